What follows belongs to an exercise in optimizing a design on an open flow for small area, a short achievable clock period and few clock cycles; a production flow would make more cautious choices.
Where RTL was checked, it was by simulation tests only, not by an equivalence proof against the original.
The runs stand in the order in which they began. Some may have run side by side, so a run need not build on the results above it, and the first need not be the original design.
The series may have gaps, and a smaller design here may also do less where the tests do not look.
The RTL of runs 1 to 7, 15, 20, 22 to 26 and 30 was laid out without a check of its function.
The clock port is modelled as an ideal driver, which makes a skipped or thinned clock tree look cheaper than it is; a real chip needs a root buffer or a tree.

==> design.v <==
`timescale 1ns/100ps
`default_nettype none
module Multiplier (
	input logic signed [31:0] Mult_op_1, 
	input logic signed [31:0] Mult_op_2,
	output logic signed [31:0] Mult_result,
	output logic signed[63:0] Mult_result_long
);
assign Mult_result_long = Mult_op_1 * Mult_op_2;
assign Mult_result = Mult_result_long[31:0];
endmodule
`timescale 1ns/100ps
`default_nettype none
module Interpolation (
	input  logic            Clock,
	input  logic            Rst_n,
   input  logic            Resetn,
	input  logic I_en,
	input logic   [7:0]   inputdata,
	input logic   [7:0]   inputdata_wire,
	output wire   [31:0]   MACdata,
	output logic   [7:0]   bottomData,
	output logic      outputready,
	input logic [3:0] sync_state,
	input logic force_state
);
enum logic [1:0] {
	Idle,
	initLoad,
	Process
} top_state_type;
logic [5:0][7:0] old_values;
logic [2:0] load_counter;
logic [2:0] async_stage_counter;
logic [7:0] op1;
logic [31:0] acc_mult_result;
logic [31:0] mult_result;
logic [31:0] sum;
assign bottomData = old_values[3];
assign load_counter = force_state ? sync_state : async_stage_counter;
Multiplier mult_unit_I (
.Mult_op_1({24'd0,op1}),
.Mult_op_2({24'd0,old_values[0]}),
.Mult_result(mult_result)
);
assign MACdata = {{8{sum[31]}}, sum[31:8]};
always_comb begin
		sum = 32'd0;
		outputready = 1'd0;
	if(load_counter == 3'd5)begin
		sum = acc_mult_result + mult_result + 8'd128;
		outputready =  1'd1;
	end
end
always_ff @(posedge Clock or negedge Rst_n) begin
	if(!Rst_n)begin
		old_values <= {8'd0,8'd0,8'd0,8'd0,8'd0,8'd0};
		async_stage_counter <= 3'd0;
		top_state_type <=Idle;
		acc_mult_result <= 32'd0;
		op1 <= 8'd0;
	end else if(!Resetn)begin
		old_values <= {8'd0,8'd0,8'd0,8'd0,8'd0,8'd0};
		async_stage_counter <= 3'd0;
		top_state_type <=Idle;
		acc_mult_result <= 32'd0;
		op1 <= 8'd0;
	end else begin
		case(top_state_type)
			Idle:begin
				async_stage_counter <= 3'd0;
				if(I_en == 1'd1)begin
					top_state_type <= initLoad;							
				end
			end
			initLoad: begin
			if(load_counter == 3'd0)begin
				old_values <= {inputdata, inputdata,inputdata,old_values[5],old_values[4],old_values[3]}; 									 
				async_stage_counter <= async_stage_counter + 3'd3;
			end else begin
				old_values <= {inputdata, old_values[5],old_values[4],old_values[3],old_values[2],old_values[1]};
				async_stage_counter <= async_stage_counter + 3'd1;
					if(load_counter == 3'd5)begin
						top_state_type <= Process;
						op1 <= 8'd21;
						async_stage_counter <= 3'd0;
					end
				end
			end
			Process: begin
				case(load_counter)
					3'd0:begin
						op1 <= 8'd52;
						if(!force_state)
							async_stage_counter <= async_stage_counter +3'd1;
						acc_mult_result <= acc_mult_result + mult_result; 
						old_values <= {old_values[0], old_values[5],old_values[4],old_values[3],old_values[2],old_values[1]};				 
					end
					3'd1:begin
						op1 <= 8'd159;
						if(!force_state)
							async_stage_counter <= async_stage_counter +3'd1;
						acc_mult_result <= acc_mult_result - mult_result;
						old_values <= {old_values[0], old_values[5],old_values[4],old_values[3],old_values[2],old_values[1]};				 
					end
					3'd2:begin
						op1 <= 8'd159;
						if(!force_state)
							async_stage_counter <= async_stage_counter +3'd1;
						acc_mult_result <= acc_mult_result + mult_result; 
						old_values <= {old_values[0], old_values[5],old_values[4],old_values[3],old_values[2],old_values[1]};				 
					end
					3'd3:begin
						op1 <= 8'd52;
						if(!force_state)
							async_stage_counter <= async_stage_counter +3'd1;
						acc_mult_result <= acc_mult_result + mult_result; 
						old_values <= {old_values[0], old_values[5],old_values[4],old_values[3],old_values[2],old_values[1]};				 
					end
					3'd4:begin
						op1 <= 8'd21;
						if(!force_state)
							async_stage_counter <= async_stage_counter +3'd1;
						acc_mult_result <= acc_mult_result - mult_result;	
						old_values <= {old_values[0], old_values[5],old_values[4],old_values[3],old_values[2],old_values[1]};				 
					end
					3'd5:begin
						acc_mult_result <= 32'd0;
						if(!force_state) begin
							async_stage_counter <= 3'd0;
							old_values <= {inputdata, old_values[0], old_values[5],old_values[4],old_values[3],old_values[2]};  				 
						end else begin
							old_values <= {inputdata_wire, old_values[0], old_values[5],old_values[4],old_values[3],old_values[2]};  
						end
						op1 <= 8'd21;
						if(!I_en)
							top_state_type <=Idle;
					end
					default:begin
						op1 <= 8'd0;
						async_stage_counter <= 3'd0;	
					end
				endcase
			end
		endcase
	end
end
endmodule
`timescale 1ns/100ps
`default_nettype none
module CSConversion (
	input  logic            Clock,
	input  logic            Rst_n,
   input  logic            Resetn,
	input  logic CS_en,
	input wire [31:0] Yi,
	input logic [31:0] Ui,
	input logic [31:0] Vi,
	output logic R_flag,
	output logic  G_flag,
	output logic  B_flag,
	output logic [7:0] Ro,
	output logic [7:0] Go,
	output logic [7:0] Bo,
	output logic [7:0] Ro_reg,
	output logic [7:0] Go_reg,
	output logic [7:0] Bo_reg,
	input logic [3:0] sync_state,
	input logic force_state
);
enum logic [1:0] {
	Idle,
	Process
} top_state_type;
reg [31:0] Y_result; 
reg [31:0] U_intermediary;
logic [2:0] async_stage_counter;
logic [2:0] stage_counter;
logic [31:0] op1;
logic [31:0] op2;
reg [31:0] mult_result;
logic [31:0] sum;
assign stage_counter = force_state ? sync_state : async_stage_counter;
Multiplier mult_unit_C (
.Mult_op_1(op1),
.Mult_op_2(op2),
.Mult_result(mult_result)
);
always_comb begin
	op1 = 0;
	op2 = 0;
	Ro = 0;
	Go = 0;
	Bo = 0;
	R_flag = 0;
	G_flag = 0;
	B_flag = 0;
	sum = 0;
	case(stage_counter)
		3'd0:begin
			op1 = (Yi-32'd16);												
			op2 = 32'd76284;
		end
		3'd1:begin
			op1 = (Vi-32'd128);
			op2 = 32'd104595;
			sum = Y_result + mult_result;
			if(sum[31])
				Ro = 8'd0;
			else if(|sum[30:24] )
				Ro = 8'd255;
			else 
				Ro = sum[23:16];
			R_flag = 1;
		end
		3'd2:begin
			op1 = (Ui-32'd128);
			op2 = 32'd25624;
		end
		3'd3:begin
			op1 = (Vi-32'd128);
			op2 = 32'd53281;
			sum = Y_result - U_intermediary - mult_result;
			if(sum[31])
				Go = 8'd0;
			else if(|sum[30:24] )
				Go = 8'd255;
			else 
				Go = sum[23:16];
			G_flag = 1;
		end
		3'd4:begin
			op1 = (Ui-32'd128);
			op2 = 32'd132251;
			sum = Y_result + mult_result;
			if(sum[31])
				Bo = 8'd0;
			else if(|sum[30:24] )
				Bo = 8'd255;
			else 
				Bo = sum[23:16];
			B_flag = 1;
		end
		default:begin
			Ro = 0;
			Go = 0;
			Bo = 0;
			R_flag = 0;
			G_flag = 0;
			B_flag = 0;
			sum = 0;
		end
	endcase
end
always_ff @(posedge Clock or negedge Rst_n) begin
	if(!Rst_n)begin
		top_state_type <=Idle;
		Y_result <= 32'd0;
		U_intermediary <= 32'd0;
		async_stage_counter <= 3'd0;
	end else if(!Resetn)begin
		top_state_type <=Idle;
		Y_result <= 32'd0;
		U_intermediary <= 32'd0;
		async_stage_counter <= 3'd0;
	end else begin
		case(top_state_type)
			Idle:begin
			async_stage_counter <= 3'd0;
				if(CS_en)begin
					top_state_type <= Process;
					Y_result <= mult_result;
				end
			end
			Process:begin
				case(stage_counter)
					3'd0:begin
						Y_result <= mult_result;
						if(!force_state)
							async_stage_counter <= async_stage_counter +3'd1;
					end
					3'd1:begin
						if(!force_state)
							async_stage_counter <= async_stage_counter +3'd1;
					end
					3'd2:begin
						U_intermediary <= mult_result;
						if(!force_state)
							async_stage_counter <= async_stage_counter +3'd1;
					end
					3'd3:begin
						if(!force_state)
							async_stage_counter <= async_stage_counter +3'd1;
					end
					3'd4:begin
						if(!force_state)
							async_stage_counter <= async_stage_counter +3'd1;
						if(!CS_en)
							top_state_type <= Idle;
					end
					3'd5:begin
						if(!force_state)
							async_stage_counter <= 3'd0;
					end
				endcase
			end
		endcase
	end
end
always_ff @(posedge Clock) begin
	if(Resetn && top_state_type == Process)begin
		case(stage_counter)
			3'd1: Ro_reg <= Ro;
			3'd3: Go_reg <= Go;
			3'd4: Bo_reg <= Bo;
			default: ;
		endcase
	end
end
endmodule
`timescale 1ns/100ps
`default_nettype none
module ColorspaceConversion_Interpolation (
	input  logic            Clock,
   input  logic            Resetn,
	input  logic 				CSI_en,
   output wire   [17:0]   SRAM_address_o,
	output  wire   [15:0]   SRAM_write_data_o,
   input  wire   [15:0]   SRAM_read_data,
	output wire SRAM_we_n_o,
	output logic [0:2] errorCode,
	output logic   done,
	output logic [8:0] CSC_x,
	output logic [7:0] CSC_y
);
localparam logic [0:2] Normal = 3'd0;
localparam logic [0:2] InitInterpolFail = 3'd1;
logic flip_flop;
logic force_state;
logic reset_CS_e;
logic enable_CS_e;
wire [31:0] Y_e;
wire [31:0] U_e;
reg [7:0] U_e_r;
wire [31:0] V_e;
reg [7:0] V_e_r;
logic R_flag_e;
logic G_flag_e;
logic B_flag_e;
logic [7:0] Ro_e;
logic [7:0] Go_e;
logic [7:0] Bo_e;
wire [7:0] nexteven_U;
logic reset_CS_o;
logic enable_CS_o;
wire [31:0] Y_o;
logic [31:0] U_o;
logic [31:0] V_o;
logic R_flag_o;
logic G_flag_o;
logic B_flag_o;
logic [7:0] Ro_o;
logic [7:0] Go_o;
logic [7:0] Bo_o;
wire [7:0] nexteven_V;
assign U_e = {24'd0, U_e_r};
assign V_e = {24'd0, V_e_r};
logic [8:0] x_counter;
logic [7:0] y_counter;
assign CSC_x = x_counter;
assign CSC_y = y_counter;
enum logic [1:0] {
	Init,
	Load_I_unit,
	GenerateUV1,
	process
} state;
logic [15:0] Y;
logic [15:0] U;
logic [15:0] U_buffer;
logic [15:0] V;
logic [31:0] U_odd;
logic [31:0] V_odd;
logic [3:0] load_counter;
logic [17:0] Y_address;
logic [17:0] U_address;
logic [17:0] V_address;
logic [17:0] write_address;
logic [17:0]   SRAM_address;
logic 	SRAM_we_n;
logic [15:0]   SRAM_write_data;
assign SRAM_address_o = SRAM_address;
assign SRAM_we_n_o = SRAM_we_n;
assign SRAM_write_data_o = SRAM_write_data;
logic enable_I_U;
logic reset_I_U;
reg [7:0] load_I_U;
wire [7:0] load_I_U_wire;
wire [31:0] Uprime;
logic outputready_U;
logic enable_I_V;
logic reset_I_V;
reg [7:0] load_I_V;
wire [7:0] load_I_V_wire;
wire [31:0] Vprime;
logic outputready_V;
Interpolation I_unit_U(
.Clock (Clock),
.Rst_n(Resetn),
.Resetn(reset_I_U),
.I_en(enable_I_U),
.MACdata(Uprime),
.inputdata(load_I_U),
.inputdata_wire(load_I_U_wire),
.outputready(outputready_U),
.bottomData(nexteven_U),
.force_state(force_state),
.sync_state(load_counter)
);
Interpolation I_unit_V(
.Clock (Clock),
.Rst_n(Resetn),
.Resetn(reset_I_V),
.I_en(enable_I_V),
.MACdata(Vprime),
.inputdata(load_I_V),
.inputdata_wire(load_I_V_wire),
.outputready(outputready_V),
.bottomData(nexteven_V),
.force_state(force_state),
.sync_state(load_counter)
);
CSConversion CS_unit_e(
.Clock (Clock),
.Rst_n(Resetn),
.Resetn(reset_CS_e),
.CS_en(enable_CS_e),
.Yi(Y_e),
.Ui(U_e),
.Vi(V_e),
.R_flag(R_flag_e),
.G_flag(G_flag_e),
.B_flag(B_flag_e),
.Ro_reg(Ro_e),
.Go_reg(Go_e),
.Bo_reg(Bo_e),
.force_state(force_state),
.sync_state(load_counter)
);
CSConversion CS_unit_o(
.Clock (Clock),
.Rst_n(Resetn),
.Resetn(reset_CS_o),
.CS_en(enable_CS_o),
.Yi(Y_o),
.Ui(U_o),
.Vi(V_o),
.R_flag(R_flag_o),
.G_flag(G_flag_o),
.B_flag(B_flag_o),
.Ro_reg(Ro_o),
.Go_reg(Go_o),
.Bo_reg(Bo_o),
.force_state(force_state),
.sync_state(load_counter)
);
assign Y_e = Y[7:0];
assign Y_o = Y[15:8];
assign load_I_V_wire = !flip_flop ? V[15:8] : (x_counter < (9'd160-9'd6) ? SRAM_read_data[15:8] : V[7:0] );  
assign load_I_U_wire = !flip_flop ? U[15:8] : U[7:0];
always_comb begin
	U_o = 32'd0;
	V_o = 32'd0;
	SRAM_write_data = 16'd0;
		case(state)
			GenerateUV1:begin
				if(outputready_V && outputready_U)begin		
					U_o = Uprime;							
					V_o = Vprime;
				end
			end
			process:begin
				case(load_counter)
				4'd0:begin
					U_o = U_odd;							
					V_o = V_odd;
					SRAM_write_data = {Go_o,Bo_o};
				end
				4'd1:begin
					U_o = U_odd;							
					V_o = V_odd;
				end
				4'd2:begin
					U_o = U_odd;							
					V_o = V_odd;
				end
				4'd3:begin
					U_o = U_odd;							
					V_o = V_odd;
				end
				4'd4:begin
					U_o = U_odd;							
					V_o = V_odd;
					SRAM_write_data = {Ro_e,Go_e};
				end
				4'd5:begin
					U_o = U_odd;							
					V_o = V_odd;
					SRAM_write_data = {Bo_e,Ro_o};
				end
			endcase
		end
	endcase
end
always_ff @(posedge Clock or negedge Resetn) begin
	if(!Resetn)begin
		SRAM_address <= 18'd0;
		Y_address <= 18'd0;
		U_address <= 18'd38400;
		V_address <= 18'd57600;
		write_address <= 18'd146944;
		reset_I_U <= 1'd1;
		reset_I_V <= 1'd1;
		reset_CS_e <= 1'd1;
		reset_CS_o <= 1'd1;
		enable_I_U <= 1'd0;
		enable_I_V <= 1'd0;
		enable_CS_e <= 1'd0;
		enable_CS_o <= 1'd0;
		U_odd <= 32'd0;
		V_odd <= 32'd0;
		U_buffer <= 16'd0;
		Y <= 16'd0;
		U <= 16'd0;
		V <= 16'd0;
		load_I_U <= 8'd0;
		load_I_V <= 8'd0;
		load_counter <= 4'd0;
		SRAM_we_n <= 1'd1;
		errorCode <= Normal;
		flip_flop <= 0;
		x_counter <= 8'd0;
		y_counter <= 9'd0;
		done <= 0;
		state <= Init;
		U_e_r <= 8'd0;
		V_e_r <= 8'd0;
		force_state<=0;
	end else begin
		case(state)
			Init:begin
			Y_address <= 18'd0;
			U_address <= 18'd38400;
			V_address <= 18'd57600;
			enable_I_U <= 1'd0;
			enable_I_V <= 1'd0;
			enable_CS_e <= 1'd0;
			enable_CS_o <= 1'd0;
			x_counter <= 9'd0;
			y_counter <= 8'd0;
			write_address <= 18'd146944;
			reset_I_U <= 1'd0;
			reset_I_V <= 1'd0;
			load_I_U <= 8'd0;
			load_I_V <= 8'd0;
			load_counter <= 4'd0;
			reset_CS_e <= 1'd0;
			reset_CS_o <= 1'd0;
				if(CSI_en)begin
					done <= 0;
					state <= Load_I_unit;				
					SRAM_address <= 18'd0;													 
					Y_address <= 18'd1;
					reset_I_U <= 1'd0;
					reset_I_V <= 1'd0;
					reset_CS_e <= 1'd0;
					reset_CS_o <= 1'd0;
				end
			end
			Load_I_unit:begin
				case(load_counter)
					4'd0:begin
						done <= 0;
						reset_I_U <= 1'd1;
						reset_I_V <= 1'd1;
						reset_CS_e <= 1'd1;
						reset_CS_o <= 1'd1;
					if(0)
						flip_flop <= 0;
						load_counter <= load_counter + 4'd1;								 
						SRAM_address <= U_address;
						U_address <= U_address + 18'd1;
					end
					4'd1:begin
						load_counter <= load_counter + 4'd1;								 
						SRAM_address <= V_address;
						V_address <= V_address + 18'd1;
					end
					4'd2:begin
						load_counter <= load_counter + 4'd1;								 
						SRAM_address <= U_address;
						U_address <= U_address + 18'd1;										 
						Y[15:8] <= SRAM_read_data[7:0];
						Y[7:0] <= SRAM_read_data[15:8];
					end
					4'd3:begin
						load_counter <= load_counter + 4'd1;								 
						SRAM_address <= V_address;
						V_address <= V_address + 18'd1;										 
						U[15:8] <= SRAM_read_data[7:0];
						U[7:0] <= SRAM_read_data[15:8];
						enable_I_U <= 1'd1;														 
						enable_I_V <= 1'd1;													    
					end
					4'd4:begin
						load_counter <= load_counter + 4'd1;								 
						SRAM_address <= U_address;
						U_address <= U_address + 18'd1;										 
						V[15:8] <= SRAM_read_data[7:0];
						V[7:0] <= SRAM_read_data[15:8];										 
						load_I_V <= SRAM_read_data[15:8];									 
						load_I_U <= U[7:0];
					end
					4'd5:begin
						load_counter <= load_counter + 4'd1;								 
						SRAM_address <= V_address;
						V_address <= V_address + 18'd1;										 
						load_I_V <=V[15:8];														 
						load_I_U <=U[15:8];														 
						U[15:8] <= SRAM_read_data[7:0];
						U[7:0] <= SRAM_read_data[15:8];
					end
					4'd6:begin
						load_counter <= load_counter + 4'd1;
						load_I_V <= SRAM_read_data[15:8];									 
						load_I_U <= U[7:0];														 
						V[15:8] <= SRAM_read_data[7:0];										 
						V[7:0] <= SRAM_read_data[15:8];												
					end
					4'd7:begin
						load_counter <= load_counter + 4'd1;
						U[15:8] <= SRAM_read_data[7:0];
						U[7:0] <= SRAM_read_data[15:8];					
						load_I_V <=V[15:8];														 
						load_I_U <=U[15:8];														 
					end
					4'd8:begin											
						V[15:8] <= SRAM_read_data[7:0];										 
						V[7:0] <= SRAM_read_data[15:8];
						state <= GenerateUV1;													 
						load_counter <= 4'd0;
					end
				endcase
			end
			GenerateUV1:begin
			case(load_counter)
					4'd0:begin
						load_counter <= load_counter + 4'd1;
					end
					4'd1:begin
						load_counter <= load_counter + 4'd1;
					end
					4'd2:begin
						load_counter <= load_counter + 4'd1;
						load_I_U<= U[7:0];
						load_I_V<= V[7:0];
					end
					4'd3:begin
						load_counter <= load_counter + 4'd1;
					end
					4'd4:begin
						load_counter <= load_counter + 4'd1;
					end
					4'd5:begin
						load_counter <= load_counter + 4'd1;
						enable_CS_e <= 1'd1;														 
						enable_CS_o <= 1'd1;
					end
					4'd6:begin
						errorCode <= InitInterpolFail;
						state <= Init;
					end
				endcase
				if(outputready_V && outputready_U)begin									 
					load_counter <= 4'd0;														 
					state <= process;
					U_odd <= Uprime;
					V_odd <= Vprime;
					U_buffer <= U;					
					U_e_r <= nexteven_U;
					V_e_r <= nexteven_V;
					force_state<=1;																 
				end
			end
			process:begin
				if(y_counter < 9'd240)begin
					if(x_counter < 9'd160)begin
						case(load_counter)
							4'd0:begin
								if(x_counter < (9'd160-9'd1))begin
									SRAM_address <= Y_address;
									Y_address <= Y_address + 18'd1;
								end
								SRAM_we_n <= 1'd1;
							end
							4'd1:begin
								if(flip_flop && x_counter < (9'd160-9'd6))begin
									SRAM_address <= U_address;
									U_address <= U_address + 18'd1;
								end
								SRAM_we_n <= 1'd1;
							end
							4'd2:begin
								if(flip_flop && x_counter < (9'd160-9'd6))begin
									SRAM_address <= V_address;
									V_address <= V_address + 18'd1;
								end
								SRAM_we_n <= 1'd1;
							end
							4'd3:begin
								if(x_counter < (9'd160-9'd1))									 
									Y[15:8] <= SRAM_read_data[7:0];
								Y[7:0] <= SRAM_read_data[15:8];
								SRAM_address <= write_address;
								write_address <= write_address + 18'd1;
								SRAM_we_n <= 1'd0;
							end
							4'd4:begin
								if(flip_flop && x_counter < (9'd160-9'd6))begin
									U[15:8] <= SRAM_read_data[7:0];
									U[7:0] <= SRAM_read_data[15:8];
								end
								SRAM_address <= write_address;
								write_address <= write_address + 18'd1;
								SRAM_we_n <= 1'd0;
							end
							4'd5:begin
								if(flip_flop && x_counter < (9'd160-9'd6))begin
									V[15:8] <= SRAM_read_data[7:0];
									V[7:0] <= SRAM_read_data[15:8];
								end
								SRAM_address <= write_address;
								write_address <= write_address + 18'd1;
								SRAM_we_n <= 1'd0;
							end
						endcase
						case(load_counter)
							4'd0:begin
								load_counter <= load_counter + 4'd1;
							end
							4'd1:begin
								load_counter <= load_counter + 4'd1;
							end
							4'd2:begin
								load_counter <= load_counter + 4'd1;
							end
							4'd3:begin
								load_counter <= load_counter + 4'd1;
								if(!flip_flop)										
									load_I_U <= U[15:8];
								else
									load_I_U <= U[7:0];
								end
							4'd4:begin
								load_counter <= load_counter + 4'd1;
							end
							4'd5:begin
								load_counter <= 4'd0;
								x_counter <= x_counter + 9'd1;
								if(x_counter < (9'd160-9'd6))
									flip_flop <= ~flip_flop;									 
								U_odd <= Uprime;
								U_buffer <= U;
							end
						endcase
						case(load_counter)
							4'd3:begin
								if(!flip_flop)
								load_I_V <= V[15:8];
								else
								load_I_V <= V[7:0];
							end
							4'd5:begin
								V_odd <= Vprime;
							end
						endcase
						case(load_counter)
							4'd5:begin
								U_e_r <= nexteven_U;
								V_e_r <= nexteven_V;
							end
						endcase
					end else begin		 
						y_counter <= y_counter+8'd1;
						x_counter <= 9'd0;
						state <= Load_I_unit;
						SRAM_address <= Y_address;
						Y_address <= Y_address + 18'd1;
						reset_I_U <= 1'd0;
						reset_I_V <= 1'd0;
						load_counter <= 4'd0;
						force_state<=0;
						reset_CS_e <= 1'd0;
						reset_CS_o <= 1'd0;
						SRAM_we_n <= 1'd1;
						enable_CS_e <= 1'd0;
						enable_CS_o <= 1'd0;
						enable_I_U <= 1'd0;														 
						enable_I_V <= 1'd0;														 
					end 
				end else begin		 
					done <=1;
					state <= Init;
					reset_I_U <= 1'd0;
					reset_I_V <= 1'd0;
					load_counter <= 4'd0;
					force_state<=0;
					SRAM_we_n <= 1'd1;
					reset_CS_e <= 1'd0;
					reset_CS_o <= 1'd0;
				end 
			end																						 
		endcase
	end
end
endmodule
`timescale 1ns/100ps
module csi_top (
	input  logic        clk,
	input  logic        rst_n,
	input  logic        start,
	output logic [17:0] sram_addr,
	output logic [15:0] sram_wdata,
	output logic        sram_we_n,
	input  logic [15:0] sram_rdata,
	output logic        done
);
logic [0:2] error_code;
logic [8:0] csc_x;
logic [7:0] csc_y;
ColorspaceConversion_Interpolation CSI_unit (
	.Clock(clk),
	.Resetn(rst_n),
	.CSI_en(start),
	.SRAM_address_o(sram_addr),
	.SRAM_write_data_o(sram_wdata),
	.SRAM_read_data(sram_rdata),
	.SRAM_we_n_o(sram_we_n),
	.errorCode(error_code),
	.done(done),
	.CSC_x(csc_x),
	.CSC_y(csc_y)
);
endmodule
==> run.sh <==
#!/bin/bash
# synth_recipe.tcl (not shown) runs the flow's synth.tcl, then flattens the netlist and writes it again
# the make line also repeats each setting of config.mk as NAME=value (left out here)
make -C /OpenROAD-flow-scripts/flow DESIGN_CONFIG=/design/flow/config.mk WORK_HOME=/design/flow/orfs CLKGATE_MAP_FILE= SYNTH_SCRIPT=/design/flow/synth_recipe.tcl finish
==> config.mk <==
export PLATFORM = sky130hd
export DESIGN_NAME = csi_top
export DESIGN_NICKNAME = csi_top
export VERILOG_FILES = /design/flow/design.v
export SDC_FILE = /design/flow/constraint.sdc
export NUM_CORES = 4
export LEC_CHECK = 0
export CAP_MARGIN = 20
export CORE_MARGIN = 2
export CORE_UTILIZATION = 40
export PLACE_DENSITY = 0.6
export SLEW_MARGIN = 20
==> constraint.sdc <==
create_clock -name core_clock -period 17.0 [get_ports {clk}]
set_input_delay 3.4000 -clock core_clock [delete_from_list [all_inputs] [get_ports {clk}]]
set_output_delay 3.4000 -clock core_clock [all_outputs]
set_load 0.01 [all_outputs]
==> flow_metrics.env, run 1 <==
export IMPL_status="no timing/DRC/antenna violations"
export IMPL_finish_net_count=8898
export IMPL_cp_required_ns=17.40
export IMPL_worstHoldPathType="flip-flop to flip-flop"
export IMPL_numCtsBuffers=76
export IMPL_drv_slew=0
export IMPL_dr_pass1_iters=9
export IMPL_first_global_vias=54469
export IMPL_die_w_um=409
export IMPL_tightest_slew_ns=1.17
export IMPL_yosys_cell_count_top_type="inv_1"
export IMPL_reg2regPathDepth=67
export IMPL_io_buffers=54
export IMPL_start_util_pct=40.3
export IMPL_synthArstFlopShare_pct=92.1
export IMPL_min_period_ns=16.31
export IMPL_hold_buffers=0
export IMPL_post_drt_wl_per_cell_um=19.5
export IMPL_holdWs_ns=0.477
export IMPL_cts_root_buf="clkbuf_16"
export IMPL_synth_avg_cell_area_um2=8.50
export IMPL_ys_flop_type="dfrtp_1"
export IMPL_synth_seq_cells=610
export IMPL_track_usage_pct=22.8
export IMPL_ys_types=102
export IMPL_crit_type="flip-flop to flip-flop"
export IMPL_hpwl_um=147000
export IMPL_hold_viol=0
export IMPL_fin_crit_sh_pct=96.0
export IMPL_crit_path_start_kind="flip-flop"
export IMPL_clock_sinks=610
export IMPL_antenna_found_initial=3
export IMPL_worst_slack_ns=0.686
export IMPL_finClkSkew_ns=0.0667
export IMPL_ys_warn_count=3
export IMPL_relSlewSlack_pct=22.3
export IMPL_slowest_delay_ns=0.56
export IMPL_drc_errors=0
export IMPL_endpoint_kind="flip-flop"
export IMPL_htreeDepth=3
export IMPL_dp_slack_ns=-0.137
export IMPL_drt_wl_total_um=195000
export IMPL_num_vias=54948
export IMPL_setup_violations_final=0
export IMPL_fmax_mhz=61.3
export IMPL_rows=148
export IMPL_grt_pass1_wl_um=308000
export IMPL_globalplace_congestion=0.927
export IMPL_hold_depth=2
export IMPL_core_um2=163000
export IMPL_overflow=0
export IMPL_maxCapViolations=0
export IMPL_ys_top_cells_by_count="inv_1, nand2_1, nor2_1"
export IMPL_drt_vias_per_instance=5.50
export IMPL_crit_path_top_delay_cell="fa_1"
export IMPL_yosysTopAreaCellShare_pct=20.8
export IMPL_cts_tree="built"
export IMPL_synthesis_instances=7730
export IMPL_syn_to_final_growth_pct=11.3
export IMPL_crit_arrival_ns=16.72
export IMPL_drive_above_1_share_pct=8.77
export IMPL_grt_start_max_net_pins=176
export IMPL_synth_top_area_cell="dfrtp_1"
export IMPL_ios=55
export IMPL_cp_common_cell="fa_1"
export IMPL_cts_buffer_depth=3
export IMPL_clock_latency_ns=0.72
export IMPL_synth_edf_count=48
export IMPL_drt_antenna_violating_nets=0
export IMPL_yosysSeqAreaShare_pct=23.6
export IMPL_synth_area_leaders="dfrtp_1, fa_1, ha_1, inv_1, nand2_1"
export IMPL_reg_top3="CSI_unit.I_unit_U.old_values (48), CSI_unit.I_unit_V.old_values (48)"
export IMPL_die_area_um2=167000
export IMPL_path_max_fanout=8
export IMPL_clk_pin_slew_ns=0.06
export IMPL_first_iter_violations=4669
export IMPL_synth_area_um2=65700
export IMPL_die_h_um=409
## final cells by class
| class | instances | area (um^2) |
|---|---|---|
| fillers | 15894 | 89800 |
| multi-input cells | 5600 | 45500 |
| flip-flops and latches | 610 | 15500 |
| well taps | 2175 | 2720 |
| clock inverters | 33 | 563 |
| diodes | 2 | 5.00 |
| repair buffers | 281 | 2300 |
| inverters | 1185 | 4450 |
| clock buffers | 106 | 2110 |
## kinds of logic (layout without fill, tap and decap cells)
| group | after synthesis | in the layout | synth area share (%) |
|---|---|---|---|
| AND/OR/NAND/NOR | 2444 | 2444 | 16.7 |
| buffers and inverters | 1521 | 1605 | 8.73 |
| other | 0 | 2 | 0 |
| flip-flops | 610 | 610 | 23.6 |
| XOR/XNOR | 282 | 282 | 3.87 |
| multiplexers | 128 | 128 | 2.13 |
| AO/OA/AOI/OAI | 1620 | 1621 | 16.4 |
| adder cells (fa/ha/maj) | 1125 | 1125 | 28.5 |
## layout by cell type, fill, tap and decap left out, drive strengths merged, types with 115 or more instances in the layout
cell	count
nor3	127
nand2	1056
o21ai	362
buf	226
inv	1188
fa	619
xnor2	170
ha	506
nand3	115
and2	115
a21oi	421
dfrtp	546
nor2	627
## per-layer routing
layer / track usage, % / part of all wire [%]
met1: 32.9 / 46
met2: 36.0 / 45
met3: 2.63 / 5.6
met4: 6.26 / 2.7
met5: 0 / 0.0036
## worst max-delay path, delay by kind of cell (launching register included)
| kind | cells | cell delay, ns |
|---|---|---|
| xor+xnor | 3 | 0.49 |
| fa+ha+maj | 15 | 6.45 |
| compound gates | 22 | 4.57 |
| mux | 1 | 0.38 |
| buf+inv | 10 | 0.70 |
| flops | 1 | 0.39 |
| simple gates | 16 | 3.02 |
## per-stage QoR
stage | instances | instance area, um^2 | utilization, % | TNS, ns
detailed placement | 9800 | 69200 | 42.5 | -1.05
global route | 9991 | 73100 | 44.9 | -0.563
finish | 9992 | 73100 | 44.9 | 0
CTS | 9939 | 71900 | 44.1 | 0
global placement | 9800 | 69200 | 42.5 | -0.549
floorplan | 7730 | 65700 | - | 0
## timing repair
action,in CTS,in global routing
buffers inserted,0,47
gates resized for setup,13,173
pin swaps,0,63
gates cloned,0,1
endpoints found under the setup margin,8,24
## path summary, 6_finish.rpt
kind	end	slack, ns	from
min	CSI_unit.V_odd[4]$_DFFE_PN0P_	0.48	CSI_unit.V_odd[4]$_DFFE_PN0P_
min in group asynchronous	CSI_unit.I_unit_U.acc_mult_result[15]$_DFFE_PN0P_	2.64	rst_n
max reg2reg	CSI_unit.CS_unit_o.Go_reg[7]$_SDFFCE_PP0P_	0.69	CSI_unit.I_unit_V.op1[4]$_DFFE_PN0P_
min reg2reg	CSI_unit.V_odd[4]$_DFFE_PN0P_	0.48	CSI_unit.V_odd[4]$_DFFE_PN0P_
max in group asynchronous	CSI_unit.CS_unit_o.Y_result[13]$_DFFE_PN0P_	11.50	rst_n
max	CSI_unit.CS_unit_o.Go_reg[7]$_SDFFCE_PP0P_	0.69	CSI_unit.I_unit_V.op1[4]$_DFFE_PN0P_
Power of run 1 is left out: the tool's default activity adds up to more than one toggle a clock period on the data nets, which glitch-free logic cannot reach.
==> run 2: changes to the inputs <==
==> design.v (replaced) <==
`timescale 1ns/100ps
module csi_rb_tree (
  input wire [7:0] y,
  input wire [8:0] x,
  input wire selb,
  output wire [26:0] s,
  output wire [26:0] c
);
  wire n1 = ~y[6] ^ x[1];
  wire n2 = ~y[6] & x[1];
  wire n3 = y[0] ^ ~y[7];
  wire n4 = y[0] & ~y[7];
  wire n5 = y[0] ^ y[2] ^ x[4];
  wire n6 = (y[0] & y[2]) | (y[0] & x[4]) | (y[2] & x[4]);
  wire n7 = y[1] ^ y[3] ^ x[5];
  wire n8 = (y[1] & y[3]) | (y[1] & x[5]) | (y[3] & x[5]);
  wire n9 = y[0] ^ y[2] ^ y[4];
  wire n10 = (y[0] & y[2]) | (y[0] & y[4]) | (y[2] & y[4]);
  wire n11 = y[1] ^ y[3] ^ y[5];
  wire n12 = (y[1] & y[3]) | (y[1] & y[5]) | (y[3] & y[5]);
  wire n13 = x[7] ^ (selb & x[4]);
  wire n14 = x[7] & (selb & x[4]);
  wire n15 = y[2] ^ y[4] ^ y[6];
  wire n16 = (y[2] & y[4]) | (y[2] & y[6]) | (y[4] & y[6]);
  wire n17 = x[8] ^ (selb ? x[5] : x[0]) ^ (~selb & x[3]);
  wire n18 = (x[8] & (selb ? x[5] : x[0])) | (x[8] & (~selb & x[3])) | ((selb ? x[5] : x[0]) & (~selb & x[3]));
  wire n19 = y[0] ^ y[3] ^ y[5];
  wire n20 = (y[0] & y[3]) | (y[0] & y[5]) | (y[3] & y[5]);
  wire n21 = y[7] ^ (~selb & x[0]) ^ (selb ? x[6] : x[1]);
  wire n22 = (y[7] & (~selb & x[0])) | (y[7] & (selb ? x[6] : x[1])) | ((~selb & x[0]) & (selb ? x[6] : x[1]));
  wire n23 = y[1] ^ y[4] ^ y[6];
  wire n24 = (y[1] & y[4]) | (y[1] & y[6]) | (y[4] & y[6]);
  wire n25 = (selb ? x[0] : x[1]) ^ (selb ? x[7] : x[2]);
  wire n26 = (selb ? x[0] : x[1]) & (selb ? x[7] : x[2]);
  wire n27 = y[2] ^ y[5] ^ y[7];
  wire n28 = (y[2] & y[5]) | (y[2] & y[7]) | (y[5] & y[7]);
  wire n29 = (selb ? x[1] : x[2]) ^ (selb ? x[8] : x[3]) ^ (~selb & x[6]);
  wire n30 = ((selb ? x[1] : x[2]) & (selb ? x[8] : x[3])) | ((selb ? x[1] : x[2]) & (~selb & x[6])) | ((selb ? x[8] : x[3]) & (~selb & x[6]));
  wire n31 = y[3] ^ y[6] ^ (selb ? x[2] : x[3]);
  wire n32 = (y[3] & y[6]) | (y[3] & (selb ? x[2] : x[3])) | (y[6] & (selb ? x[2] : x[3]));
  wire n33 = (~selb & x[4]) ^ (~selb & x[7]);
  wire n34 = (~selb & x[4]) & (~selb & x[7]);
  wire n35 = y[4] ^ y[7] ^ (selb ? x[3] : x[4]);
  wire n36 = (y[4] & y[7]) | (y[4] & (selb ? x[3] : x[4])) | (y[7] & (selb ? x[3] : x[4]));
  wire n37 = ~y[2] ^ x[0];
  wire n38 = ~y[2] & x[0];
  wire n39 = ~y[3] ^ x[1] ^ x[4];
  wire n40 = (~y[3] & x[1]) | (~y[3] & x[4]) | (x[1] & x[4]);
  wire n41 = ~y[4] ^ x[2] ^ x[5];
  wire n42 = (~y[4] & x[2]) | (~y[4] & x[5]) | (x[2] & x[5]);
  wire n43 = x[6] ^ (selb & x[3]);
  wire n44 = x[6] & (selb & x[3]);
  wire n45 = ~y[5] ^ x[0] ^ x[3];
  wire n46 = (~y[5] & x[0]) | (~y[5] & x[3]) | (x[0] & x[3]);
  wire n47 = x[6] ^ x[7] ^ (selb & x[4]);
  wire n48 = (x[6] & x[7]) | (x[6] & (selb & x[4])) | (x[7] & (selb & x[4]));
  wire n49 = x[4] ^ x[7] ^ x[8];
  wire n50 = (x[4] & x[7]) | (x[4] & x[8]) | (x[7] & x[8]);
  wire n51 = (selb & x[5]) ^ 1'b1 ^ n1;
  wire n52 = ((selb & x[5]) & 1'b1) | ((selb & x[5]) & n1) | (1'b1 & n1);
  wire n53 = x[2] ^ x[5] ^ x[8];
  wire n54 = (x[2] & x[5]) | (x[2] & x[8]) | (x[5] & x[8]);
  wire n55 = (selb & x[6]) ^ n3 ^ n2;
  wire n56 = ((selb & x[6]) & n3) | ((selb & x[6]) & n2) | (n3 & n2);
  wire n57 = y[1] ^ x[3] ^ x[6];
  wire n58 = (y[1] & x[3]) | (y[1] & x[6]) | (x[3] & x[6]);
  wire n59 = (selb & x[0]) ^ (selb & x[7]) ^ n4;
  wire n60 = ((selb & x[0]) & (selb & x[7])) | ((selb & x[0]) & n4) | ((selb & x[7]) & n4);
  wire n61 = x[7] ^ (selb & x[1]) ^ (selb & x[8]);
  wire n62 = (x[7] & (selb & x[1])) | (x[7] & (selb & x[8])) | ((selb & x[1]) & (selb & x[8]));
  wire n63 = (~selb & x[0]) ^ ~selb ^ n5;
  wire n64 = ((~selb & x[0]) & ~selb) | ((~selb & x[0]) & n5) | (~selb & n5);
  wire n65 = x[8] ^ (selb & x[2]) ^ (~selb & x[0]);
  wire n66 = (x[8] & (selb & x[2])) | (x[8] & (~selb & x[0])) | ((selb & x[2]) & (~selb & x[0]));
  wire n67 = (~selb & x[1]) ^ n7 ^ n6;
  wire n68 = ((~selb & x[1]) & n7) | ((~selb & x[1]) & n6) | (n7 & n6);
  wire n69 = x[6] ^ (selb & x[3]) ^ (~selb & x[1]);
  wire n70 = (x[6] & (selb & x[3])) | (x[6] & (~selb & x[1])) | ((selb & x[3]) & (~selb & x[1]));
  wire n71 = (~selb & x[2]) ^ n9 ^ n8;
  wire n72 = ((~selb & x[2]) & n9) | ((~selb & x[2]) & n8) | (n9 & n8);
  wire n73 = (~selb & x[2]) ^ (~selb & x[3]) ^ 1'b1;
  wire n74 = ((~selb & x[2]) & (~selb & x[3])) | ((~selb & x[2]) & 1'b1) | ((~selb & x[3]) & 1'b1);
  wire n75 = n11 ^ n13 ^ n10;
  wire n76 = (n11 & n13) | (n11 & n10) | (n13 & n10);
  wire n77 = (~selb & x[4]) ^ 1'b1 ^ n15;
  wire n78 = ((~selb & x[4]) & 1'b1) | ((~selb & x[4]) & n15) | (1'b1 & n15);
  wire n79 = n17 ^ n12 ^ n14;
  wire n80 = (n17 & n12) | (n17 & n14) | (n12 & n14);
  wire n81 = (~selb & x[4]) ^ (~selb & x[5]) ^ n19;
  wire n82 = ((~selb & x[4]) & (~selb & x[5])) | ((~selb & x[4]) & n19) | ((~selb & x[5]) & n19);
  wire n83 = n21 ^ n16 ^ n18;
  wire n84 = (n21 & n16) | (n21 & n18) | (n16 & n18);
  wire n85 = (~selb & x[5]) ^ (~selb & x[6]) ^ n23;
  wire n86 = ((~selb & x[5]) & (~selb & x[6])) | ((~selb & x[5]) & n23) | ((~selb & x[6]) & n23);
  wire n87 = n25 ^ n20 ^ n22;
  wire n88 = (n25 & n20) | (n25 & n22) | (n20 & n22);
  wire n89 = (~selb & x[7]) ^ ~selb ^ n27;
  wire n90 = ((~selb & x[7]) & ~selb) | ((~selb & x[7]) & n27) | (~selb & n27);
  wire n91 = n29 ^ n24 ^ n26;
  wire n92 = (n29 & n24) | (n29 & n26) | (n24 & n26);
  wire n93 = (~selb & x[8]) ^ selb ^ n31;
  wire n94 = ((~selb & x[8]) & selb) | ((~selb & x[8]) & n31) | (selb & n31);
  wire n95 = n33 ^ n28 ^ n30;
  wire n96 = (n33 & n28) | (n33 & n30) | (n28 & n30);
  wire n97 = (~selb & x[5]) ^ (~selb & x[8]) ^ ~selb;
  wire n98 = ((~selb & x[5]) & (~selb & x[8])) | ((~selb & x[5]) & ~selb) | ((~selb & x[8]) & ~selb);
  wire n99 = n35 ^ n32 ^ n34;
  wire n100 = (n35 & n32) | (n35 & n34) | (n32 & n34);
  wire n101 = y[5] ^ (selb ? x[4] : x[5]) ^ (~selb & x[6]);
  wire n102 = (y[5] & (selb ? x[4] : x[5])) | (y[5] & (~selb & x[6])) | ((selb ? x[4] : x[5]) & (~selb & x[6]));
  wire n103 = selb ^ n36;
  wire n104 = selb & n36;
  wire n105 = y[6] ^ (selb ? x[5] : x[6]) ^ (~selb & x[7]);
  wire n106 = (y[6] & (selb ? x[5] : x[6])) | (y[6] & (~selb & x[7])) | ((selb ? x[5] : x[6]) & (~selb & x[7]));
  wire n107 = y[7] ^ (selb ? x[6] : x[7]);
  wire n108 = y[7] & (selb ? x[6] : x[7]);
  wire n109 = ~y[0] ^ x[1];
  wire n110 = ~y[0] & x[1];
  wire n111 = ~y[1] ^ x[2] ^ x[3];
  wire n112 = (~y[1] & x[2]) | (~y[1] & x[3]) | (x[2] & x[3]);
  wire n113 = x[3] ^ x[4] ^ (selb & x[1]);
  wire n114 = (x[3] & x[4]) | (x[3] & (selb & x[1])) | (x[4] & (selb & x[1]));
  wire n115 = x[5] ^ (selb & x[2]) ^ n39;
  wire n116 = (x[5] & (selb & x[2])) | (x[5] & n39) | ((selb & x[2]) & n39);
  wire n117 = 1'b1 ^ n41 ^ n43;
  wire n118 = (1'b1 & n41) | (1'b1 & n43) | (n41 & n43);
  wire n119 = n45 ^ n47 ^ n42;
  wire n120 = (n45 & n47) | (n45 & n42) | (n47 & n42);
  wire n121 = n49 ^ n51 ^ n46;
  wire n122 = (n49 & n51) | (n49 & n46) | (n51 & n46);
  wire n123 = n53 ^ n55 ^ n50;
  wire n124 = (n53 & n55) | (n53 & n50) | (n55 & n50);
  wire n125 = n57 ^ n59 ^ n54;
  wire n126 = (n57 & n59) | (n57 & n54) | (n59 & n54);
  wire n127 = n61 ^ n63 ^ n58;
  wire n128 = (n61 & n63) | (n61 & n58) | (n63 & n58);
  wire n129 = n65 ^ n67 ^ n62;
  wire n130 = (n65 & n67) | (n65 & n62) | (n67 & n62);
  wire n131 = n69 ^ n71 ^ n66;
  wire n132 = (n69 & n71) | (n69 & n66) | (n71 & n66);
  wire n133 = n73 ^ n75 ^ n70;
  wire n134 = (n73 & n75) | (n73 & n70) | (n75 & n70);
  wire n135 = n77 ^ n79 ^ n74;
  wire n136 = (n77 & n79) | (n77 & n74) | (n79 & n74);
  wire n137 = n81 ^ n83 ^ n78;
  wire n138 = (n81 & n83) | (n81 & n78) | (n83 & n78);
  wire n139 = n85 ^ n87 ^ n82;
  wire n140 = (n85 & n87) | (n85 & n82) | (n87 & n82);
  wire n141 = n89 ^ n91 ^ n86;
  wire n142 = (n89 & n91) | (n89 & n86) | (n91 & n86);
  wire n143 = n93 ^ n95 ^ n90;
  wire n144 = (n93 & n95) | (n93 & n90) | (n95 & n90);
  wire n145 = n97 ^ n99 ^ n94;
  wire n146 = (n97 & n99) | (n97 & n94) | (n99 & n94);
  wire n147 = n101 ^ n103 ^ n98;
  wire n148 = (n101 & n103) | (n101 & n98) | (n103 & n98);
  wire n149 = 1'b1 ^ n105 ^ n102;
  wire n150 = (1'b1 & n105) | (1'b1 & n102) | (n105 & n102);
  wire n151 = (~selb & x[8]) ^ selb ^ n107;
  wire n152 = ((~selb & x[8]) & selb) | ((~selb & x[8]) & n107) | (selb & n107);
  wire n153 = (selb ? x[7] : x[8]) ^ selb;
  wire n154 = (selb ? x[7] : x[8]) & selb;
  wire n155 = x[2] ^ 1'b1;
  wire n156 = x[2] & 1'b1;
  wire n157 = (selb & x[0]) ^ n111 ^ n110;
  wire n158 = ((selb & x[0]) & n111) | ((selb & x[0]) & n110) | (n111 & n110);
  wire n159 = n37 ^ n113 ^ n112;
  wire n160 = (n37 & n113) | (n37 & n112) | (n113 & n112);
  wire n161 = n38 ^ n115 ^ n114;
  wire n162 = (n38 & n115) | (n38 & n114) | (n115 & n114);
  wire n163 = n40 ^ n117 ^ n116;
  wire n164 = (n40 & n117) | (n40 & n116) | (n117 & n116);
  wire n165 = n44 ^ n119 ^ n118;
  wire n166 = (n44 & n119) | (n44 & n118) | (n119 & n118);
  wire n167 = n48 ^ n121 ^ n120;
  wire n168 = (n48 & n121) | (n48 & n120) | (n121 & n120);
  wire n169 = n52 ^ n123 ^ n122;
  wire n170 = (n52 & n123) | (n52 & n122) | (n123 & n122);
  wire n171 = n56 ^ n125 ^ n124;
  wire n172 = (n56 & n125) | (n56 & n124) | (n125 & n124);
  wire n173 = n60 ^ n127 ^ n126;
  wire n174 = (n60 & n127) | (n60 & n126) | (n127 & n126);
  wire n175 = n64 ^ n129 ^ n128;
  wire n176 = (n64 & n129) | (n64 & n128) | (n129 & n128);
  wire n177 = n68 ^ n131 ^ n130;
  wire n178 = (n68 & n131) | (n68 & n130) | (n131 & n130);
  wire n179 = n72 ^ n133 ^ n132;
  wire n180 = (n72 & n133) | (n72 & n132) | (n133 & n132);
  wire n181 = n76 ^ n135 ^ n134;
  wire n182 = (n76 & n135) | (n76 & n134) | (n135 & n134);
  wire n183 = n80 ^ n137 ^ n136;
  wire n184 = (n80 & n137) | (n80 & n136) | (n137 & n136);
  wire n185 = n84 ^ n139 ^ n138;
  wire n186 = (n84 & n139) | (n84 & n138) | (n139 & n138);
  wire n187 = n88 ^ n141 ^ n140;
  wire n188 = (n88 & n141) | (n88 & n140) | (n141 & n140);
  wire n189 = n92 ^ n143 ^ n142;
  wire n190 = (n92 & n143) | (n92 & n142) | (n143 & n142);
  wire n191 = n96 ^ n145 ^ n144;
  wire n192 = (n96 & n145) | (n96 & n144) | (n145 & n144);
  wire n193 = n100 ^ n147 ^ n146;
  wire n194 = (n100 & n147) | (n100 & n146) | (n147 & n146);
  wire n195 = n104 ^ n149 ^ n148;
  wire n196 = (n104 & n149) | (n104 & n148) | (n149 & n148);
  wire n197 = n106 ^ n151 ^ n150;
  wire n198 = (n106 & n151) | (n106 & n150) | (n151 & n150);
  wire n199 = n108 ^ n153 ^ n152;
  wire n200 = (n108 & n153) | (n108 & n152) | (n153 & n152);
  wire n201 = (selb & x[8]) ^ ~selb ^ n154;
  wire n202 = ((selb & x[8]) & ~selb) | ((selb & x[8]) & n154) | (~selb & n154);
  assign s = {1'b1, n201, n199, n197, n195, n193, n191, n189, n187, n185, n183, n181, n179, n177, n175, n173, n171, n169, n167, n165, n163, n161, n159, n157, n109, x[0], x[0]};
  assign c = {n202, n200, n198, n196, n194, n192, n190, n188, n186, n184, n182, n180, n178, n176, n174, n172, n170, n168, n166, n164, n162, n160, n158, n156, n155, x[1], 1'b0};
endmodule
module csi_g_tree (
  input wire [7:0] y,
  input wire [8:0] u,
  input wire [8:0] v,
  output wire [26:0] s,
  output wire [26:0] c
);
  wire n1 = y[0] ^ y[3];
  wire n2 = y[0] & y[3];
  wire n3 = y[1] ^ y[4] ^ y[6];
  wire n4 = (y[1] & y[4]) | (y[1] & y[6]) | (y[4] & y[6]);
  wire n5 = y[2] ^ y[5];
  wire n6 = y[2] & y[5];
  wire n7 = y[0] ^ y[2] ^ y[4];
  wire n8 = (y[0] & y[2]) | (y[0] & y[4]) | (y[2] & y[4]);
  wire n9 = u[0] ^ ~u[3];
  wire n10 = u[0] & ~u[3];
  wire n11 = y[1] ^ y[3] ^ y[5];
  wire n12 = (y[1] & y[3]) | (y[1] & y[5]) | (y[3] & y[5]);
  wire n13 = u[1] ^ ~u[4];
  wire n14 = u[1] & ~u[4];
  wire n15 = y[2] ^ y[4] ^ y[6];
  wire n16 = (y[2] & y[4]) | (y[2] & y[6]) | (y[4] & y[6]);
  wire n17 = ~u[0] ^ u[2] ^ ~u[5];
  wire n18 = (~u[0] & u[2]) | (~u[0] & ~u[5]) | (u[2] & ~u[5]);
  wire n19 = v[1] ^ ~v[3];
  wire n20 = v[1] & ~v[3];
  wire n21 = y[5] ^ y[7] ^ ~u[1];
  wire n22 = (y[5] & y[7]) | (y[5] & ~u[1]) | (y[7] & ~u[1]);
  wire n23 = u[3] ^ ~u[6] ^ ~v[0];
  wire n24 = (u[3] & ~u[6]) | (u[3] & ~v[0]) | (~u[6] & ~v[0]);
  wire n25 = v[2] ^ ~v[4] ^ n1;
  wire n26 = (v[2] & ~v[4]) | (v[2] & n1) | (~v[4] & n1);
  wire n27 = ~u[2] ^ u[4] ^ ~u[7];
  wire n28 = (~u[2] & u[4]) | (~u[2] & ~u[7]) | (u[4] & ~u[7]);
  wire n29 = ~v[1] ^ v[3] ^ ~v[5];
  wire n30 = (~v[1] & v[3]) | (~v[1] & ~v[5]) | (v[3] & ~v[5]);
  wire n31 = 1'b1 ^ n3 ^ n2;
  wire n32 = (1'b1 & n3) | (1'b1 & n2) | (n3 & n2);
  wire n33 = y[7] ^ ~u[3] ^ u[5];
  wire n34 = (y[7] & ~u[3]) | (y[7] & u[5]) | (~u[3] & u[5]);
  wire n35 = ~u[8] ^ ~v[2] ^ v[4];
  wire n36 = (~u[8] & ~v[2]) | (~u[8] & v[4]) | (~v[2] & v[4]);
  wire n37 = ~v[6] ^ n5 ^ n4;
  wire n38 = (~v[6] & n5) | (~v[6] & n4) | (n5 & n4);
  wire n39 = y[3] ^ y[6] ^ ~u[4];
  wire n40 = (y[3] & y[6]) | (y[3] & ~u[4]) | (y[6] & ~u[4]);
  wire n41 = u[6] ^ ~v[3] ^ v[5];
  wire n42 = (u[6] & ~v[3]) | (u[6] & v[5]) | (~v[3] & v[5]);
  wire n43 = ~v[7] ^ 1'b1 ^ n6;
  wire n44 = (~v[7] & 1'b1) | (~v[7] & n6) | (1'b1 & n6);
  wire n45 = y[4] ^ y[7] ^ ~u[5];
  wire n46 = (y[4] & y[7]) | (y[4] & ~u[5]) | (y[7] & ~u[5]);
  wire n47 = u[7] ^ ~v[4] ^ v[6];
  wire n48 = (u[7] & ~v[4]) | (u[7] & v[6]) | (~v[4] & v[6]);
  wire n49 = ~v[8] ^ 1'b1;
  wire n50 = ~v[8] & 1'b1;
  wire n51 = y[5] ^ ~u[6] ^ u[8];
  wire n52 = (y[5] & ~u[6]) | (y[5] & u[8]) | (~u[6] & u[8]);
  wire n53 = ~v[5] ^ v[7];
  wire n54 = ~v[5] & v[7];
  wire n55 = y[6] ^ ~u[7];
  wire n56 = y[6] & ~u[7];
  wire n57 = ~y[3] ^ ~u[0];
  wire n58 = ~y[3] & ~u[0];
  wire n59 = ~y[4] ^ ~u[1] ^ u[3];
  wire n60 = (~y[4] & ~u[1]) | (~y[4] & u[3]) | (~u[1] & u[3]);
  wire n61 = ~y[5] ^ ~u[2] ^ u[4];
  wire n62 = (~y[5] & ~u[2]) | (~y[5] & u[4]) | (~u[2] & u[4]);
  wire n63 = ~v[2] ^ ~v[7];
  wire n64 = ~v[2] & ~v[7];
  wire n65 = ~y[6] ^ ~u[3] ^ u[5];
  wire n66 = (~y[6] & ~u[3]) | (~y[6] & u[5]) | (~u[3] & u[5]);
  wire n67 = ~v[3] ^ ~v[8] ^ 1'b1;
  wire n68 = (~v[3] & ~v[8]) | (~v[3] & 1'b1) | (~v[8] & 1'b1);
  wire n69 = y[0] ^ ~y[7] ^ ~u[4];
  wire n70 = (y[0] & ~y[7]) | (y[0] & ~u[4]) | (~y[7] & ~u[4]);
  wire n71 = u[6] ^ ~v[4] ^ 1'b1;
  wire n72 = (u[6] & ~v[4]) | (u[6] & 1'b1) | (~v[4] & 1'b1);
  wire n73 = y[1] ^ ~u[0] ^ ~u[5];
  wire n74 = (y[1] & ~u[0]) | (y[1] & ~u[5]) | (~u[0] & ~u[5]);
  wire n75 = u[7] ^ ~v[5] ^ 1'b1;
  wire n76 = (u[7] & ~v[5]) | (u[7] & 1'b1) | (~v[5] & 1'b1);
  wire n77 = y[0] ^ y[2] ^ ~u[1];
  wire n78 = (y[0] & y[2]) | (y[0] & ~u[1]) | (y[2] & ~u[1]);
  wire n79 = ~u[6] ^ u[8] ^ ~v[6];
  wire n80 = (~u[6] & u[8]) | (~u[6] & ~v[6]) | (u[8] & ~v[6]);
  wire n81 = y[1] ^ y[3] ^ ~u[2];
  wire n82 = (y[1] & y[3]) | (y[1] & ~u[2]) | (y[3] & ~u[2]);
  wire n83 = ~u[7] ^ ~v[0] ^ ~v[7];
  wire n84 = (~u[7] & ~v[0]) | (~u[7] & ~v[7]) | (~v[0] & ~v[7]);
  wire n85 = ~u[8] ^ ~v[1] ^ ~v[8];
  wire n86 = (~u[8] & ~v[1]) | (~u[8] & ~v[8]) | (~v[1] & ~v[8]);
  wire n87 = 1'b1 ^ n7 ^ n9;
  wire n88 = (1'b1 & n7) | (1'b1 & n9) | (n7 & n9);
  wire n89 = v[0] ^ ~v[2] ^ n11;
  wire n90 = (v[0] & ~v[2]) | (v[0] & n11) | (~v[2] & n11);
  wire n91 = n13 ^ n8 ^ n10;
  wire n92 = (n13 & n8) | (n13 & n10) | (n8 & n10);
  wire n93 = 1'b1 ^ n15 ^ n17;
  wire n94 = (1'b1 & n15) | (1'b1 & n17) | (n15 & n17);
  wire n95 = n19 ^ n12 ^ n14;
  wire n96 = (n19 & n12) | (n19 & n14) | (n12 & n14);
  wire n97 = n21 ^ n23 ^ n25;
  wire n98 = (n21 & n23) | (n21 & n25) | (n23 & n25);
  wire n99 = n16 ^ n18 ^ n20;
  wire n100 = (n16 & n18) | (n16 & n20) | (n18 & n20);
  wire n101 = n27 ^ n29 ^ n31;
  wire n102 = (n27 & n29) | (n27 & n31) | (n29 & n31);
  wire n103 = n22 ^ n24 ^ n26;
  wire n104 = (n22 & n24) | (n22 & n26) | (n24 & n26);
  wire n105 = n33 ^ n35 ^ n37;
  wire n106 = (n33 & n35) | (n33 & n37) | (n35 & n37);
  wire n107 = n28 ^ n30 ^ n32;
  wire n108 = (n28 & n30) | (n28 & n32) | (n30 & n32);
  wire n109 = n39 ^ n41 ^ n43;
  wire n110 = (n39 & n41) | (n39 & n43) | (n41 & n43);
  wire n111 = n34 ^ n36 ^ n38;
  wire n112 = (n34 & n36) | (n34 & n38) | (n36 & n38);
  wire n113 = n45 ^ n47 ^ n49;
  wire n114 = (n45 & n47) | (n45 & n49) | (n47 & n49);
  wire n115 = n40 ^ n42 ^ n44;
  wire n116 = (n40 & n42) | (n40 & n44) | (n42 & n44);
  wire n117 = 1'b1 ^ n51 ^ n53;
  wire n118 = (1'b1 & n51) | (1'b1 & n53) | (n51 & n53);
  wire n119 = n46 ^ n48 ^ n50;
  wire n120 = (n46 & n48) | (n46 & n50) | (n48 & n50);
  wire n121 = ~v[6] ^ v[8] ^ 1'b1;
  wire n122 = (~v[6] & v[8]) | (~v[6] & 1'b1) | (v[8] & 1'b1);
  wire n123 = n55 ^ n52 ^ n54;
  wire n124 = (n55 & n52) | (n55 & n54) | (n52 & n54);
  wire n125 = y[7] ^ ~u[8] ^ ~v[7];
  wire n126 = (y[7] & ~u[8]) | (y[7] & ~v[7]) | (~u[8] & ~v[7]);
  wire n127 = 1'b1 ^ n56;
  wire n128 = 1'b1 & n56;
  wire n129 = u[2] ^ ~v[0];
  wire n130 = u[2] & ~v[0];
  wire n131 = ~v[1] ^ ~v[6] ^ n59;
  wire n132 = (~v[1] & ~v[6]) | (~v[1] & n59) | (~v[6] & n59);
  wire n133 = 1'b1 ^ n61 ^ n63;
  wire n134 = (1'b1 & n61) | (1'b1 & n63) | (n61 & n63);
  wire n135 = n65 ^ n67 ^ n62;
  wire n136 = (n65 & n67) | (n65 & n62) | (n67 & n62);
  wire n137 = n69 ^ n71 ^ n66;
  wire n138 = (n69 & n71) | (n69 & n66) | (n71 & n66);
  wire n139 = n73 ^ n75 ^ n70;
  wire n140 = (n73 & n75) | (n73 & n70) | (n75 & n70);
  wire n141 = n77 ^ n79 ^ n74;
  wire n142 = (n77 & n79) | (n77 & n74) | (n79 & n74);
  wire n143 = n81 ^ n83 ^ n78;
  wire n144 = (n81 & n83) | (n81 & n78) | (n83 & n78);
  wire n145 = n85 ^ n87 ^ n82;
  wire n146 = (n85 & n87) | (n85 & n82) | (n87 & n82);
  wire n147 = n89 ^ n91 ^ n86;
  wire n148 = (n89 & n91) | (n89 & n86) | (n91 & n86);
  wire n149 = n93 ^ n95 ^ n90;
  wire n150 = (n93 & n95) | (n93 & n90) | (n95 & n90);
  wire n151 = n97 ^ n99 ^ n94;
  wire n152 = (n97 & n99) | (n97 & n94) | (n99 & n94);
  wire n153 = n101 ^ n103 ^ n98;
  wire n154 = (n101 & n103) | (n101 & n98) | (n103 & n98);
  wire n155 = n105 ^ n107 ^ n102;
  wire n156 = (n105 & n107) | (n105 & n102) | (n107 & n102);
  wire n157 = n109 ^ n111 ^ n106;
  wire n158 = (n109 & n111) | (n109 & n106) | (n111 & n106);
  wire n159 = n113 ^ n115 ^ n110;
  wire n160 = (n113 & n115) | (n113 & n110) | (n115 & n110);
  wire n161 = n117 ^ n119 ^ n114;
  wire n162 = (n117 & n119) | (n117 & n114) | (n119 & n114);
  wire n163 = n121 ^ n123 ^ n118;
  wire n164 = (n121 & n123) | (n121 & n118) | (n123 & n118);
  wire n165 = n125 ^ n127 ^ n122;
  wire n166 = (n125 & n127) | (n125 & n122) | (n127 & n122);
  wire n167 = ~v[8] ^ 1'b1 ^ n126;
  wire n168 = (~v[8] & 1'b1) | (~v[8] & n126) | (1'b1 & n126);
  wire n169 = ~y[0] ^ ~v[2];
  wire n170 = ~y[0] & ~v[2];
  wire n171 = ~y[1] ^ u[0] ^ ~v[3];
  wire n172 = (~y[1] & u[0]) | (~y[1] & ~v[3]) | (u[0] & ~v[3]);
  wire n173 = ~y[2] ^ u[1] ^ ~v[4];
  wire n174 = (~y[2] & u[1]) | (~y[2] & ~v[4]) | (u[1] & ~v[4]);
  wire n175 = ~v[5] ^ n57 ^ n129;
  wire n176 = (~v[5] & n57) | (~v[5] & n129) | (n57 & n129);
  wire n177 = n58 ^ n131 ^ n130;
  wire n178 = (n58 & n131) | (n58 & n130) | (n131 & n130);
  wire n179 = n60 ^ n133 ^ n132;
  wire n180 = (n60 & n133) | (n60 & n132) | (n133 & n132);
  wire n181 = n64 ^ n135 ^ n134;
  wire n182 = (n64 & n135) | (n64 & n134) | (n135 & n134);
  wire n183 = n68 ^ n137 ^ n136;
  wire n184 = (n68 & n137) | (n68 & n136) | (n137 & n136);
  wire n185 = n72 ^ n139 ^ n138;
  wire n186 = (n72 & n139) | (n72 & n138) | (n139 & n138);
  wire n187 = n76 ^ n141 ^ n140;
  wire n188 = (n76 & n141) | (n76 & n140) | (n141 & n140);
  wire n189 = n80 ^ n143 ^ n142;
  wire n190 = (n80 & n143) | (n80 & n142) | (n143 & n142);
  wire n191 = n84 ^ n145 ^ n144;
  wire n192 = (n84 & n145) | (n84 & n144) | (n145 & n144);
  wire n193 = n88 ^ n147 ^ n146;
  wire n194 = (n88 & n147) | (n88 & n146) | (n147 & n146);
  wire n195 = n92 ^ n149 ^ n148;
  wire n196 = (n92 & n149) | (n92 & n148) | (n149 & n148);
  wire n197 = n96 ^ n151 ^ n150;
  wire n198 = (n96 & n151) | (n96 & n150) | (n151 & n150);
  wire n199 = n100 ^ n153 ^ n152;
  wire n200 = (n100 & n153) | (n100 & n152) | (n153 & n152);
  wire n201 = n104 ^ n155 ^ n154;
  wire n202 = (n104 & n155) | (n104 & n154) | (n155 & n154);
  wire n203 = n108 ^ n157 ^ n156;
  wire n204 = (n108 & n157) | (n108 & n156) | (n157 & n156);
  wire n205 = n112 ^ n159 ^ n158;
  wire n206 = (n112 & n159) | (n112 & n158) | (n159 & n158);
  wire n207 = n116 ^ n161 ^ n160;
  wire n208 = (n116 & n161) | (n116 & n160) | (n161 & n160);
  wire n209 = n120 ^ n163 ^ n162;
  wire n210 = (n120 & n163) | (n120 & n162) | (n163 & n162);
  wire n211 = n124 ^ n165 ^ n164;
  wire n212 = (n124 & n165) | (n124 & n164) | (n165 & n164);
  wire n213 = n128 ^ n167 ^ n166;
  wire n214 = (n128 & n167) | (n128 & n166) | (n167 & n166);
  assign s = {1'b1, n168, n213, n211, n209, n207, n205, n203, n201, n199, n197, n195, n193, n191, n189, n187, n185, n183, n181, n179, n177, n175, n173, n171, 1'b1, ~v[1], ~v[0]};
  assign c = {1'b0, n214, n212, n210, n208, n206, n204, n202, n200, n198, n196, n194, n192, n190, n188, n186, n184, n182, n180, n178, n176, n174, n172, n170, n169, 1'b0, 1'b1};
endmodule
module csi_i_tree (
  input wire [8:0] a,
  input wire [8:0] b,
  input wire [8:0] c_in,
  output wire [16:0] s,
  output wire [16:0] c
);
  wire n1 = a[0] ^ a[2];
  wire n2 = a[0] & a[2];
  wire n3 = a[1] ^ a[3];
  wire n4 = a[1] & a[3];
  wire n5 = a[0] ^ ~a[5];
  wire n6 = a[0] & ~a[5];
  wire n7 = a[1] ^ ~a[6] ^ ~b[0];
  wire n8 = (a[1] & ~a[6]) | (a[1] & ~b[0]) | (~a[6] & ~b[0]);
  wire n9 = b[3] ^ b[4] ^ c_in[2];
  wire n10 = (b[3] & b[4]) | (b[3] & c_in[2]) | (b[4] & c_in[2]);
  wire n11 = ~a[7] ^ ~b[1] ^ b[4];
  wire n12 = (~a[7] & ~b[1]) | (~a[7] & b[4]) | (~b[1] & b[4]);
  wire n13 = b[5] ^ c_in[3] ^ c_in[5];
  wire n14 = (b[5] & c_in[3]) | (b[5] & c_in[5]) | (c_in[3] & c_in[5]);
  wire n15 = c_in[7] ^ 1'b1;
  wire n16 = c_in[7] & 1'b1;
  wire n17 = ~a[8] ^ ~b[2] ^ b[5];
  wire n18 = (~a[8] & ~b[2]) | (~a[8] & b[5]) | (~b[2] & b[5]);
  wire n19 = b[6] ^ c_in[4] ^ c_in[6];
  wire n20 = (b[6] & c_in[4]) | (b[6] & c_in[6]) | (c_in[4] & c_in[6]);
  wire n21 = c_in[8] ^ n3 ^ n2;
  wire n22 = (c_in[8] & n3) | (c_in[8] & n2) | (n3 & n2);
  wire n23 = a[2] ^ a[4] ^ ~b[3];
  wire n24 = (a[2] & a[4]) | (a[2] & ~b[3]) | (a[4] & ~b[3]);
  wire n25 = b[6] ^ b[7] ^ c_in[5];
  wire n26 = (b[6] & b[7]) | (b[6] & c_in[5]) | (b[7] & c_in[5]);
  wire n27 = c_in[7] ^ 1'b1 ^ n4;
  wire n28 = (c_in[7] & 1'b1) | (c_in[7] & n4) | (1'b1 & n4);
  wire n29 = a[3] ^ a[5] ^ ~b[4];
  wire n30 = (a[3] & a[5]) | (a[3] & ~b[4]) | (a[5] & ~b[4]);
  wire n31 = b[7] ^ b[8] ^ c_in[6];
  wire n32 = (b[7] & b[8]) | (b[7] & c_in[6]) | (b[8] & c_in[6]);
  wire n33 = c_in[8] ^ 1'b1;
  wire n34 = c_in[8] & 1'b1;
  wire n35 = a[4] ^ a[6] ^ ~b[5];
  wire n36 = (a[4] & a[6]) | (a[4] & ~b[5]) | (a[6] & ~b[5]);
  wire n37 = b[8] ^ c_in[7];
  wire n38 = b[8] & c_in[7];
  wire n39 = a[5] ^ a[7];
  wire n40 = a[5] & a[7];
  wire n41 = ~a[3] ^ b[0];
  wire n42 = ~a[3] & b[0];
  wire n43 = ~a[4] ^ b[1] ^ b[2];
  wire n44 = (~a[4] & b[1]) | (~a[4] & b[2]) | (b[1] & b[2]);
  wire n45 = c_in[0] ^ c_in[2];
  wire n46 = c_in[0] & c_in[2];
  wire n47 = b[2] ^ b[3] ^ c_in[1];
  wire n48 = (b[2] & b[3]) | (b[2] & c_in[1]) | (b[3] & c_in[1]);
  wire n49 = c_in[3] ^ c_in[5] ^ n5;
  wire n50 = (c_in[3] & c_in[5]) | (c_in[3] & n5) | (c_in[5] & n5);
  wire n51 = c_in[4] ^ c_in[6] ^ 1'b1;
  wire n52 = (c_in[4] & c_in[6]) | (c_in[4] & 1'b1) | (c_in[6] & 1'b1);
  wire n53 = n7 ^ n9 ^ n6;
  wire n54 = (n7 & n9) | (n7 & n6) | (n9 & n6);
  wire n55 = n1 ^ n11 ^ n13;
  wire n56 = (n1 & n11) | (n1 & n13) | (n11 & n13);
  wire n57 = n15 ^ n8 ^ n10;
  wire n58 = (n15 & n8) | (n15 & n10) | (n8 & n10);
  wire n59 = n17 ^ n19 ^ n21;
  wire n60 = (n17 & n19) | (n17 & n21) | (n19 & n21);
  wire n61 = n12 ^ n14 ^ n16;
  wire n62 = (n12 & n14) | (n12 & n16) | (n14 & n16);
  wire n63 = n23 ^ n25 ^ n27;
  wire n64 = (n23 & n25) | (n23 & n27) | (n25 & n27);
  wire n65 = n18 ^ n20 ^ n22;
  wire n66 = (n18 & n20) | (n18 & n22) | (n20 & n22);
  wire n67 = n29 ^ n31 ^ n33;
  wire n68 = (n29 & n31) | (n29 & n33) | (n31 & n33);
  wire n69 = n24 ^ n26 ^ n28;
  wire n70 = (n24 & n26) | (n24 & n28) | (n26 & n28);
  wire n71 = 1'b1 ^ n35 ^ n37;
  wire n72 = (1'b1 & n35) | (1'b1 & n37) | (n35 & n37);
  wire n73 = n30 ^ n32 ^ n34;
  wire n74 = (n30 & n32) | (n30 & n34) | (n32 & n34);
  wire n75 = ~b[6] ^ c_in[8] ^ 1'b1;
  wire n76 = (~b[6] & c_in[8]) | (~b[6] & 1'b1) | (c_in[8] & 1'b1);
  wire n77 = n39 ^ n36 ^ n38;
  wire n78 = (n39 & n36) | (n39 & n38) | (n36 & n38);
  wire n79 = a[6] ^ a[8] ^ ~b[7];
  wire n80 = (a[6] & a[8]) | (a[6] & ~b[7]) | (a[8] & ~b[7]);
  wire n81 = 1'b1 ^ n40;
  wire n82 = 1'b1 & n40;
  wire n83 = a[7] ^ ~b[8];
  wire n84 = a[7] & ~b[8];
  wire n85 = ~a[2] ^ b[0];
  wire n86 = ~a[2] & b[0];
  wire n87 = b[1] ^ c_in[1] ^ c_in[3];
  wire n88 = (b[1] & c_in[1]) | (b[1] & c_in[3]) | (c_in[1] & c_in[3]);
  wire n89 = c_in[4] ^ n43 ^ n45;
  wire n90 = (c_in[4] & n43) | (c_in[4] & n45) | (n43 & n45);
  wire n91 = n47 ^ n49 ^ n44;
  wire n92 = (n47 & n49) | (n47 & n44) | (n49 & n44);
  wire n93 = n51 ^ n53 ^ n48;
  wire n94 = (n51 & n53) | (n51 & n48) | (n53 & n48);
  wire n95 = n55 ^ n57 ^ n52;
  wire n96 = (n55 & n57) | (n55 & n52) | (n57 & n52);
  wire n97 = n59 ^ n61 ^ n56;
  wire n98 = (n59 & n61) | (n59 & n56) | (n61 & n56);
  wire n99 = n63 ^ n65 ^ n60;
  wire n100 = (n63 & n65) | (n63 & n60) | (n65 & n60);
  wire n101 = n67 ^ n69 ^ n64;
  wire n102 = (n67 & n69) | (n67 & n64) | (n69 & n64);
  wire n103 = n71 ^ n73 ^ n68;
  wire n104 = (n71 & n73) | (n71 & n68) | (n73 & n68);
  wire n105 = n75 ^ n77 ^ n72;
  wire n106 = (n75 & n77) | (n75 & n72) | (n77 & n72);
  wire n107 = n79 ^ n81 ^ n76;
  wire n108 = (n79 & n81) | (n79 & n76) | (n81 & n76);
  wire n109 = 1'b1 ^ n83 ^ n80;
  wire n110 = (1'b1 & n83) | (1'b1 & n80) | (n83 & n80);
  wire n111 = a[8] ^ 1'b1;
  wire n112 = a[8] & 1'b1;
  wire n113 = ~a[0] ^ c_in[0];
  wire n114 = ~a[0] & c_in[0];
  wire n115 = ~a[1] ^ c_in[1];
  wire n116 = ~a[1] & c_in[1];
  wire n117 = c_in[0] ^ c_in[2] ^ n85;
  wire n118 = (c_in[0] & c_in[2]) | (c_in[0] & n85) | (c_in[2] & n85);
  wire n119 = n41 ^ n87 ^ n86;
  wire n120 = (n41 & n87) | (n41 & n86) | (n87 & n86);
  wire n121 = n42 ^ n89 ^ n88;
  wire n122 = (n42 & n89) | (n42 & n88) | (n89 & n88);
  wire n123 = n46 ^ n91 ^ n90;
  wire n124 = (n46 & n91) | (n46 & n90) | (n91 & n90);
  wire n125 = n50 ^ n93 ^ n92;
  wire n126 = (n50 & n93) | (n50 & n92) | (n93 & n92);
  wire n127 = n54 ^ n95 ^ n94;
  wire n128 = (n54 & n95) | (n54 & n94) | (n95 & n94);
  wire n129 = n58 ^ n97 ^ n96;
  wire n130 = (n58 & n97) | (n58 & n96) | (n97 & n96);
  wire n131 = n62 ^ n99 ^ n98;
  wire n132 = (n62 & n99) | (n62 & n98) | (n99 & n98);
  wire n133 = n66 ^ n101 ^ n100;
  wire n134 = (n66 & n101) | (n66 & n100) | (n101 & n100);
  wire n135 = n70 ^ n103 ^ n102;
  wire n136 = (n70 & n103) | (n70 & n102) | (n103 & n102);
  wire n137 = n74 ^ n105 ^ n104;
  wire n138 = (n74 & n105) | (n74 & n104) | (n105 & n104);
  wire n139 = n78 ^ n107 ^ n106;
  wire n140 = (n78 & n107) | (n78 & n106) | (n107 & n106);
  wire n141 = n82 ^ n109 ^ n108;
  wire n142 = (n82 & n109) | (n82 & n108) | (n109 & n108);
  wire n143 = n84 ^ n111 ^ n110;
  wire n144 = (n84 & n111) | (n84 & n110) | (n111 & n110);
  wire n145 = 1'b1 ^ n112;
  wire n146 = 1'b1 & n112;
  assign s = {n145, n143, n141, n139, n137, n135, n133, n131, n129, n127, n125, n123, n121, n119, n117, n115, 1'b1};
  assign c = {n144, n142, n140, n138, n136, n134, n132, n130, n128, n126, n124, n122, n120, n118, n116, n114, n113};
endmodule
`timescale 1ns/100ps
module csi_top (
	input  logic        clk,
	input  logic        rst_n,
	input  logic        start,
	output logic [17:0] sram_addr,
	output logic [15:0] sram_wdata,
	output logic        sram_we_n,
	input  logic [15:0] sram_rdata,
	output logic        done
);
localparam logic [17:0] U_BASE   = 18'd38400;
localparam logic [17:0] V_BASE   = 18'd57600;
localparam logic [17:0] RGB_BASE = 18'd146944;
localparam logic [15:0] C_END    = 16'd38406;
logic        run;
logic [2:0]  ph;
logic [15:0] c;         
logic [7:0]  col;       
logic [17:0] wc;        
wire p0 = (ph == 3'd0);
wire p1 = (ph == 3'd1);
wire p2 = (ph == 3'd2);
wire p3 = (ph == 3'd3);
wire p4 = (ph == 3'd4);
wire wact = (|c[15:3]) | (c[2] & c[1]);    
logic [15:0] yw;
logic [7:0]  uh, ul, vh, vl;
logic [7:0]  L [0:10];
wire [7:0] ins = p0 ? (c[0] ? vl : vh) : (c[0] ? ul : uh);
wire head = (col == 8'd0);
wire t157 = (col == 8'd157);
wire t158 = (col == 8'd158);
wire t159 = (col == 8'd159);
wire [7:0] tp1 = t159 ? L[6] : L[4];
wire [7:0] tp2 = t159 ? L[6] : (t158 ? L[4] : L[2]);
wire [7:0] tp3 = t159 ? L[6] : (t158 ? L[4] : (t157 ? L[2] : L[0]));
logic [8:0] ia, ib, ic;
logic [8:0] uo, vo;
wire [16:0] is_, ic_;
csi_i_tree itree (.a(ia), .b(ib), .c_in(ic), .s(is_), .c(ic_));
wire [16:0] isum = is_ + ic_;
wire [8:0]  ires = isum[16:8];
function automatic logic [8:0] ex(input logic [7:0] s);    
	ex = {s[7], ~s[7], s[6:0]};
endfunction
wire [7:0] y   = (p0 | p1) ? yw[15:8] : yw[7:0];
wire [8:0] rbx = (p0 | p1) ? ex(L[7]) : (p2 ? vo : uo);
wire       selb = p1 | p3;
wire [8:0] gu  = p0 ? ex(L[6]) : uo;
wire [8:0] gv  = p0 ? ex(L[7]) : vo;
wire [26:0] rb_s, rb_c, g_s, g_c;
csi_rb_tree rbtree (.y(y), .x(rbx), .selb(selb), .s(rb_s), .c(rb_c));
csi_g_tree  gtree  (.y(y), .u(gu), .v(gv), .s(g_s), .c(g_c));
wire [16:0] rb_lo = {1'b0, rb_s[15:0]} + {1'b0, rb_c[15:0]};
wire [16:0] g_lo  = {1'b0, g_s[15:0]} + {1'b0, g_c[15:0]};
logic [10:0] rb_hs, rb_hc, g_hs, g_hc;
logic        rb_cy, g_cy;
function automatic logic [7:0] clip(input logic [10:0] h);   
	if (h[10])
		clip = 8'd0;
	else if (h[9] | h[8])
		clip = 8'd255;
	else
		clip = h[7:0];
endfunction
wire [10:0] rb_h = rb_hs + rb_hc + {10'd0, rb_cy};
wire [10:0] g_h  = g_hs + g_hc + {10'd0, g_cy};
wire [7:0]  rb   = clip(rb_h);
wire [7:0]  gg   = clip(g_h);
logic [7:0] bbuf;
always_ff @(posedge clk or negedge rst_n) begin
	if (!rst_n) begin
		run       <= 1'b0;
		done      <= 1'b0;
		sram_we_n <= 1'b1;
	end else begin
		sram_we_n <= ~(run & wact & (p1 | p3 | p4));
		if (!run) begin
			if (start) begin
				run  <= 1'b1;
				done <= 1'b0;
			end
		end else if (p0 && c == C_END) begin
			run  <= 1'b0;
			done <= 1'b1;
		end
	end
end
always_ff @(posedge clk) begin
	if (!run) begin
		ph  <= 3'd0;
		c   <= 16'd0;
		col <= 8'd155;
		wc  <= RGB_BASE;
	end else begin
		ph <= p4 ? 3'd0 : ph + 3'd1;
		if (p4) begin
			c   <= c + 16'd1;
			col <= (col == 8'd159) ? 8'd0 : col + 8'd1;
		end
		if (wact & (p1 | p3 | p4))
			wc <= wc + 18'd1;
	end
end
always_ff @(posedge clk) begin
	case (ph)
		3'd0:    sram_addr <= {2'b00, c - 16'd5};
		3'd2:    sram_addr <= (c[0] ? U_BASE : V_BASE) + {3'b000, c[15:1]};
		default: sram_addr <= wc;
	endcase
	sram_wdata[15:8] <= p1 ? rb : (p3 ? bbuf : gg);
	sram_wdata[7:0]  <= p1 ? gg : rb;
	if (p2)
		bbuf <= rb;
end
always_ff @(posedge clk) begin
	if (p3)
		yw <= sram_rdata;
	if (p0 & c[0])
		{vh, vl} <= sram_rdata;
	if (p0 & ~c[0])
		{uh, ul} <= sram_rdata;
	if (run & (p0 | p2)) begin
		L[0] <= ins;
		for (int i = 1; i <= 10; i++)
			L[i] <= L[i-1];
		if (head) begin
			L[8]  <= L[5];
			L[10] <= L[5];
		end
	end
end
always_ff @(posedge clk) begin
	ia <= {1'b0, L[6]} + {1'b0, tp1};
	ib <= {1'b0, L[8]} + {1'b0, tp2};
	ic <= {1'b0, L[10]} + {1'b0, tp3};
	if (p3)
		vo <= ires;
	if (p4)
		uo <= ires;
	rb_hs <= rb_s[26:16];
	rb_hc <= rb_c[26:16];
	rb_cy <= rb_lo[16];
	g_hs  <= g_s[26:16];
	g_hc  <= g_c[26:16];
	g_cy  <= g_lo[16];
end
endmodule
==> flow_metrics.env, run 2 <==
export IMPL_overflow=0
export IMPL_synthAdderAreaFrac_pct=28.3
export IMPL_postCtsSetupRepairBufs=0
export IMPL_tightest_slew_ns=0.960
export IMPL_met3_usage_pct=2.82
export IMPL_synth_compound_area_share_pct=8.58
export IMPL_finClkSkew_ns=0.0343
export IMPL_cts_buffer_depth=3
export IMPL_ys_top_cells_by_count="inv_1, fa_1, ha_1"
export IMPL_synth_area_leaders="edfxtp_1, fa_1, dfxtp_1, ha_1, inv_1"
export IMPL_synth_area_mux_share_pct=3.19
export IMPL_core_um2=51500
export IMPL_hold_viol=0
export IMPL_worstHoldPathType="flip-flop to flip-flop"
export IMPL_grt_start_max_net_pins=89
export IMPL_busiest_layer="met2"
export IMPL_layout_commonest_cell="inv_1"
export IMPL_finish_net_count=2386
export IMPL_yosysSeqAreaShare_pct=37.8
export IMPL_clock_sinks=314
export IMPL_synthSimpleGateAreaFrac_pct=9.51
export IMPL_r2r_end="rb_cy$_DFF_P_"
export IMPL_synth_edf_count=162
export IMPL_path_max_fanout=21
export IMPL_syn_to_final_growth_pct=12.4
export IMPL_track_usage_pct=19.0
export IMPL_fin_util_pct=45.7
export IMPL_rsz0062_at_grt="false"
export IMPL_yosys_cell_count_top_type="inv_1"
export IMPL_fillers=4844
export IMPL_placed_cells=2652
export IMPL_htreeDepth=2
export IMPL_hold_buffers=0
export IMPL_cp_required_ns=17.44
export IMPL_status="no timing/DRC/antenna violations"
export IMPL_io_buffers=54
export IMPL_setup_tns_final_ns=0
export IMPL_largest_register_ffs=88
export IMPL_synthesis_instances=1948
export IMPL_grt_pass1_wl_um=79500
export IMPL_crit_path_start_kind="flip-flop"
export IMPL_insertedDiodeCount=0
export IMPL_drt_antenna_violating_nets=0
export IMPL_drt_wl_total_um=49600
export IMPL_ys_warn_count=2
export IMPL_final_cells=2718
export IMPL_ios=55
export IMPL_drv_slew=0
export IMPL_rows=83
export IMPL_synthArstFlopShare_pct=0.955
export IMPL_die_area_um2=54200
export IMPL_ys_types=75
export IMPL_crit_start="ph[0]$_SDFF_PP0_"
export IMPL_numCtsBuffers=36
export IMPL_worstHoldEndpoint="L[2][1]$_DFFE_PP_"
export IMPL_synth_area_um2=21000
export IMPL_synth_seq_cells=314
export IMPL_grt_use_met1_pct=25.4
export IMPL_cts_tree="built"
export IMPL_cts_root_buf="clkbuf_16"
export IMPL_final_cell_mix="inv_1, fa_1, ha_1"
export IMPL_setup_violations_final=0
export IMPL_ys_flop_type="edfxtp_1"
export IMPL_hold_depth=0
export IMPL_drt_vias_per_instance=5.05
export IMPL_start_util_pct=40.7
export IMPL_yosysTopAreaCellShare_pct=23.2
export IMPL_hpwl_um=38800
export IMPL_synth_top_family_by_area="adder cells"
export IMPL_die_h_um=233
export IMPL_globalplace_congestion=0.899
export IMPL_clk_pin_slew_ns=0.06
export IMPL_drc_errors=0
export IMPL_drive_above_1_share_pct=6.43
export IMPL_relSlewSlack_pct=34.1
export IMPL_dr_pass1_iters=5
export IMPL_rr_startpoint="ph[0]$_SDFF_PP0_"
export IMPL_cts_resized=0
export IMPL_fin_crit_sh_pct=35.2
export IMPL_synth_top_area_cell="edfxtp_1"
export IMPL_dp_slack_ns=11.08
export IMPL_clock_latency_ns=0.57
export IMPL_die_w_um=233
export IMPL_num_vias=13726
export IMPL_antenna_found_initial=0
export IMPL_reg2regPathDepth=20
export IMPL_min_period_ns=5.98
export IMPL_rrSetupSlack_ns=11.02
export IMPL_post_drt_wl_per_cell_um=18.2
export IMPL_reg_top3="L (88), sram_addr (18), wc (18)"
export IMPL_worst_slack_ns=11.02
export IMPL_met2_usage_pct=31.6
export IMPL_first_iter_violations=789
export IMPL_hp_start="L[1][1]$_DFFE_PP_"
export IMPL_top_register="L"
export IMPL_first_global_vias=14471
export IMPL_maxCapViolations=0
export IMPL_crit_type="flip-flop to flip-flop"
export IMPL_endpoint_kind="flip-flop"
export IMPL_synth_avg_cell_area_um2=10.8
export IMPL_synth_xor_area_share_pct=5.48
export IMPL_crit_arrival_ns=6.42
export IMPL_fmax_mhz=167
## run 2: cell types whose count changed in the layout (fill, tap and decap cells not counted), sizes merged, moves of 89 or more
cell | before | now
dfxtp | 0 | 149
buf | 226 | 20
a21oi | 421 | 92
nor2 | 627 | 95
inv | 1188 | 330
nand2 | 1056 | 165
o21ai | 362 | 75
edfxtp | 48 | 162
a22o | 109 | 1
and3 | 101 | 12
dfrtp | 546 | 2
nor3 | 127 | 14
fa | 619 | 188
ha | 506 | 169
## run 2: layout make-up
cell class / instances / area [um^2] / share of cell area, %
multi-input cells: 1256 / 11600 / 49.1
flip-flops and latches: 314 / 7920 / 33.6
repair buffers: 74 / 694 / 2.95
well taps: 680 / 851 / 3.61
inverters: 328 / 1230 / 5.23
clock buffers: 50 / 1020 / 4.34
clock inverters: 16 / 277 / 1.17
## run 2: kinds of logic (layout without fill, tap and decap cells)
logic type,after synthesis,in the layout
flip-flops,314,314
AND/OR/NAND/NOR,420,420
XOR/XNOR,131,131
AO/OA/AOI/OAI,288,288
buffers and inverters,378,468
multiplexers,54,54
adder cells (fa/ha/maj),363,363
## run 2: per-layer routing
| layer | share of wire, % | vias up |
|---|---|---|
| met1 | 46 | 6780 |
| met3 | 4.2 | 82 |
| met5 | 0 | - |
| met4 | 2.8 | 0 |
| li1 | - | 6565 |
| met2 | 47 | 299 |
## run 2: worst max-delay path: stages, from the launching register on
cell and delay [ns]:
dfxtp_1 0.49, inv_1 0.11, ha_1 0.33, nand2b_1 0.43, inv_2 0.37, nand2_1 0.16, a21oi_1 0.07, a21oi_1 0.64
inv_1 0.23, ha_1 0.25, inv_1 0.07, fa_1 0.43, fa_1 0.52, inv_1 0.07, fa_1 0.48, ha_1 0.31
a21o_1 0.18, a21o_1 0.18, a21oi_1 0.21, o2111ai_1 0.14, and3_1 0.18
## run 2: worst max-delay path by stage
stage,end
2_1_floorplan,rb_cy$_DFF_P_
3_3_place_gp,rb_cy$_DFF_P_
3_5_place_dp,rb_cy$_DFF_P_
4_1_cts,rb_cy$_DFF_P_
5_1_grt,rb_cy$_DFF_P_
6_report,rb_cy$_DFF_P_
## run 2: stage by stage
stage / area, um^2 / hold WS [ns]
after global routing: 23600 / 0.424
after floorplan: 21000 / 0.400
after CTS: 23600 / 0.413
after detailed placement: 22300 / 0.405
final: 23600 / 0.412
after global placement: 22300 / 0.401
Power of run 2 is left out for the same reason.
## Run 3: large edit since run 2, in outline
design.v: 742 -> 728 lines; modules unchanged: 0
  csi_fa: new, 7 lines
  csi_ha: new, 7 lines
  csi_top: edited, 148 -> 712 lines, shown in part
  removed: csi_rb_tree, csi_g_tree, csi_i_tree
==> module csi_fa as of run 3 <==
module csi_fa (
	input  wire a, b, c,
	output wire s, co
);
assign s  = a ^ b ^ c;
assign co = (a & b) | (a & c) | (b & c);
endmodule
==> module csi_ha as of run 3 <==
module csi_ha (
	input  wire a, b,
	output wire s, co
);
assign s  = a ^ b;
assign co = a & b;
endmodule
==> module csi_top, changes in run 3, first 50 of 720 lines <==
@@ -14,19 +14,13 @@
 localparam logic [15:0] C_END    = 16'd38406;
 logic        run;
-logic [2:0]  ph;
+logic [4:0]  ph;        
 logic [15:0] c;         
 logic [7:0]  col;       
 logic [17:0] wc;        
-wire p0 = (ph == 3'd0);
-wire p1 = (ph == 3'd1);
-wire p2 = (ph == 3'd2);
-wire p3 = (ph == 3'd3);
-wire p4 = (ph == 3'd4);
 wire wact = (|c[15:3]) | (c[2] & c[1]);    
-logic [15:0] yw;
 logic [7:0]  uh, ul, vh, vl;
 logic [7:0]  L [0:10];
-wire [7:0] ins = p0 ? (c[0] ? vl : vh) : (c[0] ? ul : uh);
-wire head = (col == 8'd0);
+wire [7:0] ins  = ph[0] ? (c[0] ? vl : vh) : (c[0] ? ul : uh);
+wire       head = (col == 8'd0);
 wire t157 = (col == 8'd157);
 wire t158 = (col == 8'd158);
@@ -37,21 +31,582 @@
 logic [8:0] ia, ib, ic;
 logic [8:0] uo, vo;
-wire [16:0] is_, ic_;
-csi_i_tree itree (.a(ia), .b(ib), .c_in(ic), .s(is_), .c(ic_));
-wire [16:0] isum = is_ + ic_;
+wire  [16:0] it_s, it_c;
+wire it_n1 = ~ia[0];
+wire it_n2, it_n3;
+csi_ha u_it_n2 (.a(ia[1]), .b(ia[3]), .s(it_n2), .co(it_n3));
+wire it_n4, it_n5;
+csi_ha u_it_n4 (.a(ia[0]), .b(~ia[5]), .s(it_n4), .co(it_n5));
+wire it_n6 = ~(ia[1] ^ ~ia[6]);
+wire it_n7 = ia[1] | ~ia[6];
+wire it_n8, it_n9;
+csi_fa u_it_n8 (.a(~ib[0]), .b(ib[3]), .c(ib[4]), .s(it_n8), .co(it_n9));
+wire it_n10, it_n11;
+csi_fa u_it_n10 (.a(ia[2]), .b(~ia[7]), .c(~ib[1]), .s(it_n10), .co(it_n11));
+wire it_n12, it_n13;
+csi_fa u_it_n12 (.a(ib[4]), .b(ib[5]), .c(ic[3]), .s(it_n12), .co(it_n13));
+wire it_n14, it_n15;
+csi_ha u_it_n14 (.a(ic[5]), .b(ic[7]), .s(it_n14), .co(it_n15));
+wire it_n16, it_n17;
+csi_fa u_it_n16 (.a(~ia[8]), .b(~ib[2]), .c(ib[5]), .s(it_n16), .co(it_n17));
+wire it_n18, it_n19;
+csi_fa u_it_n18 (.a(ib[6]), .b(ic[4]), .c(ic[6]), .s(it_n18), .co(it_n19));
+wire it_n20, it_n21;
--- a/config.mk
+++ b/config.mk
@@ -11,2 +11,4 @@
 export PLACE_DENSITY = 0.6
 export SLEW_MARGIN = 20
+export SYNTH_HIERARCHICAL = 1
+export SYNTH_MINIMUM_KEEP_SIZE = 0
==> flow_metrics.env, run 3 <==
export IMPL_synth_avg_cell_area_um2=12.5
export IMPL_hold_buffers=0
export IMPL_relSlewSlack_pct=36.9
export IMPL_clk_pin_slew_ns=0.06
export IMPL_overflow=0
export IMPL_finish_net_count=2113
export IMPL_post_drt_wl_per_cell_um=18.9
export IMPL_num_vias=12500
export IMPL_hpwl_um=34800
export IMPL_crit_start="sram_we_n$_DFF_PN1_"
export IMPL_globalplace_congestion=0.881
export IMPL_synthesis_instances=1667
export IMPL_rows=83
export IMPL_crit_path_top_delay_cell="clkdlybuf4s50_1"
export IMPL_maxCapViolations=0
export IMPL_syn_to_final_growth_pct=12.0
export IMPL_die_h_um=232
export IMPL_path_depth=1
export IMPL_path_cells="clkdlybuf4s50_1"
export IMPL_status="no timing/DRC/antenna violations"
export IMPL_top_register="L"
export IMPL_layout_commonest_cell="fa_1"
export IMPL_drt_vias_per_instance=5.15
export IMPL_drc_errors=0
export IMPL_cts_tree="built"
export IMPL_htreeDepth=2
export IMPL_rrSetupSlack_ns=12.44
export IMPL_finClkSkew_ns=0.0264
export IMPL_yosys_cell_count_top_type="fa_1"
export IMPL_synth_area_um2=20800
export IMPL_clock_sinks=343
export IMPL_io_buffers=54
export IMPL_clock_latency_ns=0.57
export IMPL_synthArstFlopShare_pct=0.875
export IMPL_yosysSeqAreaShare_pct=40.8
export IMPL_crit_arrival_ns=1.60
export IMPL_synth_top_area_cell="edfxtp_1"
export IMPL_hp_start="L[3][5]$_DFFE_PP_"
export IMPL_setup_violations_final=0
export IMPL_hold_viol=0
export IMPL_ys_top_cells_by_count="fa_1, dfxtp_1, edfxtp_1"
export IMPL_ys_warn_count=8
export IMPL_fmax_mhz=200
export IMPL_first_global_vias=13147
export IMPL_start_util_pct=40.5
export IMPL_cts_buffer_depth=3
export IMPL_endpoint_kind="primary output"
export IMPL_largest_register_ffs=88
export IMPL_track_usage_pct=17.6
export IMPL_core_um2=51400
export IMPL_rsz0062_at_grt="false"
export IMPL_cts_resized=0
export IMPL_yosysTopAreaCellShare_pct=23.3
export IMPL_min_period_ns=5.00
export IMPL_fin_crit_sh_pct=29.4
export IMPL_path_max_fanout=1
export IMPL_tightest_slew_ns=0.943
export IMPL_die_area_um2=53900
export IMPL_drive_above_1_share_pct=8.35
export IMPL_cp_endpoint="sram_we_n"
export IMPL_synth_area_leaders="edfxtp_1, fa_1, dfxtp_1, ha_1, xnor2_1"
export IMPL_synth_edf_count=162
export IMPL_cts_root_buf="clkbuf_16"
export IMPL_worstHoldPathType="flip-flop to flip-flop"
export IMPL_ys_flop_type="dfxtp_1"
export IMPL_dr_pass1_iters=4
export IMPL_drv_slew=0
export IMPL_crit_buf_inv=1
export IMPL_setup_tns_final_ns=0
export IMPL_reg2regPathDepth=12
export IMPL_die_w_um=232
export IMPL_r2r_end="uo[8]$_DFFE_PP_"
export IMPL_first_iter_violations=774
export IMPL_crit_path_start_kind="flip-flop"
export IMPL_rr_startpoint="ia[1]$_DFF_P_"
export IMPL_ios=55
export IMPL_drt_antenna_violating_nets=0
export IMPL_reg_top3="L (88), sram_addr (18), wc (18)"
export IMPL_postCtsSetupRepairBufs=0
export IMPL_cp_top_family="buffers and inverters"
export IMPL_crit_type="flip-flop to primary output"
export IMPL_final_cell_mix="fa_1, dfxtp_1, edfxtp_1"
export IMPL_antenna_found_initial=0
export IMPL_insertedDiodeCount=0
export IMPL_grt_start_max_net_pins=89
export IMPL_slowest_delay_ns=0.53
export IMPL_cp_required_ns=13.60
export IMPL_ys_types=71
export IMPL_numCtsBuffers=38
export IMPL_synth_seq_cells=343
export IMPL_drt_wl_total_um=45900
export IMPL_grt_pass1_wl_um=73400
==> run 3: kinds of logic after synthesis <==
group	share of synthesized area, %
buf+inv	3.45
simple gates	8.85
compound gates	7.93
flops	40.8
xor+xnor	3.69
fa+ha+maj	30.8
mux	4.43
==> run 3: stage by stage <==
stage / hold WS (ns) / instance area (um^2) / instances / worst slack (ns) / util [%]
floorplan: 0.400 / 20800 / 1667 / 12.71 / -
global placement: 0.400 / 22100 / 2359 / 12.52 / 42.9
detailed placement: 0.405 / 22100 / 2359 / 12.46 / 42.9
CTS: 0.407 / 23300 / 2429 / 11.96 / 45.4
global route: 0.407 / 23300 / 2429 / 11.96 / 45.4
finish: 0.407 / 23300 / 2429 / 12.00 / 45.4
==> run 3: per-module statistics from Yosys, one instance, submodules excluded <==
module / cells inside / copies in the design
csi_top: 1416 / 1
csi_ha: 1 / 28
csi_fa: 1 / 223
==> run 3: how the worst min path moves through the flow <==
stage / to / slack [ns] / depth (start not counted)
6_report: L[4][5]$_DFFE_PP_ / 0.41 / 0
5_1_grt: L[4][5]$_DFFE_PP_ / 0.41 / 0
3_5_place_dp: L[2][0]$_DFFE_PP_ / 0.40 / 0
2_1_floorplan: L[2][0]$_DFFE_PP_ / 0.40 / 0
3_3_place_gp: L[4][0]$_DFFE_PP_ / 0.40 / 0
4_1_cts: L[4][5]$_DFFE_PP_ / 0.41 / 0
==> run 3: layout make-up <==
| class | count | area [um^2] |
|---|---|---|
| Clock buffer | 46 | 1000 |
| Multi-Input combinational cell | 1148 | 11600 |
| Timing Repair Buffer | 66 | 634 |
| Sequential cell | 343 | 8510 |
| Clock inverter | 24 | 259 |
| Inverter | 122 | 458 |
| Tap cell | 680 | 851 |
| Fill cell | 4666 | 28100 |
==> run 3: metal layers <==
metal / GRT usage (%) / share of wire [%] / up-vias
li1: - / - / 5908
met1: 24.7 / 47 / 6291
met2: 28.1 / 47 / 241
met3: 2.59 / 4.1 / 60
met4: 5.49 / 2.2 / 0
met5: 0 / 0 / -
Power of run 3 is left out for the same reason.
==> run 4: changes to the inputs <==
--- a/design.v
+++ b/design.v
@@ -68,5 +68,5 @@
 csi_fa u_it_n18 (.a(ib[6]), .b(ic[4]), .c(ic[6]), .s(it_n18), .co(it_n19));
 wire it_n20, it_n21;
-csi_fa u_it_n20 (.a(ic[8]), .b(it_n2), .c(ia[0]), .s(it_n20), .co(it_n21));
+csi_fa u_it_n20 (.a(ic[8]), .b(ia[0]), .c(it_n2), .s(it_n20), .co(it_n21));
 wire it_n22 = ~(ia[2] ^ ia[4]);
 wire it_n23 = ia[2] | ia[4];
@@ -99,13 +99,13 @@
 csi_fa u_it_n49 (.a(ic[2]), .b(ic[4]), .c(ic[6]), .s(it_n49), .co(it_n50));
 wire it_n51, it_n52;
-csi_fa u_it_n51 (.a(it_n6), .b(it_n8), .c(it_n5), .s(it_n51), .co(it_n52));
+csi_fa u_it_n51 (.a(it_n6), .b(it_n5), .c(it_n8), .s(it_n51), .co(it_n52));
 wire it_n53, it_n54;
 csi_fa u_it_n53 (.a(it_n1), .b(it_n10), .c(it_n12), .s(it_n53), .co(it_n54));
 wire it_n55, it_n56;
-csi_fa u_it_n55 (.a(it_n14), .b(it_n7), .c(it_n9), .s(it_n55), .co(it_n56));
+csi_fa u_it_n55 (.a(it_n7), .b(it_n14), .c(it_n9), .s(it_n55), .co(it_n56));
 wire it_n57, it_n58;
 csi_fa u_it_n57 (.a(it_n16), .b(it_n18), .c(it_n20), .s(it_n57), .co(it_n58));
 wire it_n59, it_n60;
-csi_fa u_it_n59 (.a(it_n11), .b(it_n13), .c(it_n15), .s(it_n59), .co(it_n60));
+csi_fa u_it_n59 (.a(it_n15), .b(it_n11), .c(it_n13), .s(it_n59), .co(it_n60));
 wire it_n61, it_n62;
 csi_fa u_it_n61 (.a(it_n22), .b(it_n24), .c(it_n26), .s(it_n61), .co(it_n62));
@@ -113,5 +113,5 @@
 csi_fa u_it_n63 (.a(it_n17), .b(it_n19), .c(it_n21), .s(it_n63), .co(it_n64));
 wire it_n65, it_n66;
-csi_fa u_it_n65 (.a(it_n28), .b(it_n30), .c(it_n32), .s(it_n65), .co(it_n66));
+csi_fa u_it_n65 (.a(it_n28), .b(it_n32), .c(it_n30), .s(it_n65), .co(it_n66));
 wire it_n67, it_n68;
 csi_fa u_it_n67 (.a(it_n23), .b(it_n25), .c(it_n27), .s(it_n67), .co(it_n68));
@@ -119,5 +119,5 @@
 csi_fa u_it_n69 (.a(ic[7]), .b(it_n34), .c(it_n36), .s(it_n69), .co(it_n70));
 wire it_n71, it_n72;
-csi_fa u_it_n71 (.a(it_n29), .b(it_n31), .c(it_n33), .s(it_n71), .co(it_n72));
+csi_fa u_it_n71 (.a(it_n29), .b(it_n33), .c(it_n31), .s(it_n71), .co(it_n72));
 wire it_n73, it_n74;
 csi_fa u_it_n73 (.a(ia[7]), .b(~ib[6]), .c(ic[8]), .s(it_n73), .co(it_n74));
@@ -134,21 +134,21 @@
 csi_fa u_it_n84 (.a(ib[1]), .b(ic[1]), .c(ic[3]), .s(it_n84), .co(it_n85));
 wire it_n86, it_n87;
-csi_fa u_it_n86 (.a(ic[4]), .b(it_n41), .c(it_n43), .s(it_n86), .co(it_n87));
+csi_fa u_it_n86 (.a(ic[4]), .b(it_n43), .c(it_n41), .s(it_n86), .co(it_n87));
 wire it_n88, it_n89;
-csi_fa u_it_n88 (.a(it_n45), .b(it_n47), .c(it_n42), .s(it_n88), .co(it_n89));
+csi_fa u_it_n88 (.a(it_n42), .b(it_n45), .c(it_n47), .s(it_n88), .co(it_n89));
 wire it_n90, it_n91;
-csi_fa u_it_n90 (.a(it_n49), .b(it_n51), .c(it_n46), .s(it_n90), .co(it_n91));
+csi_fa u_it_n90 (.a(it_n46), .b(it_n49), .c(it_n51), .s(it_n90), .co(it_n91));
 wire it_n92, it_n93;
-csi_fa u_it_n92 (.a(it_n53), .b(it_n55), .c(it_n50), .s(it_n92), .co(it_n93));
+csi_fa u_it_n92 (.a(it_n50), .b(it_n55), .c(it_n53), .s(it_n92), .co(it_n93));
 wire it_n94, it_n95;
-csi_fa u_it_n94 (.a(it_n57), .b(it_n59), .c(it_n54), .s(it_n94), .co(it_n95));
+csi_fa u_it_n94 (.a(it_n59), .b(it_n54), .c(it_n57), .s(it_n94), .co(it_n95));
 wire it_n96, it_n97;
 csi_fa u_it_n96 (.a(it_n61), .b(it_n63), .c(it_n58), .s(it_n96), .co(it_n97));
 wire it_n98, it_n99;
-csi_fa u_it_n98 (.a(it_n65), .b(it_n67), .c(it_n62), .s(it_n98), .co(it_n99));
+csi_fa u_it_n98 (.a(it_n65), .b(it_n62), .c(it_n67), .s(it_n98), .co(it_n99));
 wire it_n100, it_n101;
 csi_fa u_it_n100 (.a(it_n69), .b(it_n71), .c(it_n66), .s(it_n100), .co(it_n101));
 wire it_n102, it_n103;
-csi_fa u_it_n102 (.a(it_n73), .b(it_n75), .c(it_n70), .s(it_n102), .co(it_n103));
+csi_fa u_it_n102 (.a(it_n73), .b(it_n70), .c(it_n75), .s(it_n102), .co(it_n103));
 wire it_n104, it_n105;
 csi_fa u_it_n104 (.a(it_n77), .b(it_n79), .c(it_n74), .s(it_n104), .co(it_n105));
@@ -162,17 +162,17 @@
 csi_fa u_it_n112 (.a(ic[0]), .b(ic[2]), .c(it_n82), .s(it_n112), .co(it_n113));
 wire it_n114, it_n115;
-csi_fa u_it_n114 (.a(it_n39), .b(it_n84), .c(it_n83), .s(it_n114), .co(it_n115));
+csi_fa u_it_n114 (.a(it_n83), .b(it_n39), .c(it_n84), .s(it_n114), .co(it_n115));
 wire it_n116, it_n117;
-csi_fa u_it_n116 (.a(it_n40), .b(it_n86), .c(it_n85), .s(it_n116), .co(it_n117));
+csi_fa u_it_n116 (.a(it_n40), .b(it_n85), .c(it_n86), .s(it_n116), .co(it_n117));
 wire it_n118, it_n119;
-csi_fa u_it_n118 (.a(it_n44), .b(it_n88), .c(it_n87), .s(it_n118), .co(it_n119));
+csi_fa u_it_n118 (.a(it_n44), .b(it_n87), .c(it_n88), .s(it_n118), .co(it_n119));
 wire it_n120, it_n121;
-csi_fa u_it_n120 (.a(it_n48), .b(it_n90), .c(it_n89), .s(it_n120), .co(it_n121));
+csi_fa u_it_n120 (.a(it_n48), .b(it_n89), .c(it_n90), .s(it_n120), .co(it_n121));
 wire it_n122, it_n123;
-csi_fa u_it_n122 (.a(it_n52), .b(it_n92), .c(it_n91), .s(it_n122), .co(it_n123));
+csi_fa u_it_n122 (.a(it_n52), .b(it_n91), .c(it_n92), .s(it_n122), .co(it_n123));
 wire it_n124, it_n125;
-csi_fa u_it_n124 (.a(it_n56), .b(it_n94), .c(it_n93), .s(it_n124), .co(it_n125));
+csi_fa u_it_n124 (.a(it_n56), .b(it_n93), .c(it_n94), .s(it_n124), .co(it_n125));
 wire it_n126, it_n127;
-csi_fa u_it_n126 (.a(it_n60), .b(it_n96), .c(it_n95), .s(it_n126), .co(it_n127));
+csi_fa u_it_n126 (.a(it_n60), .b(it_n95), .c(it_n96), .s(it_n126), .co(it_n127));
 wire it_n128, it_n129;
 csi_fa u_it_n128 (.a(it_n64), .b(it_n98), .c(it_n97), .s(it_n128), .co(it_n129));
@@ -260,5 +260,5 @@
 csi_fa u_rbt_n52 (.a(rb_x[2]), .b(rb_x[5]), .c(rb_x[8]), .s(rbt_n52), .co(rbt_n53));
 wire rbt_n54, rbt_n55;
-csi_fa u_rbt_n54 (.a((rb_selb & rb_x[6])), .b(rbt_n2), .c(~rb_y[6]), .s(rbt_n54), .co(rbt_n55));
+csi_fa u_rbt_n54 (.a((rb_selb & rb_x[6])), .b(~rb_y[6]), .c(rbt_n2), .s(rbt_n54), .co(rbt_n55));
 wire rbt_n56, rbt_n57;
 csi_fa u_rbt_n56 (.a(rb_y[1]), .b(rb_x[3]), .c(rb_x[6]), .s(rbt_n56), .co(rbt_n57));
@@ -272,9 +272,9 @@
 csi_fa u_rbt_n64 (.a(rb_x[8]), .b((rb_selb & rb_x[2])), .c((~rb_selb & rb_x[0])), .s(rbt_n64), .co(rbt_n65));
 wire rbt_n66, rbt_n67;
-csi_fa u_rbt_n66 (.a((~rb_selb & rb_x[1])), .b(rbt_n6), .c(rbt_n5), .s(rbt_n66), .co(rbt_n67));
+csi_fa u_rbt_n66 (.a((~rb_selb & rb_x[1])), .b(rbt_n5), .c(rbt_n6), .s(rbt_n66), .co(rbt_n67));
 wire rbt_n68, rbt_n69;
 csi_fa u_rbt_n68 (.a(rb_x[6]), .b((rb_selb & rb_x[3])), .c((~rb_selb & rb_x[1])), .s(rbt_n68), .co(rbt_n69));
 wire rbt_n70, rbt_n71;
-csi_fa u_rbt_n70 (.a((~rb_selb & rb_x[2])), .b(rbt_n8), .c(rbt_n7), .s(rbt_n70), .co(rbt_n71));
+csi_fa u_rbt_n70 (.a((~rb_selb & rb_x[2])), .b(rbt_n7), .c(rbt_n8), .s(rbt_n70), .co(rbt_n71));
 wire rbt_n72, rbt_n73;
 csi_fa u_rbt_n72 (.a((rb_selb & rb_x[4])), .b((~rb_selb & rb_x[2])), .c((~rb_selb & rb_x[3])), .s(rbt_n72), .co(rbt_n73));
@@ -284,9 +284,9 @@
 csi_fa u_rbt_n76 (.a((~rb_selb & rb_x[3])), .b((~rb_selb & rb_x[4])), .c(rbt_n14), .s(rbt_n76), .co(rbt_n77));
 wire rbt_n78, rbt_n79;
-csi_fa u_rbt_n78 (.a(rbt_n16), .b(rbt_n11), .c(rbt_n13), .s(rbt_n78), .co(rbt_n79));
+csi_fa u_rbt_n78 (.a(rbt_n11), .b(rbt_n13), .c(rbt_n16), .s(rbt_n78), .co(rbt_n79));
 wire rbt_n80, rbt_n81;
 csi_fa u_rbt_n80 (.a((~rb_selb & rb_x[4])), .b((~rb_selb & rb_x[5])), .c(rbt_n18), .s(rbt_n80), .co(rbt_n81));
 wire rbt_n82, rbt_n83;
-csi_fa u_rbt_n82 (.a(rbt_n20), .b(rbt_n15), .c(rbt_n17), .s(rbt_n82), .co(rbt_n83));
+csi_fa u_rbt_n82 (.a(rbt_n15), .b(rbt_n17), .c(rbt_n20), .s(rbt_n82), .co(rbt_n83));
 wire rbt_n84, rbt_n85;
 csi_fa u_rbt_n84 (.a((~rb_selb & rb_x[5])), .b((~rb_selb & rb_x[6])), .c(rbt_n22), .s(rbt_n84), .co(rbt_n85));
@@ -296,5 +296,5 @@
 csi_fa u_rbt_n88 (.a((~rb_selb & rb_x[7])), .b(~rb_selb), .c(rbt_n26), .s(rbt_n88), .co(rbt_n89));
 wire rbt_n90, rbt_n91;
-csi_fa u_rbt_n90 (.a(rbt_n28), .b(rbt_n23), .c(rbt_n25), .s(rbt_n90), .co(rbt_n91));
+csi_fa u_rbt_n90 (.a(rbt_n25), .b(rbt_n23), .c(rbt_n28), .s(rbt_n90), .co(rbt_n91));
 wire rbt_n92, rbt_n93;
 csi_fa u_rbt_n92 (.a((~rb_selb & rb_x[8])), .b(rb_selb), .c(rbt_n30), .s(rbt_n92), .co(rbt_n93));
@@ -304,5 +304,5 @@
 csi_fa u_rbt_n96 (.a((~rb_selb & rb_x[5])), .b((~rb_selb & rb_x[8])), .c(~rb_selb), .s(rbt_n96), .co(rbt_n97));
 wire rbt_n98, rbt_n99;
-csi_fa u_rbt_n98 (.a(rbt_n34), .b(rbt_n31), .c(rbt_n33), .s(rbt_n98), .co(rbt_n99));
+csi_fa u_rbt_n98 (.a(rbt_n33), .b(rbt_n31), .c(rbt_n34), .s(rbt_n98), .co(rbt_n99));
 wire rbt_n100, rbt_n101;
 csi_fa u_rbt_n100 (.a(rb_y[5]), .b((rb_selb ? rb_x[4] : rb_x[5])), .c((~rb_selb & rb_x[6])), .s(rbt_n100), .co(rbt_n101));
@@ -323,33 +323,33 @@
 csi_fa u_rbt_n115 (.a((rb_selb & rb_x[3])), .b(rbt_n40), .c(rbt_n42), .s(rbt_n115), .co(rbt_n116));
 wire rbt_n117, rbt_n118;
-csi_fa u_rbt_n117 (.a(rbt_n44), .b(rbt_n46), .c(rbt_n41), .s(rbt_n117), .co(rbt_n118));
+csi_fa u_rbt_n117 (.a(rbt_n41), .b(rbt_n44), .c(rbt_n46), .s(rbt_n117), .co(rbt_n118));
 wire rbt_n119, rbt_n120;
-csi_fa u_rbt_n119 (.a(rbt_n48), .b(rbt_n50), .c(rbt_n45), .s(rbt_n119), .co(rbt_n120));
+csi_fa u_rbt_n119 (.a(rbt_n45), .b(rbt_n48), .c(rbt_n50), .s(rbt_n119), .co(rbt_n120));
 wire rbt_n121, rbt_n122;
-csi_fa u_rbt_n121 (.a(rbt_n52), .b(rbt_n54), .c(rbt_n49), .s(rbt_n121), .co(rbt_n122));
+csi_fa u_rbt_n121 (.a(rbt_n49), .b(rbt_n52), .c(rbt_n54), .s(rbt_n121), .co(rbt_n122));
 wire rbt_n123, rbt_n124;
-csi_fa u_rbt_n123 (.a(rbt_n56), .b(rbt_n58), .c(rbt_n53), .s(rbt_n123), .co(rbt_n124));
+csi_fa u_rbt_n123 (.a(rbt_n53), .b(rbt_n56), .c(rbt_n58), .s(rbt_n123), .co(rbt_n124));
 wire rbt_n125, rbt_n126;
-csi_fa u_rbt_n125 (.a(rbt_n60), .b(rbt_n62), .c(rbt_n57), .s(rbt_n125), .co(rbt_n126));
+csi_fa u_rbt_n125 (.a(rbt_n57), .b(rbt_n60), .c(rbt_n62), .s(rbt_n125), .co(rbt_n126));
 wire rbt_n127, rbt_n128;
-csi_fa u_rbt_n127 (.a(rbt_n64), .b(rbt_n66), .c(rbt_n61), .s(rbt_n127), .co(rbt_n128));
+csi_fa u_rbt_n127 (.a(rbt_n61), .b(rbt_n64), .c(rbt_n66), .s(rbt_n127), .co(rbt_n128));
 wire rbt_n129, rbt_n130;
-csi_fa u_rbt_n129 (.a(rbt_n68), .b(rbt_n70), .c(rbt_n65), .s(rbt_n129), .co(rbt_n130));
+csi_fa u_rbt_n129 (.a(rbt_n65), .b(rbt_n68), .c(rbt_n70), .s(rbt_n129), .co(rbt_n130));
 wire rbt_n131, rbt_n132;
-csi_fa u_rbt_n131 (.a(rbt_n72), .b(rbt_n74), .c(rbt_n69), .s(rbt_n131), .co(rbt_n132));
+csi_fa u_rbt_n131 (.a(rbt_n69), .b(rbt_n72), .c(rbt_n74), .s(rbt_n131), .co(rbt_n132));
 wire rbt_n133, rbt_n134;
-csi_fa u_rbt_n133 (.a(rbt_n76), .b(rbt_n78), .c(rbt_n73), .s(rbt_n133), .co(rbt_n134));
+csi_fa u_rbt_n133 (.a(rbt_n73), .b(rbt_n76), .c(rbt_n78), .s(rbt_n133), .co(rbt_n134));
 wire rbt_n135, rbt_n136;
-csi_fa u_rbt_n135 (.a(rbt_n80), .b(rbt_n82), .c(rbt_n77), .s(rbt_n135), .co(rbt_n136));
+csi_fa u_rbt_n135 (.a(rbt_n77), .b(rbt_n80), .c(rbt_n82), .s(rbt_n135), .co(rbt_n136));
 wire rbt_n137, rbt_n138;
-csi_fa u_rbt_n137 (.a(rbt_n84), .b(rbt_n86), .c(rbt_n81), .s(rbt_n137), .co(rbt_n138));
+csi_fa u_rbt_n137 (.a(rbt_n81), .b(rbt_n84), .c(rbt_n86), .s(rbt_n137), .co(rbt_n138));
 wire rbt_n139, rbt_n140;
-csi_fa u_rbt_n139 (.a(rbt_n88), .b(rbt_n90), .c(rbt_n85), .s(rbt_n139), .co(rbt_n140));
+csi_fa u_rbt_n139 (.a(rbt_n85), .b(rbt_n88), .c(rbt_n90), .s(rbt_n139), .co(rbt_n140));
 wire rbt_n141, rbt_n142;
-csi_fa u_rbt_n141 (.a(rbt_n92), .b(rbt_n94), .c(rbt_n89), .s(rbt_n141), .co(rbt_n142));
+csi_fa u_rbt_n141 (.a(rbt_n89), .b(rbt_n92), .c(rbt_n94), .s(rbt_n141), .co(rbt_n142));
 wire rbt_n143, rbt_n144;
-csi_fa u_rbt_n143 (.a(rbt_n96), .b(rbt_n98), .c(rbt_n93), .s(rbt_n143), .co(rbt_n144));
+csi_fa u_rbt_n143 (.a(rbt_n96), .b(rbt_n93), .c(rbt_n98), .s(rbt_n143), .co(rbt_n144));
 wire rbt_n145, rbt_n146;
-csi_fa u_rbt_n145 (.a(rbt_n100), .b(rbt_n102), .c(rbt_n97), .s(rbt_n145), .co(rbt_n146));
+csi_fa u_rbt_n145 (.a(rbt_n97), .b(rbt_n100), .c(rbt_n102), .s(rbt_n145), .co(rbt_n146));
 wire rbt_n147, rbt_n148;
 csi_fa u_rbt_n147 (.a((~rb_selb & rb_x[7])), .b(rbt_n104), .c(rbt_n101), .s(rbt_n147), .co(rbt_n148));
@@ -361,37 +361,37 @@
 csi_ha u_rbt_n153 (.a(rb_x[1]), .b(rb_x[2]), .s(rbt_n153), .co(rbt_n154));
 wire rbt_n155, rbt_n156;
-csi_fa u_rbt_n155 (.a((rb_selb & rb_x[0])), .b(rbt_n109), .c(~rb_y[0]), .s(rbt_n155), .co(rbt_n156));
+csi_fa u_rbt_n155 (.a((rb_selb & rb_x[0])), .b(~rb_y[0]), .c(rbt_n109), .s(rbt_n155), .co(rbt_n156));
 wire rbt_n157, rbt_n158;
-csi_fa u_rbt_n157 (.a(rbt_n36), .b(rbt_n111), .c(rbt_n110), .s(rbt_n157), .co(rbt_n158));
+csi_fa u_rbt_n157 (.a(rbt_n36), .b(rbt_n110), .c(rbt_n111), .s(rbt_n157), .co(rbt_n158));
 wire rbt_n159, rbt_n160;
-csi_fa u_rbt_n159 (.a(rbt_n37), .b(rbt_n113), .c(rbt_n112), .s(rbt_n159), .co(rbt_n160));
+csi_fa u_rbt_n159 (.a(rbt_n37), .b(rbt_n112), .c(rbt_n113), .s(rbt_n159), .co(rbt_n160));
 wire rbt_n161, rbt_n162;
 csi_fa u_rbt_n161 (.a(rbt_n39), .b(rbt_n115), .c(rbt_n114), .s(rbt_n161), .co(rbt_n162));
 wire rbt_n163, rbt_n164;
-csi_fa u_rbt_n163 (.a(rbt_n43), .b(rbt_n117), .c(rbt_n116), .s(rbt_n163), .co(rbt_n164));
+csi_fa u_rbt_n163 (.a(rbt_n43), .b(rbt_n116), .c(rbt_n117), .s(rbt_n163), .co(rbt_n164));
 wire rbt_n165, rbt_n166;
-csi_fa u_rbt_n165 (.a(rbt_n47), .b(rbt_n119), .c(rbt_n118), .s(rbt_n165), .co(rbt_n166));
+csi_fa u_rbt_n165 (.a(rbt_n47), .b(rbt_n118), .c(rbt_n119), .s(rbt_n165), .co(rbt_n166));
 wire rbt_n167, rbt_n168;
-csi_fa u_rbt_n167 (.a(rbt_n51), .b(rbt_n121), .c(rbt_n120), .s(rbt_n167), .co(rbt_n168));
+csi_fa u_rbt_n167 (.a(rbt_n51), .b(rbt_n120), .c(rbt_n121), .s(rbt_n167), .co(rbt_n168));
 wire rbt_n169, rbt_n170;
 csi_fa u_rbt_n169 (.a(rbt_n55), .b(rbt_n123), .c(rbt_n122), .s(rbt_n169), .co(rbt_n170));
 wire rbt_n171, rbt_n172;
-csi_fa u_rbt_n171 (.a(rbt_n59), .b(rbt_n125), .c(rbt_n124), .s(rbt_n171), .co(rbt_n172));
+csi_fa u_rbt_n171 (.a(rbt_n59), .b(rbt_n124), .c(rbt_n125), .s(rbt_n171), .co(rbt_n172));
 wire rbt_n173, rbt_n174;
-csi_fa u_rbt_n173 (.a(rbt_n63), .b(rbt_n127), .c(rbt_n126), .s(rbt_n173), .co(rbt_n174));
+csi_fa u_rbt_n173 (.a(rbt_n63), .b(rbt_n126), .c(rbt_n127), .s(rbt_n173), .co(rbt_n174));
 wire rbt_n175, rbt_n176;
-csi_fa u_rbt_n175 (.a(rbt_n67), .b(rbt_n129), .c(rbt_n128), .s(rbt_n175), .co(rbt_n176));
+csi_fa u_rbt_n175 (.a(rbt_n67), .b(rbt_n128), .c(rbt_n129), .s(rbt_n175), .co(rbt_n176));
 wire rbt_n177, rbt_n178;
 csi_fa u_rbt_n177 (.a(rbt_n71), .b(rbt_n131), .c(rbt_n130), .s(rbt_n177), .co(rbt_n178));
 wire rbt_n179, rbt_n180;
-csi_fa u_rbt_n179 (.a(rbt_n75), .b(rbt_n133), .c(rbt_n132), .s(rbt_n179), .co(rbt_n180));
+csi_fa u_rbt_n179 (.a(rbt_n75), .b(rbt_n132), .c(rbt_n133), .s(rbt_n179), .co(rbt_n180));
 wire rbt_n181, rbt_n182;
-csi_fa u_rbt_n181 (.a(rbt_n79), .b(rbt_n135), .c(rbt_n134), .s(rbt_n181), .co(rbt_n182));
+csi_fa u_rbt_n181 (.a(rbt_n79), .b(rbt_n134), .c(rbt_n135), .s(rbt_n181), .co(rbt_n182));
 wire rbt_n183, rbt_n184;
-csi_fa u_rbt_n183 (.a(rbt_n83), .b(rbt_n137), .c(rbt_n136), .s(rbt_n183), .co(rbt_n184));
+csi_fa u_rbt_n183 (.a(rbt_n83), .b(rbt_n136), .c(rbt_n137), .s(rbt_n183), .co(rbt_n184));
 wire rbt_n185, rbt_n186;
-csi_fa u_rbt_n185 (.a(rbt_n87), .b(rbt_n139), .c(rbt_n138), .s(rbt_n185), .co(rbt_n186));
+csi_fa u_rbt_n185 (.a(rbt_n87), .b(rbt_n138), .c(rbt_n139), .s(rbt_n185), .co(rbt_n186));
 wire rbt_n187, rbt_n188;
-csi_fa u_rbt_n187 (.a(rbt_n91), .b(rbt_n141), .c(rbt_n140), .s(rbt_n187), .co(rbt_n188));
+csi_fa u_rbt_n187 (.a(rbt_n91), .b(rbt_n140), .c(rbt_n141), .s(rbt_n187), .co(rbt_n188));
 wire rbt_n189, rbt_n190;
 csi_fa u_rbt_n189 (.a(rbt_n95), .b(rbt_n143), .c(rbt_n142), .s(rbt_n189), .co(rbt_n190));
@@ -444,5 +444,5 @@
 csi_fa u_gt_n34 (.a(g_nu[8]), .b(g_nv[3]), .c(g_nv[4]), .s(gt_n34), .co(gt_n35));
 wire gt_n36, gt_n37;
-csi_fa u_gt_n36 (.a(g_nv[6]), .b(gt_n5), .c(gt_n4), .s(gt_n36), .co(gt_n37));
+csi_fa u_gt_n36 (.a(g_nv[6]), .b(gt_n4), .c(gt_n5), .s(gt_n36), .co(gt_n37));
 wire gt_n38 = ~(g_y[3] ^ g_y[6]);
 wire gt_n39 = g_y[3] | g_y[6];
@@ -497,17 +497,17 @@
 csi_fa u_gt_n87 (.a(g_nu[0]), .b(g_nu[3]), .c(g_nv[1]), .s(gt_n87), .co(gt_n88));
 wire gt_n89, gt_n90;
-csi_fa u_gt_n89 (.a(g_nv[8]), .b(gt_n8), .c(g_y[1]), .s(gt_n89), .co(gt_n90));
+csi_fa u_gt_n89 (.a(g_nv[8]), .b(g_y[1]), .c(gt_n8), .s(gt_n89), .co(gt_n90));
 wire gt_n91, gt_n92;
 csi_fa u_gt_n91 (.a(g_nu[4]), .b(g_nv[0]), .c(g_nv[2]), .s(gt_n91), .co(gt_n92));
 wire gt_n93, gt_n94;
-csi_fa u_gt_n93 (.a(gt_n10), .b(gt_n12), .c(gt_n9), .s(gt_n93), .co(gt_n94));
+csi_fa u_gt_n93 (.a(gt_n10), .b(gt_n9), .c(gt_n12), .s(gt_n93), .co(gt_n94));
 wire gt_n95, gt_n96;
 csi_fa u_gt_n95 (.a(g_nv[3]), .b(gt_n14), .c(gt_n16), .s(gt_n95), .co(gt_n96));
 wire gt_n97, gt_n98;
-csi_fa u_gt_n97 (.a(gt_n18), .b(gt_n11), .c(gt_n13), .s(gt_n97), .co(gt_n98));
+csi_fa u_gt_n97 (.a(gt_n11), .b(gt_n18), .c(gt_n13), .s(gt_n97), .co(gt_n98));
 wire gt_n99, gt_n100;
 csi_fa u_gt_n99 (.a(gt_n20), .b(gt_n22), .c(gt_n24), .s(gt_n99), .co(gt_n100));
 wire gt_n101, gt_n102;
-csi_fa u_gt_n101 (.a(gt_n15), .b(gt_n17), .c(gt_n19), .s(gt_n101), .co(gt_n102));
+csi_fa u_gt_n101 (.a(gt_n19), .b(gt_n15), .c(gt_n17), .s(gt_n101), .co(gt_n102));
 wire gt_n103, gt_n104;
 csi_fa u_gt_n103 (.a(gt_n26), .b(gt_n28), .c(gt_n30), .s(gt_n103), .co(gt_n104));
@@ -523,5 +523,5 @@
 csi_fa u_gt_n113 (.a(gt_n33), .b(gt_n35), .c(gt_n37), .s(gt_n113), .co(gt_n114));
 wire gt_n115, gt_n116;
-csi_fa u_gt_n115 (.a(gt_n44), .b(gt_n46), .c(gt_n48), .s(gt_n115), .co(gt_n116));
+csi_fa u_gt_n115 (.a(gt_n44), .b(gt_n48), .c(gt_n46), .s(gt_n115), .co(gt_n116));
 wire gt_n117, gt_n118;
 csi_fa u_gt_n117 (.a(gt_n39), .b(gt_n41), .c(gt_n43), .s(gt_n117), .co(gt_n118));
@@ -529,5 +529,5 @@
 csi_fa u_gt_n119 (.a(g_nv[7]), .b(gt_n50), .c(gt_n52), .s(gt_n119), .co(gt_n120));
 wire gt_n121, gt_n122;
-csi_fa u_gt_n121 (.a(gt_n45), .b(gt_n47), .c(gt_n49), .s(gt_n121), .co(gt_n122));
+csi_fa u_gt_n121 (.a(gt_n45), .b(gt_n49), .c(gt_n47), .s(gt_n121), .co(gt_n122));
 wire gt_n123, gt_n124;
 csi_fa u_gt_n123 (.a(g_y[6]), .b(g_nu[8]), .c(g_nv[7]), .s(gt_n123), .co(gt_n124));
@@ -541,37 +541,37 @@
 csi_fa u_gt_n131 (.a(g_nv[5]), .b(gt_n55), .c(gt_n57), .s(gt_n131), .co(gt_n132));
 wire gt_n133, gt_n134;
-csi_fa u_gt_n133 (.a(gt_n59), .b(gt_n61), .c(gt_n56), .s(gt_n133), .co(gt_n134));
+csi_fa u_gt_n133 (.a(gt_n59), .b(gt_n56), .c(gt_n61), .s(gt_n133), .co(gt_n134));
 wire gt_n135, gt_n136;
-csi_fa u_gt_n135 (.a(gt_n63), .b(gt_n65), .c(gt_n60), .s(gt_n135), .co(gt_n136));
+csi_fa u_gt_n135 (.a(gt_n60), .b(gt_n65), .c(gt_n63), .s(gt_n135), .co(gt_n136));
 wire gt_n137, gt_n138;
-csi_fa u_gt_n137 (.a(gt_n67), .b(gt_n69), .c(gt_n64), .s(gt_n137), .co(gt_n138));
+csi_fa u_gt_n137 (.a(gt_n67), .b(gt_n64), .c(gt_n69), .s(gt_n137), .co(gt_n138));
 wire gt_n139, gt_n140;
-csi_fa u_gt_n139 (.a(gt_n71), .b(gt_n73), .c(gt_n68), .s(gt_n139), .co(gt_n140));
+csi_fa u_gt_n139 (.a(gt_n71), .b(gt_n68), .c(gt_n73), .s(gt_n139), .co(gt_n140));
 wire gt_n141, gt_n142;
-csi_fa u_gt_n141 (.a(gt_n75), .b(gt_n77), .c(gt_n72), .s(gt_n141), .co(gt_n142));
+csi_fa u_gt_n141 (.a(gt_n75), .b(gt_n72), .c(gt_n77), .s(gt_n141), .co(gt_n142));
 wire gt_n143, gt_n144;
-csi_fa u_gt_n143 (.a(gt_n79), .b(gt_n81), .c(gt_n76), .s(gt_n143), .co(gt_n144));
+csi_fa u_gt_n143 (.a(gt_n76), .b(gt_n79), .c(gt_n81), .s(gt_n143), .co(gt_n144));
 wire gt_n145, gt_n146;
-csi_fa u_gt_n145 (.a(gt_n83), .b(gt_n85), .c(gt_n80), .s(gt_n145), .co(gt_n146));
+csi_fa u_gt_n145 (.a(gt_n80), .b(gt_n83), .c(gt_n85), .s(gt_n145), .co(gt_n146));
 wire gt_n147, gt_n148;
-csi_fa u_gt_n147 (.a(gt_n87), .b(gt_n89), .c(gt_n84), .s(gt_n147), .co(gt_n148));
+csi_fa u_gt_n147 (.a(gt_n84), .b(gt_n87), .c(gt_n89), .s(gt_n147), .co(gt_n148));
 wire gt_n149, gt_n150;
-csi_fa u_gt_n149 (.a(gt_n91), .b(gt_n93), .c(gt_n88), .s(gt_n149), .co(gt_n150));
+csi_fa u_gt_n149 (.a(gt_n88), .b(gt_n91), .c(gt_n93), .s(gt_n149), .co(gt_n150));
 wire gt_n151, gt_n152;
-csi_fa u_gt_n151 (.a(gt_n95), .b(gt_n97), .c(gt_n92), .s(gt_n151), .co(gt_n152));
+csi_fa u_gt_n151 (.a(gt_n92), .b(gt_n97), .c(gt_n95), .s(gt_n151), .co(gt_n152));
 wire gt_n153, gt_n154;
-csi_fa u_gt_n153 (.a(gt_n99), .b(gt_n101), .c(gt_n96), .s(gt_n153), .co(gt_n154));
+csi_fa u_gt_n153 (.a(gt_n101), .b(gt_n96), .c(gt_n99), .s(gt_n153), .co(gt_n154));
 wire gt_n155, gt_n156;
-csi_fa u_gt_n155 (.a(gt_n103), .b(gt_n105), .c(gt_n100), .s(gt_n155), .co(gt_n156));
+csi_fa u_gt_n155 (.a(gt_n105), .b(gt_n100), .c(gt_n103), .s(gt_n155), .co(gt_n156));
 wire gt_n157, gt_n158;
-csi_fa u_gt_n157 (.a(gt_n107), .b(gt_n109), .c(gt_n104), .s(gt_n157), .co(gt_n158));
+csi_fa u_gt_n157 (.a(gt_n109), .b(gt_n104), .c(gt_n107), .s(gt_n157), .co(gt_n158));
 wire gt_n159, gt_n160;
 csi_fa u_gt_n159 (.a(gt_n111), .b(gt_n113), .c(gt_n108), .s(gt_n159), .co(gt_n160));
 wire gt_n161, gt_n162;
-csi_fa u_gt_n161 (.a(gt_n115), .b(gt_n117), .c(gt_n112), .s(gt_n161), .co(gt_n162));
+csi_fa u_gt_n161 (.a(gt_n115), .b(gt_n112), .c(gt_n117), .s(gt_n161), .co(gt_n162));
 wire gt_n163, gt_n164;
 csi_fa u_gt_n163 (.a(gt_n119), .b(gt_n121), .c(gt_n116), .s(gt_n163), .co(gt_n164));
 wire gt_n165, gt_n166;
-csi_fa u_gt_n165 (.a(gt_n123), .b(gt_n125), .c(gt_n120), .s(gt_n165), .co(gt_n166));
+csi_fa u_gt_n165 (.a(gt_n123), .b(gt_n120), .c(gt_n125), .s(gt_n165), .co(gt_n166));
 wire gt_n167, gt_n168;
 csi_fa u_gt_n167 (.a(g_nv[8]), .b(gt_n127), .c(gt_n124), .s(gt_n167), .co(gt_n168));
@@ -580,35 +580,35 @@
 csi_fa u_gt_n170 (.a(g_nu[0]), .b(g_nv[3]), .c(gt_n128), .s(gt_n170), .co(gt_n171));
 wire gt_n172, gt_n173;
-csi_fa u_gt_n172 (.a(gt_n54), .b(gt_n129), .c(~g_y[1]), .s(gt_n172), .co(gt_n173));
+csi_fa u_gt_n172 (.a(~g_y[1]), .b(gt_n54), .c(gt_n129), .s(gt_n172), .co(gt_n173));
 wire gt_n174, gt_n175;
-csi_fa u_gt_n174 (.a(~g_y[2]), .b(gt_n131), .c(gt_n130), .s(gt_n174), .co(gt_n175));
+csi_fa u_gt_n174 (.a(~g_y[2]), .b(gt_n130), .c(gt_n131), .s(gt_n174), .co(gt_n175));
 wire gt_n176, gt_n177;
-csi_fa u_gt_n176 (.a(gt_n58), .b(gt_n133), .c(gt_n132), .s(gt_n176), .co(gt_n177));
+csi_fa u_gt_n176 (.a(gt_n58), .b(gt_n132), .c(gt_n133), .s(gt_n176), .co(gt_n177));
 wire gt_n178, gt_n179;
-csi_fa u_gt_n178 (.a(gt_n62), .b(gt_n135), .c(gt_n134), .s(gt_n178), .co(gt_n179));
+csi_fa u_gt_n178 (.a(gt_n62), .b(gt_n134), .c(gt_n135), .s(gt_n178), .co(gt_n179));
 wire gt_n180, gt_n181;
-csi_fa u_gt_n180 (.a(gt_n66), .b(gt_n137), .c(gt_n136), .s(gt_n180), .co(gt_n181));
+csi_fa u_gt_n180 (.a(gt_n66), .b(gt_n136), .c(gt_n137), .s(gt_n180), .co(gt_n181));
 wire gt_n182, gt_n183;
 csi_fa u_gt_n182 (.a(gt_n70), .b(gt_n139), .c(gt_n138), .s(gt_n182), .co(gt_n183));
 wire gt_n184, gt_n185;
-csi_fa u_gt_n184 (.a(gt_n74), .b(gt_n141), .c(gt_n140), .s(gt_n184), .co(gt_n185));
+csi_fa u_gt_n184 (.a(gt_n74), .b(gt_n140), .c(gt_n141), .s(gt_n184), .co(gt_n185));
 wire gt_n186, gt_n187;
-csi_fa u_gt_n186 (.a(gt_n78), .b(gt_n143), .c(gt_n142), .s(gt_n186), .co(gt_n187));
+csi_fa u_gt_n186 (.a(gt_n78), .b(gt_n142), .c(gt_n143), .s(gt_n186), .co(gt_n187));
 wire gt_n188, gt_n189;
-csi_fa u_gt_n188 (.a(gt_n82), .b(gt_n145), .c(gt_n144), .s(gt_n188), .co(gt_n189));
+csi_fa u_gt_n188 (.a(gt_n82), .b(gt_n144), .c(gt_n145), .s(gt_n188), .co(gt_n189));
 wire gt_n190, gt_n191;
-csi_fa u_gt_n190 (.a(gt_n86), .b(gt_n147), .c(gt_n146), .s(gt_n190), .co(gt_n191));
+csi_fa u_gt_n190 (.a(gt_n86), .b(gt_n146), .c(gt_n147), .s(gt_n190), .co(gt_n191));
 wire gt_n192, gt_n193;
-csi_fa u_gt_n192 (.a(gt_n90), .b(gt_n149), .c(gt_n148), .s(gt_n192), .co(gt_n193));
+csi_fa u_gt_n192 (.a(gt_n90), .b(gt_n148), .c(gt_n149), .s(gt_n192), .co(gt_n193));
 wire gt_n194, gt_n195;
-csi_fa u_gt_n194 (.a(gt_n94), .b(gt_n151), .c(gt_n150), .s(gt_n194), .co(gt_n195));
+csi_fa u_gt_n194 (.a(gt_n94), .b(gt_n150), .c(gt_n151), .s(gt_n194), .co(gt_n195));
 wire gt_n196, gt_n197;
-csi_fa u_gt_n196 (.a(gt_n98), .b(gt_n153), .c(gt_n152), .s(gt_n196), .co(gt_n197));
+csi_fa u_gt_n196 (.a(gt_n98), .b(gt_n152), .c(gt_n153), .s(gt_n196), .co(gt_n197));
 wire gt_n198, gt_n199;
-csi_fa u_gt_n198 (.a(gt_n102), .b(gt_n155), .c(gt_n154), .s(gt_n198), .co(gt_n199));
+csi_fa u_gt_n198 (.a(gt_n102), .b(gt_n154), .c(gt_n155), .s(gt_n198), .co(gt_n199));
 wire gt_n200, gt_n201;
-csi_fa u_gt_n200 (.a(gt_n106), .b(gt_n157), .c(gt_n156), .s(gt_n200), .co(gt_n201));
+csi_fa u_gt_n200 (.a(gt_n106), .b(gt_n156), .c(gt_n157), .s(gt_n200), .co(gt_n201));
 wire gt_n202, gt_n203;
-csi_fa u_gt_n202 (.a(gt_n110), .b(gt_n159), .c(gt_n158), .s(gt_n202), .co(gt_n203));
+csi_fa u_gt_n202 (.a(gt_n110), .b(gt_n158), .c(gt_n159), .s(gt_n202), .co(gt_n203));
 wire gt_n204, gt_n205;
 csi_fa u_gt_n204 (.a(gt_n114), .b(gt_n161), .c(gt_n160), .s(gt_n204), .co(gt_n205));
--- a/config.mk
+++ b/config.mk
@@ -9,4 +9,5 @@
 export CORE_MARGIN = 2
 export CORE_UTILIZATION = 40
+export CTS_BUF_LIST = sky130_fd_sc_hd__clkbuf_4
 export PLACE_DENSITY = 0.6
 export SLEW_MARGIN = 20
==> flow_metrics.env, run 4 <==
export IMPL_die_w_um=232
export IMPL_crit_path_top_delay_cell="clkdlybuf4s50_1"
export IMPL_drc_errors=0
export IMPL_drt_antenna_violating_nets=0
export IMPL_setup_tns_final_ns=0
export IMPL_synthArstFlopShare_pct=0.875
export IMPL_cp_top_family="buffers and inverters"
export IMPL_drt_wl_total_um=46300
export IMPL_setup_violations_final=0
export IMPL_yosysTopAreaCellShare_pct=23.3
export IMPL_path_depth=1
export IMPL_rr_startpoint="ib[3]$_DFF_P_"
export IMPL_rsz0062_at_grt="false"
export IMPL_synth_area_um2=20800
export IMPL_antenna_found_initial=2
export IMPL_maxCapViolations=0
export IMPL_cp_required_ns=13.60
export IMPL_yosysSeqAreaShare_pct=40.8
export IMPL_worstHoldPathType="flip-flop to flip-flop"
export IMPL_path_max_fanout=1
export IMPL_reg2regPathDepth=12
export IMPL_cp_endpoint="sram_we_n"
export IMPL_synth_seq_cells=343
export IMPL_holdWs_ns=0.385
export IMPL_postCtsSetupRepairBufs=0
export IMPL_endpoint_kind="primary output"
export IMPL_top_register="L"
export IMPL_slowest_delay_ns=0.53
export IMPL_crit_arrival_ns=1.88
export IMPL_overflow=0
export IMPL_ys_top_cells_by_count="fa_1, dfxtp_1, edfxtp_1"
export IMPL_track_usage_pct=17.8
export IMPL_start_util_pct=40.5
export IMPL_clock_sinks=343
export IMPL_first_iter_violations=801
export IMPL_finClkSkew_ns=0.0742
export IMPL_cts_buffer_depth=3
export IMPL_ys_types=71
export IMPL_layout_commonest_cell="fa_1"
export IMPL_synth_top_area_cell="edfxtp_1"
export IMPL_core_um2=51400
export IMPL_relSlewSlack_pct=36.9
export IMPL_io_buffers=54
export IMPL_rows=83
export IMPL_numCtsBuffers=89
export IMPL_synth_avg_cell_area_um2=12.5
export IMPL_post_drt_wl_per_cell_um=18.3
export IMPL_status="no timing/DRC/antenna violations"
export IMPL_clock_latency_ns=0.84
export IMPL_reg_top3="L (88), sram_addr (18), wc (18)"
export IMPL_finish_net_count=2166
export IMPL_dr_pass1_iters=5
export IMPL_ys_warn_count=8
export IMPL_grt_start_max_net_pins=65
export IMPL_cts_resized=0
export IMPL_hold_viol=0
export IMPL_r2r_end="vo[8]$_DFFE_PP_"
export IMPL_cts_root_buf="clkbuf_4"
export IMPL_rrSetupSlack_ns=12.55
export IMPL_yosys_cell_count_top_type="fa_1"
export IMPL_crit_path_start_kind="flip-flop"
export IMPL_crit_start="sram_we_n$_DFF_PN1_"
export IMPL_cts_tree="built"
export IMPL_crit_type="flip-flop to primary output"
export IMPL_final_cell_mix="fa_1, dfxtp_1, edfxtp_1"
export IMPL_clk_pin_slew_ns=0.07
export IMPL_hold_depth=0
export IMPL_htreeDepth=3
export IMPL_globalplace_congestion=0.862
export IMPL_crit_buf_inv=1
export IMPL_drv_slew=0
export IMPL_die_h_um=232
export IMPL_path_cells="clkdlybuf4s50_1"
export IMPL_grt_pass1_wl_um=74500
export IMPL_fin_crit_sh_pct=31.1
export IMPL_hpwl_um=35000
export IMPL_ys_flop_type="dfxtp_1"
export IMPL_hold_buffers=0
export IMPL_fillers=4728
export IMPL_min_period_ns=5.28
export IMPL_num_vias=12922
export IMPL_synth_area_leaders="edfxtp_1, fa_1, dfxtp_1, ha_1, xnor2_1"
export IMPL_first_global_vias=13969
export IMPL_synthesis_instances=1667
export IMPL_syn_to_final_growth_pct=11.5
export IMPL_ios=55
export IMPL_fmax_mhz=189
export IMPL_drt_vias_per_instance=5.11
export IMPL_synth_edf_count=162
export IMPL_largest_register_ffs=88
export IMPL_die_area_um2=53900
export IMPL_tightest_slew_ns=0.946
export IMPL_drive_above_1_share_pct=12.5
## run 4: kinds of logic (layout without fill, tap and decap cells)
group / count (synthesis) / in the layout / share of synthesized area [%]
xor+xnor: 87 / 87 / 3.69
mux: 79 / 79 / 4.43
other cells: 0 / 1 / 0
flops: 343 / 343 / 40.8
fa+ha+maj: 375 / 375 / 30.8
compound gates: 247 / 247 / 7.93
buf+inv: 176 / 355 / 3.45
simple gates: 360 / 360 / 8.85
## run 4: cell type report
class	instances	area (um^2)	share of cell area, %
diodes	1	2.50	0.0108
inverters	122	458	1.97
well taps	680	851	3.66
repair buffers	68	646	2.78
clock buffers	130	976	4.20
multi-input cells	1148	11600	50.0
flip-flops and latches	343	8510	36.6
clock inverters	35	175	0.754
## run 4: worst min path at each step
stage	from	end
final	L[3][5]$_DFFE_PP_	L[4][5]$_DFFE_PP_
after global routing	L[3][5]$_DFFE_PP_	L[4][5]$_DFFE_PP_
after CTS	L[3][5]$_DFFE_PP_	L[4][5]$_DFFE_PP_
after detailed placement	L[1][0]$_DFFE_PP_	L[2][0]$_DFFE_PP_
after global placement	L[3][1]$_DFFE_PP_	L[4][1]$_DFFE_PP_
after floorplan	L[1][0]$_DFFE_PP_	L[2][0]$_DFFE_PP_
## run 4: modules after synthesis, one instance, submodules excluded
| module | times used | cell area (um^2) | flops+latches |
|---|---|---|---|
| csi_top | 1 | 16000 | 343 |
| csi_ha | 28 | 12.5 | 0 |
| csi_fa | 223 | 20.0 | 0 |
## run 4: metrics by stage
stage               worst slack (ns)  util [%]  area (um^2)  instances
finish                         11.72      45.2        23200       2527
global route                   11.61      45.2        23200       2527
CTS                            11.61      45.2        23200       2526
detailed placement             12.55      43.0        22100       2361
global placement               12.58      43.0        22100       2361
floorplan                      12.77         -        20800       1667
## run 4: per-layer routing
layer | track usage [%] | vias up | routed length [um]
li1 | - | 6078 | -
met1 | 23.8 | 6479 | 21000
met2 | 28.5 | 298 | 21900
met3 | 3.50 | 67 | 2130
met4 | 7.21 | 0 | 1200
met5 | 0 | - | 0
Power of run 4 is left out for the same reason.
==> run 5: changes to the inputs <==
--- a/config.mk
+++ b/config.mk
@@ -9,5 +9,6 @@
 export CORE_MARGIN = 2
 export CORE_UTILIZATION = 40
-export CTS_BUF_LIST = sky130_fd_sc_hd__clkbuf_4
+export CTS_BUF_LIST = sky130_fd_sc_hd__clkbuf_8
+export CTS_CLUSTER_SIZE = 50
 export PLACE_DENSITY = 0.6
 export SLEW_MARGIN = 20
==> flow_metrics.env, run 5 <==
export IMPL_cts_tree="built"
export IMPL_cp_required_ns=13.60
export IMPL_crit_path_start_kind="flip-flop"
export IMPL_start_util_pct=40.5
export IMPL_yosysTopAreaCellShare_pct=23.3
export IMPL_drt_vias_per_instance=5.15
export IMPL_postCtsSetupRepairBufs=0
export IMPL_cts_buffer_depth=3
export IMPL_crit_buf_inv=1
export IMPL_maxCapViolations=0
export IMPL_fin_crit_sh_pct=30.1
export IMPL_rsz0062_at_grt="false"
export IMPL_cts_resized=0
export IMPL_ys_top_cells_by_count="fa_1, dfxtp_1, edfxtp_1"
export IMPL_synth_seq_cells=343
export IMPL_insertedDiodeCount=0
export IMPL_status="no timing/DRC/antenna violations"
export IMPL_clock_latency_ns=0.68
export IMPL_htreeDepth=2
export IMPL_crit_arrival_ns=1.71
export IMPL_core_um2=51400
export IMPL_io_buffers=54
export IMPL_synth_area_leaders="edfxtp_1, fa_1, dfxtp_1, ha_1, xnor2_1"
export IMPL_first_iter_violations=893
export IMPL_yosysSeqAreaShare_pct=40.8
export IMPL_ys_warn_count=8
export IMPL_ios=55
export IMPL_ys_flop_type="dfxtp_1"
export IMPL_layout_commonest_cell="fa_1"
export IMPL_track_usage_pct=17.7
export IMPL_relSlewSlack_pct=36.8
export IMPL_dr_pass1_iters=5
export IMPL_setup_tns_final_ns=0
export IMPL_synth_avg_cell_area_um2=12.5
export IMPL_num_vias=12709
export IMPL_slowest_delay_ns=0.53
export IMPL_worstHoldPathType="flip-flop to flip-flop"
export IMPL_finish_net_count=2135
export IMPL_path_cells="clkdlybuf4s50_1"
export IMPL_globalplace_congestion=0.862
export IMPL_synthArstFlopShare_pct=0.875
export IMPL_cp_top_family="buffers and inverters"
export IMPL_grt_pass1_wl_um=74600
export IMPL_reg_top3="L (88), sram_addr (18), wc (18)"
export IMPL_path_max_fanout=1
export IMPL_rows=83
export IMPL_clock_sinks=343
export IMPL_overflow=0
export IMPL_clk_pin_slew_ns=0.06
export IMPL_fillers=4692
export IMPL_drv_slew=0
export IMPL_endpoint_kind="primary output"
export IMPL_tightest_slew_ns=0.946
export IMPL_synth_edf_count=162
export IMPL_antenna_found_initial=1
export IMPL_hpwl_um=35000
export IMPL_synth_area_um2=20800
export IMPL_synthesis_instances=1667
export IMPL_finClkSkew_ns=0.0381
export IMPL_drive_above_1_share_pct=9.83
export IMPL_crit_type="flip-flop to primary output"
export IMPL_top_register="L"
export IMPL_largest_register_ffs=88
export IMPL_min_period_ns=5.11
export IMPL_first_global_vias=13767
export IMPL_ys_types=71
export IMPL_syn_to_final_growth_pct=11.9
export IMPL_yosys_cell_count_top_type="fa_1"
export IMPL_die_area_um2=53900
export IMPL_crit_path_top_delay_cell="clkdlybuf4s50_1"
export IMPL_hold_buffers=0
export IMPL_numCtsBuffers=58
export IMPL_drt_antenna_violating_nets=0
export IMPL_fmax_mhz=196
export IMPL_setup_violations_final=0
export IMPL_drt_wl_total_um=46100
export IMPL_die_h_um=232
export IMPL_post_drt_wl_per_cell_um=18.7
export IMPL_die_w_um=232
export IMPL_hold_viol=0
export IMPL_synth_top_area_cell="edfxtp_1"
export IMPL_drc_errors=0
export IMPL_final_cell_mix="fa_1, dfxtp_1, edfxtp_1"
export IMPL_cts_root_buf="clkbuf_8"
export IMPL_grt_start_max_net_pins=65
-- run 5: cell counts after synthesis --
Identical to the previous run, type by type.
-- run 5: layer usage --
layer / routed length (um) / track usage (%)
met5: 0 / 0
met4: 1110 / 5.43
met3: 2330 / 3.40
met2: 21900 / 28.6
met1: 20700 / 24.2
-- run 5: per-module statistics from Yosys (local to each module, per instance) --
module,flops+latches,copies in the design
csi_fa,0,223
csi_ha,0,28
csi_top,343,1
-- run 5: cell families (layout without fill, tap and decap cells) --
| logic type | after synthesis | in the layout | synth area share (%) |
|---|---|---|---|
| adders and majority gates | 375 | 375 | 30.8 |
| buffers and inverters | 176 | 299 | 3.45 |
| muxes | 79 | 79 | 4.43 |
| DFF | 343 | 343 | 40.8 |
| and+or+nand+nor | 360 | 360 | 8.85 |
| AOI/OAI and AO/OA | 247 | 247 | 7.93 |
| xor gates and xnor gates | 87 | 87 | 3.69 |
-- run 5: area by class of cell --
class / count / area [um^2] / area share, %
Clock buffer: 71 / 977 / 4.19
Multi-Input combinational cell: 1148 / 11600 / 49.8
Clock inverter: 38 / 262 / 1.12
Sequential cell: 343 / 8510 / 36.5
Tap cell: 680 / 851 / 3.65
Timing Repair Buffer: 68 / 646 / 2.77
Inverter: 122 / 458 / 1.96
-- run 5: through the flow --
stage	cell area, um^2	hold WS [ns]	util (%)	worst slack, ns	cells
final	23300	0.415	45.4	11.89	2470
after floorplan	20800	0.400	-	12.77	1667
after CTS	23300	0.418	45.4	11.83	2470
after global placement	22100	0.401	43.0	12.58	2361
after global routing	23300	0.422	45.4	11.81	2470
after detailed placement	22100	0.405	43.0	12.55	2361
-- run 5: path summary, 6_finish.rpt --
path	from	depth (start not counted)	slack, ns	end
min reg2reg	L[1][6]$_DFFE_PP_	0	0.41	L[2][6]$_DFFE_PP_
min in group asynchronous	rst_n	1	2.91	done$_DFFE_PN0P_
max in group asynchronous	rst_n	1	13.85	sram_we_n$_DFF_PN1_
min	L[1][6]$_DFFE_PP_	0	0.41	L[2][6]$_DFFE_PP_
max	sram_we_n$_DFF_PN1_	1	11.89	sram_we_n
max reg2reg	ib[3]$_DFF_P_	12	12.56	uo[8]$_DFFE_PP_
Power of run 5 is left out for the same reason.
==> run 6: changes to the inputs <==
==> flow/run.sh (new file) <==
#!/bin/bash
# Standard ORFS layout; the I/O ports get a buf_2 as their port buffer.
set -euo pipefail
bash standard.sh "BUFFER_PORTS_ARGS=-buffer_cell sky130_fd_sc_hd__buf_2" finish > flow.log 2>&1
==> standard.sh (new file) <==
#!/bin/bash
# synth_recipe.tcl (not shown) runs the flow's synth.tcl, then flattens the netlist and writes it again
# the make line also repeats each setting of config.mk as NAME=value (left out here)
make -C /OpenROAD-flow-scripts/flow DESIGN_CONFIG=/design/flow/config.mk WORK_HOME=/design/flow/orfs CLKGATE_MAP_FILE= SYNTH_SCRIPT=/design/flow/synth_recipe.tcl "${@:-finish}"
--- a/config.mk
+++ b/config.mk
@@ -9,6 +9,4 @@
 export CORE_MARGIN = 2
 export CORE_UTILIZATION = 40
-export CTS_BUF_LIST = sky130_fd_sc_hd__clkbuf_8
-export CTS_CLUSTER_SIZE = 50
 export PLACE_DENSITY = 0.6
 export SLEW_MARGIN = 20
removed: run.sh
==> flow_metrics.env, run 6 <==
export IMPL_yosysTopAreaCellShare_pct=23.3
export IMPL_endpoint_kind="primary output"
export IMPL_drc_errors=0
export IMPL_top_register="L"
export IMPL_drt_antenna_violating_nets=0
export IMPL_fin_crit_sh_pct=27.1
export IMPL_ios=55
export IMPL_multiInputGateArea_um2=11600
export IMPL_synth_area_leaders="edfxtp_1, fa_1, dfxtp_1, ha_1, xnor2_1"
export IMPL_die_w_um=232
export IMPL_syn_to_final_growth_pct=10.4
export IMPL_numCtsBuffers=37
export IMPL_fmax_mhz=217
export IMPL_start_util_pct=40.5
export IMPL_ys_flop_type="dfxtp_1"
export IMPL_layout_commonest_cell="fa_1"
export IMPL_htreeDepth=2
export IMPL_synth_top_area_cell="edfxtp_1"
export IMPL_path_max_fanout=1
export IMPL_crit_path_top_delay_cell="dfstp_2"
export IMPL_cts_root_buf="clkbuf_16"
export IMPL_crit_type="flip-flop to primary output"
export IMPL_ys_warn_count=8
export IMPL_dr_pass1_iters=5
export IMPL_place_area_um2=21800
export IMPL_setup_violations_final=0
export IMPL_crit_arrival_ns=1.21
export IMPL_core_um2=51400
export IMPL_cp_required_ns=13.60
export IMPL_relSlewSlack_pct=33.0
export IMPL_slowest_delay_ns=0.52
export IMPL_antenna_found_initial=2
export IMPL_die_h_um=232
export IMPL_hold_viol=0
export IMPL_overflow=0
export IMPL_drt_wl_total_um=46000
export IMPL_crit_path_start_kind="flip-flop"
export IMPL_synth_area_um2=20800
export IMPL_final_cell_mix="fa_1, dfxtp_1, edfxtp_1"
export IMPL_fillers=4692
export IMPL_tightest_slew_ns=1.00
export IMPL_post_drt_wl_per_cell_um=19.0
export IMPL_min_period_ns=4.61
export IMPL_clk_pin_slew_ns=0.06
export IMPL_first_global_vias=13435
export IMPL_cts_buffer_depth=3
export IMPL_synthArstFlopShare_pct=0.875
export IMPL_worstHoldPathType="flip-flop to flip-flop"
export IMPL_rows=83
export IMPL_yosysSeqAreaShare_pct=40.8
export IMPL_placed_cells=2358
export IMPL_num_vias=12521
export IMPL_drive_above_1_share_pct=11.3
export IMPL_grt_pass1_wl_um=74000
export IMPL_cts_tree="built"
export IMPL_largest_register_ffs=88
export IMPL_io_buffers=54
export IMPL_regArea_um2=8510
export IMPL_finClkSkew_ns=0.0303
export IMPL_grt_start_max_net_pins=89
export IMPL_synth_edf_count=162
export IMPL_reg_top3="L (88), sram_addr (18), wc (18)"
export IMPL_clock_sinks=343
export IMPL_insertedDiodeCount=0
export IMPL_final_cells=2426
export IMPL_holdWs_ns=0.416
export IMPL_fin_area_um2=23000
export IMPL_drt_vias_per_instance=5.16
export IMPL_clock_latency_ns=0.57
export IMPL_synth_seq_cells=343
export IMPL_synth_avg_cell_area_um2=12.5
export IMPL_first_iter_violations=705
export IMPL_path_cells="buf_2"
export IMPL_yosys_cell_count_top_type="fa_1"
export IMPL_finish_net_count=2111
export IMPL_postCtsSetupRepairBufs=0
export IMPL_synthesis_instances=1667
export IMPL_status="no timing/DRC/antenna violations"
export IMPL_ys_top_cells_by_count="fa_1, dfxtp_1, edfxtp_1"
export IMPL_cp_top_family="flip-flops"
export IMPL_globalplace_congestion=0.880
export IMPL_track_usage_pct=17.6
export IMPL_maxCapViolations=0
export IMPL_rsz0062_at_grt="false"
export IMPL_crit_buf_inv=1
export IMPL_drv_slew=0
export IMPL_ys_types=71
export IMPL_setup_tns_final_ns=0
export IMPL_hpwl_um=35400
export IMPL_die_area_um2=53900
export IMPL_cts_resized=0
export IMPL_hold_buffers=0
run 6: cell counts after synthesis:
No cell type changed its count.
run 6: per-module statistics from Yosys (local to each module, per instance):
module,cell area (um^2),cells,copies in the design
csi_ha,12.5,1,28
csi_fa,20.0,1,223
csi_top,16000,1416,1
run 6: metrics by stage:
stage	util [%]	setup WS, ns
5_1_grt	44.7	12.31
2_1_floorplan	-	12.77
6_report	44.7	12.39
3_3_place_gp	42.4	12.58
3_5_place_dp	42.4	12.53
4_1_cts	44.7	12.35
run 6: layout make-up:
class,count,share of cell area [%]
Timing Repair Buffer,65,1.55
Clock inverter,20,0.892
Clock buffer,48,4.38
Multi-Input combinational cell,1148,50.5
Tap cell,680,3.70
Sequential cell,343,37.0
Inverter,122,1.99
run 6: path summary, 6_finish.rpt:
| check | startpoint | to | slack [ns] | cells past startpoint |
|---|---|---|---|---|
| worst max-delay path | sram_we_n$_DFF_PN1_ | sram_we_n | 12.39 | 1 |
| worst min-delay path | L[3][6]$_DFFE_PP_ | L[4][6]$_DFFE_PP_ | 0.42 | 0 |
| worst max register to register | ib[3]$_DFF_P_ | uo[8]$_DFFE_PP_ | 12.57 | 12 |
| worst min register to register | L[3][6]$_DFFE_PP_ | L[4][6]$_DFFE_PP_ | 0.42 | 0 |
| max in group asynchronous | rst_n | sram_we_n$_DFF_PN1_ | 14.20 | 1 |
| min in group asynchronous | rst_n | run$_DFF_PN0_ | 2.60 | 1 |
run 6: cells by family (layout without fill, tap and decap cells):
family	count (synthesis)	count (layout)	synth area share, %
AO/OA/AOI/OAI	247	247	7.93
XOR/XNOR	87	87	3.69
adder cells (fa/ha/maj)	375	375	30.8
buffers and inverters	176	255	3.45
flip-flops	343	343	40.8
multiplexers	79	79	4.43
AND/OR/NAND/NOR	360	360	8.85
run 6: layer usage:
metal,track usage [%],up-vias,share of wire [%]
met5,0,-,0
met4,5.39,0,2.7
met3,3.07,67,4.1
met2,29.1,244,48
met1,23.7,6316,45
li1,-,5894,-
Power of run 6 is left out for the same reason.
==> run 7: changes to the inputs <==
--- a/design.v
+++ b/design.v
@@ -30,4 +30,5 @@
 localparam logic [15:0] C_END    = 16'd38406;
 logic        run;
+logic        we;        
 logic [4:0]  ph;        
 logic [15:0] c;         
@@ -38,12 +39,12 @@
 logic [7:0]  L [0:10];
 wire [7:0] ins  = ph[0] ? (c[0] ? vl : vh) : (c[0] ? ul : uh);
-wire       head = (col == 8'd0);
-wire t157 = (col == 8'd157);
-wire t158 = (col == 8'd158);
-wire t159 = (col == 8'd159);
+logic      head, t157, t158, t159;    
 wire [7:0] tp1 = t159 ? L[6] : L[4];
 wire [7:0] tp2 = t159 ? L[6] : (t158 ? L[4] : L[2]);
 wire [7:0] tp3 = t159 ? L[6] : (t158 ? L[4] : (t157 ? L[2] : L[0]));
 logic [8:0] ia, ib, ic;
+wire [7:0] tm1 = L[8];
+wire [7:0] tm2 = L[10];
+wire [7:0] tp0 = L[6];
 logic [8:0] uo, vo;
 wire  [16:0] it_s, it_c;
@@ -190,6 +191,8 @@
 assign it_s = {it_n140, it_n138, it_n136, it_n134, it_n132, it_n130, it_n128, it_n126, it_n124, it_n122, it_n120, it_n118, it_n116, it_n114, it_n112, it_n110, ic[0]};
 assign it_c = {it_n139, it_n137, it_n135, it_n133, it_n131, it_n129, it_n127, it_n125, it_n123, it_n121, it_n119, it_n117, it_n115, it_n113, it_n111, ~ia[0], it_n109};
-wire [16:0] isum = it_s + it_c;
-wire [8:0]  ires = isum[16:8];
+wire [8:0]  it_lo = {1'b0, it_s[7:0]} + {1'b0, it_c[7:0]};
+logic [8:0] i_hs, i_hc;
+logic       i_cy;
+wire [8:0]  ires = i_hs + i_hc + {8'd0, i_cy};
 function automatic logic [8:0] ex(input logic [7:0] s);    
 	ex = {s[7], ~s[7], s[6:0]};
@@ -644,7 +647,7 @@
 		run       <= 1'b0;
 		done      <= 1'b0;
-		sram_we_n <= 1'b1;
+		we   <= 1'b0;
 	end else begin
-		sram_we_n <= ~(run & wact & (ph[1] | ph[3] | ph[4]));
+		we   <= run & wact & (ph[1] | ph[3] | ph[4]);
 		if (!run) begin
 			if (start) begin
@@ -662,11 +665,19 @@
 		ph  <= 5'b00001;
 		c   <= 16'd0;
-		col <= 8'd155;
+		col  <= 8'd155;
+		head <= 1'b0;
+		t157 <= 1'b0;
+		t158 <= 1'b0;
+		t159 <= 1'b0;
 		wc  <= RGB_BASE;
 	end else begin
 		ph <= {ph[3:0], ph[4]};
 		if (ph[4]) begin
-			c   <= c + 16'd1;
-			col <= (col == 8'd159) ? 8'd0 : col + 8'd1;
+			c    <= c + 16'd1;
+			col  <= t159 ? 8'd0 : col + 8'd1;
+			head <= t159;
+			t157 <= (col == 8'd156);
+			t158 <= t157;
+			t159 <= t158;
 		end
 		if (wact & (ph[1] | ph[3] | ph[4]))
@@ -674,4 +685,5 @@
 	end
 end
+assign sram_we_n = ~we;
 always_ff @(posedge clk) begin
 	if (ph[0])
@@ -712,10 +724,13 @@
 	gnu  <= ~(ph[4] ? ex(L[6]) : uo);
 	gnv  <= ~(ph[4] ? ex(L[7]) : vo);
-	ia <= {1'b0, L[6]} + {1'b0, tp1};
-	ib <= {1'b0, L[8]} + {1'b0, tp2};
-	ic <= {1'b0, L[10]} + {1'b0, tp3};
-	if (ph[3])
-		vo <= ires;
+	ia <= {1'b0, tp0} + {1'b0, tp1};
+	ib <= {1'b0, tm1} + {1'b0, tp2};
+	ic <= {1'b0, tm2} + {1'b0, tp3};
+	i_hs <= it_s[16:8];
+	i_hc <= it_c[16:8];
+	i_cy <= it_lo[8];
 	if (ph[4])
+		vo <= ires;
+	if (ph[0])
 		uo <= ires;
 	rb_hs <= rbt_s[26:16];
==> flow/run.sh (replaced) <==
#!/bin/bash
# Standard ORFS layout with buf_2 port buffers and timing repair aimed at a
# 4.3 ns path delay (the constraints stay the design's: 17 ns clock).
set -euo pipefail
bash standard.sh "BUFFER_PORTS_ARGS=-buffer_cell sky130_fd_sc_hd__buf_2" SETUP_SLACK_MARGIN=12.7 finish > flow.log 2>&1
==> flow_metrics.env, run 7 <==
export IMPL_tightest_slew_ns=0.997
export IMPL_yosysTopAreaCellShare_pct=23.1
export IMPL_cp_top_family="flip-flops"
export IMPL_htreeDepth=2
export IMPL_endpoint_kind="primary output"
export IMPL_reg2regPathDepth=11
export IMPL_post_drt_wl_per_cell_um=18.1
export IMPL_setup_violations_final=0
export IMPL_rows=84
export IMPL_fillers=4774
export IMPL_ys_warn_count=8
export IMPL_hold_viol=0
export IMPL_cts_root_buf="clkbuf_16"
export IMPL_synthArstFlopShare_pct=0.820
export IMPL_hpwl_um=34700
export IMPL_ys_types=58
export IMPL_dr_pass1_iters=6
export IMPL_crit_path_top_delay_cell="dfrtp_1"
export IMPL_yosysSeqAreaShare_pct=42.5
export IMPL_holdWs_ns=0.419
export IMPL_synthesis_instances=1719
export IMPL_num_vias=12564
export IMPL_synth_top_area_cell="edfxtp_1"
export IMPL_hold_depth=0
export IMPL_finish_net_count=2168
export IMPL_io_buffers=54
export IMPL_final_cells=2492
export IMPL_fin_crit_sh_pct=26.2
export IMPL_cts_tree="built"
export IMPL_reg_top3="L (88), sram_addr (18), wc (18)"
export IMPL_crit_type="flip-flop to primary output"
export IMPL_clk_pin_slew_ns=0.06
export IMPL_synth_area_um2=21100
export IMPL_clock_sinks=366
export IMPL_hp_start="L[1][7]$_DFFE_PP_"
export IMPL_ys_flop_type="dfxtp_1"
export IMPL_worstHoldEndpoint="L[2][7]$_DFFE_PP_"
export IMPL_crit_path_start_kind="flip-flop"
export IMPL_antenna_found_initial=1
export IMPL_die_w_um=234
export IMPL_globalplace_congestion=0.873
export IMPL_first_iter_violations=721
export IMPL_status="no timing/DRC/antenna violations"
export IMPL_min_period_ns=4.45
export IMPL_rr_startpoint="ycur[7]$_DFFE_PP_"
export IMPL_setup_tns_final_ns=0
export IMPL_drv_slew=0
export IMPL_slowest_delay_ns=0.38
export IMPL_layout_commonest_cell="fa_1"
export IMPL_synth_seq_cells=366
export IMPL_cts_resized=13
export IMPL_worstHoldPathType="flip-flop to flip-flop"
export IMPL_fmax_mhz=225
export IMPL_postCtsSetupRepairBufs=0
export IMPL_relSlewSlack_pct=33.4
export IMPL_drt_antenna_violating_nets=0
export IMPL_synth_avg_cell_area_um2=12.3
export IMPL_grt_pass1_wl_um=73500
export IMPL_track_usage_pct=17.3
export IMPL_die_area_um2=54600
export IMPL_path_cells="buf_2"
export IMPL_yosys_cell_count_top_type="fa_1"
export IMPL_drc_errors=0
export IMPL_largest_register_ffs=88
export IMPL_crit_buf_inv=1
export IMPL_r2r_end="rb_cy$_DFF_P_"
export IMPL_synth_edf_count=162
export IMPL_finClkSkew_ns=0.0100
export IMPL_numCtsBuffers=39
export IMPL_drt_wl_total_um=45100
export IMPL_rrSetupSlack_ns=12.90
export IMPL_first_global_vias=13450
export IMPL_start_util_pct=40.3
export IMPL_crit_start="done$_DFFE_PN0P_"
export IMPL_clock_latency_ns=0.54
export IMPL_cts_buffer_depth=3
export IMPL_top_register="L"
export IMPL_ios=55
export IMPL_cp_required_ns=13.60
export IMPL_synth_area_leaders="edfxtp_1, fa_1, dfxtp_1, ha_1, inv_1"
export IMPL_rsz0062_at_grt="true"
export IMPL_drive_above_1_share_pct=10.5
export IMPL_overflow=0
export IMPL_crit_arrival_ns=1.05
export IMPL_syn_to_final_growth_pct=11.7
export IMPL_path_max_fanout=2
export IMPL_insertedDiodeCount=0
export IMPL_maxCapViolations=0
export IMPL_final_cell_mix="fa_1, dfxtp_1, edfxtp_1"
export IMPL_hold_buffers=0
export IMPL_ys_top_cells_by_count="fa_1, dfxtp_1, edfxtp_1"
export IMPL_grt_start_max_net_pins=80
export IMPL_die_h_um=234
export IMPL_drt_vias_per_instance=5.04
export IMPL_placed_cells=2422
export IMPL_core_um2=52300
[run 7: stage by stage]
step,setup slack [ns],util [%],instance area [um^2]
global placement,12.86,42.3,22100
finish,12.55,45.0,23600
detailed placement,12.71,42.3,22100
global route,12.50,45.0,23600
floorplan,13.10,-,21100
CTS,12.52,44.8,23500
[run 7: cells by family after synthesis]
family,synth area share (%)
xor+xnor,3.53
fa+ha+maj,30.5
mux,3.38
buf+inv,3.68
simple gates,8.63
flops,42.5
compound gates,7.80
[run 7: cell type report]
type / instances / area, um^2 / share of cell area [%]
well taps: 688 / 861 / 3.66
inverters: 153 / 574 / 2.44
flip-flops and latches: 366 / 8990 / 38.2
repair buffers: 67 / 474 / 2.01
clock inverters: 13 / 133 / 0.563
clock buffers: 57 / 1170 / 4.96
multi-input cells: 1148 / 11400 / 48.2
[run 7: worst max path at each step]
stage / cells after the start / slack (ns) / endpoint
floorplan: 1 / 13.10 / ycur[0]$_DFFE_PP_
global placement: 11 / 12.86 / rb_cy$_DFF_P_
detailed placement: 11 / 12.71 / rb_cy$_DFF_P_
CTS: 1 / 12.52 / done
global route: 2 / 12.50 / sram_we_n
finish: 1 / 12.55 / done
[run 7: Yosys stat by module, one instance, submodules excluded]
module   cells inside  area [um^2]  times used
csi_ha              1         12.5          28
csi_fa              1         20.0         223
csi_top          1468        16300           1
[run 7: worst register-to-register path: cells and delay by family, from the launching register on]
family                     cells  cell delay, ns
and+or+nand+nor                1            0.27
buffers and inverters          1            0.25
adders and majority gates      5            2.00
AOI/OAI and AO/OA              4            0.69
DFF                            1            0.79
[run 7: routing by layer]
metal / share of wire [%] / GRT usage [%] / vias up
li1: - / - / 5972
met1: 47 / 24.7 / 6260
met2: 46 / 27.2 / 265
met3: 4.7 / 2.89 / 65
met4: 2.1 / 4.71 / 2
met5: 0.033 / 0 / -
Power of run 7 is left out for the same reason.
==> run 8: changes to the inputs <==
--- a/design.v
+++ b/design.v
@@ -191,8 +191,6 @@
 assign it_s = {it_n140, it_n138, it_n136, it_n134, it_n132, it_n130, it_n128, it_n126, it_n124, it_n122, it_n120, it_n118, it_n116, it_n114, it_n112, it_n110, ic[0]};
 assign it_c = {it_n139, it_n137, it_n135, it_n133, it_n131, it_n129, it_n127, it_n125, it_n123, it_n121, it_n119, it_n117, it_n115, it_n113, it_n111, ~ia[0], it_n109};
-wire [8:0]  it_lo = {1'b0, it_s[7:0]} + {1'b0, it_c[7:0]};
-logic [8:0] i_hs, i_hc;
-logic       i_cy;
-wire [8:0]  ires = i_hs + i_hc + {8'd0, i_cy};
+wire [16:0] isum = it_s + it_c;
+wire [8:0]  ires = isum[16:8];
 function automatic logic [8:0] ex(input logic [7:0] s);    
 	ex = {s[7], ~s[7], s[6:0]};
@@ -727,10 +725,7 @@
 	ib <= {1'b0, tm1} + {1'b0, tp2};
 	ic <= {1'b0, tm2} + {1'b0, tp3};
-	i_hs <= it_s[16:8];
-	i_hc <= it_c[16:8];
-	i_cy <= it_lo[8];
-	if (ph[4])
+	if (ph[3])
 		vo <= ires;
-	if (ph[0])
+	if (ph[4])
 		uo <= ires;
 	rb_hs <= rbt_s[26:16];
==> flow_metrics.env, run 8 <==
export IMPL_rows=83
export IMPL_hp_start="L[3][0]$_DFFE_PP_"
export IMPL_cts_root_buf="clkbuf_16"
export IMPL_relSlewSlack_pct=27.8
export IMPL_min_period_ns=4.47
export IMPL_drc_errors=0
export IMPL_ys_types=67
export IMPL_rsz0062_at_grt="true"
export IMPL_cp_required_ns=13.60
export IMPL_crit_arrival_ns=1.07
export IMPL_overflow=0
export IMPL_hpwl_um=33900
export IMPL_yosysSeqAreaShare_pct=41.6
export IMPL_die_w_um=231
export IMPL_fmax_mhz=224
export IMPL_hold_viol=0
export IMPL_ys_warn_count=8
export IMPL_track_usage_pct=17.4
export IMPL_die_area_um2=53400
export IMPL_synthArstFlopShare_pct=0.865
export IMPL_reg_top3="L (88), sram_addr (18), wc (18)"
export IMPL_reg2regPathDepth=12
export IMPL_drt_antenna_violating_nets=0
export IMPL_yosys_cell_count_top_type="fa_1"
export IMPL_regArea_um2=8610
export IMPL_first_iter_violations=777
export IMPL_start_util_pct=40.3
export IMPL_globalplace_congestion=0.856
export IMPL_ios=55
export IMPL_clock_sinks=347
export IMPL_crit_buf_inv=1
export IMPL_tightest_slew_ns=1.08
export IMPL_post_drt_wl_per_cell_um=18.0
export IMPL_yosysTopAreaCellShare_pct=23.6
export IMPL_hold_depth=0
export IMPL_synth_avg_cell_area_um2=12.3
export IMPL_cp_top_family="flip-flops"
export IMPL_grt_pass1_wl_um=72700
export IMPL_drt_vias_per_instance=5.06
export IMPL_setup_tns_final_ns=0
export IMPL_synth_area_um2=20600
export IMPL_crit_type="flip-flop to primary output"
export IMPL_htreeDepth=2
export IMPL_synth_seq_cells=347
export IMPL_synth_top_area_cell="edfxtp_1"
export IMPL_syn_to_final_growth_pct=12.2
export IMPL_drt_wl_total_um=44200
export IMPL_numCtsBuffers=40
export IMPL_largest_register_ffs=88
export IMPL_rr_startpoint="ia[1]$_DFF_P_"
export IMPL_fillers=4627
export IMPL_core_um2=51100
export IMPL_final_cell_mix="fa_1, edfxtp_1, dfxtp_1"
export IMPL_finClkSkew_ns=0.0323
export IMPL_grt_start_max_net_pins=69
export IMPL_cts_buffer_depth=3
export IMPL_cts_tree="built"
export IMPL_worstHoldEndpoint="L[4][0]$_DFFE_PP_"
export IMPL_drv_slew=0
export IMPL_rrSetupSlack_ns=12.78
export IMPL_top_register="L"
export IMPL_crit_path_start_kind="flip-flop"
export IMPL_layout_commonest_cell="fa_1"
export IMPL_status="no timing/DRC/antenna violations"
export IMPL_drive_above_1_share_pct=11.6
export IMPL_synth_edf_count=162
export IMPL_clock_latency_ns=0.56
export IMPL_first_global_vias=13238
export IMPL_num_vias=12411
export IMPL_maxCapViolations=0
export IMPL_path_cells="buf_2"
export IMPL_die_h_um=231
export IMPL_dr_pass1_iters=5
export IMPL_path_max_fanout=2
export IMPL_multiInputGateArea_um2=11400
export IMPL_antenna_found_initial=0
export IMPL_io_buffers=54
export IMPL_finish_net_count=2133
export IMPL_insertedDiodeCount=0
export IMPL_setup_violations_final=0
export IMPL_clk_pin_slew_ns=0.06
export IMPL_ys_top_cells_by_count="fa_1, dfxtp_1, edfxtp_1"
export IMPL_slowest_delay_ns=0.38
export IMPL_r2r_end="uo[8]$_DFFE_PP_"
export IMPL_endpoint_kind="primary output"
export IMPL_synthesis_instances=1679
export IMPL_crit_path_top_delay_cell="dfrtp_1"
export IMPL_worstHoldPathType="flip-flop to flip-flop"
export IMPL_ys_flop_type="dfxtp_1"
export IMPL_synth_area_leaders="edfxtp_1, fa_1, dfxtp_1, ha_1, inv_1"
export IMPL_fin_crit_sh_pct=26.3
-- run 8: cell types whose count changed after synthesis, sizes merged, moves of 7 or more --
cell    previous run  this run
inv              153       143
and2              49        41
a21oi             70        58
nor2b             39        29
dfxtp            201       182
o22ai             11        18
nor3              21        30
clkbuf            46        39
-- run 8: what timing repair did --
| action | 4_1_cts | 5_1_grt |
|---|---|---|
| resized for setup | 9 | 36 |
| gates cloned | 0 | 0 |
| setup endpoints to repair | 46 | 45 |
| setup buffers | 1 | 3 |
| pin swaps | 1 | 2 |
| hold buffers | 0 | 0 |
-- run 8: worst max path at each step --
stage	from	slack, ns	to	cells past startpoint
after global routing	we$_DFF_PN0_	12.48	sram_we_n	2
after detailed placement	ia[7]$_DFF_P_	12.44	vo[8]$_DFFE_PP_	13
final	done$_DFFE_PN0P_	12.53	done	1
after CTS	we$_DFF_PN0_	12.48	sram_we_n	2
after floorplan	ia[7]$_DFF_P_	12.88	uo[7]$_DFFE_PP_	13
after global placement	ia[7]$_DFF_P_	12.49	uo[8]$_DFFE_PP_	13
-- run 8: Yosys stat by module (local to each module, per instance) --
module   area [um^2]  cells inside  copies in the design
csi_top        15800          1428                     1
csi_fa          20.0             1                   223
csi_ha          12.5             1                    28
-- run 8: metal layers --
layer	GRT usage, %	vias up	part of all wire [%]
li1	-	5897	-
met1	24.1	6234	46
met2	28.1	227	48
met3	3.27	53	4.6
met4	4.62	0	2.0
met5	0	-	0
-- run 8: stage by stage --
stage,cells,util [%],cell area (um^2),setup WS [ns],hold WS [ns]
floorplan,1679,-,20600,12.88,0.400
global placement,2375,42.3,21600,12.49,0.402
detailed placement,2375,42.3,21600,12.44,0.405
CTS,2449,45.0,23000,12.48,0.418
global route,2452,45.3,23100,12.48,0.426
finish,2452,45.3,23100,12.53,0.414
-- run 8: kinds of logic (layout without fill, tap and decap cells) --
family | count (synthesis) | count (layout) | synth area share [%]
adder cells (fa/ha/maj) | 373 | 373 | 31.0
AND/OR/NAND/NOR | 359 | 359 | 8.78
flip-flops | 347 | 347 | 41.6
AO/OA/AOI/OAI | 263 | 263 | 7.96
buffers and inverters | 194 | 287 | 3.59
XOR/XNOR | 83 | 83 | 3.53
multiplexers | 60 | 60 | 3.46
-- run 8: layout make-up --
cell class	instances	share of cell area, %
well taps	680	3.68
inverters	144	2.34
multi-input cells	1138	49.1
clock inverters	18	0.692
flip-flops and latches	347	37.2
repair buffers	70	2.09
clock buffers	55	4.90
Testbench counts for the RTL of run 8, summed over its fixed seeds: cycles 2,304,384.
Power of run 8 is left out for the same reason.
==> run 9: changes to the inputs <==
--- a/config.mk
+++ b/config.mk
@@ -8,6 +8,6 @@
 export CAP_MARGIN = 20
 export CORE_MARGIN = 2
-export CORE_UTILIZATION = 40
-export PLACE_DENSITY = 0.6
+export CORE_UTILIZATION = 65
+export PLACE_DENSITY = 0.75
 export SLEW_MARGIN = 20
 export SYNTH_HIERARCHICAL = 1
==> flow_metrics.env, run 9 <==
export IMPL_fin_util_pct=72.1
export IMPL_crit_path_start_kind="flip-flop"
export IMPL_syn_to_final_growth_pct=9.86
export IMPL_hp_start="L[3][5]$_DFFE_PP_"
export IMPL_min_period_ns=4.44
export IMPL_drc_errors=0
export IMPL_die_w_um=182
export IMPL_cp_top_family="flip-flops"
export IMPL_synthesis_instances=1679
export IMPL_die_area_um2=33200
export IMPL_reg_top3="L (88), sram_addr (18), wc (18)"
export IMPL_rrSetupSlack_ns=12.72
export IMPL_synth_seq_cells=347
export IMPL_yosys_cell_count_top_type="fa_1"
export IMPL_multiInputGateArea_um2=11400
export IMPL_final_cell_mix="fa_1, edfxtp_1, dfxtp_1"
export IMPL_rows=65
export IMPL_ys_warn_count=8
export IMPL_ys_types=67
export IMPL_synth_edf_count=162
export IMPL_rr_startpoint="ia[1]$_DFF_P_"
export IMPL_setup_tns_final_ns=0
export IMPL_dr_pass1_iters=5
export IMPL_relSlewSlack_pct=30.3
export IMPL_drt_antenna_violating_nets=0
export IMPL_yosysSeqAreaShare_pct=41.6
export IMPL_yosysTopAreaCellShare_pct=23.6
export IMPL_hold_buffers=0
export IMPL_start_util_pct=65.7
export IMPL_grt_start_max_net_pins=89
export IMPL_maxCapViolations=0
export IMPL_worstHoldEndpoint="L[4][5]$_DFFE_PP_"
export IMPL_regArea_um2=8620
export IMPL_insertedDiodeCount=0
export IMPL_ys_top_cells_by_count="fa_1, dfxtp_1, edfxtp_1"
export IMPL_cts_tree="built"
export IMPL_antenna_found_initial=0
export IMPL_grt_pass1_wl_um=70200
export IMPL_die_h_um=182
export IMPL_globalplace_congestion=0.880
export IMPL_drv_slew=0
export IMPL_fmax_mhz=225
export IMPL_finClkSkew_ns=0.0220
export IMPL_fin_crit_sh_pct=26.1
export IMPL_top_register="L"
export IMPL_track_usage_pct=27.3
export IMPL_numCtsBuffers=36
export IMPL_rsz0062_at_grt="true"
export IMPL_synth_top_area_cell="edfxtp_1"
export IMPL_post_drt_wl_per_cell_um=19.8
export IMPL_overflow=0
export IMPL_status="no timing/DRC/antenna violations"
export IMPL_cp_required_ns=13.60
export IMPL_ios=55
export IMPL_setup_violations_final=0
export IMPL_drive_above_1_share_pct=12.2
export IMPL_synth_avg_cell_area_um2=12.3
export IMPL_drt_wl_total_um=43100
export IMPL_core_um2=31400
export IMPL_num_vias=12664
export IMPL_first_iter_violations=954
export IMPL_hold_depth=0
export IMPL_hpwl_um=32400
export IMPL_holdWs_ns=0.415
export IMPL_path_max_fanout=2
export IMPL_synth_area_um2=20600
export IMPL_ys_flop_type="dfxtp_1"
export IMPL_path_cells="buf_2"
export IMPL_tightest_slew_ns=1.04
export IMPL_layout_commonest_cell="fa_1"
export IMPL_worstHoldPathType="flip-flop to flip-flop"
export IMPL_finish_net_count=2133
export IMPL_clk_pin_slew_ns=0.06
export IMPL_synth_area_leaders="edfxtp_1, fa_1, dfxtp_1, ha_1, inv_1"
export IMPL_htreeDepth=2
export IMPL_r2r_end="uo[8]$_DFFE_PP_"
export IMPL_clock_sinks=347
export IMPL_reg2regPathDepth=12
export IMPL_crit_arrival_ns=1.04
export IMPL_cts_buffer_depth=3
export IMPL_clock_latency_ns=0.53
export IMPL_cts_root_buf="clkbuf_16"
export IMPL_slowest_delay_ns=0.37
export IMPL_crit_buf_inv=1
export IMPL_fillers=2141
export IMPL_io_buffers=54
export IMPL_drt_vias_per_instance=5.83
export IMPL_synthArstFlopShare_pct=0.865
export IMPL_endpoint_kind="primary output"
export IMPL_first_global_vias=13134
export IMPL_largest_register_ffs=88
export IMPL_crit_type="flip-flop to primary output"
export IMPL_crit_path_top_delay_cell="dfrtp_1"
export IMPL_hold_viol=0
==> run 9: cell families (layout without fill, tap and decap cells) <==
| logic type | count (synthesis) | count (layout) | synth area share (%) |
|---|---|---|---|
| muxes | 60 | 60 | 3.46 |
| buffers and inverters | 194 | 284 | 3.59 |
| AOI/OAI and AO/OA | 263 | 263 | 7.96 |
| and+or+nand+nor | 359 | 359 | 8.78 |
| xor gates and xnor gates | 83 | 83 | 3.53 |
| adders and majority gates | 373 | 373 | 31.0 |
| DFF | 347 | 347 | 41.6 |
==> run 9: worst max-delay path by stage <==
stage	start	end	slack, ns	cells after the start
after detailed placement	ia[7]$_DFF_P_	uo[8]$_DFFE_PP_	12.45	13
after global placement	ia[7]$_DFF_P_	uo[7]$_DFFE_PP_	12.53	13
after CTS	done$_DFFE_PN0P_	done	12.53	1
after global routing	we$_DFF_PN0_	sram_we_n	12.53	2
final	done$_DFFE_PN0P_	done	12.56	1
after floorplan	ia[7]$_DFF_P_	uo[7]$_DFFE_PP_	12.88	13
==> run 9: worst register-to-register path: stages, from the launching register on <==
cell	delay, ns
dfxtp_2	0.34
ha_4	0.23
fa_1	0.46
fa_2	0.55
fa_2	0.44
fa_1	0.43
ha_4	0.28
a21o_1	0.16
a21oi_2	0.22
o32ai_4	0.15
o41a_1	0.44
mux2i_1	0.18
nand4_1	0.13
==> run 9: repair_timing <==
item,in CTS,in global routing
pin swaps,1,13
endpoints found under the setup margin,46,45
resized for setup,8,41
buffers inserted,1,9
==> run 9: Yosys stat by module, one instance, submodules excluded <==
module,copies in the design,area (um^2),cells
csi_fa,223,20.0,1
csi_top,1,15800,1428
csi_ha,28,12.5,1
==> run 9: area by class of cell <==
cell class / instances / share of cell area, %
clock inverter: 20 / 0.608
timing repair buffer: 74 / 2.09
multi-input combinational: 1138 / 50.3
clock buffer: 46 / 4.37
inverter: 144 / 2.39
tap: 402 / 2.22
sequential: 347 / 38.1
==> run 9: routing by layer <==
metal,GRT usage [%],vias to the layer above,wire [um]
li1,-,5888,-
met1,39.9,6348,19600
met2,43.6,371,20200
met3,4.59,57,2550
met4,6.13,0,772
met5,0,-,0
==> run 9: per-stage QoR <==
step | setup WS [ns] | cells | area, um^2
6_report | 12.56 | 2171 | 22600
5_1_grt | 12.53 | 2171 | 22600
4_1_cts | 12.53 | 2162 | 22400
3_5_place_dp | 12.45 | 2095 | 21300
3_3_place_gp | 12.53 | 2095 | 21300
2_1_floorplan | 12.88 | 1679 | 20600
Power of run 9 is left out for the same reason.
==> run 10: changes to the inputs <==
--- a/config.mk
+++ b/config.mk
@@ -9,4 +9,6 @@
 export CORE_MARGIN = 2
 export CORE_UTILIZATION = 65
+export CTS_CLUSTER_DIAMETER = 70
+export CTS_CLUSTER_SIZE = 36
 export PLACE_DENSITY = 0.75
 export SLEW_MARGIN = 20
==> flow_metrics.env, run 10 <==
export IMPL_ys_flop_type="dfxtp_1"
export IMPL_hold_buffers=0
export IMPL_slowest_delay_ns=0.39
export IMPL_synth_area_um2=20600
export IMPL_relSlewSlack_pct=29.8
export IMPL_reg_top3="L (88), sram_addr (18), wc (18)"
export IMPL_numCtsBuffers=22
export IMPL_crit_arrival_ns=1.10
export IMPL_r2r_end="uo[8]$_DFFE_PP_"
export IMPL_grt_pass1_wl_um=70000
export IMPL_io_buffers=54
export IMPL_synth_top_area_cell="edfxtp_1"
export IMPL_num_vias=12523
export IMPL_setup_violations_final=0
export IMPL_endpoint_kind="primary output"
export IMPL_yosysSeqAreaShare_pct=41.6
export IMPL_rows=65
export IMPL_die_h_um=182
export IMPL_overflow=0
export IMPL_post_drt_wl_per_cell_um=20.0
export IMPL_crit_type="flip-flop to primary output"
export IMPL_first_iter_violations=832
export IMPL_ys_types=67
export IMPL_min_period_ns=4.50
export IMPL_first_global_vias=13016
export IMPL_fin_crit_sh_pct=26.5
export IMPL_cts_tree="built"
export IMPL_drv_slew=0
export IMPL_cp_required_ns=13.60
export IMPL_rrSetupSlack_ns=12.74
export IMPL_drive_above_1_share_pct=11.1
export IMPL_cp_top_family="flip-flops"
export IMPL_core_um2=31400
export IMPL_regArea_um2=8620
export IMPL_rr_startpoint="ia[3]$_DFF_P_"
export IMPL_ios=55
export IMPL_yosys_cell_count_top_type="fa_1"
export IMPL_drt_antenna_violating_nets=0
export IMPL_die_w_um=182
export IMPL_start_util_pct=65.7
export IMPL_fmax_mhz=222
export IMPL_crit_path_top_delay_cell="dfrtp_1"
export IMPL_dr_pass1_iters=5
export IMPL_fillers=2165
export IMPL_met2_usage_pct=44.0
export IMPL_drt_vias_per_instance=5.85
export IMPL_clock_sinks=347
export IMPL_path_max_fanout=2
export IMPL_maxCapViolations=0
export IMPL_synth_seq_cells=347
export IMPL_layout_commonest_cell="fa_1"
export IMPL_die_area_um2=33200
export IMPL_worstHoldEndpoint="L[4][7]$_DFFE_PP_"
export IMPL_insertedDiodeCount=0
export IMPL_finClkSkew_ns=0.0457
export IMPL_placed_cells=2095
export IMPL_hold_viol=0
export IMPL_worstHoldPathType="flip-flop to flip-flop"
export IMPL_syn_to_final_growth_pct=8.77
export IMPL_globalplace_congestion=0.880
export IMPL_synth_area_leaders="edfxtp_1, fa_1, dfxtp_1, ha_1, inv_1"
export IMPL_finish_net_count=2116
export IMPL_synthArstFlopShare_pct=0.865
export IMPL_hpwl_um=32400
export IMPL_ys_warn_count=8
export IMPL_hold_depth=0
export IMPL_top_register="L"
export IMPL_multiInputGateArea_um2=11400
export IMPL_grt_use_met1_pct=39.9
export IMPL_hp_start="L[3][7]$_DFFE_PP_"
export IMPL_drt_wl_total_um=42900
export IMPL_htreeDepth=1
export IMPL_track_usage_pct=27.2
export IMPL_status="no timing/DRC/antenna violations"
export IMPL_final_cells=2142
export IMPL_antenna_found_initial=0
export IMPL_final_cell_mix="fa_1, edfxtp_1, dfxtp_1"
export IMPL_reg2regPathDepth=12
export IMPL_busiest_layer="met2"
export IMPL_drc_errors=0
export IMPL_synth_avg_cell_area_um2=12.3
export IMPL_ys_top_cells_by_count="fa_1, dfxtp_1, edfxtp_1"
export IMPL_tightest_slew_ns=1.05
export IMPL_crit_buf_inv=1
export IMPL_grt_start_max_net_pins=89
export IMPL_yosysTopAreaCellShare_pct=23.6
export IMPL_synth_edf_count=162
export IMPL_met3_usage_pct=4.35
export IMPL_cts_root_buf="clkbuf_16"
export IMPL_cts_buffer_depth=3
export IMPL_path_cells="buf_2"
export IMPL_rsz0062_at_grt="true"
export IMPL_clk_pin_slew_ns=0.11
export IMPL_synthesis_instances=1679
export IMPL_crit_path_start_kind="flip-flop"
export IMPL_setup_tns_final_ns=0
export IMPL_largest_register_ffs=88
export IMPL_clock_latency_ns=0.57
export IMPL_fin_util_pct=71.4
==> run 10: changes by cell type in the layout (fill, tap and decap cells not counted), moves of 4 or more <==
cell	before	now
clkinv_16	1	7
clkbuf_16	37	22
clkinv_2	10	0
inv_12	0	4
clkbuf_1	6	0
==> run 10: timing repair <==
item                       CTS  global route
pin swaps                    2            10
resized for setup           18            31
setup endpoints to repair   46            43
hold endpoints to repair     0             0
buffers inserted             2             5
==> run 10: kinds of logic (layout without fill, tap and decap cells) <==
family	after synthesis	count (layout)	synth area share [%]
compound gates	263	263	7.96
xor+xnor	83	83	3.53
fa+ha+maj	373	373	31.0
buf+inv	194	255	3.59
flops	347	347	41.6
mux	60	60	3.46
simple gates	359	359	8.78
==> run 10: per-layer routing <==
| layer | routed length, um | up-vias |
|---|---|---|
| met5 | 0 | - |
| met4 | 656 | 0 |
| met3 | 2620 | 49 |
| met2 | 20300 | 343 |
| met1 | 19400 | 6301 |
| li1 | - | 5830 |
==> run 10: modules after synthesis (local to each module, per instance) <==
module	cell area (um^2)	cells inside	times used
csi_ha	12.5	1	28
csi_fa	20.0	1	223
csi_top	15800	1428	1
==> run 10: cell type report <==
cell class                 count  area share (%)
timing repair buffer          71            2.07
clock inverter                17            1.56
clock buffer                  23            2.52
sequential                   347            38.4
multi-input combinational   1138            50.8
tap                          402            2.24
inverter                     144            2.41
==> run 10: per-stage QoR <==
stage | cell area, um^2 | setup WS [ns] | hold slack, ns
2_1_floorplan | 20600 | 12.88 | 0.400
3_3_place_gp | 21300 | 12.53 | 0.400
3_5_place_dp | 21300 | 12.45 | 0.405
4_1_cts | 22300 | 12.48 | 0.432
5_1_grt | 22400 | 12.47 | 0.438
6_report | 22400 | 12.50 | 0.431
==> run 10: worst max-delay path by stage <==
stage | start | to | slack, ns | depth (start not counted)
detailed placement | ia[7]$_DFF_P_ | uo[8]$_DFFE_PP_ | 12.45 | 13
CTS | done$_DFFE_PN0P_ | done | 12.48 | 1
finish | done$_DFFE_PN0P_ | done | 12.50 | 1
global route | done$_DFFE_PN0P_ | done | 12.47 | 1
global placement | ia[7]$_DFF_P_ | uo[7]$_DFFE_PP_ | 12.53 | 13
floorplan | ia[7]$_DFF_P_ | uo[7]$_DFFE_PP_ | 12.88 | 13
Power of run 10 is left out for the same reason.
==> run 11: changes to the inputs <==
--- a/config.mk
+++ b/config.mk
@@ -9,6 +9,6 @@
 export CORE_MARGIN = 2
 export CORE_UTILIZATION = 65
-export CTS_CLUSTER_DIAMETER = 70
-export CTS_CLUSTER_SIZE = 36
+export CTS_CLUSTER_DIAMETER = 100
+export CTS_CLUSTER_SIZE = 30
 export PLACE_DENSITY = 0.75
 export SLEW_MARGIN = 20
==> flow_metrics.env, run 11 <==
export IMPL_status="no timing/DRC/antenna violations"
export IMPL_finClkSkew_ns=0.0375
export IMPL_drt_antenna_violating_nets=0
export IMPL_numCtsBuffers=16
export IMPL_crit_type="flip-flop to primary output"
export IMPL_io_buffers=54
export IMPL_synth_seq_cells=347
export IMPL_drc_errors=0
export IMPL_cts_root_buf="clkbuf_16"
export IMPL_num_vias=12466
export IMPL_synthesis_instances=1679
export IMPL_core_um2=31400
export IMPL_drive_above_1_share_pct=9.72
export IMPL_synth_edf_count=162
export IMPL_drt_wl_total_um=42500
export IMPL_setup_violations_final=0
export IMPL_insertedDiodeCount=0
export IMPL_post_drt_wl_per_cell_um=20.0
export IMPL_endpoint_kind="primary output"
export IMPL_synthArstFlopShare_pct=0.865
export IMPL_holdWs_ns=0.417
export IMPL_final_cell_mix="fa_1, dfxtp_1, edfxtp_1"
export IMPL_grt_start_max_net_pins=89
export IMPL_hold_buffers=0
export IMPL_ys_warn_count=8
export IMPL_start_util_pct=65.7
export IMPL_rsz0062_at_grt="true"
export IMPL_fin_crit_sh_pct=26.3
export IMPL_drt_vias_per_instance=5.85
export IMPL_yosysSeqAreaShare_pct=41.6
export IMPL_tightest_slew_ns=1.04
export IMPL_grt_pass1_wl_um=69100
export IMPL_rr_startpoint="ib[3]$_DFF_P_"
export IMPL_rrSetupSlack_ns=12.72
export IMPL_setup_tns_final_ns=0
export IMPL_track_usage_pct=26.8
export IMPL_maxCapViolations=0
export IMPL_fmax_mhz=224
export IMPL_fillers=2228
export IMPL_cp_required_ns=13.60
export IMPL_htreeDepth=1
export IMPL_ios=55
export IMPL_relSlewSlack_pct=30.4
export IMPL_clock_sinks=347
export IMPL_largest_register_ffs=88
export IMPL_crit_path_start_kind="flip-flop"
export IMPL_cp_endpoint="sram_we_n"
export IMPL_ys_types=67
export IMPL_dr_pass1_iters=5
export IMPL_layout_commonest_cell="fa_1"
export IMPL_cts_tree="built"
export IMPL_min_period_ns=4.47
export IMPL_synth_area_um2=20600
export IMPL_synth_top_area_cell="edfxtp_1"
export IMPL_die_h_um=182
export IMPL_crit_start="we$_DFF_PN0_"
export IMPL_antenna_found_initial=0
export IMPL_crit_arrival_ns=1.07
export IMPL_synth_avg_cell_area_um2=12.3
export IMPL_worstHoldPathType="flip-flop to flip-flop"
export IMPL_globalplace_congestion=0.880
export IMPL_die_w_um=182
export IMPL_reg2regPathDepth=12
export IMPL_r2r_end="vo[8]$_DFFE_PP_"
export IMPL_yosys_cell_count_top_type="fa_1"
export IMPL_final_cells=2130
export IMPL_rows=65
export IMPL_top_register="L"
export IMPL_ys_top_cells_by_count="fa_1, dfxtp_1, edfxtp_1"
export IMPL_cts_buffer_depth=3
export IMPL_overflow=0
export IMPL_ys_flop_type="dfxtp_1"
export IMPL_syn_to_final_growth_pct=6.79
export IMPL_path_max_fanout=1
export IMPL_first_iter_violations=936
export IMPL_hold_viol=0
export IMPL_die_area_um2=33200
export IMPL_placed_cells=2095
export IMPL_synth_area_leaders="edfxtp_1, fa_1, dfxtp_1, ha_1, inv_1"
export IMPL_clk_pin_slew_ns=0.11
export IMPL_first_global_vias=12846
export IMPL_finish_net_count=2110
export IMPL_yosysTopAreaCellShare_pct=23.6
export IMPL_hpwl_um=32400
export IMPL_reg_top3="L (88), sram_addr (18), wc (18)"
export IMPL_clock_latency_ns=0.54
export IMPL_drv_slew=0
## run 11: cell counts after synthesis
Identical to the previous run, type by type.
## run 11: through the flow
| step | setup WS (ns) | area (um^2) | utilization, % |
|---|---|---|---|
| 2_1_floorplan | 12.88 | 20600 | - |
| 3_3_place_gp | 12.53 | 21300 | 67.8 |
| 3_5_place_dp | 12.45 | 21300 | 67.8 |
| 4_1_cts | 12.50 | 21800 | 69.6 |
| 5_1_grt | 12.48 | 22000 | 70.1 |
| 6_report | 12.53 | 22000 | 70.1 |
## run 11: how the worst min path moves through the flow
stage	slack, ns	cells past startpoint	start	end
finish	0.42	0	L[3][5]$_DFFE_PP_	L[4][5]$_DFFE_PP_
global route	0.43	0	L[3][5]$_DFFE_PP_	L[4][5]$_DFFE_PP_
CTS	0.42	0	L[3][5]$_DFFE_PP_	L[4][5]$_DFFE_PP_
floorplan	0.40	0	L[1][0]$_DFFE_PP_	L[2][0]$_DFFE_PP_
detailed placement	0.40	0	L[1][5]$_DFFE_PP_	L[2][5]$_DFFE_PP_
global placement	0.40	0	L[3][1]$_DFFE_PP_	L[4][1]$_DFFE_PP_
## run 11: timing repair
item	4_1_cts	5_1_grt
resized for setup	7	32
setup endpoints to repair	46	45
endpoints found under the hold margin	0	0
pin swaps	1	5
gates cloned	0	0
setup buffers	1	6
## run 11: worst max-delay path, cell delays in order, from the launching register on
cell and delay, ns:
dfrtp_1 0.37, inv_1 0.04, buf_2 0.12
## run 11: logic make-up (layout without fill, tap and decap cells)
logic type | Yosys count | count (layout) | share of synthesized area (%)
compound gates | 263 | 263 | 7.96
xor+xnor | 83 | 83 | 3.53
fa+ha+maj | 373 | 373 | 31.0
buf+inv | 194 | 243 | 3.59
flops | 347 | 347 | 41.6
mux | 60 | 60 | 3.46
simple gates | 359 | 359 | 8.78
## run 11: modules after synthesis (local to each module, per instance)
module | cells | copies in the design
csi_fa | 1 | 223
csi_ha | 1 | 28
csi_top | 1428 | 1
## run 11: final cells by class
class | count | area [um^2] | share of cell area [%]
multi-input combinational | 1138 | 11400 | 51.6
sequential | 347 | 8610 | 39.1
inverter | 144 | 541 | 2.46
tap | 402 | 503 | 2.28
clock buffer | 25 | 490 | 2.23
timing repair buffer | 71 | 458 | 2.08
clock inverter | 3 | 52.6 | 0.239
## run 11: routing by layer
| metal | global-route usage (%) | vias to the layer above | routed length (um) |
|---|---|---|---|
| li1 | - | 5819 | - |
| met1 | 39.4 | 6241 | 19100 |
| met2 | 43.8 | 366 | 20100 |
| met3 | 3.85 | 40 | 2600 |
| met4 | 4.45 | 0 | 711 |
| met5 | 0 | - | 0 |
Power of run 11 is left out for the same reason.
==> run 12: changes to the inputs <==
==> flow/run.sh (replaced) <==
#!/bin/bash
# Standard ORFS layout with buf_2 port buffers and timing repair aimed at a
# 4.3 ns path delay (the constraints stay the design's: 17 ns clock).
set -euo pipefail
bash standard.sh "BUFFER_PORTS_ARGS=-buffer_cell sky130_fd_sc_hd__buf_2" SETUP_SLACK_MARGIN=12.8 MATCH_CELL_FOOTPRINT=0 finish > flow.log 2>&1
==> flow_metrics.env, run 12 <==
export IMPL_crit_path_start_kind="flip-flop"
export IMPL_insertedDiodeCount=0
export IMPL_largest_register_ffs=88
export IMPL_final_cell_mix="fa_1, edfxtp_1, dfxtp_1"
export IMPL_synth_top_area_cell="edfxtp_1"
export IMPL_grt_start_max_net_pins=89
export IMPL_ios=55
export IMPL_fmax_mhz=224
export IMPL_yosys_cell_count_top_type="fa_1"
export IMPL_drc_errors=0
export IMPL_clock_latency_ns=0.53
export IMPL_worstHoldEndpoint="L[4][5]$_DFFE_PP_"
export IMPL_rows=65
export IMPL_clock_sinks=347
export IMPL_first_iter_violations=988
export IMPL_num_vias=12490
export IMPL_finish_net_count=2118
export IMPL_fin_crit_sh_pct=26.3
export IMPL_relSlewSlack_pct=29.9
export IMPL_maxCapViolations=0
export IMPL_finClkSkew_ns=0.0368
export IMPL_layout_commonest_cell="fa_1"
export IMPL_endpoint_kind="primary output"
export IMPL_rr_startpoint="ia[3]$_DFF_P_"
export IMPL_track_usage_pct=26.9
export IMPL_cp_required_ns=13.60
export IMPL_synthAdderAreaFrac_pct=31.0
export IMPL_overflow=0
export IMPL_synth_area_mux_share_pct=3.46
export IMPL_clk_pin_slew_ns=0.11
export IMPL_synthesis_instances=1679
export IMPL_rrSetupSlack_ns=12.81
export IMPL_tightest_slew_ns=1.05
export IMPL_multiInputGateArea_um2=11400
export IMPL_die_w_um=182
export IMPL_cts_root_buf="clkbuf_16"
export IMPL_die_area_um2=33200
export IMPL_drt_wl_total_um=42600
export IMPL_synth_edf_count=162
export IMPL_path_max_fanout=1
export IMPL_io_buffers=54
export IMPL_synth_avg_cell_area_um2=12.3
export IMPL_numCtsBuffers=16
export IMPL_grt_pass1_wl_um=69300
export IMPL_synthSimpleGateAreaFrac_pct=8.78
export IMPL_worstHoldPathType="flip-flop to flip-flop"
export IMPL_synth_compound_area_share_pct=7.96
export IMPL_hold_buffers=0
export IMPL_reg2regPathDepth=12
export IMPL_synth_top_family_by_area="adder cells"
export IMPL_hp_start="L[3][5]$_DFFE_PP_"
export IMPL_ys_types=67
export IMPL_setup_tns_final_ns=0
export IMPL_htreeDepth=1
export IMPL_crit_buf_inv=2
export IMPL_rsz0062_at_grt="true"
export IMPL_synth_area_leaders="edfxtp_1, fa_1, dfxtp_1, ha_1, inv_1"
export IMPL_ys_warn_count=8
export IMPL_first_global_vias=12883
export IMPL_status="no timing/DRC/antenna violations"
export IMPL_globalplace_congestion=0.880
export IMPL_fillers=2210
export IMPL_syn_to_final_growth_pct=7.35
export IMPL_drv_slew=0
export IMPL_drive_above_1_share_pct=10.5
export IMPL_die_h_um=182
export IMPL_crit_type="flip-flop to primary output"
export IMPL_reg_top3="L (88), sram_addr (18), wc (18)"
export IMPL_synth_xor_area_share_pct=3.53
export IMPL_min_period_ns=4.47
export IMPL_dr_pass1_iters=5
export IMPL_regArea_um2=8610
export IMPL_cts_tree="built"
export IMPL_synth_seq_cells=347
export IMPL_core_um2=31400
export IMPL_place_area_um2=21300
export IMPL_start_util_pct=65.7
export IMPL_post_drt_wl_per_cell_um=19.9
export IMPL_setup_violations_final=0
export IMPL_drt_antenna_violating_nets=0
export IMPL_hold_depth=0
export IMPL_ys_flop_type="dfxtp_1"
export IMPL_yosysTopAreaCellShare_pct=23.6
export IMPL_fin_util_pct=70.5
export IMPL_ys_top_cells_by_count="fa_1, dfxtp_1, edfxtp_1"
export IMPL_slowest_delay_ns=0.37
export IMPL_crit_arrival_ns=1.07
export IMPL_yosysSeqAreaShare_pct=41.6
export IMPL_holdWs_ns=0.417
export IMPL_crit_path_top_delay_cell="dfrtp_1"
export IMPL_synthArstFlopShare_pct=0.865
export IMPL_path_cells="inv_1 -> buf_2"
export IMPL_cp_top_family="flip-flops"
export IMPL_r2r_end="vo[8]$_DFFE_PP_"
export IMPL_synth_area_um2=20600
export IMPL_hold_viol=0
export IMPL_fin_area_um2=22100
export IMPL_top_register="L"
export IMPL_cts_buffer_depth=3
export IMPL_drt_vias_per_instance=5.84
export IMPL_antenna_found_initial=0
export IMPL_hpwl_um=32400
-- run 12: cell type report --
class / count / share of cell area [%]
clock inverters: 3 / 0.237
well taps: 402 / 2.27
inverters: 144 / 2.44
flip-flops and latches: 347 / 38.9
multi-input cells: 1138 / 51.5
repair buffers: 79 / 2.45
clock buffers: 25 / 2.22
-- run 12: per-stage QoR --
step / setup WS [ns] / cells
global route: 12.48 / 2138
CTS: 12.50 / 2126
floorplan: 12.88 / 1679
global placement: 12.53 / 2095
detailed placement: 12.45 / 2095
finish: 12.53 / 2138
-- run 12: metal layers --
layer | vias to the layer above | share of wire, % | track usage [%]
met1 | 6267 | 45 | 39.5
li1 | 5839 | - | -
met4 | 0 | 1.7 | 4.45
met3 | 38 | 5.9 | 3.85
met2 | 346 | 47 | 44.0
met5 | - | 0 | 0
-- run 12: modules after synthesis, one instance, submodules excluded --
module | cells | times used | flip-flops and latches | cell area, um^2
csi_top | 1428 | 1 | 347 | 15800
csi_fa | 1 | 223 | 0 | 20.0
csi_ha | 1 | 28 | 0 | 12.5
-- run 12: worst max-delay path by stage --
stage             startpoint         endpoint  slack (ns)  cells past startpoint
2_1_floorplan  ia[7]$_DFF_P_  uo[7]$_DFFE_PP_       12.88                     13
3_3_place_gp   ia[7]$_DFF_P_  uo[7]$_DFFE_PP_       12.53                     13
3_5_place_dp   ia[7]$_DFF_P_  uo[8]$_DFFE_PP_       12.45                     13
4_1_cts         we$_DFF_PN0_        sram_we_n       12.50                      2
5_1_grt         we$_DFF_PN0_        sram_we_n       12.48                      2
6_report        we$_DFF_PN0_        sram_we_n       12.53                      2
-- run 12: what timing repair did --
item / in CTS / in global routing
hold endpoints to repair: 0 / 0
setup buffers: 3 / 12
pin swaps: 4 / 10
endpoints found under the setup margin: 47 / 43
cloned: 0 / 0
gates resized for setup: 18 / 29
-- run 12: worst reg2reg max path, cell delays in order (launching register included) --
cell,delay (ns)
dfxtp_2,0.35
ha_4,0.24
fa_2,0.53
fa_2,0.44
fa_1,0.54
fa_2,0.46
ha_4,0.18
a21o_1,0.18
a21oi_2,0.21
o32ai_4,0.13
o41a_1,0.38
mux2i_1,0.18
nand4_1,0.13
-- run 12: logic make-up after synthesis --
group	Yosys count
adder cells (fa/ha/maj)	373
AO/OA/AOI/OAI	263
buffers and inverters	194
flip-flops	347
AND/OR/NAND/NOR	359
XOR/XNOR	83
multiplexers	60
Power of run 12 is left out for the same reason.
==> run 13: changes to the inputs <==
--- a/design.v
+++ b/design.v
@@ -28,5 +28,5 @@
 localparam logic [17:0] V_BASE   = 18'd57600;
 localparam logic [17:0] RGB_BASE = 18'd146944;
-localparam logic [15:0] C_END    = 16'd38406;
+localparam logic [15:0] C_END    = 16'd38405;
 logic        run;
 logic        we;        
@@ -35,9 +35,10 @@
 logic [7:0]  col;       
 logic [17:0] wc;        
-wire wact = (|c[15:3]) | (c[2] & c[1]);    
-logic [7:0]  uh, ul, vh, vl;
+wire wact = (|c[15:3]) | (c[2] & (c[1] | c[0]));    
+logic [7:0]  ul, vh, vl;
 logic [7:0]  L [0:10];
-wire [7:0] ins  = ph[0] ? (c[0] ? vl : vh) : (c[0] ? ul : uh);
+wire [7:0] ins  = ph[0] ? (c[0] ? ul : sram_rdata[15:8]) : (c[0] ? vh : vl);
 logic      head, t157, t158, t159;    
+wire       hmod = (ph[0] & head) | (ph[4] & t159);    
 wire [7:0] tp1 = t159 ? L[6] : L[4];
 wire [7:0] tp2 = t159 ? L[6] : (t158 ? L[4] : L[2]);
@@ -47,5 +48,4 @@
 wire [7:0] tm2 = L[10];
 wire [7:0] tp0 = L[6];
-logic [8:0] uo, vo;
 wire  [16:0] it_s, it_c;
 wire it_n1 = ~ia[0];
@@ -686,5 +686,5 @@
 always_ff @(posedge clk) begin
 	if (ph[0])
-		sram_addr <= {2'b00, c - 16'd5};
+		sram_addr <= {2'b00, c - 16'd4};
 	else if (ph[2])
 		sram_addr <= (c[0] ? U_BASE : V_BASE) + {3'b000, c[15:1]};
@@ -706,10 +706,10 @@
 		{vh, vl} <= sram_rdata;
 	if (ph[0] & ~c[0])
-		{uh, ul} <= sram_rdata;
-	if (run & (ph[0] | ph[2])) begin
+		ul <= sram_rdata[7:0];
+	if (run & (ph[0] | ph[4])) begin
 		L[0] <= ins;
 		for (int i = 1; i <= 10; i++)
 			L[i] <= L[i-1];
-		if (head) begin
+		if (hmod) begin
 			L[8]  <= L[5];
 			L[10] <= L[5];
@@ -718,15 +718,12 @@
 end
 always_ff @(posedge clk) begin
-	xcur <= ph[4] ? ex(L[7]) : (ph[0] ? ex(L[6]) : (ph[1] ? vo : uo));
+	xcur <= (ph[4] | ph[0]) ? ex(L[5]) : ires;
 	selb <= ph[0] | ph[2];
-	gnu  <= ~(ph[4] ? ex(L[6]) : uo);
-	gnv  <= ~(ph[4] ? ex(L[7]) : vo);
+	gnu  <= ~(ph[4] ? ex(L[4]) : ires);
+	if (ph[4] | ph[1])
+		gnv <= ~(ph[4] ? ex(L[5]) : ires);
 	ia <= {1'b0, tp0} + {1'b0, tp1};
 	ib <= {1'b0, tm1} + {1'b0, tp2};
 	ic <= {1'b0, tm2} + {1'b0, tp3};
-	if (ph[3])
-		vo <= ires;
-	if (ph[4])
-		uo <= ires;
 	rb_hs <= rbt_s[26:16];
 	rb_hc <= rbt_c[26:16];
==> flow/run.sh (replaced) <==
#!/bin/bash
# Standard ORFS layout with buf_2 port buffers, a shallower clock tree (no
# intermediate buffers between the root and the sink-cluster buffers) and timing
# repair aimed at a 4.3 ns path delay. The constraints stay the design's.
set -euo pipefail
bash standard.sh "BUFFER_PORTS_ARGS=-buffer_cell sky130_fd_sc_hd__buf_2" SETUP_SLACK_MARGIN=12.7 \
  "CTS_ARGS=-sink_clustering_enable -repair_clock_nets -sink_clustering_size 30 -sink_clustering_max_diameter 100 -distance_between_buffers 400 -branching_point_buffers_distance 400" \
  finish > flow.log 2>&1
==> flow_metrics.env, run 13 <==
export IMPL_drc_errors=0
export IMPL_ios=55
export IMPL_die_area_um2=32200
export IMPL_finish_net_count=2084
export IMPL_layout_commonest_cell="fa_1"
export IMPL_top_register="L"
export IMPL_dr_pass1_iters=5
export IMPL_clock_sinks=321
export IMPL_synthArstFlopShare_pct=0.935
export IMPL_worstHoldPathType="flip-flop to flip-flop"
export IMPL_tightest_slew_ns=1.10
export IMPL_numCtsBuffers=15
export IMPL_hold_viol=0
export IMPL_cp_required_ns=13.60
export IMPL_crit_arrival_ns=1.05
export IMPL_fillers=2170
export IMPL_synth_area_leaders="fa_1, edfxtp_1, dfxtp_1, ha_1, inv_1"
export IMPL_rows=64
export IMPL_crit_buf_inv=1
export IMPL_num_vias=12453
export IMPL_yosys_cell_count_top_type="fa_1"
export IMPL_setup_tns_final_ns=0
export IMPL_largest_register_ffs=88
export IMPL_antenna_found_initial=0
export IMPL_ys_warn_count=8
export IMPL_clk_pin_slew_ns=0.11
export IMPL_syn_to_final_growth_pct=6.98
export IMPL_finClkSkew_ns=0.0214
export IMPL_crit_path_top_delay_cell="dfrtp_1"
export IMPL_insertedDiodeCount=0
export IMPL_path_cells="buf_2"
export IMPL_crit_path_start_kind="flip-flop"
export IMPL_synth_seq_cells=321
export IMPL_ys_flop_type="dfxtp_1"
export IMPL_placed_cells=2063
export IMPL_io_buffers=54
export IMPL_drive_above_1_share_pct=10.4
export IMPL_crit_type="flip-flop to primary output"
export IMPL_fmax_mhz=225
export IMPL_htreeDepth=1
export IMPL_synth_top_area_cell="fa_1"
export IMPL_cts_tree="built"
export IMPL_die_h_um=180
export IMPL_grt_start_max_net_pins=85
export IMPL_synthesis_instances=1649
export IMPL_cts_buffer_depth=3
export IMPL_drt_vias_per_instance=5.95
export IMPL_overflow=0
export IMPL_grt_pass1_wl_um=69800
export IMPL_globalplace_congestion=0.873
export IMPL_core_um2=30500
export IMPL_first_global_vias=13026
export IMPL_setup_violations_final=0
export IMPL_drt_antenna_violating_nets=0
export IMPL_ys_top_cells_by_count="fa_1, dfxtp_1, edfxtp_1, ha_1, inv_1"
export IMPL_fin_crit_sh_pct=26.1
export IMPL_ys_types=68
export IMPL_clock_latency_ns=0.52
export IMPL_start_util_pct=65.7
export IMPL_synth_edf_count=145
export IMPL_drv_slew=0
export IMPL_maxCapViolations=0
export IMPL_hold_buffers=0
export IMPL_track_usage_pct=27.4
export IMPL_endpoint_kind="primary output"
export IMPL_synth_area_um2=20000
export IMPL_relSlewSlack_pct=25.9
export IMPL_die_w_um=180
export IMPL_first_iter_violations=972
export IMPL_hpwl_um=33200
export IMPL_status="no timing/DRC/antenna violations"
export IMPL_post_drt_wl_per_cell_um=20.6
export IMPL_yosysTopAreaCellShare_pct=23.1
export IMPL_final_cell_mix="fa_1, dfxtp_1, edfxtp_1"
export IMPL_path_max_fanout=2
export IMPL_cts_root_buf="clkbuf_16"
export IMPL_min_period_ns=4.45
export IMPL_drt_wl_total_um=43100
export IMPL_yosysSeqAreaShare_pct=39.4
export IMPL_synth_avg_cell_area_um2=12.1
export IMPL_rsz0062_at_grt="true"
export IMPL_slowest_delay_ns=0.40
export IMPL_final_cells=2094
export IMPL_cp_top_family="flip-flops"
export IMPL_reg_top3="L (88), sram_addr (18), wc (18)"
-- run 13: cell count changes in the layout (fill, tap and decap cells not counted), sizes merged, moves of 9 or more --
cell and delta:
dfxtp -9, o22ai -18, a211oi +11, nand2 +25, nor3 -12, and2 +9, xnor2 -11, buf -9
nor2 -23, edfxtp -17
-- run 13: worst register-to-register path: stages, from the launching register on --
cell and delay (ns):
dfxtp_2 0.36, ha_4 0.24, fa_1 0.45, fa_1 0.53
fa_1 0.45, fa_1 0.56, ha_4 0.22, a211oi_2 0.24
o21ai_2 0.12, o2111ai_4 0.26, a21oi_4 0.12, buf_4 0.17
o2111ai_1 0.20, o31ai_1 0.13, nor3_1 0.21
-- run 13: final cells by class --
type,count,area [um^2],share of cell area [%]
Clock buffer,20,415,1.94
Tap cell,396,495,2.31
Clock inverter,6,65.1,0.304
Sequential cell,321,7910,36.9
Timing Repair Buffer,70,453,2.11
Multi-Input combinational cell,1147,11600,54.1
Inverter,134,503,2.35
-- run 13: repair_timing --
action | 4_1_cts | 5_1_grt
endpoints found under the setup margin | 53 | 54
resized for setup | 19 | 36
setup buffers | 2 | 3
pin swaps | 4 | 7
hold endpoints to repair | 0 | 0
-- run 13: routing by layer --
metal	wire, um	vias up	GRT usage [%]
li1	-	5725	-
met1	19100	6219	40.2
met2	19800	438	43.0
met3	3030	71	4.56
met4	1090	0	6.73
met5	0	-	0
-- run 13: worst paths after layout --
| path | from | to | slack [ns] | cells after the start |
|---|---|---|---|---|
| min in group asynchronous | rst_n | done$_DFFE_PN0P_ | 2.66 | 1 |
| max | done$_DFFE_PN0P_ | done | 12.55 | 1 |
| max reg2reg | ia[1]$_DFF_P_ | gnv[7]$_DFFE_PP_ | 12.58 | 14 |
| max in group asynchronous | rst_n | we$_DFF_PN0_ | 14.23 | 1 |
| min reg2reg | L[3][0]$_DFFE_PP_ | L[4][0]$_DFFE_PP_ | 0.42 | 0 |
| min | L[3][0]$_DFFE_PP_ | L[4][0]$_DFFE_PP_ | 0.42 | 0 |
-- run 13: modules after synthesis (local to each module, per instance) --
module	flops+latches	times used	cells	cell area [um^2]
csi_top	321	1	1398	15200
csi_fa	0	223	1	20.0
csi_ha	0	28	1	12.5
-- run 13: through the flow --
stage / util, % / cell area (um^2) / hold slack (ns) / setup slack [ns]
2_1_floorplan: - / 20000 / 0.400 / 12.73
3_3_place_gp: 67.8 / 20700 / 0.401 / 12.40
3_5_place_dp: 67.8 / 20700 / 0.405 / 12.33
4_1_cts: 69.7 / 21300 / 0.423 / 12.53
5_1_grt: 70.2 / 21400 / 0.419 / 12.43
6_report: 70.2 / 21400 / 0.418 / 12.55
-- run 13: logic make-up after synthesis --
kind of cell,synth area share [%]
buffers and inverters,3.48
XOR/XNOR,3.50
AO/OA/AOI/OAI,8.33
flip-flops,39.4
multiplexers,3.49
AND/OR/NAND/NOR,9.67
adder cells (fa/ha/maj),32.1
Testbench counts for the RTL of run 13, summed over its fixed seeds: cycles 2,304,324.
Power of run 13 is left out for the same reason.
==> run 14: changes to the inputs <==
==> flow/run.sh (replaced) <==
#!/bin/bash
# Standard ORFS layout with buf_2 port buffers and timing repair aimed at a
# 4.3 ns path delay (the constraints stay the design's: 17 ns clock).
set -euo pipefail
bash standard.sh "BUFFER_PORTS_ARGS=-buffer_cell sky130_fd_sc_hd__buf_2" SETUP_SLACK_MARGIN=12.7 finish > flow.log 2>&1
==> flow_metrics.env, run 14 <==
export IMPL_final_cell_mix="fa_1, dfxtp_1, edfxtp_1"
export IMPL_ys_top_cells_by_count="fa_1, dfxtp_1, edfxtp_1, ha_1, inv_1"
export IMPL_relSlewSlack_pct=25.9
export IMPL_finish_net_count=2084
export IMPL_htreeDepth=1
export IMPL_numCtsBuffers=15
export IMPL_synth_seq_cells=321
export IMPL_clock_latency_ns=0.52
export IMPL_crit_arrival_ns=1.05
export IMPL_fin_crit_sh_pct=26.1
export IMPL_ys_flop_type="dfxtp_1"
export IMPL_crit_type="flip-flop to primary output"
export IMPL_path_cells="buf_2"
export IMPL_finClkSkew_ns=0.0214
export IMPL_slowest_delay_ns=0.40
export IMPL_synth_area_leaders="fa_1, edfxtp_1, dfxtp_1, ha_1, inv_1"
export IMPL_reg2regPathDepth=14
export IMPL_yosys_cell_count_top_type="fa_1"
export IMPL_hpwl_um=33200
export IMPL_cp_top_family="flip-flops"
export IMPL_globalplace_congestion=0.873
export IMPL_synthArstFlopShare_pct=0.935
export IMPL_cts_buffer_depth=3
export IMPL_die_w_um=180
export IMPL_drt_antenna_violating_nets=0
export IMPL_crit_path_top_delay_cell="dfrtp_1"
export IMPL_crit_path_start_kind="flip-flop"
export IMPL_ys_warn_count=8
export IMPL_largest_register_ffs=88
export IMPL_drt_vias_per_instance=5.95
export IMPL_yosysSeqAreaShare_pct=39.4
export IMPL_clock_sinks=321
export IMPL_overflow=0
export IMPL_antenna_found_initial=0
export IMPL_cts_root_buf="clkbuf_16"
export IMPL_layout_commonest_cell="fa_1"
export IMPL_tightest_slew_ns=1.10
export IMPL_maxCapViolations=0
export IMPL_ios=55
export IMPL_rsz0062_at_grt="true"
export IMPL_status="no timing/DRC/antenna violations"
export IMPL_drc_errors=0
export IMPL_post_drt_wl_per_cell_um=20.6
export IMPL_path_max_fanout=2
export IMPL_hold_depth=0
export IMPL_num_vias=12453
export IMPL_clk_pin_slew_ns=0.11
export IMPL_hold_viol=0
export IMPL_dr_pass1_iters=5
export IMPL_top_register="L"
export IMPL_synth_avg_cell_area_um2=12.1
export IMPL_reg_top3="L (88), sram_addr (18), wc (18)"
export IMPL_synth_top_area_cell="fa_1"
export IMPL_die_area_um2=32200
export IMPL_fmax_mhz=225
export IMPL_drive_above_1_share_pct=10.4
export IMPL_worstHoldPathType="flip-flop to flip-flop"
export IMPL_yosysTopAreaCellShare_pct=23.1
export IMPL_crit_buf_inv=1
export IMPL_ys_types=68
export IMPL_min_period_ns=4.45
export IMPL_endpoint_kind="primary output"
export IMPL_core_um2=30500
export IMPL_syn_to_final_growth_pct=6.98
export IMPL_start_util_pct=65.7
export IMPL_setup_violations_final=0
export IMPL_grt_start_max_net_pins=85
export IMPL_grt_pass1_wl_um=69800
export IMPL_synth_area_um2=20000
export IMPL_first_global_vias=13026
export IMPL_first_iter_violations=972
export IMPL_insertedDiodeCount=0
export IMPL_setup_tns_final_ns=0
export IMPL_die_h_um=180
export IMPL_io_buffers=54
export IMPL_synth_edf_count=145
export IMPL_cp_required_ns=13.60
export IMPL_drt_wl_total_um=43100
export IMPL_cts_tree="built"
export IMPL_drv_slew=0
export IMPL_rows=64
export IMPL_path_depth=1
export IMPL_synthesis_instances=1649
export IMPL_track_usage_pct=27.4
==> run 14: cell counts in the layout (fill, tap and decap cells not counted) <==
No cell type changed its count.
==> run 14: final cells by class <==
type                       instances  area [um^2]
sequential                       321         7910
tap                              396          495
clock inverter                     6         65.1
clock buffer                      20          415
multi-input combinational       1147        11600
timing repair buffer              70          453
fill                            2170         9080
inverter                         134          503
==> run 14: metal layers <==
metal | share of wire, % | vias to the layer above | wire length (um) | GRT usage (%)
met1 | 44 | 6219 | 19100 | 40.2
met4 | 2.5 | 0 | 1090 | 6.73
li1 | - | 5725 | - | -
met5 | 0 | - | 0 | 0
met3 | 7.0 | 71 | 3030 | 4.56
met2 | 46 | 438 | 19800 | 43.0
==> run 14: path summary, 6_finish.rpt <==
kind	from	endpoint	slack, ns
worst max-delay path	done$_DFFE_PN0P_	done	12.55
worst min-delay path	L[3][0]$_DFFE_PP_	L[4][0]$_DFFE_PP_	0.42
worst max register to register	ia[1]$_DFF_P_	gnv[7]$_DFFE_PP_	12.58
worst min register to register	L[3][0]$_DFFE_PP_	L[4][0]$_DFFE_PP_	0.42
max in group asynchronous	rst_n	we$_DFF_PN0_	14.23
min in group asynchronous	rst_n	done$_DFFE_PN0P_	2.66
==> run 14: stage by stage <==
stage	utilization, %	instance area, um^2	std cells	setup slack [ns]	hold WS (ns)
detailed placement	67.8	20700	2063	12.33	0.405
finish	70.2	21400	2094	12.55	0.418
floorplan	-	20000	1649	12.73	0.400
global placement	67.8	20700	2063	12.40	0.401
global route	70.2	21400	2094	12.43	0.419
CTS	69.7	21300	2091	12.53	0.423
==> run 14: what timing repair did <==
item / 4_1_cts / 5_1_grt
setup endpoints to repair: 53 / 54
setup buffers: 2 / 3
gates resized for setup: 19 / 36
hold buffers: 0 / 0
pin swaps: 4 / 7
==> run 14: per-module statistics from Yosys (local to each module, per instance) <==
module,flip-flops and latches,area (um^2),cells inside,copies in the design
csi_top,321,15200,1398,1
csi_fa,0,20.0,1,223
csi_ha,0,12.5,1,28
==> run 14: kinds of logic after synthesis <==
group	after synthesis	synth area share, %
DFF	321	39.4
xor gates and xnor gates	80	3.50
and+or+nand+nor	377	9.67
adders and majority gates	376	32.1
buffers and inverters	181	3.48
AOI/OAI and AO/OA	256	8.33
muxes	58	3.49
Power of run 14 is left out for the same reason.
==> run 15: changes to the inputs <==
--- a/design.v
+++ b/design.v
@@ -35,4 +35,127 @@
 logic [7:0]  col;       
 logic [17:0] wc;        
+wire [15:0] c_inc;
+assign c_inc[0] = ~c[0];
+wire c_inc_s1, c_inc_c1;
+csi_ha u_c_inc_1 (.a(c[1]), .b(c[0]), .s(c_inc_s1), .co(c_inc_c1));
+assign c_inc[1] = c_inc_s1;
+wire c_inc_s2, c_inc_c2;
+csi_ha u_c_inc_2 (.a(c[2]), .b(c_inc_c1), .s(c_inc_s2), .co(c_inc_c2));
+assign c_inc[2] = c_inc_s2;
+wire c_inc_s3, c_inc_c3;
+csi_ha u_c_inc_3 (.a(c[3]), .b(c_inc_c2), .s(c_inc_s3), .co(c_inc_c3));
+assign c_inc[3] = c_inc_s3;
+wire c_inc_s4, c_inc_c4;
+csi_ha u_c_inc_4 (.a(c[4]), .b(c_inc_c3), .s(c_inc_s4), .co(c_inc_c4));
+assign c_inc[4] = c_inc_s4;
+wire c_inc_s5, c_inc_c5;
+csi_ha u_c_inc_5 (.a(c[5]), .b(c_inc_c4), .s(c_inc_s5), .co(c_inc_c5));
+assign c_inc[5] = c_inc_s5;
+wire c_inc_s6, c_inc_c6;
+csi_ha u_c_inc_6 (.a(c[6]), .b(c_inc_c5), .s(c_inc_s6), .co(c_inc_c6));
+assign c_inc[6] = c_inc_s6;
+wire c_inc_s7, c_inc_c7;
+csi_ha u_c_inc_7 (.a(c[7]), .b(c_inc_c6), .s(c_inc_s7), .co(c_inc_c7));
+assign c_inc[7] = c_inc_s7;
+wire c_inc_s8, c_inc_c8;
+csi_ha u_c_inc_8 (.a(c[8]), .b(c_inc_c7), .s(c_inc_s8), .co(c_inc_c8));
+assign c_inc[8] = c_inc_s8;
+wire c_inc_s9, c_inc_c9;
+csi_ha u_c_inc_9 (.a(c[9]), .b(c_inc_c8), .s(c_inc_s9), .co(c_inc_c9));
+assign c_inc[9] = c_inc_s9;
+wire c_inc_s10, c_inc_c10;
+csi_ha u_c_inc_10 (.a(c[10]), .b(c_inc_c9), .s(c_inc_s10), .co(c_inc_c10));
+assign c_inc[10] = c_inc_s10;
+wire c_inc_s11, c_inc_c11;
+csi_ha u_c_inc_11 (.a(c[11]), .b(c_inc_c10), .s(c_inc_s11), .co(c_inc_c11));
+assign c_inc[11] = c_inc_s11;
+wire c_inc_s12, c_inc_c12;
+csi_ha u_c_inc_12 (.a(c[12]), .b(c_inc_c11), .s(c_inc_s12), .co(c_inc_c12));
+assign c_inc[12] = c_inc_s12;
+wire c_inc_s13, c_inc_c13;
+csi_ha u_c_inc_13 (.a(c[13]), .b(c_inc_c12), .s(c_inc_s13), .co(c_inc_c13));
+assign c_inc[13] = c_inc_s13;
+wire c_inc_s14, c_inc_c14;
+csi_ha u_c_inc_14 (.a(c[14]), .b(c_inc_c13), .s(c_inc_s14), .co(c_inc_c14));
+assign c_inc[14] = c_inc_s14;
+wire c_inc_s15, c_inc_c15;
+csi_ha u_c_inc_15 (.a(c[15]), .b(c_inc_c14), .s(c_inc_s15), .co(c_inc_c15));
+assign c_inc[15] = c_inc_s15;
+wire [17:0] wc_inc;
+assign wc_inc[0] = ~wc[0];
+wire wc_inc_s1, wc_inc_c1;
+csi_ha u_wc_inc_1 (.a(wc[1]), .b(wc[0]), .s(wc_inc_s1), .co(wc_inc_c1));
+assign wc_inc[1] = wc_inc_s1;
+wire wc_inc_s2, wc_inc_c2;
+csi_ha u_wc_inc_2 (.a(wc[2]), .b(wc_inc_c1), .s(wc_inc_s2), .co(wc_inc_c2));
+assign wc_inc[2] = wc_inc_s2;
+wire wc_inc_s3, wc_inc_c3;
+csi_ha u_wc_inc_3 (.a(wc[3]), .b(wc_inc_c2), .s(wc_inc_s3), .co(wc_inc_c3));
+assign wc_inc[3] = wc_inc_s3;
+wire wc_inc_s4, wc_inc_c4;
+csi_ha u_wc_inc_4 (.a(wc[4]), .b(wc_inc_c3), .s(wc_inc_s4), .co(wc_inc_c4));
+assign wc_inc[4] = wc_inc_s4;
+wire wc_inc_s5, wc_inc_c5;
+csi_ha u_wc_inc_5 (.a(wc[5]), .b(wc_inc_c4), .s(wc_inc_s5), .co(wc_inc_c5));
+assign wc_inc[5] = wc_inc_s5;
+wire wc_inc_s6, wc_inc_c6;
+csi_ha u_wc_inc_6 (.a(wc[6]), .b(wc_inc_c5), .s(wc_inc_s6), .co(wc_inc_c6));
+assign wc_inc[6] = wc_inc_s6;
+wire wc_inc_s7, wc_inc_c7;
+csi_ha u_wc_inc_7 (.a(wc[7]), .b(wc_inc_c6), .s(wc_inc_s7), .co(wc_inc_c7));
+assign wc_inc[7] = wc_inc_s7;
+wire wc_inc_s8, wc_inc_c8;
+csi_ha u_wc_inc_8 (.a(wc[8]), .b(wc_inc_c7), .s(wc_inc_s8), .co(wc_inc_c8));
+assign wc_inc[8] = wc_inc_s8;
+wire wc_inc_s9, wc_inc_c9;
+csi_ha u_wc_inc_9 (.a(wc[9]), .b(wc_inc_c8), .s(wc_inc_s9), .co(wc_inc_c9));
+assign wc_inc[9] = wc_inc_s9;
+wire wc_inc_s10, wc_inc_c10;
+csi_ha u_wc_inc_10 (.a(wc[10]), .b(wc_inc_c9), .s(wc_inc_s10), .co(wc_inc_c10));
+assign wc_inc[10] = wc_inc_s10;
+wire wc_inc_s11, wc_inc_c11;
+csi_ha u_wc_inc_11 (.a(wc[11]), .b(wc_inc_c10), .s(wc_inc_s11), .co(wc_inc_c11));
+assign wc_inc[11] = wc_inc_s11;
+wire wc_inc_s12, wc_inc_c12;
+csi_ha u_wc_inc_12 (.a(wc[12]), .b(wc_inc_c11), .s(wc_inc_s12), .co(wc_inc_c12));
+assign wc_inc[12] = wc_inc_s12;
+wire wc_inc_s13, wc_inc_c13;
+csi_ha u_wc_inc_13 (.a(wc[13]), .b(wc_inc_c12), .s(wc_inc_s13), .co(wc_inc_c13));
+assign wc_inc[13] = wc_inc_s13;
+wire wc_inc_s14, wc_inc_c14;
+csi_ha u_wc_inc_14 (.a(wc[14]), .b(wc_inc_c13), .s(wc_inc_s14), .co(wc_inc_c14));
+assign wc_inc[14] = wc_inc_s14;
+wire wc_inc_s15, wc_inc_c15;
+csi_ha u_wc_inc_15 (.a(wc[15]), .b(wc_inc_c14), .s(wc_inc_s15), .co(wc_inc_c15));
+assign wc_inc[15] = wc_inc_s15;
+wire wc_inc_s16, wc_inc_c16;
+csi_ha u_wc_inc_16 (.a(wc[16]), .b(wc_inc_c15), .s(wc_inc_s16), .co(wc_inc_c16));
+assign wc_inc[16] = wc_inc_s16;
+wire wc_inc_s17, wc_inc_c17;
+csi_ha u_wc_inc_17 (.a(wc[17]), .b(wc_inc_c16), .s(wc_inc_s17), .co(wc_inc_c17));
+assign wc_inc[17] = wc_inc_s17;
+wire [7:0] col_inc;
+assign col_inc[0] = ~col[0];
+wire col_inc_s1, col_inc_c1;
+csi_ha u_col_inc_1 (.a(col[1]), .b(col[0]), .s(col_inc_s1), .co(col_inc_c1));
+assign col_inc[1] = col_inc_s1;
+wire col_inc_s2, col_inc_c2;
+csi_ha u_col_inc_2 (.a(col[2]), .b(col_inc_c1), .s(col_inc_s2), .co(col_inc_c2));
+assign col_inc[2] = col_inc_s2;
+wire col_inc_s3, col_inc_c3;
+csi_ha u_col_inc_3 (.a(col[3]), .b(col_inc_c2), .s(col_inc_s3), .co(col_inc_c3));
+assign col_inc[3] = col_inc_s3;
+wire col_inc_s4, col_inc_c4;
+csi_ha u_col_inc_4 (.a(col[4]), .b(col_inc_c3), .s(col_inc_s4), .co(col_inc_c4));
+assign col_inc[4] = col_inc_s4;
+wire col_inc_s5, col_inc_c5;
+csi_ha u_col_inc_5 (.a(col[5]), .b(col_inc_c4), .s(col_inc_s5), .co(col_inc_c5));
+assign col_inc[5] = col_inc_s5;
+wire col_inc_s6, col_inc_c6;
+csi_ha u_col_inc_6 (.a(col[6]), .b(col_inc_c5), .s(col_inc_s6), .co(col_inc_c6));
+assign col_inc[6] = col_inc_s6;
+wire col_inc_s7, col_inc_c7;
+csi_ha u_col_inc_7 (.a(col[7]), .b(col_inc_c6), .s(col_inc_s7), .co(col_inc_c7));
+assign col_inc[7] = col_inc_s7;
 wire wact = (|c[15:3]) | (c[2] & (c[1] | c[0]));    
 logic [7:0]  ul, vh, vl;
@@ -49,146 +172,141 @@
 wire [7:0] tp0 = L[6];
 wire  [16:0] it_s, it_c;
-wire it_n1 = ~ia[0];
-wire it_n2, it_n3;
-csi_ha u_it_n2 (.a(ia[1]), .b(ia[3]), .s(it_n2), .co(it_n3));
-wire it_n4, it_n5;
-csi_ha u_it_n4 (.a(ia[0]), .b(~ia[5]), .s(it_n4), .co(it_n5));
-wire it_n6 = ~(ia[1] ^ ~ia[6]);
-wire it_n7 = ia[1] | ~ia[6];
-wire it_n8, it_n9;
-csi_fa u_it_n8 (.a(~ib[0]), .b(ib[3]), .c(ib[4]), .s(it_n8), .co(it_n9));
-wire it_n10, it_n11;
-csi_fa u_it_n10 (.a(ia[2]), .b(~ia[7]), .c(~ib[1]), .s(it_n10), .co(it_n11));
-wire it_n12, it_n13;
-csi_fa u_it_n12 (.a(ib[4]), .b(ib[5]), .c(ic[3]), .s(it_n12), .co(it_n13));
-wire it_n14, it_n15;
-csi_ha u_it_n14 (.a(ic[5]), .b(ic[7]), .s(it_n14), .co(it_n15));
-wire it_n16, it_n17;
-csi_fa u_it_n16 (.a(~ia[8]), .b(~ib[2]), .c(ib[5]), .s(it_n16), .co(it_n17));
-wire it_n18, it_n19;
-csi_fa u_it_n18 (.a(ib[6]), .b(ic[4]), .c(ic[6]), .s(it_n18), .co(it_n19));
-wire it_n20, it_n21;
-csi_fa u_it_n20 (.a(ic[8]), .b(ia[0]), .c(it_n2), .s(it_n20), .co(it_n21));
-wire it_n22 = ~(ia[2] ^ ia[4]);
-wire it_n23 = ia[2] | ia[4];
-wire it_n24, it_n25;
-csi_fa u_it_n24 (.a(~ib[3]), .b(ib[6]), .c(ib[7]), .s(it_n24), .co(it_n25));
-wire it_n26, it_n27;
-csi_fa u_it_n26 (.a(ic[5]), .b(ic[7]), .c(it_n3), .s(it_n26), .co(it_n27));
-wire it_n28 = ~(ia[3] ^ ia[5]);
-wire it_n29 = ia[3] | ia[5];
-wire it_n30, it_n31;
-csi_fa u_it_n30 (.a(~ib[4]), .b(ib[7]), .c(ib[8]), .s(it_n30), .co(it_n31));
-wire it_n32, it_n33;
-csi_ha u_it_n32 (.a(ic[6]), .b(ic[8]), .s(it_n32), .co(it_n33));
-wire it_n34 = ~(ia[4] ^ ia[6]);
-wire it_n35 = ia[4] | ia[6];
+wire it_n1 = ~(ia[0] ^ ~ia[5]);
+wire it_n2 = ia[0] | ~ia[5];
+wire it_n3, it_n4;
+csi_fa u_it_n3 (.a(ia[1]), .b(~ia[6]), .c(~ib[0]), .s(it_n3), .co(it_n4));
+wire it_n5, it_n6;
+csi_ha u_it_n5 (.a(ib[3]), .b(ib[4]), .s(it_n5), .co(it_n6));
+wire it_n7, it_n8;
+csi_fa u_it_n7 (.a(ia[0]), .b(ia[2]), .c(~ia[7]), .s(it_n7), .co(it_n8));
+wire it_n9, it_n10;
+csi_fa u_it_n9 (.a(~ib[1]), .b(ib[4]), .c(ib[5]), .s(it_n9), .co(it_n10));
+wire it_n11, it_n12;
+csi_ha u_it_n11 (.a(ic[3]), .b(ic[5]), .s(it_n11), .co(it_n12));
+wire it_n13, it_n14;
+csi_fa u_it_n13 (.a(ia[1]), .b(ia[3]), .c(~ia[8]), .s(it_n13), .co(it_n14));
+wire it_n15, it_n16;
+csi_fa u_it_n15 (.a(~ib[2]), .b(ib[5]), .c(ib[6]), .s(it_n15), .co(it_n16));
+wire it_n17, it_n18;
+csi_fa u_it_n17 (.a(ic[4]), .b(ic[6]), .c(ic[8]), .s(it_n17), .co(it_n18));
+wire it_n19 = ~(ia[2] ^ ia[4]);
+wire it_n20 = ia[2] | ia[4];
+wire it_n21, it_n22;
+csi_fa u_it_n21 (.a(~ib[3]), .b(ib[6]), .c(ib[7]), .s(it_n21), .co(it_n22));
+wire it_n23, it_n24;
+csi_ha u_it_n23 (.a(ic[5]), .b(ic[7]), .s(it_n23), .co(it_n24));
+wire it_n25 = ~(ia[3] ^ ia[5]);
+wire it_n26 = ia[3] | ia[5];
+wire it_n27, it_n28;
+csi_fa u_it_n27 (.a(~ib[4]), .b(ib[7]), .c(ib[8]), .s(it_n27), .co(it_n28));
+wire it_n29, it_n30;
+csi_ha u_it_n29 (.a(ic[6]), .b(ic[8]), .s(it_n29), .co(it_n30));
+wire it_n31 = ~(ia[4] ^ ia[6]);
+wire it_n32 = ia[4] | ia[6];
+wire it_n33, it_n34;
+csi_ha u_it_n33 (.a(~ib[5]), .b(ib[8]), .s(it_n33), .co(it_n34));
+wire it_n35 = ~ia[5];
 wire it_n36, it_n37;
-csi_ha u_it_n36 (.a(~ib[5]), .b(ib[8]), .s(it_n36), .co(it_n37));
-wire it_n38 = ~ia[5];
-wire it_n39, it_n40;
-csi_ha u_it_n39 (.a(~ia[3]), .b(ib[0]), .s(it_n39), .co(it_n40));
-wire it_n41, it_n42;
-csi_fa u_it_n41 (.a(~ia[4]), .b(ib[1]), .c(ib[2]), .s(it_n41), .co(it_n42));
-wire it_n43, it_n44;
-csi_ha u_it_n43 (.a(ic[0]), .b(ic[2]), .s(it_n43), .co(it_n44));
-wire it_n45, it_n46;
-csi_fa u_it_n45 (.a(ib[2]), .b(ib[3]), .c(ic[1]), .s(it_n45), .co(it_n46));
-wire it_n47, it_n48;
-csi_fa u_it_n47 (.a(ic[3]), .b(ic[5]), .c(it_n4), .s(it_n47), .co(it_n48));
-wire it_n49, it_n50;
-csi_fa u_it_n49 (.a(ic[2]), .b(ic[4]), .c(ic[6]), .s(it_n49), .co(it_n50));
-wire it_n51, it_n52;
-csi_fa u_it_n51 (.a(it_n6), .b(it_n5), .c(it_n8), .s(it_n51), .co(it_n52));
-wire it_n53, it_n54;
-csi_fa u_it_n53 (.a(it_n1), .b(it_n10), .c(it_n12), .s(it_n53), .co(it_n54));
-wire it_n55, it_n56;
-csi_fa u_it_n55 (.a(it_n7), .b(it_n14), .c(it_n9), .s(it_n55), .co(it_n56));
-wire it_n57, it_n58;
-csi_fa u_it_n57 (.a(it_n16), .b(it_n18), .c(it_n20), .s(it_n57), .co(it_n58));
-wire it_n59, it_n60;
-csi_fa u_it_n59 (.a(it_n15), .b(it_n11), .c(it_n13), .s(it_n59), .co(it_n60));
-wire it_n61, it_n62;
-csi_fa u_it_n61 (.a(it_n22), .b(it_n24), .c(it_n26), .s(it_n61), .co(it_n62));
-wire it_n63, it_n64;
-csi_fa u_it_n63 (.a(it_n17), .b(it_n19), .c(it_n21), .s(it_n63), .co(it_n64));
-wire it_n65, it_n66;
-csi_fa u_it_n65 (.a(it_n28), .b(it_n32), .c(it_n30), .s(it_n65), .co(it_n66));
-wire it_n67, it_n68;
-csi_fa u_it_n67 (.a(it_n23), .b(it_n25), .c(it_n27), .s(it_n67), .co(it_n68));
-wire it_n69, it_n70;
-csi_fa u_it_n69 (.a(ic[7]), .b(it_n34), .c(it_n36), .s(it_n69), .co(it_n70));
-wire it_n71, it_n72;
-csi_fa u_it_n71 (.a(it_n29), .b(it_n33), .c(it_n31), .s(it_n71), .co(it_n72));
-wire it_n73, it_n74;
-csi_fa u_it_n73 (.a(ia[7]), .b(~ib[6]), .c(ic[8]), .s(it_n73), .co(it_n74));
-wire it_n75, it_n76;
-csi_fa u_it_n75 (.a(it_n38), .b(it_n35), .c(it_n37), .s(it_n75), .co(it_n76));
-wire it_n77 = ~(ia[6] ^ ia[8]);
-wire it_n78 = ia[6] | ia[8];
+csi_ha u_it_n36 (.a(~ia[3]), .b(ib[0]), .s(it_n36), .co(it_n37));
+wire it_n38, it_n39;
+csi_fa u_it_n38 (.a(~ia[4]), .b(ib[1]), .c(ib[2]), .s(it_n38), .co(it_n39));
+wire it_n40, it_n41;
+csi_ha u_it_n40 (.a(ic[0]), .b(ic[2]), .s(it_n40), .co(it_n41));
+wire it_n42, it_n43;
+csi_fa u_it_n42 (.a(ib[2]), .b(ib[3]), .c(ic[1]), .s(it_n42), .co(it_n43));
+wire it_n44, it_n45;
+csi_fa u_it_n44 (.a(ic[3]), .b(ic[5]), .c(it_n1), .s(it_n44), .co(it_n45));
+wire it_n46, it_n47;
+csi_fa u_it_n46 (.a(ic[2]), .b(ic[4]), .c(ic[6]), .s(it_n46), .co(it_n47));
+wire it_n48, it_n49;
+csi_fa u_it_n48 (.a(it_n2), .b(it_n5), .c(it_n3), .s(it_n48), .co(it_n49));
+wire it_n50, it_n51;
+csi_fa u_it_n50 (.a(ic[7]), .b(it_n7), .c(it_n9), .s(it_n50), .co(it_n51));
+wire it_n52, it_n53;
+csi_fa u_it_n52 (.a(it_n6), .b(it_n11), .c(it_n4), .s(it_n52), .co(it_n53));
+wire it_n54, it_n55;
+csi_fa u_it_n54 (.a(it_n13), .b(it_n15), .c(it_n17), .s(it_n54), .co(it_n55));
+wire it_n56, it_n57;
+csi_fa u_it_n56 (.a(it_n12), .b(it_n8), .c(it_n10), .s(it_n56), .co(it_n57));
+wire it_n58, it_n59;
+csi_fa u_it_n58 (.a(it_n19), .b(it_n23), .c(it_n21), .s(it_n58), .co(it_n59));
+wire it_n60, it_n61;
+csi_fa u_it_n60 (.a(it_n14), .b(it_n16), .c(it_n18), .s(it_n60), .co(it_n61));
+wire it_n62, it_n63;
+csi_fa u_it_n62 (.a(it_n25), .b(it_n29), .c(it_n27), .s(it_n62), .co(it_n63));
+wire it_n64, it_n65;
+csi_fa u_it_n64 (.a(it_n20), .b(it_n24), .c(it_n22), .s(it_n64), .co(it_n65));
+wire it_n66, it_n67;
+csi_fa u_it_n66 (.a(ic[7]), .b(it_n31), .c(it_n33), .s(it_n66), .co(it_n67));
+wire it_n68, it_n69;
+csi_fa u_it_n68 (.a(it_n26), .b(it_n30), .c(it_n28), .s(it_n68), .co(it_n69));
+wire it_n70, it_n71;
+csi_fa u_it_n70 (.a(ia[7]), .b(~ib[6]), .c(ic[8]), .s(it_n70), .co(it_n71));
+wire it_n72, it_n73;
+csi_fa u_it_n72 (.a(it_n35), .b(it_n32), .c(it_n34), .s(it_n72), .co(it_n73));
+wire it_n74 = ~(ia[6] ^ ia[8]);
+wire it_n75 = ia[6] | ia[8];
+wire it_n76, it_n77;
+csi_ha u_it_n76 (.a(~ib[7]), .b(ia[5]), .s(it_n76), .co(it_n77));
+wire it_n78 = ~ia[7];
 wire it_n79, it_n80;
-csi_ha u_it_n79 (.a(~ib[7]), .b(ia[5]), .s(it_n79), .co(it_n80));
-wire it_n81 = ~ia[7];
-wire it_n82, it_n83;
-csi_ha u_it_n82 (.a(~ia[2]), .b(ib[0]), .s(it_n82), .co(it_n83));
-wire it_n84, it_n85;
-csi_fa u_it_n84 (.a(ib[1]), .b(ic[1]), .c(ic[3]), .s(it_n84), .co(it_n85));
-wire it_n86, it_n87;
-csi_fa u_it_n86 (.a(ic[4]), .b(it_n43), .c(it_n41), .s(it_n86), .co(it_n87));
-wire it_n88, it_n89;
-csi_fa u_it_n88 (.a(it_n42), .b(it_n45), .c(it_n47), .s(it_n88), .co(it_n89));
-wire it_n90, it_n91;
-csi_fa u_it_n90 (.a(it_n46), .b(it_n49), .c(it_n51), .s(it_n90), .co(it_n91));
-wire it_n92, it_n93;
-csi_fa u_it_n92 (.a(it_n50), .b(it_n55), .c(it_n53), .s(it_n92), .co(it_n93));
-wire it_n94, it_n95;
-csi_fa u_it_n94 (.a(it_n59), .b(it_n54), .c(it_n57), .s(it_n94), .co(it_n95));
-wire it_n96, it_n97;
-csi_fa u_it_n96 (.a(it_n61), .b(it_n63), .c(it_n58), .s(it_n96), .co(it_n97));
-wire it_n98, it_n99;
-csi_fa u_it_n98 (.a(it_n65), .b(it_n62), .c(it_n67), .s(it_n98), .co(it_n99));
-wire it_n100, it_n101;
-csi_fa u_it_n100 (.a(it_n69), .b(it_n71), .c(it_n66), .s(it_n100), .co(it_n101));
-wire it_n102, it_n103;
-csi_fa u_it_n102 (.a(it_n73), .b(it_n70), .c(it_n75), .s(it_n102), .co(it_n103));
-wire it_n104, it_n105;
-csi_fa u_it_n104 (.a(it_n77), .b(it_n79), .c(it_n74), .s(it_n104), .co(it_n105));
-wire it_n106, it_n107;
-csi_fa u_it_n106 (.a(~ib[8]), .b(it_n81), .c(it_n78), .s(it_n106), .co(it_n107));
-wire it_n108 = ~ia[8];
-wire it_n109 = ~~ia[0];
-wire it_n110, it_n111;
-csi_ha u_it_n110 (.a(~ia[1]), .b(ic[1]), .s(it_n110), .co(it_n111));
-wire it_n112, it_n113;
-csi_fa u_it_n112 (.a(ic[0]), .b(ic[2]), .c(it_n82), .s(it_n112), .co(it_n113));
-wire it_n114, it_n115;
-csi_fa u_it_n114 (.a(it_n83), .b(it_n39), .c(it_n84), .s(it_n114), .co(it_n115));
-wire it_n116, it_n117;
-csi_fa u_it_n116 (.a(it_n40), .b(it_n85), .c(it_n86), .s(it_n116), .co(it_n117));
-wire it_n118, it_n119;
-csi_fa u_it_n118 (.a(it_n44), .b(it_n87), .c(it_n88), .s(it_n118), .co(it_n119));
-wire it_n120, it_n121;
-csi_fa u_it_n120 (.a(it_n48), .b(it_n89), .c(it_n90), .s(it_n120), .co(it_n121));
-wire it_n122, it_n123;
-csi_fa u_it_n122 (.a(it_n52), .b(it_n91), .c(it_n92), .s(it_n122), .co(it_n123));
-wire it_n124, it_n125;
-csi_fa u_it_n124 (.a(it_n56), .b(it_n93), .c(it_n94), .s(it_n124), .co(it_n125));
-wire it_n126, it_n127;
-csi_fa u_it_n126 (.a(it_n60), .b(it_n95), .c(it_n96), .s(it_n126), .co(it_n127));
-wire it_n128, it_n129;
-csi_fa u_it_n128 (.a(it_n64), .b(it_n98), .c(it_n97), .s(it_n128), .co(it_n129));
-wire it_n130, it_n131;
-csi_fa u_it_n130 (.a(it_n68), .b(it_n100), .c(it_n99), .s(it_n130), .co(it_n131));
-wire it_n132, it_n133;
-csi_fa u_it_n132 (.a(it_n72), .b(it_n102), .c(it_n101), .s(it_n132), .co(it_n133));
-wire it_n134, it_n135;
-csi_fa u_it_n134 (.a(it_n76), .b(it_n104), .c(it_n103), .s(it_n134), .co(it_n135));
-wire it_n136, it_n137;
-csi_fa u_it_n136 (.a(it_n80), .b(it_n106), .c(it_n105), .s(it_n136), .co(it_n137));
-wire it_n138, it_n139;
-csi_fa u_it_n138 (.a(ia[7]), .b(it_n108), .c(it_n107), .s(it_n138), .co(it_n139));
-wire it_n140 = ~ia[8];
-assign it_s = {it_n140, it_n138, it_n136, it_n134, it_n132, it_n130, it_n128, it_n126, it_n124, it_n122, it_n120, it_n118, it_n116, it_n114, it_n112, it_n110, ic[0]};
-assign it_c = {it_n139, it_n137, it_n135, it_n133, it_n131, it_n129, it_n127, it_n125, it_n123, it_n121, it_n119, it_n117, it_n115, it_n113, it_n111, ~ia[0], it_n109};
+csi_ha u_it_n79 (.a(~ia[2]), .b(ib[0]), .s(it_n79), .co(it_n80));
+wire it_n81, it_n82;
+csi_fa u_it_n81 (.a(ib[1]), .b(ic[1]), .c(ic[3]), .s(it_n81), .co(it_n82));
+wire it_n83, it_n84;
+csi_fa u_it_n83 (.a(ic[4]), .b(it_n40), .c(it_n38), .s(it_n83), .co(it_n84));
+wire it_n85, it_n86;
+csi_fa u_it_n85 (.a(it_n39), .b(it_n42), .c(it_n44), .s(it_n85), .co(it_n86));
+wire it_n87, it_n88;
+csi_fa u_it_n87 (.a(it_n43), .b(it_n46), .c(it_n48), .s(it_n87), .co(it_n88));
+wire it_n89, it_n90;
+csi_fa u_it_n89 (.a(it_n47), .b(it_n52), .c(it_n50), .s(it_n89), .co(it_n90));
+wire it_n91, it_n92;
+csi_fa u_it_n91 (.a(it_n56), .b(it_n51), .c(it_n54), .s(it_n91), .co(it_n92));
+wire it_n93, it_n94;
+csi_fa u_it_n93 (.a(it_n58), .b(it_n60), .c(it_n55), .s(it_n93), .co(it_n94));
+wire it_n95, it_n96;
+csi_fa u_it_n95 (.a(it_n64), .b(it_n59), .c(it_n62), .s(it_n95), .co(it_n96));
+wire it_n97, it_n98;
+csi_fa u_it_n97 (.a(it_n66), .b(it_n68), .c(it_n63), .s(it_n97), .co(it_n98));
+wire it_n99, it_n100;
+csi_fa u_it_n99 (.a(it_n70), .b(it_n67), .c(it_n72), .s(it_n99), .co(it_n100));
+wire it_n101, it_n102;
+csi_fa u_it_n101 (.a(it_n74), .b(it_n76), .c(it_n71), .s(it_n101), .co(it_n102));
+wire it_n103, it_n104;
+csi_fa u_it_n103 (.a(~ib[8]), .b(it_n78), .c(it_n75), .s(it_n103), .co(it_n104));
+wire it_n105 = ~ia[8];
+wire it_n106 = ~~ia[1];
+wire it_n107, it_n108;
+csi_fa u_it_n107 (.a(ic[0]), .b(ic[2]), .c(it_n79), .s(it_n107), .co(it_n108));
+wire it_n109, it_n110;
+csi_fa u_it_n109 (.a(it_n80), .b(it_n36), .c(it_n81), .s(it_n109), .co(it_n110));
+wire it_n111, it_n112;
+csi_fa u_it_n111 (.a(it_n37), .b(it_n82), .c(it_n83), .s(it_n111), .co(it_n112));
+wire it_n113, it_n114;
+csi_fa u_it_n113 (.a(it_n41), .b(it_n84), .c(it_n85), .s(it_n113), .co(it_n114));
+wire it_n115, it_n116;
+csi_fa u_it_n115 (.a(it_n45), .b(it_n86), .c(it_n87), .s(it_n115), .co(it_n116));
+wire it_n117, it_n118;
+csi_fa u_it_n117 (.a(it_n49), .b(it_n88), .c(it_n89), .s(it_n117), .co(it_n118));
+wire it_n119, it_n120;
+csi_fa u_it_n119 (.a(it_n53), .b(it_n90), .c(it_n91), .s(it_n119), .co(it_n120));
+wire it_n121, it_n122;
+csi_fa u_it_n121 (.a(it_n57), .b(it_n92), .c(it_n93), .s(it_n121), .co(it_n122));
+wire it_n123, it_n124;
+csi_fa u_it_n123 (.a(it_n61), .b(it_n95), .c(it_n94), .s(it_n123), .co(it_n124));
+wire it_n125, it_n126;
+csi_fa u_it_n125 (.a(it_n65), .b(it_n96), .c(it_n97), .s(it_n125), .co(it_n126));
+wire it_n127, it_n128;
+csi_fa u_it_n127 (.a(it_n69), .b(it_n99), .c(it_n98), .s(it_n127), .co(it_n128));
+wire it_n129, it_n130;
+csi_fa u_it_n129 (.a(it_n73), .b(it_n101), .c(it_n100), .s(it_n129), .co(it_n130));
+wire it_n131, it_n132;
+csi_fa u_it_n131 (.a(it_n77), .b(it_n103), .c(it_n102), .s(it_n131), .co(it_n132));
+wire it_n133, it_n134;
+csi_fa u_it_n133 (.a(ia[7]), .b(it_n105), .c(it_n104), .s(it_n133), .co(it_n134));
+wire it_n135 = ~ia[8];
+assign it_s = {it_n135, it_n133, it_n131, it_n129, it_n127, it_n125, it_n123, it_n121, it_n119, it_n117, it_n115, it_n113, it_n111, it_n109, it_n107, ic[1], ~ia[0]};
+assign it_c = {it_n134, it_n132, it_n130, it_n128, it_n126, it_n124, it_n122, it_n120, it_n118, it_n116, it_n114, it_n112, it_n110, it_n108, ~ia[1], it_n106, ic[0]};
 wire [16:0] isum = it_s + it_c;
 wire [8:0]  ires = isum[16:8];
@@ -672,6 +790,6 @@
 		ph <= {ph[3:0], ph[4]};
 		if (ph[4]) begin
-			c    <= c + 16'd1;
-			col  <= t159 ? 8'd0 : col + 8'd1;
+			c    <= c_inc;
+			col  <= t159 ? 8'd0 : col_inc;
 			head <= t159;
 			t157 <= (col == 8'd156);
@@ -680,5 +798,5 @@
 		end
 		if (wact & (ph[1] | ph[3] | ph[4]))
-			wc <= wc + 18'd1;
+			wc <= wc_inc;
 	end
 end
@@ -723,5 +841,5 @@
 	if (ph[4] | ph[1])
 		gnv <= ~(ph[4] ? ex(L[5]) : ires);
-	ia <= {1'b0, tp0} + {1'b0, tp1};
+	ia <= {1'b0, tp0} + {1'b0, tp1} + 9'd1;    
 	ib <= {1'b0, tm1} + {1'b0, tp2};
 	ic <= {1'b0, tm2} + {1'b0, tp3};
==> flow_metrics.env, run 15 <==
export IMPL_io_buffers=54
export IMPL_cp_common_cell="fa_1"
export IMPL_htreeDepth=1
export IMPL_globalplace_congestion=0.902
export IMPL_clock_sinks=321
export IMPL_yosys_cell_count_top_type="fa_1"
export IMPL_synth_edf_count=145
export IMPL_finish_net_count=2053
export IMPL_drt_vias_per_instance=5.90
export IMPL_synthArstFlopShare_pct=0.935
export IMPL_crit_path_top_delay_cell="fa_1"
export IMPL_synth_area_leaders="fa_1, edfxtp_1, dfxtp_1, ha_1, mux2i_1"
export IMPL_core_um2=29800
export IMPL_cts_root_buf="clkbuf_16"
export IMPL_clock_latency_ns=0.52
export IMPL_cp_required_ns=17.27
export IMPL_synthesis_instances=1568
export IMPL_path_max_fanout=3
export IMPL_num_vias=11955
export IMPL_crit_path_start_kind="flip-flop"
export IMPL_hpwl_um=32600
export IMPL_crit_arrival_ns=4.83
export IMPL_fmax_mhz=219
export IMPL_fin_crit_sh_pct=26.8
export IMPL_antenna_found_initial=0
export IMPL_endpoint_kind="flip-flop"
export IMPL_rsz0062_at_grt="true"
export IMPL_grt_pass1_wl_um=68700
export IMPL_synth_seq_cells=321
export IMPL_ys_top_cells_by_count="fa_1, ha_1, dfxtp_1"
export IMPL_setup_violations_final=0
export IMPL_min_period_ns=4.56
export IMPL_overflow=0
export IMPL_holdWs_ns=0.421
export IMPL_path_cells="inv_2 -> fa_1 -> fa_1 -> fa_1 -> fa_1 -> ha_4 -> and3_4 -> a221o_1 -> o2111a_2 -> o2111ai_4 -> nand3b_1 -> a21oi_2 -> xor2_1 -> mux2_2"
export IMPL_synth_avg_cell_area_um2=12.6
export IMPL_drt_antenna_violating_nets=0
export IMPL_first_global_vias=12763
export IMPL_post_drt_wl_per_cell_um=20.8
export IMPL_slowest_delay_ns=0.54
export IMPL_start_util_pct=66.3
export IMPL_ios=55
export IMPL_setup_tns_final_ns=0
export IMPL_synth_top_area_cell="fa_1"
export IMPL_cts_buffer_depth=3
export IMPL_hold_viol=0
export IMPL_yosysTopAreaCellShare_pct=23.3
export IMPL_synth_area_um2=19700
export IMPL_crit_type="flip-flop to flip-flop"
export IMPL_die_area_um2=31800
export IMPL_layout_commonest_cell="fa_1"
export IMPL_ys_warn_count=8
export IMPL_die_w_um=178
export IMPL_track_usage_pct=28.3
export IMPL_syn_to_final_growth_pct=7.92
export IMPL_final_cell_mix="fa_1, ha_1, dfxtp_1"
export IMPL_drv_slew=0
export IMPL_maxCapViolations=0
export IMPL_ys_types=66
export IMPL_grt_start_max_net_pins=83
export IMPL_tightest_slew_ns=1.02
export IMPL_yosysSeqAreaShare_pct=40.0
export IMPL_ys_flop_type="dfxtp_1"
export IMPL_relSlewSlack_pct=32.1
export IMPL_status="no timing/DRC/antenna violations"
export IMPL_clk_pin_slew_ns=0.12
export IMPL_top_register="L"
export IMPL_first_iter_violations=916
export IMPL_numCtsBuffers=15
export IMPL_drc_errors=0
export IMPL_drt_wl_total_um=42000
export IMPL_dr_pass1_iters=5
export IMPL_insertedDiodeCount=0
export IMPL_cts_tree="built"
export IMPL_die_h_um=178
export IMPL_finClkSkew_ns=0.0308
export IMPL_reg_top3="L (88), sram_addr (18), wc (18)"
export IMPL_rows=63
export IMPL_worstHoldPathType="flip-flop to flip-flop"
export IMPL_largest_register_ffs=88
export IMPL_drive_above_1_share_pct=11.6
## run 15: cell types whose count changed in the layout (fill, tap and decap cells not counted), moves of 13 or more
cell | previous run | this run
inv_1 | 133 | 120
xnor2_1 | 46 | 27
nor2_1 | 57 | 92
nand3_1 | 21 | 8
mux2i_1 | 35 | 67
o21ai_0 | 79 | 62
nand2_1 | 110 | 92
and2_1 | 49 | 12
ha_1 | 143 | 174
## run 15: cell type report
cell class	instances	area, um^2
flip-flops and latches	321	7920
well taps	390	488
repair buffers	85	591
inverters	125	472
clock inverters	4	71.3
multi-input cells	1080	11400
clock buffers	21	398
fillers	2110	8480
## run 15: what timing repair did
item / CTS / global route
setup buffers: 10 / 7
setup endpoints to repair: 52 / 61
gates resized for setup: 18 / 31
endpoints found under the hold margin: 0 / 0
pin swaps: 10 / 7
hold buffers: 0 / 0
## run 15: kinds of logic after synthesis
group,after synthesis,synth area share [%]
compound gates,228,7.62
xor+xnor,53,2.35
fa+ha+maj,406,34.5
buf+inv,167,3.22
flops,321,40.0
mux,93,5.33
simple gates,300,7.04
## run 15: metrics by stage
stage / setup slack, ns / cell area, um^2 / util, % / std cells
after detailed placement: 12.37 / 20500 / 68.7 / 1983
after floorplan: 12.64 / 19800 / - / 1568
final: 12.44 / 21300 / 71.5 / 2026
after global routing: 12.29 / 21300 / 71.5 / 2026
after global placement: 12.43 / 20500 / 68.7 / 1983
after CTS: 12.40 / 21100 / 70.8 / 2018
## run 15: critical path: cells and delay by family, from the launching register on
kind                       cells  cell delay (ns)
adders and majority gates      5             2.18
AOI/OAI and AO/OA              4             1.01
DFF                            1             0.38
and+or+nand+nor                2             0.32
muxes                          1             0.28
xor gates and xnor gates       1             0.11
buffers and inverters          1             0.04
## run 15: routing by layer
layer	GRT usage [%]	up-vias	part of all wire, %
met5	0	-	0
met2	44.9	347	46
met1	41.1	6058	45
met4	5.18	0	1.7
li1	-	5506	-
met3	6.03	44	7.1
## run 15: final timing paths
check / start / endpoint / depth (start not counted) / slack (ns)
max: ib[1]$_DFF_P_ / gnv[7]$_DFFE_PP_ / 14 / 12.44
min: L[3][6]$_DFFE_PP_ / L[4][6]$_DFFE_PP_ / 0 / 0.42
max reg2reg: ib[1]$_DFF_P_ / gnv[7]$_DFFE_PP_ / 14 / 12.44
min reg2reg: L[3][6]$_DFFE_PP_ / L[4][6]$_DFFE_PP_ / 0 / 0.42
max in group asynchronous: rst_n / we$_DFF_PN0_ / 1 / 14.21
min in group asynchronous: rst_n / run$_DFF_PN0_ / 1 / 2.68
## run 15: modules after synthesis, one instance, submodules excluded
module   times used  area, um^2  flops+latches  cells inside
csi_top           1       14500            321          1280
csi_fa          222        20.0              0             1
csi_ha           66        12.5              0             1
Power of run 15 is left out for the same reason.
==> run 16: changes to the inputs <==
--- a/design.v
+++ b/design.v
@@ -172,141 +172,146 @@
 wire [7:0] tp0 = L[6];
 wire  [16:0] it_s, it_c;
-wire it_n1 = ~(ia[0] ^ ~ia[5]);
-wire it_n2 = ia[0] | ~ia[5];
-wire it_n3, it_n4;
-csi_fa u_it_n3 (.a(ia[1]), .b(~ia[6]), .c(~ib[0]), .s(it_n3), .co(it_n4));
-wire it_n5, it_n6;
-csi_ha u_it_n5 (.a(ib[3]), .b(ib[4]), .s(it_n5), .co(it_n6));
-wire it_n7, it_n8;
-csi_fa u_it_n7 (.a(ia[0]), .b(ia[2]), .c(~ia[7]), .s(it_n7), .co(it_n8));
-wire it_n9, it_n10;
-csi_fa u_it_n9 (.a(~ib[1]), .b(ib[4]), .c(ib[5]), .s(it_n9), .co(it_n10));
-wire it_n11, it_n12;
-csi_ha u_it_n11 (.a(ic[3]), .b(ic[5]), .s(it_n11), .co(it_n12));
-wire it_n13, it_n14;
-csi_fa u_it_n13 (.a(ia[1]), .b(ia[3]), .c(~ia[8]), .s(it_n13), .co(it_n14));
-wire it_n15, it_n16;
-csi_fa u_it_n15 (.a(~ib[2]), .b(ib[5]), .c(ib[6]), .s(it_n15), .co(it_n16));
-wire it_n17, it_n18;
-csi_fa u_it_n17 (.a(ic[4]), .b(ic[6]), .c(ic[8]), .s(it_n17), .co(it_n18));
-wire it_n19 = ~(ia[2] ^ ia[4]);
-wire it_n20 = ia[2] | ia[4];
-wire it_n21, it_n22;
-csi_fa u_it_n21 (.a(~ib[3]), .b(ib[6]), .c(ib[7]), .s(it_n21), .co(it_n22));
-wire it_n23, it_n24;
-csi_ha u_it_n23 (.a(ic[5]), .b(ic[7]), .s(it_n23), .co(it_n24));
-wire it_n25 = ~(ia[3] ^ ia[5]);
-wire it_n26 = ia[3] | ia[5];
-wire it_n27, it_n28;
-csi_fa u_it_n27 (.a(~ib[4]), .b(ib[7]), .c(ib[8]), .s(it_n27), .co(it_n28));
-wire it_n29, it_n30;
-csi_ha u_it_n29 (.a(ic[6]), .b(ic[8]), .s(it_n29), .co(it_n30));
-wire it_n31 = ~(ia[4] ^ ia[6]);
-wire it_n32 = ia[4] | ia[6];
-wire it_n33, it_n34;
-csi_ha u_it_n33 (.a(~ib[5]), .b(ib[8]), .s(it_n33), .co(it_n34));
-wire it_n35 = ~ia[5];
+wire it_n1 = ~ia[0];
+wire it_n2, it_n3;
+csi_ha u_it_n2 (.a(ia[1]), .b(ia[3]), .s(it_n2), .co(it_n3));
+wire it_n4, it_n5;
+csi_ha u_it_n4 (.a(ia[0]), .b(~ia[5]), .s(it_n4), .co(it_n5));
+wire it_n6 = ~(ia[1] ^ ~ia[6]);
+wire it_n7 = ia[1] | ~ia[6];
+wire it_n8, it_n9;
+csi_fa u_it_n8 (.a(~ib[0]), .b(ib[3]), .c(ib[4]), .s(it_n8), .co(it_n9));
+wire it_n10, it_n11;
+csi_fa u_it_n10 (.a(ia[2]), .b(~ia[7]), .c(~ib[1]), .s(it_n10), .co(it_n11));
+wire it_n12, it_n13;
+csi_fa u_it_n12 (.a(ib[4]), .b(ib[5]), .c(ic[3]), .s(it_n12), .co(it_n13));
+wire it_n14, it_n15;
+csi_ha u_it_n14 (.a(ic[5]), .b(ic[7]), .s(it_n14), .co(it_n15));
+wire it_n16, it_n17;
+csi_fa u_it_n16 (.a(~ia[8]), .b(~ib[2]), .c(ib[5]), .s(it_n16), .co(it_n17));
+wire it_n18, it_n19;
+csi_fa u_it_n18 (.a(ib[6]), .b(ic[4]), .c(ic[6]), .s(it_n18), .co(it_n19));
+wire it_n20, it_n21;
+csi_fa u_it_n20 (.a(ic[8]), .b(ia[0]), .c(it_n2), .s(it_n20), .co(it_n21));
+wire it_n22 = ~(ia[2] ^ ia[4]);
+wire it_n23 = ia[2] | ia[4];
+wire it_n24, it_n25;
+csi_fa u_it_n24 (.a(~ib[3]), .b(ib[6]), .c(ib[7]), .s(it_n24), .co(it_n25));
+wire it_n26, it_n27;
+csi_fa u_it_n26 (.a(ic[5]), .b(ic[7]), .c(it_n3), .s(it_n26), .co(it_n27));
+wire it_n28 = ~(ia[3] ^ ia[5]);
+wire it_n29 = ia[3] | ia[5];
+wire it_n30, it_n31;
+csi_fa u_it_n30 (.a(~ib[4]), .b(ib[7]), .c(ib[8]), .s(it_n30), .co(it_n31));
+wire it_n32, it_n33;
+csi_ha u_it_n32 (.a(ic[6]), .b(ic[8]), .s(it_n32), .co(it_n33));
+wire it_n34 = ~(ia[4] ^ ia[6]);
+wire it_n35 = ia[4] | ia[6];
 wire it_n36, it_n37;
-csi_ha u_it_n36 (.a(~ia[3]), .b(ib[0]), .s(it_n36), .co(it_n37));
-wire it_n38, it_n39;
-csi_fa u_it_n38 (.a(~ia[4]), .b(ib[1]), .c(ib[2]), .s(it_n38), .co(it_n39));
-wire it_n40, it_n41;
-csi_ha u_it_n40 (.a(ic[0]), .b(ic[2]), .s(it_n40), .co(it_n41));
-wire it_n42, it_n43;
-csi_fa u_it_n42 (.a(ib[2]), .b(ib[3]), .c(ic[1]), .s(it_n42), .co(it_n43));
-wire it_n44, it_n45;
-csi_fa u_it_n44 (.a(ic[3]), .b(ic[5]), .c(it_n1), .s(it_n44), .co(it_n45));
-wire it_n46, it_n47;
-csi_fa u_it_n46 (.a(ic[2]), .b(ic[4]), .c(ic[6]), .s(it_n46), .co(it_n47));
-wire it_n48, it_n49;
-csi_fa u_it_n48 (.a(it_n2), .b(it_n5), .c(it_n3), .s(it_n48), .co(it_n49));
-wire it_n50, it_n51;
-csi_fa u_it_n50 (.a(ic[7]), .b(it_n7), .c(it_n9), .s(it_n50), .co(it_n51));
-wire it_n52, it_n53;
-csi_fa u_it_n52 (.a(it_n6), .b(it_n11), .c(it_n4), .s(it_n52), .co(it_n53));
-wire it_n54, it_n55;
-csi_fa u_it_n54 (.a(it_n13), .b(it_n15), .c(it_n17), .s(it_n54), .co(it_n55));
-wire it_n56, it_n57;
-csi_fa u_it_n56 (.a(it_n12), .b(it_n8), .c(it_n10), .s(it_n56), .co(it_n57));
-wire it_n58, it_n59;
-csi_fa u_it_n58 (.a(it_n19), .b(it_n23), .c(it_n21), .s(it_n58), .co(it_n59));
-wire it_n60, it_n61;
-csi_fa u_it_n60 (.a(it_n14), .b(it_n16), .c(it_n18), .s(it_n60), .co(it_n61));
-wire it_n62, it_n63;
-csi_fa u_it_n62 (.a(it_n25), .b(it_n29), .c(it_n27), .s(it_n62), .co(it_n63));
-wire it_n64, it_n65;
-csi_fa u_it_n64 (.a(it_n20), .b(it_n24), .c(it_n22), .s(it_n64), .co(it_n65));
-wire it_n66, it_n67;
-csi_fa u_it_n66 (.a(ic[7]), .b(it_n31), .c(it_n33), .s(it_n66), .co(it_n67));
-wire it_n68, it_n69;
-csi_fa u_it_n68 (.a(it_n26), .b(it_n30), .c(it_n28), .s(it_n68), .co(it_n69));
-wire it_n70, it_n71;
-csi_fa u_it_n70 (.a(ia[7]), .b(~ib[6]), .c(ic[8]), .s(it_n70), .co(it_n71));
-wire it_n72, it_n73;
-csi_fa u_it_n72 (.a(it_n35), .b(it_n32), .c(it_n34), .s(it_n72), .co(it_n73));
-wire it_n74 = ~(ia[6] ^ ia[8]);
-wire it_n75 = ia[6] | ia[8];
-wire it_n76, it_n77;
-csi_ha u_it_n76 (.a(~ib[7]), .b(ia[5]), .s(it_n76), .co(it_n77));
-wire it_n78 = ~ia[7];
+csi_ha u_it_n36 (.a(~ib[5]), .b(ib[8]), .s(it_n36), .co(it_n37));
+wire it_n38 = ~ia[5];
+wire it_n39, it_n40;
+csi_ha u_it_n39 (.a(~ia[3]), .b(ib[0]), .s(it_n39), .co(it_n40));
+wire it_n41, it_n42;
+csi_fa u_it_n41 (.a(~ia[4]), .b(ib[1]), .c(ib[2]), .s(it_n41), .co(it_n42));
+wire it_n43, it_n44;
+csi_ha u_it_n43 (.a(ic[0]), .b(ic[2]), .s(it_n43), .co(it_n44));
+wire it_n45, it_n46;
+csi_fa u_it_n45 (.a(ib[2]), .b(ib[3]), .c(ic[1]), .s(it_n45), .co(it_n46));
+wire it_n47, it_n48;
+csi_fa u_it_n47 (.a(ic[3]), .b(ic[5]), .c(it_n4), .s(it_n47), .co(it_n48));
+wire it_n49, it_n50;
+csi_fa u_it_n49 (.a(ic[2]), .b(ic[4]), .c(ic[6]), .s(it_n49), .co(it_n50));
+wire it_n51, it_n52;
+csi_fa u_it_n51 (.a(it_n6), .b(it_n5), .c(it_n8), .s(it_n51), .co(it_n52));
+wire it_n53, it_n54;
+csi_fa u_it_n53 (.a(it_n1), .b(it_n10), .c(it_n12), .s(it_n53), .co(it_n54));
+wire it_n55, it_n56;
+csi_fa u_it_n55 (.a(it_n7), .b(it_n14), .c(it_n9), .s(it_n55), .co(it_n56));
+wire it_n57, it_n58;
+csi_fa u_it_n57 (.a(it_n16), .b(it_n18), .c(it_n20), .s(it_n57), .co(it_n58));
+wire it_n59, it_n60;
+csi_fa u_it_n59 (.a(it_n15), .b(it_n11), .c(it_n13), .s(it_n59), .co(it_n60));
+wire it_n61, it_n62;
+csi_fa u_it_n61 (.a(it_n22), .b(it_n24), .c(it_n26), .s(it_n61), .co(it_n62));
+wire it_n63, it_n64;
+csi_fa u_it_n63 (.a(it_n17), .b(it_n19), .c(it_n21), .s(it_n63), .co(it_n64));
+wire it_n65, it_n66;
+csi_fa u_it_n65 (.a(it_n28), .b(it_n32), .c(it_n30), .s(it_n65), .co(it_n66));
+wire it_n67, it_n68;
+csi_fa u_it_n67 (.a(it_n23), .b(it_n25), .c(it_n27), .s(it_n67), .co(it_n68));
+wire it_n69, it_n70;
+csi_fa u_it_n69 (.a(ic[7]), .b(it_n34), .c(it_n36), .s(it_n69), .co(it_n70));
+wire it_n71, it_n72;
+csi_fa u_it_n71 (.a(it_n29), .b(it_n33), .c(it_n31), .s(it_n71), .co(it_n72));
+wire it_n73, it_n74;
+csi_fa u_it_n73 (.a(ia[7]), .b(~ib[6]), .c(ic[8]), .s(it_n73), .co(it_n74));
+wire it_n75, it_n76;
+csi_fa u_it_n75 (.a(it_n38), .b(it_n35), .c(it_n37), .s(it_n75), .co(it_n76));
+wire it_n77 = ~(ia[6] ^ ia[8]);
+wire it_n78 = ia[6] | ia[8];
 wire it_n79, it_n80;
-csi_ha u_it_n79 (.a(~ia[2]), .b(ib[0]), .s(it_n79), .co(it_n80));
-wire it_n81, it_n82;
-csi_fa u_it_n81 (.a(ib[1]), .b(ic[1]), .c(ic[3]), .s(it_n81), .co(it_n82));
-wire it_n83, it_n84;
-csi_fa u_it_n83 (.a(ic[4]), .b(it_n40), .c(it_n38), .s(it_n83), .co(it_n84));
-wire it_n85, it_n86;
-csi_fa u_it_n85 (.a(it_n39), .b(it_n42), .c(it_n44), .s(it_n85), .co(it_n86));
-wire it_n87, it_n88;
-csi_fa u_it_n87 (.a(it_n43), .b(it_n46), .c(it_n48), .s(it_n87), .co(it_n88));
-wire it_n89, it_n90;
-csi_fa u_it_n89 (.a(it_n47), .b(it_n52), .c(it_n50), .s(it_n89), .co(it_n90));
-wire it_n91, it_n92;
-csi_fa u_it_n91 (.a(it_n56), .b(it_n51), .c(it_n54), .s(it_n91), .co(it_n92));
-wire it_n93, it_n94;
-csi_fa u_it_n93 (.a(it_n58), .b(it_n60), .c(it_n55), .s(it_n93), .co(it_n94));
-wire it_n95, it_n96;
-csi_fa u_it_n95 (.a(it_n64), .b(it_n59), .c(it_n62), .s(it_n95), .co(it_n96));
-wire it_n97, it_n98;
-csi_fa u_it_n97 (.a(it_n66), .b(it_n68), .c(it_n63), .s(it_n97), .co(it_n98));
-wire it_n99, it_n100;
-csi_fa u_it_n99 (.a(it_n70), .b(it_n67), .c(it_n72), .s(it_n99), .co(it_n100));
-wire it_n101, it_n102;
-csi_fa u_it_n101 (.a(it_n74), .b(it_n76), .c(it_n71), .s(it_n101), .co(it_n102));
-wire it_n103, it_n104;
-csi_fa u_it_n103 (.a(~ib[8]), .b(it_n78), .c(it_n75), .s(it_n103), .co(it_n104));
-wire it_n105 = ~ia[8];
-wire it_n106 = ~~ia[1];
-wire it_n107, it_n108;
-csi_fa u_it_n107 (.a(ic[0]), .b(ic[2]), .c(it_n79), .s(it_n107), .co(it_n108));
-wire it_n109, it_n110;
-csi_fa u_it_n109 (.a(it_n80), .b(it_n36), .c(it_n81), .s(it_n109), .co(it_n110));
-wire it_n111, it_n112;
-csi_fa u_it_n111 (.a(it_n37), .b(it_n82), .c(it_n83), .s(it_n111), .co(it_n112));
-wire it_n113, it_n114;
-csi_fa u_it_n113 (.a(it_n41), .b(it_n84), .c(it_n85), .s(it_n113), .co(it_n114));
-wire it_n115, it_n116;
-csi_fa u_it_n115 (.a(it_n45), .b(it_n86), .c(it_n87), .s(it_n115), .co(it_n116));
-wire it_n117, it_n118;
-csi_fa u_it_n117 (.a(it_n49), .b(it_n88), .c(it_n89), .s(it_n117), .co(it_n118));
-wire it_n119, it_n120;
-csi_fa u_it_n119 (.a(it_n53), .b(it_n90), .c(it_n91), .s(it_n119), .co(it_n120));
-wire it_n121, it_n122;
-csi_fa u_it_n121 (.a(it_n57), .b(it_n92), .c(it_n93), .s(it_n121), .co(it_n122));
-wire it_n123, it_n124;
-csi_fa u_it_n123 (.a(it_n61), .b(it_n95), .c(it_n94), .s(it_n123), .co(it_n124));
-wire it_n125, it_n126;
-csi_fa u_it_n125 (.a(it_n65), .b(it_n96), .c(it_n97), .s(it_n125), .co(it_n126));
-wire it_n127, it_n128;
-csi_fa u_it_n127 (.a(it_n69), .b(it_n99), .c(it_n98), .s(it_n127), .co(it_n128));
-wire it_n129, it_n130;
-csi_fa u_it_n129 (.a(it_n73), .b(it_n101), .c(it_n100), .s(it_n129), .co(it_n130));
-wire it_n131, it_n132;
-csi_fa u_it_n131 (.a(it_n77), .b(it_n103), .c(it_n102), .s(it_n131), .co(it_n132));
-wire it_n133, it_n134;
-csi_fa u_it_n133 (.a(ia[7]), .b(it_n105), .c(it_n104), .s(it_n133), .co(it_n134));
-wire it_n135 = ~ia[8];
-assign it_s = {it_n135, it_n133, it_n131, it_n129, it_n127, it_n125, it_n123, it_n121, it_n119, it_n117, it_n115, it_n113, it_n111, it_n109, it_n107, ic[1], ~ia[0]};
-assign it_c = {it_n134, it_n132, it_n130, it_n128, it_n126, it_n124, it_n122, it_n120, it_n118, it_n116, it_n114, it_n112, it_n110, it_n108, ~ia[1], it_n106, ic[0]};
+csi_ha u_it_n79 (.a(~ib[7]), .b(ia[5]), .s(it_n79), .co(it_n80));
+wire it_n81 = ~ia[7];
+wire it_n82, it_n83;
+csi_ha u_it_n82 (.a(~ia[2]), .b(ib[0]), .s(it_n82), .co(it_n83));
+wire it_n84, it_n85;
+csi_fa u_it_n84 (.a(ib[1]), .b(ic[1]), .c(ic[3]), .s(it_n84), .co(it_n85));
+wire it_n86, it_n87;
+csi_fa u_it_n86 (.a(ic[4]), .b(it_n43), .c(it_n41), .s(it_n86), .co(it_n87));
+wire it_n88, it_n89;
+csi_fa u_it_n88 (.a(it_n42), .b(it_n45), .c(it_n47), .s(it_n88), .co(it_n89));
+wire it_n90, it_n91;
+csi_fa u_it_n90 (.a(it_n46), .b(it_n49), .c(it_n51), .s(it_n90), .co(it_n91));
+wire it_n92, it_n93;
+csi_fa u_it_n92 (.a(it_n50), .b(it_n55), .c(it_n53), .s(it_n92), .co(it_n93));
+wire it_n94, it_n95;
+csi_fa u_it_n94 (.a(it_n59), .b(it_n54), .c(it_n57), .s(it_n94), .co(it_n95));
+wire it_n96, it_n97;
+csi_fa u_it_n96 (.a(it_n61), .b(it_n63), .c(it_n58), .s(it_n96), .co(it_n97));
+wire it_n98, it_n99;
+csi_fa u_it_n98 (.a(it_n65), .b(it_n62), .c(it_n67), .s(it_n98), .co(it_n99));
+wire it_n100, it_n101;
+csi_fa u_it_n100 (.a(it_n69), .b(it_n71), .c(it_n66), .s(it_n100), .co(it_n101));
+wire it_n102, it_n103;
+csi_fa u_it_n102 (.a(it_n73), .b(it_n70), .c(it_n75), .s(it_n102), .co(it_n103));
+wire it_n104, it_n105;
+csi_fa u_it_n104 (.a(it_n77), .b(it_n79), .c(it_n74), .s(it_n104), .co(it_n105));
+wire it_n106, it_n107;
+csi_fa u_it_n106 (.a(~ib[8]), .b(it_n81), .c(it_n78), .s(it_n106), .co(it_n107));
+wire it_n108 = ~ia[8];
+wire it_n109 = ~~ia[0];
+wire it_n110, it_n111;
+csi_ha u_it_n110 (.a(~ia[1]), .b(ic[1]), .s(it_n110), .co(it_n111));
+wire it_n112, it_n113;
+csi_fa u_it_n112 (.a(ic[0]), .b(ic[2]), .c(it_n82), .s(it_n112), .co(it_n113));
+wire it_n114, it_n115;
+csi_fa u_it_n114 (.a(it_n83), .b(it_n39), .c(it_n84), .s(it_n114), .co(it_n115));
+wire it_n116, it_n117;
+csi_fa u_it_n116 (.a(it_n40), .b(it_n85), .c(it_n86), .s(it_n116), .co(it_n117));
+wire it_n118, it_n119;
+csi_fa u_it_n118 (.a(it_n44), .b(it_n87), .c(it_n88), .s(it_n118), .co(it_n119));
+wire it_n120, it_n121;
+csi_fa u_it_n120 (.a(it_n48), .b(it_n89), .c(it_n90), .s(it_n120), .co(it_n121));
+wire it_n122, it_n123;
+csi_fa u_it_n122 (.a(it_n52), .b(it_n91), .c(it_n92), .s(it_n122), .co(it_n123));
+wire it_n124, it_n125;
+csi_fa u_it_n124 (.a(it_n56), .b(it_n93), .c(it_n94), .s(it_n124), .co(it_n125));
+wire it_n126, it_n127;
+csi_fa u_it_n126 (.a(it_n60), .b(it_n95), .c(it_n96), .s(it_n126), .co(it_n127));
+wire it_n128, it_n129;
+csi_fa u_it_n128 (.a(it_n64), .b(it_n98), .c(it_n97), .s(it_n128), .co(it_n129));
+wire it_n130, it_n131;
+csi_fa u_it_n130 (.a(it_n68), .b(it_n100), .c(it_n99), .s(it_n130), .co(it_n131));
+wire it_n132, it_n133;
+csi_fa u_it_n132 (.a(it_n72), .b(it_n102), .c(it_n101), .s(it_n132), .co(it_n133));
+wire it_n134, it_n135;
+csi_fa u_it_n134 (.a(it_n76), .b(it_n104), .c(it_n103), .s(it_n134), .co(it_n135));
+wire it_n136, it_n137;
+csi_fa u_it_n136 (.a(it_n80), .b(it_n106), .c(it_n105), .s(it_n136), .co(it_n137));
+wire it_n138, it_n139;
+csi_fa u_it_n138 (.a(ia[7]), .b(it_n108), .c(it_n107), .s(it_n138), .co(it_n139));
+wire it_n140 = ~ia[8];
+assign it_s = {it_n140, it_n138, it_n136, it_n134, it_n132, it_n130, it_n128, it_n126, it_n124, it_n122, it_n120, it_n118, it_n116, it_n114, it_n112, it_n110, ic[0]};
+assign it_c = {it_n139, it_n137, it_n135, it_n133, it_n131, it_n129, it_n127, it_n125, it_n123, it_n121, it_n119, it_n117, it_n115, it_n113, it_n111, ~ia[0], it_n109};
 wire [16:0] isum = it_s + it_c;
 wire [8:0]  ires = isum[16:8];
@@ -841,5 +846,5 @@
 	if (ph[4] | ph[1])
 		gnv <= ~(ph[4] ? ex(L[5]) : ires);
-	ia <= {1'b0, tp0} + {1'b0, tp1} + 9'd1;    
+	ia <= {1'b0, tp0} + {1'b0, tp1};
 	ib <= {1'b0, tm1} + {1'b0, tp2};
 	ic <= {1'b0, tm2} + {1'b0, tp3};
==> flow_metrics.env, run 16 <==
export IMPL_status="no timing/DRC/antenna violations"
export IMPL_synth_area_um2=19900
export IMPL_finClkSkew_ns=0.0343
export IMPL_path_cells="inv_1 -> buf_2"
export IMPL_syn_to_final_growth_pct=8.23
export IMPL_ys_types=66
export IMPL_crit_path_top_delay_cell="dfrtp_1"
export IMPL_drt_antenna_violating_nets=0
export IMPL_synthesis_instances=1587
export IMPL_core_um2=30300
export IMPL_hpwl_um=31600
export IMPL_start_util_pct=65.6
export IMPL_synth_compound_area_share_pct=8.15
export IMPL_fin_util_pct=71.0
export IMPL_synthSimpleGateAreaFrac_pct=7.35
export IMPL_crit_arrival_ns=1.07
export IMPL_finish_net_count=2069
export IMPL_fin_crit_sh_pct=26.3
export IMPL_synth_xor_area_share_pct=2.07
export IMPL_post_drt_wl_per_cell_um=20.1
export IMPL_synthAdderAreaFrac_pct=34.4
export IMPL_hold_viol=0
export IMPL_synth_top_area_cell="fa_1"
export IMPL_drc_errors=0
export IMPL_cts_buffer_depth=3
export IMPL_drive_above_1_share_pct=12.8
export IMPL_synth_top_family_by_area="adder cells"
export IMPL_r2r_end="xcur[8]$_DFF_P_"
export IMPL_layout_commonest_cell="fa_1"
export IMPL_drt_wl_total_um=41100
export IMPL_crit_path_start_kind="flip-flop"
export IMPL_die_area_um2=32000
export IMPL_synthArstFlopShare_pct=0.935
export IMPL_reg2regPathDepth=14
export IMPL_synth_area_mux_share_pct=5.19
export IMPL_rsz0062_at_grt="true"
export IMPL_regArea_um2=7930
export IMPL_ys_warn_count=8
export IMPL_cp_endpoint="sram_we_n"
export IMPL_yosys_cell_count_top_type="fa_1"
export IMPL_multiInputGateArea_um2=11600
export IMPL_rr_startpoint="ia[7]$_DFF_P_"
export IMPL_rows=64
export IMPL_top_register="L"
export IMPL_die_w_um=179
export IMPL_final_cell_mix="fa_1, ha_1, edfxtp_1, dfxtp_1, inv_1"
export IMPL_die_h_um=179
export IMPL_largest_register_ffs=88
export IMPL_grt_start_max_net_pins=89
export IMPL_ios=55
export IMPL_setup_tns_final_ns=0
export IMPL_cts_root_buf="clkbuf_16"
export IMPL_crit_start="we$_DFF_PN0_"
export IMPL_crit_type="flip-flop to primary output"
export IMPL_cp_required_ns=13.60
export IMPL_yosysSeqAreaShare_pct=39.7
export IMPL_insertedDiodeCount=0
export IMPL_relSlewSlack_pct=20.7
export IMPL_yosysTopAreaCellShare_pct=23.2
export IMPL_htreeDepth=1
export IMPL_first_global_vias=12557
export IMPL_ys_top_cells_by_count="fa_1, ha_1, dfxtp_1"
export IMPL_rrSetupSlack_ns=12.66
export IMPL_globalplace_congestion=0.879
export IMPL_setup_violations_final=0
export IMPL_clk_pin_slew_ns=0.11
export IMPL_maxCapViolations=0
export IMPL_synth_seq_cells=321
export IMPL_clock_sinks=321
export IMPL_ys_flop_type="dfxtp_1"
export IMPL_overflow=0
export IMPL_synth_area_leaders="fa_1, edfxtp_1, dfxtp_1, ha_1, mux2i_1"
export IMPL_endpoint_kind="primary output"
export IMPL_cts_tree="built"
export IMPL_synth_avg_cell_area_um2=12.5
export IMPL_synth_edf_count=145
export IMPL_reg_top3="L (88), sram_addr (18), wc (18)"
export IMPL_drt_vias_per_instance=5.82
export IMPL_slowest_delay_ns=0.38
export IMPL_drv_slew=0
export IMPL_dr_pass1_iters=5
export IMPL_num_vias=11911
export IMPL_fillers=2098
export IMPL_numCtsBuffers=15
export IMPL_path_max_fanout=1
export IMPL_min_period_ns=4.47
export IMPL_clock_latency_ns=0.54
export IMPL_worstHoldPathType="flip-flop to flip-flop"
export IMPL_fmax_mhz=224
export IMPL_antenna_found_initial=0
export IMPL_io_buffers=54
export IMPL_grt_pass1_wl_um=65800
export IMPL_tightest_slew_ns=1.19
export IMPL_track_usage_pct=27.0
export IMPL_first_iter_violations=850
## run 16: changes by cell type after synthesis, sizes merged, moves of 5 or more
cell     change
nor2b       +11
a21boi       +5
inv          +7
a2111oi      +8
xor2         -8
## run 16: through the flow
stage / cell area (um^2) / instances / worst slack (ns) / hold slack, ns
after floorplan: 19900 / 1587 / 12.82 / 0.400
after global placement: 20600 / 2007 / 12.56 / 0.401
after detailed placement: 20600 / 2007 / 12.47 / 0.406
after CTS: 21200 / 2032 / 12.52 / 0.421
after global routing: 21500 / 2046 / 12.50 / 0.420
final: 21500 / 2046 / 12.53 / 0.418
## run 16: logic make-up (layout without fill, tap and decap cells)
kind of cell,after synthesis,after routing
fa+ha+maj,408,408
flops,321,321
simple gates,311,311
compound gates,239,239
buf+inv,171,234
mux,90,90
xor+xnor,47,47
## run 16: modules after synthesis (local to each module, per instance)
module / flip-flops and latches / copies in the design / cell area (um^2)
csi_top: 321 / 1 / 14600
csi_fa: 0 / 223 / 20.0
csi_ha: 0 / 67 / 12.5
## run 16: worst max-delay path, delay by kind of cell, from the launching register on
| kind | cells | cell delay (ns) |
|---|---|---|
| buffers and inverters | 2 | 0.17 |
| flip-flops | 1 | 0.38 |
## run 16: per-layer routing
metal | vias up | wire length, um | global-route usage (%)
met5 | - | 0 | 0
li1 | 5574 | - | -
met1 | 5976 | 17900 | 38.1
met3 | 50 | 2750 | 4.58
met2 | 311 | 19800 | 44.6
met4 | 0 | 690 | 5.45
## run 16: final cells by class
cell class	instances	area share, %
multi-input cells	1095	53.8
flip-flops and latches	321	36.8
repair buffers	78	2.63
well taps	396	2.30
inverters	131	2.29
clock buffers	21	1.85
clock inverters	4	0.348
## run 16: worst min path at each step
stage / startpoint / end / cells past startpoint
global route: L[1][2]$_DFFE_PP_ / L[2][2]$_DFFE_PP_ / 0
CTS: L[1][2]$_DFFE_PP_ / L[2][2]$_DFFE_PP_ / 0
finish: L[1][2]$_DFFE_PP_ / L[2][2]$_DFFE_PP_ / 0
global placement: L[1][6]$_DFFE_PP_ / L[2][6]$_DFFE_PP_ / 0
detailed placement: L[3][6]$_DFFE_PP_ / L[4][6]$_DFFE_PP_ / 0
floorplan: L[1][0]$_DFFE_PP_ / L[2][0]$_DFFE_PP_ / 0
## run 16: repair_timing
item / 4_1_cts / 5_1_grt
pin swaps: 2 / 22
resized for setup: 21 / 62
hold buffers: 0 / 0
setup endpoints to repair: 48 / 53
buffers inserted: 0 / 14
Testbench counts for the RTL of run 16, summed over its fixed seeds: cycles 2,304,324.
Power of run 16 is left out for the same reason.
==> run 17: changes to the inputs <==
==> flow/run.sh (replaced) <==
#!/bin/bash
# Standard ORFS layout with buf_2 port buffers, clock tree options below, and
# timing repair aimed at a 4.3 ns path delay. The constraints stay the design's.
set -euo pipefail
bash standard.sh "BUFFER_PORTS_ARGS=-buffer_cell sky130_fd_sc_hd__buf_2" SETUP_SLACK_MARGIN=12.7 \
  "CTS_ARGS=-sink_clustering_enable -repair_clock_nets -sink_clustering_size 40 -sink_clustering_max_diameter 70 -dont_use_dummy_load" \
  finish > flow.log 2>&1
==> flow_metrics.env, run 17 <==
export IMPL_syn_to_final_growth_pct=8.67
export IMPL_ys_top_cells_by_count="fa_1, ha_1, dfxtp_1"
export IMPL_yosysSeqAreaShare_pct=39.7
export IMPL_finClkSkew_ns=0.0814
export IMPL_layout_commonest_cell="fa_1"
export IMPL_synth_xor_area_share_pct=2.07
export IMPL_path_cells="inv_1 -> buf_2"
export IMPL_core_um2=30300
export IMPL_crit_arrival_ns=1.04
export IMPL_fin_crit_sh_pct=26.1
export IMPL_overflow=0
export IMPL_synth_area_leaders="fa_1, edfxtp_1, dfxtp_1, ha_1, mux2i_1"
export IMPL_die_area_um2=32000
export IMPL_drive_above_1_share_pct=13.1
export IMPL_crit_type="flip-flop to primary output"
export IMPL_drv_slew=0
export IMPL_hold_buffers=0
export IMPL_synth_compound_area_share_pct=8.15
export IMPL_clock_sinks=321
export IMPL_status="no timing/DRC/antenna violations"
export IMPL_crit_path_start_kind="flip-flop"
export IMPL_die_h_um=179
export IMPL_first_iter_violations=794
export IMPL_cts_buffer_depth=3
export IMPL_synthArstFlopShare_pct=0.935
export IMPL_die_w_um=179
export IMPL_synthAdderAreaFrac_pct=34.4
export IMPL_synthesis_instances=1587
export IMPL_synth_area_mux_share_pct=5.19
export IMPL_path_max_fanout=1
export IMPL_numCtsBuffers=23
export IMPL_crit_path_top_delay_cell="dfrtp_1"
export IMPL_clk_pin_slew_ns=0.12
export IMPL_ys_flop_type="dfxtp_1"
export IMPL_worstHoldPathType="flip-flop to flip-flop"
export IMPL_post_drt_wl_per_cell_um=20.1
export IMPL_ys_types=66
export IMPL_drc_errors=0
export IMPL_rows=64
export IMPL_hold_viol=0
export IMPL_min_period_ns=4.44
export IMPL_slowest_delay_ns=0.37
export IMPL_grt_pass1_wl_um=66200
export IMPL_clock_latency_ns=0.56
export IMPL_finish_net_count=2076
export IMPL_tightest_slew_ns=1.21
export IMPL_drt_vias_per_instance=5.84
export IMPL_synth_top_area_cell="fa_1"
export IMPL_cts_tree="built"
export IMPL_final_cell_mix="fa_1, ha_1, dfxtp_1"
export IMPL_hpwl_um=31600
export IMPL_reg_top3="L (88), sram_addr (18), wc (18)"
export IMPL_io_buffers=54
export IMPL_ios=55
export IMPL_fmax_mhz=225
export IMPL_track_usage_pct=27.0
export IMPL_largest_register_ffs=88
export IMPL_setup_violations_final=0
export IMPL_synth_seq_cells=321
export IMPL_maxCapViolations=0
export IMPL_synth_area_um2=19900
export IMPL_yosys_cell_count_top_type="fa_1"
export IMPL_synth_avg_cell_area_um2=12.5
export IMPL_start_util_pct=65.6
export IMPL_yosysTopAreaCellShare_pct=23.2
export IMPL_dr_pass1_iters=5
export IMPL_synthSimpleGateAreaFrac_pct=7.35
export IMPL_insertedDiodeCount=0
export IMPL_relSlewSlack_pct=19.3
export IMPL_htreeDepth=1
export IMPL_crit_buf_inv=2
export IMPL_cp_top_family="flip-flops"
export IMPL_setup_tns_final_ns=0
export IMPL_synth_edf_count=145
export IMPL_synth_top_family_by_area="adder cells"
export IMPL_fin_area_um2=21600
export IMPL_num_vias=11922
export IMPL_globalplace_congestion=0.879
export IMPL_first_global_vias=12655
export IMPL_cp_required_ns=13.60
export IMPL_drt_antenna_violating_nets=0
export IMPL_endpoint_kind="primary output"
export IMPL_cts_root_buf="clkbuf_16"
export IMPL_drt_wl_total_um=41100
export IMPL_fillers=2100
export IMPL_place_area_um2=20600
export IMPL_ys_warn_count=8
export IMPL_rsz0062_at_grt="true"
export IMPL_grt_start_max_net_pins=89
export IMPL_top_register="L"
export IMPL_antenna_found_initial=0
-- run 17: cell counts after synthesis --
No cell type changed its count.
-- run 17: modules after synthesis, one instance, submodules excluded --
module   area, um^2  flip-flops and latches
csi_ha         12.5                       0
csi_top       14600                     321
csi_fa         20.0                       0
-- run 17: kinds of logic (layout without fill, tap and decap cells) --
group | Yosys count | count (layout)
AOI/OAI and AO/OA | 239 | 239
buffers and inverters | 171 | 231
and+or+nand+nor | 311 | 311
muxes | 90 | 90
adders and majority gates | 408 | 408
xor gates and xnor gates | 47 | 47
DFF | 321 | 321
-- run 17: area by class of cell --
class	count	area, um^2	area share [%]
Clock buffer	23	576	2.66
Tap cell	396	495	2.29
Timing Repair Buffer	77	558	2.58
Inverter	131	492	2.27
Multi-Input combinational cell	1095	11600	53.5
Sequential cell	321	7930	36.7
-- run 17: path summary, 6_finish.rpt --
kind,startpoint,end,slack [ns],cells past startpoint
max reg2reg,ib[0]$_DFF_P_,gnv[6]$_DFFE_PP_,12.73,14
min,L[1][2]$_DFFE_PP_,L[2][2]$_DFFE_PP_,0.33,0
max,we$_DFF_PN0_,sram_we_n,12.56,2
max in group asynchronous,rst_n,we$_DFF_PN0_,14.22,1
min reg2reg,L[1][2]$_DFFE_PP_,L[2][2]$_DFFE_PP_,0.33,0
min in group asynchronous,rst_n,run$_DFF_PN0_,2.67,1
-- run 17: layer usage --
metal,global-route usage [%],routed length [um]
met1,38.3,18100
met2,44.5,19500
met3,4.62,2710
met4,5.39,729
met5,0,0
-- run 17: timing repair --
| action | in CTS | in global routing |
|---|---|---|
| gates resized for setup | 22 | 62 |
| setup buffers | 0 | 13 |
| pin swaps | 1 | 23 |
| setup endpoints to repair | 46 | 57 |
-- run 17: stage by stage --
step | hold WS (ns) | setup WS [ns] | utilization [%] | cells
2_1_floorplan | 0.400 | 12.82 | - | 1587
3_3_place_gp | 0.401 | 12.56 | 68.0 | 2007
3_5_place_dp | 0.406 | 12.47 | 68.0 | 2007
4_1_cts | 0.330 | 12.54 | 70.2 | 2030
5_1_grt | 0.322 | 12.52 | 71.3 | 2043
6_report | 0.330 | 12.56 | 71.3 | 2043
Power of run 17 is left out for the same reason.
==> run 18: changes to the inputs <==
==> flow/run.sh (replaced) <==
#!/bin/bash
# Standard ORFS layout with buf_2 port buffers, clock tree options below, and
# timing repair aimed at a 4.3 ns path delay. The constraints stay the design's.
set -euo pipefail
bash standard.sh "BUFFER_PORTS_ARGS=-buffer_cell sky130_fd_sc_hd__buf_2" SETUP_SLACK_MARGIN=12.7 \
  "CTS_ARGS=-sink_clustering_enable -repair_clock_nets -sink_clustering_size 30 -sink_clustering_max_diameter 100 -dont_use_dummy_load -sink_clustering_levels 1" \
  finish > flow.log 2>&1
--- a/config.mk
+++ b/config.mk
@@ -8,8 +8,8 @@
 export CAP_MARGIN = 20
 export CORE_MARGIN = 2
-export CORE_UTILIZATION = 65
+export CORE_UTILIZATION = 75
 export CTS_CLUSTER_DIAMETER = 100
 export CTS_CLUSTER_SIZE = 30
-export PLACE_DENSITY = 0.75
+export PLACE_DENSITY = 0.85
 export SLEW_MARGIN = 20
 export SYNTH_HIERARCHICAL = 1
==> flow_metrics.env, run 18 <==
export IMPL_track_usage_pct=31.3
export IMPL_ys_top_cells_by_count="fa_1, ha_1, dfxtp_1"
export IMPL_first_iter_violations=1003
export IMPL_rr_startpoint="ia[1]$_DFF_P_"
export IMPL_fmax_mhz=224
export IMPL_hold_viol=0
export IMPL_fin_crit_sh_pct=26.3
export IMPL_path_max_fanout=1
export IMPL_holdWs_ns=0.430
export IMPL_drt_vias_per_instance=6.27
export IMPL_insertedDiodeCount=0
export IMPL_layout_commonest_cell="fa_1"
export IMPL_worst_slack_ns=12.54
export IMPL_globalplace_congestion=0.915
export IMPL_drc_errors=0
export IMPL_setup_violations_final=0
export IMPL_cts_buffer_depth=3
export IMPL_die_w_um=167
export IMPL_cp_required_ns=13.60
export IMPL_dr_pass1_iters=7
export IMPL_clk_pin_slew_ns=0.11
export IMPL_rsz0062_at_grt="true"
export IMPL_crit_arrival_ns=1.06
export IMPL_tightest_slew_ns=0.963
export IMPL_clock_sinks=321
export IMPL_grt_pass1_wl_um=67900
export IMPL_synthesis_instances=1587
export IMPL_yosys_cell_count_top_type="fa_1"
export IMPL_drv_slew=0
export IMPL_post_drt_wl_per_cell_um=21.7
export IMPL_multiInputGateArea_um2=11600
export IMPL_overflow=0
export IMPL_drt_antenna_violating_nets=0
export IMPL_top_register="L"
export IMPL_syn_to_final_growth_pct=6.74
export IMPL_first_global_vias=13194
export IMPL_reg_top3="L (88), sram_addr (18), wc (18)"
export IMPL_synth_area_um2=19900
export IMPL_synth_top_area_cell="fa_1"
export IMPL_htreeDepth=1
export IMPL_fillers=1465
export IMPL_synth_avg_cell_area_um2=12.5
export IMPL_clock_latency_ns=0.52
export IMPL_die_area_um2=27900
export IMPL_numCtsBuffers=15
export IMPL_finish_net_count=2060
export IMPL_synth_area_leaders="fa_1, edfxtp_1, dfxtp_1, ha_1, mux2i_1"
export IMPL_maxCapViolations=0
export IMPL_min_period_ns=4.46
export IMPL_hp_start="L[3][2]$_DFFE_PP_"
export IMPL_rows=59
export IMPL_regArea_um2=7930
export IMPL_core_um2=26100
export IMPL_yosysTopAreaCellShare_pct=23.2
export IMPL_relSlewSlack_pct=35.3
export IMPL_ys_warn_count=8
export IMPL_ys_types=66
export IMPL_synth_seq_cells=321
export IMPL_final_cell_mix="fa_1, ha_1, dfxtp_1"
export IMPL_io_buffers=54
export IMPL_start_util_pct=76.4
export IMPL_die_h_um=167
export IMPL_largest_register_ffs=88
export IMPL_drt_wl_total_um=42600
export IMPL_crit_type="flip-flop to primary output"
export IMPL_crit_start="we$_DFF_PN0_"
export IMPL_ys_flop_type="dfxtp_1"
export IMPL_yosysSeqAreaShare_pct=39.7
export IMPL_endpoint_kind="primary output"
export IMPL_dp_slack_ns=12.45
export IMPL_worstHoldPathType="flip-flop to flip-flop"
export IMPL_grt_start_max_net_pins=89
export IMPL_drive_above_1_share_pct=11.7
export IMPL_finClkSkew_ns=0.0523
export IMPL_setup_tns_final_ns=0
export IMPL_cts_tree="built"
export IMPL_cts_root_buf="clkbuf_16"
export IMPL_synth_edf_count=145
export IMPL_crit_path_start_kind="flip-flop"
export IMPL_antenna_found_initial=0
export IMPL_status="no timing/DRC/antenna violations"
export IMPL_ios=55
export IMPL_synthArstFlopShare_pct=0.935
export IMPL_num_vias=12332
export IMPL_hpwl_um=32400
==> run 18: logic make-up (layout without fill, tap and decap cells) <==
| logic type | Yosys count | after routing | share of synthesized area (%) |
|---|---|---|---|
| DFF | 321 | 321 | 39.7 |
| adders and majority gates | 408 | 408 | 34.4 |
| muxes | 90 | 90 | 5.19 |
| and+or+nand+nor | 311 | 311 | 7.35 |
| buffers and inverters | 171 | 215 | 3.24 |
| AOI/OAI and AO/OA | 239 | 239 | 8.15 |
| xor gates and xnor gates | 47 | 47 | 2.07 |
==> run 18: worst paths after layout <==
kind                                endpoint  slack, ns  cells past startpoint
max                                sram_we_n      12.54                      2
min in group asynchronous       we$_DFF_PN0_       2.65                      1
min                        L[4][2]$_DFFE_PP_       0.43                      0
min reg2reg                L[4][2]$_DFFE_PP_       0.43                      0
max reg2reg                 gnv[7]$_DFFE_PP_      12.71                     13
max in group asynchronous   done$_DFFE_PN0P_      14.24                      1
==> run 18: repair_timing <==
item                                    in CTS  in global routing
gates resized for setup                     10                 56
hold endpoints to repair                     0                  0
hold buffers                                 0                  0
setup buffers                                1                  3
pin swaps                                    1                 20
endpoints found under the setup margin      48                 53
==> run 18: worst max-delay path, cell delays in order, from the launching register on <==
cell     delay [ns]
dfrtp_1        0.38
inv_1          0.05
buf_2          0.12
==> run 18: area by class of cell <==
type | count | area share (%)
timing repair buffer | 69 | 2.15
tap | 335 | 1.97
inverter | 131 | 2.31
sequential | 321 | 37.3
clock buffer | 15 | 1.77
multi-input combinational | 1095 | 54.5
==> run 18: per-module statistics from Yosys, one instance, submodules excluded <==
| module | cells | times used | flip-flops and latches |
|---|---|---|---|
| csi_fa | 1 | 223 | 0 |
| csi_top | 1297 | 1 | 321 |
| csi_ha | 1 | 67 | 0 |
==> run 18: metal layers <==
layer  track usage [%]  part of all wire (%)  vias to the layer above
li1                  -                     -                     5549
met1              42.5                    41                     6240
met2              53.0                    50                      452
met3              5.49                   7.1                       91
met4              8.43                   2.7                        0
met5                 0                     0                        -
==> run 18: stage by stage <==
step | area, um^2 | util (%) | cells
floorplan | 19900 | - | 1587
global route | 21200 | 81.5 | 1966
finish | 21200 | 81.5 | 1966
global placement | 20500 | 78.8 | 1946
detailed placement | 20600 | 78.9 | 1947
CTS | 21000 | 80.5 | 1963
Power of run 18 is left out for the same reason.
==> run 19: changes to the inputs <==
--- a/config.mk
+++ b/config.mk
@@ -6,11 +6,11 @@
 export NUM_CORES = 4
 export LEC_CHECK = 0
-export CAP_MARGIN = 20
+export CAP_MARGIN = 0
 export CORE_MARGIN = 2
-export CORE_UTILIZATION = 75
+export CORE_UTILIZATION = 65
 export CTS_CLUSTER_DIAMETER = 100
 export CTS_CLUSTER_SIZE = 30
-export PLACE_DENSITY = 0.85
-export SLEW_MARGIN = 20
+export PLACE_DENSITY = 0.75
+export SLEW_MARGIN = 0
 export SYNTH_HIERARCHICAL = 1
 export SYNTH_MINIMUM_KEEP_SIZE = 0
==> flow_metrics.env, run 19 <==
export IMPL_status="no timing/DRC/antenna violations"
export IMPL_yosysSeqAreaShare_pct=39.7
export IMPL_ys_top_cells_by_count="fa_1, ha_1, dfxtp_1"
export IMPL_die_area_um2=32000
export IMPL_crit_buf_inv=2
export IMPL_cts_tree="built"
export IMPL_top_register="L"
export IMPL_place_area_um2=20600
export IMPL_fmax_mhz=225
export IMPL_first_global_vias=12578
export IMPL_rsz0062_at_grt="true"
export IMPL_clk_pin_slew_ns=0.10
export IMPL_fin_crit_sh_pct=26.1
export IMPL_largest_register_ffs=88
export IMPL_drv_slew=0
export IMPL_yosysTopAreaCellShare_pct=23.2
export IMPL_ys_types=66
export IMPL_dr_pass1_iters=5
export IMPL_synth_top_area_cell="fa_1"
export IMPL_ys_warn_count=8
export IMPL_maxCapViolations=0
export IMPL_synth_edf_count=145
export IMPL_path_max_fanout=1
export IMPL_setup_tns_final_ns=0
export IMPL_overflow=0
export IMPL_insertedDiodeCount=0
export IMPL_cts_buffer_depth=3
export IMPL_endpoint_kind="primary output"
export IMPL_relSlewSlack_pct=14.1
export IMPL_htreeDepth=1
export IMPL_die_h_um=179
export IMPL_hold_depth=0
export IMPL_min_period_ns=4.44
export IMPL_holdWs_ns=0.382
export IMPL_placed_cells=2007
export IMPL_hpwl_um=31600
export IMPL_antenna_found_initial=1
export IMPL_crit_arrival_ns=1.04
export IMPL_clock_sinks=321
export IMPL_final_cells=2030
export IMPL_grt_start_max_net_pins=89
export IMPL_drt_vias_per_instance=5.87
export IMPL_cts_root_buf="clkbuf_16"
export IMPL_drt_antenna_violating_nets=0
export IMPL_core_um2=30300
export IMPL_reg2regPathDepth=13
export IMPL_drt_wl_total_um=40900
export IMPL_setup_violations_final=0
export IMPL_path_depth=2
export IMPL_synth_seq_cells=321
export IMPL_clock_latency_ns=0.53
export IMPL_ys_flop_type="dfxtp_1"
export IMPL_first_iter_violations=832
export IMPL_rows=64
export IMPL_slowest_delay_ns=0.39
export IMPL_synth_area_leaders="fa_1, edfxtp_1, dfxtp_1, ha_1, mux2i_1"
export IMPL_post_drt_wl_per_cell_um=20.1
export IMPL_final_cell_mix="fa_1, ha_1, dfxtp_1"
export IMPL_numCtsBuffers=15
export IMPL_rr_startpoint="ia[3]$_DFF_P_"
export IMPL_num_vias=11923
export IMPL_fillers=2123
export IMPL_crit_path_top_delay_cell="dfrtp_1"
export IMPL_synthArstFlopShare_pct=0.935
export IMPL_hp_start="L[1][2]$_DFFE_PP_"
export IMPL_finClkSkew_ns=0.0750
export IMPL_worstHoldPathType="flip-flop to flip-flop"
export IMPL_yosys_cell_count_top_type="fa_1"
export IMPL_synthesis_instances=1587
export IMPL_globalplace_congestion=0.879
export IMPL_cp_required_ns=13.60
export IMPL_layout_commonest_cell="fa_1"
export IMPL_crit_path_start_kind="flip-flop"
export IMPL_crit_start="we$_DFF_PN0_"
export IMPL_drive_above_1_share_pct=12.1
export IMPL_fin_area_um2=21400
export IMPL_io_buffers=54
export IMPL_reg_top3="L (88), sram_addr (18), wc (18)"
export IMPL_path_cells="inv_1 -> buf_2"
export IMPL_tightest_slew_ns=1.28
export IMPL_cp_top_family="flip-flops"
export IMPL_track_usage_pct=27.0
export IMPL_crit_type="flip-flop to primary output"
export IMPL_ios=55
export IMPL_finish_net_count=2063
export IMPL_hold_viol=0
export IMPL_die_w_um=179
export IMPL_grt_pass1_wl_um=65900
export IMPL_drc_errors=0
export IMPL_syn_to_final_growth_pct=7.46
export IMPL_synth_area_um2=19900
export IMPL_synth_avg_cell_area_um2=12.5
export IMPL_start_util_pct=65.6
## run 19: cell counts after synthesis
Identical to the previous run, type by type.
## run 19: timing repair
action	4_1_cts	5_1_grt
endpoints found under the setup margin	48	53
buffers inserted	0	8
hold buffers	0	0
gates resized for setup	15	67
pin swaps	2	29
cloned	0	0
## run 19: path summary, 6_finish.rpt
path / slack (ns) / to
max in group asynchronous: 14.22 / run$_DFF_PN0_
hold / removal: 0.38 / L[2][2]$_DFFE_PP_
setup reg to reg: 12.69 / gnv[7]$_DFFE_PP_
min in group asynchronous: 2.68 / done$_DFFE_PN0P_
hold reg to reg: 0.38 / L[2][2]$_DFFE_PP_
setup / recovery: 12.56 / sram_we_n
## run 19: cells by family (layout without fill, tap and decap cells)
group	Yosys count	in the layout	share of synthesized area (%)
adder cells (fa/ha/maj)	408	408	34.4
flip-flops	321	321	39.7
AND/OR/NAND/NOR	311	311	7.35
AO/OA/AOI/OAI	239	239	8.15
buffers and inverters	171	218	3.24
multiplexers	90	90	5.19
XOR/XNOR	47	47	2.07
## run 19: worst reg2reg max path, cell delays in order (launching register included)
cell	delay [ns]
dfxtp_2	0.36
ha_4	0.24
fa_1	0.56
fa_1	0.45
fa_2	0.56
fa_2	0.46
ha_4	0.19
a21o_1	0.16
a21oi_2	0.14
inv_2	0.07
o2111ai_4	0.30
a21boi_2	0.11
o21ai_1	0.31
a31oi_2	0.13
## run 19: modules after synthesis (local to each module, per instance)
module	flops+latches	cells inside	area (um^2)	copies in the design
csi_top	321	1297	14600	1
csi_fa	0	1	20.0	223
csi_ha	0	1	12.5	67
## run 19: stage by stage
stage | setup slack (ns) | utilization, %
floorplan | 12.82 | -
global placement | 12.56 | 68.0
detailed placement | 12.48 | 68.0
CTS | 12.54 | 69.4
global route | 12.52 | 70.5
finish | 12.56 | 70.5
## run 19: area by class of cell
class / instances / area [um^2] / share of cell area [%]
sequential: 321 / 7930 / 37.1
clock buffer: 15 / 375 / 1.75
inverter: 131 / 492 / 2.30
tap: 396 / 495 / 2.32
timing repair buffer: 72 / 500 / 2.34
multi-input combinational: 1095 / 11600 / 54.2
## run 19: layer usage
metal	part of all wire, %	vias up	track usage, %
met4	1.4	0	4.64
met5	0	-	0
li1	-	5556	-
met2	48	298	44.9
met3	5.9	42	4.52
met1	45	6027	38.4
Power of run 19 is left out for the same reason.
==> run 20: changes to the inputs <==
--- a/design.v
+++ b/design.v
@@ -34,5 +34,5 @@
 logic [15:0] c;         
 logic [7:0]  col;       
-logic [17:0] wc;        
+logic [16:0] wc;        
 wire [15:0] c_inc;
 assign c_inc[0] = ~c[0];
@@ -82,5 +82,5 @@
 csi_ha u_c_inc_15 (.a(c[15]), .b(c_inc_c14), .s(c_inc_s15), .co(c_inc_c15));
 assign c_inc[15] = c_inc_s15;
-wire [17:0] wc_inc;
+wire [16:0] wc_inc;
 assign wc_inc[0] = ~wc[0];
 wire wc_inc_s1, wc_inc_c1;
@@ -132,7 +132,4 @@
 csi_ha u_wc_inc_16 (.a(wc[16]), .b(wc_inc_c15), .s(wc_inc_s16), .co(wc_inc_c16));
 assign wc_inc[16] = wc_inc_s16;
-wire wc_inc_s17, wc_inc_c17;
-csi_ha u_wc_inc_17 (.a(wc[17]), .b(wc_inc_c16), .s(wc_inc_s17), .co(wc_inc_c17));
-assign wc_inc[17] = wc_inc_s17;
 wire [7:0] col_inc;
 assign col_inc[0] = ~col[0];
@@ -791,5 +788,5 @@
 		t158 <= 1'b0;
 		t159 <= 1'b0;
-		wc  <= RGB_BASE;
+		wc  <= RGB_BASE[16:0];
 	end else begin
 		ph <= {ph[3:0], ph[4]};
@@ -813,5 +810,5 @@
 		sram_addr <= (c[0] ? U_BASE : V_BASE) + {3'b000, c[15:1]};
 	else
-		sram_addr <= wc;
+		sram_addr <= {1'b1, wc};
 	sram_wdata[15:8] <= ph[1] ? rb : (ph[3] ? bbuf : gg);
 	sram_wdata[7:0]  <= ph[1] ? gg : rb;
@@ -844,6 +841,5 @@
 	selb <= ph[0] | ph[2];
 	gnu  <= ~(ph[4] ? ex(L[4]) : ires);
-	if (ph[4] | ph[1])
-		gnv <= ~(ph[4] ? ex(L[5]) : ires);
+	gnv  <= ~(ph[4] ? ex(L[5]) : xcur);    
 	ia <= {1'b0, tp0} + {1'b0, tp1};
 	ib <= {1'b0, tm1} + {1'b0, tp2};
--- a/config.mk
+++ b/config.mk
@@ -6,5 +6,5 @@
 export NUM_CORES = 4
 export LEC_CHECK = 0
-export CAP_MARGIN = 0
+export CAP_MARGIN = 20
 export CORE_MARGIN = 2
 export CORE_UTILIZATION = 65
@@ -12,5 +12,5 @@
 export CTS_CLUSTER_SIZE = 30
 export PLACE_DENSITY = 0.75
-export SLEW_MARGIN = 0
+export SLEW_MARGIN = 20
 export SYNTH_HIERARCHICAL = 1
 export SYNTH_MINIMUM_KEEP_SIZE = 0
==> flow_metrics.env, run 20 <==
export IMPL_status="no timing/DRC/antenna violations"
export IMPL_worstHoldPathType="flip-flop to flip-flop"
export IMPL_crit_path_start_kind="flip-flop"
export IMPL_grt_start_max_net_pins=67
export IMPL_endpoint_kind="primary output"
export IMPL_setup_tns_final_ns=0
export IMPL_hold_viol=0
export IMPL_synth_area_leaders="fa_1, edfxtp_1, dfxtp_1, ha_1, mux2i_1"
export IMPL_hold_buffers=0
export IMPL_drt_antenna_violating_nets=0
export IMPL_synth_avg_cell_area_um2=12.3
export IMPL_globalplace_congestion=0.920
export IMPL_placed_cells=2040
export IMPL_largest_register_ffs=88
export IMPL_die_area_um2=32200
export IMPL_dp_slack_ns=12.62
export IMPL_fillers=2192
export IMPL_first_iter_violations=853
export IMPL_syn_to_final_growth_pct=7.01
export IMPL_layout_commonest_cell="fa_1"
export IMPL_yosys_cell_count_top_type="fa_1"
export IMPL_rsz0062_at_grt="true"
export IMPL_finish_net_count=2093
export IMPL_dr_pass1_iters=7
export IMPL_drt_vias_per_instance=5.97
export IMPL_first_global_vias=12739
export IMPL_antenna_found_initial=0
export IMPL_synth_edf_count=136
export IMPL_drive_above_1_share_pct=11.2
export IMPL_synth_seq_cells=320
export IMPL_synthesis_instances=1625
export IMPL_clock_sinks=320
export IMPL_tightest_slew_ns=1.06
export IMPL_yosysTopAreaCellShare_pct=23.1
export IMPL_slowest_delay_ns=0.38
export IMPL_cts_buffer_depth=3
export IMPL_io_buffers=54
export IMPL_drc_errors=0
export IMPL_min_period_ns=4.46
export IMPL_path_max_fanout=1
export IMPL_insertedDiodeCount=0
export IMPL_crit_path_top_delay_cell="dfrtp_1"
export IMPL_clk_pin_slew_ns=0.11
export IMPL_synth_area_um2=20000
export IMPL_synthArstFlopShare_pct=0.938
export IMPL_clock_latency_ns=0.52
export IMPL_crit_type="flip-flop to primary output"
export IMPL_reg_top3="L (88), sram_addr (18), wc (17)"
export IMPL_hpwl_um=32400
export IMPL_maxCapViolations=0
export IMPL_ys_flop_type="dfxtp_1"
export IMPL_die_h_um=180
export IMPL_rows=64
export IMPL_fin_crit_sh_pct=26.2
export IMPL_path_cells="inv_1 -> buf_2"
export IMPL_overflow=0
export IMPL_ys_warn_count=8
export IMPL_fmax_mhz=224
export IMPL_final_cells=2061
export IMPL_finClkSkew_ns=0.0484
export IMPL_post_drt_wl_per_cell_um=20.3
export IMPL_regArea_um2=7820
export IMPL_start_util_pct=65.7
export IMPL_numCtsBuffers=15
export IMPL_track_usage_pct=26.8
export IMPL_drt_wl_total_um=41800
export IMPL_drv_slew=0
export IMPL_multiInputGateArea_um2=11800
export IMPL_crit_arrival_ns=1.06
export IMPL_die_w_um=180
export IMPL_top_register="L"
export IMPL_ys_types=71
export IMPL_num_vias=12307
export IMPL_relSlewSlack_pct=28.8
export IMPL_cp_required_ns=13.60
export IMPL_ios=55
export IMPL_setup_violations_final=0
export IMPL_ys_top_cells_by_count="fa_1, dfxtp_1, ha_1"
export IMPL_htreeDepth=1
export IMPL_cts_tree="built"
export IMPL_final_cell_mix="fa_1, ha_1, dfxtp_1"
export IMPL_grt_pass1_wl_um=68200
export IMPL_yosysSeqAreaShare_pct=38.8
export IMPL_synth_top_area_cell="fa_1"
export IMPL_worst_slack_ns=12.54
export IMPL_core_um2=30500
export IMPL_cts_root_buf="clkbuf_16"
==> run 20: final cells by class <==
type                       instances  share of cell area (%)
clock buffer                      15                    1.75
multi-input combinational       1129                    54.9
sequential                       320                    36.4
inverter                         132                    2.31
tap                              396                    2.31
timing repair buffer              69                    2.32
==> run 20: cells by family (layout without fill, tap and decap cells) <==
kind of cell | count (synthesis) | count (layout) | share of synthesized area [%]
adder cells (fa/ha/maj) | 407 | 407 | 34.1
AND/OR/NAND/NOR | 328 | 328 | 7.83
flip-flops | 320 | 320 | 38.8
AO/OA/AOI/OAI | 251 | 251 | 8.41
buffers and inverters | 176 | 216 | 3.37
multiplexers | 95 | 95 | 5.38
XOR/XNOR | 48 | 48 | 2.10
==> run 20: path summary, 6_finish.rpt <==
check | from | end | slack (ns) | cells past startpoint
hold reg to reg | L[1][3]$_DFFE_PP_ | L[2][3]$_DFFE_PP_ | 0.43 | 0
setup / recovery | we$_DFF_PN0_ | sram_we_n | 12.54 | 2
setup reg to reg | ia[1]$_DFF_P_ | xcur[3]$_DFF_P_ | 12.75 | 14
hold / removal | L[1][3]$_DFFE_PP_ | L[2][3]$_DFFE_PP_ | 0.43 | 0
max in group asynchronous | rst_n | we$_DFF_PN0_ | 14.24 | 1
min in group asynchronous | rst_n | run$_DFF_PN0_ | 2.65 | 1
==> run 20: worst max-delay path, delay by kind of cell, from the launching register on <==
kind	cells	cell delay [ns]
flip-flops	1	0.38
buffers and inverters	2	0.16
==> run 20: stage by stage <==
stage          utilization [%]  area (um^2)  hold WS, ns
3_5_place_dp              67.9        20700        0.405
2_1_floorplan                -        20000        0.400
6_report                  70.3        21400        0.430
4_1_cts                   69.4        21200        0.429
3_3_place_gp              67.9        20700        0.401
5_1_grt                   70.3        21400        0.438
==> run 20: what timing repair did <==
| action | 4_1_cts | 5_1_grt |
|---|---|---|
| setup endpoints to repair | 40 | 46 |
| buffers inserted | 1 | 4 |
| resized for setup | 19 | 51 |
| pin swaps | 1 | 8 |
==> run 20: metal layers <==
| layer | vias up | GRT usage, % | share of wire, % |
|---|---|---|---|
| met4 | 0 | 6.15 | 2.1 |
| met5 | - | 0 | 0 |
| met3 | 58 | 3.75 | 6.1 |
| li1 | 5684 | - | - |
| met1 | 6224 | 40.3 | 46 |
| met2 | 341 | 41.9 | 46 |
==> run 20: per-module statistics from Yosys, one instance, submodules excluded <==
module   copies in the design  flip-flops and latches  cells inside
csi_fa                    223                       0             1
csi_top                     1                     320          1336
csi_ha                     66                       0             1
Power of run 20 is left out for the same reason.
==> run 21: changes to the inputs <==
--- a/design.v
+++ b/design.v
@@ -34,5 +34,5 @@
 logic [15:0] c;         
 logic [7:0]  col;       
-logic [16:0] wc;        
+logic [17:0] wc;        
 wire [15:0] c_inc;
 assign c_inc[0] = ~c[0];
@@ -82,5 +82,5 @@
 csi_ha u_c_inc_15 (.a(c[15]), .b(c_inc_c14), .s(c_inc_s15), .co(c_inc_c15));
 assign c_inc[15] = c_inc_s15;
-wire [16:0] wc_inc;
+wire [17:0] wc_inc;
 assign wc_inc[0] = ~wc[0];
 wire wc_inc_s1, wc_inc_c1;
@@ -132,4 +132,7 @@
 csi_ha u_wc_inc_16 (.a(wc[16]), .b(wc_inc_c15), .s(wc_inc_s16), .co(wc_inc_c16));
 assign wc_inc[16] = wc_inc_s16;
+wire wc_inc_s17, wc_inc_c17;
+csi_ha u_wc_inc_17 (.a(wc[17]), .b(wc_inc_c16), .s(wc_inc_s17), .co(wc_inc_c17));
+assign wc_inc[17] = wc_inc_s17;
 wire [7:0] col_inc;
 assign col_inc[0] = ~col[0];
@@ -788,5 +791,5 @@
 		t158 <= 1'b0;
 		t159 <= 1'b0;
-		wc  <= RGB_BASE[16:0];
+		wc  <= RGB_BASE;
 	end else begin
 		ph <= {ph[3:0], ph[4]};
@@ -810,5 +813,5 @@
 		sram_addr <= (c[0] ? U_BASE : V_BASE) + {3'b000, c[15:1]};
 	else
-		sram_addr <= {1'b1, wc};
+		sram_addr <= wc;
 	sram_wdata[15:8] <= ph[1] ? rb : (ph[3] ? bbuf : gg);
 	sram_wdata[7:0]  <= ph[1] ? gg : rb;
@@ -841,5 +844,6 @@
 	selb <= ph[0] | ph[2];
 	gnu  <= ~(ph[4] ? ex(L[4]) : ires);
-	gnv  <= ~(ph[4] ? ex(L[5]) : xcur);    
+	if (ph[4] | ph[1])
+		gnv <= ~(ph[4] ? ex(L[5]) : ires);
 	ia <= {1'b0, tp0} + {1'b0, tp1};
 	ib <= {1'b0, tm1} + {1'b0, tp2};
==> flow_metrics.env, run 21 <==
export IMPL_status="no timing/DRC/antenna violations"
export IMPL_rows=64
export IMPL_yosysSeqAreaShare_pct=39.7
export IMPL_fmax_mhz=225
export IMPL_yosys_cell_count_top_type="fa_1"
export IMPL_tightest_slew_ns=1.15
export IMPL_yosysTopAreaCellShare_pct=23.2
export IMPL_num_vias=11861
export IMPL_final_cells=2030
export IMPL_cp_required_ns=13.60
export IMPL_path_max_fanout=1
export IMPL_hpwl_um=31600
export IMPL_worstHoldPathType="flip-flop to flip-flop"
export IMPL_synthesis_instances=1587
export IMPL_synth_area_um2=19900
export IMPL_grt_start_max_net_pins=89
export IMPL_synthArstFlopShare_pct=0.935
export IMPL_syn_to_final_growth_pct=7.27
export IMPL_cts_tree="built"
export IMPL_globalplace_congestion=0.879
export IMPL_placed_cells=2007
export IMPL_drt_wl_total_um=40700
export IMPL_reg_top3="L (88), sram_addr (18), wc (18)"
export IMPL_first_iter_violations=878
export IMPL_track_usage_pct=26.9
export IMPL_min_period_ns=4.44
export IMPL_die_h_um=179
export IMPL_die_area_um2=32000
export IMPL_cts_root_buf="clkbuf_16"
export IMPL_crit_path_start_kind="flip-flop"
export IMPL_ios=55
export IMPL_layout_commonest_cell="fa_1"
export IMPL_rsz0062_at_grt="true"
export IMPL_finClkSkew_ns=0.0754
export IMPL_fin_crit_sh_pct=26.1
export IMPL_top_register="L"
export IMPL_numCtsBuffers=15
export IMPL_grt_pass1_wl_um=65600
export IMPL_setup_tns_final_ns=0
export IMPL_maxCapViolations=0
export IMPL_post_drt_wl_per_cell_um=20.1
export IMPL_hold_buffers=0
export IMPL_synth_avg_cell_area_um2=12.5
export IMPL_ys_types=66
export IMPL_drive_above_1_share_pct=11.8
export IMPL_setup_violations_final=0
export IMPL_crit_arrival_ns=1.04
export IMPL_multiInputGateArea_um2=11500
export IMPL_crit_path_top_delay_cell="dfrtp_1"
export IMPL_clock_latency_ns=0.53
export IMPL_hold_viol=0
export IMPL_drt_antenna_violating_nets=0
export IMPL_drt_vias_per_instance=5.84
export IMPL_clock_sinks=321
export IMPL_cts_buffer_depth=3
export IMPL_crit_type="flip-flop to primary output"
export IMPL_first_global_vias=12542
export IMPL_synth_top_area_cell="fa_1"
export IMPL_slowest_delay_ns=0.38
export IMPL_relSlewSlack_pct=22.9
export IMPL_clk_pin_slew_ns=0.11
export IMPL_htreeDepth=1
export IMPL_regArea_um2=7930
export IMPL_synth_edf_count=145
export IMPL_synth_seq_cells=321
export IMPL_drv_slew=0
export IMPL_overflow=0
export IMPL_endpoint_kind="primary output"
export IMPL_start_util_pct=65.6
export IMPL_final_cell_mix="fa_1, ha_1, dfxtp_1"
export IMPL_fillers=2124
export IMPL_dr_pass1_iters=5
export IMPL_ys_warn_count=8
export IMPL_finish_net_count=2063
export IMPL_ys_top_cells_by_count="fa_1, ha_1, dfxtp_1"
export IMPL_die_w_um=179
export IMPL_largest_register_ffs=88
export IMPL_synth_area_leaders="fa_1, edfxtp_1, dfxtp_1, ha_1, mux2i_1"
export IMPL_ys_flop_type="dfxtp_1"
export IMPL_drc_errors=0
export IMPL_io_buffers=54
export IMPL_core_um2=30300
export IMPL_antenna_found_initial=0
export IMPL_path_cells="inv_1 -> buf_2"
export IMPL_insertedDiodeCount=0
-- run 21: changes by cell type after synthesis, moves of 5 or more --
cell / before / now
nor2b_1: 31 / 37
o22ai_1: 2 / 8
a21o_1: 22 / 27
edfxtp_1: 136 / 145
o221ai_1: 5 / 0
a31o_2: 0 / 5
nor2_1: 105 / 98
dfxtp_1: 181 / 173
a2111oi_2: 3 / 8
nand3b_1: 5 / 0
-- run 21: layout make-up --
class                           count  area share (%)
Tap cell                          396            2.32
Inverter                          131            2.31
Multi-Input combinational cell   1095            54.1
Timing Repair Buffer               72            2.40
Sequential cell                   321            37.1
Clock buffer                       15            1.76
-- run 21: critical path: cells and delay by family, from the launching register on --
family,cells,cell delay [ns]
buf+inv,2,0.17
flops,1,0.38
-- run 21: per-layer routing --
layer	GRT usage [%]	vias up	share of wire (%)
met3	4.54	56	6.3
li1	-	5550	-
met5	0	-	0
met1	38.1	5954	44
met2	44.5	301	48
met4	5.49	0	1.9
-- run 21: cells by family (layout without fill, tap and decap cells) --
group / count (synthesis) / count (layout) / synth area share [%]
AOI/OAI and AO/OA: 239 / 239 / 8.15
adders and majority gates: 408 / 408 / 34.4
muxes: 90 / 90 / 5.19
buffers and inverters: 171 / 218 / 3.24
and+or+nand+nor: 311 / 311 / 7.35
DFF: 321 / 321 / 39.7
xor gates and xnor gates: 47 / 47 / 2.07
-- run 21: per-module statistics from Yosys (local to each module, per instance) --
module	flops+latches	area (um^2)
csi_top	321	14600
csi_fa	0	20.0
csi_ha	0	12.5
-- run 21: timing repair --
item / in CTS / in global routing
resized for setup: 21 / 51
pin swaps: 2 / 12
endpoints found under the setup margin: 48 / 53
setup buffers: 0 / 8
-- run 21: path summary, 6_finish.rpt --
kind | from | to | slack (ns) | cells past startpoint
max | we$_DFF_PN0_ | sram_we_n | 12.56 | 2
min | L[1][2]$_DFFE_PP_ | L[2][2]$_DFFE_PP_ | 0.38 | 0
max reg2reg | ia[3]$_DFF_P_ | xcur[7]$_DFF_P_ | 12.75 | 13
min reg2reg | L[1][2]$_DFFE_PP_ | L[2][2]$_DFFE_PP_ | 0.38 | 0
max in group asynchronous | rst_n | we$_DFF_PN0_ | 14.21 | 1
min in group asynchronous | rst_n | run$_DFF_PN0_ | 2.68 | 1
-- run 21: per-stage QoR --
step | setup WS (ns) | utilization (%) | instance area, um^2 | hold slack, ns
floorplan | 12.82 | - | 19900 | 0.400
global placement | 12.56 | 68.0 | 20600 | 0.401
detailed placement | 12.47 | 68.0 | 20600 | 0.406
CTS | 12.54 | 69.5 | 21100 | 0.386
global route | 12.53 | 70.4 | 21400 | 0.384
finish | 12.56 | 70.4 | 21400 | 0.381
Testbench counts for the RTL of run 21, summed over its fixed seeds: cycles 2,304,324.
Power of run 21 is left out for the same reason.
==> run 22: changes to the inputs <==
--- a/design.v
+++ b/design.v
@@ -34,5 +34,5 @@
 logic [15:0] c;         
 logic [7:0]  col;       
-logic [17:0] wc;        
+logic [16:0] wc;        
 wire [15:0] c_inc;
 assign c_inc[0] = ~c[0];
@@ -82,5 +82,5 @@
 csi_ha u_c_inc_15 (.a(c[15]), .b(c_inc_c14), .s(c_inc_s15), .co(c_inc_c15));
 assign c_inc[15] = c_inc_s15;
-wire [17:0] wc_inc;
+wire [16:0] wc_inc;
 assign wc_inc[0] = ~wc[0];
 wire wc_inc_s1, wc_inc_c1;
@@ -132,7 +132,4 @@
 csi_ha u_wc_inc_16 (.a(wc[16]), .b(wc_inc_c15), .s(wc_inc_s16), .co(wc_inc_c16));
 assign wc_inc[16] = wc_inc_s16;
-wire wc_inc_s17, wc_inc_c17;
-csi_ha u_wc_inc_17 (.a(wc[17]), .b(wc_inc_c16), .s(wc_inc_s17), .co(wc_inc_c17));
-assign wc_inc[17] = wc_inc_s17;
 wire [7:0] col_inc;
 assign col_inc[0] = ~col[0];
@@ -171,4 +168,22 @@
 wire [7:0] tm2 = L[10];
 wire [7:0] tp0 = L[6];
+wire [8:0] sa;
+wire sa_s0, sa_c0;
+csi_ha u_sa_0 (.a(tp0[0]), .b(tp1[0]), .s(sa_s0), .co(sa_c0));
+wire sa_s1, sa_c1;
+csi_fa u_sa_1 (.a(tp0[1]), .b(tp1[1]), .c(sa_c0), .s(sa_s1), .co(sa_c1));
+wire sa_s2, sa_c2;
+csi_fa u_sa_2 (.a(tp0[2]), .b(tp1[2]), .c(sa_c1), .s(sa_s2), .co(sa_c2));
+wire sa_s3, sa_c3;
+csi_fa u_sa_3 (.a(tp0[3]), .b(tp1[3]), .c(sa_c2), .s(sa_s3), .co(sa_c3));
+wire sa_s4, sa_c4;
+csi_fa u_sa_4 (.a(tp0[4]), .b(tp1[4]), .c(sa_c3), .s(sa_s4), .co(sa_c4));
+wire sa_s5, sa_c5;
+csi_fa u_sa_5 (.a(tp0[5]), .b(tp1[5]), .c(sa_c4), .s(sa_s5), .co(sa_c5));
+wire sa_s6, sa_c6;
+csi_fa u_sa_6 (.a(tp0[6]), .b(tp1[6]), .c(sa_c5), .s(sa_s6), .co(sa_c6));
+wire sa_s7, sa_c7;
+csi_fa u_sa_7 (.a(tp0[7]), .b(tp1[7]), .c(sa_c6), .s(sa_s7), .co(sa_c7));
+assign sa = {sa_c7, sa_s7, sa_s6, sa_s5, sa_s4, sa_s3, sa_s2, sa_s1, sa_s0};
 wire  [16:0] it_s, it_c;
 wire it_n1 = ~ia[0];
@@ -791,5 +806,5 @@
 		t158 <= 1'b0;
 		t159 <= 1'b0;
-		wc  <= RGB_BASE;
+		wc  <= RGB_BASE[16:0];
 	end else begin
 		ph <= {ph[3:0], ph[4]};
@@ -813,9 +828,8 @@
 		sram_addr <= (c[0] ? U_BASE : V_BASE) + {3'b000, c[15:1]};
 	else
-		sram_addr <= wc;
+		sram_addr <= {1'b1, wc};
 	sram_wdata[15:8] <= ph[1] ? rb : (ph[3] ? bbuf : gg);
 	sram_wdata[7:0]  <= ph[1] ? gg : rb;
-	if (ph[2])
-		bbuf <= rb;
+	bbuf <= rb;    
 end
 always_ff @(posedge clk) begin
@@ -844,7 +858,6 @@
 	selb <= ph[0] | ph[2];
 	gnu  <= ~(ph[4] ? ex(L[4]) : ires);
-	if (ph[4] | ph[1])
-		gnv <= ~(ph[4] ? ex(L[5]) : ires);
-	ia <= {1'b0, tp0} + {1'b0, tp1};
+	gnv  <= ~(ph[4] ? ex(L[5]) : xcur);    
+	ia <= sa;
 	ib <= {1'b0, tm1} + {1'b0, tp2};
 	ic <= {1'b0, tm2} + {1'b0, tp3};
==> flow_metrics.env, run 22 <==
export IMPL_finish_net_count=2024
export IMPL_first_global_vias=12079
export IMPL_rsz0062_at_grt="true"
export IMPL_crit_arrival_ns=1.05
export IMPL_maxCapViolations=0
export IMPL_yosysSeqAreaShare_pct=39.0
export IMPL_ys_top_cells_by_count="fa_1, dfxtp_1, ha_1"
export IMPL_rrSetupSlack_ns=12.80
export IMPL_drv_slew=0
export IMPL_worstHoldPathType="flip-flop to flip-flop"
export IMPL_tightest_slew_ns=1.02
export IMPL_start_util_pct=66.3
export IMPL_grt_use_met1_pct=39.5
export IMPL_final_cell_mix="fa_1, dfxtp_1, ha_1"
export IMPL_dp_slack_ns=12.37
export IMPL_rr_startpoint="ia[1]$_DFF_P_"
export IMPL_path_cells="inv_1 -> buf_2"
export IMPL_min_period_ns=4.45
export IMPL_relSlewSlack_pct=32.0
export IMPL_status="no timing/DRC/antenna violations"
export IMPL_crit_path_start_kind="flip-flop"
export IMPL_layout_commonest_cell="fa_1"
export IMPL_path_max_fanout=1
export IMPL_grt_pass1_wl_um=64300
export IMPL_synth_area_leaders="fa_1, edfxtp_1, dfxtp_1, ha_1, mux2i_1"
export IMPL_finClkSkew_ns=0.0608
export IMPL_synthesis_instances=1549
export IMPL_cts_tree="built"
export IMPL_drc_errors=0
export IMPL_fin_crit_sh_pct=26.2
export IMPL_track_usage_pct=26.3
export IMPL_cts_root_buf="clkbuf_16"
export IMPL_met2_usage_pct=41.7
export IMPL_synth_area_mux_share_pct=5.48
export IMPL_busiest_layer="met2"
export IMPL_reg2regPathDepth=16
export IMPL_post_drt_wl_per_cell_um=20.0
export IMPL_synth_top_area_cell="fa_1"
export IMPL_top_register="L"
export IMPL_synthAdderAreaFrac_pct=34.8
export IMPL_drive_above_1_share_pct=11.4
export IMPL_cp_required_ns=13.60
export IMPL_setup_violations_final=0
export IMPL_io_buffers=54
export IMPL_syn_to_final_growth_pct=6.57
export IMPL_ys_flop_type="dfxtp_1"
export IMPL_numCtsBuffers=15
export IMPL_ys_types=84
export IMPL_path_depth=2
export IMPL_grt_start_max_net_pins=58
export IMPL_slowest_delay_ns=0.38
export IMPL_synth_compound_area_share_pct=8.02
export IMPL_endpoint_kind="primary output"
export IMPL_die_w_um=178
export IMPL_synthSimpleGateAreaFrac_pct=7.29
export IMPL_clock_sinks=320
export IMPL_crit_buf_inv=2
export IMPL_num_vias=11645
export IMPL_hpwl_um=31100
export IMPL_drt_antenna_violating_nets=0
export IMPL_yosysTopAreaCellShare_pct=24.0
export IMPL_crit_start="we$_DFF_PN0_"
export IMPL_core_um2=29800
export IMPL_synth_xor_area_share_pct=2.13
export IMPL_r2r_end="xcur[2]$_DFF_P_"
export IMPL_cp_endpoint="sram_we_n"
export IMPL_largest_register_ffs=88
export IMPL_crit_type="flip-flop to primary output"
export IMPL_final_cells=1987
export IMPL_synth_top_family_by_area="adder cells"
export IMPL_worst_slack_ns=12.55
export IMPL_crit_path_top_delay_cell="dfrtp_1"
export IMPL_clk_pin_slew_ns=0.11
export IMPL_synthArstFlopShare_pct=0.938
export IMPL_drt_wl_total_um=39700
export IMPL_synth_seq_cells=320
export IMPL_cp_top_family="flip-flops"
export IMPL_synth_avg_cell_area_um2=12.7
export IMPL_antenna_found_initial=0
export IMPL_met3_usage_pct=4.05
export IMPL_placed_cells=1965
export IMPL_synth_edf_count=128
export IMPL_setup_tns_final_ns=0
export IMPL_die_area_um2=31800
export IMPL_overflow=0
export IMPL_first_iter_violations=999
export IMPL_htreeDepth=1
export IMPL_ys_warn_count=8
export IMPL_drt_vias_per_instance=5.86
export IMPL_fin_util_pct=70.6
export IMPL_hold_buffers=0
export IMPL_ios=55
export IMPL_dr_pass1_iters=5
export IMPL_reg_top3="L (88), sram_addr (18), wc (17)"
export IMPL_clock_latency_ns=0.52
export IMPL_yosys_cell_count_top_type="fa_1"
export IMPL_insertedDiodeCount=0
export IMPL_synth_area_um2=19700
export IMPL_cts_buffer_depth=3
export IMPL_hold_viol=0
export IMPL_globalplace_congestion=0.930
export IMPL_fmax_mhz=225
export IMPL_rows=63
export IMPL_die_h_um=178
==> run 22: timing repair <==
| item | 4_1_cts | 5_1_grt |
|---|---|---|
| endpoints found under the setup margin | 41 | 51 |
| endpoints found under the hold margin | 0 | 0 |
| setup buffers | 2 | 5 |
| pin swaps | 3 | 8 |
| gates cloned | 0 | 0 |
| gates resized for setup | 15 | 35 |
==> run 22: cell type report <==
type,count,area [um^2]
fill,2080,8760
multi-input combinational,1067,11500
tap,390,488
timing repair buffer,72,494
inverter,123,462
sequential,320,7730
clock buffer,15,375
==> run 22: worst register-to-register path, cell delays in order (launching register included) <==
cell	delay, ns
dfxtp_2	0.35
ha_4	0.24
fa_1	0.45
fa_1	0.51
fa_1	0.43
fa_1	0.54
ha_4	0.22
a211oi_2	0.17
o21ai_1	0.11
o21ai_2	0.14
buf_6	0.14
buf_6	0.09
buf_4	0.10
nor2_2	0.04
nor2_1	0.15
xnor2_1	0.13
mux2_4	0.27
==> run 22: cells by family after synthesis <==
kind of cell             count (synthesis)
flip-flops                             320
multiplexers                            96
adder cells (fa/ha/maj)                407
AO/OA/AOI/OAI                          230
XOR/XNOR                                48
buffers and inverters                  162
AND/OR/NAND/NOR                        286
==> run 22: stage by stage <==
step,instance area (um^2),hold slack [ns]
5_1_grt,21000,0.438
4_1_cts,20900,0.429
6_report,21000,0.426
3_5_place_dp,20400,0.405
2_1_floorplan,19700,0.400
3_3_place_gp,20400,0.401
==> run 22: metal layers <==
metal | up-vias | share of wire (%) | wire length, um
li1 | 5423 | - | -
met1 | 5864 | 46 | 18300
met2 | 320 | 46 | 18200
met3 | 38 | 6.5 | 2590
met4 | 0 | 1.5 | 615
met5 | - | 0 | 0
==> run 22: how the worst min path moves through the flow <==
stage	cells past startpoint	start	to	slack (ns)
after floorplan	0	L[1][0]$_DFFE_PP_	L[2][0]$_DFFE_PP_	0.40
after global placement	0	L[3][3]$_DFFE_PP_	L[4][3]$_DFFE_PP_	0.40
after detailed placement	0	L[3][2]$_DFFE_PP_	L[4][2]$_DFFE_PP_	0.41
after CTS	0	L[3][2]$_DFFE_PP_	L[4][2]$_DFFE_PP_	0.43
after global routing	0	L[1][5]$_DFFE_PP_	L[2][5]$_DFFE_PP_	0.44
final	0	L[3][2]$_DFFE_PP_	L[4][2]$_DFFE_PP_	0.43
==> run 22: Yosys stat by module, one instance, submodules excluded <==
module	area (um^2)	times used
csi_ha	12.5	67
csi_top	14300	1
csi_fa	20.0	230
Power of run 22 is left out for the same reason.
==> run 23: changes to the inputs <==
--- a/design.v
+++ b/design.v
@@ -161,7 +161,8 @@
 logic      head, t157, t158, t159;    
 wire       hmod = (ph[0] & head) | (ph[4] & t159);    
-wire [7:0] tp1 = t159 ? L[6] : L[4];
-wire [7:0] tp2 = t159 ? L[6] : (t158 ? L[4] : L[2]);
-wire [7:0] tp3 = t159 ? L[6] : (t158 ? L[4] : (t157 ? L[2] : L[0]));
+logic tn2, tn3;
+wire [7:0] tp1 = ({8{~t159}} & L[4]) | ({8{t159}} & L[6]);
+wire [7:0] tp2 = ({8{tn2}} & L[2]) | ({8{t158}} & L[4]) | ({8{t159}} & L[6]);
+wire [7:0] tp3 = ({8{tn3}} & L[0]) | ({8{t157}} & L[2]) | ({8{t158}} & L[4]) | ({8{t159}} & L[6]);
 logic [8:0] ia, ib, ic;
 wire [7:0] tm1 = L[8];
@@ -186,4 +187,40 @@
 csi_fa u_sa_7 (.a(tp0[7]), .b(tp1[7]), .c(sa_c6), .s(sa_s7), .co(sa_c7));
 assign sa = {sa_c7, sa_s7, sa_s6, sa_s5, sa_s4, sa_s3, sa_s2, sa_s1, sa_s0};
+wire [8:0] sb;
+wire sb_s0, sb_c0;
+csi_ha u_sb_0 (.a(tm1[0]), .b(tp2[0]), .s(sb_s0), .co(sb_c0));
+wire sb_s1, sb_c1;
+csi_fa u_sb_1 (.a(tm1[1]), .b(tp2[1]), .c(sb_c0), .s(sb_s1), .co(sb_c1));
+wire sb_s2, sb_c2;
+csi_fa u_sb_2 (.a(tm1[2]), .b(tp2[2]), .c(sb_c1), .s(sb_s2), .co(sb_c2));
+wire sb_s3, sb_c3;
+csi_fa u_sb_3 (.a(tm1[3]), .b(tp2[3]), .c(sb_c2), .s(sb_s3), .co(sb_c3));
+wire sb_s4, sb_c4;
+csi_fa u_sb_4 (.a(tm1[4]), .b(tp2[4]), .c(sb_c3), .s(sb_s4), .co(sb_c4));
+wire sb_s5, sb_c5;
+csi_fa u_sb_5 (.a(tm1[5]), .b(tp2[5]), .c(sb_c4), .s(sb_s5), .co(sb_c5));
+wire sb_s6, sb_c6;
+csi_fa u_sb_6 (.a(tm1[6]), .b(tp2[6]), .c(sb_c5), .s(sb_s6), .co(sb_c6));
+wire sb_s7, sb_c7;
+csi_fa u_sb_7 (.a(tm1[7]), .b(tp2[7]), .c(sb_c6), .s(sb_s7), .co(sb_c7));
+assign sb = {sb_c7, sb_s7, sb_s6, sb_s5, sb_s4, sb_s3, sb_s2, sb_s1, sb_s0};
+wire [8:0] sc;
+wire sc_s0, sc_c0;
+csi_ha u_sc_0 (.a(tm2[0]), .b(tp3[0]), .s(sc_s0), .co(sc_c0));
+wire sc_s1, sc_c1;
+csi_fa u_sc_1 (.a(tm2[1]), .b(tp3[1]), .c(sc_c0), .s(sc_s1), .co(sc_c1));
+wire sc_s2, sc_c2;
+csi_fa u_sc_2 (.a(tm2[2]), .b(tp3[2]), .c(sc_c1), .s(sc_s2), .co(sc_c2));
+wire sc_s3, sc_c3;
+csi_fa u_sc_3 (.a(tm2[3]), .b(tp3[3]), .c(sc_c2), .s(sc_s3), .co(sc_c3));
+wire sc_s4, sc_c4;
+csi_fa u_sc_4 (.a(tm2[4]), .b(tp3[4]), .c(sc_c3), .s(sc_s4), .co(sc_c4));
+wire sc_s5, sc_c5;
+csi_fa u_sc_5 (.a(tm2[5]), .b(tp3[5]), .c(sc_c4), .s(sc_s5), .co(sc_c5));
+wire sc_s6, sc_c6;
+csi_fa u_sc_6 (.a(tm2[6]), .b(tp3[6]), .c(sc_c5), .s(sc_s6), .co(sc_c6));
+wire sc_s7, sc_c7;
+csi_fa u_sc_7 (.a(tm2[7]), .b(tp3[7]), .c(sc_c6), .s(sc_s7), .co(sc_c7));
+assign sc = {sc_c7, sc_s7, sc_s6, sc_s5, sc_s4, sc_s3, sc_s2, sc_s1, sc_s0};
 wire  [16:0] it_s, it_c;
 wire it_n1 = ~ia[0];
@@ -806,4 +843,6 @@
 		t158 <= 1'b0;
 		t159 <= 1'b0;
+		tn2  <= 1'b1;
+		tn3  <= 1'b1;
 		wc  <= RGB_BASE[16:0];
 	end else begin
@@ -816,4 +855,6 @@
 			t158 <= t157;
 			t159 <= t158;
+			tn2  <= ~(t157 | t158) | t159;
+			tn3  <= ~((col == 8'd156) | t157 | t158) | t159;
 		end
 		if (wact & (ph[1] | ph[3] | ph[4]))
@@ -860,6 +901,6 @@
 	gnv  <= ~(ph[4] ? ex(L[5]) : xcur);    
 	ia <= sa;
-	ib <= {1'b0, tm1} + {1'b0, tp2};
-	ic <= {1'b0, tm2} + {1'b0, tp3};
+	ib <= sb;
+	ic <= sc;
 	rb_hs <= rbt_s[26:16];
 	rb_hc <= rbt_c[26:16];
==> flow_metrics.env, run 23 <==
export IMPL_status="no timing/DRC/antenna violations"
export IMPL_core_um2=29700
export IMPL_yosysSeqAreaShare_pct=39.4
export IMPL_drt_vias_per_instance=6.06
export IMPL_crit_type="flip-flop to primary output"
export IMPL_first_global_vias=12539
export IMPL_rrSetupSlack_ns=12.76
export IMPL_synth_seq_cells=322
export IMPL_htreeDepth=1
export IMPL_cp_top_family="flip-flops"
export IMPL_regArea_um2=7760
export IMPL_synth_xor_area_share_pct=1.66
export IMPL_io_buffers=54
export IMPL_globalplace_congestion=0.950
export IMPL_multiInputGateArea_um2=11400
export IMPL_crit_path_start_kind="flip-flop"
export IMPL_crit_buf_inv=2
export IMPL_min_period_ns=4.46
export IMPL_clk_pin_slew_ns=0.11
export IMPL_maxCapViolations=0
export IMPL_drt_wl_total_um=40900
export IMPL_path_depth=2
export IMPL_synthArstFlopShare_pct=0.932
export IMPL_crit_start="we$_DFF_PN0_"
export IMPL_cts_root_buf="clkbuf_16"
export IMPL_clock_latency_ns=0.53
export IMPL_endpoint_kind="primary output"
export IMPL_final_cell_mix="fa_1, dfxtp_1, ha_1"
export IMPL_clock_sinks=322
export IMPL_cp_endpoint="sram_we_n"
export IMPL_ys_warn_count=8
export IMPL_rr_startpoint="ia[1]$_DFF_P_"
export IMPL_die_h_um=178
export IMPL_rows=63
export IMPL_ys_flop_type="dfxtp_1"
export IMPL_layout_commonest_cell="fa_1"
export IMPL_synth_avg_cell_area_um2=12.9
export IMPL_synth_edf_count=128
export IMPL_tightest_slew_ns=0.923
export IMPL_setup_violations_final=0
export IMPL_crit_path_top_delay_cell="dfrtp_1"
export IMPL_first_iter_violations=1031
export IMPL_synthAdderAreaFrac_pct=35.3
export IMPL_path_max_fanout=1
export IMPL_overflow=0
export IMPL_antenna_found_initial=0
export IMPL_synth_top_family_by_area="adder cells"
export IMPL_finClkSkew_ns=0.0554
export IMPL_fillers=2103
export IMPL_cts_buffer_depth=3
export IMPL_grt_start_max_net_pins=75
export IMPL_path_cells="inv_1 -> buf_2"
export IMPL_synth_area_um2=19600
export IMPL_synthesis_instances=1520
export IMPL_die_w_um=178
export IMPL_synth_area_mux_share_pct=4.84
export IMPL_worstHoldPathType="flip-flop to flip-flop"
export IMPL_synth_top_area_cell="fa_1"
export IMPL_setup_tns_final_ns=0
export IMPL_relSlewSlack_pct=38.3
export IMPL_rsz0062_at_grt="true"
export IMPL_die_area_um2=31600
export IMPL_fin_crit_sh_pct=26.3
export IMPL_drc_errors=0
export IMPL_hpwl_um=32100
export IMPL_crit_arrival_ns=1.06
export IMPL_drive_above_1_share_pct=10.6
export IMPL_start_util_pct=66.1
export IMPL_syn_to_final_growth_pct=6.52
export IMPL_cp_required_ns=13.60
export IMPL_finish_net_count=1990
export IMPL_post_drt_wl_per_cell_um=20.9
export IMPL_drv_slew=0
export IMPL_hold_buffers=0
export IMPL_r2r_end="xcur[5]$_DFF_P_"
export IMPL_top_register="L"
export IMPL_reg2regPathDepth=12
export IMPL_ys_top_cells_by_count="fa_1, dfxtp_1, ha_1"
export IMPL_yosys_cell_count_top_type="fa_1"
export IMPL_numCtsBuffers=15
export IMPL_worst_slack_ns=12.54
export IMPL_num_vias=11855
export IMPL_fmax_mhz=224
export IMPL_cts_tree="built"
export IMPL_ios=55
export IMPL_synth_area_leaders="fa_1, edfxtp_1, dfxtp_1, ha_1, mux2i_1"
export IMPL_ys_types=69
export IMPL_grt_pass1_wl_um=66400
export IMPL_yosysTopAreaCellShare_pct=25.4
export IMPL_synth_compound_area_share_pct=8.91
export IMPL_largest_register_ffs=88
export IMPL_dr_pass1_iters=5
export IMPL_drt_antenna_violating_nets=0
export IMPL_track_usage_pct=27.4
export IMPL_dp_slack_ns=12.72
export IMPL_hold_viol=0
export IMPL_slowest_delay_ns=0.38
export IMPL_synthSimpleGateAreaFrac_pct=6.95
export IMPL_reg_top3="L (88), sram_addr (18), wc (17)"
export IMPL_insertedDiodeCount=0
run 23: area by class of cell:
type	count	share of cell area [%]
Clock buffer	15	1.79
Sequential cell	322	37.1
Inverter	109	1.96
Tap cell	390	2.33
Timing Repair Buffer	71	2.42
Multi-Input combinational cell	1048	54.4
run 23: timing repair:
action,CTS,global route
hold endpoints to repair,0,0
pin swaps,0,3
setup buffers,0,8
gates resized for setup,13,20
setup endpoints to repair,40,50
run 23: cell families after synthesis:
logic type	after synthesis
DFF	322
buffers and inverters	150
muxes	82
and+or+nand+nor	285
adders and majority gates	404
xor gates and xnor gates	35
AOI/OAI and AO/OA	242
run 23: routing by layer:
| layer | part of all wire (%) | global-route usage, % | vias to the layer above |
|---|---|---|---|
| met5 | 0 | 0 | - |
| met4 | 2.2 | 6.11 | 0 |
| met3 | 6.1 | 4.76 | 60 |
| met2 | 47 | 44.1 | 377 |
| met1 | 45 | 39.3 | 6002 |
| li1 | - | - | 5416 |
run 23: Yosys stat by module, one instance, submodules excluded:
module | times used | area [um^2]
csi_ha | 69 | 12.5
csi_top | 1 | 13900
csi_fa | 244 | 20.0
run 23: stage by stage:
step           instance area, um^2  util, %  cells  hold slack [ns]
2_1_floorplan                19600        -   1520            0.400
3_5_place_dp                 20300     68.4   1931            0.405
3_3_place_gp                 20300     68.4   1931            0.401
6_report                     20900     70.4   1955            0.393
4_1_cts                      20700     69.8   1946            0.392
5_1_grt                      20900     70.4   1955            0.410
run 23: worst register-to-register path: cells and delay by family, from the launching register on:
| family | cells | cell delay [ns] |
|---|---|---|
| simple gates | 1 | 0.13 |
| compound gates | 5 | 1.22 |
| fa+ha+maj | 6 | 2.47 |
| flops | 1 | 0.32 |
run 23: worst min path at each step:
| stage | slack (ns) | end | from | depth (start not counted) |
|---|---|---|---|---|
| 2_1_floorplan | 0.40 | L[2][0]$_DFFE_PP_ | L[1][0]$_DFFE_PP_ | 0 |
| 3_3_place_gp | 0.40 | L[2][0]$_DFFE_PP_ | L[1][0]$_DFFE_PP_ | 0 |
| 3_5_place_dp | 0.40 | L[2][1]$_DFFE_PP_ | L[1][1]$_DFFE_PP_ | 0 |
| 4_1_cts | 0.39 | L[4][0]$_DFFE_PP_ | L[3][0]$_DFFE_PP_ | 0 |
| 5_1_grt | 0.41 | L[4][0]$_DFFE_PP_ | L[3][0]$_DFFE_PP_ | 0 |
| 6_report | 0.39 | L[4][0]$_DFFE_PP_ | L[3][0]$_DFFE_PP_ | 0 |
Power of run 23 is left out for the same reason.
==> run 24: changes to the inputs <==
--- a/design.v
+++ b/design.v
@@ -156,7 +156,7 @@
 assign col_inc[7] = col_inc_s7;
 wire wact = (|c[15:3]) | (c[2] & (c[1] | c[0]));    
-logic [7:0]  ul, vh, vl;
+logic [7:0]  q0, q1;      
 logic [7:0]  L [0:10];
-wire [7:0] ins  = ph[0] ? (c[0] ? ul : sram_rdata[15:8]) : (c[0] ? vh : vl);
+wire [7:0] ins  = (ph[0] & ~c[0]) ? sram_rdata[15:8] : q0;
 logic      head, t157, t158, t159;    
 wire       hmod = (ph[0] & head) | (ph[4] & t159);    
@@ -171,5 +171,6 @@
 wire [8:0] sa;
 wire sa_s0, sa_c0;
-csi_ha u_sa_0 (.a(tp0[0]), .b(tp1[0]), .s(sa_s0), .co(sa_c0));
+assign sa_s0 = ~(tp0[0] ^ tp1[0]);
+assign sa_c0 = tp0[0] | tp1[0];
 wire sa_s1, sa_c1;
 csi_fa u_sa_1 (.a(tp0[1]), .b(tp1[1]), .c(sa_c0), .s(sa_s1), .co(sa_c1));
@@ -224,146 +225,141 @@
 assign sc = {sc_c7, sc_s7, sc_s6, sc_s5, sc_s4, sc_s3, sc_s2, sc_s1, sc_s0};
 wire  [16:0] it_s, it_c;
-wire it_n1 = ~ia[0];
-wire it_n2, it_n3;
-csi_ha u_it_n2 (.a(ia[1]), .b(ia[3]), .s(it_n2), .co(it_n3));
-wire it_n4, it_n5;
-csi_ha u_it_n4 (.a(ia[0]), .b(~ia[5]), .s(it_n4), .co(it_n5));
-wire it_n6 = ~(ia[1] ^ ~ia[6]);
-wire it_n7 = ia[1] | ~ia[6];
-wire it_n8, it_n9;
-csi_fa u_it_n8 (.a(~ib[0]), .b(ib[3]), .c(ib[4]), .s(it_n8), .co(it_n9));
-wire it_n10, it_n11;
-csi_fa u_it_n10 (.a(ia[2]), .b(~ia[7]), .c(~ib[1]), .s(it_n10), .co(it_n11));
-wire it_n12, it_n13;
-csi_fa u_it_n12 (.a(ib[4]), .b(ib[5]), .c(ic[3]), .s(it_n12), .co(it_n13));
-wire it_n14, it_n15;
-csi_ha u_it_n14 (.a(ic[5]), .b(ic[7]), .s(it_n14), .co(it_n15));
-wire it_n16, it_n17;
-csi_fa u_it_n16 (.a(~ia[8]), .b(~ib[2]), .c(ib[5]), .s(it_n16), .co(it_n17));
-wire it_n18, it_n19;
-csi_fa u_it_n18 (.a(ib[6]), .b(ic[4]), .c(ic[6]), .s(it_n18), .co(it_n19));
-wire it_n20, it_n21;
-csi_fa u_it_n20 (.a(ic[8]), .b(ia[0]), .c(it_n2), .s(it_n20), .co(it_n21));
-wire it_n22 = ~(ia[2] ^ ia[4]);
-wire it_n23 = ia[2] | ia[4];
-wire it_n24, it_n25;
-csi_fa u_it_n24 (.a(~ib[3]), .b(ib[6]), .c(ib[7]), .s(it_n24), .co(it_n25));
-wire it_n26, it_n27;
-csi_fa u_it_n26 (.a(ic[5]), .b(ic[7]), .c(it_n3), .s(it_n26), .co(it_n27));
-wire it_n28 = ~(ia[3] ^ ia[5]);
-wire it_n29 = ia[3] | ia[5];
-wire it_n30, it_n31;
-csi_fa u_it_n30 (.a(~ib[4]), .b(ib[7]), .c(ib[8]), .s(it_n30), .co(it_n31));
-wire it_n32, it_n33;
-csi_ha u_it_n32 (.a(ic[6]), .b(ic[8]), .s(it_n32), .co(it_n33));
-wire it_n34 = ~(ia[4] ^ ia[6]);
-wire it_n35 = ia[4] | ia[6];
+wire it_n1 = ~(ia[0] ^ ~ia[5]);
+wire it_n2 = ia[0] | ~ia[5];
+wire it_n3, it_n4;
+csi_fa u_it_n3 (.a(ia[1]), .b(~ia[6]), .c(~ib[0]), .s(it_n3), .co(it_n4));
+wire it_n5, it_n6;
+csi_ha u_it_n5 (.a(ib[3]), .b(ib[4]), .s(it_n5), .co(it_n6));
+wire it_n7, it_n8;
+csi_fa u_it_n7 (.a(ia[0]), .b(ia[2]), .c(~ia[7]), .s(it_n7), .co(it_n8));
+wire it_n9, it_n10;
+csi_fa u_it_n9 (.a(~ib[1]), .b(ib[4]), .c(ib[5]), .s(it_n9), .co(it_n10));
+wire it_n11, it_n12;
+csi_ha u_it_n11 (.a(ic[3]), .b(ic[5]), .s(it_n11), .co(it_n12));
+wire it_n13, it_n14;
+csi_fa u_it_n13 (.a(ia[1]), .b(ia[3]), .c(~ia[8]), .s(it_n13), .co(it_n14));
+wire it_n15, it_n16;
+csi_fa u_it_n15 (.a(~ib[2]), .b(ib[5]), .c(ib[6]), .s(it_n15), .co(it_n16));
+wire it_n17, it_n18;
+csi_fa u_it_n17 (.a(ic[4]), .b(ic[6]), .c(ic[8]), .s(it_n17), .co(it_n18));
+wire it_n19 = ~(ia[2] ^ ia[4]);
+wire it_n20 = ia[2] | ia[4];
+wire it_n21, it_n22;
+csi_fa u_it_n21 (.a(~ib[3]), .b(ib[6]), .c(ib[7]), .s(it_n21), .co(it_n22));
+wire it_n23, it_n24;
+csi_ha u_it_n23 (.a(ic[5]), .b(ic[7]), .s(it_n23), .co(it_n24));
+wire it_n25 = ~(ia[3] ^ ia[5]);
+wire it_n26 = ia[3] | ia[5];
+wire it_n27, it_n28;
+csi_fa u_it_n27 (.a(~ib[4]), .b(ib[7]), .c(ib[8]), .s(it_n27), .co(it_n28));
+wire it_n29, it_n30;
+csi_ha u_it_n29 (.a(ic[6]), .b(ic[8]), .s(it_n29), .co(it_n30));
+wire it_n31 = ~(ia[4] ^ ia[6]);
+wire it_n32 = ia[4] | ia[6];
+wire it_n33, it_n34;
+csi_ha u_it_n33 (.a(~ib[5]), .b(ib[8]), .s(it_n33), .co(it_n34));
+wire it_n35 = ~ia[5];
 wire it_n36, it_n37;
-csi_ha u_it_n36 (.a(~ib[5]), .b(ib[8]), .s(it_n36), .co(it_n37));
-wire it_n38 = ~ia[5];
-wire it_n39, it_n40;
-csi_ha u_it_n39 (.a(~ia[3]), .b(ib[0]), .s(it_n39), .co(it_n40));
-wire it_n41, it_n42;
-csi_fa u_it_n41 (.a(~ia[4]), .b(ib[1]), .c(ib[2]), .s(it_n41), .co(it_n42));
-wire it_n43, it_n44;
-csi_ha u_it_n43 (.a(ic[0]), .b(ic[2]), .s(it_n43), .co(it_n44));
-wire it_n45, it_n46;
-csi_fa u_it_n45 (.a(ib[2]), .b(ib[3]), .c(ic[1]), .s(it_n45), .co(it_n46));
-wire it_n47, it_n48;
-csi_fa u_it_n47 (.a(ic[3]), .b(ic[5]), .c(it_n4), .s(it_n47), .co(it_n48));
-wire it_n49, it_n50;
-csi_fa u_it_n49 (.a(ic[2]), .b(ic[4]), .c(ic[6]), .s(it_n49), .co(it_n50));
-wire it_n51, it_n52;
-csi_fa u_it_n51 (.a(it_n6), .b(it_n5), .c(it_n8), .s(it_n51), .co(it_n52));
-wire it_n53, it_n54;
-csi_fa u_it_n53 (.a(it_n1), .b(it_n10), .c(it_n12), .s(it_n53), .co(it_n54));
-wire it_n55, it_n56;
-csi_fa u_it_n55 (.a(it_n7), .b(it_n14), .c(it_n9), .s(it_n55), .co(it_n56));
-wire it_n57, it_n58;
-csi_fa u_it_n57 (.a(it_n16), .b(it_n18), .c(it_n20), .s(it_n57), .co(it_n58));
-wire it_n59, it_n60;
-csi_fa u_it_n59 (.a(it_n15), .b(it_n11), .c(it_n13), .s(it_n59), .co(it_n60));
-wire it_n61, it_n62;
-csi_fa u_it_n61 (.a(it_n22), .b(it_n24), .c(it_n26), .s(it_n61), .co(it_n62));
-wire it_n63, it_n64;
-csi_fa u_it_n63 (.a(it_n17), .b(it_n19), .c(it_n21), .s(it_n63), .co(it_n64));
-wire it_n65, it_n66;
-csi_fa u_it_n65 (.a(it_n28), .b(it_n32), .c(it_n30), .s(it_n65), .co(it_n66));
-wire it_n67, it_n68;
-csi_fa u_it_n67 (.a(it_n23), .b(it_n25), .c(it_n27), .s(it_n67), .co(it_n68));
-wire it_n69, it_n70;
-csi_fa u_it_n69 (.a(ic[7]), .b(it_n34), .c(it_n36), .s(it_n69), .co(it_n70));
-wire it_n71, it_n72;
-csi_fa u_it_n71 (.a(it_n29), .b(it_n33), .c(it_n31), .s(it_n71), .co(it_n72));
-wire it_n73, it_n74;
-csi_fa u_it_n73 (.a(ia[7]), .b(~ib[6]), .c(ic[8]), .s(it_n73), .co(it_n74));
-wire it_n75, it_n76;
-csi_fa u_it_n75 (.a(it_n38), .b(it_n35), .c(it_n37), .s(it_n75), .co(it_n76));
-wire it_n77 = ~(ia[6] ^ ia[8]);
-wire it_n78 = ia[6] | ia[8];
+csi_ha u_it_n36 (.a(~ia[3]), .b(ib[0]), .s(it_n36), .co(it_n37));
+wire it_n38, it_n39;
+csi_fa u_it_n38 (.a(~ia[4]), .b(ib[1]), .c(ib[2]), .s(it_n38), .co(it_n39));
+wire it_n40, it_n41;
+csi_ha u_it_n40 (.a(ic[0]), .b(ic[2]), .s(it_n40), .co(it_n41));
+wire it_n42, it_n43;
+csi_fa u_it_n42 (.a(ib[2]), .b(ib[3]), .c(ic[1]), .s(it_n42), .co(it_n43));
+wire it_n44, it_n45;
+csi_fa u_it_n44 (.a(ic[3]), .b(ic[5]), .c(it_n1), .s(it_n44), .co(it_n45));
+wire it_n46, it_n47;
+csi_fa u_it_n46 (.a(ic[2]), .b(ic[4]), .c(ic[6]), .s(it_n46), .co(it_n47));
+wire it_n48, it_n49;
+csi_fa u_it_n48 (.a(it_n2), .b(it_n5), .c(it_n3), .s(it_n48), .co(it_n49));
+wire it_n50, it_n51;
+csi_fa u_it_n50 (.a(ic[7]), .b(it_n7), .c(it_n9), .s(it_n50), .co(it_n51));
+wire it_n52, it_n53;
+csi_fa u_it_n52 (.a(it_n6), .b(it_n11), .c(it_n4), .s(it_n52), .co(it_n53));
+wire it_n54, it_n55;
+csi_fa u_it_n54 (.a(it_n13), .b(it_n15), .c(it_n17), .s(it_n54), .co(it_n55));
+wire it_n56, it_n57;
+csi_fa u_it_n56 (.a(it_n12), .b(it_n8), .c(it_n10), .s(it_n56), .co(it_n57));
+wire it_n58, it_n59;
+csi_fa u_it_n58 (.a(it_n19), .b(it_n23), .c(it_n21), .s(it_n58), .co(it_n59));
+wire it_n60, it_n61;
+csi_fa u_it_n60 (.a(it_n14), .b(it_n16), .c(it_n18), .s(it_n60), .co(it_n61));
+wire it_n62, it_n63;
+csi_fa u_it_n62 (.a(it_n25), .b(it_n29), .c(it_n27), .s(it_n62), .co(it_n63));
+wire it_n64, it_n65;
+csi_fa u_it_n64 (.a(it_n20), .b(it_n24), .c(it_n22), .s(it_n64), .co(it_n65));
+wire it_n66, it_n67;
+csi_fa u_it_n66 (.a(ic[7]), .b(it_n31), .c(it_n33), .s(it_n66), .co(it_n67));
+wire it_n68, it_n69;
+csi_fa u_it_n68 (.a(it_n26), .b(it_n30), .c(it_n28), .s(it_n68), .co(it_n69));
+wire it_n70, it_n71;
+csi_fa u_it_n70 (.a(ia[7]), .b(~ib[6]), .c(ic[8]), .s(it_n70), .co(it_n71));
+wire it_n72, it_n73;
+csi_fa u_it_n72 (.a(it_n35), .b(it_n32), .c(it_n34), .s(it_n72), .co(it_n73));
+wire it_n74 = ~(ia[6] ^ ia[8]);
+wire it_n75 = ia[6] | ia[8];
+wire it_n76, it_n77;
+csi_ha u_it_n76 (.a(~ib[7]), .b(ia[5]), .s(it_n76), .co(it_n77));
+wire it_n78 = ~ia[7];
 wire it_n79, it_n80;
-csi_ha u_it_n79 (.a(~ib[7]), .b(ia[5]), .s(it_n79), .co(it_n80));
-wire it_n81 = ~ia[7];
-wire it_n82, it_n83;
-csi_ha u_it_n82 (.a(~ia[2]), .b(ib[0]), .s(it_n82), .co(it_n83));
-wire it_n84, it_n85;
-csi_fa u_it_n84 (.a(ib[1]), .b(ic[1]), .c(ic[3]), .s(it_n84), .co(it_n85));
-wire it_n86, it_n87;
-csi_fa u_it_n86 (.a(ic[4]), .b(it_n43), .c(it_n41), .s(it_n86), .co(it_n87));
-wire it_n88, it_n89;
-csi_fa u_it_n88 (.a(it_n42), .b(it_n45), .c(it_n47), .s(it_n88), .co(it_n89));
-wire it_n90, it_n91;
-csi_fa u_it_n90 (.a(it_n46), .b(it_n49), .c(it_n51), .s(it_n90), .co(it_n91));
-wire it_n92, it_n93;
-csi_fa u_it_n92 (.a(it_n50), .b(it_n55), .c(it_n53), .s(it_n92), .co(it_n93));
-wire it_n94, it_n95;
-csi_fa u_it_n94 (.a(it_n59), .b(it_n54), .c(it_n57), .s(it_n94), .co(it_n95));
-wire it_n96, it_n97;
-csi_fa u_it_n96 (.a(it_n61), .b(it_n63), .c(it_n58), .s(it_n96), .co(it_n97));
-wire it_n98, it_n99;
-csi_fa u_it_n98 (.a(it_n65), .b(it_n62), .c(it_n67), .s(it_n98), .co(it_n99));
-wire it_n100, it_n101;
-csi_fa u_it_n100 (.a(it_n69), .b(it_n71), .c(it_n66), .s(it_n100), .co(it_n101));
-wire it_n102, it_n103;
-csi_fa u_it_n102 (.a(it_n73), .b(it_n70), .c(it_n75), .s(it_n102), .co(it_n103));
-wire it_n104, it_n105;
-csi_fa u_it_n104 (.a(it_n77), .b(it_n79), .c(it_n74), .s(it_n104), .co(it_n105));
-wire it_n106, it_n107;
-csi_fa u_it_n106 (.a(~ib[8]), .b(it_n81), .c(it_n78), .s(it_n106), .co(it_n107));
-wire it_n108 = ~ia[8];
-wire it_n109 = ~~ia[0];
-wire it_n110, it_n111;
-csi_ha u_it_n110 (.a(~ia[1]), .b(ic[1]), .s(it_n110), .co(it_n111));
-wire it_n112, it_n113;
-csi_fa u_it_n112 (.a(ic[0]), .b(ic[2]), .c(it_n82), .s(it_n112), .co(it_n113));
-wire it_n114, it_n115;
-csi_fa u_it_n114 (.a(it_n83), .b(it_n39), .c(it_n84), .s(it_n114), .co(it_n115));
-wire it_n116, it_n117;
-csi_fa u_it_n116 (.a(it_n40), .b(it_n85), .c(it_n86), .s(it_n116), .co(it_n117));
-wire it_n118, it_n119;
-csi_fa u_it_n118 (.a(it_n44), .b(it_n87), .c(it_n88), .s(it_n118), .co(it_n119));
-wire it_n120, it_n121;
-csi_fa u_it_n120 (.a(it_n48), .b(it_n89), .c(it_n90), .s(it_n120), .co(it_n121));
-wire it_n122, it_n123;
-csi_fa u_it_n122 (.a(it_n52), .b(it_n91), .c(it_n92), .s(it_n122), .co(it_n123));
-wire it_n124, it_n125;
-csi_fa u_it_n124 (.a(it_n56), .b(it_n93), .c(it_n94), .s(it_n124), .co(it_n125));
-wire it_n126, it_n127;
-csi_fa u_it_n126 (.a(it_n60), .b(it_n95), .c(it_n96), .s(it_n126), .co(it_n127));
-wire it_n128, it_n129;
-csi_fa u_it_n128 (.a(it_n64), .b(it_n98), .c(it_n97), .s(it_n128), .co(it_n129));
-wire it_n130, it_n131;
-csi_fa u_it_n130 (.a(it_n68), .b(it_n100), .c(it_n99), .s(it_n130), .co(it_n131));
-wire it_n132, it_n133;
-csi_fa u_it_n132 (.a(it_n72), .b(it_n102), .c(it_n101), .s(it_n132), .co(it_n133));
-wire it_n134, it_n135;
-csi_fa u_it_n134 (.a(it_n76), .b(it_n104), .c(it_n103), .s(it_n134), .co(it_n135));
-wire it_n136, it_n137;
-csi_fa u_it_n136 (.a(it_n80), .b(it_n106), .c(it_n105), .s(it_n136), .co(it_n137));
-wire it_n138, it_n139;
-csi_fa u_it_n138 (.a(ia[7]), .b(it_n108), .c(it_n107), .s(it_n138), .co(it_n139));
-wire it_n140 = ~ia[8];
-assign it_s = {it_n140, it_n138, it_n136, it_n134, it_n132, it_n130, it_n128, it_n126, it_n124, it_n122, it_n120, it_n118, it_n116, it_n114, it_n112, it_n110, ic[0]};
-assign it_c = {it_n139, it_n137, it_n135, it_n133, it_n131, it_n129, it_n127, it_n125, it_n123, it_n121, it_n119, it_n117, it_n115, it_n113, it_n111, ~ia[0], it_n109};
+csi_ha u_it_n79 (.a(~ia[2]), .b(ib[0]), .s(it_n79), .co(it_n80));
+wire it_n81, it_n82;
+csi_fa u_it_n81 (.a(ib[1]), .b(ic[1]), .c(ic[3]), .s(it_n81), .co(it_n82));
+wire it_n83, it_n84;
+csi_fa u_it_n83 (.a(ic[4]), .b(it_n40), .c(it_n38), .s(it_n83), .co(it_n84));
+wire it_n85, it_n86;
+csi_fa u_it_n85 (.a(it_n39), .b(it_n42), .c(it_n44), .s(it_n85), .co(it_n86));
+wire it_n87, it_n88;
+csi_fa u_it_n87 (.a(it_n43), .b(it_n46), .c(it_n48), .s(it_n87), .co(it_n88));
+wire it_n89, it_n90;
+csi_fa u_it_n89 (.a(it_n47), .b(it_n52), .c(it_n50), .s(it_n89), .co(it_n90));
+wire it_n91, it_n92;
+csi_fa u_it_n91 (.a(it_n56), .b(it_n51), .c(it_n54), .s(it_n91), .co(it_n92));
+wire it_n93, it_n94;
+csi_fa u_it_n93 (.a(it_n58), .b(it_n60), .c(it_n55), .s(it_n93), .co(it_n94));
+wire it_n95, it_n96;
+csi_fa u_it_n95 (.a(it_n64), .b(it_n59), .c(it_n62), .s(it_n95), .co(it_n96));
+wire it_n97, it_n98;
+csi_fa u_it_n97 (.a(it_n66), .b(it_n68), .c(it_n63), .s(it_n97), .co(it_n98));
+wire it_n99, it_n100;
+csi_fa u_it_n99 (.a(it_n70), .b(it_n67), .c(it_n72), .s(it_n99), .co(it_n100));
+wire it_n101, it_n102;
+csi_fa u_it_n101 (.a(it_n74), .b(it_n76), .c(it_n71), .s(it_n101), .co(it_n102));
+wire it_n103, it_n104;
+csi_fa u_it_n103 (.a(~ib[8]), .b(it_n78), .c(it_n75), .s(it_n103), .co(it_n104));
+wire it_n105 = ~ia[8];
+wire it_n106 = ~~ia[1];
+wire it_n107, it_n108;
+csi_fa u_it_n107 (.a(ic[0]), .b(ic[2]), .c(it_n79), .s(it_n107), .co(it_n108));
+wire it_n109, it_n110;
+csi_fa u_it_n109 (.a(it_n80), .b(it_n36), .c(it_n81), .s(it_n109), .co(it_n110));
+wire it_n111, it_n112;
+csi_fa u_it_n111 (.a(it_n37), .b(it_n82), .c(it_n83), .s(it_n111), .co(it_n112));
+wire it_n113, it_n114;
+csi_fa u_it_n113 (.a(it_n41), .b(it_n84), .c(it_n85), .s(it_n113), .co(it_n114));
+wire it_n115, it_n116;
+csi_fa u_it_n115 (.a(it_n45), .b(it_n86), .c(it_n87), .s(it_n115), .co(it_n116));
+wire it_n117, it_n118;
+csi_fa u_it_n117 (.a(it_n49), .b(it_n88), .c(it_n89), .s(it_n117), .co(it_n118));
+wire it_n119, it_n120;
+csi_fa u_it_n119 (.a(it_n53), .b(it_n90), .c(it_n91), .s(it_n119), .co(it_n120));
+wire it_n121, it_n122;
+csi_fa u_it_n121 (.a(it_n57), .b(it_n92), .c(it_n93), .s(it_n121), .co(it_n122));
+wire it_n123, it_n124;
+csi_fa u_it_n123 (.a(it_n61), .b(it_n95), .c(it_n94), .s(it_n123), .co(it_n124));
+wire it_n125, it_n126;
+csi_fa u_it_n125 (.a(it_n65), .b(it_n96), .c(it_n97), .s(it_n125), .co(it_n126));
+wire it_n127, it_n128;
+csi_fa u_it_n127 (.a(it_n69), .b(it_n99), .c(it_n98), .s(it_n127), .co(it_n128));
+wire it_n129, it_n130;
+csi_fa u_it_n129 (.a(it_n73), .b(it_n101), .c(it_n100), .s(it_n129), .co(it_n130));
+wire it_n131, it_n132;
+csi_fa u_it_n131 (.a(it_n77), .b(it_n103), .c(it_n102), .s(it_n131), .co(it_n132));
+wire it_n133, it_n134;
+csi_fa u_it_n133 (.a(ia[7]), .b(it_n105), .c(it_n104), .s(it_n133), .co(it_n134));
+wire it_n135 = ~ia[8];
+assign it_s = {it_n135, it_n133, it_n131, it_n129, it_n127, it_n125, it_n123, it_n121, it_n119, it_n117, it_n115, it_n113, it_n111, it_n109, it_n107, ic[1], ~ia[0]};
+assign it_c = {it_n134, it_n132, it_n130, it_n128, it_n126, it_n124, it_n122, it_n120, it_n118, it_n116, it_n114, it_n112, it_n110, it_n108, ~ia[1], it_n106, ic[0]};
 wire [16:0] isum = it_s + it_c;
 wire [8:0]  ires = isum[16:8];
@@ -881,8 +877,8 @@
 		ycur <= ylo;
 	end
-	if (ph[0] & c[0])
-		{vh, vl} <= sram_rdata;
-	if (ph[0] & ~c[0])
-		ul <= sram_rdata[7:0];
+	if ((ph[0] & c[0]) | ph[4])
+		q0 <= ph[0] ? sram_rdata[15:8] : q1;
+	if (ph[0])
+		q1 <= sram_rdata[7:0];
 	if (run & (ph[0] | ph[4])) begin
 		L[0] <= ins;
@@ -900,5 +896,5 @@
 	gnu  <= ~(ph[4] ? ex(L[4]) : ires);
 	gnv  <= ~(ph[4] ? ex(L[5]) : xcur);    
-	ia <= sa;
+	ia <= sa;    
 	ib <= sb;
 	ic <= sc;
==> flow_metrics.env, run 24 <==
export IMPL_globalplace_congestion=0.934
export IMPL_hp_start="L[3][5]$_DFFE_PP_"
export IMPL_ys_warn_count=8
export IMPL_numCtsBuffers=15
export IMPL_crit_type="flip-flop to primary output"
export IMPL_drc_errors=0
export IMPL_tightest_slew_ns=1.01
export IMPL_ys_types=70
export IMPL_worst_slack_ns=12.55
export IMPL_min_period_ns=4.45
export IMPL_setup_tns_final_ns=0
export IMPL_synth_seq_cells=314
export IMPL_first_iter_violations=1061
export IMPL_clk_pin_slew_ns=0.11
export IMPL_endpoint_kind="primary output"
export IMPL_synthesis_instances=1506
export IMPL_dr_pass1_iters=5
export IMPL_finClkSkew_ns=0.0728
export IMPL_start_util_pct=66.3
export IMPL_rsz0062_at_grt="true"
export IMPL_drt_vias_per_instance=5.95
export IMPL_hpwl_um=31100
export IMPL_drt_antenna_violating_nets=0
export IMPL_ios=55
export IMPL_cp_required_ns=13.60
export IMPL_synth_edf_count=120
export IMPL_status="no timing/DRC/antenna violations"
export IMPL_yosysSeqAreaShare_pct=39.2
export IMPL_largest_register_ffs=88
export IMPL_num_vias=11512
export IMPL_relSlewSlack_pct=32.1
export IMPL_antenna_found_initial=2
export IMPL_yosys_cell_count_top_type="fa_1"
export IMPL_ys_flop_type="dfxtp_1"
export IMPL_syn_to_final_growth_pct=6.40
export IMPL_synth_area_leaders="fa_1, dfxtp_1, edfxtp_1, ha_1, mux2i_1"
export IMPL_die_area_um2=30800
export IMPL_fillers=2107
export IMPL_synth_avg_cell_area_um2=12.7
export IMPL_top_register="L"
export IMPL_overflow=0
export IMPL_path_max_fanout=1
export IMPL_maxCapViolations=0
export IMPL_grt_pass1_wl_um=64500
export IMPL_placed_cells=1918
export IMPL_ys_top_cells_by_count="fa_1, dfxtp_1, ha_1"
export IMPL_grt_start_max_net_pins=89
export IMPL_cts_buffer_depth=3
export IMPL_core_um2=28900
export IMPL_rr_startpoint="t159$_SDFFE_PN0P_"
export IMPL_first_global_vias=12065
export IMPL_layout_commonest_cell="fa_1"
export IMPL_fin_crit_sh_pct=26.2
export IMPL_worstHoldPathType="flip-flop to flip-flop"
export IMPL_post_drt_wl_per_cell_um=20.5
export IMPL_crit_path_start_kind="flip-flop"
export IMPL_hold_depth=0
export IMPL_io_buffers=54
export IMPL_finish_net_count=1972
export IMPL_reg2regPathDepth=11
export IMPL_r2r_end="ic[7]$_DFF_P_"
export IMPL_final_cell_mix="fa_1, dfxtp_1, ha_1"
export IMPL_yosysTopAreaCellShare_pct=26.0
export IMPL_drv_slew=0
export IMPL_track_usage_pct=27.0
export IMPL_synthArstFlopShare_pct=0.955
export IMPL_fmax_mhz=225
export IMPL_crit_arrival_ns=1.05
export IMPL_rows=62
export IMPL_hold_viol=0
export IMPL_cts_root_buf="clkbuf_16"
export IMPL_die_w_um=176
export IMPL_rrSetupSlack_ns=12.79
export IMPL_reg_top3="L (88), sram_addr (18), wc (17)"
export IMPL_clock_sinks=314
export IMPL_htreeDepth=1
export IMPL_dp_slack_ns=12.70
export IMPL_clock_latency_ns=0.53
export IMPL_cts_tree="built"
export IMPL_drt_wl_total_um=39700
export IMPL_synth_area_um2=19100
export IMPL_drive_above_1_share_pct=11.0
export IMPL_final_cells=1934
export IMPL_synth_top_area_cell="fa_1"
export IMPL_die_h_um=176
export IMPL_setup_violations_final=0
export IMPL_worstHoldEndpoint="L[4][5]$_DFFE_PP_"
export IMPL_hold_buffers=0
[run 24: layout make-up]
cell class,instances,area [um^2],area share [%]
Clock buffer,15,375,1.85
Timing Repair Buffer,66,440,2.17
Sequential cell,314,7530,37.0
Multi-Input combinational cell,1043,11100,54.6
Tap cell,384,480,2.36
Inverter,111,417,2.05
Antenna cell,1,2.50,0.0123
[run 24: worst max-delay path: stages (launching register included)]
cell and delay [ns]:
dfrtp_1 0.38, inv_1 0.05, buf_2 0.12
[run 24: cells by family (layout without fill, tap and decap cells)]
| logic type | count (synthesis) | after routing | share of synthesized area (%) |
|---|---|---|---|
| multiplexers | 95 | 95 | 5.24 |
| buffers and inverters | 149 | 192 | 3.04 |
| flip-flops | 314 | 314 | 39.2 |
| adder cells (fa/ha/maj) | 402 | 402 | 36.0 |
| XOR/XNOR | 34 | 34 | 1.56 |
| other | 0 | 1 | 0 |
| AND/OR/NAND/NOR | 297 | 297 | 7.34 |
| AO/OA/AOI/OAI | 215 | 215 | 7.53 |
[run 24: repair_timing]
| action | CTS | global route |
|---|---|---|
| buffers inserted | 0 | 0 |
| pin swaps | 0 | 5 |
| cloned | 0 | 0 |
| resized for setup | 3 | 33 |
| endpoints found under the setup margin | 37 | 47 |
[run 24: modules after synthesis, one instance, submodules excluded]
| module | cells inside | area [um^2] | flops+latches |
|---|---|---|---|
| csi_fa | 1 | 20.0 | 0 |
| csi_top | 1196 | 13400 | 314 |
| csi_ha | 1 | 12.5 | 0 |
[run 24: metal layers]
layer / share of wire (%) / global-route usage [%] / vias up
met1: 45 / 39.7 / 5818
met2: 47 / 43.3 / 360
li1: - / - / 5277
met4: 1.8 / 5.72 / 2
met3: 6.0 / 4.11 / 55
met5: 0.033 / 0 / -
[run 24: per-stage QoR]
step | util [%] | hold slack [ns] | instance area, um^2
3_5_place_dp | 68.7 | 0.406 | 19800
3_3_place_gp | 68.7 | 0.402 | 19800
4_1_cts | 70.0 | 0.402 | 20200
6_report | 70.5 | 0.405 | 20300
2_1_floorplan | - | 0.400 | 19100
5_1_grt | 70.5 | 0.410 | 20300
[run 24: how the worst max path moves through the flow]
stage | startpoint | end | slack [ns] | cells past startpoint
2_1_floorplan | ib[2]$_DFF_P_ | gnu[7]$_DFF_P_ | 12.97 | 13
3_3_place_gp | ib[2]$_DFF_P_ | gnu[7]$_DFF_P_ | 12.77 | 13
3_5_place_dp | ib[2]$_DFF_P_ | gnu[7]$_DFF_P_ | 12.70 | 13
4_1_cts | we$_DFF_PN0_ | sram_we_n | 12.53 | 2
5_1_grt | we$_DFF_PN0_ | sram_we_n | 12.50 | 2
6_report | we$_DFF_PN0_ | sram_we_n | 12.55 | 2
Power of run 24 is left out for the same reason.
==> run 25: changes to the inputs <==
--- a/design.v
+++ b/design.v
@@ -807,6 +807,94 @@
 		clip = h[7:0];
 endfunction
-wire [10:0] rb_h = rb_hs + rb_hc + {10'd0, rb_cy};
-wire [10:0] g_h  = g_hs + g_hc + {10'd0, g_cy};
+wire [10:0] rb_h;
+wire rb_h_s0, rb_h_c0;
+csi_fa u_rb_h_0 (.a(rb_hs[0]), .b(rb_hc[0]), .c(rb_cy), .s(rb_h_s0), .co(rb_h_c0));
+assign rb_h[0] = rb_h_s0;
+wire rb_h_s1, rb_h_c1;
+csi_fa u_rb_h_1 (.a(rb_hs[1]), .b(rb_hc[1]), .c(rb_h_c0), .s(rb_h_s1), .co(rb_h_c1));
+assign rb_h[1] = rb_h_s1;
+wire rb_h_s2, rb_h_c2;
+csi_fa u_rb_h_2 (.a(rb_hs[2]), .b(rb_hc[2]), .c(rb_h_c1), .s(rb_h_s2), .co(rb_h_c2));
+assign rb_h[2] = rb_h_s2;
+wire rb_h_s3, rb_h_c3;
+csi_fa u_rb_h_3 (.a(rb_hs[3]), .b(rb_hc[3]), .c(rb_h_c2), .s(rb_h_s3), .co(rb_h_c3));
+assign rb_h[3] = rb_h_s3;
+wire rb_h_s4, rb_h_c4;
+csi_fa u_rb_h_4 (.a(rb_hs[4]), .b(rb_hc[4]), .c(rb_h_c3), .s(rb_h_s4), .co(rb_h_c4));
+assign rb_h[4] = rb_h_s4;
+wire rb_h_s5, rb_h_c5;
+csi_fa u_rb_h_5 (.a(rb_hs[5]), .b(rb_hc[5]), .c(rb_h_c4), .s(rb_h_s5), .co(rb_h_c5));
+assign rb_h[5] = rb_h_s5;
+wire rb_h_h0s6, rb_h_h0c6;
+csi_ha u_rb_h_h0_6 (.a(rb_hs[6]), .b(rb_hc[6]), .s(rb_h_h0s6), .co(rb_h_h0c6));
+wire rb_h_h0s7, rb_h_h0c7;
+csi_fa u_rb_h_h0_7 (.a(rb_hs[7]), .b(rb_hc[7]), .c(rb_h_h0c6), .s(rb_h_h0s7), .co(rb_h_h0c7));
+wire rb_h_h0s8, rb_h_h0c8;
+csi_fa u_rb_h_h0_8 (.a(rb_hs[8]), .b(rb_hc[8]), .c(rb_h_h0c7), .s(rb_h_h0s8), .co(rb_h_h0c8));
+wire rb_h_h0s9, rb_h_h0c9;
+csi_fa u_rb_h_h0_9 (.a(rb_hs[9]), .b(rb_hc[9]), .c(rb_h_h0c8), .s(rb_h_h0s9), .co(rb_h_h0c9));
+wire rb_h_h0s10, rb_h_h0c10;
+csi_fa u_rb_h_h0_10 (.a(rb_hs[10]), .b(rb_hc[10]), .c(rb_h_h0c9), .s(rb_h_h0s10), .co(rb_h_h0c10));
+wire rb_h_h1s6, rb_h_h1c6;
+assign rb_h_h1s6 = ~(rb_hs[6] ^ rb_hc[6]);
+assign rb_h_h1c6 = rb_hs[6] | rb_hc[6];
+wire rb_h_h1s7, rb_h_h1c7;
+csi_fa u_rb_h_h1_7 (.a(rb_hs[7]), .b(rb_hc[7]), .c(rb_h_h1c6), .s(rb_h_h1s7), .co(rb_h_h1c7));
+wire rb_h_h1s8, rb_h_h1c8;
+csi_fa u_rb_h_h1_8 (.a(rb_hs[8]), .b(rb_hc[8]), .c(rb_h_h1c7), .s(rb_h_h1s8), .co(rb_h_h1c8));
+wire rb_h_h1s9, rb_h_h1c9;
+csi_fa u_rb_h_h1_9 (.a(rb_hs[9]), .b(rb_hc[9]), .c(rb_h_h1c8), .s(rb_h_h1s9), .co(rb_h_h1c9));
+wire rb_h_h1s10, rb_h_h1c10;
+csi_fa u_rb_h_h1_10 (.a(rb_hs[10]), .b(rb_hc[10]), .c(rb_h_h1c9), .s(rb_h_h1s10), .co(rb_h_h1c10));
+assign rb_h[6] = rb_h_c5 ? rb_h_h1s6 : rb_h_h0s6;
+assign rb_h[7] = rb_h_c5 ? rb_h_h1s7 : rb_h_h0s7;
+assign rb_h[8] = rb_h_c5 ? rb_h_h1s8 : rb_h_h0s8;
+assign rb_h[9] = rb_h_c5 ? rb_h_h1s9 : rb_h_h0s9;
+assign rb_h[10] = rb_h_c5 ? rb_h_h1s10 : rb_h_h0s10;
+wire [10:0] g_h;
+wire g_h_s0, g_h_c0;
+csi_fa u_g_h_0 (.a(g_hs[0]), .b(g_hc[0]), .c(g_cy), .s(g_h_s0), .co(g_h_c0));
+assign g_h[0] = g_h_s0;
+wire g_h_s1, g_h_c1;
+csi_fa u_g_h_1 (.a(g_hs[1]), .b(g_hc[1]), .c(g_h_c0), .s(g_h_s1), .co(g_h_c1));
+assign g_h[1] = g_h_s1;
+wire g_h_s2, g_h_c2;
+csi_fa u_g_h_2 (.a(g_hs[2]), .b(g_hc[2]), .c(g_h_c1), .s(g_h_s2), .co(g_h_c2));
+assign g_h[2] = g_h_s2;
+wire g_h_s3, g_h_c3;
+csi_fa u_g_h_3 (.a(g_hs[3]), .b(g_hc[3]), .c(g_h_c2), .s(g_h_s3), .co(g_h_c3));
+assign g_h[3] = g_h_s3;
+wire g_h_s4, g_h_c4;
+csi_fa u_g_h_4 (.a(g_hs[4]), .b(g_hc[4]), .c(g_h_c3), .s(g_h_s4), .co(g_h_c4));
+assign g_h[4] = g_h_s4;
+wire g_h_s5, g_h_c5;
+csi_fa u_g_h_5 (.a(g_hs[5]), .b(g_hc[5]), .c(g_h_c4), .s(g_h_s5), .co(g_h_c5));
+assign g_h[5] = g_h_s5;
+wire g_h_h0s6, g_h_h0c6;
+csi_ha u_g_h_h0_6 (.a(g_hs[6]), .b(g_hc[6]), .s(g_h_h0s6), .co(g_h_h0c6));
+wire g_h_h0s7, g_h_h0c7;
+csi_fa u_g_h_h0_7 (.a(g_hs[7]), .b(g_hc[7]), .c(g_h_h0c6), .s(g_h_h0s7), .co(g_h_h0c7));
+wire g_h_h0s8, g_h_h0c8;
+csi_fa u_g_h_h0_8 (.a(g_hs[8]), .b(g_hc[8]), .c(g_h_h0c7), .s(g_h_h0s8), .co(g_h_h0c8));
+wire g_h_h0s9, g_h_h0c9;
+csi_fa u_g_h_h0_9 (.a(g_hs[9]), .b(g_hc[9]), .c(g_h_h0c8), .s(g_h_h0s9), .co(g_h_h0c9));
+wire g_h_h0s10, g_h_h0c10;
+csi_fa u_g_h_h0_10 (.a(g_hs[10]), .b(g_hc[10]), .c(g_h_h0c9), .s(g_h_h0s10), .co(g_h_h0c10));
+wire g_h_h1s6, g_h_h1c6;
+assign g_h_h1s6 = ~(g_hs[6] ^ g_hc[6]);
+assign g_h_h1c6 = g_hs[6] | g_hc[6];
+wire g_h_h1s7, g_h_h1c7;
+csi_fa u_g_h_h1_7 (.a(g_hs[7]), .b(g_hc[7]), .c(g_h_h1c6), .s(g_h_h1s7), .co(g_h_h1c7));
+wire g_h_h1s8, g_h_h1c8;
+csi_fa u_g_h_h1_8 (.a(g_hs[8]), .b(g_hc[8]), .c(g_h_h1c7), .s(g_h_h1s8), .co(g_h_h1c8));
+wire g_h_h1s9, g_h_h1c9;
+csi_fa u_g_h_h1_9 (.a(g_hs[9]), .b(g_hc[9]), .c(g_h_h1c8), .s(g_h_h1s9), .co(g_h_h1c9));
+wire g_h_h1s10, g_h_h1c10;
+csi_fa u_g_h_h1_10 (.a(g_hs[10]), .b(g_hc[10]), .c(g_h_h1c9), .s(g_h_h1s10), .co(g_h_h1c10));
+assign g_h[6] = g_h_c5 ? g_h_h1s6 : g_h_h0s6;
+assign g_h[7] = g_h_c5 ? g_h_h1s7 : g_h_h0s7;
+assign g_h[8] = g_h_c5 ? g_h_h1s8 : g_h_h0s8;
+assign g_h[9] = g_h_c5 ? g_h_h1s9 : g_h_h0s9;
+assign g_h[10] = g_h_c5 ? g_h_h1s10 : g_h_h0s10;
 wire [7:0]  rb   = clip(rb_h);
 wire [7:0]  gg   = clip(g_h);
==> flow_metrics.env, run 25 <==
export IMPL_regArea_um2=7540
export IMPL_syn_to_final_growth_pct=7.08
export IMPL_synthArstFlopShare_pct=0.955
export IMPL_crit_path_top_delay_cell="dfrtp_1"
export IMPL_slowest_delay_ns=0.38
export IMPL_post_drt_wl_per_cell_um=20.8
export IMPL_reg_top3="L (88), sram_addr (18), wc (17)"
export IMPL_hold_viol=0
export IMPL_insertedDiodeCount=0
export IMPL_synth_avg_cell_area_um2=13.2
export IMPL_cp_required_ns=13.60
export IMPL_relSlewSlack_pct=29.9
export IMPL_synth_compound_area_share_pct=6.08
export IMPL_drt_vias_per_instance=5.93
export IMPL_grt_start_max_net_pins=59
export IMPL_htreeDepth=1
export IMPL_ios=55
export IMPL_numCtsBuffers=14
export IMPL_fin_area_um2=20300
export IMPL_crit_arrival_ns=1.06
export IMPL_die_h_um=175
export IMPL_hp_start="L[3][3]$_DFFE_PP_"
export IMPL_synth_seq_cells=314
export IMPL_clock_sinks=314
export IMPL_path_cells="inv_1 -> buf_2"
export IMPL_min_period_ns=4.46
export IMPL_yosysSeqAreaShare_pct=39.5
export IMPL_synth_top_family_by_area="adder cells"
export IMPL_clk_pin_slew_ns=0.11
export IMPL_die_area_um2=30600
export IMPL_top_register="L"
export IMPL_ys_warn_count=8
export IMPL_ys_flop_type="dfxtp_1"
export IMPL_reg2regPathDepth=12
export IMPL_rows=62
export IMPL_rsz0062_at_grt="true"
export IMPL_place_area_um2=19700
export IMPL_crit_start="we$_DFF_PN0_"
export IMPL_setup_violations_final=0
export IMPL_synthSimpleGateAreaFrac_pct=6.43
export IMPL_drt_antenna_violating_nets=0
export IMPL_crit_path_start_kind="flip-flop"
export IMPL_yosysTopAreaCellShare_pct=28.7
export IMPL_worstHoldPathType="flip-flop to flip-flop"
export IMPL_finClkSkew_ns=0.0632
export IMPL_hpwl_um=30300
export IMPL_endpoint_kind="primary output"
export IMPL_status="no timing/DRC/antenna violations"
export IMPL_ys_top_cells_by_count="fa_1, dfxtp_1, ha_1"
export IMPL_multiInputGateArea_um2=11100
export IMPL_globalplace_congestion=0.939
export IMPL_r2r_end="xcur[7]$_DFF_P_"
export IMPL_drv_slew=0
export IMPL_cp_top_family="flip-flops"
export IMPL_first_global_vias=11893
export IMPL_first_iter_violations=760
export IMPL_synth_area_leaders="fa_1, dfxtp_1, edfxtp_1, ha_1, mux2i_1"
export IMPL_yosys_cell_count_top_type="fa_1"
export IMPL_tightest_slew_ns=1.05
export IMPL_path_max_fanout=1
export IMPL_rr_startpoint="ia[8]$_DFF_P_"
export IMPL_drive_above_1_share_pct=12.7
export IMPL_cts_tree="built"
export IMPL_cts_root_buf="clkbuf_16"
export IMPL_crit_type="flip-flop to primary output"
export IMPL_fmax_mhz=224
export IMPL_hold_buffers=0
export IMPL_cts_buffer_depth=3
export IMPL_finish_net_count=1926
export IMPL_synth_area_um2=19000
export IMPL_fin_util_pct=70.7
export IMPL_rrSetupSlack_ns=12.79
export IMPL_synth_area_mux_share_pct=5.74
export IMPL_core_um2=28800
export IMPL_synthAdderAreaFrac_pct=37.9
export IMPL_overflow=0
export IMPL_num_vias=11116
export IMPL_path_depth=2
export IMPL_maxCapViolations=0
export IMPL_final_cell_mix="fa_1, dfxtp_1, ha_1"
export IMPL_track_usage_pct=26.9
export IMPL_synthesis_instances=1442
export IMPL_ys_types=61
export IMPL_crit_buf_inv=2
export IMPL_largest_register_ffs=88
export IMPL_layout_commonest_cell="fa_1"
export IMPL_start_util_pct=66.0
export IMPL_synth_top_area_cell="fa_1"
export IMPL_die_w_um=175
export IMPL_drt_wl_total_um=39100
export IMPL_synth_xor_area_share_pct=1.11
export IMPL_io_buffers=54
export IMPL_synth_edf_count=120
export IMPL_drc_errors=0
export IMPL_antenna_found_initial=1
export IMPL_dr_pass1_iters=5
export IMPL_fillers=1958
export IMPL_grt_pass1_wl_um=63600
export IMPL_clock_latency_ns=0.52
export IMPL_setup_tns_final_ns=0
export IMPL_cp_endpoint="sram_we_n"
export IMPL_fin_crit_sh_pct=26.2
==> run 25: what timing repair did <==
| item | in CTS | in global routing |
|---|---|---|
| setup buffers | 0 | 6 |
| pin swaps | 0 | 2 |
| endpoints found under the setup margin | 45 | 58 |
| gates resized for setup | 19 | 51 |
==> run 25: per-module statistics from Yosys (local to each module, per instance) <==
module / cell area (um^2) / copies in the design / cells inside
csi_fa: 20.0 / 271 / 1
csi_ha: 12.5 / 69 / 1
csi_top: 12700 / 1 / 1102
==> run 25: logic make-up after synthesis <==
logic type,Yosys count
AOI/OAI and AO/OA,177
muxes,104
DFF,314
and+or+nand+nor,256
other,2
adders and majority gates,413
buffers and inverters,152
xor gates and xnor gates,24
==> run 25: layout make-up <==
class	instances	area share [%]
multi-input cells	982	54.3
flip-flops and latches	314	37.1
repair buffers	70	2.47
well taps	384	2.36
inverters	112	2.07
clock buffers	14	1.72
==> run 25: worst min-delay path by stage <==
stage                                   end  slack (ns)  depth (start not counted)
after floorplan           L[2][0]$_DFFE_PP_        0.40                          0
after global placement    L[2][7]$_DFFE_PP_        0.40                          0
after detailed placement  L[2][6]$_DFFE_PP_        0.40                          0
after CTS                 L[2][6]$_DFFE_PP_        0.43                          0
after global routing      L[2][5]$_DFFE_PP_        0.44                          0
final                     L[4][3]$_DFFE_PP_        0.43                          0
==> run 25: routing by layer <==
metal / wire length (um) / track usage, %
met1: 17400 / 39.2
met2: 18800 / 44.3
met3: 2190 / 3.46
met4: 708 / 5.52
met5: 13 / 0
==> run 25: through the flow <==
step | hold slack (ns) | setup WS, ns | cells
6_report | 0.427 | 12.54 | 1876
5_1_grt | 0.443 | 12.49 | 1876
4_1_cts | 0.429 | 12.52 | 1870
3_5_place_dp | 0.405 | 12.59 | 1856
3_3_place_gp | 0.401 | 12.73 | 1856
2_1_floorplan | 0.400 | 12.99 | 1448
Power of run 25 is left out for the same reason.
==> run 26: changes to the inputs <==
==> flow/run.sh (replaced) <==
#!/bin/bash
# Standard ORFS layout with buf_2 port buffers, clock tree options below
# the constraints stay the design's.
set -euo pipefail
bash standard.sh "BUFFER_PORTS_ARGS=-buffer_cell sky130_fd_sc_hd__buf_2" \
  "CTS_ARGS=-sink_clustering_enable -repair_clock_nets -sink_clustering_size 30 -sink_clustering_max_diameter 100 -dont_use_dummy_load -sink_clustering_levels 1" \
  finish > flow.log 2>&1
==> flow_metrics.env, run 26 <==
export IMPL_antenna_found_initial=1
export IMPL_m1WireLength_um=17400
export IMPL_num_vias=11053
export IMPL_endpoint_kind="primary output"
export IMPL_ys_types=61
export IMPL_crit_arrival_ns=1.05
export IMPL_place_area_um2=19700
export IMPL_ys_top_cells_by_count="fa_1, dfxtp_1, ha_1"
export IMPL_setup_violations_final=0
export IMPL_hold_buffers=0
export IMPL_fin_area_um2=20000
export IMPL_synth_edf_count=120
export IMPL_worst_slack_ns=12.55
export IMPL_die_h_um=175
export IMPL_largest_register_ffs=88
export IMPL_die_area_um2=30600
export IMPL_dr_wl_met2_um=18300
export IMPL_drt_vias_per_instance=5.91
export IMPL_synth_area_leaders="fa_1, dfxtp_1, edfxtp_1, ha_1, mux2i_1"
export IMPL_synthArstFlopShare_pct=0.955
export IMPL_insertedDiodeCount=0
export IMPL_path_cells="inv_1 -> buf_2"
export IMPL_drt_wl_total_um=39000
export IMPL_syn_to_final_growth_pct=5.41
export IMPL_rr_startpoint="ib[2]$_DFF_P_"
export IMPL_worstHoldPathType="flip-flop to flip-flop"
export IMPL_synth_area_um2=19000
export IMPL_clk_pin_slew_ns=0.11
export IMPL_slowest_delay_ns=0.38
export IMPL_drive_above_1_share_pct=9.62
export IMPL_regArea_um2=7510
export IMPL_hp_start="L[3][0]$_DFFE_PP_"
export IMPL_clock_latency_ns=0.51
export IMPL_ys_flop_type="dfxtp_1"
export IMPL_yosys_cell_count_top_type="fa_1"
export IMPL_post_drt_wl_per_cell_um=20.8
export IMPL_tightest_slew_ns=0.908
export IMPL_first_global_vias=11911
export IMPL_drc_errors=0
export IMPL_drt_antenna_violating_nets=0
export IMPL_synthesis_instances=1442
export IMPL_status="no timing/DRC/antenna violations"
export IMPL_track_usage_pct=27.0
export IMPL_io_buffers=54
export IMPL_globalplace_congestion=0.910
export IMPL_grt_start_max_net_pins=71
export IMPL_hpwl_um=30200
export IMPL_synth_seq_cells=314
export IMPL_fin_crit_sh_pct=26.2
export IMPL_yosysTopAreaCellShare_pct=28.7
export IMPL_cts_root_buf="clkbuf_16"
export IMPL_min_period_ns=4.45
export IMPL_crit_start="we$_DFF_PN0_"
export IMPL_multiInputGateArea_um2=10900
export IMPL_top_register="L"
export IMPL_setup_tns_final_ns=0
export IMPL_cp_required_ns=13.60
export IMPL_crit_path_top_delay_cell="dfrtp_1"
export IMPL_core_um2=28800
export IMPL_fillers=1967
export IMPL_relSlewSlack_pct=39.2
export IMPL_start_util_pct=66.0
export IMPL_cts_tree="built"
export IMPL_final_cell_mix="fa_1, dfxtp_1, ha_1"
export IMPL_grt_pass1_wl_um=63700
export IMPL_clock_sinks=314
export IMPL_yosysSeqAreaShare_pct=39.5
export IMPL_cts_resized=0
export IMPL_ios=55
export IMPL_maxCapViolations=0
export IMPL_path_max_fanout=1
export IMPL_crit_path_start_kind="flip-flop"
export IMPL_overflow=0
export IMPL_rows=62
export IMPL_postCtsSetupRepairBufs=0
export IMPL_finish_net_count=1920
export IMPL_hold_depth=0
export IMPL_ys_warn_count=8
export IMPL_dr_pass1_iters=7
export IMPL_htreeDepth=1
export IMPL_topRoutingLayerUsed="met5"
export IMPL_cts_buffer_depth=3
export IMPL_finClkSkew_ns=0.0330
export IMPL_synth_top_area_cell="fa_1"
export IMPL_numCtsBuffers=14
export IMPL_reg_top3="L (88), sram_addr (18), wc (17)"
export IMPL_wl_met3_um=2450
export IMPL_drv_slew=0
export IMPL_die_w_um=175
export IMPL_dp_slack_ns=12.62
export IMPL_first_iter_violations=911
export IMPL_crit_type="flip-flop to primary output"
export IMPL_layout_commonest_cell="fa_1"
export IMPL_synth_avg_cell_area_um2=13.2
export IMPL_hold_viol=0
export IMPL_fmax_mhz=225
export IMPL_rsz0062_at_grt="false"
export IMPL_reg2regPathDepth=12
[run 26: cell counts after synthesis]
No cell type changed its count.
[run 26: area by class of cell]
cell class | instances | area share [%]
multi-input cells | 982 | 54.6
flip-flops and latches | 314 | 37.5
well taps | 384 | 2.40
inverters | 112 | 2.10
clock buffers | 14 | 1.75
repair buffers | 64 | 1.72
[run 26: critical path: cells and delay by family, from the launching register on]
kind     cells  cell delay (ns)
buf+inv      2             0.17
flops        1             0.38
[run 26: modules after synthesis, one instance, submodules excluded]
module	cell area, um^2	copies in the design	flops+latches
csi_fa	20.0	271	0
csi_ha	12.5	69	0
csi_top	12700	1	314
[run 26: final timing paths]
path / endpoint / slack (ns)
worst max register to register: xcur[5]$_DFF_P_ / 12.56
worst min-delay path: L[4][0]$_DFFE_PP_ / 0.42
min in group asynchronous: we$_DFF_PN0_ / 2.67
worst max-delay path: sram_we_n / 12.55
max in group asynchronous: done$_DFFE_PN0P_ / 14.23
worst min register to register: L[4][0]$_DFFE_PP_ / 0.42
[run 26: kinds of logic (layout without fill, tap and decap cells)]
kind of cell | after synthesis | count (layout) | synth area share (%)
AND/OR/NAND/NOR | 256 | 256 | 6.43
XOR/XNOR | 24 | 24 | 1.11
multiplexers | 104 | 104 | 5.74
flip-flops | 314 | 314 | 39.5
other | 2 | 8 | 0.0395
buffers and inverters | 152 | 190 | 3.17
AO/OA/AOI/OAI | 177 | 177 | 6.08
adder cells (fa/ha/maj) | 413 | 413 | 37.9
[run 26: stage by stage]
step | utilization, % | hold slack (ns) | instances
finish | 69.6 | 0.419 | 1870
global route | 69.6 | 0.438 | 1870
CTS | 69.6 | 0.426 | 1870
detailed placement | 68.4 | 0.405 | 1856
global placement | 68.4 | 0.400 | 1856
floorplan | - | 0.400 | 1448
[run 26: routing by layer]
| metal | vias up | global-route usage, % |
|---|---|---|
| li1 | 4983 | - |
| met1 | 5658 | 39.3 |
| met5 | - | 0 |
| met3 | 59 | 4.83 |
| met2 | 351 | 43.2 |
| met4 | 2 | 6.32 |
Power of run 26 is left out for the same reason.
==> run 27: changes to the inputs <==
--- a/design.v
+++ b/design.v
@@ -807,94 +807,6 @@
 		clip = h[7:0];
 endfunction
-wire [10:0] rb_h;
-wire rb_h_s0, rb_h_c0;
-csi_fa u_rb_h_0 (.a(rb_hs[0]), .b(rb_hc[0]), .c(rb_cy), .s(rb_h_s0), .co(rb_h_c0));
-assign rb_h[0] = rb_h_s0;
-wire rb_h_s1, rb_h_c1;
-csi_fa u_rb_h_1 (.a(rb_hs[1]), .b(rb_hc[1]), .c(rb_h_c0), .s(rb_h_s1), .co(rb_h_c1));
-assign rb_h[1] = rb_h_s1;
-wire rb_h_s2, rb_h_c2;
-csi_fa u_rb_h_2 (.a(rb_hs[2]), .b(rb_hc[2]), .c(rb_h_c1), .s(rb_h_s2), .co(rb_h_c2));
-assign rb_h[2] = rb_h_s2;
-wire rb_h_s3, rb_h_c3;
-csi_fa u_rb_h_3 (.a(rb_hs[3]), .b(rb_hc[3]), .c(rb_h_c2), .s(rb_h_s3), .co(rb_h_c3));
-assign rb_h[3] = rb_h_s3;
-wire rb_h_s4, rb_h_c4;
-csi_fa u_rb_h_4 (.a(rb_hs[4]), .b(rb_hc[4]), .c(rb_h_c3), .s(rb_h_s4), .co(rb_h_c4));
-assign rb_h[4] = rb_h_s4;
-wire rb_h_s5, rb_h_c5;
-csi_fa u_rb_h_5 (.a(rb_hs[5]), .b(rb_hc[5]), .c(rb_h_c4), .s(rb_h_s5), .co(rb_h_c5));
-assign rb_h[5] = rb_h_s5;
-wire rb_h_h0s6, rb_h_h0c6;
-csi_ha u_rb_h_h0_6 (.a(rb_hs[6]), .b(rb_hc[6]), .s(rb_h_h0s6), .co(rb_h_h0c6));
-wire rb_h_h0s7, rb_h_h0c7;
-csi_fa u_rb_h_h0_7 (.a(rb_hs[7]), .b(rb_hc[7]), .c(rb_h_h0c6), .s(rb_h_h0s7), .co(rb_h_h0c7));
-wire rb_h_h0s8, rb_h_h0c8;
-csi_fa u_rb_h_h0_8 (.a(rb_hs[8]), .b(rb_hc[8]), .c(rb_h_h0c7), .s(rb_h_h0s8), .co(rb_h_h0c8));
-wire rb_h_h0s9, rb_h_h0c9;
-csi_fa u_rb_h_h0_9 (.a(rb_hs[9]), .b(rb_hc[9]), .c(rb_h_h0c8), .s(rb_h_h0s9), .co(rb_h_h0c9));
-wire rb_h_h0s10, rb_h_h0c10;
-csi_fa u_rb_h_h0_10 (.a(rb_hs[10]), .b(rb_hc[10]), .c(rb_h_h0c9), .s(rb_h_h0s10), .co(rb_h_h0c10));
-wire rb_h_h1s6, rb_h_h1c6;
-assign rb_h_h1s6 = ~(rb_hs[6] ^ rb_hc[6]);
-assign rb_h_h1c6 = rb_hs[6] | rb_hc[6];
-wire rb_h_h1s7, rb_h_h1c7;
-csi_fa u_rb_h_h1_7 (.a(rb_hs[7]), .b(rb_hc[7]), .c(rb_h_h1c6), .s(rb_h_h1s7), .co(rb_h_h1c7));
-wire rb_h_h1s8, rb_h_h1c8;
-csi_fa u_rb_h_h1_8 (.a(rb_hs[8]), .b(rb_hc[8]), .c(rb_h_h1c7), .s(rb_h_h1s8), .co(rb_h_h1c8));
-wire rb_h_h1s9, rb_h_h1c9;
-csi_fa u_rb_h_h1_9 (.a(rb_hs[9]), .b(rb_hc[9]), .c(rb_h_h1c8), .s(rb_h_h1s9), .co(rb_h_h1c9));
-wire rb_h_h1s10, rb_h_h1c10;
-csi_fa u_rb_h_h1_10 (.a(rb_hs[10]), .b(rb_hc[10]), .c(rb_h_h1c9), .s(rb_h_h1s10), .co(rb_h_h1c10));
-assign rb_h[6] = rb_h_c5 ? rb_h_h1s6 : rb_h_h0s6;
-assign rb_h[7] = rb_h_c5 ? rb_h_h1s7 : rb_h_h0s7;
-assign rb_h[8] = rb_h_c5 ? rb_h_h1s8 : rb_h_h0s8;
-assign rb_h[9] = rb_h_c5 ? rb_h_h1s9 : rb_h_h0s9;
-assign rb_h[10] = rb_h_c5 ? rb_h_h1s10 : rb_h_h0s10;
-wire [10:0] g_h;
-wire g_h_s0, g_h_c0;
-csi_fa u_g_h_0 (.a(g_hs[0]), .b(g_hc[0]), .c(g_cy), .s(g_h_s0), .co(g_h_c0));
-assign g_h[0] = g_h_s0;
-wire g_h_s1, g_h_c1;
-csi_fa u_g_h_1 (.a(g_hs[1]), .b(g_hc[1]), .c(g_h_c0), .s(g_h_s1), .co(g_h_c1));
-assign g_h[1] = g_h_s1;
-wire g_h_s2, g_h_c2;
-csi_fa u_g_h_2 (.a(g_hs[2]), .b(g_hc[2]), .c(g_h_c1), .s(g_h_s2), .co(g_h_c2));
-assign g_h[2] = g_h_s2;
-wire g_h_s3, g_h_c3;
-csi_fa u_g_h_3 (.a(g_hs[3]), .b(g_hc[3]), .c(g_h_c2), .s(g_h_s3), .co(g_h_c3));
-assign g_h[3] = g_h_s3;
-wire g_h_s4, g_h_c4;
-csi_fa u_g_h_4 (.a(g_hs[4]), .b(g_hc[4]), .c(g_h_c3), .s(g_h_s4), .co(g_h_c4));
-assign g_h[4] = g_h_s4;
-wire g_h_s5, g_h_c5;
-csi_fa u_g_h_5 (.a(g_hs[5]), .b(g_hc[5]), .c(g_h_c4), .s(g_h_s5), .co(g_h_c5));
-assign g_h[5] = g_h_s5;
-wire g_h_h0s6, g_h_h0c6;
-csi_ha u_g_h_h0_6 (.a(g_hs[6]), .b(g_hc[6]), .s(g_h_h0s6), .co(g_h_h0c6));
-wire g_h_h0s7, g_h_h0c7;
-csi_fa u_g_h_h0_7 (.a(g_hs[7]), .b(g_hc[7]), .c(g_h_h0c6), .s(g_h_h0s7), .co(g_h_h0c7));
-wire g_h_h0s8, g_h_h0c8;
-csi_fa u_g_h_h0_8 (.a(g_hs[8]), .b(g_hc[8]), .c(g_h_h0c7), .s(g_h_h0s8), .co(g_h_h0c8));
-wire g_h_h0s9, g_h_h0c9;
-csi_fa u_g_h_h0_9 (.a(g_hs[9]), .b(g_hc[9]), .c(g_h_h0c8), .s(g_h_h0s9), .co(g_h_h0c9));
-wire g_h_h0s10, g_h_h0c10;
-csi_fa u_g_h_h0_10 (.a(g_hs[10]), .b(g_hc[10]), .c(g_h_h0c9), .s(g_h_h0s10), .co(g_h_h0c10));
-wire g_h_h1s6, g_h_h1c6;
-assign g_h_h1s6 = ~(g_hs[6] ^ g_hc[6]);
-assign g_h_h1c6 = g_hs[6] | g_hc[6];
-wire g_h_h1s7, g_h_h1c7;
-csi_fa u_g_h_h1_7 (.a(g_hs[7]), .b(g_hc[7]), .c(g_h_h1c6), .s(g_h_h1s7), .co(g_h_h1c7));
-wire g_h_h1s8, g_h_h1c8;
-csi_fa u_g_h_h1_8 (.a(g_hs[8]), .b(g_hc[8]), .c(g_h_h1c7), .s(g_h_h1s8), .co(g_h_h1c8));
-wire g_h_h1s9, g_h_h1c9;
-csi_fa u_g_h_h1_9 (.a(g_hs[9]), .b(g_hc[9]), .c(g_h_h1c8), .s(g_h_h1s9), .co(g_h_h1c9));
-wire g_h_h1s10, g_h_h1c10;
-csi_fa u_g_h_h1_10 (.a(g_hs[10]), .b(g_hc[10]), .c(g_h_h1c9), .s(g_h_h1s10), .co(g_h_h1c10));
-assign g_h[6] = g_h_c5 ? g_h_h1s6 : g_h_h0s6;
-assign g_h[7] = g_h_c5 ? g_h_h1s7 : g_h_h0s7;
-assign g_h[8] = g_h_c5 ? g_h_h1s8 : g_h_h0s8;
-assign g_h[9] = g_h_c5 ? g_h_h1s9 : g_h_h0s9;
-assign g_h[10] = g_h_c5 ? g_h_h1s10 : g_h_h0s10;
+wire [10:0] rb_h = rb_hs + rb_hc + {10'd0, rb_cy};
+wire [10:0] g_h  = g_hs + g_hc + {10'd0, g_cy};
 wire [7:0]  rb   = clip(rb_h);
 wire [7:0]  gg   = clip(g_h);
@@ -902,6 +814,6 @@
 always_ff @(posedge clk or negedge rst_n) begin
 	if (!rst_n) begin
-		run       <= 1'b0;
-		done      <= 1'b0;
+		run  <= 1'b0;
+		done <= 1'b0;
 		we   <= 1'b0;
 	end else begin
@@ -920,6 +832,6 @@
 always_ff @(posedge clk) begin
 	if (!run) begin
-		ph  <= 5'b00001;
-		c   <= 16'd0;
+		ph   <= 5'b00001;
+		c    <= 16'd0;
 		col  <= 8'd155;
 		head <= 1'b0;
@@ -929,5 +841,5 @@
 		tn2  <= 1'b1;
 		tn3  <= 1'b1;
-		wc  <= RGB_BASE[16:0];
+		wc   <= RGB_BASE[16:0];
 	end else begin
 		ph <= {ph[3:0], ph[4]};
==> flow/run.sh (replaced) <==
#!/bin/bash
# Standard ORFS layout with buf_2 port buffers, clock tree options below, and
# timing repair aimed at a 4.3 ns path delay. The constraints stay the design's.
set -euo pipefail
bash standard.sh "BUFFER_PORTS_ARGS=-buffer_cell sky130_fd_sc_hd__buf_2" SETUP_SLACK_MARGIN=12.7 \
  "CTS_ARGS=-sink_clustering_enable -repair_clock_nets -sink_clustering_size 30 -sink_clustering_max_diameter 100 -dont_use_dummy_load -sink_clustering_levels 1" \
  finish > flow.log 2>&1
==> flow_metrics.env, run 27 <==
export IMPL_status="no timing/DRC/antenna violations"
export IMPL_first_iter_violations=1061
export IMPL_drc_errors=0
export IMPL_hold_depth=0
export IMPL_clock_sinks=314
export IMPL_synthArstFlopShare_pct=0.955
export IMPL_min_period_ns=4.45
export IMPL_finClkSkew_ns=0.0728
export IMPL_drt_wl_total_um=39700
export IMPL_post_drt_wl_per_cell_um=20.5
export IMPL_ys_warn_count=8
export IMPL_crit_path_top_delay_cell="dfrtp_1"
export IMPL_maxCapViolations=0
export IMPL_placed_cells=1918
export IMPL_crit_type="flip-flop to primary output"
export IMPL_ys_types=70
export IMPL_synthAdderAreaFrac_pct=36.0
export IMPL_synth_xor_area_share_pct=1.56
export IMPL_synthesis_instances=1506
export IMPL_synth_area_um2=19100
export IMPL_synth_top_area_cell="fa_1"
export IMPL_reg2regPathDepth=11
export IMPL_ys_flop_type="dfxtp_1"
export IMPL_start_util_pct=66.3
export IMPL_cts_root_buf="clkbuf_16"
export IMPL_r2r_end="ic[7]$_DFF_P_"
export IMPL_cts_buffer_depth=3
export IMPL_slowest_delay_ns=0.38
export IMPL_fin_util_pct=70.5
export IMPL_yosys_cell_count_top_type="fa_1"
export IMPL_regArea_um2=7530
export IMPL_io_buffers=54
export IMPL_finish_net_count=1972
export IMPL_globalplace_congestion=0.934
export IMPL_overflow=0
export IMPL_hp_start="L[3][5]$_DFFE_PP_"
export IMPL_path_max_fanout=1
export IMPL_synth_seq_cells=314
export IMPL_drv_slew=0
export IMPL_first_global_vias=12065
export IMPL_relSlewSlack_pct=32.1
export IMPL_rsz0062_at_grt="true"
export IMPL_rr_startpoint="t159$_SDFFE_PN0P_"
export IMPL_cp_required_ns=13.60
export IMPL_fmax_mhz=225
export IMPL_clk_pin_slew_ns=0.11
export IMPL_top_register="L"
export IMPL_largest_register_ffs=88
export IMPL_numCtsBuffers=15
export IMPL_synth_top_family_by_area="adder cells"
export IMPL_drt_vias_per_instance=5.95
export IMPL_rrSetupSlack_ns=12.79
export IMPL_endpoint_kind="primary output"
export IMPL_ios=55
export IMPL_synth_area_mux_share_pct=5.24
export IMPL_worstHoldEndpoint="L[4][5]$_DFFE_PP_"
export IMPL_ys_top_cells_by_count="fa_1, dfxtp_1, ha_1"
export IMPL_setup_tns_final_ns=0
export IMPL_track_usage_pct=27.0
export IMPL_antenna_found_initial=2
export IMPL_grt_pass1_wl_um=64500
export IMPL_clock_latency_ns=0.53
export IMPL_cts_tree="built"
export IMPL_die_area_um2=30800
export IMPL_multiInputGateArea_um2=11100
export IMPL_fin_crit_sh_pct=26.2
export IMPL_crit_path_start_kind="flip-flop"
export IMPL_hold_buffers=0
export IMPL_setup_violations_final=0
export IMPL_synthSimpleGateAreaFrac_pct=7.34
export IMPL_layout_commonest_cell="fa_1"
export IMPL_synth_edf_count=120
export IMPL_crit_arrival_ns=1.05
export IMPL_hold_viol=0
export IMPL_htreeDepth=1
export IMPL_cp_top_family="flip-flops"
export IMPL_num_vias=11512
export IMPL_tightest_slew_ns=1.01
export IMPL_syn_to_final_growth_pct=6.40
export IMPL_fillers=2107
export IMPL_final_cell_mix="fa_1, dfxtp_1, ha_1"
export IMPL_core_um2=28900
export IMPL_rows=62
export IMPL_drive_above_1_share_pct=11.0
export IMPL_drt_antenna_violating_nets=0
export IMPL_dr_pass1_iters=5
export IMPL_synth_area_leaders="fa_1, dfxtp_1, edfxtp_1, ha_1, mux2i_1"
export IMPL_reg_top3="L (88), sram_addr (18), wc (17)"
export IMPL_die_h_um=176
export IMPL_yosysSeqAreaShare_pct=39.2
export IMPL_hpwl_um=31100
export IMPL_synth_compound_area_share_pct=7.53
export IMPL_final_cells=1934
export IMPL_yosysTopAreaCellShare_pct=26.0
export IMPL_crit_buf_inv=2
export IMPL_synth_avg_cell_area_um2=12.7
export IMPL_path_cells="inv_1 -> buf_2"
export IMPL_die_w_um=176
export IMPL_worstHoldPathType="flip-flop to flip-flop"
export IMPL_grt_start_max_net_pins=89
run 27: cell type report:
type	instances	share of cell area, %
tap	384	2.36
sequential	314	37.0
timing repair buffer	66	2.17
clock buffer	15	1.85
multi-input combinational	1043	54.6
inverter	111	2.05
antenna	1	0.0123
run 27: worst max path at each step:
stage,start,endpoint,slack [ns],depth (start not counted)
finish,we$_DFF_PN0_,sram_we_n,12.55,2
global route,we$_DFF_PN0_,sram_we_n,12.50,2
global placement,ib[2]$_DFF_P_,gnu[7]$_DFF_P_,12.77,13
floorplan,ib[2]$_DFF_P_,gnu[7]$_DFF_P_,12.97,13
detailed placement,ib[2]$_DFF_P_,gnu[7]$_DFF_P_,12.70,13
CTS,we$_DFF_PN0_,sram_we_n,12.53,2
run 27: layer usage:
| layer | track usage [%] | routed length (um) | part of all wire, % | up-vias |
|---|---|---|---|---|
| met3 | 4.11 | 2370 | 6.0 | 55 |
| met2 | 43.3 | 18700 | 47 | 360 |
| met1 | 39.7 | 17900 | 45 | 5818 |
| li1 | - | - | - | 5277 |
| met4 | 5.72 | 721 | 1.8 | 2 |
| met5 | 0 | 13 | 0.033 | - |
run 27: modules after synthesis (local to each module, per instance):
module	times used	cells inside	cell area, um^2	flip-flops and latches
csi_ha	67	1	12.5	0
csi_fa	243	1	20.0	0
csi_top	1	1196	13400	314
run 27: kinds of logic after synthesis:
family | Yosys count
buffers and inverters | 149
AO/OA/AOI/OAI | 215
AND/OR/NAND/NOR | 297
flip-flops | 314
multiplexers | 95
XOR/XNOR | 34
adder cells (fa/ha/maj) | 402
run 27: what timing repair did:
item / in CTS / in global routing
endpoints found under the setup margin: 37 / 47
setup buffers: 0 / 0
pin swaps: 0 / 5
gates resized for setup: 3 / 33
run 27: stage by stage:
stage               setup WS [ns]  instance area (um^2)  hold WS [ns]
finish                      12.55                 20300         0.405
global placement            12.77                 19800         0.402
detailed placement          12.70                 19800         0.406
CTS                         12.53                 20200         0.402
floorplan                   12.97                 19100         0.400
global route                12.50                 20300         0.410
Testbench counts for the RTL of run 27, summed over its fixed seeds: cycles 2,304,324.
Power of run 27 is left out for the same reason.
==> run 28: changes to the inputs <==
==> flow/run.sh (replaced) <==
#!/bin/bash
# Standard ORFS layout with buf_2 port buffers, the clock tree options below with
# its branch-buffer level removed (flow/post_cts.tcl), and timing repair aimed
# at a 4.3 ns path delay. The constraints stay the design's (17 ns clock).
set -euo pipefail
here=$(pwd)
bash standard.sh "BUFFER_PORTS_ARGS=-buffer_cell sky130_fd_sc_hd__buf_2" SETUP_SLACK_MARGIN=12.7 \
  "CTS_ARGS=-sink_clustering_enable -repair_clock_nets -sink_clustering_size 30 -sink_clustering_max_diameter 100 -dont_use_dummy_load -sink_clustering_levels 1" \
  "POST_CTS_TCL=$here/flow/post_cts.tcl" \
  finish > flow.log 2>&1
==> flow/post_cts.tcl (new file) <==
# Runs at the end of ORFS's CTS step (POST_CTS_TCL). TritonCTS puts one level of
# H-tree branch buffers between the root buffer and the sink-cluster buffers;
# this removes that level so the root buffer drives every cluster buffer
# directly. Every register keeps the same number of buffers (two) on its clock
# path, so the tree stays balanced; only the common insertion delay shrinks.
set block [ord::get_db_block]
set root [$block findInst clkbuf_0_clk]
if { $root == "NULL" } {
  puts "post_cts: no root buffer clkbuf_0_clk, tree left as is"
  return
}
set root_net [[$root findITerm X] getNet]
set removed 0
foreach it [$root_net getITerms] {
  set inst [$it getInst]
  if { $inst == $root } { continue }
  set name [$inst getName]
  if { ![string match "clkbuf_1_*" $name] } { continue }
  set out_net [[$inst findITerm X] getNet]
  foreach load [$out_net getITerms] {
    if { [$load getInst] == $inst } { continue }
    $load disconnect
    $load connect $root_net
  }
  [$inst findITerm A] disconnect
  [$inst findITerm X] disconnect
  odb::dbInst_destroy $inst
  odb::dbNet_destroy $out_net
  incr removed
}
puts "post_cts: removed $removed branch buffers; root drives [llength [$root_net getITerms]] pins"
estimate_parasitics -placement
report_clock_skew
==> flow_metrics.env, run 28 <==
export IMPL_r2r_end="ic[7]$_DFF_P_"
export IMPL_cp_required_ns=13.60
export IMPL_finClkSkew_ns=0.0570
export IMPL_globalplace_congestion=0.934
export IMPL_ios=55
export IMPL_drt_antenna_violating_nets=0
export IMPL_status="no timing/DRC/antenna violations"
export IMPL_drc_errors=0
export IMPL_fmax_mhz=227
export IMPL_drt_wl_total_um=39700
export IMPL_overflow=0
export IMPL_synth_avg_cell_area_um2=12.7
export IMPL_ys_types=70
export IMPL_core_um2=28900
export IMPL_rr_startpoint="t159$_SDFFE_PN0P_"
export IMPL_clock_latency_ns=0.47
export IMPL_setup_violations_final=0
export IMPL_synthesis_instances=1506
export IMPL_endpoint_kind="primary output"
export IMPL_crit_type="flip-flop to primary output"
export IMPL_tightest_slew_ns=1.01
export IMPL_rsz0062_at_grt="true"
export IMPL_dr_pass1_iters=5
export IMPL_grt_pass1_wl_um=64400
export IMPL_synth_area_leaders="fa_1, dfxtp_1, edfxtp_1, ha_1, mux2i_1"
export IMPL_synth_area_um2=19100
export IMPL_ys_warn_count=8
export IMPL_crit_buf_inv=2
export IMPL_synth_top_area_cell="fa_1"
export IMPL_final_cell_mix="fa_1, dfxtp_1, ha_1"
export IMPL_maxCapViolations=0
export IMPL_crit_path_top_delay_cell="dfrtp_1"
export IMPL_largest_register_ffs=88
export IMPL_io_buffers=54
export IMPL_die_w_um=176
export IMPL_ys_top_cells_by_count="fa_1, dfxtp_1, ha_1"
export IMPL_reg2regPathDepth=11
export IMPL_grt_start_max_net_pins=89
export IMPL_layout_commonest_cell="fa_1"
export IMPL_path_max_fanout=1
export IMPL_yosysSeqAreaShare_pct=39.2
export IMPL_start_util_pct=66.3
export IMPL_num_vias=11520
export IMPL_hold_viol=0
export IMPL_yosysTopAreaCellShare_pct=26.0
export IMPL_drv_slew=0
export IMPL_ys_flop_type="dfxtp_1"
export IMPL_clock_sinks=314
export IMPL_finish_net_count=1970
export IMPL_hpwl_um=31100
export IMPL_cp_top_family="flip-flops"
export IMPL_die_area_um2=30800
export IMPL_die_h_um=176
export IMPL_multiInputGateArea_um2=11100
export IMPL_drive_above_1_share_pct=10.9
export IMPL_crit_arrival_ns=1.00
export IMPL_drt_vias_per_instance=5.96
export IMPL_first_iter_violations=1064
export IMPL_path_depth=2
export IMPL_yosys_cell_count_top_type="fa_1"
export IMPL_post_drt_wl_per_cell_um=20.5
export IMPL_crit_path_start_kind="flip-flop"
export IMPL_relSlewSlack_pct=32.1
export IMPL_path_cells="inv_1 -> buf_2"
export IMPL_synth_edf_count=120
export IMPL_min_period_ns=4.40
export IMPL_synth_seq_cells=314
export IMPL_slowest_delay_ns=0.38
export IMPL_rows=62
export IMPL_crit_start="we$_DFF_PN0_"
export IMPL_worstHoldPathType="flip-flop to flip-flop"
export IMPL_reg_top3="L (88), sram_addr (18), wc (17)"
export IMPL_syn_to_final_growth_pct=6.14
export IMPL_synthArstFlopShare_pct=0.955
export IMPL_fin_crit_sh_pct=25.9
export IMPL_clk_pin_slew_ns=0.11
export IMPL_regArea_um2=7530
export IMPL_rrSetupSlack_ns=12.80
export IMPL_cp_endpoint="sram_we_n"
export IMPL_setup_tns_final_ns=0
export IMPL_top_register="L"
export IMPL_antenna_found_initial=2
export IMPL_first_global_vias=12045
export IMPL_track_usage_pct=27.6
export IMPL_fillers=2113
-- run 28: changes by cell type in the layout (fill, tap and decap cells not counted) --
cell       change
clkbuf_16      -2
-- run 28: worst register-to-register path: cells and delay by family (launching register included) --
| family | cells | cell delay (ns) |
|---|---|---|
| adders and majority gates | 8 | 3.04 |
| buffers and inverters | 1 | 0.15 |
| DFF | 1 | 0.49 |
| AOI/OAI and AO/OA | 2 | 0.41 |
-- run 28: Yosys stat by module (local to each module, per instance) --
module | cell area (um^2) | flops+latches | cells | copies in the design
csi_fa | 20.0 | 0 | 1 | 243
csi_top | 13400 | 314 | 1196 | 1
csi_ha | 12.5 | 0 | 1 | 67
-- run 28: kinds of logic after synthesis --
logic type	count (synthesis)	synth area share [%]
and+or+nand+nor	297	7.34
buffers and inverters	149	3.04
DFF	314	39.2
adders and majority gates	402	36.0
muxes	95	5.24
AOI/OAI and AO/OA	215	7.53
xor gates and xnor gates	34	1.56
-- run 28: through the flow --
| stage | util (%) | setup slack [ns] | cell area, um^2 | hold slack, ns | cells |
|---|---|---|---|---|---|
| 2_1_floorplan | - | 12.97 | 19100 | 0.400 | 1506 |
| 3_3_place_gp | 68.7 | 12.77 | 19800 | 0.402 | 1917 |
| 3_5_place_dp | 68.7 | 12.70 | 19800 | 0.406 | 1918 |
| 5_1_grt | 70.3 | 12.54 | 20300 | 0.410 | 1931 |
| 6_report | 70.3 | 12.60 | 20300 | 0.403 | 1932 |
-- run 28: routing by layer --
layer	track usage, %	routed length [um]
met5	0	13
met4	7.78	751
met3	5.30	2330
met2	43.3	18700
met1	39.7	17800
-- run 28: layout make-up --
cell class	instances	share of cell area [%]
repair buffers	66	2.17
clock buffers	13	1.60
flip-flops and latches	314	37.1
well taps	384	2.37
inverters	111	2.05
diodes	1	0.0123
multi-input cells	1043	54.7
-- run 28: how the worst min path moves through the flow --
stage | startpoint | end | slack (ns) | cells past startpoint
after floorplan | L[1][0]$_DFFE_PP_ | L[2][0]$_DFFE_PP_ | 0.40 | 0
final | L[3][5]$_DFFE_PP_ | L[4][5]$_DFFE_PP_ | 0.40 | 0
after global placement | L[3][6]$_DFFE_PP_ | L[4][6]$_DFFE_PP_ | 0.40 | 0
after global routing | L[1][6]$_DFFE_PP_ | L[2][6]$_DFFE_PP_ | 0.41 | 0
after detailed placement | L[3][1]$_DFFE_PP_ | L[4][1]$_DFFE_PP_ | 0.41 | 0
Power of run 28 is left out for the same reason.
==> run 29: changes to the inputs <==
==> flow/post_cts.tcl (replaced) <==
# Runs at the end of ORFS's CTS step (POST_CTS_TCL). TritonCTS builds
# clk -> root buffer -> H-tree branch buffers -> sink-cluster buffers -> registers.
# This removes the branch-buffer level and splits the root into $nroot buffers,
# each driven by the clock port and driving the cluster buffers of one sector of
# the die. Every register keeps the same two buffers on its clock path, so the
# tree stays balanced; only the common insertion delay shrinks.
set nroot 3
set block [ord::get_db_block]
set root [$block findInst clkbuf_0_clk]
if { $root == "NULL" } {
  puts "post_cts: no root buffer clkbuf_0_clk, tree left as is"
  return
}
set clk_net [[$root findITerm A] getNet]
set root_net [[$root findITerm X] getNet]

# 1. root drives the cluster buffers directly
foreach it [$root_net getITerms] {
  set inst [$it getInst]
  if { $inst == $root } { continue }
  if { ![string match "clkbuf_1_*" [$inst getName]] } { continue }
  set out_net [[$inst findITerm X] getNet]
  foreach load [$out_net getITerms] {
    if { [$load getInst] == $inst } { continue }
    $load disconnect
    $load connect $root_net
  }
  [$inst findITerm A] disconnect
  [$inst findITerm X] disconnect
  odb::dbInst_destroy $inst
  odb::dbNet_destroy $out_net
}

# 2. split the cluster buffers into sectors around their centroid
set leaves {}
set sx 0
set sy 0
foreach it [$root_net getITerms] {
  set inst [$it getInst]
  if { $inst == $root } { continue }
  set b [$inst getBBox]
  set x [expr { ([$b xMin] + [$b xMax]) / 2.0 }]
  set y [expr { ([$b yMin] + [$b yMax]) / 2.0 }]
  lappend leaves [list $it $x $y]
  set sx [expr { $sx + $x }]
  set sy [expr { $sy + $y }]
}
set n [llength $leaves]
set cx [expr { $sx / $n }]
set cy [expr { $sy / $n }]
set sorted {}
foreach l $leaves {
  lappend sorted [list [expr { atan2([lindex $l 2] - $cy, [lindex $l 1] - $cx) }] {*}$l]
}
set sorted [lsort -real -index 0 $sorted]
set master [[ord::get_db] findMaster sky130_fd_sc_hd__clkbuf_16]
for { set g 1 } { $g < $nroot } { incr g } {
  set lo [expr { $g * $n / $nroot }]
  set hi [expr { ($g + 1) * $n / $nroot }]
  set grp [lrange $sorted $lo [expr { $hi - 1 }]]
  set gx 0
  set gy 0
  foreach l $grp {
    set gx [expr { $gx + [lindex $l 2] }]
    set gy [expr { $gy + [lindex $l 3] }]
  }
  set gx [expr { int($gx / [llength $grp]) }]
  set gy [expr { int($gy / [llength $grp]) }]
  set buf [odb::dbInst_create $block $master "clkbuf_0_${g}_clk"]
  set net [odb::dbNet_create $block "clknet_0_${g}_clk"]
  $net setSigType CLOCK
  $buf setLocation $gx $gy
  $buf setPlacementStatus PLACED
  [$buf findITerm A] connect $clk_net
  [$buf findITerm X] connect $net
  foreach l $grp {
    set it [lindex $l 1]
    $it disconnect
    $it connect $net
  }
}
# group 0 stays on the original root
detailed_placement
check_placement -verbose
estimate_parasitics -placement
puts "post_cts: $nroot root buffers for $n cluster buffers"
report_clock_skew
==> flow_metrics.env, run 29 <==
export IMPL_path_cells="inv_1 -> buf_2"
export IMPL_drc_errors=0
export IMPL_finish_net_count=1972
export IMPL_status="no timing/DRC/antenna violations"
export IMPL_num_vias=11562
export IMPL_layout_commonest_cell="fa_1"
export IMPL_rrSetupSlack_ns=12.81
export IMPL_path_max_fanout=1
export IMPL_yosysTopAreaCellShare_pct=26.0
export IMPL_track_usage_pct=27.2
export IMPL_syn_to_final_growth_pct=5.99
export IMPL_start_util_pct=66.3
export IMPL_first_iter_violations=994
export IMPL_reg_top3="L (88), sram_addr (18), wc (17)"
export IMPL_drt_wl_total_um=39700
export IMPL_synth_area_um2=19100
export IMPL_rsz0062_at_grt="true"
export IMPL_synth_avg_cell_area_um2=12.7
export IMPL_multiInputGateArea_um2=11100
export IMPL_grt_pass1_wl_um=64400
export IMPL_top_register="L"
export IMPL_crit_buf_inv=2
export IMPL_antenna_found_initial=2
export IMPL_relSlewSlack_pct=33.9
export IMPL_dr_pass1_iters=5
export IMPL_die_h_um=176
export IMPL_slowest_delay_ns=0.38
export IMPL_synthesis_instances=1506
export IMPL_crit_type="flip-flop to primary output"
export IMPL_ys_types=70
export IMPL_die_w_um=176
export IMPL_regArea_um2=7510
export IMPL_maxCapViolations=0
export IMPL_synthArstFlopShare_pct=0.955
export IMPL_crit_path_start_kind="flip-flop"
export IMPL_core_um2=28900
export IMPL_setup_violations_final=0
export IMPL_finClkSkew_ns=0.0601
export IMPL_io_buffers=54
export IMPL_ys_warn_count=8
export IMPL_final_cell_mix="fa_1, dfxtp_1, ha_1"
export IMPL_rows=62
export IMPL_clock_latency_ns=0.35
export IMPL_fin_crit_sh_pct=25.2
export IMPL_ios=55
export IMPL_first_global_vias=12073
export IMPL_synth_top_area_cell="fa_1"
export IMPL_fmax_mhz=234
export IMPL_min_period_ns=4.28
export IMPL_clk_pin_slew_ns=0.11
export IMPL_hold_viol=0
export IMPL_yosys_cell_count_top_type="fa_1"
export IMPL_die_area_um2=30800
export IMPL_largest_register_ffs=88
export IMPL_hpwl_um=31100
export IMPL_clock_sinks=314
export IMPL_cp_required_ns=13.60
export IMPL_crit_arrival_ns=0.88
export IMPL_post_drt_wl_per_cell_um=20.5
export IMPL_synth_seq_cells=314
export IMPL_drive_above_1_share_pct=10.3
export IMPL_drv_slew=0
export IMPL_globalplace_congestion=0.934
export IMPL_cp_top_family="flip-flops"
export IMPL_worstHoldPathType="flip-flop to flip-flop"
export IMPL_ys_top_cells_by_count="fa_1, dfxtp_1, ha_1"
export IMPL_setup_tns_final_ns=0
export IMPL_ys_flop_type="dfxtp_1"
export IMPL_overflow=0
export IMPL_synth_area_leaders="fa_1, dfxtp_1, edfxtp_1, ha_1, mux2i_1"
export IMPL_endpoint_kind="primary output"
export IMPL_synth_edf_count=120
export IMPL_drt_vias_per_instance=5.98
export IMPL_grt_start_max_net_pins=89
export IMPL_crit_path_top_delay_cell="dfrtp_1"
export IMPL_drt_antenna_violating_nets=0
export IMPL_yosysSeqAreaShare_pct=39.2
export IMPL_fillers=2115
export IMPL_tightest_slew_ns=0.988
run 29: cell counts after synthesis:
Identical to the previous run, type by type.
run 29: metrics by stage:
stage	hold slack, ns	cell area [um^2]	instances	setup slack, ns	utilization (%)
after floorplan	0.400	19100	1506	12.97	-
after global placement	0.402	19800	1917	12.77	68.7
after detailed placement	0.406	19800	1918	12.70	68.7
after global routing	0.410	20300	1933	12.63	70.2
final	0.402	20300	1934	12.72	70.2
run 29: cell families (layout without fill, tap and decap cells):
group	Yosys count	count (layout)	synth area share [%]
AND/OR/NAND/NOR	297	297	7.34
multiplexers	95	95	5.24
AO/OA/AOI/OAI	215	215	7.53
adder cells (fa/ha/maj)	402	402	36.0
XOR/XNOR	34	34	1.56
buffers and inverters	149	192	3.04
flip-flops	314	314	39.2
other	0	1	0
run 29: routing by layer:
metal / vias up / global-route usage, % / wire (um)
met5: - / 0 / 13
met4: 2 / 6.58 / 791
met3: 60 / 4.22 / 2360
met2: 377 / 43.3 / 18800
met1: 5849 / 39.8 / 17700
li1: 5274 / - / -
run 29: path summary, 6_finish.rpt:
| check | startpoint | end | cells after the start |
|---|---|---|---|
| setup reg to reg | t159$_SDFFE_PN0P_ | ic[7]$_DFF_P_ | 11 |
| hold reg to reg | L[3][5]$_DFFE_PP_ | L[4][5]$_DFFE_PP_ | 0 |
| max in group asynchronous | rst_n | run$_DFF_PN0_ | 1 |
| hold / removal | L[3][5]$_DFFE_PP_ | L[4][5]$_DFFE_PP_ | 0 |
| min in group asynchronous | rst_n | we$_DFF_PN0_ | 1 |
| setup / recovery | we$_DFF_PN0_ | sram_we_n | 2 |
run 29: Yosys stat by module, one instance, submodules excluded:
module / times used / flip-flops and latches / cells / area, um^2
csi_top: 1 / 314 / 1196 / 13400
csi_ha: 67 / 0 / 1 / 12.5
csi_fa: 243 / 0 / 1 / 20.0
run 29: layout make-up, clock buffers not listed:
class                      instances  share of cell area, %
antenna                            1                 0.0123
inverter                         111                   2.06
tap                              384                   2.37
buffer                             2                  0.247
multi-input combinational       1043                   54.8
timing repair buffer              66                   1.83
sequential                       314                   37.1
Power of run 29 is left out for the same reason.
==> run 30: changes to the inputs <==
--- a/design.v
+++ b/design.v
@@ -206,22 +206,4 @@
 csi_fa u_sb_7 (.a(tm1[7]), .b(tp2[7]), .c(sb_c6), .s(sb_s7), .co(sb_c7));
 assign sb = {sb_c7, sb_s7, sb_s6, sb_s5, sb_s4, sb_s3, sb_s2, sb_s1, sb_s0};
-wire [8:0] sc;
-wire sc_s0, sc_c0;
-csi_ha u_sc_0 (.a(tm2[0]), .b(tp3[0]), .s(sc_s0), .co(sc_c0));
-wire sc_s1, sc_c1;
-csi_fa u_sc_1 (.a(tm2[1]), .b(tp3[1]), .c(sc_c0), .s(sc_s1), .co(sc_c1));
-wire sc_s2, sc_c2;
-csi_fa u_sc_2 (.a(tm2[2]), .b(tp3[2]), .c(sc_c1), .s(sc_s2), .co(sc_c2));
-wire sc_s3, sc_c3;
-csi_fa u_sc_3 (.a(tm2[3]), .b(tp3[3]), .c(sc_c2), .s(sc_s3), .co(sc_c3));
-wire sc_s4, sc_c4;
-csi_fa u_sc_4 (.a(tm2[4]), .b(tp3[4]), .c(sc_c3), .s(sc_s4), .co(sc_c4));
-wire sc_s5, sc_c5;
-csi_fa u_sc_5 (.a(tm2[5]), .b(tp3[5]), .c(sc_c4), .s(sc_s5), .co(sc_c5));
-wire sc_s6, sc_c6;
-csi_fa u_sc_6 (.a(tm2[6]), .b(tp3[6]), .c(sc_c5), .s(sc_s6), .co(sc_c6));
-wire sc_s7, sc_c7;
-csi_fa u_sc_7 (.a(tm2[7]), .b(tp3[7]), .c(sc_c6), .s(sc_s7), .co(sc_c7));
-assign sc = {sc_c7, sc_s7, sc_s6, sc_s5, sc_s4, sc_s3, sc_s2, sc_s1, sc_s0};
 wire  [16:0] it_s, it_c;
 wire it_n1 = ~(ia[0] ^ ~ia[5]);
@@ -898,5 +880,5 @@
 	ia <= sa;    
 	ib <= sb;
-	ic <= sc;
+	ic <= {1'b0, tm2} + {1'b0, tp3};
 	rb_hs <= rbt_s[26:16];
 	rb_hc <= rbt_c[26:16];
--- a/flow/post_cts.tcl
+++ b/flow/post_cts.tcl
@@ -5,5 +5,5 @@
 # the die. Every register keeps the same two buffers on its clock path, so the
 # tree stays balanced; only the common insertion delay shrinks.
-set nroot 3
+set nroot 4
 set block [ord::get_db_block]
 set root [$block findInst clkbuf_0_clk]
==> flow_metrics.env, run 30 <==
export IMPL_status="no timing/DRC/antenna violations"
export IMPL_crit_path_start_kind="flip-flop"
export IMPL_synth_seq_cells=314
export IMPL_track_usage_pct=28.2
export IMPL_first_global_vias=12517
export IMPL_drt_wl_total_um=42000
export IMPL_clk_pin_slew_ns=0.10
export IMPL_clock_sinks=314
export IMPL_hp_start="L[3][7]$_DFFE_PP_"
export IMPL_insertedDiodeCount=0
export IMPL_num_vias=12175
export IMPL_first_iter_violations=965
export IMPL_ys_types=73
export IMPL_synth_avg_cell_area_um2=12.4
export IMPL_ys_warn_count=8
export IMPL_synth_edf_count=120
export IMPL_setup_violations_final=0
export IMPL_finish_net_count=2040
export IMPL_worstHoldPathType="flip-flop to flip-flop"
export IMPL_synth_area_leaders="fa_1, dfxtp_1, edfxtp_1, ha_1, mux2i_1"
export IMPL_die_h_um=177
export IMPL_die_w_um=177
export IMPL_setup_tns_final_ns=0
export IMPL_largest_register_ffs=88
export IMPL_rr_startpoint="ia[7]$_DFF_P_"
export IMPL_start_util_pct=66.0
export IMPL_cp_required_ns=17.20
export IMPL_drt_vias_per_instance=6.07
export IMPL_crit_type="flip-flop to flip-flop"
export IMPL_rows=63
export IMPL_hold_depth=0
export IMPL_crit_path_top_delay_cell="fa_1"
export IMPL_maxCapViolations=0
export IMPL_synthArstFlopShare_pct=0.955
export IMPL_slowest_delay_ns=0.55
export IMPL_grt_pass1_wl_um=67600
export IMPL_synth_area_um2=19600
export IMPL_clock_latency_ns=0.32
export IMPL_grt_start_max_net_pins=89
export IMPL_globalplace_congestion=0.921
export IMPL_dr_pass1_iters=5
export IMPL_drive_above_1_share_pct=11.3
export IMPL_path_max_fanout=6
export IMPL_drv_slew=0
export IMPL_path_cells="inv_2 -> fa_1 -> fa_1 -> fa_1 -> fa_1 -> ha_4 -> a2111oi_4 -> o21ai_1 -> o211a_4 -> a311oi_4 -> xnor2_2 -> mux2_2"
export IMPL_hpwl_um=32300
export IMPL_post_drt_wl_per_cell_um=20.9
export IMPL_reg2regPathDepth=12
export IMPL_drc_errors=0
export IMPL_crit_start="ia[7]$_DFF_P_"
export IMPL_synthesis_instances=1571
export IMPL_final_cell_mix="fa_1, dfxtp_1, ha_1"
export IMPL_cp_common_cell="fa_1"
export IMPL_io_buffers=54
export IMPL_synth_top_area_cell="fa_1"
export IMPL_yosysSeqAreaShare_pct=38.4
export IMPL_crit_arrival_ns=4.48
export IMPL_yosysTopAreaCellShare_pct=24.8
export IMPL_endpoint_kind="flip-flop"
export IMPL_overflow=0
export IMPL_top_register="L"
export IMPL_reg_top3="L (88), sram_addr (18), wc (17)"
export IMPL_core_um2=29600
export IMPL_hold_viol=0
export IMPL_yosys_cell_count_top_type="fa_1"
export IMPL_rsz0062_at_grt="true"
export IMPL_ys_top_cells_by_count="fa_1, dfxtp_1, ha_1"
export IMPL_drt_antenna_violating_nets=0
export IMPL_relSlewSlack_pct=35.8
export IMPL_antenna_found_initial=1
export IMPL_finClkSkew_ns=0.0421
export IMPL_ios=55
export IMPL_syn_to_final_growth_pct=6.51
export IMPL_die_area_um2=31500
export IMPL_fmax_mhz=233
export IMPL_fin_crit_sh_pct=25.2
export IMPL_ys_flop_type="dfxtp_1"
export IMPL_layout_commonest_cell="fa_1"
export IMPL_tightest_slew_ns=0.953
export IMPL_min_period_ns=4.29
-- run 30: cell type report, clock buffers not listed --
| cell class | instances | area (um^2) |
|---|---|---|
| Inverter | 120 | 450 |
| Fill cell | 2161 | 8810 |
| Tap cell | 390 | 488 |
| Buffer | 3 | 75.1 |
| Timing Repair Buffer | 70 | 429 |
| Sequential cell | 314 | 7530 |
| Multi-Input combinational cell | 1096 | 11500 |
-- run 30: final timing paths --
path	endpoint	slack, ns
setup / recovery	xcur[4]$_DFF_P_	12.71
hold / removal	L[4][7]$_DFFE_PP_	0.37
max in group asynchronous	run$_DFF_PN0_	14.05
hold reg to reg	L[4][7]$_DFFE_PP_	0.37
setup reg to reg	xcur[4]$_DFF_P_	12.71
min in group asynchronous	we$_DFF_PN0_	2.84
-- run 30: cells by family after synthesis --
family,synth area share [%]
multiplexers,4.96
buffers and inverters,3.18
XOR/XNOR,1.57
AO/OA/AOI/OAI,9.58
flip-flops,38.4
adder cells (fa/ha/maj),35.1
AND/OR/NAND/NOR,7.29
-- run 30: critical path: cells and delay by family (launching register included) --
family          cells  cell delay [ns]
xor+xnor            1             0.10
mux                 1             0.26
compound gates      4             1.19
fa+ha+maj           5             2.18
buf+inv             1             0.06
flops               1             0.38
-- run 30: modules after synthesis (local to each module, per instance) --
module	cells	copies in the design
csi_fa	1	236
csi_ha	1	66
csi_top	1269	1
-- run 30: per-stage QoR --
stage	cells	area (um^2)	worst slack [ns]	hold slack [ns]	utilization, %
5_1_grt	2006	20800	12.63	0.374	70.3
3_3_place_gp	1982	20200	12.63	0.401	68.2
3_5_place_dp	1982	20200	12.49	0.405	68.2
2_1_floorplan	1571	19600	12.80	0.400	-
6_report	2006	20800	12.71	0.375	70.3
-- run 30: per-layer routing --
| metal | part of all wire (%) | global-route usage [%] |
|---|---|---|
| met1 | 46 | 40.8 |
| met2 | 47 | 46.0 |
| met3 | 5.5 | 4.09 |
| met4 | 1.6 | 5.40 |
| met5 | 0 | 0 |
Power of run 30 is left out for the same reason.
==> run 31: changes to the inputs <==
--- a/design.v
+++ b/design.v
@@ -206,4 +206,22 @@
 csi_fa u_sb_7 (.a(tm1[7]), .b(tp2[7]), .c(sb_c6), .s(sb_s7), .co(sb_c7));
 assign sb = {sb_c7, sb_s7, sb_s6, sb_s5, sb_s4, sb_s3, sb_s2, sb_s1, sb_s0};
+wire [8:0] sc;
+wire sc_s0, sc_c0;
+csi_ha u_sc_0 (.a(tm2[0]), .b(tp3[0]), .s(sc_s0), .co(sc_c0));
+wire sc_s1, sc_c1;
+csi_fa u_sc_1 (.a(tm2[1]), .b(tp3[1]), .c(sc_c0), .s(sc_s1), .co(sc_c1));
+wire sc_s2, sc_c2;
+csi_fa u_sc_2 (.a(tm2[2]), .b(tp3[2]), .c(sc_c1), .s(sc_s2), .co(sc_c2));
+wire sc_s3, sc_c3;
+csi_fa u_sc_3 (.a(tm2[3]), .b(tp3[3]), .c(sc_c2), .s(sc_s3), .co(sc_c3));
+wire sc_s4, sc_c4;
+csi_fa u_sc_4 (.a(tm2[4]), .b(tp3[4]), .c(sc_c3), .s(sc_s4), .co(sc_c4));
+wire sc_s5, sc_c5;
+csi_fa u_sc_5 (.a(tm2[5]), .b(tp3[5]), .c(sc_c4), .s(sc_s5), .co(sc_c5));
+wire sc_s6, sc_c6;
+csi_fa u_sc_6 (.a(tm2[6]), .b(tp3[6]), .c(sc_c5), .s(sc_s6), .co(sc_c6));
+wire sc_s7, sc_c7;
+csi_fa u_sc_7 (.a(tm2[7]), .b(tp3[7]), .c(sc_c6), .s(sc_s7), .co(sc_c7));
+assign sc = {sc_c7, sc_s7, sc_s6, sc_s5, sc_s4, sc_s3, sc_s2, sc_s1, sc_s0};
 wire  [16:0] it_s, it_c;
 wire it_n1 = ~(ia[0] ^ ~ia[5]);
@@ -880,5 +898,5 @@
 	ia <= sa;    
 	ib <= sb;
-	ic <= {1'b0, tm2} + {1'b0, tp3};
+	ic <= sc;
 	rb_hs <= rbt_s[26:16];
 	rb_hc <= rbt_c[26:16];
==> flow/run.sh (replaced) <==
#!/bin/bash
# Standard ORFS layout with buf_2 port buffers, the clock tree options below with
# its branch-buffer level removed (flow/post_cts.tcl), and timing repair aimed
# at a 4.2 ns path delay. The constraints stay the design's (17 ns clock).
set -euo pipefail
here=$(pwd)
bash standard.sh "BUFFER_PORTS_ARGS=-buffer_cell sky130_fd_sc_hd__buf_2" SETUP_SLACK_MARGIN=12.8 MATCH_CELL_FOOTPRINT=0 \
  "CTS_ARGS=-sink_clustering_enable -repair_clock_nets -sink_clustering_size 24 -sink_clustering_max_diameter 100 -dont_use_dummy_load -sink_clustering_levels 1" \
  "POST_CTS_TCL=$here/flow/post_cts.tcl" \
  finish > flow.log 2>&1
--- a/flow/post_cts.tcl
+++ b/flow/post_cts.tcl
@@ -5,5 +5,5 @@
 # the die. Every register keeps the same two buffers on its clock path, so the
 # tree stays balanced; only the common insertion delay shrinks.
-set nroot 4
+set nroot 3
 set block [ord::get_db_block]
 set root [$block findInst clkbuf_0_clk]
==> flow_metrics.env, run 31 <==
export IMPL_status="no timing/DRC/antenna violations"
export IMPL_drc_errors=0
export IMPL_crit_type="flip-flop to primary output"
export IMPL_yosysSeqAreaShare_pct=39.2
export IMPL_cp_endpoint="sram_we_n"
export IMPL_final_cell_mix="fa_1, dfxtp_1, ha_1"
export IMPL_ys_types=70
export IMPL_synth_edf_count=120
export IMPL_synth_seq_cells=314
export IMPL_cp_required_ns=13.60
export IMPL_synthesis_instances=1506
export IMPL_path_cells="inv_1 -> buf_2"
export IMPL_endpoint_kind="primary output"
export IMPL_syn_to_final_growth_pct=7.30
export IMPL_crit_start="we$_DFF_PN0_"
export IMPL_overflow=0
export IMPL_clock_latency_ns=0.35
export IMPL_antenna_found_initial=2
export IMPL_ios=55
export IMPL_top_register="L"
export IMPL_rrSetupSlack_ns=12.91
export IMPL_synth_area_um2=19100
export IMPL_path_max_fanout=1
export IMPL_die_w_um=176
export IMPL_rows=62
export IMPL_first_iter_violations=936
export IMPL_clk_pin_slew_ns=0.10
export IMPL_dr_pass1_iters=5
export IMPL_finish_net_count=1980
export IMPL_fmax_mhz=234
export IMPL_rr_startpoint="t158$_SDFFE_PN0P_"
export IMPL_ys_top_cells_by_count="fa_1, dfxtp_1, ha_1"
export IMPL_tightest_slew_ns=1.00
export IMPL_io_buffers=54
export IMPL_globalplace_congestion=0.934
export IMPL_crit_arrival_ns=0.88
export IMPL_fillers=2077
export IMPL_synth_avg_cell_area_um2=12.7
export IMPL_fin_crit_sh_pct=25.2
export IMPL_maxCapViolations=0
export IMPL_core_um2=28900
export IMPL_setup_violations_final=0
export IMPL_drv_slew=0
export IMPL_setup_tns_final_ns=0
export IMPL_r2r_end="ic[7]$_DFF_P_"
export IMPL_drt_antenna_violating_nets=0
export IMPL_reg_top3="L (88), sram_addr (18), wc (17)"
export IMPL_die_h_um=176
export IMPL_num_vias=11616
export IMPL_min_period_ns=4.28
export IMPL_largest_register_ffs=88
export IMPL_grt_use_met1_pct=39.5
export IMPL_hold_viol=0
export IMPL_reg2regPathDepth=11
export IMPL_ys_flop_type="dfxtp_1"
export IMPL_grt_pass1_wl_um=64600
export IMPL_met3_usage_pct=4.39
export IMPL_synth_top_area_cell="fa_1"
export IMPL_layout_commonest_cell="fa_1"
export IMPL_worstHoldPathType="flip-flop to flip-flop"
export IMPL_yosysTopAreaCellShare_pct=26.0
export IMPL_crit_path_start_kind="flip-flop"
export IMPL_yosys_cell_count_top_type="fa_1"
export IMPL_first_global_vias=12124
export IMPL_hpwl_um=31100
export IMPL_clock_sinks=314
export IMPL_drive_above_1_share_pct=12.2
export IMPL_met2_usage_pct=43.7
export IMPL_drt_wl_total_um=40100
export IMPL_die_area_um2=30800
export IMPL_ys_warn_count=8
export IMPL_finClkSkew_ns=0.0579
export IMPL_rsz0062_at_grt="true"
export IMPL_busiest_layer="met2"
export IMPL_synth_area_leaders="fa_1, dfxtp_1, edfxtp_1, ha_1, mux2i_1"
export IMPL_crit_path_top_delay_cell="dfrtp_1"
export IMPL_grt_start_max_net_pins=89
export IMPL_track_usage_pct=27.3
export IMPL_post_drt_wl_per_cell_um=20.7
export IMPL_slowest_delay_ns=0.37
export IMPL_relSlewSlack_pct=32.8
export IMPL_start_util_pct=66.3
export IMPL_synthArstFlopShare_pct=0.955
export IMPL_drt_vias_per_instance=5.98
run 31: metal layers:
metal	routed length [um]	up-vias
met4	783	2
met5	13	-
met2	19100	371
met3	2390	63
li1	-	5289
met1	17900	5891
run 31: area by class of cell, clock buffers not listed:
type                            instances  area [um^2]  area share [%]
Multi-Input combinational cell       1043        11200            54.4
Sequential cell                       314         7540            36.8
Timing Repair Buffer                   72          485            2.37
Tap cell                              384          480            2.34
Inverter                              111          417            2.03
Buffer                                  2         50.0           0.244
Antenna cell                            1         2.50          0.0122
run 31: cell families (layout without fill, tap and decap cells):
logic type | count (synthesis) | after routing | synth area share (%)
flip-flops | 314 | 314 | 39.2
AO/OA/AOI/OAI | 215 | 215 | 7.53
buffers and inverters | 149 | 200 | 3.04
AND/OR/NAND/NOR | 297 | 297 | 7.34
multiplexers | 95 | 95 | 5.24
adder cells (fa/ha/maj) | 402 | 402 | 36.0
XOR/XNOR | 34 | 34 | 1.56
other | 0 | 1 | 0
run 31: critical path, delay by kind of cell (launching register included):
family   cells  cell delay [ns]
buf+inv      2             0.17
flops        1             0.37
run 31: worst min path at each step:
stage	endpoint	slack, ns	cells past startpoint	start
after floorplan	L[2][0]$_DFFE_PP_	0.40	0	L[1][0]$_DFFE_PP_
after global placement	L[4][6]$_DFFE_PP_	0.40	0	L[3][6]$_DFFE_PP_
after detailed placement	L[4][1]$_DFFE_PP_	0.41	0	L[3][1]$_DFFE_PP_
after global routing	L[4][7]$_DFFE_PP_	0.39	0	L[3][7]$_DFFE_PP_
final	L[4][7]$_DFFE_PP_	0.38	0	L[3][7]$_DFFE_PP_
run 31: through the flow:
step           hold slack (ns)  instance area, um^2  cells  util [%]  setup WS, ns
3_5_place_dp             0.406                19800   1918      68.7         12.70
5_1_grt                  0.392                20500   1941      71.1         12.67
2_1_floorplan            0.400                19100   1506         -         12.97
3_3_place_gp             0.402                19800   1917      68.7         12.77
6_report                 0.375                20500   1942      71.1         12.72
run 31: modules after synthesis (local to each module, per instance):
| module | cells inside | times used | cell area (um^2) |
|---|---|---|---|
| csi_ha | 1 | 67 | 12.5 |
| csi_fa | 1 | 243 | 20.0 |
| csi_top | 1196 | 1 | 13400 |
Testbench counts for the RTL of run 31, summed over its fixed seeds: cycles 2,304,324.
Power of run 31 is left out for the same reason.
==> run 32: changes to the inputs <==
==> flow/run.sh (replaced) <==
#!/bin/bash
# Standard ORFS layout with buf_2 port buffers, the clock tree options below with
# its branch-buffer level removed (flow/post_cts.tcl), and timing repair aimed
# at a 4.3 ns path delay. The constraints stay the design's (17 ns clock).
set -euo pipefail
here=$(pwd)
bash standard.sh "BUFFER_PORTS_ARGS=-buffer_cell sky130_fd_sc_hd__buf_2" SETUP_SLACK_MARGIN=12.7 \
  "CTS_ARGS=-sink_clustering_enable -repair_clock_nets -sink_clustering_size 30 -sink_clustering_max_diameter 100 -dont_use_dummy_load -sink_clustering_levels 1" \
  "POST_CTS_TCL=$here/flow/post_cts.tcl" \
  finish > flow.log 2>&1
--- a/config.mk
+++ b/config.mk
@@ -8,8 +8,8 @@
 export CAP_MARGIN = 20
 export CORE_MARGIN = 2
-export CORE_UTILIZATION = 65
+export CORE_UTILIZATION = 75
 export CTS_CLUSTER_DIAMETER = 100
 export CTS_CLUSTER_SIZE = 30
-export PLACE_DENSITY = 0.75
+export PLACE_DENSITY = 0.85
 export SLEW_MARGIN = 20
 export SYNTH_HIERARCHICAL = 1
==> flow_metrics.env, run 32 <==
export IMPL_crit_buf_inv=2
export IMPL_rsz0062_at_grt="true"
export IMPL_crit_path_start_kind="flip-flop"
export IMPL_layout_commonest_cell="fa_1"
export IMPL_cp_required_ns=13.60
export IMPL_setup_violations_final=0
export IMPL_ys_top_cells_by_count="fa_1, dfxtp_1, ha_1"
export IMPL_core_um2=25100
export IMPL_io_buffers=54
export IMPL_ys_warn_count=8
export IMPL_path_max_fanout=1
export IMPL_yosysTopAreaCellShare_pct=26.0
export IMPL_endpoint_kind="primary output"
export IMPL_yosys_cell_count_top_type="fa_1"
export IMPL_die_w_um=164
export IMPL_met3_usage_pct=5.97
export IMPL_worstHoldPathType="flip-flop to flip-flop"
export IMPL_synthesis_instances=1506
export IMPL_first_global_vias=12726
export IMPL_clk_pin_slew_ns=0.11
export IMPL_grt_start_max_net_pins=89
export IMPL_synthArstFlopShare_pct=0.955
export IMPL_crit_type="flip-flop to primary output"
export IMPL_final_cell_mix="fa_1, dfxtp_1, ha_1"
export IMPL_dr_pass1_iters=5
export IMPL_ys_flop_type="dfxtp_1"
export IMPL_slowest_delay_ns=0.39
export IMPL_synth_area_um2=19100
export IMPL_synth_edf_count=120
export IMPL_met2_usage_pct=54.4
export IMPL_largest_register_ffs=88
export IMPL_hpwl_um=32100
export IMPL_clock_latency_ns=0.35
export IMPL_status="no timing/DRC/antenna violations"
export IMPL_start_util_pct=76.1
export IMPL_maxCapViolations=0
export IMPL_cp_top_family="flip-flops"
export IMPL_busiest_layer="met2"
export IMPL_num_vias=11904
export IMPL_min_period_ns=4.29
export IMPL_hp_start="L[3][0]$_DFFE_PP_"
export IMPL_rows=58
export IMPL_first_iter_violations=1179
export IMPL_drt_wl_total_um=41600
export IMPL_synth_avg_cell_area_um2=12.7
export IMPL_globalplace_congestion=0.934
export IMPL_drive_above_1_share_pct=10.4
export IMPL_overflow=0
export IMPL_top_register="L"
export IMPL_insertedDiodeCount=0
export IMPL_drc_errors=0
export IMPL_path_cells="inv_1 -> buf_2"
export IMPL_ys_types=70
export IMPL_drt_vias_per_instance=6.35
export IMPL_syn_to_final_growth_pct=5.47
export IMPL_crit_start="we$_DFF_PN0_"
export IMPL_setup_tns_final_ns=0
export IMPL_ios=55
export IMPL_grt_pass1_wl_um=67100
export IMPL_tightest_slew_ns=1.09
export IMPL_fin_crit_sh_pct=25.2
export IMPL_yosysSeqAreaShare_pct=39.2
export IMPL_finish_net_count=1968
export IMPL_grt_use_met1_pct=46.0
export IMPL_finClkSkew_ns=0.0536
export IMPL_antenna_found_initial=0
export IMPL_hold_viol=0
export IMPL_track_usage_pct=33.1
export IMPL_drv_slew=0
export IMPL_drt_antenna_violating_nets=0
export IMPL_fmax_mhz=233
export IMPL_rr_startpoint="L[4][0]$_DFFE_PP_"
export IMPL_die_area_um2=26800
export IMPL_crit_path_top_delay_cell="dfrtp_1"
export IMPL_synth_area_leaders="fa_1, dfxtp_1, edfxtp_1, ha_1, mux2i_1"
export IMPL_clock_sinks=314
export IMPL_crit_arrival_ns=0.89
export IMPL_holdWs_ns=0.399
export IMPL_reg_top3="L (88), sram_addr (18), wc (17)"
export IMPL_synth_top_area_cell="fa_1"
export IMPL_die_h_um=164
export IMPL_relSlewSlack_pct=27.1
export IMPL_synth_seq_cells=314
export IMPL_post_drt_wl_per_cell_um=22.2
-- run 32: cell counts after synthesis --
Identical to the previous run, type by type.
-- run 32: final timing paths --
check	cells after the start	end	slack [ns]
max	2	sram_we_n	12.71
min	0	L[4][0]$_DFFE_PP_	0.40
max reg2reg	11	ic[7]$_DFF_P_	12.82
min reg2reg	0	L[4][0]$_DFFE_PP_	0.40
max in group asynchronous	1	done$_DFFE_PN0P_	14.06
min in group asynchronous	1	run$_DFF_PN0_	2.84
-- run 32: worst register-to-register path, delay by kind of cell (launching register included) --
family | cells | cell delay (ns)
AND/OR/NAND/NOR | 1 | 0.09
adder cells (fa/ha/maj) | 8 | 3.03
AO/OA/AOI/OAI | 2 | 0.48
flip-flops | 1 | 0.48
-- run 32: per-module statistics from Yosys (local to each module, per instance) --
module / times used / flip-flops and latches / area [um^2]
csi_fa: 243 / 0 / 20.0
csi_top: 1 / 314 / 13400
csi_ha: 67 / 0 / 12.5
-- run 32: cells by family after synthesis --
group,share of synthesized area [%]
adder cells (fa/ha/maj),36.0
XOR/XNOR,1.56
buffers and inverters,3.04
AND/OR/NAND/NOR,7.34
multiplexers,5.24
flip-flops,39.2
AO/OA/AOI/OAI,7.53
-- run 32: metal layers --
metal | vias to the layer above | part of all wire, %
li1 | 5265 | -
met1 | 6045 | 41
met2 | 508 | 48
met3 | 86 | 8.0
met4 | 0 | 2.7
met5 | - | 0
-- run 32: area by class of cell, clock buffers not listed --
cell class              count  area [um^2]
fillers                  1460         4940
plain buffers               2         50.0
repair buffers             63          354
flip-flops and latches    314         7520
multi-input cells        1043        11100
inverters                 111          417
well taps                 330          413
-- run 32: stage by stage --
step                area [um^2]  cells  setup WS [ns]  utilization, %
finish                    20200   1875          12.71            80.3
global placement          19700   1859          12.80            78.5
floorplan                 19100   1506          12.97               -
detailed placement        19700   1860          12.62            78.6
global route              20200   1875          12.66            80.3
Power of run 32 is left out for the same reason.

[separate check: timing with driven ports]
The flow's constraints put no driver on any port. The routed layouts listed below were extracted and timed again, unchanged, in two steps.
Step 1 (the two cells are an assumption about what drives the block):
set clk [get_ports {clk}]
set_driving_cell -lib_cell sky130_fd_sc_hd__clkbuf_16 $clk
set_driving_cell -lib_cell sky130_fd_sc_hd__buf_2 [delete_from_list [all_inputs] $clk]
Step 2 times the ports against the registers' clock, not the clock port: input delays grow and output delays shrink by t, the midpoint of the rising clock arrivals with the driver on.
Slacks: ideal ports / drivers / drivers and shift; pairs: ideal ports / drivers.
| run | shift t [ns] | slack for setup (ns) | hold WS [ns] | slew at the worst register clock pin (ns) | cell pins on the clock port's net |
|---|---|---|---|---|---|
| run 1 | 0.770 | 0.686 / 0.686 / 0.686 | 0.477 / 0.477 / 0.477 | 0.07 / 0.07 | 1 |
| run 2 | 0.609 | 11.020 / 11.020 / 11.020 | 0.412 / 0.412 / 0.412 | 0.06 / 0.06 | 1 |
| run 3 | 0.617 | 11.996 / 11.940 / 12.438 | 0.407 / 0.407 / 0.407 | 0.07 / 0.07 | 1 |
| run 4 | 0.855 | 11.717 / 11.663 / 12.518 | 0.385 / 0.385 / 0.385 | 0.07 / 0.07 | 1 |
| run 5 | 0.706 | 11.890 / 11.839 / 12.545 | 0.415 / 0.415 / 0.415 | 0.07 / 0.07 | 1 |
| run 6 | 0.613 | 12.389 / 12.333 / 12.569 | 0.416 / 0.416 / 0.416 | 0.06 / 0.06 | 1 |
| run 7 | 0.581 | 12.551 / 12.501 / 12.897 | 0.419 / 0.419 / 0.419 | 0.06 / 0.06 | 1 |
| run 8 | 0.599 | 12.529 / 12.477 / 12.775 | 0.414 / 0.414 / 0.414 | 0.06 / 0.06 | 1 |
| run 9 | 0.572 | 12.562 / 12.508 / 12.721 | 0.415 / 0.415 / 0.415 | 0.07 / 0.07 | 1 |
| run 10 | 0.603 | 12.499 / 12.447 / 12.743 | 0.431 / 0.431 / 0.431 | 0.12 / 0.12 | 1 |
| run 11 | 0.570 | 12.528 / 12.475 / 12.722 | 0.417 / 0.417 / 0.417 | 0.11 / 0.11 | 1 |
| run 12 | 0.570 | 12.526 / 12.473 / 12.809 | 0.417 / 0.417 / 0.417 | 0.11 / 0.11 | 1 |
| run 13 | 0.559 | 12.555 / 12.504 / 12.578 | 0.418 / 0.418 / 0.418 | 0.12 / 0.12 | 1 |
| run 14 | 0.559 | 12.555 / 12.504 / 12.578 | 0.418 / 0.418 / 0.418 | 0.12 / 0.12 | 1 |
| run 15 | 0.557 | 12.440 / 12.440 / 12.440 | 0.421 / 0.421 / 0.421 | 0.12 / 0.12 | 1 |
| run 16 | 0.570 | 12.533 / 12.479 / 12.657 | 0.418 / 0.418 / 0.418 | 0.12 / 0.12 | 1 |
| run 17 | 0.570 | 12.557 / 12.505 / 12.734 | 0.330 / 0.330 / 0.330 | 0.12 / 0.12 | 1 |
| run 18 | 0.540 | 12.537 / 12.487 / 12.712 | 0.430 / 0.430 / 0.430 | 0.11 / 0.11 | 1 |
| run 19 | 0.552 | 12.561 / 12.503 / 12.694 | 0.382 / 0.382 / 0.382 | 0.12 / 0.12 | 1 |
| run 20 | 0.548 | 12.544 / 12.491 / 12.748 | 0.430 / 0.430 / 0.430 | 0.11 / 0.11 | 1 |
| run 21 | 0.542 | 12.563 / 12.509 / 12.752 | 0.381 / 0.381 / 0.381 | 0.12 / 0.12 | 1 |
| run 22 | 0.539 | 12.546 / 12.494 / 12.760 | 0.426 / 0.426 / 0.426 | 0.12 / 0.12 | 1 |
| run 23 | 0.553 | 12.536 / 12.484 / 12.756 | 0.393 / 0.393 / 0.393 | 0.11 / 0.11 | 1 |
| run 24 | 0.542 | 12.552 / 12.501 / 12.793 | 0.405 / 0.405 / 0.405 | 0.12 / 0.12 | 1 |
| run 25 | 0.541 | 12.541 / 12.489 / 12.794 | 0.427 / 0.427 / 0.427 | 0.11 / 0.11 | 1 |
| run 26 | 0.544 | 12.554 / 12.502 / 12.558 | 0.419 / 0.419 / 0.419 | 0.12 / 0.12 | 1 |
| run 27 | 0.542 | 12.552 / 12.501 / 12.793 | 0.405 / 0.405 / 0.405 | 0.12 / 0.12 | 1 |
| run 28 | 0.492 | 12.596 / 12.546 / 12.796 | 0.403 / 0.403 / 0.403 | 0.12 / 0.12 | 1 |
| run 29 | 0.399 | 12.723 / 12.644 / 12.808 | 0.402 / 0.402 / 0.402 | 0.12 / 0.12 | 3 |
| run 30 | 0.402 | 12.713 / 12.633 / 12.713 | 0.375 / 0.375 / 0.375 | 0.11 / 0.11 | 4 |
| run 31 | 0.398 | 12.720 / 12.644 / 12.906 | 0.375 / 0.375 / 0.375 | 0.10 / 0.10 | 3 |
| run 32 | 0.401 | 12.711 / 12.637 / 12.822 | 0.399 / 0.399 / 0.399 | 0.11 / 0.11 | 3 |
After both steps every run listed still meets setup and hold.
